Source: an optimization exercise on an open RTL-to-GDS flow (aim: small area, a short achievable clock period and few clock cycles per item). Production flows keep margins and buffers that such runs may drop.
Where RTL was checked, it was by simulation tests only, not by an equivalence proof against the original.
Order is by start time. A run may have started before the one above it ended, and the first run may already hold edits.
The series may have gaps, and a smaller design here may also do less where the tests do not look.
Function not checked in runs 2 to 5, 7 and 10: the RTL went through the layout flow alone.
In runs 10 to 18 the design's own scripts or RTL, not TritonCTS, make the clock network.
The flow treats the clock pin as an ideal source. Dropping or thinning the clock tree relies on that and would not hold on a real chip.
Power and IR drop assume default switching activity.

===== flow/config.mk =====
export PLATFORM = sky130hd
export DESIGN_NAME = mul_top
export DESIGN_NICKNAME = mul_top
export VERILOG_FILES = /design/flow/design.v
export SDC_FILE = /design/flow/constraint.sdc
export NUM_CORES = 4
export LEC_CHECK = 0
export CAP_MARGIN = 20
export CORE_MARGIN = 2
export CORE_UTILIZATION = 40
export SLEW_MARGIN = 20

===== flow/constraint.sdc =====
create_clock -name core_clock -period 10.0 [get_ports {clk}]
set_input_delay 2.0000 -clock core_clock [delete_from_list [all_inputs] [get_ports {clk}]]
set_output_delay 2.0000 -clock core_clock [all_outputs]
set_load 0.01 [all_outputs]

===== flow/design.v =====
module mulN #(parameter N = 2)(input [N-1:0]a,b,output [2*N:0]res);
  wire [N-1:0][2*N:0]row;
  wire [N-1:0][2*N:0]shiftrow;
  wire [N-2:0][2*N:0] partialProd;
  genvar i,j;
  for(i=0;i<N;i=i+1) begin
    assign row[i][2*N:N] = {(N+1){1'b0}};
    for(j=0;j<N;j=j+1) begin
      assign row[i][j] = a[j]&b[i];
    end
    assign shiftrow[i] = row[i]<<i;
    if(i==N-1) begin
      assign res = shiftrow[i]+partialProd[i-1];
    end
    else if(i!=0) begin
      assign partialProd[i] = shiftrow[i] + partialProd[i-1];
    end
    else assign partialProd[i] = shiftrow[i];
  end
endmodule
module mul_top (
  input              clk,
  input              rst,
  input              in_valid,
  input      [15:0]  a,
  input      [15:0]  b,
  output reg         out_valid,
  output reg [32:0]  res
);
  localparam N = 16;
  reg          v_q;
  reg [N-1:0]  a_q, b_q;
  wire [2*N:0] prod;
  mulN #(.N(N)) u_mul (a_q, b_q, prod);
  always @(posedge clk) begin
    if (rst) begin
      v_q       <= 1'b0;
      out_valid <= 1'b0;
    end else begin
      v_q       <= in_valid;
      out_valid <= v_q;
    end
    a_q <= a;
    b_q <= b;
    res <= prod;
  end
endmodule

===== flow/run.sh =====
#!/bin/bash
# synth_recipe.tcl (not shown) runs the flow's synth.tcl, then flattens the netlist and writes it again
# the make line also repeats each setting of config.mk as NAME=value (left out here)
make -C /OpenROAD-flow-scripts/flow DESIGN_CONFIG=/design/flow/config.mk WORK_HOME=/design/flow/orfs CLKGATE_MAP_FILE= SYNTH_SCRIPT=/design/flow/synth_recipe.tcl finish

==> flow_summary.ini, run 1 <==
[outcome]
status = timing/DRC/antenna clean

[detailed_routing]
vias = 6974
totalWireLength_microns = 21380
drc = 0
drt_first_pass_iters = 4
viasPerCell = 4.918
wire_per_inst_microns = 15.08
drtIter0Drc = 202
ant_nets = 0

[yosys]
syn-cell-area_sq_mm = 0.009960
yosysUniqueCellTypes = 54
synth-edff-count = 0
synthFlopType = dfxtp_1
synth-seq-cells = 67
synth_cells = 1047
synth.avg_cell_area_sq_um = 9.512
yosys_warnings = 1
synth-async-reset-ratio_pct = 0
ys_seq_area_share_pct = 13.47

[worst_setup_path]
worstSetupEndpointType = register
start_kind = register
critPathMaxFanout = 16
critPathArrivalTime_ns = 7.91
critPathKind = register to register
crit_required_ns = 10.24

[grt]
antenna_found_initial = 0
grt_usage_pct = 17.56
grt-ovfl-total = 0
first_global_vias = 7576
grt_max_degree = 17
grt_pass1_wl_microns = 36850

[clocking]
insertion_delay_ns = 0.35
hold_buffers = 0
cts_setup_buffers = 0
cts_root_buf = clkbuf_16
numClockSinks = 67
cts_tree = yes
clk_pin_slew_ns = 0.07
cts_resized = 0
numCtsBuffers = 9
clk_path_buf_depth = 2
cts.htree.levels = 3

[timing]
period_needed_ns = 7.671
max_slew.worst_pin.slew_ns = 0.7156
finalSetupViolCount = 0
period_share_pct = 76.71
maxSlewViolCount = 0
clock-skew-final_ns = 0.009061
hold_viol = 0
tns_ns = 0
slew_headroom_pct = 52.23
fmax_mhz = 130.4
rsz0062_at_grt = false

[job]
maxCapViolations = 0

[floorplanning]
start_util_pct = 40.83
core_area_sq_mm = 0.02439
die_x_microns = 161.8
io_pins = 69
die-area_sq_mm = 0.02618
die_h_microns = 161.8
num_rows = 57

[layout]
area_delta_synth_final_pct = 12.45
fin_nets = 1419
diodes = 0
final_common_cell = fa_1
layout_common_cells = 187 x fa_1, 185 x inv_1, 142 x and2_1
drive_above_1_share_pct = 2.377

[min_path]
hold_class = register to register

[placement]
post-dp-hpwl_microns = 17450
io_buffers = 68
globalplace.congestion = 0.8529
[logic make-up after synthesis]
group	synth area share (%)
AOI/OAI and AO/OA	6.910
xor gates and xnor gates	3.078
adders and majority gates	51.16
buffers and inverters	8.455
DFF	13.47
and+or+nand+nor	16.93
[sequential cells by signal (all words and copies together), names as in the netlist]
name       flops
a_q           16
out_valid      1
b_q           16
v_q            1
res           33
[metal layers]
metal	share of wire (%)	track usage, %	vias up	routed length [microns]
met2	52	31.64	90	11100
met5	0	0	-	0
li1	-	-	3303	-
met3	2.7	2.375	18	587
met1	44	22.50	3563	9424
met4	1.2	3.781	0	267
[worst max-delay path: stages (launching register included)]
cell and delay, ns:
dfxtp_1 0.67, and2_1 0.21, ha_1 0.16, inv_1 0.06
fa_1 0.45, nor2b_1 0.13, o21ai_0 0.11, a21boi_1 0.26
o211ai_1 0.18, a21oi_1 0.20, nor3_1 0.08, xnor2_1 0.21
fa_1 0.45, inv_1 0.08, fa_1 0.44, fa_1 0.46
fa_1 0.48, inv_1 0.05, fa_1 0.49, fa_1 0.50
ha_1 0.40, a2111oi_0 0.44, o21ai_1 0.20, nand2_1 0.13
o21ai_1 0.12, a41oi_1 0.35, o21ai_1 0.13, xor2_1 0.15
[cell type report]
class / count / area, sq um
clock inverter: 7 / 76.32
inverter: 185 / 694.4
clock buffer: 9 / 225.2
sequential: 67 / 1341
fill: 2394 / 13190
timing repair buffer: 68 / 680.7
tap: 324 / 405.4
multi-input combinational: 758 / 7776
[cells in the mapped netlist, types with 4 or more instances]
library cell,instances,share of area [%]
fa_1,187,38
inv_1,185,7.0
and2_1,142,8.9
nand2_1,133,5.0
ha_1,108,14
dfxtp_1,67,13
a21oi_1,35,1.8
clkbuf_1,35,1.3
xnor2_1,25,2.2
nor2_1,13,0.49
a21o_1,12,0.90
xor2_1,10,0.88
o21ai_0,9,0.45
nor3_1,8,0.40
nor2b_1,7,0.44
o21ai_1,6,0.30
o21a_1,5,0.38
and3_1,4,0.25
nand2b_1,4,0.25
nand3_1,4,0.20
[per-stage QoR]
step                instances  utilization [%]  instance area, sq um  hold WS [ns]  setup WS (ns)
floorplan                1047                -                  9960        0.4138          3.142
global placement         1402            44.68                 10900        0.4220          2.593
detailed placement       1402            44.68                 10900        0.4443          2.368
CTS                      1418            45.92                 11200        0.4462          2.314
global route             1418            45.92                 11200        0.4641          1.832
finish                   1418            45.92                 11200        0.4397          2.329
[worst paths after layout]
| path | endpoint | slack, ns | cells after the start | start |
|---|---|---|---|---|
| setup reg to reg | res[28] | 2.33 | 27 | a_q[1] |
| hold / removal | out_valid | 0.44 | 1 | v_q |
| hold reg to reg | out_valid | 0.44 | 1 | v_q |
| setup / recovery | res[28] | 2.33 | 27 | a_q[1] |
Testbench counts, summed over its fixed seeds: cycles 16,008, items 16,000.
Power of run 1 is not shown: the default activity estimate is doubtful for this run.
==> run 2, diff against run 1 <==
==> flow/design.v (replaced) <==
module mulN #(parameter N = 2)(input [N-1:0]a,b,output [2*N:0]res);
  wire [N-1:0][2*N:0]row;
  wire [N-1:0][2*N:0]shiftrow;
  wire [N-2:0][2*N:0] partialProd;
  genvar i,j;
  for(i=0;i<N;i=i+1) begin
    assign row[i][2*N:N] = {(N+1){1'b0}};
    for(j=0;j<N;j=j+1) begin
      assign row[i][j] = a[j]&b[i];
    end
    assign shiftrow[i] = row[i]<<i;
    if(i==N-1) begin
      assign res = shiftrow[i]+partialProd[i-1];
    end
    else if(i!=0) begin
      assign partialProd[i] = shiftrow[i] + partialProd[i-1];
    end
    else assign partialProd[i] = shiftrow[i];
  end
endmodule
module mul_top (
  input              clk,
  input              rst,
  input              in_valid,
  input      [15:0]  a,
  input      [15:0]  b,
  output             out_valid,
  output     [32:0]  res
);
  reg [15:0] a_q, b_q;
  always @(posedge clk) begin a_q <= a; b_q <= b; end
  reg [2:0] v;
  always @(posedge clk) begin
    if (rst) v <= 0;
    else v <= {v[1:0], in_valid};
  end
  assign out_valid = v[2];
  wire pp_0_0 = a_q[0] & b_q[0];
  wire pp_0_1 = a_q[1] & b_q[0];
  wire pp_0_2 = a_q[2] & b_q[0];
  wire pp_0_3 = a_q[3] & b_q[0];
  wire pp_0_4 = a_q[4] & b_q[0];
  wire pp_0_5 = a_q[5] & b_q[0];
  wire pp_0_6 = a_q[6] & b_q[0];
  wire pp_0_7 = a_q[7] & b_q[0];
  wire pp_0_8 = a_q[8] & b_q[0];
  wire pp_0_9 = a_q[9] & b_q[0];
  wire pp_0_10 = a_q[10] & b_q[0];
  wire pp_0_11 = a_q[11] & b_q[0];
  wire pp_0_12 = a_q[12] & b_q[0];
  wire pp_0_13 = a_q[13] & b_q[0];
  wire pp_0_14 = a_q[14] & b_q[0];
  wire pp_0_15 = a_q[15] & b_q[0];
  wire pp_1_0 = a_q[0] & b_q[1];
  wire pp_1_1 = a_q[1] & b_q[1];
  wire pp_1_2 = a_q[2] & b_q[1];
  wire pp_1_3 = a_q[3] & b_q[1];
  wire pp_1_4 = a_q[4] & b_q[1];
  wire pp_1_5 = a_q[5] & b_q[1];
  wire pp_1_6 = a_q[6] & b_q[1];
  wire pp_1_7 = a_q[7] & b_q[1];
  wire pp_1_8 = a_q[8] & b_q[1];
  wire pp_1_9 = a_q[9] & b_q[1];
  wire pp_1_10 = a_q[10] & b_q[1];
  wire pp_1_11 = a_q[11] & b_q[1];
  wire pp_1_12 = a_q[12] & b_q[1];
  wire pp_1_13 = a_q[13] & b_q[1];
  wire pp_1_14 = a_q[14] & b_q[1];
  wire pp_1_15 = a_q[15] & b_q[1];
  wire pp_2_0 = a_q[0] & b_q[2];
  wire pp_2_1 = a_q[1] & b_q[2];
  wire pp_2_2 = a_q[2] & b_q[2];
  wire pp_2_3 = a_q[3] & b_q[2];
  wire pp_2_4 = a_q[4] & b_q[2];
  wire pp_2_5 = a_q[5] & b_q[2];
  wire pp_2_6 = a_q[6] & b_q[2];
  wire pp_2_7 = a_q[7] & b_q[2];
  wire pp_2_8 = a_q[8] & b_q[2];
  wire pp_2_9 = a_q[9] & b_q[2];
  wire pp_2_10 = a_q[10] & b_q[2];
  wire pp_2_11 = a_q[11] & b_q[2];
  wire pp_2_12 = a_q[12] & b_q[2];
  wire pp_2_13 = a_q[13] & b_q[2];
  wire pp_2_14 = a_q[14] & b_q[2];
  wire pp_2_15 = a_q[15] & b_q[2];
  wire pp_3_0 = a_q[0] & b_q[3];
  wire pp_3_1 = a_q[1] & b_q[3];
  wire pp_3_2 = a_q[2] & b_q[3];
  wire pp_3_3 = a_q[3] & b_q[3];
  wire pp_3_4 = a_q[4] & b_q[3];
  wire pp_3_5 = a_q[5] & b_q[3];
  wire pp_3_6 = a_q[6] & b_q[3];
  wire pp_3_7 = a_q[7] & b_q[3];
  wire pp_3_8 = a_q[8] & b_q[3];
  wire pp_3_9 = a_q[9] & b_q[3];
  wire pp_3_10 = a_q[10] & b_q[3];
  wire pp_3_11 = a_q[11] & b_q[3];
  wire pp_3_12 = a_q[12] & b_q[3];
  wire pp_3_13 = a_q[13] & b_q[3];
  wire pp_3_14 = a_q[14] & b_q[3];
  wire pp_3_15 = a_q[15] & b_q[3];
  wire pp_4_0 = a_q[0] & b_q[4];
  wire pp_4_1 = a_q[1] & b_q[4];
  wire pp_4_2 = a_q[2] & b_q[4];
  wire pp_4_3 = a_q[3] & b_q[4];
  wire pp_4_4 = a_q[4] & b_q[4];
  wire pp_4_5 = a_q[5] & b_q[4];
  wire pp_4_6 = a_q[6] & b_q[4];
  wire pp_4_7 = a_q[7] & b_q[4];
  wire pp_4_8 = a_q[8] & b_q[4];
  wire pp_4_9 = a_q[9] & b_q[4];
  wire pp_4_10 = a_q[10] & b_q[4];
  wire pp_4_11 = a_q[11] & b_q[4];
  wire pp_4_12 = a_q[12] & b_q[4];
  wire pp_4_13 = a_q[13] & b_q[4];
  wire pp_4_14 = a_q[14] & b_q[4];
  wire pp_4_15 = a_q[15] & b_q[4];
  wire pp_5_0 = a_q[0] & b_q[5];
  wire pp_5_1 = a_q[1] & b_q[5];
  wire pp_5_2 = a_q[2] & b_q[5];
  wire pp_5_3 = a_q[3] & b_q[5];
  wire pp_5_4 = a_q[4] & b_q[5];
  wire pp_5_5 = a_q[5] & b_q[5];
  wire pp_5_6 = a_q[6] & b_q[5];
  wire pp_5_7 = a_q[7] & b_q[5];
  wire pp_5_8 = a_q[8] & b_q[5];
  wire pp_5_9 = a_q[9] & b_q[5];
  wire pp_5_10 = a_q[10] & b_q[5];
  wire pp_5_11 = a_q[11] & b_q[5];
  wire pp_5_12 = a_q[12] & b_q[5];
  wire pp_5_13 = a_q[13] & b_q[5];
  wire pp_5_14 = a_q[14] & b_q[5];
  wire pp_5_15 = a_q[15] & b_q[5];
  wire pp_6_0 = a_q[0] & b_q[6];
  wire pp_6_1 = a_q[1] & b_q[6];
  wire pp_6_2 = a_q[2] & b_q[6];
  wire pp_6_3 = a_q[3] & b_q[6];
  wire pp_6_4 = a_q[4] & b_q[6];
  wire pp_6_5 = a_q[5] & b_q[6];
  wire pp_6_6 = a_q[6] & b_q[6];
  wire pp_6_7 = a_q[7] & b_q[6];
  wire pp_6_8 = a_q[8] & b_q[6];
  wire pp_6_9 = a_q[9] & b_q[6];
  wire pp_6_10 = a_q[10] & b_q[6];
  wire pp_6_11 = a_q[11] & b_q[6];
  wire pp_6_12 = a_q[12] & b_q[6];
  wire pp_6_13 = a_q[13] & b_q[6];
  wire pp_6_14 = a_q[14] & b_q[6];
  wire pp_6_15 = a_q[15] & b_q[6];
  wire pp_7_0 = a_q[0] & b_q[7];
  wire pp_7_1 = a_q[1] & b_q[7];
  wire pp_7_2 = a_q[2] & b_q[7];
  wire pp_7_3 = a_q[3] & b_q[7];
  wire pp_7_4 = a_q[4] & b_q[7];
  wire pp_7_5 = a_q[5] & b_q[7];
  wire pp_7_6 = a_q[6] & b_q[7];
  wire pp_7_7 = a_q[7] & b_q[7];
  wire pp_7_8 = a_q[8] & b_q[7];
  wire pp_7_9 = a_q[9] & b_q[7];
  wire pp_7_10 = a_q[10] & b_q[7];
  wire pp_7_11 = a_q[11] & b_q[7];
  wire pp_7_12 = a_q[12] & b_q[7];
  wire pp_7_13 = a_q[13] & b_q[7];
  wire pp_7_14 = a_q[14] & b_q[7];
  wire pp_7_15 = a_q[15] & b_q[7];
  wire pp_8_0 = a_q[0] & b_q[8];
  wire pp_8_1 = a_q[1] & b_q[8];
  wire pp_8_2 = a_q[2] & b_q[8];
  wire pp_8_3 = a_q[3] & b_q[8];
  wire pp_8_4 = a_q[4] & b_q[8];
  wire pp_8_5 = a_q[5] & b_q[8];
  wire pp_8_6 = a_q[6] & b_q[8];
  wire pp_8_7 = a_q[7] & b_q[8];
  wire pp_8_8 = a_q[8] & b_q[8];
  wire pp_8_9 = a_q[9] & b_q[8];
  wire pp_8_10 = a_q[10] & b_q[8];
  wire pp_8_11 = a_q[11] & b_q[8];
  wire pp_8_12 = a_q[12] & b_q[8];
  wire pp_8_13 = a_q[13] & b_q[8];
  wire pp_8_14 = a_q[14] & b_q[8];
  wire pp_8_15 = a_q[15] & b_q[8];
  wire pp_9_0 = a_q[0] & b_q[9];
  wire pp_9_1 = a_q[1] & b_q[9];
  wire pp_9_2 = a_q[2] & b_q[9];
  wire pp_9_3 = a_q[3] & b_q[9];
  wire pp_9_4 = a_q[4] & b_q[9];
  wire pp_9_5 = a_q[5] & b_q[9];
  wire pp_9_6 = a_q[6] & b_q[9];
  wire pp_9_7 = a_q[7] & b_q[9];
  wire pp_9_8 = a_q[8] & b_q[9];
  wire pp_9_9 = a_q[9] & b_q[9];
  wire pp_9_10 = a_q[10] & b_q[9];
  wire pp_9_11 = a_q[11] & b_q[9];
  wire pp_9_12 = a_q[12] & b_q[9];
  wire pp_9_13 = a_q[13] & b_q[9];
  wire pp_9_14 = a_q[14] & b_q[9];
  wire pp_9_15 = a_q[15] & b_q[9];
  wire pp_10_0 = a_q[0] & b_q[10];
  wire pp_10_1 = a_q[1] & b_q[10];
  wire pp_10_2 = a_q[2] & b_q[10];
  wire pp_10_3 = a_q[3] & b_q[10];
  wire pp_10_4 = a_q[4] & b_q[10];
  wire pp_10_5 = a_q[5] & b_q[10];
  wire pp_10_6 = a_q[6] & b_q[10];
  wire pp_10_7 = a_q[7] & b_q[10];
  wire pp_10_8 = a_q[8] & b_q[10];
  wire pp_10_9 = a_q[9] & b_q[10];
  wire pp_10_10 = a_q[10] & b_q[10];
  wire pp_10_11 = a_q[11] & b_q[10];
  wire pp_10_12 = a_q[12] & b_q[10];
  wire pp_10_13 = a_q[13] & b_q[10];
  wire pp_10_14 = a_q[14] & b_q[10];
  wire pp_10_15 = a_q[15] & b_q[10];
  wire pp_11_0 = a_q[0] & b_q[11];
  wire pp_11_1 = a_q[1] & b_q[11];
  wire pp_11_2 = a_q[2] & b_q[11];
  wire pp_11_3 = a_q[3] & b_q[11];
  wire pp_11_4 = a_q[4] & b_q[11];
  wire pp_11_5 = a_q[5] & b_q[11];
  wire pp_11_6 = a_q[6] & b_q[11];
  wire pp_11_7 = a_q[7] & b_q[11];
  wire pp_11_8 = a_q[8] & b_q[11];
  wire pp_11_9 = a_q[9] & b_q[11];
  wire pp_11_10 = a_q[10] & b_q[11];
  wire pp_11_11 = a_q[11] & b_q[11];
  wire pp_11_12 = a_q[12] & b_q[11];
  wire pp_11_13 = a_q[13] & b_q[11];
  wire pp_11_14 = a_q[14] & b_q[11];
  wire pp_11_15 = a_q[15] & b_q[11];
  wire pp_12_0 = a_q[0] & b_q[12];
  wire pp_12_1 = a_q[1] & b_q[12];
  wire pp_12_2 = a_q[2] & b_q[12];
  wire pp_12_3 = a_q[3] & b_q[12];
  wire pp_12_4 = a_q[4] & b_q[12];
  wire pp_12_5 = a_q[5] & b_q[12];
  wire pp_12_6 = a_q[6] & b_q[12];
  wire pp_12_7 = a_q[7] & b_q[12];
  wire pp_12_8 = a_q[8] & b_q[12];
  wire pp_12_9 = a_q[9] & b_q[12];
  wire pp_12_10 = a_q[10] & b_q[12];
  wire pp_12_11 = a_q[11] & b_q[12];
  wire pp_12_12 = a_q[12] & b_q[12];
  wire pp_12_13 = a_q[13] & b_q[12];
  wire pp_12_14 = a_q[14] & b_q[12];
  wire pp_12_15 = a_q[15] & b_q[12];
  wire pp_13_0 = a_q[0] & b_q[13];
  wire pp_13_1 = a_q[1] & b_q[13];
  wire pp_13_2 = a_q[2] & b_q[13];
  wire pp_13_3 = a_q[3] & b_q[13];
  wire pp_13_4 = a_q[4] & b_q[13];
  wire pp_13_5 = a_q[5] & b_q[13];
  wire pp_13_6 = a_q[6] & b_q[13];
  wire pp_13_7 = a_q[7] & b_q[13];
  wire pp_13_8 = a_q[8] & b_q[13];
  wire pp_13_9 = a_q[9] & b_q[13];
  wire pp_13_10 = a_q[10] & b_q[13];
  wire pp_13_11 = a_q[11] & b_q[13];
  wire pp_13_12 = a_q[12] & b_q[13];
  wire pp_13_13 = a_q[13] & b_q[13];
  wire pp_13_14 = a_q[14] & b_q[13];
  wire pp_13_15 = a_q[15] & b_q[13];
  wire pp_14_0 = a_q[0] & b_q[14];
  wire pp_14_1 = a_q[1] & b_q[14];
  wire pp_14_2 = a_q[2] & b_q[14];
  wire pp_14_3 = a_q[3] & b_q[14];
  wire pp_14_4 = a_q[4] & b_q[14];
  wire pp_14_5 = a_q[5] & b_q[14];
  wire pp_14_6 = a_q[6] & b_q[14];
  wire pp_14_7 = a_q[7] & b_q[14];
  wire pp_14_8 = a_q[8] & b_q[14];
  wire pp_14_9 = a_q[9] & b_q[14];
  wire pp_14_10 = a_q[10] & b_q[14];
  wire pp_14_11 = a_q[11] & b_q[14];
  wire pp_14_12 = a_q[12] & b_q[14];
  wire pp_14_13 = a_q[13] & b_q[14];
  wire pp_14_14 = a_q[14] & b_q[14];
  wire pp_14_15 = a_q[15] & b_q[14];
  wire pp_15_0 = a_q[0] & b_q[15];
  wire pp_15_1 = a_q[1] & b_q[15];
  wire pp_15_2 = a_q[2] & b_q[15];
  wire pp_15_3 = a_q[3] & b_q[15];
  wire pp_15_4 = a_q[4] & b_q[15];
  wire pp_15_5 = a_q[5] & b_q[15];
  wire pp_15_6 = a_q[6] & b_q[15];
  wire pp_15_7 = a_q[7] & b_q[15];
  wire pp_15_8 = a_q[8] & b_q[15];
  wire pp_15_9 = a_q[9] & b_q[15];
  wire pp_15_10 = a_q[10] & b_q[15];
  wire pp_15_11 = a_q[11] & b_q[15];
  wire pp_15_12 = a_q[12] & b_q[15];
  wire pp_15_13 = a_q[13] & b_q[15];
  wire pp_15_14 = a_q[14] & b_q[15];
  wire pp_15_15 = a_q[15] & b_q[15];
  wire s1 = pp_0_13 ^ pp_1_12;
  wire c2 = pp_0_13 & pp_1_12;
  wire s3 = pp_0_14 ^ pp_1_13 ^ pp_2_12;
  wire c4 = (pp_0_14 & pp_1_13) | (pp_0_14 & pp_2_12) | (pp_1_13 & pp_2_12);
  wire s5 = pp_3_11 ^ pp_4_10;
  wire c6 = pp_3_11 & pp_4_10;
  wire s7 = pp_0_15 ^ pp_1_14 ^ pp_2_13;
  wire c8 = (pp_0_15 & pp_1_14) | (pp_0_15 & pp_2_13) | (pp_1_14 & pp_2_13);
  wire s9 = pp_3_12 ^ pp_4_11 ^ pp_5_10;
  wire c10 = (pp_3_12 & pp_4_11) | (pp_3_12 & pp_5_10) | (pp_4_11 & pp_5_10);
  wire s11 = pp_6_9 ^ pp_7_8;
  wire c12 = pp_6_9 & pp_7_8;
  wire s13 = pp_1_15 ^ pp_2_14 ^ pp_3_13;
  wire c14 = (pp_1_15 & pp_2_14) | (pp_1_15 & pp_3_13) | (pp_2_14 & pp_3_13);
  wire s15 = pp_4_12 ^ pp_5_11 ^ pp_6_10;
  wire c16 = (pp_4_12 & pp_5_11) | (pp_4_12 & pp_6_10) | (pp_5_11 & pp_6_10);
  wire s17 = pp_7_9 ^ pp_8_8;
  wire c18 = pp_7_9 & pp_8_8;
  wire s19 = pp_2_15 ^ pp_3_14 ^ pp_4_13;
  wire c20 = (pp_2_15 & pp_3_14) | (pp_2_15 & pp_4_13) | (pp_3_14 & pp_4_13);
  wire s21 = pp_5_12 ^ pp_6_11 ^ pp_7_10;
  wire c22 = (pp_5_12 & pp_6_11) | (pp_5_12 & pp_7_10) | (pp_6_11 & pp_7_10);
  wire s23 = pp_3_15 ^ pp_4_14 ^ pp_5_13;
  wire c24 = (pp_3_15 & pp_4_14) | (pp_3_15 & pp_5_13) | (pp_4_14 & pp_5_13);
  wire s25 = pp_0_9 ^ pp_1_8;
  wire c26 = pp_0_9 & pp_1_8;
  wire s27 = pp_0_10 ^ pp_1_9 ^ pp_2_8;
  wire c28 = (pp_0_10 & pp_1_9) | (pp_0_10 & pp_2_8) | (pp_1_9 & pp_2_8);
  wire s29 = pp_3_7 ^ pp_4_6;
  wire c30 = pp_3_7 & pp_4_6;
  wire s31 = pp_0_11 ^ pp_1_10 ^ pp_2_9;
  wire c32 = (pp_0_11 & pp_1_10) | (pp_0_11 & pp_2_9) | (pp_1_10 & pp_2_9);
  wire s33 = pp_3_8 ^ pp_4_7 ^ pp_5_6;
  wire c34 = (pp_3_8 & pp_4_7) | (pp_3_8 & pp_5_6) | (pp_4_7 & pp_5_6);
  wire s35 = pp_6_5 ^ pp_7_4;
  wire c36 = pp_6_5 & pp_7_4;
  wire s37 = pp_0_12 ^ pp_1_11 ^ pp_2_10;
  wire c38 = (pp_0_12 & pp_1_11) | (pp_0_12 & pp_2_10) | (pp_1_11 & pp_2_10);
  wire s39 = pp_3_9 ^ pp_4_8 ^ pp_5_7;
  wire c40 = (pp_3_9 & pp_4_8) | (pp_3_9 & pp_5_7) | (pp_4_8 & pp_5_7);
  wire s41 = pp_6_6 ^ pp_7_5 ^ pp_8_4;
  wire c42 = (pp_6_6 & pp_7_5) | (pp_6_6 & pp_8_4) | (pp_7_5 & pp_8_4);
  wire s43 = pp_9_3 ^ pp_10_2;
  wire c44 = pp_9_3 & pp_10_2;
  wire s45 = s1 ^ pp_2_11 ^ pp_3_10;
  wire c46 = (s1 & pp_2_11) | (s1 & pp_3_10) | (pp_2_11 & pp_3_10);
  wire s47 = pp_4_9 ^ pp_5_8 ^ pp_6_7;
  wire c48 = (pp_4_9 & pp_5_8) | (pp_4_9 & pp_6_7) | (pp_5_8 & pp_6_7);
  wire s49 = pp_7_6 ^ pp_8_5 ^ pp_9_4;
  wire c50 = (pp_7_6 & pp_8_5) | (pp_7_6 & pp_9_4) | (pp_8_5 & pp_9_4);
  wire s51 = pp_10_3 ^ pp_11_2 ^ pp_12_1;
  wire c52 = (pp_10_3 & pp_11_2) | (pp_10_3 & pp_12_1) | (pp_11_2 & pp_12_1);
  wire s53 = s3 ^ s5 ^ pp_5_9;
  wire c54 = (s3 & s5) | (s3 & pp_5_9) | (s5 & pp_5_9);
  wire s55 = pp_6_8 ^ pp_7_7 ^ pp_8_6;
  wire c56 = (pp_6_8 & pp_7_7) | (pp_6_8 & pp_8_6) | (pp_7_7 & pp_8_6);
  wire s57 = pp_9_5 ^ pp_10_4 ^ pp_11_3;
  wire c58 = (pp_9_5 & pp_10_4) | (pp_9_5 & pp_11_3) | (pp_10_4 & pp_11_3);
  wire s59 = pp_12_2 ^ pp_13_1 ^ pp_14_0;
  wire c60 = (pp_12_2 & pp_13_1) | (pp_12_2 & pp_14_0) | (pp_13_1 & pp_14_0);
  wire s61 = s7 ^ s9 ^ s11;
  wire c62 = (s7 & s9) | (s7 & s11) | (s9 & s11);
  wire s63 = pp_8_7 ^ pp_9_6 ^ pp_10_5;
  wire c64 = (pp_8_7 & pp_9_6) | (pp_8_7 & pp_10_5) | (pp_9_6 & pp_10_5);
  wire s65 = pp_11_4 ^ pp_12_3 ^ pp_13_2;
  wire c66 = (pp_11_4 & pp_12_3) | (pp_11_4 & pp_13_2) | (pp_12_3 & pp_13_2);
  wire s67 = pp_14_1 ^ pp_15_0 ^ c4;
  wire c68 = (pp_14_1 & pp_15_0) | (pp_14_1 & c4) | (pp_15_0 & c4);
  wire s69 = s13 ^ s15 ^ s17;
  wire c70 = (s13 & s15) | (s13 & s17) | (s15 & s17);
  wire s71 = pp_9_7 ^ pp_10_6 ^ pp_11_5;
  wire c72 = (pp_9_7 & pp_10_6) | (pp_9_7 & pp_11_5) | (pp_10_6 & pp_11_5);
  wire s73 = pp_12_4 ^ pp_13_3 ^ pp_14_2;
  wire c74 = (pp_12_4 & pp_13_3) | (pp_12_4 & pp_14_2) | (pp_13_3 & pp_14_2);
  wire s75 = pp_15_1 ^ c8 ^ c10;
  wire c76 = (pp_15_1 & c8) | (pp_15_1 & c10) | (c8 & c10);
  wire s77 = s19 ^ s21 ^ pp_8_9;
  wire c78 = (s19 & s21) | (s19 & pp_8_9) | (s21 & pp_8_9);
  wire s79 = pp_9_8 ^ pp_10_7 ^ pp_11_6;
  wire c80 = (pp_9_8 & pp_10_7) | (pp_9_8 & pp_11_6) | (pp_10_7 & pp_11_6);
  wire s81 = pp_12_5 ^ pp_13_4 ^ pp_14_3;
  wire c82 = (pp_12_5 & pp_13_4) | (pp_12_5 & pp_14_3) | (pp_13_4 & pp_14_3);
  wire s83 = pp_15_2 ^ c14 ^ c16;
  wire c84 = (pp_15_2 & c14) | (pp_15_2 & c16) | (c14 & c16);
  wire s85 = s23 ^ pp_6_12 ^ pp_7_11;
  wire c86 = (s23 & pp_6_12) | (s23 & pp_7_11) | (pp_6_12 & pp_7_11);
  wire s87 = pp_8_10 ^ pp_9_9 ^ pp_10_8;
  wire c88 = (pp_8_10 & pp_9_9) | (pp_8_10 & pp_10_8) | (pp_9_9 & pp_10_8);
  wire s89 = pp_11_7 ^ pp_12_6 ^ pp_13_5;
  wire c90 = (pp_11_7 & pp_12_6) | (pp_11_7 & pp_13_5) | (pp_12_6 & pp_13_5);
  wire s91 = pp_14_4 ^ pp_15_3 ^ c20;
  wire c92 = (pp_14_4 & pp_15_3) | (pp_14_4 & c20) | (pp_15_3 & c20);
  wire s93 = pp_4_15 ^ pp_5_14 ^ pp_6_13;
  wire c94 = (pp_4_15 & pp_5_14) | (pp_4_15 & pp_6_13) | (pp_5_14 & pp_6_13);
  wire s95 = pp_7_12 ^ pp_8_11 ^ pp_9_10;
  wire c96 = (pp_7_12 & pp_8_11) | (pp_7_12 & pp_9_10) | (pp_8_11 & pp_9_10);
  wire s97 = pp_10_9 ^ pp_11_8 ^ pp_12_7;
  wire c98 = (pp_10_9 & pp_11_8) | (pp_10_9 & pp_12_7) | (pp_11_8 & pp_12_7);
  wire s99 = pp_13_6 ^ pp_14_5 ^ pp_15_4;
  wire c100 = (pp_13_6 & pp_14_5) | (pp_13_6 & pp_15_4) | (pp_14_5 & pp_15_4);
  wire s101 = pp_5_15 ^ pp_6_14 ^ pp_7_13;
  wire c102 = (pp_5_15 & pp_6_14) | (pp_5_15 & pp_7_13) | (pp_6_14 & pp_7_13);
  wire s103 = pp_8_12 ^ pp_9_11 ^ pp_10_10;
  wire c104 = (pp_8_12 & pp_9_11) | (pp_8_12 & pp_10_10) | (pp_9_11 & pp_10_10);
  wire s105 = pp_11_9 ^ pp_12_8 ^ pp_13_7;
  wire c106 = (pp_11_9 & pp_12_8) | (pp_11_9 & pp_13_7) | (pp_12_8 & pp_13_7);
  wire s107 = pp_6_15 ^ pp_7_14 ^ pp_8_13;
  wire c108 = (pp_6_15 & pp_7_14) | (pp_6_15 & pp_8_13) | (pp_7_14 & pp_8_13);
  wire s109 = pp_9_12 ^ pp_10_11 ^ pp_11_10;
  wire c110 = (pp_9_12 & pp_10_11) | (pp_9_12 & pp_11_10) | (pp_10_11 & pp_11_10);
  wire s111 = pp_7_15 ^ pp_8_14 ^ pp_9_13;
  wire c112 = (pp_7_15 & pp_8_14) | (pp_7_15 & pp_9_13) | (pp_8_14 & pp_9_13);
  wire s113 = pp_0_6 ^ pp_1_5;
  wire c114 = pp_0_6 & pp_1_5;
  wire s115 = pp_0_7 ^ pp_1_6 ^ pp_2_5;
  wire c116 = (pp_0_7 & pp_1_6) | (pp_0_7 & pp_2_5) | (pp_1_6 & pp_2_5);
  wire s117 = pp_3_4 ^ pp_4_3;
  wire c118 = pp_3_4 & pp_4_3;
  wire s119 = pp_0_8 ^ pp_1_7 ^ pp_2_6;
  wire c120 = (pp_0_8 & pp_1_7) | (pp_0_8 & pp_2_6) | (pp_1_7 & pp_2_6);
  wire s121 = pp_3_5 ^ pp_4_4 ^ pp_5_3;
  wire c122 = (pp_3_5 & pp_4_4) | (pp_3_5 & pp_5_3) | (pp_4_4 & pp_5_3);
  wire s123 = pp_6_2 ^ pp_7_1;
  wire c124 = pp_6_2 & pp_7_1;
  wire s125 = s25 ^ pp_2_7 ^ pp_3_6;
  wire c126 = (s25 & pp_2_7) | (s25 & pp_3_6) | (pp_2_7 & pp_3_6);
  wire s127 = pp_4_5 ^ pp_5_4 ^ pp_6_3;
  wire c128 = (pp_4_5 & pp_5_4) | (pp_4_5 & pp_6_3) | (pp_5_4 & pp_6_3);
  wire s129 = pp_7_2 ^ pp_8_1 ^ pp_9_0;
  wire c130 = (pp_7_2 & pp_8_1) | (pp_7_2 & pp_9_0) | (pp_8_1 & pp_9_0);
  wire s131 = s27 ^ s29 ^ pp_5_5;
  wire c132 = (s27 & s29) | (s27 & pp_5_5) | (s29 & pp_5_5);
  wire s133 = pp_6_4 ^ pp_7_3 ^ pp_8_2;
  wire c134 = (pp_6_4 & pp_7_3) | (pp_6_4 & pp_8_2) | (pp_7_3 & pp_8_2);
  wire s135 = pp_9_1 ^ pp_10_0 ^ c26;
  wire c136 = (pp_9_1 & pp_10_0) | (pp_9_1 & c26) | (pp_10_0 & c26);
  wire s137 = s31 ^ s33 ^ s35;
  wire c138 = (s31 & s33) | (s31 & s35) | (s33 & s35);
  wire s139 = pp_8_3 ^ pp_9_2 ^ pp_10_1;
  wire c140 = (pp_8_3 & pp_9_2) | (pp_8_3 & pp_10_1) | (pp_9_2 & pp_10_1);
  wire s141 = pp_11_0 ^ c28 ^ c30;
  wire c142 = (pp_11_0 & c28) | (pp_11_0 & c30) | (c28 & c30);
  wire s143 = s37 ^ s39 ^ s41;
  wire c144 = (s37 & s39) | (s37 & s41) | (s39 & s41);
  wire s145 = s43 ^ pp_11_1 ^ pp_12_0;
  wire c146 = (s43 & pp_11_1) | (s43 & pp_12_0) | (pp_11_1 & pp_12_0);
  wire s147 = c32 ^ c34 ^ c36;
  wire c148 = (c32 & c34) | (c32 & c36) | (c34 & c36);
  wire s149 = s45 ^ s47 ^ s49;
  wire c150 = (s45 & s47) | (s45 & s49) | (s47 & s49);
  wire s151 = s51 ^ pp_13_0 ^ c38;
  wire c152 = (s51 & pp_13_0) | (s51 & c38) | (pp_13_0 & c38);
  wire s153 = c40 ^ c42 ^ c44;
  wire c154 = (c40 & c42) | (c40 & c44) | (c42 & c44);
  wire s155 = s53 ^ s55 ^ s57;
  wire c156 = (s53 & s55) | (s53 & s57) | (s55 & s57);
  wire s157 = s59 ^ c2 ^ c46;
  wire c158 = (s59 & c2) | (s59 & c46) | (c2 & c46);
  wire s159 = c48 ^ c50 ^ c52;
  wire c160 = (c48 & c50) | (c48 & c52) | (c50 & c52);
  wire s161 = s61 ^ s63 ^ s65;
  wire c162 = (s61 & s63) | (s61 & s65) | (s63 & s65);
  wire s163 = s67 ^ c6 ^ c54;
  wire c164 = (s67 & c6) | (s67 & c54) | (c6 & c54);
  wire s165 = c56 ^ c58 ^ c60;
  wire c166 = (c56 & c58) | (c56 & c60) | (c58 & c60);
  wire s167 = s69 ^ s71 ^ s73;
  wire c168 = (s69 & s71) | (s69 & s73) | (s71 & s73);
  wire s169 = s75 ^ c12 ^ c62;
  wire c170 = (s75 & c12) | (s75 & c62) | (c12 & c62);
  wire s171 = c64 ^ c66 ^ c68;
  wire c172 = (c64 & c66) | (c64 & c68) | (c66 & c68);
  wire s173 = s77 ^ s79 ^ s81;
  wire c174 = (s77 & s79) | (s77 & s81) | (s79 & s81);
  wire s175 = s83 ^ c18 ^ c70;
  wire c176 = (s83 & c18) | (s83 & c70) | (c18 & c70);
  wire s177 = c72 ^ c74 ^ c76;
  wire c178 = (c72 & c74) | (c72 & c76) | (c74 & c76);
  wire s179 = s85 ^ s87 ^ s89;
  wire c180 = (s85 & s87) | (s85 & s89) | (s87 & s89);
  wire s181 = s91 ^ c22 ^ c78;
  wire c182 = (s91 & c22) | (s91 & c78) | (c22 & c78);
  wire s183 = c80 ^ c82 ^ c84;
  wire c184 = (c80 & c82) | (c80 & c84) | (c82 & c84);
  wire s185 = s93 ^ s95 ^ s97;
  wire c186 = (s93 & s95) | (s93 & s97) | (s95 & s97);
  wire s187 = s99 ^ c24 ^ c86;
  wire c188 = (s99 & c24) | (s99 & c86) | (c24 & c86);
  wire s189 = c88 ^ c90 ^ c92;
  wire c190 = (c88 & c90) | (c88 & c92) | (c90 & c92);
  wire s191 = s101 ^ s103 ^ s105;
  wire c192 = (s101 & s103) | (s101 & s105) | (s103 & s105);
  wire s193 = pp_14_6 ^ pp_15_5 ^ c94;
  wire c194 = (pp_14_6 & pp_15_5) | (pp_14_6 & c94) | (pp_15_5 & c94);
  wire s195 = c96 ^ c98 ^ c100;
  wire c196 = (c96 & c98) | (c96 & c100) | (c98 & c100);
  wire s197 = s107 ^ s109 ^ pp_12_9;
  wire c198 = (s107 & s109) | (s107 & pp_12_9) | (s109 & pp_12_9);
  wire s199 = pp_13_8 ^ pp_14_7 ^ pp_15_6;
  wire c200 = (pp_13_8 & pp_14_7) | (pp_13_8 & pp_15_6) | (pp_14_7 & pp_15_6);
  wire s201 = c102 ^ c104 ^ c106;
  wire c202 = (c102 & c104) | (c102 & c106) | (c104 & c106);
  wire s203 = s111 ^ pp_10_12 ^ pp_11_11;
  wire c204 = (s111 & pp_10_12) | (s111 & pp_11_11) | (pp_10_12 & pp_11_11);
  wire s205 = pp_12_10 ^ pp_13_9 ^ pp_14_8;
  wire c206 = (pp_12_10 & pp_13_9) | (pp_12_10 & pp_14_8) | (pp_13_9 & pp_14_8);
  wire s207 = pp_15_7 ^ c108 ^ c110;
  wire c208 = (pp_15_7 & c108) | (pp_15_7 & c110) | (c108 & c110);
  wire s209 = pp_8_15 ^ pp_9_14 ^ pp_10_13;
  wire c210 = (pp_8_15 & pp_9_14) | (pp_8_15 & pp_10_13) | (pp_9_14 & pp_10_13);
  wire s211 = pp_11_12 ^ pp_12_11 ^ pp_13_10;
  wire c212 = (pp_11_12 & pp_12_11) | (pp_11_12 & pp_13_10) | (pp_12_11 & pp_13_10);
  wire s213 = pp_14_9 ^ pp_15_8 ^ c112;
  wire c214 = (pp_14_9 & pp_15_8) | (pp_14_9 & c112) | (pp_15_8 & c112);
  wire s215 = pp_9_15 ^ pp_10_14 ^ pp_11_13;
  wire c216 = (pp_9_15 & pp_10_14) | (pp_9_15 & pp_11_13) | (pp_10_14 & pp_11_13);
  wire s217 = pp_12_12 ^ pp_13_11 ^ pp_14_10;
  wire c218 = (pp_12_12 & pp_13_11) | (pp_12_12 & pp_14_10) | (pp_13_11 & pp_14_10);
  wire s219 = pp_10_15 ^ pp_11_14 ^ pp_12_13;
  wire c220 = (pp_10_15 & pp_11_14) | (pp_10_15 & pp_12_13) | (pp_11_14 & pp_12_13);
  wire s221 = pp_0_4 ^ pp_1_3;
  wire c222 = pp_0_4 & pp_1_3;
  wire s223 = pp_0_5 ^ pp_1_4 ^ pp_2_3;
  wire c224 = (pp_0_5 & pp_1_4) | (pp_0_5 & pp_2_3) | (pp_1_4 & pp_2_3);
  wire s225 = pp_3_2 ^ pp_4_1;
  wire c226 = pp_3_2 & pp_4_1;
  wire s227 = s113 ^ pp_2_4 ^ pp_3_3;
  wire c228 = (s113 & pp_2_4) | (s113 & pp_3_3) | (pp_2_4 & pp_3_3);
  wire s229 = pp_4_2 ^ pp_5_1 ^ pp_6_0;
  wire c230 = (pp_4_2 & pp_5_1) | (pp_4_2 & pp_6_0) | (pp_5_1 & pp_6_0);
  wire s231 = s115 ^ s117 ^ pp_5_2;
  wire c232 = (s115 & s117) | (s115 & pp_5_2) | (s117 & pp_5_2);
  wire s233 = pp_6_1 ^ pp_7_0 ^ c114;
  wire c234 = (pp_6_1 & pp_7_0) | (pp_6_1 & c114) | (pp_7_0 & c114);
  wire s235 = s119 ^ s121 ^ s123;
  wire c236 = (s119 & s121) | (s119 & s123) | (s121 & s123);
  wire s237 = pp_8_0 ^ c116 ^ c118;
  wire c238 = (pp_8_0 & c116) | (pp_8_0 & c118) | (c116 & c118);
  wire s239 = s125 ^ s127 ^ s129;
  wire c240 = (s125 & s127) | (s125 & s129) | (s127 & s129);
  wire s241 = c120 ^ c122 ^ c124;
  wire c242 = (c120 & c122) | (c120 & c124) | (c122 & c124);
  wire s243 = s131 ^ s133 ^ s135;
  wire c244 = (s131 & s133) | (s131 & s135) | (s133 & s135);
  wire s245 = c126 ^ c128 ^ c130;
  wire c246 = (c126 & c128) | (c126 & c130) | (c128 & c130);
  wire s247 = s137 ^ s139 ^ s141;
  wire c248 = (s137 & s139) | (s137 & s141) | (s139 & s141);
  wire s249 = c132 ^ c134 ^ c136;
  wire c250 = (c132 & c134) | (c132 & c136) | (c134 & c136);
  wire s251 = s143 ^ s145 ^ s147;
  wire c252 = (s143 & s145) | (s143 & s147) | (s145 & s147);
  wire s253 = c138 ^ c140 ^ c142;
  wire c254 = (c138 & c140) | (c138 & c142) | (c140 & c142);
  wire s255 = s149 ^ s151 ^ s153;
  wire c256 = (s149 & s151) | (s149 & s153) | (s151 & s153);
  wire s257 = c144 ^ c146 ^ c148;
  wire c258 = (c144 & c146) | (c144 & c148) | (c146 & c148);
  wire s259 = s155 ^ s157 ^ s159;
  wire c260 = (s155 & s157) | (s155 & s159) | (s157 & s159);
  wire s261 = c150 ^ c152 ^ c154;
  wire c262 = (c150 & c152) | (c150 & c154) | (c152 & c154);
  wire s263 = s161 ^ s163 ^ s165;
  wire c264 = (s161 & s163) | (s161 & s165) | (s163 & s165);
  wire s265 = c156 ^ c158 ^ c160;
  wire c266 = (c156 & c158) | (c156 & c160) | (c158 & c160);
  wire s267 = s167 ^ s169 ^ s171;
  wire c268 = (s167 & s169) | (s167 & s171) | (s169 & s171);
  wire s269 = c162 ^ c164 ^ c166;
  wire c270 = (c162 & c164) | (c162 & c166) | (c164 & c166);
  wire s271 = s173 ^ s175 ^ s177;
  wire c272 = (s173 & s175) | (s173 & s177) | (s175 & s177);
  wire s273 = c168 ^ c170 ^ c172;
  wire c274 = (c168 & c170) | (c168 & c172) | (c170 & c172);
  wire s275 = s179 ^ s181 ^ s183;
  wire c276 = (s179 & s181) | (s179 & s183) | (s181 & s183);
  wire s277 = c174 ^ c176 ^ c178;
  wire c278 = (c174 & c176) | (c174 & c178) | (c176 & c178);
  wire s279 = s185 ^ s187 ^ s189;
  wire c280 = (s185 & s187) | (s185 & s189) | (s187 & s189);
  wire s281 = c180 ^ c182 ^ c184;
  wire c282 = (c180 & c182) | (c180 & c184) | (c182 & c184);
  wire s283 = s191 ^ s193 ^ s195;
  wire c284 = (s191 & s193) | (s191 & s195) | (s193 & s195);
  wire s285 = c186 ^ c188 ^ c190;
  wire c286 = (c186 & c188) | (c186 & c190) | (c188 & c190);
  wire s287 = s197 ^ s199 ^ s201;
  wire c288 = (s197 & s199) | (s197 & s201) | (s199 & s201);
  wire s289 = c192 ^ c194 ^ c196;
  wire c290 = (c192 & c194) | (c192 & c196) | (c194 & c196);
  wire s291 = s203 ^ s205 ^ s207;
  wire c292 = (s203 & s205) | (s203 & s207) | (s205 & s207);
  wire s293 = c198 ^ c200 ^ c202;
  wire c294 = (c198 & c200) | (c198 & c202) | (c200 & c202);
  wire s295 = s209 ^ s211 ^ s213;
  wire c296 = (s209 & s211) | (s209 & s213) | (s211 & s213);
  wire s297 = c204 ^ c206 ^ c208;
  wire c298 = (c204 & c206) | (c204 & c208) | (c206 & c208);
  wire s299 = s215 ^ s217 ^ pp_15_9;
  wire c300 = (s215 & s217) | (s215 & pp_15_9) | (s217 & pp_15_9);
  wire s301 = c210 ^ c212 ^ c214;
  wire c302 = (c210 & c212) | (c210 & c214) | (c212 & c214);
  wire s303 = s219 ^ pp_13_12 ^ pp_14_11;
  wire c304 = (s219 & pp_13_12) | (s219 & pp_14_11) | (pp_13_12 & pp_14_11);
  wire s305 = pp_15_10 ^ c216 ^ c218;
  wire c306 = (pp_15_10 & c216) | (pp_15_10 & c218) | (c216 & c218);
  wire s307 = pp_11_15 ^ pp_12_14 ^ pp_13_13;
  wire c308 = (pp_11_15 & pp_12_14) | (pp_11_15 & pp_13_13) | (pp_12_14 & pp_13_13);
  wire s309 = pp_14_12 ^ pp_15_11 ^ c220;
  wire c310 = (pp_14_12 & pp_15_11) | (pp_14_12 & c220) | (pp_15_11 & c220);
  wire s311 = pp_12_15 ^ pp_13_14 ^ pp_14_13;
  wire c312 = (pp_12_15 & pp_13_14) | (pp_12_15 & pp_14_13) | (pp_13_14 & pp_14_13);
  wire s313 = pp_0_3 ^ pp_1_2;
  wire c314 = pp_0_3 & pp_1_2;
  wire s315 = s221 ^ pp_2_2 ^ pp_3_1;
  wire c316 = (s221 & pp_2_2) | (s221 & pp_3_1) | (pp_2_2 & pp_3_1);
  wire s317 = s223 ^ s225 ^ pp_5_0;
  wire c318 = (s223 & s225) | (s223 & pp_5_0) | (s225 & pp_5_0);
  wire s319 = s227 ^ s229 ^ c224;
  wire c320 = (s227 & s229) | (s227 & c224) | (s229 & c224);
  wire s321 = s231 ^ s233 ^ c228;
  wire c322 = (s231 & s233) | (s231 & c228) | (s233 & c228);
  wire s323 = s235 ^ s237 ^ c232;
  wire c324 = (s235 & s237) | (s235 & c232) | (s237 & c232);
  wire s325 = s239 ^ s241 ^ c236;
  wire c326 = (s239 & s241) | (s239 & c236) | (s241 & c236);
  wire s327 = s243 ^ s245 ^ c240;
  wire c328 = (s243 & s245) | (s243 & c240) | (s245 & c240);
  wire s329 = s247 ^ s249 ^ c244;
  wire c330 = (s247 & s249) | (s247 & c244) | (s249 & c244);
  wire s331 = s251 ^ s253 ^ c248;
  wire c332 = (s251 & s253) | (s251 & c248) | (s253 & c248);
  wire s333 = s255 ^ s257 ^ c252;
  wire c334 = (s255 & s257) | (s255 & c252) | (s257 & c252);
  wire s335 = s259 ^ s261 ^ c256;
  wire c336 = (s259 & s261) | (s259 & c256) | (s261 & c256);
  wire s337 = s263 ^ s265 ^ c260;
  wire c338 = (s263 & s265) | (s263 & c260) | (s265 & c260);
  wire s339 = s267 ^ s269 ^ c264;
  wire c340 = (s267 & s269) | (s267 & c264) | (s269 & c264);
  wire s341 = s271 ^ s273 ^ c268;
  wire c342 = (s271 & s273) | (s271 & c268) | (s273 & c268);
  wire s343 = s275 ^ s277 ^ c272;
  wire c344 = (s275 & s277) | (s275 & c272) | (s277 & c272);
  wire s345 = s279 ^ s281 ^ c276;
  wire c346 = (s279 & s281) | (s279 & c276) | (s281 & c276);
  wire s347 = s283 ^ s285 ^ c280;
  wire c348 = (s283 & s285) | (s283 & c280) | (s285 & c280);
  wire s349 = s287 ^ s289 ^ c284;
  wire c350 = (s287 & s289) | (s287 & c284) | (s289 & c284);
  wire s351 = s291 ^ s293 ^ c288;
  wire c352 = (s291 & s293) | (s291 & c288) | (s293 & c288);
  wire s353 = s295 ^ s297 ^ c292;
  wire c354 = (s295 & s297) | (s295 & c292) | (s297 & c292);
  wire s355 = s299 ^ s301 ^ c296;
  wire c356 = (s299 & s301) | (s299 & c296) | (s301 & c296);
  wire s357 = s303 ^ s305 ^ c300;
  wire c358 = (s303 & s305) | (s303 & c300) | (s305 & c300);
  wire s359 = s307 ^ s309 ^ c304;
  wire c360 = (s307 & s309) | (s307 & c304) | (s309 & c304);
  wire s361 = s311 ^ pp_15_12 ^ c308;
  wire c362 = (s311 & pp_15_12) | (s311 & c308) | (pp_15_12 & c308);
  wire s363 = pp_13_15 ^ pp_14_14 ^ pp_15_13;
  wire c364 = (pp_13_15 & pp_14_14) | (pp_13_15 & pp_15_13) | (pp_14_14 & pp_15_13);
  wire s365 = pp_0_2 ^ pp_1_1;
  wire c366 = pp_0_2 & pp_1_1;
  wire s367 = s313 ^ pp_2_1 ^ pp_3_0;
  wire c368 = (s313 & pp_2_1) | (s313 & pp_3_0) | (pp_2_1 & pp_3_0);
  wire s369 = s315 ^ pp_4_0 ^ c314;
  wire c370 = (s315 & pp_4_0) | (s315 & c314) | (pp_4_0 & c314);
  wire s371 = s317 ^ c222 ^ c316;
  wire c372 = (s317 & c222) | (s317 & c316) | (c222 & c316);
  wire s373 = s319 ^ c226 ^ c318;
  wire c374 = (s319 & c226) | (s319 & c318) | (c226 & c318);
  wire s375 = s321 ^ c230 ^ c320;
  wire c376 = (s321 & c230) | (s321 & c320) | (c230 & c320);
  wire s377 = s323 ^ c234 ^ c322;
  wire c378 = (s323 & c234) | (s323 & c322) | (c234 & c322);
  wire s379 = s325 ^ c238 ^ c324;
  wire c380 = (s325 & c238) | (s325 & c324) | (c238 & c324);
  wire s381 = s327 ^ c242 ^ c326;
  wire c382 = (s327 & c242) | (s327 & c326) | (c242 & c326);
  wire s383 = s329 ^ c246 ^ c328;
  wire c384 = (s329 & c246) | (s329 & c328) | (c246 & c328);
  wire s385 = s331 ^ c250 ^ c330;
  wire c386 = (s331 & c250) | (s331 & c330) | (c250 & c330);
  wire s387 = s333 ^ c254 ^ c332;
  wire c388 = (s333 & c254) | (s333 & c332) | (c254 & c332);
  wire s389 = s335 ^ c258 ^ c334;
  wire c390 = (s335 & c258) | (s335 & c334) | (c258 & c334);
  wire s391 = s337 ^ c262 ^ c336;
  wire c392 = (s337 & c262) | (s337 & c336) | (c262 & c336);
  wire s393 = s339 ^ c266 ^ c338;
  wire c394 = (s339 & c266) | (s339 & c338) | (c266 & c338);
  wire s395 = s341 ^ c270 ^ c340;
  wire c396 = (s341 & c270) | (s341 & c340) | (c270 & c340);
  wire s397 = s343 ^ c274 ^ c342;
  wire c398 = (s343 & c274) | (s343 & c342) | (c274 & c342);
  wire s399 = s345 ^ c278 ^ c344;
  wire c400 = (s345 & c278) | (s345 & c344) | (c278 & c344);
  wire s401 = s347 ^ c282 ^ c346;
  wire c402 = (s347 & c282) | (s347 & c346) | (c282 & c346);
  wire s403 = s349 ^ c286 ^ c348;
  wire c404 = (s349 & c286) | (s349 & c348) | (c286 & c348);
  wire s405 = s351 ^ c290 ^ c350;
  wire c406 = (s351 & c290) | (s351 & c350) | (c290 & c350);
  wire s407 = s353 ^ c294 ^ c352;
  wire c408 = (s353 & c294) | (s353 & c352) | (c294 & c352);
  wire s409 = s355 ^ c298 ^ c354;
  wire c410 = (s355 & c298) | (s355 & c354) | (c298 & c354);
  wire s411 = s357 ^ c302 ^ c356;
  wire c412 = (s357 & c302) | (s357 & c356) | (c302 & c356);
  wire s413 = s359 ^ c306 ^ c358;
  wire c414 = (s359 & c306) | (s359 & c358) | (c306 & c358);
  wire s415 = s361 ^ c310 ^ c360;
  wire c416 = (s361 & c310) | (s361 & c360) | (c310 & c360);
  wire s417 = s363 ^ c312 ^ c362;
  wire c418 = (s363 & c312) | (s363 & c362) | (c312 & c362);
  wire s419 = pp_14_15 ^ pp_15_14 ^ c364;
  wire c420 = (pp_14_15 & pp_15_14) | (pp_14_15 & c364) | (pp_15_14 & c364);
  reg [60:0] rtree;
  always @(posedge clk) rtree <= {c420, pp_15_15, c418, s419, c416, s417, c414, s415, c412, s413, c410, s411, c408, s409, c406, s407, c404, s405, c402, s403, c400, s401, c398, s399, c396, s397, c394, s395, c392, s393, c390, s391, c388, s389, c386, s387, c384, s385, c382, s383, c380, s381, c378, s379, c376, s377, c374, s375, c372, s373, c370, s371, c368, s369, c366, s367, pp_2_0, s365, pp_1_0, pp_0_1, pp_0_0};
  wire [31:0] fa_a = {1'b0, rtree[59], rtree[57], rtree[55], rtree[53], rtree[51], rtree[49], rtree[47], rtree[45], rtree[43], rtree[41], rtree[39], rtree[37], rtree[35], rtree[33], rtree[31], rtree[29], rtree[27], rtree[25], rtree[23], rtree[21], rtree[19], rtree[17], rtree[15], rtree[13], rtree[11], rtree[9], rtree[7], rtree[5], rtree[3], rtree[1], rtree[0]};
  wire [31:0] fa_b = {1'b0, rtree[60], rtree[58], rtree[56], rtree[54], rtree[52], rtree[50], rtree[48], rtree[46], rtree[44], rtree[42], rtree[40], rtree[38], rtree[36], rtree[34], rtree[32], rtree[30], rtree[28], rtree[26], rtree[24], rtree[22], rtree[20], rtree[18], rtree[16], rtree[14], rtree[12], rtree[10], rtree[8], rtree[6], rtree[4], rtree[2], 1'b0};
  wire [31:0] prod = fa_a + fa_b;
  reg [31:0] res_q;
  always @(posedge clk) res_q <= prod;
  assign res = {1'b0, res_q};
endmodule
==> run 2 against run 1 <==
  * Still clean on timing, DRC and antenna
  * Sequential share of layout area increased by 9.3 points
  * Register-to-register slack improved by 3.5 ns
  * Global-route usage rose by 1.8 points
  * Synthesized cell count decreased by 0.76%
  * Area after synthesis rose by 4.8%
  * Clock-buffer cell count grew 9
  * First-iteration DRC count is 71% higher
  * Non-clock buffer count decreased by 1
  * Wire length rose by 13%
  * Core utilization increased by 0.60 points
  * Clock skew grew 0.0081 ns
==> flow_summary.ini, run 2 <==
[layout]
reg.largest.list = rtree x61, res_q x32
num-fill-cells = 2468
layout_common_cells = 196 x fa_1, 187 x inv_1, 159 x and2_1
top_register = rtree
drive_above_1_share_pct = 3.724
largest_reg_flops = 61
finalNonFillerCells = 1436
fin_nets = 1364
stdcell_area_sq_mm = 0.01202
area_delta_synth_final_pct = 15.17
diodes = 0
final_common_cell = fa_1

[clocking]
insertion_delay_ns = 0.44
cts_tree = yes
clk_pin_slew_ns = 0.07
hold_buffers = 0
numClockSinks = 128
clk_path_buf_depth = 2
cts.htree.levels = 4
cts_resized = 0
cts_root_buf = clkbuf_16
cts_setup_buffers = 0
numCtsBuffers = 17

[floorplanning]
die_x_microns = 165.5
core_area_sq_mm = 0.02584
io_pins = 69
die_h_microns = 165.5
start_util_pct = 40.39
die-area_sq_mm = 0.02740
num_rows = 59

[yosys]
synth-async-reset-ratio_pct = 0
synth-edff-count = 0
synthFlopType = dfxtp_1
synth.top_cell.area_share_pct = 37.60
synth_cells = 1039
syn-cell-area_sq_mm = 0.01044
yosys_warnings = 1
yosysMostFrequentCell = fa_1
synth_top_area_cell = fa_1
yosysUniqueCellTypes = 45
ys_seq_area_share_pct = 24.55
synth-seq-cells = 128
synth.avg_cell_area_sq_um = 10.04
synthTopCellsByArea = fa_1 38%, dfxtp_1 25%, and2_1 9.5%, inv_1 6.7%, ha_1 5.4%
synthTopCellsByCount = 196 x fa_1, 187 x inv_1, 159 x and2_1

[timing]
clock-skew-final_ns = 0.01720
slew_headroom_pct = 43.97
period_needed_ns = 4.153
maxSlewViolCount = 0
rsz0062_at_grt = false
fmax_mhz = 240.8
finalSetupViolCount = 0
tns_ns = 0
period_share_pct = 41.53
max_slew.worst_pin.slew_ns = 0.8393
hold_viol = 0

[min_path]
hold_class = register to register

[detailed_routing]
drt_first_pass_iters = 5
totalWireLength_microns = 24250
drc = 0
wire_per_inst_microns = 16.88
vias = 6875
drtIter0Drc = 346
ant_nets = 0
viasPerCell = 4.788

[worst_setup_path]
critPathMaxFanout = 16
critPathTopFamily = adder cells
critPathArrivalTime_ns = 4.45
slowest_delay_ns = 0.68
worstSetupEndpointType = register
cp_common_cell = fa_1
start_kind = register
crit_buf_inv = 1
cp_cell_sequence = nand2_1 -> fa_1 -> inv_1 -> fa_1 -> fa_1 -> fa_1 -> fa_1 -> fa_1
crit_slowest_cell = dfxtp_1
critPathKind = register to register
crit_required_ns = 10.30

[power]
p_leak_nw = 5.580
swShare_pct = 39.99
combPwrFrac_pct = 52.8
clkPwrFrac_pct = 22.0
ir_worst_vdd_v = 0.0001463
p_seq_share_pct = 25.3
p_int_mw = 1.866
power_density_mw_per_mm2 = 258.8
power.total_mw = 3.110
p_sw_mw = 1.244

[placement]
post-dp-hpwl_microns = 18230
placed_area_sq_mm = 0.01137
dp.cells = 1404
globalplace.congestion = 0.8118
io_buffers = 67

[grt]
antenna_found_initial = 0
grt-ovfl-total = 0
grt_usage_pct = 19.38
grt_max_degree = 17
first_global_vias = 7451
grt_pass1_wl_microns = 40000

[outcome]
status = timing/DRC/antenna clean

[job]
maxCapViolations = 0
run 2: cell types whose count changed after synthesis, sizes merged, moves of 4 or more:
cell and delta:
ha -63, dfxtp +61, and2 +18, nand2 -17, xnor2 -10, fa +9, nor2 +9, a21o -6
o21ai +4
run 2: layer usage:
metal | track usage (%) | routed length (microns)
met3 | 5.370 | 1755
met4 | 4.781 | 350
met1 | 26.26 | 11080
met2 | 30.89 | 11060
met5 | 0 | 0
run 2: area by class of cell:
class	count	area, sq um	area share (%)
multi-input cells	687	7020	58.41
flip-flops and latches	128	2562	21.32
inverters	187	701.9	5.840
repair buffers	67	670.6	5.580
clock buffers	18	439.2	3.654
well taps	335	419.2	3.487
clock inverters	14	205.2	1.707
run 2: power groups by stage:
stage	registers (mW)	clock network, mW	logic [mW]
after floorplan	0.786	0	1.12
after global placement	0.796	0	1.59
after detailed placement	0.797	0	1.65
after CTS	0.787	0.701	1.65
after global routing	0.800	0.720	1.87
final	0.785	0.683	1.64
run 2: kinds of logic (layout without fill, tap and decap cells):
family          after synthesis  after routing  synth area share, %
xor+xnor                     26             26                2.182
flops                       128            128                24.55
compound gates               88             88                5.611
other cells                   1              1              0.03593
buf+inv                     224            286                8.176
simple gates                331            331                16.45
fa+ha+maj                   241            241                42.99
run 2: stage by stage:
stage                     setup slack (ns)  util (%)  hold slack [ns]
final                                5.847     46.52           0.3334
after global routing                 5.597     46.52           0.3416
after CTS                            5.793     46.52           0.3383
after detailed placement             5.817     44.02           0.3322
after global placement               5.918     44.02           0.3206
after floorplan                      6.067         -           0.3096
run 2: final timing paths:
check | startpoint | to | slack (ns) | cells after the start
min reg2reg | rtree[0] | res_q[0] | 0.33 | 0
max reg2reg | a_q[12] | rtree[33] | 5.85 | 8
max | a_q[12] | rtree[33] | 5.85 | 8
min | rtree[0] | res_q[0] | 0.33 | 0
run 2: worst reg2reg max path, delay by kind of cell, from the launching register on:
| kind | cells | cell delay (ns) |
|---|---|---|
| adders and majority gates | 6 | 3.10 |
| DFF | 1 | 0.68 |
| buffers and inverters | 1 | 0.06 |
| and+or+nand+nor | 1 | 0.18 |
==> run 3, diff against run 2 <==
--- a/flow/design.v
+++ b/flow/design.v
@@ -655,66 +655,66 @@
   wire c362 = (s311 & pp_15_12) | (s311 & c308) | (pp_15_12 & c308);
   wire s363 = pp_13_15 ^ pp_14_14 ^ pp_15_13;
   wire c364 = (pp_13_15 & pp_14_14) | (pp_13_15 & pp_15_13) | (pp_14_14 & pp_15_13);
-  wire s365 = pp_0_2 ^ pp_1_1;
-  wire c366 = pp_0_2 & pp_1_1;
-  wire s367 = s313 ^ pp_2_1 ^ pp_3_0;
-  wire c368 = (s313 & pp_2_1) | (s313 & pp_3_0) | (pp_2_1 & pp_3_0);
-  wire s369 = s315 ^ pp_4_0 ^ c314;
-  wire c370 = (s315 & pp_4_0) | (s315 & c314) | (pp_4_0 & c314);
-  wire s371 = s317 ^ c222 ^ c316;
-  wire c372 = (s317 & c222) | (s317 & c316) | (c222 & c316);
-  wire s373 = s319 ^ c226 ^ c318;
-  wire c374 = (s319 & c226) | (s319 & c318) | (c226 & c318);
-  wire s375 = s321 ^ c230 ^ c320;
-  wire c376 = (s321 & c230) | (s321 & c320) | (c230 & c320);
-  wire s377 = s323 ^ c234 ^ c322;
-  wire c378 = (s323 & c234) | (s323 & c322) | (c234 & c322);
-  wire s379 = s325 ^ c238 ^ c324;
-  wire c380 = (s325 & c238) | (s325 & c324) | (c238 & c324);
-  wire s381 = s327 ^ c242 ^ c326;
-  wire c382 = (s327 & c242) | (s327 & c326) | (c242 & c326);
-  wire s383 = s329 ^ c246 ^ c328;
-  wire c384 = (s329 & c246) | (s329 & c328) | (c246 & c328);
-  wire s385 = s331 ^ c250 ^ c330;
-  wire c386 = (s331 & c250) | (s331 & c330) | (c250 & c330);
-  wire s387 = s333 ^ c254 ^ c332;
-  wire c388 = (s333 & c254) | (s333 & c332) | (c254 & c332);
-  wire s389 = s335 ^ c258 ^ c334;
-  wire c390 = (s335 & c258) | (s335 & c334) | (c258 & c334);
-  wire s391 = s337 ^ c262 ^ c336;
-  wire c392 = (s337 & c262) | (s337 & c336) | (c262 & c336);
-  wire s393 = s339 ^ c266 ^ c338;
-  wire c394 = (s339 & c266) | (s339 & c338) | (c266 & c338);
-  wire s395 = s341 ^ c270 ^ c340;
-  wire c396 = (s341 & c270) | (s341 & c340) | (c270 & c340);
-  wire s397 = s343 ^ c274 ^ c342;
-  wire c398 = (s343 & c274) | (s343 & c342) | (c274 & c342);
-  wire s399 = s345 ^ c278 ^ c344;
-  wire c400 = (s345 & c278) | (s345 & c344) | (c278 & c344);
-  wire s401 = s347 ^ c282 ^ c346;
-  wire c402 = (s347 & c282) | (s347 & c346) | (c282 & c346);
-  wire s403 = s349 ^ c286 ^ c348;
-  wire c404 = (s349 & c286) | (s349 & c348) | (c286 & c348);
-  wire s405 = s351 ^ c290 ^ c350;
-  wire c406 = (s351 & c290) | (s351 & c350) | (c290 & c350);
-  wire s407 = s353 ^ c294 ^ c352;
-  wire c408 = (s353 & c294) | (s353 & c352) | (c294 & c352);
-  wire s409 = s355 ^ c298 ^ c354;
-  wire c410 = (s355 & c298) | (s355 & c354) | (c298 & c354);
-  wire s411 = s357 ^ c302 ^ c356;
-  wire c412 = (s357 & c302) | (s357 & c356) | (c302 & c356);
-  wire s413 = s359 ^ c306 ^ c358;
-  wire c414 = (s359 & c306) | (s359 & c358) | (c306 & c358);
-  wire s415 = s361 ^ c310 ^ c360;
-  wire c416 = (s361 & c310) | (s361 & c360) | (c310 & c360);
-  wire s417 = s363 ^ c312 ^ c362;
-  wire c418 = (s363 & c312) | (s363 & c362) | (c312 & c362);
-  wire s419 = pp_14_15 ^ pp_15_14 ^ c364;
-  wire c420 = (pp_14_15 & pp_15_14) | (pp_14_15 & c364) | (pp_15_14 & c364);
-  reg [60:0] rtree;
-  always @(posedge clk) rtree <= {c420, pp_15_15, c418, s419, c416, s417, c414, s415, c412, s413, c410, s411, c408, s409, c406, s407, c404, s405, c402, s403, c400, s401, c398, s399, c396, s397, c394, s395, c392, s393, c390, s391, c388, s389, c386, s387, c384, s385, c382, s383, c380, s381, c378, s379, c376, s377, c374, s375, c372, s373, c370, s371, c368, s369, c366, s367, pp_2_0, s365, pp_1_0, pp_0_1, pp_0_0};
-  wire [31:0] fa_a = {1'b0, rtree[59], rtree[57], rtree[55], rtree[53], rtree[51], rtree[49], rtree[47], rtree[45], rtree[43], rtree[41], rtree[39], rtree[37], rtree[35], rtree[33], rtree[31], rtree[29], rtree[27], rtree[25], rtree[23], rtree[21], rtree[19], rtree[17], rtree[15], rtree[13], rtree[11], rtree[9], rtree[7], rtree[5], rtree[3], rtree[1], rtree[0]};
-  wire [31:0] fa_b = {1'b0, rtree[60], rtree[58], rtree[56], rtree[54], rtree[52], rtree[50], rtree[48], rtree[46], rtree[44], rtree[42], rtree[40], rtree[38], rtree[36], rtree[34], rtree[32], rtree[30], rtree[28], rtree[26], rtree[24], rtree[22], rtree[20], rtree[18], rtree[16], rtree[14], rtree[12], rtree[10], rtree[8], rtree[6], rtree[4], rtree[2], 1'b0};
+  reg [87:0] rst5;
+  always @(posedge clk) rst5 <= {pp_15_15, c364, pp_15_14, pp_14_15, c362, c312, s363, c360, c310, s361, c358, c306, s359, c356, c302, s357, c354, c298, s355, c352, c294, s353, c350, c290, s351, c348, c286, s349, c346, c282, s347, c344, c278, s345, c342, c274, s343, c340, c270, s341, c338, c266, s339, c336, c262, s337, c334, c258, s335, c332, c254, s333, c330, c250, s331, c328, c246, s329, c326, c242, s327, c324, c238, s325, c322, c234, s323, c320, c230, s321, c318, c226, s319, c316, c222, s317, c314, pp_4_0, s315, pp_3_0, pp_2_1, s313, pp_2_0, pp_1_1, pp_0_2, pp_1_0, pp_0_1, pp_0_0};
+  wire s365 = rst5[3] ^ rst5[4];
+  wire c366 = rst5[3] & rst5[4];
+  wire s367 = rst5[6] ^ rst5[7] ^ rst5[8];
+  wire c368 = (rst5[6] & rst5[7]) | (rst5[6] & rst5[8]) | (rst5[7] & rst5[8]);
+  wire s369 = rst5[9] ^ rst5[10] ^ rst5[11];
+  wire c370 = (rst5[9] & rst5[10]) | (rst5[9] & rst5[11]) | (rst5[10] & rst5[11]);
+  wire s371 = rst5[12] ^ rst5[13] ^ rst5[14];
+  wire c372 = (rst5[12] & rst5[13]) | (rst5[12] & rst5[14]) | (rst5[13] & rst5[14]);
+  wire s373 = rst5[15] ^ rst5[16] ^ rst5[17];
+  wire c374 = (rst5[15] & rst5[16]) | (rst5[15] & rst5[17]) | (rst5[16] & rst5[17]);
+  wire s375 = rst5[18] ^ rst5[19] ^ rst5[20];
+  wire c376 = (rst5[18] & rst5[19]) | (rst5[18] & rst5[20]) | (rst5[19] & rst5[20]);
+  wire s377 = rst5[21] ^ rst5[22] ^ rst5[23];
+  wire c378 = (rst5[21] & rst5[22]) | (rst5[21] & rst5[23]) | (rst5[22] & rst5[23]);
+  wire s379 = rst5[24] ^ rst5[25] ^ rst5[26];
+  wire c380 = (rst5[24] & rst5[25]) | (rst5[24] & rst5[26]) | (rst5[25] & rst5[26]);
+  wire s381 = rst5[27] ^ rst5[28] ^ rst5[29];
+  wire c382 = (rst5[27] & rst5[28]) | (rst5[27] & rst5[29]) | (rst5[28] & rst5[29]);
+  wire s383 = rst5[30] ^ rst5[31] ^ rst5[32];
+  wire c384 = (rst5[30] & rst5[31]) | (rst5[30] & rst5[32]) | (rst5[31] & rst5[32]);
+  wire s385 = rst5[33] ^ rst5[34] ^ rst5[35];
+  wire c386 = (rst5[33] & rst5[34]) | (rst5[33] & rst5[35]) | (rst5[34] & rst5[35]);
+  wire s387 = rst5[36] ^ rst5[37] ^ rst5[38];
+  wire c388 = (rst5[36] & rst5[37]) | (rst5[36] & rst5[38]) | (rst5[37] & rst5[38]);
+  wire s389 = rst5[39] ^ rst5[40] ^ rst5[41];
+  wire c390 = (rst5[39] & rst5[40]) | (rst5[39] & rst5[41]) | (rst5[40] & rst5[41]);
+  wire s391 = rst5[42] ^ rst5[43] ^ rst5[44];
+  wire c392 = (rst5[42] & rst5[43]) | (rst5[42] & rst5[44]) | (rst5[43] & rst5[44]);
+  wire s393 = rst5[45] ^ rst5[46] ^ rst5[47];
+  wire c394 = (rst5[45] & rst5[46]) | (rst5[45] & rst5[47]) | (rst5[46] & rst5[47]);
+  wire s395 = rst5[48] ^ rst5[49] ^ rst5[50];
+  wire c396 = (rst5[48] & rst5[49]) | (rst5[48] & rst5[50]) | (rst5[49] & rst5[50]);
+  wire s397 = rst5[51] ^ rst5[52] ^ rst5[53];
+  wire c398 = (rst5[51] & rst5[52]) | (rst5[51] & rst5[53]) | (rst5[52] & rst5[53]);
+  wire s399 = rst5[54] ^ rst5[55] ^ rst5[56];
+  wire c400 = (rst5[54] & rst5[55]) | (rst5[54] & rst5[56]) | (rst5[55] & rst5[56]);
+  wire s401 = rst5[57] ^ rst5[58] ^ rst5[59];
+  wire c402 = (rst5[57] & rst5[58]) | (rst5[57] & rst5[59]) | (rst5[58] & rst5[59]);
+  wire s403 = rst5[60] ^ rst5[61] ^ rst5[62];
+  wire c404 = (rst5[60] & rst5[61]) | (rst5[60] & rst5[62]) | (rst5[61] & rst5[62]);
+  wire s405 = rst5[63] ^ rst5[64] ^ rst5[65];
+  wire c406 = (rst5[63] & rst5[64]) | (rst5[63] & rst5[65]) | (rst5[64] & rst5[65]);
+  wire s407 = rst5[66] ^ rst5[67] ^ rst5[68];
+  wire c408 = (rst5[66] & rst5[67]) | (rst5[66] & rst5[68]) | (rst5[67] & rst5[68]);
+  wire s409 = rst5[69] ^ rst5[70] ^ rst5[71];
+  wire c410 = (rst5[69] & rst5[70]) | (rst5[69] & rst5[71]) | (rst5[70] & rst5[71]);
+  wire s411 = rst5[72] ^ rst5[73] ^ rst5[74];
+  wire c412 = (rst5[72] & rst5[73]) | (rst5[72] & rst5[74]) | (rst5[73] & rst5[74]);
+  wire s413 = rst5[75] ^ rst5[76] ^ rst5[77];
+  wire c414 = (rst5[75] & rst5[76]) | (rst5[75] & rst5[77]) | (rst5[76] & rst5[77]);
+  wire s415 = rst5[78] ^ rst5[79] ^ rst5[80];
+  wire c416 = (rst5[78] & rst5[79]) | (rst5[78] & rst5[80]) | (rst5[79] & rst5[80]);
+  wire s417 = rst5[81] ^ rst5[82] ^ rst5[83];
+  wire c418 = (rst5[81] & rst5[82]) | (rst5[81] & rst5[83]) | (rst5[82] & rst5[83]);
+  wire s419 = rst5[84] ^ rst5[85] ^ rst5[86];
+  wire c420 = (rst5[84] & rst5[85]) | (rst5[84] & rst5[86]) | (rst5[85] & rst5[86]);
+  wire [31:0] fa_a = {1'b0, rst5[87], s419, s417, s415, s413, s411, s409, s407, s405, s403, s401, s399, s397, s395, s393, s391, s389, s387, s385, s383, s381, s379, s377, s375, s373, s371, s369, s367, s365, rst5[1], rst5[0]};
+  wire [31:0] fa_b = {1'b0, c420, c418, c416, c414, c412, c410, c408, c406, c404, c402, c400, c398, c396, c394, c392, c390, c388, c386, c384, c382, c380, c378, c376, c374, c372, c370, c368, c366, rst5[5], rst5[2], 1'b0};
   wire [31:0] prod = fa_a + fa_b;
   reg [31:0] res_q;
   always @(posedge clk) res_q <= prod;
==> run 3 against run 2 <==
  * Flip-flop and latch count is 27 higher
  * Wire length is 4.1% higher
  * Sequential power is 17% higher
  * Non-clock buffer count stayed put
  * Cell count is 3.3% higher
  * Die area is 5.5% higher
  * First-iteration DRC count is 18% higher
  * Setup slack better by 0.45 ns
  * Register-to-register slack better by 0.45 ns
==> flow_summary.ini, run 3 <==
[grt]
grt_pass1_wl_microns = 41980
grt_max_degree = 17
grt-ovfl-total = 0
grt_usage_pct = 19.11
first_global_vias = 7708
antenna_found_initial = 0

[power]
power_density_mw_per_mm2 = 278.8
ir_worst_vdd_v = 0.0001495
power.total_mw = 3.501
p_leak_nw = 5.918

[job]
maxCapViolations = 0

[detailed_routing]
totalWireLength_microns = 25240
vias = 7170
drt_first_pass_iters = 5
drtIter0Drc = 410
viasPerCell = 4.832
drc = 0
wire_per_inst_microns = 17.01
ant_nets = 0

[timing]
maxSlewViolCount = 0
worst_slack_ns = 6.301
period_needed_ns = 3.699
rsz0062_at_grt = false
tns_ns = 0
clock-skew-final_ns = 0.01326
period_share_pct = 36.99
fmax_mhz = 270.3
hold_viol = 0
finalSetupViolCount = 0
whs_ns = 0.3258
slew_headroom_pct = 43.99
max_slew.worst_pin.slew_ns = 0.8391

[worst_setup_path]
r2r_slack_ns = 6.30
worstSetupEndpointType = register
critPathMaxFanout = 16
r2r-start = a_q[12]
critPathKind = register to register
reg2reg_to = rst5[39]
crit_required_ns = 10.29
start_kind = register
critPathArrivalTime_ns = 3.99
reg2regPathDepth = 9

[yosys]
yosys_warnings = 1
synthTopCellsByArea = fa_1 36%, dfxtp_1 28%, and2_1 7.3%, inv_1 7.2%, ha_1 5.1%
synth_top_area_cell = fa_1
ys_seq_area_share_pct = 28.15
synth-async-reset-ratio_pct = 0
synth_cells = 1083
yosysUniqueCellTypes = 54
synth.avg_cell_area_sq_um = 10.18
synth-seq-cells = 155
syn-cell-area_sq_mm = 0.01102
synth.top_cell.area_share_pct = 35.60
synthTopCellsByCount = 211 x inv_1, 196 x fa_1, 155 x dfxtp_1
synthFlopType = dfxtp_1
yosysMostFrequentCell = inv_1
synth-edff-count = 0

[layout]
stdcell_area_sq_mm = 0.01256
largest_reg_flops = 88
drive_above_1_share_pct = 3.762
final_common_cell = inv_1
num-fill-cells = 2579
fin_nets = 1406
layout_common_cells = 211 x inv_1, 196 x fa_1, 155 x dfxtp_1
area_delta_synth_final_pct = 13.95
diodes = 0
reg.largest.list = rst5 x88, res_q x32
top_register = rst5

[min_path]
hold_class = register to register
whs_path_depth = 0
min_to = res_q[0]
hold_start = rst5[0]

[placement]
io_buffers = 67
globalplace.congestion = 0.8607
pre_cts_slack_ns = 6.329
placed_area_sq_mm = 0.01195
post-dp-hpwl_microns = 19580

[clocking]
cts.htree.levels = 4
numClockSinks = 155
clk_path_buf_depth = 2
clk_pin_slew_ns = 0.06
cts_root_buf = clkbuf_16
cts_tree = yes
cts_resized = 0
insertion_delay_ns = 0.42
cts_setup_buffers = 0
numCtsBuffers = 17
hold_buffers = 0

[outcome]
status = timing/DRC/antenna clean

[floorplanning]
core_area_sq_mm = 0.02703
die_h_microns = 170.0
num_rows = 60
die_x_microns = 170.0
start_util_pct = 40.78
io_pins = 69
die-area_sq_mm = 0.02890
run 3: cell types whose count changed after synthesis, moves of 6 or more:
cell and delta:
nand2_1 +23, dfxtp_1 +27, inv_1 +24, o21ai_1 +6, and2_1 -31
run 3: logic make-up (layout without fill, tap and decap cells):
logic type,count (synthesis),in the layout,share of synthesized area [%]
AND/OR/NAND/NOR,315,315,14.34
flip-flops,155,155,28.15
XOR/XNOR,25,25,1.987
AO/OA/AOI/OAI,96,96,6.073
other,1,1,0.03402
adder cells (fa/ha/maj),241,241,40.71
buffers and inverters,250,310,8.707
run 3: worst max-delay path by stage:
stage	from	end	slack (ns)
after floorplan	a_q[12]	rst5[39]	6.56
after global placement	b_q[5]	rst5[48]	6.43
after detailed placement	a_q[12]	rst5[39]	6.33
after CTS	a_q[12]	rst5[39]	6.32
after global routing	a_q[12]	rst5[39]	6.13
final	a_q[12]	rst5[39]	6.30
run 3: per-layer routing:
metal	track usage [%]	vias up	routed length (microns)
met3	3.860	36	1438
met1	26.99	3595	11910
met5	0	-	0
met2	29.74	210	11340
li1	-	3329	-
met4	5.871	0	549
run 3: worst max-delay path, stage by stage, from the launching register on:
cell and delay [ns]:
dfxtp_1 0.69, nand2_1 0.17, fa_1 0.57, inv_1 0.05, fa_1 0.49, fa_1 0.50, inv_1 0.05, fa_1 0.52
inv_1 0.06, fa_1 0.47
run 3: final cells by class:
cell class	instances	area (sq um)	area share, %
inverters	211	792.0	6.306
flip-flops and latches	155	3103	24.71
clock buffers	22	444.2	3.537
well taps	341	426.7	3.397
clock inverters	10	163.9	1.305
multi-input cells	678	6959	55.41
repair buffers	67	670.6	5.340
run 3: per-stage QoR:
| stage | utilization, % | instances |
|---|---|---|
| after global routing | 46.47 | 1484 |
| after global placement | 44.22 | 1452 |
| after floorplan | - | 1083 |
| final | 46.47 | 1484 |
| after CTS | 46.47 | 1484 |
| after detailed placement | 44.22 | 1452 |
run 3: power breakdown:
part | leakage, nW | switching, mW | internal (mW)
logic | 4.33 | 1.07 | 0.832
registers | 1.30 | 0.103 | 0.818
clock network | 0.293 | 0.263 | 0.420
==> run 4, diff against run 3 <==
--- a/flow/design.v
+++ b/flow/design.v
@@ -603,118 +603,118 @@
   wire c310 = (pp_14_12 & pp_15_11) | (pp_14_12 & c220) | (pp_15_11 & c220);
   wire s311 = pp_12_15 ^ pp_13_14 ^ pp_14_13;
   wire c312 = (pp_12_15 & pp_13_14) | (pp_12_15 & pp_14_13) | (pp_13_14 & pp_14_13);
-  wire s313 = pp_0_3 ^ pp_1_2;
-  wire c314 = pp_0_3 & pp_1_2;
-  wire s315 = s221 ^ pp_2_2 ^ pp_3_1;
-  wire c316 = (s221 & pp_2_2) | (s221 & pp_3_1) | (pp_2_2 & pp_3_1);
-  wire s317 = s223 ^ s225 ^ pp_5_0;
-  wire c318 = (s223 & s225) | (s223 & pp_5_0) | (s225 & pp_5_0);
-  wire s319 = s227 ^ s229 ^ c224;
-  wire c320 = (s227 & s229) | (s227 & c224) | (s229 & c224);
-  wire s321 = s231 ^ s233 ^ c228;
-  wire c322 = (s231 & s233) | (s231 & c228) | (s233 & c228);
-  wire s323 = s235 ^ s237 ^ c232;
-  wire c324 = (s235 & s237) | (s235 & c232) | (s237 & c232);
-  wire s325 = s239 ^ s241 ^ c236;
-  wire c326 = (s239 & s241) | (s239 & c236) | (s241 & c236);
-  wire s327 = s243 ^ s245 ^ c240;
-  wire c328 = (s243 & s245) | (s243 & c240) | (s245 & c240);
-  wire s329 = s247 ^ s249 ^ c244;
-  wire c330 = (s247 & s249) | (s247 & c244) | (s249 & c244);
-  wire s331 = s251 ^ s253 ^ c248;
-  wire c332 = (s251 & s253) | (s251 & c248) | (s253 & c248);
-  wire s333 = s255 ^ s257 ^ c252;
-  wire c334 = (s255 & s257) | (s255 & c252) | (s257 & c252);
-  wire s335 = s259 ^ s261 ^ c256;
-  wire c336 = (s259 & s261) | (s259 & c256) | (s261 & c256);
-  wire s337 = s263 ^ s265 ^ c260;
-  wire c338 = (s263 & s265) | (s263 & c260) | (s265 & c260);
-  wire s339 = s267 ^ s269 ^ c264;
-  wire c340 = (s267 & s269) | (s267 & c264) | (s269 & c264);
-  wire s341 = s271 ^ s273 ^ c268;
-  wire c342 = (s271 & s273) | (s271 & c268) | (s273 & c268);
-  wire s343 = s275 ^ s277 ^ c272;
-  wire c344 = (s275 & s277) | (s275 & c272) | (s277 & c272);
-  wire s345 = s279 ^ s281 ^ c276;
-  wire c346 = (s279 & s281) | (s279 & c276) | (s281 & c276);
-  wire s347 = s283 ^ s285 ^ c280;
-  wire c348 = (s283 & s285) | (s283 & c280) | (s285 & c280);
-  wire s349 = s287 ^ s289 ^ c284;
-  wire c350 = (s287 & s289) | (s287 & c284) | (s289 & c284);
-  wire s351 = s291 ^ s293 ^ c288;
-  wire c352 = (s291 & s293) | (s291 & c288) | (s293 & c288);
-  wire s353 = s295 ^ s297 ^ c292;
-  wire c354 = (s295 & s297) | (s295 & c292) | (s297 & c292);
-  wire s355 = s299 ^ s301 ^ c296;
-  wire c356 = (s299 & s301) | (s299 & c296) | (s301 & c296);
-  wire s357 = s303 ^ s305 ^ c300;
-  wire c358 = (s303 & s305) | (s303 & c300) | (s305 & c300);
-  wire s359 = s307 ^ s309 ^ c304;
-  wire c360 = (s307 & s309) | (s307 & c304) | (s309 & c304);
-  wire s361 = s311 ^ pp_15_12 ^ c308;
-  wire c362 = (s311 & pp_15_12) | (s311 & c308) | (pp_15_12 & c308);
-  wire s363 = pp_13_15 ^ pp_14_14 ^ pp_15_13;
-  wire c364 = (pp_13_15 & pp_14_14) | (pp_13_15 & pp_15_13) | (pp_14_14 & pp_15_13);
-  reg [87:0] rst5;
-  always @(posedge clk) rst5 <= {pp_15_15, c364, pp_15_14, pp_14_15, c362, c312, s363, c360, c310, s361, c358, c306, s359, c356, c302, s357, c354, c298, s355, c352, c294, s353, c350, c290, s351, c348, c286, s349, c346, c282, s347, c344, c278, s345, c342, c274, s343, c340, c270, s341, c338, c266, s339, c336, c262, s337, c334, c258, s335, c332, c254, s333, c330, c250, s331, c328, c246, s329, c326, c242, s327, c324, c238, s325, c322, c234, s323, c320, c230, s321, c318, c226, s319, c316, c222, s317, c314, pp_4_0, s315, pp_3_0, pp_2_1, s313, pp_2_0, pp_1_1, pp_0_2, pp_1_0, pp_0_1, pp_0_0};
-  wire s365 = rst5[3] ^ rst5[4];
-  wire c366 = rst5[3] & rst5[4];
-  wire s367 = rst5[6] ^ rst5[7] ^ rst5[8];
-  wire c368 = (rst5[6] & rst5[7]) | (rst5[6] & rst5[8]) | (rst5[7] & rst5[8]);
-  wire s369 = rst5[9] ^ rst5[10] ^ rst5[11];
-  wire c370 = (rst5[9] & rst5[10]) | (rst5[9] & rst5[11]) | (rst5[10] & rst5[11]);
-  wire s371 = rst5[12] ^ rst5[13] ^ rst5[14];
-  wire c372 = (rst5[12] & rst5[13]) | (rst5[12] & rst5[14]) | (rst5[13] & rst5[14]);
-  wire s373 = rst5[15] ^ rst5[16] ^ rst5[17];
-  wire c374 = (rst5[15] & rst5[16]) | (rst5[15] & rst5[17]) | (rst5[16] & rst5[17]);
-  wire s375 = rst5[18] ^ rst5[19] ^ rst5[20];
-  wire c376 = (rst5[18] & rst5[19]) | (rst5[18] & rst5[20]) | (rst5[19] & rst5[20]);
-  wire s377 = rst5[21] ^ rst5[22] ^ rst5[23];
-  wire c378 = (rst5[21] & rst5[22]) | (rst5[21] & rst5[23]) | (rst5[22] & rst5[23]);
-  wire s379 = rst5[24] ^ rst5[25] ^ rst5[26];
-  wire c380 = (rst5[24] & rst5[25]) | (rst5[24] & rst5[26]) | (rst5[25] & rst5[26]);
-  wire s381 = rst5[27] ^ rst5[28] ^ rst5[29];
-  wire c382 = (rst5[27] & rst5[28]) | (rst5[27] & rst5[29]) | (rst5[28] & rst5[29]);
-  wire s383 = rst5[30] ^ rst5[31] ^ rst5[32];
-  wire c384 = (rst5[30] & rst5[31]) | (rst5[30] & rst5[32]) | (rst5[31] & rst5[32]);
-  wire s385 = rst5[33] ^ rst5[34] ^ rst5[35];
-  wire c386 = (rst5[33] & rst5[34]) | (rst5[33] & rst5[35]) | (rst5[34] & rst5[35]);
-  wire s387 = rst5[36] ^ rst5[37] ^ rst5[38];
-  wire c388 = (rst5[36] & rst5[37]) | (rst5[36] & rst5[38]) | (rst5[37] & rst5[38]);
-  wire s389 = rst5[39] ^ rst5[40] ^ rst5[41];
-  wire c390 = (rst5[39] & rst5[40]) | (rst5[39] & rst5[41]) | (rst5[40] & rst5[41]);
-  wire s391 = rst5[42] ^ rst5[43] ^ rst5[44];
-  wire c392 = (rst5[42] & rst5[43]) | (rst5[42] & rst5[44]) | (rst5[43] & rst5[44]);
-  wire s393 = rst5[45] ^ rst5[46] ^ rst5[47];
-  wire c394 = (rst5[45] & rst5[46]) | (rst5[45] & rst5[47]) | (rst5[46] & rst5[47]);
-  wire s395 = rst5[48] ^ rst5[49] ^ rst5[50];
-  wire c396 = (rst5[48] & rst5[49]) | (rst5[48] & rst5[50]) | (rst5[49] & rst5[50]);
-  wire s397 = rst5[51] ^ rst5[52] ^ rst5[53];
-  wire c398 = (rst5[51] & rst5[52]) | (rst5[51] & rst5[53]) | (rst5[52] & rst5[53]);
-  wire s399 = rst5[54] ^ rst5[55] ^ rst5[56];
-  wire c400 = (rst5[54] & rst5[55]) | (rst5[54] & rst5[56]) | (rst5[55] & rst5[56]);
-  wire s401 = rst5[57] ^ rst5[58] ^ rst5[59];
-  wire c402 = (rst5[57] & rst5[58]) | (rst5[57] & rst5[59]) | (rst5[58] & rst5[59]);
-  wire s403 = rst5[60] ^ rst5[61] ^ rst5[62];
-  wire c404 = (rst5[60] & rst5[61]) | (rst5[60] & rst5[62]) | (rst5[61] & rst5[62]);
-  wire s405 = rst5[63] ^ rst5[64] ^ rst5[65];
-  wire c406 = (rst5[63] & rst5[64]) | (rst5[63] & rst5[65]) | (rst5[64] & rst5[65]);
-  wire s407 = rst5[66] ^ rst5[67] ^ rst5[68];
-  wire c408 = (rst5[66] & rst5[67]) | (rst5[66] & rst5[68]) | (rst5[67] & rst5[68]);
-  wire s409 = rst5[69] ^ rst5[70] ^ rst5[71];
-  wire c410 = (rst5[69] & rst5[70]) | (rst5[69] & rst5[71]) | (rst5[70] & rst5[71]);
-  wire s411 = rst5[72] ^ rst5[73] ^ rst5[74];
-  wire c412 = (rst5[72] & rst5[73]) | (rst5[72] & rst5[74]) | (rst5[73] & rst5[74]);
-  wire s413 = rst5[75] ^ rst5[76] ^ rst5[77];
-  wire c414 = (rst5[75] & rst5[76]) | (rst5[75] & rst5[77]) | (rst5[76] & rst5[77]);
-  wire s415 = rst5[78] ^ rst5[79] ^ rst5[80];
-  wire c416 = (rst5[78] & rst5[79]) | (rst5[78] & rst5[80]) | (rst5[79] & rst5[80]);
-  wire s417 = rst5[81] ^ rst5[82] ^ rst5[83];
-  wire c418 = (rst5[81] & rst5[82]) | (rst5[81] & rst5[83]) | (rst5[82] & rst5[83]);
-  wire s419 = rst5[84] ^ rst5[85] ^ rst5[86];
-  wire c420 = (rst5[84] & rst5[85]) | (rst5[84] & rst5[86]) | (rst5[85] & rst5[86]);
-  wire [31:0] fa_a = {1'b0, rst5[87], s419, s417, s415, s413, s411, s409, s407, s405, s403, s401, s399, s397, s395, s393, s391, s389, s387, s385, s383, s381, s379, s377, s375, s373, s371, s369, s367, s365, rst5[1], rst5[0]};
-  wire [31:0] fa_b = {1'b0, c420, c418, c416, c414, c412, c410, c408, c406, c404, c402, c400, c398, c396, c394, c392, c390, c388, c386, c384, c382, c380, c378, c376, c374, c372, c370, c368, c366, rst5[5], rst5[2], 1'b0};
+  reg [112:0] rst4;
+  always @(posedge clk) rst4 <= {pp_15_15, pp_15_14, pp_14_15, c312, pp_15_13, pp_14_14, pp_13_15, c310, c308, pp_15_12, s311, c306, c304, s309, s307, c302, c300, s305, s303, c298, c296, s301, s299, c294, c292, s297, s295, c290, c288, s293, s291, c286, c284, s289, s287, c282, c280, s285, s283, c278, c276, s281, s279, c274, c272, s277, s275, c270, c268, s273, s271, c266, c264, s269, s267, c262, c260, s265, s263, c258, c256, s261, s259, c254, c252, s257, s255, c250, c248, s253, s251, c246, c244, s249, s247, c242, c240, s245, s243, c238, c236, s241, s239, c234, c232, s237, s235, c230, c228, s233, s231, c226, c224, s229, s227, c222, pp_5_0, s225, s223, pp_4_0, pp_3_1, pp_2_2, s221, pp_3_0, pp_2_1, pp_1_2, pp_0_3, pp_2_0, pp_1_1, pp_0_2, pp_1_0, pp_0_1, pp_0_0};
+  wire s313 = rst4[6] ^ rst4[7];
+  wire c314 = rst4[6] & rst4[7];
+  wire s315 = rst4[10] ^ rst4[11] ^ rst4[12];
+  wire c316 = (rst4[10] & rst4[11]) | (rst4[10] & rst4[12]) | (rst4[11] & rst4[12]);
+  wire s317 = rst4[14] ^ rst4[15] ^ rst4[16];
+  wire c318 = (rst4[14] & rst4[15]) | (rst4[14] & rst4[16]) | (rst4[15] & rst4[16]);
+  wire s319 = rst4[18] ^ rst4[19] ^ rst4[20];
+  wire c320 = (rst4[18] & rst4[19]) | (rst4[18] & rst4[20]) | (rst4[19] & rst4[20]);
+  wire s321 = rst4[22] ^ rst4[23] ^ rst4[24];
+  wire c322 = (rst4[22] & rst4[23]) | (rst4[22] & rst4[24]) | (rst4[23] & rst4[24]);
+  wire s323 = rst4[26] ^ rst4[27] ^ rst4[28];
+  wire c324 = (rst4[26] & rst4[27]) | (rst4[26] & rst4[28]) | (rst4[27] & rst4[28]);
+  wire s325 = rst4[30] ^ rst4[31] ^ rst4[32];
+  wire c326 = (rst4[30] & rst4[31]) | (rst4[30] & rst4[32]) | (rst4[31] & rst4[32]);
+  wire s327 = rst4[34] ^ rst4[35] ^ rst4[36];
+  wire c328 = (rst4[34] & rst4[35]) | (rst4[34] & rst4[36]) | (rst4[35] & rst4[36]);
+  wire s329 = rst4[38] ^ rst4[39] ^ rst4[40];
+  wire c330 = (rst4[38] & rst4[39]) | (rst4[38] & rst4[40]) | (rst4[39] & rst4[40]);
+  wire s331 = rst4[42] ^ rst4[43] ^ rst4[44];
+  wire c332 = (rst4[42] & rst4[43]) | (rst4[42] & rst4[44]) | (rst4[43] & rst4[44]);
+  wire s333 = rst4[46] ^ rst4[47] ^ rst4[48];
+  wire c334 = (rst4[46] & rst4[47]) | (rst4[46] & rst4[48]) | (rst4[47] & rst4[48]);
+  wire s335 = rst4[50] ^ rst4[51] ^ rst4[52];
+  wire c336 = (rst4[50] & rst4[51]) | (rst4[50] & rst4[52]) | (rst4[51] & rst4[52]);
+  wire s337 = rst4[54] ^ rst4[55] ^ rst4[56];
+  wire c338 = (rst4[54] & rst4[55]) | (rst4[54] & rst4[56]) | (rst4[55] & rst4[56]);
+  wire s339 = rst4[58] ^ rst4[59] ^ rst4[60];
+  wire c340 = (rst4[58] & rst4[59]) | (rst4[58] & rst4[60]) | (rst4[59] & rst4[60]);
+  wire s341 = rst4[62] ^ rst4[63] ^ rst4[64];
+  wire c342 = (rst4[62] & rst4[63]) | (rst4[62] & rst4[64]) | (rst4[63] & rst4[64]);
+  wire s343 = rst4[66] ^ rst4[67] ^ rst4[68];
+  wire c344 = (rst4[66] & rst4[67]) | (rst4[66] & rst4[68]) | (rst4[67] & rst4[68]);
+  wire s345 = rst4[70] ^ rst4[71] ^ rst4[72];
+  wire c346 = (rst4[70] & rst4[71]) | (rst4[70] & rst4[72]) | (rst4[71] & rst4[72]);
+  wire s347 = rst4[74] ^ rst4[75] ^ rst4[76];
+  wire c348 = (rst4[74] & rst4[75]) | (rst4[74] & rst4[76]) | (rst4[75] & rst4[76]);
+  wire s349 = rst4[78] ^ rst4[79] ^ rst4[80];
+  wire c350 = (rst4[78] & rst4[79]) | (rst4[78] & rst4[80]) | (rst4[79] & rst4[80]);
+  wire s351 = rst4[82] ^ rst4[83] ^ rst4[84];
+  wire c352 = (rst4[82] & rst4[83]) | (rst4[82] & rst4[84]) | (rst4[83] & rst4[84]);
+  wire s353 = rst4[86] ^ rst4[87] ^ rst4[88];
+  wire c354 = (rst4[86] & rst4[87]) | (rst4[86] & rst4[88]) | (rst4[87] & rst4[88]);
+  wire s355 = rst4[90] ^ rst4[91] ^ rst4[92];
+  wire c356 = (rst4[90] & rst4[91]) | (rst4[90] & rst4[92]) | (rst4[91] & rst4[92]);
+  wire s357 = rst4[94] ^ rst4[95] ^ rst4[96];
+  wire c358 = (rst4[94] & rst4[95]) | (rst4[94] & rst4[96]) | (rst4[95] & rst4[96]);
+  wire s359 = rst4[98] ^ rst4[99] ^ rst4[100];
+  wire c360 = (rst4[98] & rst4[99]) | (rst4[98] & rst4[100]) | (rst4[99] & rst4[100]);
+  wire s361 = rst4[102] ^ rst4[103] ^ rst4[104];
+  wire c362 = (rst4[102] & rst4[103]) | (rst4[102] & rst4[104]) | (rst4[103] & rst4[104]);
+  wire s363 = rst4[106] ^ rst4[107] ^ rst4[108];
+  wire c364 = (rst4[106] & rst4[107]) | (rst4[106] & rst4[108]) | (rst4[107] & rst4[108]);
+  wire s365 = rst4[3] ^ rst4[4];
+  wire c366 = rst4[3] & rst4[4];
+  wire s367 = s313 ^ rst4[8] ^ rst4[9];
+  wire c368 = (s313 & rst4[8]) | (s313 & rst4[9]) | (rst4[8] & rst4[9]);
+  wire s369 = s315 ^ rst4[13] ^ c314;
+  wire c370 = (s315 & rst4[13]) | (s315 & c314) | (rst4[13] & c314);
+  wire s371 = s317 ^ rst4[17] ^ c316;
+  wire c372 = (s317 & rst4[17]) | (s317 & c316) | (rst4[17] & c316);
+  wire s373 = s319 ^ rst4[21] ^ c318;
+  wire c374 = (s319 & rst4[21]) | (s319 & c318) | (rst4[21] & c318);
+  wire s375 = s321 ^ rst4[25] ^ c320;
+  wire c376 = (s321 & rst4[25]) | (s321 & c320) | (rst4[25] & c320);
+  wire s377 = s323 ^ rst4[29] ^ c322;
+  wire c378 = (s323 & rst4[29]) | (s323 & c322) | (rst4[29] & c322);
+  wire s379 = s325 ^ rst4[33] ^ c324;
+  wire c380 = (s325 & rst4[33]) | (s325 & c324) | (rst4[33] & c324);
+  wire s381 = s327 ^ rst4[37] ^ c326;
+  wire c382 = (s327 & rst4[37]) | (s327 & c326) | (rst4[37] & c326);
+  wire s383 = s329 ^ rst4[41] ^ c328;
+  wire c384 = (s329 & rst4[41]) | (s329 & c328) | (rst4[41] & c328);
+  wire s385 = s331 ^ rst4[45] ^ c330;
+  wire c386 = (s331 & rst4[45]) | (s331 & c330) | (rst4[45] & c330);
+  wire s387 = s333 ^ rst4[49] ^ c332;
+  wire c388 = (s333 & rst4[49]) | (s333 & c332) | (rst4[49] & c332);
+  wire s389 = s335 ^ rst4[53] ^ c334;
+  wire c390 = (s335 & rst4[53]) | (s335 & c334) | (rst4[53] & c334);
+  wire s391 = s337 ^ rst4[57] ^ c336;
+  wire c392 = (s337 & rst4[57]) | (s337 & c336) | (rst4[57] & c336);
+  wire s393 = s339 ^ rst4[61] ^ c338;
+  wire c394 = (s339 & rst4[61]) | (s339 & c338) | (rst4[61] & c338);
+  wire s395 = s341 ^ rst4[65] ^ c340;
+  wire c396 = (s341 & rst4[65]) | (s341 & c340) | (rst4[65] & c340);
+  wire s397 = s343 ^ rst4[69] ^ c342;
+  wire c398 = (s343 & rst4[69]) | (s343 & c342) | (rst4[69] & c342);
+  wire s399 = s345 ^ rst4[73] ^ c344;
+  wire c400 = (s345 & rst4[73]) | (s345 & c344) | (rst4[73] & c344);
+  wire s401 = s347 ^ rst4[77] ^ c346;
+  wire c402 = (s347 & rst4[77]) | (s347 & c346) | (rst4[77] & c346);
+  wire s403 = s349 ^ rst4[81] ^ c348;
+  wire c404 = (s349 & rst4[81]) | (s349 & c348) | (rst4[81] & c348);
+  wire s405 = s351 ^ rst4[85] ^ c350;
+  wire c406 = (s351 & rst4[85]) | (s351 & c350) | (rst4[85] & c350);
+  wire s407 = s353 ^ rst4[89] ^ c352;
+  wire c408 = (s353 & rst4[89]) | (s353 & c352) | (rst4[89] & c352);
+  wire s409 = s355 ^ rst4[93] ^ c354;
+  wire c410 = (s355 & rst4[93]) | (s355 & c354) | (rst4[93] & c354);
+  wire s411 = s357 ^ rst4[97] ^ c356;
+  wire c412 = (s357 & rst4[97]) | (s357 & c356) | (rst4[97] & c356);
+  wire s413 = s359 ^ rst4[101] ^ c358;
+  wire c414 = (s359 & rst4[101]) | (s359 & c358) | (rst4[101] & c358);
+  wire s415 = s361 ^ rst4[105] ^ c360;
+  wire c416 = (s361 & rst4[105]) | (s361 & c360) | (rst4[105] & c360);
+  wire s417 = s363 ^ rst4[109] ^ c362;
+  wire c418 = (s363 & rst4[109]) | (s363 & c362) | (rst4[109] & c362);
+  wire s419 = rst4[110] ^ rst4[111] ^ c364;
+  wire c420 = (rst4[110] & rst4[111]) | (rst4[110] & c364) | (rst4[111] & c364);
+  wire [31:0] fa_a = {1'b0, rst4[112], s419, s417, s415, s413, s411, s409, s407, s405, s403, s401, s399, s397, s395, s393, s391, s389, s387, s385, s383, s381, s379, s377, s375, s373, s371, s369, s367, s365, rst4[1], rst4[0]};
+  wire [31:0] fa_b = {1'b0, c420, c418, c416, c414, c412, c410, c408, c406, c404, c402, c400, c398, c396, c394, c392, c390, c388, c386, c384, c382, c380, c378, c376, c374, c372, c370, c368, c366, rst4[5], rst4[2], 1'b0};
   wire [31:0] prod = fa_a + fa_b;
   reg [31:0] res_q;
   always @(posedge clk) res_q <= prod;
==> run 4 against run 3 <==
  * Global-route usage shrank 0.061 points
  * Setup slack improved by 0.33 ns
  * Worst hold slack improved by 0.0073 ns
  * Clock skew grew 0.0013 ns
  * Non-clock buffer count rose by 2
  * Still clean
  * Die area is 4.9% higher
==> flow_summary.ini, run 4 <==
[yosys]
yosysMostFrequentCell = and2_1
synth-seq-cells = 180
synth.avg_cell_area_sq_um = 11.07
synthFlopType = dfxtp_1
synth-edff-count = 0
synth_cells = 1045
synth_top_area_cell = fa_1
synth-async-reset-ratio_pct = 0
synth.top_cell.area_share_pct = 33.91
syn-cell-area_sq_mm = 0.01157
ys_seq_area_share_pct = 31.15
yosys_warnings = 1
synthTopCellsByCount = 206 x and2_1, 196 x fa_1, 180 x dfxtp_1
yosysUniqueCellTypes = 61
synthTopCellsByArea = fa_1 34%, dfxtp_1 31%, and2_1 11%, ha_1 4.9%, inv_1 3.6%

[floorplanning]
num_rows = 62
die_x_microns = 174.1
io_pins = 69
die_h_microns = 174.1
start_util_pct = 40.42
die-area_sq_mm = 0.03030
core_area_sq_mm = 0.02863

[timing]
max_slew.worst_pin.slew_ns = 0.8458
tns_ns = 0
finalSetupViolCount = 0
fmax_mhz = 296.6
whs_ns = 0.3332
period_needed_ns = 3.372
period_share_pct = 33.72
maxSlewViolCount = 0
clock-skew-final_ns = 0.01458
slew_headroom_pct = 43.53
hold_viol = 0
rsz0062_at_grt = false

[worst_setup_path]
cp_cell_sequence = inv_1 -> fa_1 -> fa_1 -> inv_1 -> ha_1 -> o211ai_1 -> o211ai_2 -> a31oi_1 -> o32ai_2 -> a221o_1 -> a21o_1
worstSetupEndpointType = register
crit_required_ns = 10.34
r2r-start = rst4[10]
critPathKind = register to register
slowest_delay_ns = 0.49
critPathMaxFanout = 6
start_kind = register
critPathArrivalTime_ns = 3.72
crit_path_start = rst4[10]
crit_slowest_cell = fa_1

[clocking]
hold_buffers = 0
clk_path_buf_depth = 2
cts_tree = yes
cts_resized = 0
cts.htree.levels = 4
numCtsBuffers = 17
cts_setup_buffers = 0
cts_root_buf = clkbuf_16
clk_pin_slew_ns = 0.07
numClockSinks = 180
insertion_delay_ns = 0.45

[layout]
finalNonFillerCells = 1487
layout_common_cells = 206 x and2_1, 196 x fa_1, 180 x dfxtp_1
area_delta_synth_final_pct = 13.28
drive_above_1_share_pct = 4.533
largest_reg_flops = 113
diodes = 0
top_register = rst4
final_common_cell = and2_1
reg.largest.list = rst4 x113, res_q x32
fin_nets = 1366

[grt]
use_met3_pct = 3.828
grt_usage_pct = 19.05
grt-busiest-layer = met2
grt_max_degree = 20
use_met2_pct = 29.42
grt_pass1_wl_microns = 43970
first_global_vias = 8061
met1_usage_pct = 26.71
antenna_found_initial = 1
grt-ovfl-total = 0

[detailed_routing]
totalWireLength_microns = 26910
drt_first_pass_iters = 4
viasPerCell = 4.839
drc = 0
vias = 7196
wire_per_inst_microns = 18.10
ant_nets = 0
drtIter0Drc = 324

[placement]
dp.cells = 1455
globalplace.congestion = 0.8538
post-dp-hpwl_microns = 19260
io_buffers = 67

[min_path]
hold_class = register to register
hold_start = rst4[0]

[job]
maxCapViolations = 0

[outcome]
status = timing/DRC/antenna clean
run 4: cell count changes after synthesis, moves of 3 or more:
| cell | previous run | this run |
|---|---|---|
| nor2_1 | 17 | 21 |
| o21ai_0 | 11 | 17 |
| a21oi_1 | 29 | 34 |
| and2_1 | 128 | 206 |
| nand2b_1 | 1 | 5 |
| o21ai_1 | 7 | 2 |
| nand2_1 | 139 | 73 |
| inv_1 | 211 | 112 |
| dfxtp_1 | 155 | 180 |
| nor3_1 | 3 | 6 |
| a21o_1 | 10 | 4 |
run 4: worst paths after layout:
path	end	slack (ns)	cells past startpoint
setup / recovery	res_q[31]	6.63	11
hold / removal	res_q[0]	0.33	0
setup reg to reg	res_q[31]	6.63	11
hold reg to reg	res_q[0]	0.33	0
run 4: logic make-up (layout without fill, tap and decap cells):
kind of cell | count (synthesis) | after routing | share of synthesized area (%)
AND/OR/NAND/NOR | 346 | 346 | 16.60
adder cells (fa/ha/maj) | 241 | 241 | 38.78
flip-flops | 180 | 180 | 31.15
buffers and inverters | 155 | 213 | 5.537
AO/OA/AOI/OAI | 97 | 97 | 6.002
XOR/XNOR | 24 | 24 | 1.817
other | 1 | 1 | 0.03241
multiplexers | 1 | 1 | 0.08652
run 4: cell type report:
class	instances	area, sq um
inverters	112	420.4
fillers	2621	15520
flip-flops and latches	180	3603
clock buffers	18	429.2
well taps	384	480.5
clock inverters	14	161.4
multi-input cells	710	7326
repair buffers	69	685.7
run 4: metrics by stage:
step | util [%] | cell area (sq um) | setup slack [ns]
2_1_floorplan | - | 11570 | 7.026
3_3_place_gp | 43.72 | 12520 | 6.662
4_1_cts | 45.79 | 13110 | 6.641
6_report | 45.79 | 13110 | 6.628
5_1_grt | 45.79 | 13110 | 6.443
3_5_place_dp | 43.72 | 12520 | 6.659
run 4: layer usage:
metal | share of wire, % | wire (microns) | vias up
li1 | - | - | 3322
met4 | 2.2 | 597 | 0
met3 | 5.1 | 1376 | 42
met5 | 0 | 0 | -
met1 | 49 | 13080 | 3649
met2 | 44 | 11870 | 183
run 4: critical path, delay by kind of cell, from the launching register on:
kind                       cells  cell delay, ns
DFF                            1            0.31
AOI/OAI and AO/OA              6            1.54
buffers and inverters          2            0.09
adders and majority gates      3            1.32
Power of run 4 is not shown: the default activity estimate is doubtful for this run.
==> run 5, diff against run 4 <==
==> flow/design.v (replaced) <==
module mulN #(parameter N = 2)(input [N-1:0]a,b,output [2*N:0]res);
  wire [N-1:0][2*N:0]row;
  wire [N-1:0][2*N:0]shiftrow;
  wire [N-2:0][2*N:0] partialProd;
  genvar i,j;
  for(i=0;i<N;i=i+1) begin
    assign row[i][2*N:N] = {(N+1){1'b0}};
    for(j=0;j<N;j=j+1) begin
      assign row[i][j] = a[j]&b[i];
    end
    assign shiftrow[i] = row[i]<<i;
    if(i==N-1) begin
      assign res = shiftrow[i]+partialProd[i-1];
    end
    else if(i!=0) begin
      assign partialProd[i] = shiftrow[i] + partialProd[i-1];
    end
    else assign partialProd[i] = shiftrow[i];
  end
endmodule
module mul_top (
  input              clk,
  input              rst,
  input              in_valid,
  input      [15:0]  a,
  input      [15:0]  b,
  output             out_valid,
  output     [32:0]  res
);
  reg [15:0] a_q, b_q;
  always @(posedge clk) begin a_q <= a; b_q <= b; end
  reg [8:0] one_q, two_q, neg_q;
  always @(posedge clk) begin
    one_q[0] <= b[0] ^ 1'b0; two_q[0] <= (b[1] & ~b[0] & ~1'b0) | (~b[1] & b[0] & 1'b0); neg_q[0] <= b[1];
    one_q[1] <= b[2] ^ b[1]; two_q[1] <= (b[3] & ~b[2] & ~b[1]) | (~b[3] & b[2] & b[1]); neg_q[1] <= b[3];
    one_q[2] <= b[4] ^ b[3]; two_q[2] <= (b[5] & ~b[4] & ~b[3]) | (~b[5] & b[4] & b[3]); neg_q[2] <= b[5];
    one_q[3] <= b[6] ^ b[5]; two_q[3] <= (b[7] & ~b[6] & ~b[5]) | (~b[7] & b[6] & b[5]); neg_q[3] <= b[7];
    one_q[4] <= b[8] ^ b[7]; two_q[4] <= (b[9] & ~b[8] & ~b[7]) | (~b[9] & b[8] & b[7]); neg_q[4] <= b[9];
    one_q[5] <= b[10] ^ b[9]; two_q[5] <= (b[11] & ~b[10] & ~b[9]) | (~b[11] & b[10] & b[9]); neg_q[5] <= b[11];
    one_q[6] <= b[12] ^ b[11]; two_q[6] <= (b[13] & ~b[12] & ~b[11]) | (~b[13] & b[12] & b[11]); neg_q[6] <= b[13];
    one_q[7] <= b[14] ^ b[13]; two_q[7] <= (b[15] & ~b[14] & ~b[13]) | (~b[15] & b[14] & b[13]); neg_q[7] <= b[15];
    one_q[8] <= 1'b0 ^ b[15]; two_q[8] <= (1'b0 & ~1'b0 & ~b[15]) | (~1'b0 & 1'b0 & b[15]); neg_q[8] <= 1'b0;
  end
  reg [2:0] v;
  always @(posedge clk) begin
    if (rst) v <= 0;
    else v <= {v[1:0], in_valid};
  end
  assign out_valid = v[2];
  wire one_0 = one_q[0], two_0 = two_q[0], neg_0 = neg_q[0];
  wire one_1 = one_q[1], two_1 = two_q[1], neg_1 = neg_q[1];
  wire one_2 = one_q[2], two_2 = two_q[2], neg_2 = neg_q[2];
  wire one_3 = one_q[3], two_3 = two_q[3], neg_3 = neg_q[3];
  wire one_4 = one_q[4], two_4 = two_q[4], neg_4 = neg_q[4];
  wire one_5 = one_q[5], two_5 = two_q[5], neg_5 = neg_q[5];
  wire one_6 = one_q[6], two_6 = two_q[6], neg_6 = neg_q[6];
  wire one_7 = one_q[7], two_7 = two_q[7], neg_7 = neg_q[7];
  wire one_8 = one_q[8], two_8 = two_q[8], neg_8 = neg_q[8];
  wire pp_0_0 = ((one_0 & a_q[0]) | (two_0 & 1'b0)) ^ neg_0;
  wire pp_0_1 = ((one_0 & a_q[1]) | (two_0 & a_q[0])) ^ neg_0;
  wire pp_0_2 = ((one_0 & a_q[2]) | (two_0 & a_q[1])) ^ neg_0;
  wire pp_0_3 = ((one_0 & a_q[3]) | (two_0 & a_q[2])) ^ neg_0;
  wire pp_0_4 = ((one_0 & a_q[4]) | (two_0 & a_q[3])) ^ neg_0;
  wire pp_0_5 = ((one_0 & a_q[5]) | (two_0 & a_q[4])) ^ neg_0;
  wire pp_0_6 = ((one_0 & a_q[6]) | (two_0 & a_q[5])) ^ neg_0;
  wire pp_0_7 = ((one_0 & a_q[7]) | (two_0 & a_q[6])) ^ neg_0;
  wire pp_0_8 = ((one_0 & a_q[8]) | (two_0 & a_q[7])) ^ neg_0;
  wire pp_0_9 = ((one_0 & a_q[9]) | (two_0 & a_q[8])) ^ neg_0;
  wire pp_0_10 = ((one_0 & a_q[10]) | (two_0 & a_q[9])) ^ neg_0;
  wire pp_0_11 = ((one_0 & a_q[11]) | (two_0 & a_q[10])) ^ neg_0;
  wire pp_0_12 = ((one_0 & a_q[12]) | (two_0 & a_q[11])) ^ neg_0;
  wire pp_0_13 = ((one_0 & a_q[13]) | (two_0 & a_q[12])) ^ neg_0;
  wire pp_0_14 = ((one_0 & a_q[14]) | (two_0 & a_q[13])) ^ neg_0;
  wire pp_0_15 = ((one_0 & a_q[15]) | (two_0 & a_q[14])) ^ neg_0;
  wire pp_0_16 = ((one_0 & 1'b0) | (two_0 & a_q[15])) ^ neg_0;
  wire ns_0 = ~neg_0;
  wire pp_1_0 = ((one_1 & a_q[0]) | (two_1 & 1'b0)) ^ neg_1;
  wire pp_1_1 = ((one_1 & a_q[1]) | (two_1 & a_q[0])) ^ neg_1;
  wire pp_1_2 = ((one_1 & a_q[2]) | (two_1 & a_q[1])) ^ neg_1;
  wire pp_1_3 = ((one_1 & a_q[3]) | (two_1 & a_q[2])) ^ neg_1;
  wire pp_1_4 = ((one_1 & a_q[4]) | (two_1 & a_q[3])) ^ neg_1;
  wire pp_1_5 = ((one_1 & a_q[5]) | (two_1 & a_q[4])) ^ neg_1;
  wire pp_1_6 = ((one_1 & a_q[6]) | (two_1 & a_q[5])) ^ neg_1;
  wire pp_1_7 = ((one_1 & a_q[7]) | (two_1 & a_q[6])) ^ neg_1;
  wire pp_1_8 = ((one_1 & a_q[8]) | (two_1 & a_q[7])) ^ neg_1;
  wire pp_1_9 = ((one_1 & a_q[9]) | (two_1 & a_q[8])) ^ neg_1;
  wire pp_1_10 = ((one_1 & a_q[10]) | (two_1 & a_q[9])) ^ neg_1;
  wire pp_1_11 = ((one_1 & a_q[11]) | (two_1 & a_q[10])) ^ neg_1;
  wire pp_1_12 = ((one_1 & a_q[12]) | (two_1 & a_q[11])) ^ neg_1;
  wire pp_1_13 = ((one_1 & a_q[13]) | (two_1 & a_q[12])) ^ neg_1;
  wire pp_1_14 = ((one_1 & a_q[14]) | (two_1 & a_q[13])) ^ neg_1;
  wire pp_1_15 = ((one_1 & a_q[15]) | (two_1 & a_q[14])) ^ neg_1;
  wire pp_1_16 = ((one_1 & 1'b0) | (two_1 & a_q[15])) ^ neg_1;
  wire ns_1 = ~neg_1;
  wire pp_2_0 = ((one_2 & a_q[0]) | (two_2 & 1'b0)) ^ neg_2;
  wire pp_2_1 = ((one_2 & a_q[1]) | (two_2 & a_q[0])) ^ neg_2;
  wire pp_2_2 = ((one_2 & a_q[2]) | (two_2 & a_q[1])) ^ neg_2;
  wire pp_2_3 = ((one_2 & a_q[3]) | (two_2 & a_q[2])) ^ neg_2;
  wire pp_2_4 = ((one_2 & a_q[4]) | (two_2 & a_q[3])) ^ neg_2;
  wire pp_2_5 = ((one_2 & a_q[5]) | (two_2 & a_q[4])) ^ neg_2;
  wire pp_2_6 = ((one_2 & a_q[6]) | (two_2 & a_q[5])) ^ neg_2;
  wire pp_2_7 = ((one_2 & a_q[7]) | (two_2 & a_q[6])) ^ neg_2;
  wire pp_2_8 = ((one_2 & a_q[8]) | (two_2 & a_q[7])) ^ neg_2;
  wire pp_2_9 = ((one_2 & a_q[9]) | (two_2 & a_q[8])) ^ neg_2;
  wire pp_2_10 = ((one_2 & a_q[10]) | (two_2 & a_q[9])) ^ neg_2;
  wire pp_2_11 = ((one_2 & a_q[11]) | (two_2 & a_q[10])) ^ neg_2;
  wire pp_2_12 = ((one_2 & a_q[12]) | (two_2 & a_q[11])) ^ neg_2;
  wire pp_2_13 = ((one_2 & a_q[13]) | (two_2 & a_q[12])) ^ neg_2;
  wire pp_2_14 = ((one_2 & a_q[14]) | (two_2 & a_q[13])) ^ neg_2;
  wire pp_2_15 = ((one_2 & a_q[15]) | (two_2 & a_q[14])) ^ neg_2;
  wire pp_2_16 = ((one_2 & 1'b0) | (two_2 & a_q[15])) ^ neg_2;
  wire ns_2 = ~neg_2;
  wire pp_3_0 = ((one_3 & a_q[0]) | (two_3 & 1'b0)) ^ neg_3;
  wire pp_3_1 = ((one_3 & a_q[1]) | (two_3 & a_q[0])) ^ neg_3;
  wire pp_3_2 = ((one_3 & a_q[2]) | (two_3 & a_q[1])) ^ neg_3;
  wire pp_3_3 = ((one_3 & a_q[3]) | (two_3 & a_q[2])) ^ neg_3;
  wire pp_3_4 = ((one_3 & a_q[4]) | (two_3 & a_q[3])) ^ neg_3;
  wire pp_3_5 = ((one_3 & a_q[5]) | (two_3 & a_q[4])) ^ neg_3;
  wire pp_3_6 = ((one_3 & a_q[6]) | (two_3 & a_q[5])) ^ neg_3;
  wire pp_3_7 = ((one_3 & a_q[7]) | (two_3 & a_q[6])) ^ neg_3;
  wire pp_3_8 = ((one_3 & a_q[8]) | (two_3 & a_q[7])) ^ neg_3;
  wire pp_3_9 = ((one_3 & a_q[9]) | (two_3 & a_q[8])) ^ neg_3;
  wire pp_3_10 = ((one_3 & a_q[10]) | (two_3 & a_q[9])) ^ neg_3;
  wire pp_3_11 = ((one_3 & a_q[11]) | (two_3 & a_q[10])) ^ neg_3;
  wire pp_3_12 = ((one_3 & a_q[12]) | (two_3 & a_q[11])) ^ neg_3;
  wire pp_3_13 = ((one_3 & a_q[13]) | (two_3 & a_q[12])) ^ neg_3;
  wire pp_3_14 = ((one_3 & a_q[14]) | (two_3 & a_q[13])) ^ neg_3;
  wire pp_3_15 = ((one_3 & a_q[15]) | (two_3 & a_q[14])) ^ neg_3;
  wire pp_3_16 = ((one_3 & 1'b0) | (two_3 & a_q[15])) ^ neg_3;
  wire ns_3 = ~neg_3;
  wire pp_4_0 = ((one_4 & a_q[0]) | (two_4 & 1'b0)) ^ neg_4;
  wire pp_4_1 = ((one_4 & a_q[1]) | (two_4 & a_q[0])) ^ neg_4;
  wire pp_4_2 = ((one_4 & a_q[2]) | (two_4 & a_q[1])) ^ neg_4;
  wire pp_4_3 = ((one_4 & a_q[3]) | (two_4 & a_q[2])) ^ neg_4;
  wire pp_4_4 = ((one_4 & a_q[4]) | (two_4 & a_q[3])) ^ neg_4;
  wire pp_4_5 = ((one_4 & a_q[5]) | (two_4 & a_q[4])) ^ neg_4;
  wire pp_4_6 = ((one_4 & a_q[6]) | (two_4 & a_q[5])) ^ neg_4;
  wire pp_4_7 = ((one_4 & a_q[7]) | (two_4 & a_q[6])) ^ neg_4;
  wire pp_4_8 = ((one_4 & a_q[8]) | (two_4 & a_q[7])) ^ neg_4;
  wire pp_4_9 = ((one_4 & a_q[9]) | (two_4 & a_q[8])) ^ neg_4;
  wire pp_4_10 = ((one_4 & a_q[10]) | (two_4 & a_q[9])) ^ neg_4;
  wire pp_4_11 = ((one_4 & a_q[11]) | (two_4 & a_q[10])) ^ neg_4;
  wire pp_4_12 = ((one_4 & a_q[12]) | (two_4 & a_q[11])) ^ neg_4;
  wire pp_4_13 = ((one_4 & a_q[13]) | (two_4 & a_q[12])) ^ neg_4;
  wire pp_4_14 = ((one_4 & a_q[14]) | (two_4 & a_q[13])) ^ neg_4;
  wire pp_4_15 = ((one_4 & a_q[15]) | (two_4 & a_q[14])) ^ neg_4;
  wire pp_4_16 = ((one_4 & 1'b0) | (two_4 & a_q[15])) ^ neg_4;
  wire ns_4 = ~neg_4;
  wire pp_5_0 = ((one_5 & a_q[0]) | (two_5 & 1'b0)) ^ neg_5;
  wire pp_5_1 = ((one_5 & a_q[1]) | (two_5 & a_q[0])) ^ neg_5;
  wire pp_5_2 = ((one_5 & a_q[2]) | (two_5 & a_q[1])) ^ neg_5;
  wire pp_5_3 = ((one_5 & a_q[3]) | (two_5 & a_q[2])) ^ neg_5;
  wire pp_5_4 = ((one_5 & a_q[4]) | (two_5 & a_q[3])) ^ neg_5;
  wire pp_5_5 = ((one_5 & a_q[5]) | (two_5 & a_q[4])) ^ neg_5;
  wire pp_5_6 = ((one_5 & a_q[6]) | (two_5 & a_q[5])) ^ neg_5;
  wire pp_5_7 = ((one_5 & a_q[7]) | (two_5 & a_q[6])) ^ neg_5;
  wire pp_5_8 = ((one_5 & a_q[8]) | (two_5 & a_q[7])) ^ neg_5;
  wire pp_5_9 = ((one_5 & a_q[9]) | (two_5 & a_q[8])) ^ neg_5;
  wire pp_5_10 = ((one_5 & a_q[10]) | (two_5 & a_q[9])) ^ neg_5;
  wire pp_5_11 = ((one_5 & a_q[11]) | (two_5 & a_q[10])) ^ neg_5;
  wire pp_5_12 = ((one_5 & a_q[12]) | (two_5 & a_q[11])) ^ neg_5;
  wire pp_5_13 = ((one_5 & a_q[13]) | (two_5 & a_q[12])) ^ neg_5;
  wire pp_5_14 = ((one_5 & a_q[14]) | (two_5 & a_q[13])) ^ neg_5;
  wire pp_5_15 = ((one_5 & a_q[15]) | (two_5 & a_q[14])) ^ neg_5;
  wire pp_5_16 = ((one_5 & 1'b0) | (two_5 & a_q[15])) ^ neg_5;
  wire ns_5 = ~neg_5;
  wire pp_6_0 = ((one_6 & a_q[0]) | (two_6 & 1'b0)) ^ neg_6;
  wire pp_6_1 = ((one_6 & a_q[1]) | (two_6 & a_q[0])) ^ neg_6;
  wire pp_6_2 = ((one_6 & a_q[2]) | (two_6 & a_q[1])) ^ neg_6;
  wire pp_6_3 = ((one_6 & a_q[3]) | (two_6 & a_q[2])) ^ neg_6;
  wire pp_6_4 = ((one_6 & a_q[4]) | (two_6 & a_q[3])) ^ neg_6;
  wire pp_6_5 = ((one_6 & a_q[5]) | (two_6 & a_q[4])) ^ neg_6;
  wire pp_6_6 = ((one_6 & a_q[6]) | (two_6 & a_q[5])) ^ neg_6;
  wire pp_6_7 = ((one_6 & a_q[7]) | (two_6 & a_q[6])) ^ neg_6;
  wire pp_6_8 = ((one_6 & a_q[8]) | (two_6 & a_q[7])) ^ neg_6;
  wire pp_6_9 = ((one_6 & a_q[9]) | (two_6 & a_q[8])) ^ neg_6;
  wire pp_6_10 = ((one_6 & a_q[10]) | (two_6 & a_q[9])) ^ neg_6;
  wire pp_6_11 = ((one_6 & a_q[11]) | (two_6 & a_q[10])) ^ neg_6;
  wire pp_6_12 = ((one_6 & a_q[12]) | (two_6 & a_q[11])) ^ neg_6;
  wire pp_6_13 = ((one_6 & a_q[13]) | (two_6 & a_q[12])) ^ neg_6;
  wire pp_6_14 = ((one_6 & a_q[14]) | (two_6 & a_q[13])) ^ neg_6;
  wire pp_6_15 = ((one_6 & a_q[15]) | (two_6 & a_q[14])) ^ neg_6;
  wire pp_6_16 = ((one_6 & 1'b0) | (two_6 & a_q[15])) ^ neg_6;
  wire ns_6 = ~neg_6;
  wire pp_7_0 = ((one_7 & a_q[0]) | (two_7 & 1'b0)) ^ neg_7;
  wire pp_7_1 = ((one_7 & a_q[1]) | (two_7 & a_q[0])) ^ neg_7;
  wire pp_7_2 = ((one_7 & a_q[2]) | (two_7 & a_q[1])) ^ neg_7;
  wire pp_7_3 = ((one_7 & a_q[3]) | (two_7 & a_q[2])) ^ neg_7;
  wire pp_7_4 = ((one_7 & a_q[4]) | (two_7 & a_q[3])) ^ neg_7;
  wire pp_7_5 = ((one_7 & a_q[5]) | (two_7 & a_q[4])) ^ neg_7;
  wire pp_7_6 = ((one_7 & a_q[6]) | (two_7 & a_q[5])) ^ neg_7;
  wire pp_7_7 = ((one_7 & a_q[7]) | (two_7 & a_q[6])) ^ neg_7;
  wire pp_7_8 = ((one_7 & a_q[8]) | (two_7 & a_q[7])) ^ neg_7;
  wire pp_7_9 = ((one_7 & a_q[9]) | (two_7 & a_q[8])) ^ neg_7;
  wire pp_7_10 = ((one_7 & a_q[10]) | (two_7 & a_q[9])) ^ neg_7;
  wire pp_7_11 = ((one_7 & a_q[11]) | (two_7 & a_q[10])) ^ neg_7;
  wire pp_7_12 = ((one_7 & a_q[12]) | (two_7 & a_q[11])) ^ neg_7;
  wire pp_7_13 = ((one_7 & a_q[13]) | (two_7 & a_q[12])) ^ neg_7;
  wire pp_7_14 = ((one_7 & a_q[14]) | (two_7 & a_q[13])) ^ neg_7;
  wire pp_7_15 = ((one_7 & a_q[15]) | (two_7 & a_q[14])) ^ neg_7;
  wire pp_7_16 = ((one_7 & 1'b0) | (two_7 & a_q[15])) ^ neg_7;
  wire ns_7 = ~neg_7;
  wire pp_8_0 = one_8 & a_q[0];
  wire pp_8_1 = one_8 & a_q[1];
  wire pp_8_2 = one_8 & a_q[2];
  wire pp_8_3 = one_8 & a_q[3];
  wire pp_8_4 = one_8 & a_q[4];
  wire pp_8_5 = one_8 & a_q[5];
  wire pp_8_6 = one_8 & a_q[6];
  wire pp_8_7 = one_8 & a_q[7];
  wire pp_8_8 = one_8 & a_q[8];
  wire pp_8_9 = one_8 & a_q[9];
  wire pp_8_10 = one_8 & a_q[10];
  wire pp_8_11 = one_8 & a_q[11];
  wire pp_8_12 = one_8 & a_q[12];
  wire pp_8_13 = one_8 & a_q[13];
  wire pp_8_14 = one_8 & a_q[14];
  wire pp_8_15 = one_8 & a_q[15];
  wire s1, c2;
  mul_ha u_s1 (pp_0_10, pp_1_8, s1, c2);
  wire s3, c4;
  mul_ha u_s3 (pp_0_11, pp_1_9, s3, c4);
  wire s5, c6;
  mul_fa u_s5 (pp_0_12, pp_1_10, pp_2_8, s5, c6);
  wire s7, c8;
  mul_ha u_s7 (pp_3_6, pp_4_4, s7, c8);
  wire s9, c10;
  mul_fa u_s9 (pp_0_13, pp_1_11, pp_2_9, s9, c10);
  wire s11, c12;
  mul_ha u_s11 (pp_3_7, pp_4_5, s11, c12);
  wire s13, c14;
  mul_fa u_s13 (pp_0_14, pp_1_12, pp_2_10, s13, c14);
  wire s15, c16;
  mul_fa u_s15 (pp_3_8, pp_4_6, pp_5_4, s15, c16);
  wire s17, c18;
  mul_ha u_s17 (pp_6_2, pp_7_0, s17, c18);
  wire s19, c20;
  mul_fa u_s19 (pp_0_15, pp_1_13, pp_2_11, s19, c20);
  wire s21, c22;
  mul_fa u_s21 (pp_3_9, pp_4_7, pp_5_5, s21, c22);
  wire s23, c24;
  mul_ha u_s23 (pp_6_3, pp_7_1, s23, c24);
  wire s25, c26;
  mul_fa u_s25 (pp_0_16, pp_1_14, pp_2_12, s25, c26);
  wire s27, c28;
  mul_fa u_s27 (pp_3_10, pp_4_8, pp_5_6, s27, c28);
  wire s29, c30;
  mul_fa u_s29 (pp_6_4, pp_7_2, pp_8_0, s29, c30);
  wire s31, c32;
  mul_fa u_s31 (pp_1_15, pp_2_13, pp_3_11, s31, c32);
  wire s33, c34;
  mul_fa u_s33 (pp_4_9, pp_5_7, pp_6_5, s33, c34);
  wire s35, c36;
  mul_fa u_s35 (pp_7_3, pp_8_1, neg_0, s35, c36);
  wire s37, c38;
  mul_fa u_s37 (pp_1_16, pp_2_14, pp_3_12, s37, c38);
  wire s39, c40;
  mul_fa u_s39 (pp_4_10, pp_5_8, pp_6_6, s39, c40);
  wire s41, c42;
  mul_fa u_s41 (pp_7_4, pp_8_2, neg_0, s41, c42);
  wire s43, c44;
  mul_fa u_s43 (ns_1, pp_2_15, pp_3_13, s43, c44);
  wire s45, c46;
  mul_fa u_s45 (pp_4_11, pp_5_9, pp_6_7, s45, c46);
  wire s47, c48;
  mul_fa u_s47 (pp_7_5, pp_8_3, ns_0, s47, c48);
  wire s49, c50;
  mul_fa1 u_s49 (pp_2_16, pp_3_14, s49, c50);
  wire s51, c52;
  mul_fa u_s51 (pp_4_12, pp_5_10, pp_6_8, s51, c52);
  wire s53, c54;
  mul_ha u_s53 (pp_7_6, pp_8_4, s53, c54);
  wire s55, c56;
  mul_fa u_s55 (ns_2, pp_3_15, pp_4_13, s55, c56);
  wire s57, c58;
  mul_fa u_s57 (pp_5_11, pp_6_9, pp_7_7, s57, c58);
  wire s59, c60;
  mul_fa1 u_s59 (pp_3_16, pp_4_14, s59, c60);
  wire s61, c62;
  mul_ha u_s61 (pp_5_12, pp_6_10, s61, c62);
  wire s63, c64;
  mul_fa u_s63 (ns_3, pp_4_15, pp_5_13, s63, c64);
  wire s65, c66;
  mul_ha u_s65 (1'b1, pp_4_16, s65, c66);
  wire s67, c68;
  mul_ha u_s67 (pp_0_6, pp_1_4, s67, c68);
  wire s69, c70;
  mul_ha u_s69 (pp_0_7, pp_1_5, s69, c70);
  wire s71, c72;
  mul_fa u_s71 (pp_0_8, pp_1_6, pp_2_4, s71, c72);
  wire s73, c74;
  mul_ha u_s73 (pp_3_2, pp_4_0, s73, c74);
  wire s75, c76;
  mul_fa u_s75 (pp_0_9, pp_1_7, pp_2_5, s75, c76);
  wire s77, c78;
  mul_ha u_s77 (pp_3_3, pp_4_1, s77, c78);
  wire s79, c80;
  mul_fa u_s79 (s1, pp_2_6, pp_3_4, s79, c80);
  wire s81, c82;
  mul_fa u_s81 (pp_4_2, pp_5_0, neg_5, s81, c82);
  wire s83, c84;
  mul_fa u_s83 (s3, pp_2_7, pp_3_5, s83, c84);
  wire s85, c86;
  mul_fa u_s85 (pp_4_3, pp_5_1, c2, s85, c86);
  wire s87, c88;
  mul_fa u_s87 (s5, s7, pp_5_2, s87, c88);
  wire s89, c90;
  mul_fa u_s89 (pp_6_0, neg_6, c4, s89, c90);
  wire s91, c92;
  mul_fa u_s91 (s9, s11, pp_5_3, s91, c92);
  wire s93, c94;
  mul_fa u_s93 (pp_6_1, c6, c8, s93, c94);
  wire s95, c96;
  mul_fa u_s95 (s13, s15, s17, s95, c96);
  wire s97, c98;
  mul_fa u_s97 (neg_7, c10, c12, s97, c98);
  wire s99, c100;
  mul_fa u_s99 (s19, s21, s23, s99, c100);
  wire s101, c102;
  mul_fa u_s101 (c14, c16, c18, s101, c102);
  wire s103, c104;
  mul_fa u_s103 (s25, s27, s29, s103, c104);
  wire s105, c106;
  mul_fa u_s105 (c20, c22, c24, s105, c106);
  wire s107, c108;
  mul_fa u_s107 (s31, s33, s35, s107, c108);
  wire s109, c110;
  mul_fa u_s109 (c26, c28, c30, s109, c110);
  wire s111, c112;
  mul_fa u_s111 (s37, s39, s41, s111, c112);
  wire s113, c114;
  mul_fa u_s113 (c32, c34, c36, s113, c114);
  wire s115, c116;
  mul_fa u_s115 (s43, s45, s47, s115, c116);
  wire s117, c118;
  mul_fa u_s117 (c38, c40, c42, s117, c118);
  wire s119, c120;
  mul_fa u_s119 (s49, s51, s53, s119, c120);
  wire s121, c122;
  mul_fa u_s121 (c44, c46, c48, s121, c122);
  wire s123, c124;
  mul_fa u_s123 (s55, s57, pp_8_5, s123, c124);
  wire s125, c126;
  mul_fa u_s125 (c50, c52, c54, s125, c126);
  wire s127, c128;
  mul_fa u_s127 (s59, s61, pp_7_8, s127, c128);
  wire s129, c130;
  mul_fa u_s129 (pp_8_6, c56, c58, s129, c130);
  wire s131, c132;
  mul_fa u_s131 (s63, pp_6_11, pp_7_9, s131, c132);
  wire s133, c134;
  mul_fa u_s133 (pp_8_7, c60, c62, s133, c134);
  wire s135, c136;
  mul_fa u_s135 (s65, pp_5_14, pp_6_12, s135, c136);
  wire s137, c138;
  mul_fa u_s137 (pp_7_10, pp_8_8, c64, s137, c138);
  wire s139, c140;
  mul_fa u_s139 (ns_4, pp_5_15, pp_6_13, s139, c140);
  wire s141, c142;
  mul_fa u_s141 (pp_7_11, pp_8_9, c66, s141, c142);
  wire s143, c144;
  mul_fa1 u_s143 (pp_5_16, pp_6_14, s143, c144);
  wire s145, c146;
  mul_ha u_s145 (pp_7_12, pp_8_10, s145, c146);
  wire s147, c148;
  mul_fa u_s147 (ns_5, pp_6_15, pp_7_13, s147, c148);
  wire s149, c150;
  mul_ha u_s149 (1'b1, pp_6_16, s149, c150);
  wire s151, c152;
  mul_ha u_s151 (pp_0_4, pp_1_2, s151, c152);
  wire s153, c154;
  mul_ha u_s153 (pp_0_5, pp_1_3, s153, c154);
  wire s155, c156;
  mul_fa u_s155 (s67, pp_2_2, pp_3_0, s155, c156);
  wire s157, c158;
  mul_fa u_s157 (s69, pp_2_3, pp_3_1, s157, c158);
  wire s159, c160;
  mul_fa u_s159 (s71, s73, neg_4, s159, c160);
  wire s161, c162;
  mul_fa u_s161 (s75, s77, c72, s161, c162);
  wire s163, c164;
  mul_fa u_s163 (s79, s81, c76, s163, c164);
  wire s165, c166;
  mul_fa u_s165 (s83, s85, c80, s165, c166);
  wire s167, c168;
  mul_fa u_s167 (s87, s89, c84, s167, c168);
  wire s169, c170;
  mul_fa u_s169 (s91, s93, c88, s169, c170);
  wire s171, c172;
  mul_fa u_s171 (s95, s97, c92, s171, c172);
  wire s173, c174;
  mul_fa u_s173 (s99, s101, c96, s173, c174);
  wire s175, c176;
  mul_fa u_s175 (s103, s105, c100, s175, c176);
  wire s177, c178;
  mul_fa u_s177 (s107, s109, c104, s177, c178);
  wire s179, c180;
  mul_fa u_s179 (s111, s113, c108, s179, c180);
  wire s181, c182;
  mul_fa u_s181 (s115, s117, c112, s181, c182);
  wire s183, c184;
  mul_fa u_s183 (s119, s121, c116, s183, c184);
  wire s185, c186;
  mul_fa u_s185 (s123, s125, c120, s185, c186);
  wire s187, c188;
  mul_fa u_s187 (s127, s129, c124, s187, c188);
  wire s189, c190;
  mul_fa u_s189 (s131, s133, c128, s189, c190);
  wire s191, c192;
  mul_fa u_s191 (s135, s137, c132, s191, c192);
  wire s193, c194;
  mul_fa u_s193 (s139, s141, c136, s193, c194);
  wire s195, c196;
  mul_fa u_s195 (s143, s145, c140, s195, c196);
  wire s197, c198;
  mul_fa u_s197 (s147, pp_8_11, c144, s197, c198);
  wire s199, c200;
  mul_fa u_s199 (s149, pp_7_14, pp_8_12, s199, c200);
  wire s201, c202;
  mul_fa u_s201 (ns_6, pp_7_15, pp_8_13, s201, c202);
  wire s203, c204;
  mul_ha u_s203 (1'b1, pp_7_16, s203, c204);
  wire s205, c206;
  mul_ha u_s205 (pp_0_2, pp_1_0, s205, c206);
  wire s207, c208;
  mul_ha u_s207 (pp_0_3, pp_1_1, s207, c208);
  wire s209, c210;
  mul_fa u_s209 (s151, pp_2_0, neg_2, s209, c210);
  wire s211, c212;
  mul_fa u_s211 (s153, pp_2_1, c152, s211, c212);
  wire s213, c214;
  mul_fa u_s213 (s155, neg_3, c154, s213, c214);
  wire s215, c216;
  mul_fa u_s215 (s157, c68, c156, s215, c216);
  wire s217, c218;
  mul_fa u_s217 (s159, c70, c158, s217, c218);
  wire s219, c220;
  mul_fa u_s219 (s161, c74, c160, s219, c220);
  wire s221, c222;
  mul_fa u_s221 (s163, c78, c162, s221, c222);
  wire s223, c224;
  mul_fa u_s223 (s165, c82, c164, s223, c224);
  wire s225, c226;
  mul_fa u_s225 (s167, c86, c166, s225, c226);
  wire s227, c228;
  mul_fa u_s227 (s169, c90, c168, s227, c228);
  wire s229, c230;
  mul_fa u_s229 (s171, c94, c170, s229, c230);
  wire s231, c232;
  mul_fa u_s231 (s173, c98, c172, s231, c232);
  wire s233, c234;
  mul_fa u_s233 (s175, c102, c174, s233, c234);
  wire s235, c236;
  mul_fa u_s235 (s177, c106, c176, s235, c236);
  wire s237, c238;
  mul_fa u_s237 (s179, c110, c178, s237, c238);
  wire s239, c240;
  mul_fa u_s239 (s181, c114, c180, s239, c240);
  wire s241, c242;
  mul_fa u_s241 (s183, c118, c182, s241, c242);
  wire s243, c244;
  mul_fa u_s243 (s185, c122, c184, s243, c244);
  wire s245, c246;
  mul_fa u_s245 (s187, c126, c186, s245, c246);
  wire s247, c248;
  mul_fa u_s247 (s189, c130, c188, s247, c248);
  wire s249, c250;
  mul_fa u_s249 (s191, c134, c190, s249, c250);
  wire s251, c252;
  mul_fa u_s251 (s193, c138, c192, s251, c252);
  wire s253, c254;
  mul_fa u_s253 (s195, c142, c194, s253, c254);
  wire s255, c256;
  mul_fa u_s255 (s197, c146, c196, s255, c256);
  wire s257, c258;
  mul_fa u_s257 (s199, c148, c198, s257, c258);
  wire s259, c260;
  mul_fa u_s259 (s201, c150, c200, s259, c260);
  wire s261, c262;
  mul_fa u_s261 (s203, pp_8_14, c202, s261, c262);
  wire s263, c264;
  mul_fa u_s263 (ns_7, pp_8_15, c204, s263, c264);
  reg [63:0] rtree;
  always @(posedge clk) rtree <= {c264, c262, s263, c260, s261, c258, s259, c256, s257, c254, s255, c252, s253, c250, s251, c248, s249, c246, s247, c244, s245, c242, s243, c240, s241, c238, s239, c236, s237, c234, s235, c232, s233, c230, s231, c228, s229, c226, s227, c224, s225, c222, s223, c220, s221, c218, s219, c216, s217, c214, s215, c212, s213, c210, s211, c208, s209, c206, s207, neg_1, s205, pp_0_1, neg_0, pp_0_0};
  wire [31:0] fa_a = {rtree[61], rtree[59], rtree[57], rtree[55], rtree[53], rtree[51], rtree[49], rtree[47], rtree[45], rtree[43], rtree[41], rtree[39], rtree[37], rtree[35], rtree[33], rtree[31], rtree[29], rtree[27], rtree[25], rtree[23], rtree[21], rtree[19], rtree[17], rtree[15], rtree[13], rtree[11], rtree[9], rtree[7], rtree[5], rtree[3], rtree[2], rtree[0]};
  wire [31:0] fa_b = {rtree[62], rtree[60], rtree[58], rtree[56], rtree[54], rtree[52], rtree[50], rtree[48], rtree[46], rtree[44], rtree[42], rtree[40], rtree[38], rtree[36], rtree[34], rtree[32], rtree[30], rtree[28], rtree[26], rtree[24], rtree[22], rtree[20], rtree[18], rtree[16], rtree[14], rtree[12], rtree[10], rtree[8], rtree[6], rtree[4], 1'b0, rtree[1]};
  wire [31:0] prod = fa_a + fa_b;
  reg [31:0] res_q;
  always @(posedge clk) res_q <= prod;
  assign res = {1'b0, res_q};
endmodule
module mul_fa (input a, input b, input c, output s, output co);
  assign s = a ^ b ^ c;
  assign co = (a & b) | (a & c) | (b & c);
endmodule
module mul_fa1 (input a, input b, output s, output co);
  assign s = ~(a ^ b);
  assign co = a | b;
endmodule
module mul_ha (input a, input b, output s, output co);
  assign s = a ^ b;
  assign co = a & b;
endmodule
==> flow/flow/run.sh (new file) <==
# Standard ORFS layout (standard.sh) with plain buf_1 port buffers
# and a tighter setup-repair target; the SDC and clock period are unchanged.
export BUFFER_PORTS_ARGS="-buffer_cell sky130_fd_sc_hd__buf_1"
bash standard.sh SETUP_SLACK_MARGIN=7  finish > standard.log 2>&1
==> flow/standard.sh (new file) <==
#!/bin/bash
# synth_recipe.tcl (not shown) runs the flow's synth.tcl, then flattens the netlist and writes it again
# the make line also repeats each setting of config.mk as NAME=value (left out here)
make -C /OpenROAD-flow-scripts/flow DESIGN_CONFIG=/design/flow/config.mk WORK_HOME=/design/flow/orfs CLKGATE_MAP_FILE= SYNTH_SCRIPT=/design/flow/synth_recipe.tcl "${@:-finish}"
--- a/flow/config.mk
+++ b/flow/config.mk
@@ -9,3 +9,4 @@
 export CORE_MARGIN = 2
 export CORE_UTILIZATION = 40
 export SLEW_MARGIN = 20
+export SYNTH_HIERARCHICAL = 1
removed: flow/run.sh
==> run 5 against run 4 <==
  * Maximum frequency up 12%
  * Die area down 15%
  * Cell count down 12%
  * Critical path depth down 5
  * Final area down 14%
  * Global-route usage up 0.12 points
  * Clock-buffer cell count up 2
  * Register-to-register slack better by 0.37 ns
  * Clock skew up 0.0028 ns
  * Wire length down 8.0%
  * Critical path type unchanged
==> flow_summary.ini, run 5 <==
[clocking]
hold_buffers = 0
cts_tree = yes
cts.htree.levels = 4
insertion_delay_ns = 0.43
cts_root_buf = clkbuf_16
clk_pin_slew_ns = 0.07
numCtsBuffers = 17
numClockSinks = 138
clk_path_buf_depth = 2

[power]
power_density_mw_per_mm2 = 313.0
ir_worst_vdd_v = 0.0001085
power.total_mw = 3.540
p_leak_nw = 4.462

[worst_setup_path]
critPathMaxFanout = 15
start_kind = register
critPathArrivalTime_ns = 3.29
slowest_delay_ns = 0.56
cp_cell_sequence = a22oi_1 -> xnor2_1 -> fa_1 -> fa_1 -> fa_1 -> fa_1
cp_common_cell = fa_1
crit_path_start = a_q[9]
r2r-start = a_q[9]
crit_required_ns = 10.29
worstSetupEndpointType = register
crit_slowest_cell = fa_1
critPathKind = register to register

[placement]
io_buffers = 67
dp.cells = 1243
placed_area_sq_mm = 0.01018
globalplace.congestion = 0.8557
pre_cts_slack_ns = 6.474
post-dp-hpwl_microns = 16490

[timing]
fmax_mhz = 333.2
hold_viol = 0
whs_ns = 0.4471
rsz0062_at_grt = true
max_slew.worst_pin.slew_ns = 0.5106
tns_ns = 0
slew_headroom_pct = 65.67
clock-skew-final_ns = 0.01737
worst_slack_ns = 6.999
period_needed_ns = 3.001
period_share_pct = 30.01
maxSlewViolCount = 0
finalSetupViolCount = 0

[layout]
fin_nets = 1176
finalNonFillerCells = 1315
drive_above_1_share_pct = 13.22
stdcell_area_sq_mm = 0.01131
layout_common_cells = 145 x xnor2_1, 115 x a22oi_1, 108 x fa_1
reg.largest.list = rtree x63, res_q x32, a_q x16
final_common_cell = xnor2_1
diodes = 0
finalCoreUtilization_pct = 46.65
area_delta_synth_final_pct = 15.05
top_register = rtree
largest_reg_flops = 63

[floorplanning]
start_util_pct = 40.55
io_pins = 69
die_h_microns = 160.8
core_area_sq_mm = 0.02425
die-area_sq_mm = 0.02585
num_rows = 57
die_x_microns = 160.8

[yosys]
synth-edff-count = 0
yosys_warnings = 7
synthTopCellsByCount = 147 x xnor2_1, 138 x dfxtp_1, 121 x a22oi_1
syn-cell-area_sq_mm = 0.009832
yosysMostFrequentCell = xnor2_1
synth_cells = 937
synth.avg_cell_area_sq_um = 10.49
synthTopCellsByArea = dfxtp_1 28%, fa_1 22%, xnor2_1 13%, a22oi_1 9.2%, ha_1 6.9%
synthFlopType = dfxtp_1
synth-seq-cells = 138
synth_top_area_cell = dfxtp_1
synth-async-reset-ratio_pct = 0
ys_seq_area_share_pct = 28.10
synth.top_cell.area_share_pct = 28.10
yosysUniqueCellTypes = 57

[detailed_routing]
drt_first_pass_iters = 5
viasPerCell = 5.326
drtIter0Drc = 569
vias = 7004
ant_nets = 0
totalWireLength_microns = 24760
drc = 0
wire_per_inst_microns = 18.83

[grt]
antenna_found_initial = 0
grt-ovfl-total = 0
grt_usage_pct = 19.17
grt_max_degree = 36
grt_pass1_wl_microns = 38520
first_global_vias = 7054

[job]
maxCapViolations = 0

[outcome]
status = timing/DRC/antenna clean

[min_path]
hold_class = register to register
hold_start = v[1]
[run 5: changes by cell type in the layout (fill, tap and decap cells not counted), moves of 13 or more]
cell	delta
a21o_1	+13
a22oi_1	+115
and2_1	-188
buf_1	+67
buf_4	+32
clkdlybuf4s50_1	-67
dfxtp_1	-78
dfxtp_4	+35
fa_1	-88
inv_1	-81
nand2_1	-41
xnor2_1	+130
[run 5: critical path, delay by kind of cell, from the launching register on]
| family | cells | cell delay, ns |
|---|---|---|
| compound gates | 1 | 0.14 |
| flops | 1 | 0.49 |
| fa+ha+maj | 4 | 2.01 |
| xor+xnor | 1 | 0.22 |
[run 5: logic make-up (layout without fill, tap and decap cells)]
| group | after synthesis | after routing | share of synthesized area (%) |
|---|---|---|---|
| AO/OA/AOI/OAI | 225 | 225 | 16.44 |
| multiplexers | 1 | 1 | 0.1018 |
| adder cells (fa/ha/maj) | 163 | 163 | 29.07 |
| flip-flops | 138 | 138 | 28.10 |
| AND/OR/NAND/NOR | 117 | 117 | 6.439 |
| other | 2 | 4 | 0.07638 |
| XOR/XNOR | 168 | 168 | 14.97 |
| buffers and inverters | 123 | 175 | 4.810 |
[run 5: worst paths after layout]
| path | to | slack, ns | depth (start not counted) |
|---|---|---|---|
| worst max register to register | rtree[37] | 7.00 | 6 |
| worst min-delay path | v[2] | 0.45 | 1 |
| worst max-delay path | rtree[37] | 7.00 | 6 |
| worst min register to register | v[2] | 0.45 | 1 |
[run 5: repair_timing]
item / in CTS / in global routing
setup endpoints to repair: 34 / 22
setup buffers: 5 / 35
pin swaps: 0 / 12
hold endpoints to repair: 0 / 0
gates resized for setup: 69 / 21
[run 5: modules after synthesis, one instance, submodules excluded]
module | times used | cell area, sq um | cells
mul_fa1 | 3 | 27.53 | 5
mul_ha | 20 | 12.51 | 1
mul_top | 1 | 7317 | 793
mul_fa | 109 | 20.02 | 1
[run 5: area by class of cell]
type | instances | area [sq um]
Sequential cell | 138 | 2895
Clock inverter | 12 | 161.4
Multi-Input combinational cell | 678 | 6651
Timing Repair Buffer | 112 | 635.6
Tap cell | 324 | 405.4
Clock buffer | 20 | 446.7
Inverter | 31 | 116.4
Fill cell | 2313 | 12940
[run 5: per-layer routing]
metal / vias to the layer above / GRT usage (%) / share of wire [%]
met4: 0 / 7.630 / 2.1
met5: - / 0 / 0
met3: 35 / 4.158 / 7.4
met2: 310 / 29.57 / 45
li1: 3279 / - / -
met1: 3380 / 26.34 / 46
[run 5: power breakdown]
part	internal [mW]	total [mW]	switching, mW
clock	0.403	0.655	0.253
combinational	0.895	2.00	1.10
sequential	0.784	0.886	0.102
==> run 6, diff against run 5 <==
--- a/flow/design.v
+++ b/flow/design.v
@@ -420,70 +420,70 @@
   mul_fa u_s201 (ns_6, pp_7_15, pp_8_13, s201, c202);
   wire s203, c204;
   mul_ha u_s203 (1'b1, pp_7_16, s203, c204);
+  reg [91:0] rst3;
+  always @(posedge clk) rst3 <= {c204, pp_8_15, ns_7, c202, pp_8_14, s203, c200, c150, s201, c198, c148, s199, c196, c146, s197, c194, c142, s195, c192, c138, s193, c190, c134, s191, c188, c130, s189, c186, c126, s187, c184, c122, s185, c182, c118, s183, c180, c114, s181, c178, c110, s179, c176, c106, s177, c174, c102, s175, c172, c98, s173, c170, c94, s171, c168, c90, s169, c166, c86, s167, c164, c82, s165, c162, c78, s163, c160, c74, s161, c158, c70, s159, c156, c68, s157, c154, neg_3, s155, c152, pp_2_1, s153, neg_2, pp_2_0, s151, pp_1_1, pp_0_3, neg_1, pp_1_0, pp_0_2, pp_0_1, neg_0, pp_0_0};
   wire s205, c206;
-  mul_ha u_s205 (pp_0_2, pp_1_0, s205, c206);
+  mul_ha u_s205 (rst3[3], rst3[4], s205, c206);
   wire s207, c208;
-  mul_ha u_s207 (pp_0_3, pp_1_1, s207, c208);
+  mul_ha u_s207 (rst3[6], rst3[7], s207, c208);
   wire s209, c210;
-  mul_fa u_s209 (s151, pp_2_0, neg_2, s209, c210);
+  mul_fa u_s209 (rst3[8], rst3[9], rst3[10], s209, c210);
   wire s211, c212;
-  mul_fa u_s211 (s153, pp_2_1, c152, s211, c212);
+  mul_fa u_s211 (rst3[11], rst3[12], rst3[13], s211, c212);
   wire s213, c214;
-  mul_fa u_s213 (s155, neg_3, c154, s213, c214);
+  mul_fa u_s213 (rst3[14], rst3[15], rst3[16], s213, c214);
   wire s215, c216;
-  mul_fa u_s215 (s157, c68, c156, s215, c216);
+  mul_fa u_s215 (rst3[17], rst3[18], rst3[19], s215, c216);
   wire s217, c218;
-  mul_fa u_s217 (s159, c70, c158, s217, c218);
+  mul_fa u_s217 (rst3[20], rst3[21], rst3[22], s217, c218);
   wire s219, c220;
-  mul_fa u_s219 (s161, c74, c160, s219, c220);
+  mul_fa u_s219 (rst3[23], rst3[24], rst3[25], s219, c220);
   wire s221, c222;
-  mul_fa u_s221 (s163, c78, c162, s221, c222);
+  mul_fa u_s221 (rst3[26], rst3[27], rst3[28], s221, c222);
   wire s223, c224;
-  mul_fa u_s223 (s165, c82, c164, s223, c224);
+  mul_fa u_s223 (rst3[29], rst3[30], rst3[31], s223, c224);
   wire s225, c226;
-  mul_fa u_s225 (s167, c86, c166, s225, c226);
+  mul_fa u_s225 (rst3[32], rst3[33], rst3[34], s225, c226);
   wire s227, c228;
-  mul_fa u_s227 (s169, c90, c168, s227, c228);
+  mul_fa u_s227 (rst3[35], rst3[36], rst3[37], s227, c228);
   wire s229, c230;
-  mul_fa u_s229 (s171, c94, c170, s229, c230);
+  mul_fa u_s229 (rst3[38], rst3[39], rst3[40], s229, c230);
   wire s231, c232;
-  mul_fa u_s231 (s173, c98, c172, s231, c232);
+  mul_fa u_s231 (rst3[41], rst3[42], rst3[43], s231, c232);
   wire s233, c234;
-  mul_fa u_s233 (s175, c102, c174, s233, c234);
+  mul_fa u_s233 (rst3[44], rst3[45], rst3[46], s233, c234);
   wire s235, c236;
-  mul_fa u_s235 (s177, c106, c176, s235, c236);
+  mul_fa u_s235 (rst3[47], rst3[48], rst3[49], s235, c236);
   wire s237, c238;
-  mul_fa u_s237 (s179, c110, c178, s237, c238);
+  mul_fa u_s237 (rst3[50], rst3[51], rst3[52], s237, c238);
   wire s239, c240;
-  mul_fa u_s239 (s181, c114, c180, s239, c240);
+  mul_fa u_s239 (rst3[53], rst3[54], rst3[55], s239, c240);
   wire s241, c242;
-  mul_fa u_s241 (s183, c118, c182, s241, c242);
+  mul_fa u_s241 (rst3[56], rst3[57], rst3[58], s241, c242);
   wire s243, c244;
-  mul_fa u_s243 (s185, c122, c184, s243, c244);
+  mul_fa u_s243 (rst3[59], rst3[60], rst3[61], s243, c244);
   wire s245, c246;
-  mul_fa u_s245 (s187, c126, c186, s245, c246);
+  mul_fa u_s245 (rst3[62], rst3[63], rst3[64], s245, c246);
   wire s247, c248;
-  mul_fa u_s247 (s189, c130, c188, s247, c248);
+  mul_fa u_s247 (rst3[65], rst3[66], rst3[67], s247, c248);
   wire s249, c250;
-  mul_fa u_s249 (s191, c134, c190, s249, c250);
+  mul_fa u_s249 (rst3[68], rst3[69], rst3[70], s249, c250);
   wire s251, c252;
-  mul_fa u_s251 (s193, c138, c192, s251, c252);
+  mul_fa u_s251 (rst3[71], rst3[72], rst3[73], s251, c252);
   wire s253, c254;
-  mul_fa u_s253 (s195, c142, c194, s253, c254);
+  mul_fa u_s253 (rst3[74], rst3[75], rst3[76], s253, c254);
   wire s255, c256;
-  mul_fa u_s255 (s197, c146, c196, s255, c256);
+  mul_fa u_s255 (rst3[77], rst3[78], rst3[79], s255, c256);
   wire s257, c258;
-  mul_fa u_s257 (s199, c148, c198, s257, c258);
+  mul_fa u_s257 (rst3[80], rst3[81], rst3[82], s257, c258);
   wire s259, c260;
-  mul_fa u_s259 (s201, c150, c200, s259, c260);
+  mul_fa u_s259 (rst3[83], rst3[84], rst3[85], s259, c260);
   wire s261, c262;
-  mul_fa u_s261 (s203, pp_8_14, c202, s261, c262);
+  mul_fa u_s261 (rst3[86], rst3[87], rst3[88], s261, c262);
   wire s263, c264;
-  mul_fa u_s263 (ns_7, pp_8_15, c204, s263, c264);
-  reg [63:0] rtree;
-  always @(posedge clk) rtree <= {c264, c262, s263, c260, s261, c258, s259, c256, s257, c254, s255, c252, s253, c250, s251, c248, s249, c246, s247, c244, s245, c242, s243, c240, s241, c238, s239, c236, s237, c234, s235, c232, s233, c230, s231, c228, s229, c226, s227, c224, s225, c222, s223, c220, s221, c218, s219, c216, s217, c214, s215, c212, s213, c210, s211, c208, s209, c206, s207, neg_1, s205, pp_0_1, neg_0, pp_0_0};
-  wire [31:0] fa_a = {rtree[61], rtree[59], rtree[57], rtree[55], rtree[53], rtree[51], rtree[49], rtree[47], rtree[45], rtree[43], rtree[41], rtree[39], rtree[37], rtree[35], rtree[33], rtree[31], rtree[29], rtree[27], rtree[25], rtree[23], rtree[21], rtree[19], rtree[17], rtree[15], rtree[13], rtree[11], rtree[9], rtree[7], rtree[5], rtree[3], rtree[2], rtree[0]};
-  wire [31:0] fa_b = {rtree[62], rtree[60], rtree[58], rtree[56], rtree[54], rtree[52], rtree[50], rtree[48], rtree[46], rtree[44], rtree[42], rtree[40], rtree[38], rtree[36], rtree[34], rtree[32], rtree[30], rtree[28], rtree[26], rtree[24], rtree[22], rtree[20], rtree[18], rtree[16], rtree[14], rtree[12], rtree[10], rtree[8], rtree[6], rtree[4], 1'b0, rtree[1]};
+  mul_fa u_s263 (rst3[89], rst3[90], rst3[91], s263, c264);
+  wire [31:0] fa_a = {s263, s261, s259, s257, s255, s253, s251, s249, s247, s245, s243, s241, s239, s237, s235, s233, s231, s229, s227, s225, s223, s221, s219, s217, s215, s213, s211, s209, s207, s205, rst3[2], rst3[0]};
+  wire [31:0] fa_b = {c262, c260, c258, c256, c254, c252, c250, c248, c246, c244, c242, c240, c238, c236, c234, c232, c230, c228, c226, c224, c222, c220, c218, c216, c214, c212, c210, c208, c206, rst3[5], 1'b0, rst3[1]};
   wire [31:0] prod = fa_a + fa_b;
   reg [31:0] res_q;
   always @(posedge clk) res_q <= prod;
==> flow/flow/run.sh (replaced) <==
# Standard ORFS layout (standard.sh) with plain buf_1 port buffers
# and a tighter setup-repair target; the SDC and clock period are unchanged.
export BUFFER_PORTS_ARGS="-buffer_cell sky130_fd_sc_hd__buf_1"
bash standard.sh SETUP_SLACK_MARGIN=7.2  finish > standard.log 2>&1
==> run 6 against run 5 <==
  * Sequential share of layout area up 3.3 points
  * Die area grew 5.8%
  * Setup slack improved by 0.13 ns
  * Global-route usage increased by 0.15 points
  * Synthesized cell count rose by 3.1%
  * Non-clock buffer count is 33 lower
  * Flip-flop and latch count up 29
  * Area after synthesis is 5.9% higher
  * Highest routed layer unchanged
  * Worst hold slack lost 0.0014 ns
  * Maximum frequency up 4.7%
==> flow_summary.ini, run 6 <==
[detailed_routing]
viasPerCell = 5.359
drt_first_pass_iters = 7
drtIter0Drc = 542
met1_length_microns = 11640
ant_nets = 0
wl_met2_microns = 10870
wire_per_inst_microns = 19.18
totalWireLength_microns = 25350
top_layer_used = met4
vias = 7085
wl_met3_microns = 2090
drc = 0

[clocking]
clk_pin_slew_ns = 0.07
numClockSinks = 167
cts_tree = yes
insertion_delay_ns = 0.43
clk_path_buf_depth = 2
hold_buffers = 0
numCtsBuffers = 17
cts.htree.levels = 4
cts_root_buf = clkbuf_16

[grt]
grt_usage_pct = 19.32
first_global_vias = 7257
grt_pass1_wl_microns = 40280
grt-ovfl-total = 0
antenna_found_initial = 0
grt_max_degree = 36

[worst_setup_path]
cp_cell_sequence = buf_2
slowest_delay_ns = 0.31
critPathKind = register to primary output
r2r_slack_ns = 7.30
critPathMaxFanout = 1
critPathArrivalTime_ns = 0.87
crit_buf_inv = 1
crit_path_start = res_q[10]
start_kind = register
critPathTopFamily = flip-flops
crit_slowest_cell = dfxtp_1
worstSetupEndpointType = primary output
r2r-start = one_q[3]
crit_required_ns = 8.00

[timing]
maxSlewViolCount = 0
fmax_mhz = 348.8
period_share_pct = 28.67
finalSetupViolCount = 0
tns_ns = 0
max_slew.worst_pin.slew_ns = 0.7052
clock-skew-final_ns = 0.008023
rsz0062_at_grt = true
hold_viol = 0
slew_headroom_pct = 52.92
period_needed_ns = 2.867

[yosys]
syn-cell-area_sq_mm = 0.01041
synth-edff-count = 0
synth.top_cell.area_share_pct = 32.11
synthTopCellsByCount = 167 x dfxtp_1, 147 x xnor2_1, 121 x a22oi_1
yosysMostFrequentCell = dfxtp_1
yosysUniqueCellTypes = 57
synthTopCellsByArea = dfxtp_1 32%, fa_1 21%, xnor2_1 12%, a22oi_1 8.7%, ha_1 6.5%
synth_cells = 966
synth-seq-cells = 167
synthFlopType = dfxtp_1
yosys_warnings = 7
synth-async-reset-ratio_pct = 0
synth_top_area_cell = dfxtp_1
synth.avg_cell_area_sq_um = 10.78
ys_seq_area_share_pct = 32.11

[placement]
post-dp-hpwl_microns = 17270
placed_area_sq_mm = 0.01078
globalplace.congestion = 0.8673
io_buffers = 67

[floorplanning]
die_h_microns = 165.3
die_x_microns = 165.3
num_rows = 59
start_util_pct = 40.30
io_pins = 69
die-area_sq_mm = 0.02734
core_area_sq_mm = 0.02584

[layout]
stdcell_area_sq_mm = 0.01181
diodes = 0
final_common_cell = xnor2_1
area_delta_synth_final_pct = 13.46
seqCellArea_sq_mm = 0.003412
reg.largest.list = rst3 x92, res_q x32, a_q x16
num-fill-cells = 2409
drive_above_1_share_pct = 17.22
multi_input_area_sq_mm = 0.006834
largest_reg_flops = 92
top_register = rst3
fin_nets = 1172
layout_common_cells = 147 x xnor2_1, 121 x a22oi_1, 118 x dfxtp_1

[min_path]
hold_class = register to register
hold_start = v[0]

[job]
maxCapViolations = 0

[outcome]
status = timing/DRC/antenna clean
-- run 6: area by class of cell --
| cell class | instances | area share (%) |
|---|---|---|
| flip-flops and latches | 167 | 28.88 |
| clock inverters | 15 | 1.154 |
| multi-input cells | 678 | 57.85 |
| inverters | 31 | 0.9850 |
| well taps | 335 | 3.548 |
| repair buffers | 79 | 3.982 |
| clock buffers | 17 | 3.601 |
-- run 6: kinds of logic (layout without fill, tap and decap cells) --
kind of cell,count (synthesis),after routing,share of synthesized area [%]
buffers and inverters,123,142,4.542
xor gates and xnor gates,168,168,14.13
AOI/OAI and AO/OA,225,225,15.52
muxes,1,1,0.09613
and+or+nand+nor,117,117,6.080
other,2,4,0.07212
adders and majority gates,163,163,27.45
DFF,167,167,32.11
-- run 6: final timing paths --
kind | endpoint | cells after the start
max | res[10] | 1
max reg2reg | rst3[53] | 5
min | v[1] | 1
min reg2reg | v[1] | 1
-- run 6: modules after synthesis, one instance, submodules excluded --
module,copies in the design,area (sq um)
mul_fa1,3,27.53
mul_ha,20,12.51
mul_fa,109,20.02
mul_top,1,7898
-- run 6: per-stage QoR --
step                setup slack [ns]  std cells  utilization, %  hold WS, ns
floorplan                      7.230        968               -       0.3290
global placement               6.980       1284           41.72       0.4209
detailed placement             6.943       1284           41.72       0.4347
CTS                            7.089       1319           44.63       0.4485
global route                   7.088       1322           45.72       0.4699
finish                         7.133       1322           45.72       0.4456
-- run 6: routing by layer --
| layer | GRT usage, % | up-vias |
|---|---|---|
| li1 | - | 3295 |
| met1 | 27.72 | 3443 |
| met2 | 28.13 | 296 |
| met3 | 4.496 | 51 |
| met4 | 7.641 | 0 |
| met5 | 0 | - |
-- run 6: repair_timing --
action                     in CTS  in global routing
setup endpoints to repair      64                 55
buffers inserted                3                  3
pin swaps                       8                 14
gates resized for setup        77                 64
Testbench counts for the RTL of run 6, summed over its fixed seeds: cycles 16,016, items 16,000.
Power of run 6 is not shown: the default activity estimate is doubtful for this run.
==> run 7, diff against run 6 <==
--- a/flow/design.v
+++ b/flow/design.v
@@ -420,70 +420,89 @@
   mul_fa u_s201 (ns_6, pp_7_15, pp_8_13, s201, c202);
   wire s203, c204;
   mul_ha u_s203 (1'b1, pp_7_16, s203, c204);
-  reg [91:0] rst3;
-  always @(posedge clk) rst3 <= {c204, pp_8_15, ns_7, c202, pp_8_14, s203, c200, c150, s201, c198, c148, s199, c196, c146, s197, c194, c142, s195, c192, c138, s193, c190, c134, s191, c188, c130, s189, c186, c126, s187, c184, c122, s185, c182, c118, s183, c180, c114, s181, c178, c110, s179, c176, c106, s177, c174, c102, s175, c172, c98, s173, c170, c94, s171, c168, c90, s169, c166, c86, s167, c164, c82, s165, c162, c78, s163, c160, c74, s161, c158, c70, s159, c156, c68, s157, c154, neg_3, s155, c152, pp_2_1, s153, neg_2, pp_2_0, s151, pp_1_1, pp_0_3, neg_1, pp_1_0, pp_0_2, pp_0_1, neg_0, pp_0_0};
+  wire [13:0] lsum_st3 = {2'b0, {s165, s163, s161, s159, s157, s155, s153, s151, pp_0_3, pp_0_2, pp_0_1, pp_0_0}} + {2'b0, {c82, c78, c74, c70, c68, neg_3, pp_2_1, pp_2_0, pp_1_1, pp_1_0, 1'b0, neg_0}} + {2'b0, {c164, c162, c160, c158, c156, c154, c152, neg_2, 1'b0, neg_1, 1'b0, 1'b0}};
+  reg [73:0] rst3;
+  always @(posedge clk) rst3 <= {c204, pp_8_15, ns_7, c202, pp_8_14, s203, c200, c150, s201, c198, c148, s199, c196, c146, s197, c194, c142, s195, c192, c138, s193, c190, c134, s191, c188, c130, s189, c186, c126, s187, c184, c122, s185, c182, c118, s183, c180, c114, s181, c178, c110, s179, c176, c106, s177, c174, c102, s175, c172, c98, s173, c170, c94, s171, lsum_st3[13], c168, c90, s169, lsum_st3[12], c166, c86, s167, lsum_st3[11], lsum_st3[10], lsum_st3[9], lsum_st3[8], lsum_st3[7], lsum_st3[6], lsum_st3[5], lsum_st3[4], lsum_st3[3], lsum_st3[2], lsum_st3[1], lsum_st3[0]};
   wire s205, c206;
-  mul_ha u_s205 (rst3[3], rst3[4], s205, c206);
+  mul_fa u_s205 (rst3[12], rst3[13], rst3[14], s205, c206);
   wire s207, c208;
-  mul_ha u_s207 (rst3[6], rst3[7], s207, c208);
+  mul_fa u_s207 (rst3[16], rst3[17], rst3[18], s207, c208);
   wire s209, c210;
-  mul_fa u_s209 (rst3[8], rst3[9], rst3[10], s209, c210);
+  mul_fa u_s209 (rst3[20], rst3[21], rst3[22], s209, c210);
   wire s211, c212;
-  mul_fa u_s211 (rst3[11], rst3[12], rst3[13], s211, c212);
+  mul_fa u_s211 (rst3[23], rst3[24], rst3[25], s211, c212);
   wire s213, c214;
-  mul_fa u_s213 (rst3[14], rst3[15], rst3[16], s213, c214);
+  mul_fa u_s213 (rst3[26], rst3[27], rst3[28], s213, c214);
   wire s215, c216;
-  mul_fa u_s215 (rst3[17], rst3[18], rst3[19], s215, c216);
+  mul_fa u_s215 (rst3[29], rst3[30], rst3[31], s215, c216);
   wire s217, c218;
-  mul_fa u_s217 (rst3[20], rst3[21], rst3[22], s217, c218);
+  mul_fa u_s217 (rst3[32], rst3[33], rst3[34], s217, c218);
   wire s219, c220;
-  mul_fa u_s219 (rst3[23], rst3[24], rst3[25], s219, c220);
+  mul_fa u_s219 (rst3[35], rst3[36], rst3[37], s219, c220);
   wire s221, c222;
-  mul_fa u_s221 (rst3[26], rst3[27], rst3[28], s221, c222);
+  mul_fa u_s221 (rst3[38], rst3[39], rst3[40], s221, c222);
   wire s223, c224;
-  mul_fa u_s223 (rst3[29], rst3[30], rst3[31], s223, c224);
+  mul_fa u_s223 (rst3[41], rst3[42], rst3[43], s223, c224);
   wire s225, c226;
-  mul_fa u_s225 (rst3[32], rst3[33], rst3[34], s225, c226);
+  mul_fa u_s225 (rst3[44], rst3[45], rst3[46], s225, c226);
   wire s227, c228;
-  mul_fa u_s227 (rst3[35], rst3[36], rst3[37], s227, c228);
+  mul_fa u_s227 (rst3[47], rst3[48], rst3[49], s227, c228);
   wire s229, c230;
-  mul_fa u_s229 (rst3[38], rst3[39], rst3[40], s229, c230);
+  mul_fa u_s229 (rst3[50], rst3[51], rst3[52], s229, c230);
   wire s231, c232;
-  mul_fa u_s231 (rst3[41], rst3[42], rst3[43], s231, c232);
+  mul_fa u_s231 (rst3[53], rst3[54], rst3[55], s231, c232);
   wire s233, c234;
-  mul_fa u_s233 (rst3[44], rst3[45], rst3[46], s233, c234);
+  mul_fa u_s233 (rst3[56], rst3[57], rst3[58], s233, c234);
   wire s235, c236;
-  mul_fa u_s235 (rst3[47], rst3[48], rst3[49], s235, c236);
+  mul_fa u_s235 (rst3[59], rst3[60], rst3[61], s235, c236);
   wire s237, c238;
-  mul_fa u_s237 (rst3[50], rst3[51], rst3[52], s237, c238);
+  mul_fa u_s237 (rst3[62], rst3[63], rst3[64], s237, c238);
   wire s239, c240;
-  mul_fa u_s239 (rst3[53], rst3[54], rst3[55], s239, c240);
+  mul_fa u_s239 (rst3[65], rst3[66], rst3[67], s239, c240);
   wire s241, c242;
-  mul_fa u_s241 (rst3[56], rst3[57], rst3[58], s241, c242);
+  mul_fa u_s241 (rst3[68], rst3[69], rst3[70], s241, c242);
   wire s243, c244;
-  mul_fa u_s243 (rst3[59], rst3[60], rst3[61], s243, c244);
+  mul_fa u_s243 (rst3[71], rst3[72], rst3[73], s243, c244);
   wire s245, c246;
-  mul_fa u_s245 (rst3[62], rst3[63], rst3[64], s245, c246);
+  mul_ha u_s245 (s207, rst3[19], s245, c246);
   wire s247, c248;
-  mul_fa u_s247 (rst3[65], rst3[66], rst3[67], s247, c248);
+  mul_ha u_s247 (s209, c208, s247, c248);
   wire s249, c250;
-  mul_fa u_s249 (rst3[68], rst3[69], rst3[70], s249, c250);
+  mul_ha u_s249 (s211, c210, s249, c250);
   wire s251, c252;
-  mul_fa u_s251 (rst3[71], rst3[72], rst3[73], s251, c252);
+  mul_ha u_s251 (s213, c212, s251, c252);
   wire s253, c254;
-  mul_fa u_s253 (rst3[74], rst3[75], rst3[76], s253, c254);
+  mul_ha u_s253 (s215, c214, s253, c254);
   wire s255, c256;
-  mul_fa u_s255 (rst3[77], rst3[78], rst3[79], s255, c256);
+  mul_ha u_s255 (s217, c216, s255, c256);
   wire s257, c258;
-  mul_fa u_s257 (rst3[80], rst3[81], rst3[82], s257, c258);
+  mul_ha u_s257 (s219, c218, s257, c258);
   wire s259, c260;
-  mul_fa u_s259 (rst3[83], rst3[84], rst3[85], s259, c260);
+  mul_ha u_s259 (s221, c220, s259, c260);
   wire s261, c262;
-  mul_fa u_s261 (rst3[86], rst3[87], rst3[88], s261, c262);
+  mul_ha u_s261 (s223, c222, s261, c262);
   wire s263, c264;
-  mul_fa u_s263 (rst3[89], rst3[90], rst3[91], s263, c264);
-  wire [31:0] fa_a = {s263, s261, s259, s257, s255, s253, s251, s249, s247, s245, s243, s241, s239, s237, s235, s233, s231, s229, s227, s225, s223, s221, s219, s217, s215, s213, s211, s209, s207, s205, rst3[2], rst3[0]};
-  wire [31:0] fa_b = {c262, c260, c258, c256, c254, c252, c250, c248, c246, c244, c242, c240, c238, c236, c234, c232, c230, c228, c226, c224, c222, c220, c218, c216, c214, c212, c210, c208, c206, rst3[5], 1'b0, rst3[1]};
+  mul_ha u_s263 (s225, c224, s263, c264);
+  wire s265, c266;
+  mul_ha u_s265 (s227, c226, s265, c266);
+  wire s267, c268;
+  mul_ha u_s267 (s229, c228, s267, c268);
+  wire s269, c270;
+  mul_ha u_s269 (s231, c230, s269, c270);
+  wire s271, c272;
+  mul_ha u_s271 (s233, c232, s271, c272);
+  wire s273, c274;
+  mul_ha u_s273 (s235, c234, s273, c274);
+  wire s275, c276;
+  mul_ha u_s275 (s237, c236, s275, c276);
+  wire s277, c278;
+  mul_ha u_s277 (s239, c238, s277, c278);
+  wire s279, c280;
+  mul_ha u_s279 (s241, c240, s279, c280);
+  wire s281, c282;
+  mul_ha u_s281 (s243, c242, s281, c282);
+  wire [31:0] fa_a = {s281, s279, s277, s275, s273, s271, s269, s267, s265, s263, s261, s259, s257, s255, s253, s251, s249, s247, s245, s205, rst3[11], rst3[10], rst3[9], rst3[8], rst3[7], rst3[6], rst3[5], rst3[4], rst3[3], rst3[2], rst3[1], rst3[0]};
+  wire [31:0] fa_b = {c280, c278, c276, c274, c272, c270, c268, c266, c264, c262, c260, c258, c256, c254, c252, c250, c248, c246, c206, rst3[15], 1'b0, 1'b0, 1'b0, 1'b0, 1'b0, 1'b0, 1'b0, 1'b0, 1'b0, 1'b0, 1'b0, 1'b0};
   wire [31:0] prod = fa_a + fa_b;
   reg [31:0] res_q;
   always @(posedge clk) res_q <= prod;
==> run 7 against run 6 <==
  * Register-to-register slack lost 0.88 ns
  * Wire length shrank 6.8%
  * Final area grew 3.0%
  * Via count shrank 2.2%
  * Still clean on timing, DRC and antenna
  * Setup slack lost 0.71 ns
==> flow_summary.ini, run 7 <==
[worst_setup_path]
crit_required_ns = 10.37
cp_common_cell = fa_1
r2r-start = a_q[7]
start_kind = register
critPathArrivalTime_ns = 3.95
r2r_slack_ns = 6.42
critPathMaxFanout = 6
reg2reg_to = rst3[11]
cp_cell_sequence = buf_8 -> a22oi_2 -> xnor2_2 -> fa_1 -> fa_2 -> fa_1 -> ha_4 -> a21o_4 -> a2111oi_4 -> o31ai_2 -> a21oi_1 -> xnor2_1
crit_slowest_cell = fa_2
reg2regPathDepth = 12
critPathKind = register to register
worstSetupEndpointType = register
crit_path_start = a_q[7]
slowest_delay_ns = 0.59

[clocking]
numCtsBuffers = 17
clk_path_buf_depth = 2
cts.htree.levels = 4
cts_root_buf = clkbuf_16
numClockSinks = 149
clk_pin_slew_ns = 0.07
cts_tree = yes
insertion_delay_ns = 0.43

[detailed_routing]
totalWireLength_microns = 23630
vias = 6932
wire_per_inst_microns = 17.92
drt_first_pass_iters = 6
viasPerCell = 5.255
ant_nets = 0
drc = 0
drtIter0Drc = 410

[yosys]
synthTopCellsByCount = 149 x dfxtp_1, 149 x xnor2_1, 121 x a22oi_1
synth.top_cell.area_share_pct = 29.85
synth_cells = 922
synthFlopType = dfxtp_1
syn-cell-area_sq_mm = 0.009993
yosys_warnings = 7
synth-async-reset-ratio_pct = 0
synth.avg_cell_area_sq_um = 10.84
yosysUniqueCellTypes = 50
synth-seq-cells = 149
synthTopCellsByArea = dfxtp_1 30%, fa_1 22%, xnor2_1 13%, a22oi_1 9.1%, ha_1 9.0%
synth-edff-count = 0
synth_top_area_cell = dfxtp_1
ys_seq_area_share_pct = 29.85

[timing]
period_share_pct = 35.81
hold_viol = 0
clock-skew-final_ns = 0.01632
period_needed_ns = 3.581
fmax_mhz = 279.2
tns_ns = 0
maxSlewViolCount = 0
finalSetupViolCount = 0
rsz0062_at_grt = true

[grt]
grt_max_degree = 36
first_global_vias = 7228
antenna_found_initial = 0
grt-ovfl-total = 0
grt_pass1_wl_microns = 38090
grt_usage_pct = 18.56

[layout]
fin_nets = 1198
final_common_cell = xnor2_1
num-fill-cells = 2187
largest_reg_flops = 74
top_register = rst3
layout_common_cells = 147 x xnor2_1, 109 x dfxtp_1, 107 x fa_1
area_delta_synth_final_pct = 21.80
diodes = 0
reg.largest.list = rst3 x74, res_q x32, a_q x16
stdcell_area_sq_mm = 0.01217
finalCoreUtilization_pct = 49.90
drive_above_1_share_pct = 23.12

[min_path]
hold_class = register to register
whs_path_depth = 0
min_to = res_q[4]
hold_start = rst3[4]

[job]
maxCapViolations = 0

[floorplanning]
die-area_sq_mm = 0.02626
die_x_microns = 162.1
num_rows = 57
die_h_microns = 162.1
core_area_sq_mm = 0.02439
start_util_pct = 40.97
io_pins = 69

[outcome]
status = timing/DRC/antenna clean

[placement]
globalplace.congestion = 0.8553
io_buffers = 67
placed_area_sq_mm = 0.01061
post-dp-hpwl_microns = 15880
[run 7: changes by cell type after synthesis, moves of 5 or more]
cell | previous run | this run
a211oi_1 | 6 | 1
dfxtp_1 | 167 | 149
nand4_1 | 9 | 3
ha_1 | 54 | 72
clkbuf_1 | 81 | 73
nor2_1 | 15 | 9
[run 7: Yosys stat by module (local to each module, per instance)]
| module | flip-flops and latches | area [sq um] | cells inside |
|---|---|---|---|
| mul_fa | 0 | 20.02 | 1 |
| mul_top | 149 | 7426 | 769 |
| mul_fa1 | 0 | 27.53 | 5 |
| mul_ha | 0 | 12.51 | 1 |
[run 7: how the worst max path moves through the flow]
stage,to,slack (ns)
final,rst3[11],6.42
after global routing,rst3[15],6.28
after CTS,rst3[15],6.42
after detailed placement,rst3[11],6.02
after global placement,rst3[15],6.06
after floorplan,rst3[15],6.45
[run 7: area by class of cell]
type	count	area [sq um]	area share, %
inverters	34	127.6	1.049
flip-flops and latches	149	3065	25.18
multi-input cells	657	7107	58.39
well taps	324	405.4	3.331
clock inverters	11	116.4	0.9560
repair buffers	123	899.6	7.391
clock buffers	21	450.4	3.701
[run 7: critical path, delay by kind of cell (launching register included)]
kind	cells	cell delay [ns]
fa+ha+maj	4	1.79
compound gates	5	0.98
flops	1	0.32
xor+xnor	2	0.27
buf+inv	1	0.13
[run 7: what timing repair did]
| item | CTS | global route |
|---|---|---|
| gates cloned | 0 | 1 |
| pin swaps | 12 | 21 |
| setup buffers | 28 | 9 |
| gates resized for setup | 109 | 69 |
| setup endpoints to repair | 70 | 56 |
| hold buffers | 0 | 0 |
[run 7: routing by layer]
| metal | wire length [microns] | track usage (%) |
|---|---|---|
| met3 | 1488 | 4.750 |
| met4 | 473 | 5.511 |
| met1 | 11100 | 25.82 |
| met5 | 0 | 0 |
| met2 | 10570 | 28.59 |
[run 7: cell families after synthesis]
family | count (synthesis) | synth area share (%)
compound gates | 205 | 14.51
fa+ha+maj | 181 | 30.85
xor+xnor | 167 | 14.77
flops | 149 | 29.85
buf+inv | 118 | 4.520
simple gates | 99 | 5.309
other cells | 2 | 0.07515
mux | 1 | 0.1127
[run 7: per-stage QoR]
step                hold WS, ns  instances  worst slack [ns]
detailed placement       0.3135       1249             6.016
global route             0.3249       1319             6.279
finish                   0.3203       1319             6.419
global placement         0.3134       1249             6.061
floorplan                0.3096        924             6.448
CTS                      0.3255       1309             6.416
Power of run 7 is not shown: the default activity estimate is doubtful for this run.
==> run 8, diff against run 7 <==
==> flow/design.v: back to that of run 6 <==
==> flow/flow/run.sh (replaced) <==
# Standard ORFS layout (standard.sh) with plain buf_1 port buffers
# and a tighter setup-repair target; the SDC and clock period are unchanged.
export BUFFER_PORTS_ARGS="-buffer_cell sky130_fd_sc_hd__buf_1"
export POST_CTS_TCL=$PWD/flow/post_cts.tcl
bash standard.sh SETUP_SLACK_MARGIN=7.4 CTS_CLUSTER_SIZE=45 CTS_CLUSTER_DIAMETER=200 finish > standard.log 2>&1
==> flow/flow/post_cts.tcl (new file) <==
set block [ord::get_db_block]
set port_net [$block findNet clk]
set roots {}
foreach it [$port_net getITerms] { lappend roots [$it getInst] }
puts "post_cts: clock port drives [llength $roots] cell pins"
if {[llength $roots] == 1} {
  set root [lindex $roots 0]
  set master [[$root getMaster] getName]
  set out_net [[$root findITerm X] getNet]
  set loads {}
  foreach it [$out_net getITerms] { if {[$it getInst] != $root} { lappend loads $it } }
  set ok [expr {[llength $loads] <= 4 && [string match *clkbuf* $master]}]
  foreach it $loads { if {![string match *clkbuf* [[[$it getInst] getMaster] getName]]} { set ok 0 } }
  puts "post_cts: root [$root getName] ($master) drives [llength $loads] loads; remove: $ok"
  if {$ok} {
    foreach it $loads { $it disconnect; $it connect $port_net }
    [$root findITerm A] disconnect
    [$root findITerm X] disconnect
    odb::dbInst_destroy $root
    odb::dbNet_destroy $out_net
    estimate_parasitics -placement
    report_clock_skew
    repair_timing_helper
    detailed_placement
    check_placement -verbose
  }
}
==> run 8 against run 7 <==
  * Still clean on timing, DRC and antenna
  * Critical endpoint is now res[7]
  * Final area increased by 0.87%
  * Die area increased by 4.1%
  * Via count is 2.8% higher
  * Largest cell class unchanged
==> flow_summary.ini, run 8 <==
[floorplanning]
io_pins = 69
core_area_sq_mm = 0.02584
start_util_pct = 40.30
die_h_microns = 165.3
num_rows = 59
die_x_microns = 165.3
die-area_sq_mm = 0.02734

[grt]
grt-ovfl-total = 0
use_met2_pct = 28.45
grt_max_degree = 36
grt-busiest-layer = met2
first_global_vias = 7225
met1_usage_pct = 27.19
antenna_found_initial = 0
grt_pass1_wl_microns = 40080
grt_usage_pct = 19.19
use_met3_pct = 4.870

[timing]
period_share_pct = 28.63
period_needed_ns = 2.863
clock-skew-final_ns = 0.01495
maxSlewViolCount = 0
hold_viol = 0
finalSetupViolCount = 0
rsz0062_at_grt = true
tns_ns = 0
fmax_mhz = 349.3

[detailed_routing]
drtIter0Drc = 462
ant_nets = 0
totalWireLength_microns = 25560
wire_per_inst_microns = 18.99
viasPerCell = 5.293
drc = 0
vias = 7125
drt_first_pass_iters = 6

[yosys]
yosysMostFrequentCell = dfxtp_1
synthTopCellsByCount = 167 x dfxtp_1, 147 x xnor2_1, 121 x a22oi_1
synthFlopType = dfxtp_1
yosys_warnings = 7
synth-edff-count = 0
synth.top_cell.area_share_pct = 32.11
yosysUniqueCellTypes = 57
synth_top_area_cell = dfxtp_1
syn-cell-area_sq_mm = 0.01041
ys_seq_area_share_pct = 32.11
synth-async-reset-ratio_pct = 0
synth_cells = 966
synth.avg_cell_area_sq_um = 10.78
synth-seq-cells = 167
synthTopCellsByArea = dfxtp_1 32%, fa_1 21%, xnor2_1 12%, a22oi_1 8.7%, ha_1 6.5%

[placement]
post-dp-hpwl_microns = 17120
globalplace.congestion = 0.8601
io_buffers = 67

[layout]
reg.largest.list = rst3 x92, res_q x32, a_q x16
top_register = rst3
fin_nets = 1197
largest_reg_flops = 92
area_delta_synth_final_pct = 17.92
layout_common_cells = 146 x xnor2_1, 117 x a22oi_1, 114 x dfxtp_1
drive_above_1_share_pct = 22.06
diodes = 0
final_common_cell = xnor2_1

[worst_setup_path]
critPathKind = register to primary output
cp_cell_sequence = buf_2
crit_slowest_cell = dfxtp_1
crit_buf_inv = 1
crit_required_ns = 8.00
critPathMaxFanout = 1
critPathTopFamily = flip-flops
worstSetupEndpointType = primary output
slowest_delay_ns = 0.31
critPathArrivalTime_ns = 0.86
start_kind = register

[clocking]
cts_tree = yes
clk_pin_slew_ns = 0.07
numClockSinks = 167
insertion_delay_ns = 0.43

[outcome]
status = timing/DRC/antenna clean

[job]
maxCapViolations = 0

[min_path]
hold_class = register to register
## run 8: final cells by class
| cell class | instances | area, sq um |
|---|---|---|
| timing repair buffer | 104 | 695.7 |
| inverter | 31 | 116.4 |
| fill | 2368 | 13560 |
| multi-input combinational | 678 | 7007 |
| clock inverter | 10 | 87.58 |
| sequential | 167 | 3492 |
| tap | 335 | 419.2 |
| clock buffer | 21 | 460.4 |
## run 8: kinds of logic after synthesis
family | count (synthesis) | synth area share, %
other | 2 | 0.07212
AO/OA/AOI/OAI | 225 | 15.52
AND/OR/NAND/NOR | 117 | 6.080
multiplexers | 1 | 0.09613
XOR/XNOR | 168 | 14.13
buffers and inverters | 123 | 4.542
adder cells (fa/ha/maj) | 163 | 27.45
flip-flops | 167 | 32.11
## run 8: layer usage
metal | part of all wire [%] | vias up
met3 | 7.6 | 47
met1 | 46 | 3458
met2 | 44 | 271
met4 | 2.4 | 0
met5 | 0 | -
li1 | - | 3349
## run 8: worst paths after layout
check	startpoint	endpoint	slack (ns)	depth (start not counted)
min	v[1]	v[2]	0.45	1
max	res_q[7]	res[7]	7.14	1
min reg2reg	v[1]	v[2]	0.45	1
max reg2reg	rst3[8]	res_q[31]	7.26	9
## run 8: Yosys stat by module (local to each module, per instance)
module	cell area, sq um	flops+latches	cells inside	copies in the design
mul_fa	20.02	0	1	109
mul_fa1	27.53	0	5	3
mul_ha	12.51	0	1	20
mul_top	7898	167	822	1
## run 8: per-stage QoR
stage / cells / util, % / area [sq um] / hold slack [ns] / worst slack [ns]
floorplan: 968 / - / 10480 / 0.3300 / 7.391
global placement: 1283 / 41.69 / 10770 / 0.4213 / 6.917
detailed placement: 1283 / 41.69 / 10770 / 0.4446 / 6.936
global route: 1346 / 47.52 / 12280 / 0.4730 / 7.089
finish: 1346 / 47.52 / 12280 / 0.4475 / 7.137
Testbench counts for the RTL of run 8, summed over its fixed seeds: cycles 16,016, items 16,000.
Power of run 8 is not shown: the default activity estimate is doubtful for this run.
==> run 9, diff against run 8 <==
==> flow/flow/run.sh (replaced) <==
# Standard ORFS layout (standard.sh) with plain buf_1 port buffers
# and a tighter setup-repair target; the SDC and clock period are unchanged.
export BUFFER_PORTS_ARGS="-buffer_cell sky130_fd_sc_hd__buf_1"
export POST_CTS_TCL=$PWD/flow/post_cts.tcl
bash standard.sh SETUP_SLACK_MARGIN=7.4  finish > standard.log 2>&1
==> flow/flow/post_cts.tcl (replaced) <==
set nclus 4
set block [ord::get_db_block]
set db [ord::get_db]
set port_net [$block findNet clk]

proc is_clkbuf {inst} { return [string match sky130_fd_sc_hd__clkbuf* [[$inst getMaster] getName]] }

# collect the register clock pins below the clock port, and the clock buffers
set sinks {}
set bufs {}
set todo [list $port_net]
while {[llength $todo]} {
  set net [lindex $todo 0]; set todo [lrange $todo 1 end]
  foreach it [$net getITerms] {
    set inst [$it getInst]
    if {[$it isOutputSignal]} { continue }
    if {[is_clkbuf $inst]} {
      lappend bufs $inst
      lappend todo [[$inst findITerm X] getNet]
    } else {
      lappend sinks $it
    }
  }
}
puts "post_cts: [llength $sinks] sinks, [llength $bufs] clock buffers"

# remove the existing buffers and their nets
foreach b $bufs {
  set on [[$b findITerm X] getNet]
  foreach it [$b getITerms] { if {[$it getNet] ne "NULL"} { $it disconnect } }
  odb::dbInst_destroy $b
  if {$on ne "NULL"} {
    foreach it [$on getITerms] { $it disconnect }
    odb::dbNet_destroy $on
  }
}

# sink locations
set pts {}
foreach it $sinks {
  set bb [[$it getInst] getBBox]
  lappend pts [list [expr {([$bb xMin] + [$bb xMax]) / 2.0}] [expr {([$bb yMin] + [$bb yMax]) / 2.0}]]
}
# k-means, seeded from the extremes of the bounding box quadrants
set xs [lmap p $pts {lindex $p 0}]; set ys [lmap p $pts {lindex $p 1}]
set x0 [tcl::mathfunc::min {*}$xs]; set x1 [tcl::mathfunc::max {*}$xs]
set y0 [tcl::mathfunc::min {*}$ys]; set y1 [tcl::mathfunc::max {*}$ys]
set cx [list [expr {$x0 + ($x1-$x0)*0.25}] [expr {$x0 + ($x1-$x0)*0.75}] [expr {$x0 + ($x1-$x0)*0.25}] [expr {$x0 + ($x1-$x0)*0.75}]]
set cy [list [expr {$y0 + ($y1-$y0)*0.25}] [expr {$y0 + ($y1-$y0)*0.25}] [expr {$y0 + ($y1-$y0)*0.75}] [expr {$y0 + ($y1-$y0)*0.75}]]
set n [llength $pts]
set cap [expr {int(ceil($n / double($nclus))) + 2}]
for {set iter 0} {$iter < 30} {incr iter} {
  # balanced assignment: nearest centre with room
  set order {}
  set i 0
  foreach p $pts {
    set best 1e30
    for {set k 0} {$k < $nclus} {incr k} {
      set d [expr {abs([lindex $p 0]-[lindex $cx $k]) + abs([lindex $p 1]-[lindex $cy $k])}]
      if {$d < $best} { set best $d }
    }
    lappend order [list $i $best]
    incr i
  }
  set asg [lrepeat $n 0]
  set cnt [lrepeat $nclus 0]
  foreach e [lsort -real -decreasing -index 1 $order] {
    set i [lindex $e 0]; set p [lindex $pts $i]
    set best 1e30; set bk 0
    for {set k 0} {$k < $nclus} {incr k} {
      if {[lindex $cnt $k] >= $cap} { continue }
      set d [expr {abs([lindex $p 0]-[lindex $cx $k]) + abs([lindex $p 1]-[lindex $cy $k])}]
      if {$d < $best} { set best $d; set bk $k }
    }
    lset asg $i $bk
    lset cnt $bk [expr {[lindex $cnt $bk] + 1}]
  }
  set sx [lrepeat $nclus 0.0]; set sy [lrepeat $nclus 0.0]
  for {set i 0} {$i < $n} {incr i} {
    set k [lindex $asg $i]; set p [lindex $pts $i]
    lset sx $k [expr {[lindex $sx $k] + [lindex $p 0]}]
    lset sy $k [expr {[lindex $sy $k] + [lindex $p 1]}]
  }
  for {set k 0} {$k < $nclus} {incr k} {
    if {[lindex $cnt $k] > 0} {
      lset cx $k [expr {[lindex $sx $k] / [lindex $cnt $k]}]
      lset cy $k [expr {[lindex $sy $k] / [lindex $cnt $k]}]
    }
  }
}
puts "post_cts: cluster sizes $cnt"

set master [$db findMaster sky130_fd_sc_hd__clkbuf_16]
for {set k 0} {$k < $nclus} {incr k} {
  if {[lindex $cnt $k] == 0} { continue }
  set inst [odb::dbInst_create $block $master clkbuf_bench_$k]
  set net [odb::dbNet_create $block clknet_bench_$k]
  $net setSigType CLOCK
  [$inst findITerm A] connect $port_net
  [$inst findITerm X] connect $net
  $inst setLocation [expr {int([lindex $cx $k])}] [expr {int([lindex $cy $k])}]
  $inst setPlacementStatus PLACED
  set_dont_touch $inst
  for {set i 0} {$i < $n} {incr i} {
    if {[lindex $asg $i] == $k} { [lindex $sinks $i] connect $net }
  }
}
foreach it [$port_net getITerms] { }
detailed_placement
foreach inst [$block getInsts] { if {[string match clkbuf_bench_* [$inst getName]]} { unset_dont_touch $inst } }
estimate_parasitics -placement
report_clock_skew
report_clock_latency
repair_timing_helper
detailed_placement
check_placement -verbose
==> run 9 against run 8 <==
  * The run now fails in clock tree synthesis (4_1_cts)
  * Area after synthesis stayed put
  * Synthesized cell count stayed put
==> flow_summary.ini, run 9 <==
[floorplanning]
die_x_microns = 165.3
start_util_pct = 40.30
die_h_microns = 165.3
num_rows = 59
io_pins = 69

[yosys]
synth-seq-cells = 167
synthTopCellsByArea = dfxtp_1 32%, fa_1 21%, xnor2_1 12%, a22oi_1 8.7%, ha_1 6.5%
yosysUniqueCellTypes = 57
synth.avg_cell_area_sq_um = 10.78
ys_seq_area_share_pct = 32.11
yosys_warnings = 7
synth-edff-count = 0
synth_top_area_cell = dfxtp_1
synthFlopType = dfxtp_1
synth-async-reset-ratio_pct = 0
syn-cell-area_sq_mm = 0.01041
synth_cells = 966
synth.top_cell.area_share_pct = 32.11
yosysMostFrequentCell = dfxtp_1
synthTopCellsByCount = 167 x dfxtp_1, 147 x xnor2_1, 121 x a22oi_1

[placement]
dp.cells = 1283
post-dp-hpwl_microns = 17120
io_buffers = 67
globalplace.congestion = 0.8601
pre_cts_slack_ns = 6.936

[outcome]
status = stopped before the end
error = Error: cts.tcl, 90 invalid command name "NULL"
failed_stage = clock tree synthesis (4_1_cts)

[clocking]
numClockSinks = 167
-- run 9: modules after synthesis, one instance, submodules excluded --
module,cell area (sq um),times used,flip-flops and latches
mul_fa,20.02,109,0
mul_fa1,27.53,3,0
mul_ha,12.51,20,0
mul_top,7898,1,167
-- run 9: kinds of logic after synthesis --
kind of cell / after synthesis / synth area share [%]
muxes: 1 / 0.09613
other: 2 / 0.07212
adders and majority gates: 163 / 27.45
buffers and inverters: 123 / 4.542
DFF: 167 / 32.11
and+or+nand+nor: 117 / 6.080
AOI/OAI and AO/OA: 225 / 15.52
xor gates and xnor gates: 168 / 14.13
-- run 9: through the flow --
stage	util [%]	hold slack, ns	area (sq um)
detailed placement	41.69	0.4446	10770
global placement	41.69	0.4213	10770
floorplan	-	0.3300	10480
-- run 9: how the worst max path moves through the flow --
stage / from / endpoint / slack [ns]
after floorplan: a_q[1] / rst3[44] / 7.39
after global placement: neg_q[5] / rst3[44] / 6.92
after detailed placement: neg_q[5] / rst3[44] / 6.94
==> run 10, diff against run 9 <==
--- a/flow/design.v
+++ b/flow/design.v
@@ -420,70 +420,105 @@
   mul_fa u_s201 (ns_6, pp_7_15, pp_8_13, s201, c202);
   wire s203, c204;
   mul_ha u_s203 (1'b1, pp_7_16, s203, c204);
-  reg [91:0] rst3;
-  always @(posedge clk) rst3 <= {c204, pp_8_15, ns_7, c202, pp_8_14, s203, c200, c150, s201, c198, c148, s199, c196, c146, s197, c194, c142, s195, c192, c138, s193, c190, c134, s191, c188, c130, s189, c186, c126, s187, c184, c122, s185, c182, c118, s183, c180, c114, s181, c178, c110, s179, c176, c106, s177, c174, c102, s175, c172, c98, s173, c170, c94, s171, c168, c90, s169, c166, c86, s167, c164, c82, s165, c162, c78, s163, c160, c74, s161, c158, c70, s159, c156, c68, s157, c154, neg_3, s155, c152, pp_2_1, s153, neg_2, pp_2_0, s151, pp_1_1, pp_0_3, neg_1, pp_1_0, pp_0_2, pp_0_1, neg_0, pp_0_0};
+  wire [9:0] lsum_st3 = {2'b0, {s157, s155, s153, s151, pp_0_3, pp_0_2, pp_0_1, pp_0_0}} + {2'b0, {c68, neg_3, pp_2_1, pp_2_0, pp_1_1, pp_1_0, 1'b0, neg_0}} + {2'b0, {c156, c154, c152, neg_2, 1'b0, neg_1, 1'b0, 1'b0}};
+  reg [81:0] rst3;
+  always @(posedge clk) rst3 <= {c204, pp_8_15, ns_7, c202, pp_8_14, s203, c200, c150, s201, c198, c148, s199, c196, c146, s197, c194, c142, s195, c192, c138, s193, c190, c134, s191, c188, c130, s189, c186, c126, s187, c184, c122, s185, c182, c118, s183, c180, c114, s181, c178, c110, s179, c176, c106, s177, c174, c102, s175, c172, c98, s173, c170, c94, s171, c168, c90, s169, c166, c86, s167, c164, c82, s165, c162, c78, s163, lsum_st3[9], c160, c74, s161, lsum_st3[8], c158, c70, s159, lsum_st3[7], lsum_st3[6], lsum_st3[5], lsum_st3[4], lsum_st3[3], lsum_st3[2], lsum_st3[1], lsum_st3[0]};
   wire s205, c206;
-  mul_ha u_s205 (rst3[3], rst3[4], s205, c206);
+  mul_fa u_s205 (rst3[8], rst3[9], rst3[10], s205, c206);
   wire s207, c208;
-  mul_ha u_s207 (rst3[6], rst3[7], s207, c208);
+  mul_fa u_s207 (rst3[12], rst3[13], rst3[14], s207, c208);
   wire s209, c210;
-  mul_fa u_s209 (rst3[8], rst3[9], rst3[10], s209, c210);
+  mul_fa u_s209 (rst3[16], rst3[17], rst3[18], s209, c210);
   wire s211, c212;
-  mul_fa u_s211 (rst3[11], rst3[12], rst3[13], s211, c212);
+  mul_fa u_s211 (rst3[19], rst3[20], rst3[21], s211, c212);
   wire s213, c214;
-  mul_fa u_s213 (rst3[14], rst3[15], rst3[16], s213, c214);
+  mul_fa u_s213 (rst3[22], rst3[23], rst3[24], s213, c214);
   wire s215, c216;
-  mul_fa u_s215 (rst3[17], rst3[18], rst3[19], s215, c216);
+  mul_fa u_s215 (rst3[25], rst3[26], rst3[27], s215, c216);
   wire s217, c218;
-  mul_fa u_s217 (rst3[20], rst3[21], rst3[22], s217, c218);
+  mul_fa u_s217 (rst3[28], rst3[29], rst3[30], s217, c218);
   wire s219, c220;
-  mul_fa u_s219 (rst3[23], rst3[24], rst3[25], s219, c220);
+  mul_fa u_s219 (rst3[31], rst3[32], rst3[33], s219, c220);
   wire s221, c222;
-  mul_fa u_s221 (rst3[26], rst3[27], rst3[28], s221, c222);
+  mul_fa u_s221 (rst3[34], rst3[35], rst3[36], s221, c222);
   wire s223, c224;
-  mul_fa u_s223 (rst3[29], rst3[30], rst3[31], s223, c224);
+  mul_fa u_s223 (rst3[37], rst3[38], rst3[39], s223, c224);
   wire s225, c226;
-  mul_fa u_s225 (rst3[32], rst3[33], rst3[34], s225, c226);
+  mul_fa u_s225 (rst3[40], rst3[41], rst3[42], s225, c226);
   wire s227, c228;
-  mul_fa u_s227 (rst3[35], rst3[36], rst3[37], s227, c228);
+  mul_fa u_s227 (rst3[43], rst3[44], rst3[45], s227, c228);
   wire s229, c230;
-  mul_fa u_s229 (rst3[38], rst3[39], rst3[40], s229, c230);
+  mul_fa u_s229 (rst3[46], rst3[47], rst3[48], s229, c230);
   wire s231, c232;
-  mul_fa u_s231 (rst3[41], rst3[42], rst3[43], s231, c232);
+  mul_fa u_s231 (rst3[49], rst3[50], rst3[51], s231, c232);
   wire s233, c234;
-  mul_fa u_s233 (rst3[44], rst3[45], rst3[46], s233, c234);
+  mul_fa u_s233 (rst3[52], rst3[53], rst3[54], s233, c234);
   wire s235, c236;
-  mul_fa u_s235 (rst3[47], rst3[48], rst3[49], s235, c236);
+  mul_fa u_s235 (rst3[55], rst3[56], rst3[57], s235, c236);
   wire s237, c238;
-  mul_fa u_s237 (rst3[50], rst3[51], rst3[52], s237, c238);
+  mul_fa u_s237 (rst3[58], rst3[59], rst3[60], s237, c238);
   wire s239, c240;
-  mul_fa u_s239 (rst3[53], rst3[54], rst3[55], s239, c240);
+  mul_fa u_s239 (rst3[61], rst3[62], rst3[63], s239, c240);
   wire s241, c242;
-  mul_fa u_s241 (rst3[56], rst3[57], rst3[58], s241, c242);
+  mul_fa u_s241 (rst3[64], rst3[65], rst3[66], s241, c242);
   wire s243, c244;
-  mul_fa u_s243 (rst3[59], rst3[60], rst3[61], s243, c244);
+  mul_fa u_s243 (rst3[67], rst3[68], rst3[69], s243, c244);
   wire s245, c246;
-  mul_fa u_s245 (rst3[62], rst3[63], rst3[64], s245, c246);
+  mul_fa u_s245 (rst3[70], rst3[71], rst3[72], s245, c246);
   wire s247, c248;
-  mul_fa u_s247 (rst3[65], rst3[66], rst3[67], s247, c248);
+  mul_fa u_s247 (rst3[73], rst3[74], rst3[75], s247, c248);
   wire s249, c250;
-  mul_fa u_s249 (rst3[68], rst3[69], rst3[70], s249, c250);
+  mul_fa u_s249 (rst3[76], rst3[77], rst3[78], s249, c250);
   wire s251, c252;
-  mul_fa u_s251 (rst3[71], rst3[72], rst3[73], s251, c252);
+  mul_fa u_s251 (rst3[79], rst3[80], rst3[81], s251, c252);
   wire s253, c254;
-  mul_fa u_s253 (rst3[74], rst3[75], rst3[76], s253, c254);
+  mul_ha u_s253 (s207, rst3[15], s253, c254);
   wire s255, c256;
-  mul_fa u_s255 (rst3[77], rst3[78], rst3[79], s255, c256);
+  mul_ha u_s255 (s209, c208, s255, c256);
   wire s257, c258;
-  mul_fa u_s257 (rst3[80], rst3[81], rst3[82], s257, c258);
+  mul_ha u_s257 (s211, c210, s257, c258);
   wire s259, c260;
-  mul_fa u_s259 (rst3[83], rst3[84], rst3[85], s259, c260);
+  mul_ha u_s259 (s213, c212, s259, c260);
   wire s261, c262;
-  mul_fa u_s261 (rst3[86], rst3[87], rst3[88], s261, c262);
+  mul_ha u_s261 (s215, c214, s261, c262);
   wire s263, c264;
-  mul_fa u_s263 (rst3[89], rst3[90], rst3[91], s263, c264);
-  wire [31:0] fa_a = {s263, s261, s259, s257, s255, s253, s251, s249, s247, s245, s243, s241, s239, s237, s235, s233, s231, s229, s227, s225, s223, s221, s219, s217, s215, s213, s211, s209, s207, s205, rst3[2], rst3[0]};
-  wire [31:0] fa_b = {c262, c260, c258, c256, c254, c252, c250, c248, c246, c244, c242, c240, c238, c236, c234, c232, c230, c228, c226, c224, c222, c220, c218, c216, c214, c212, c210, c208, c206, rst3[5], 1'b0, rst3[1]};
+  mul_ha u_s263 (s217, c216, s263, c264);
+  wire s265, c266;
+  mul_ha u_s265 (s219, c218, s265, c266);
+  wire s267, c268;
+  mul_ha u_s267 (s221, c220, s267, c268);
+  wire s269, c270;
+  mul_ha u_s269 (s223, c222, s269, c270);
+  wire s271, c272;
+  mul_ha u_s271 (s225, c224, s271, c272);
+  wire s273, c274;
+  mul_ha u_s273 (s227, c226, s273, c274);
+  wire s275, c276;
+  mul_ha u_s275 (s229, c228, s275, c276);
+  wire s277, c278;
+  mul_ha u_s277 (s231, c230, s277, c278);
+  wire s279, c280;
+  mul_ha u_s279 (s233, c232, s279, c280);
+  wire s281, c282;
+  mul_ha u_s281 (s235, c234, s281, c282);
+  wire s283, c284;
+  mul_ha u_s283 (s237, c236, s283, c284);
+  wire s285, c286;
+  mul_ha u_s285 (s239, c238, s285, c286);
+  wire s287, c288;
+  mul_ha u_s287 (s241, c240, s287, c288);
+  wire s289, c290;
+  mul_ha u_s289 (s243, c242, s289, c290);
+  wire s291, c292;
+  mul_ha u_s291 (s245, c244, s291, c292);
+  wire s293, c294;
+  mul_ha u_s293 (s247, c246, s293, c294);
+  wire s295, c296;
+  mul_ha u_s295 (s249, c248, s295, c296);
+  wire s297, c298;
+  mul_ha u_s297 (s251, c250, s297, c298);
+  wire [31:0] fa_a = {s297, s295, s293, s291, s289, s287, s285, s283, s281, s279, s277, s275, s273, s271, s269, s267, s265, s263, s261, s259, s257, s255, s253, s205, rst3[7], rst3[6], rst3[5], rst3[4], rst3[3], rst3[2], rst3[1], rst3[0]};
+  wire [31:0] fa_b = {c296, c294, c292, c290, c288, c286, c284, c282, c280, c278, c276, c274, c272, c270, c268, c266, c264, c262, c260, c258, c256, c254, c206, rst3[11], 1'b0, 1'b0, 1'b0, 1'b0, 1'b0, 1'b0, 1'b0, 1'b0};
   wire [31:0] prod = fa_a + fa_b;
   reg [31:0] res_q;
   always @(posedge clk) res_q <= prod;
==> flow/flow/run.sh (replaced) <==
# Standard ORFS layout (standard.sh) with plain buf_1 port buffers
# and a tighter setup-repair target; the SDC and clock period are unchanged.
export BUFFER_PORTS_ARGS="-buffer_cell sky130_fd_sc_hd__buf_1"
export POST_CTS_TCL=$PWD/flow/post_cts.tcl
bash standard.sh SETUP_SLACK_MARGIN=7.2  finish > standard.log 2>&1
==> flow/flow/post_cts.tcl (replaced) <==
set ngrp 4
set nsub 2
if {[info exists ::env(FLOW_NGRP)]} { set ngrp $::env(FLOW_NGRP) }
if {[info exists ::env(FLOW_NSUB)]} { set nsub $::env(FLOW_NSUB) }
set midcell sky130_fd_sc_hd__clkbuf_8
if {[info exists ::env(FLOW_MIDCELL)]} { set midcell $::env(FLOW_MIDCELL) }
set block [ord::get_db_block]
set db [ord::get_db]
set port_net [$block findNet clk]

# collect the register clock pins below the clock port, the clock buffers and
# the dummy loads that CTS added
set sinks {}
set bufs {}
set todo [list $port_net]
while {[llength $todo]} {
  set net [lindex $todo 0]; set todo [lrange $todo 1 end]
  foreach it [$net getITerms] {
    set inst [$it getInst]
    if {[$it isOutputSignal]} { continue }
    set m [[$inst getMaster] getName]
    set on "NULL"
    foreach o [$inst getITerms] { if {[$o isOutputSignal]} { set on [$o getNet] } }
    if {[string match *__df* $m]} {
      lappend sinks $it
    } elseif {$on eq "NULL" || [string match sky130_fd_sc_hd__clkbuf* $m]} {
      lappend bufs $inst
      if {$on ne "NULL"} { lappend todo $on }
    } else {
      error "post_cts: unexpected cell $m on the clock tree"
    }
  }
}
puts "post_cts: [llength $sinks] sinks, [llength $bufs] clock tree cells removed"
foreach b $bufs {
  set nets {}
  foreach it [$b getITerms] {
    if {[$it isOutputSignal] && [$it getNet] ne "NULL"} { lappend nets [$it getNet] }
  }
  foreach it [$b getITerms] { if {[$it getNet] ne "NULL"} { $it disconnect } }
  odb::dbInst_destroy $b
  foreach on $nets {
    foreach it [$on getITerms] { $it disconnect }
    odb::dbNet_destroy $on
  }
}

set pts {}
foreach it $sinks {
  set bb [[$it getInst] getBBox]
  lappend pts [list [expr {([$bb xMin] + [$bb xMax]) / 2.0}] [expr {([$bb yMin] + [$bb yMax]) / 2.0}]]
}

# balanced k-means on a subset of points; returns {assignments centres}
proc kmeans {pts idx k} {
  set n [llength $idx]
  set xs {}; set ys {}
  foreach i $idx { lappend xs [lindex $pts $i 0]; lappend ys [lindex $pts $i 1] }
  set x0 [tcl::mathfunc::min {*}$xs]; set x1 [tcl::mathfunc::max {*}$xs]
  set y0 [tcl::mathfunc::min {*}$ys]; set y1 [tcl::mathfunc::max {*}$ys]
  set cx {}; set cy {}
  if {($x1 - $x0) >= ($y1 - $y0)} { set gx [expr {int(ceil(sqrt($k)))}]; set gy [expr {int(ceil($k / double($gx)))}] } else { set gy [expr {int(ceil(sqrt($k)))}]; set gx [expr {int(ceil($k / double($gy)))}] }
  for {set c 0} {$c < $k} {incr c} {
    set i [expr {$c % $gx}]; set j [expr {$c / $gx}]
    lappend cx [expr {$x0 + ($x1-$x0)*($i+0.5)/$gx}]
    lappend cy [expr {$y0 + ($y1-$y0)*($j+0.5)/$gy}]
  }
  set cap [expr {int(ceil($n / double($k))) + 1}]
  for {set iter 0} {$iter < 40} {incr iter} {
    set order {}
    foreach i $idx {
      set best 1e30
      for {set c 0} {$c < $k} {incr c} {
        set d [expr {abs([lindex $pts $i 0]-[lindex $cx $c]) + abs([lindex $pts $i 1]-[lindex $cy $c])}]
        if {$d < $best} { set best $d }
      }
      lappend order [list $i $best]
    }
    set asg [dict create]
    set cnt [lrepeat $k 0]
    foreach e [lsort -real -decreasing -index 1 $order] {
      set i [lindex $e 0]
      set best 1e30; set bk 0
      for {set c 0} {$c < $k} {incr c} {
        if {[lindex $cnt $c] >= $cap} { continue }
        set d [expr {abs([lindex $pts $i 0]-[lindex $cx $c]) + abs([lindex $pts $i 1]-[lindex $cy $c])}]
        if {$d < $best} { set best $d; set bk $c }
      }
      dict set asg $i $bk
      lset cnt $bk [expr {[lindex $cnt $bk] + 1}]
    }
    set sx [lrepeat $k 0.0]; set sy [lrepeat $k 0.0]
    foreach i $idx {
      set c [dict get $asg $i]
      lset sx $c [expr {[lindex $sx $c] + [lindex $pts $i 0]}]
      lset sy $c [expr {[lindex $sy $c] + [lindex $pts $i 1]}]
    }
    for {set c 0} {$c < $k} {incr c} {
      if {[lindex $cnt $c] > 0} {
        lset cx $c [expr {[lindex $sx $c] / [lindex $cnt $c]}]
        lset cy $c [expr {[lindex $sy $c] / [lindex $cnt $c]}]
      }
    }
  }
  return [list $asg $cx $cy $cnt]
}

proc add_buf {block master name in_net x y} {
  set inst [odb::dbInst_create $block $master $name]
  set net [odb::dbNet_create $block clknet_$name]
  $net setSigType CLOCK
  [$inst findITerm A] connect $in_net
  [$inst findITerm X] connect $net
  $inst setLocation [expr {int($x)}] [expr {int($y)}]
  $inst setPlacementStatus PLACED
  return $net
}

set leafm [$db findMaster sky130_fd_sc_hd__clkbuf_16]
set midm [$db findMaster $midcell]
set all {}
for {set i 0} {$i < [llength $pts]} {incr i} { lappend all $i }
lassign [kmeans $pts $all $ngrp] gasg gcx gcy gcnt
puts "post_cts: group sizes $gcnt"
for {set g 0} {$g < $ngrp} {incr g} {
  set gidx {}
  foreach i $all { if {[dict get $gasg $i] == $g} { lappend gidx $i } }
  if {![llength $gidx]} { continue }
  if {$nsub <= 1} {
    set lnet [add_buf $block $leafm my_g${g} $port_net [lindex $gcx $g] [lindex $gcy $g]]
    foreach i $gidx { [lindex $sinks $i] connect $lnet }
    continue
  }
  lassign [kmeans $pts $gidx $nsub] sasg scx scy scnt
  puts "post_cts: group $g sub-group sizes $scnt"
  # the group buffer sits at the centre of its leaf buffers
  set mx 0.0; set my 0.0; set nk 0
  for {set s 0} {$s < $nsub} {incr s} { if {[lindex $scnt $s] > 0} { set mx [expr {$mx + [lindex $scx $s]}]; set my [expr {$my + [lindex $scy $s]}]; incr nk } }
  set mnet [add_buf $block $midm my_g${g} $port_net [expr {$mx / $nk}] [expr {$my / $nk}]]
  for {set s 0} {$s < $nsub} {incr s} {
    if {[lindex $scnt $s] == 0} { continue }
    set lnet [add_buf $block $leafm my_g${g}_s${s} $mnet [lindex $scx $s] [lindex $scy $s]]
    foreach i $gidx { if {[dict get $sasg $i] == $s} { [lindex $sinks $i] connect $lnet } }
  }
}
detailed_placement
estimate_parasitics -placement
report_clock_skew
report_clock_latency
repair_timing_helper
detailed_placement
check_placement -verbose
==> run 10 against run 9 <==
  * Now clean on timing, DRC and antenna
  * Area after synthesis shrank 0.38%
  * Synthesized cell count shrank 0.83%
==> flow_summary.ini, run 10 <==
[yosys]
synthTopCellsByCount = 157 x dfxtp_1, 152 x xnor2_1, 119 x a22oi_1
yosysUniqueCellTypes = 55
synth_cells = 958
synth-seq-cells = 157
synth.top_cell.area_share_pct = 30.30
synthTopCellsByArea = dfxtp_1 30%, fa_1 21%, xnor2_1 13%, ha_1 9.2%, a22oi_1 8.6%
syn-cell-area_sq_mm = 0.01037
synth-async-reset-ratio_pct = 0
yosysMostFrequentCell = dfxtp_1
synthFlopType = dfxtp_1
synth_top_area_cell = dfxtp_1
synth-edff-count = 0
synth.avg_cell_area_sq_um = 10.83
ys_seq_area_share_pct = 30.30
yosys_warnings = 7

[timing]
rsz0062_at_grt = true
hold_viol = 0
tns_ns = 0
whs_ns = 0.3307
clock-skew-final_ns = 0.01502
maxSlewViolCount = 0
period_needed_ns = 2.864
finalSetupViolCount = 0
period_share_pct = 28.64
fmax_mhz = 349.1

[grt]
grt-ovfl-total = 0
first_global_vias = 7309
grt_usage_pct = 17.69
grt_pass1_wl_microns = 37980
grt_max_degree = 36
antenna_found_initial = 0

[layout]
area_delta_synth_final_pct = 13.50
drive_above_1_share_pct = 18.48
top_register = rst3
num-fill-cells = 2303
final_common_cell = xnor2_1
fin_nets = 1212
layout_common_cells = 152 x xnor2_1, 118 x dfxtp_1, 111 x a22oi_1
largest_reg_flops = 82
reg.largest.list = rst3 x82, res_q x32, a_q x16
diodes = 0

[worst_setup_path]
crit_slowest_cell = fa_1
critPathTopFamily = adder cells
reg2regPathDepth = 11
worstSetupEndpointType = register
crit_required_ns = 10.18
slowest_delay_ns = 0.50
crit_buf_inv = 1
critPathMaxFanout = 17
cp_cell_sequence = buf_6 -> a22oi_2 -> xnor2_1 -> ha_1 -> fa_1 -> fa_1 -> ha_4 -> nor2_1 -> nor2_1 -> o41ai_2 -> xnor2_1
start_kind = register
critPathKind = register to register
worst-path-stages = 11
critPathArrivalTime_ns = 3.04

[clocking]
numClockSinks = 157
clk_pin_slew_ns = 0.08
insertion_delay_ns = 0.29

[floorplanning]
num_rows = 58
core_area_sq_mm = 0.02533
start_util_pct = 40.95
io_pins = 69
die_x_microns = 165.0
die_h_microns = 165.0
die-area_sq_mm = 0.02723

[min_path]
whs_path_depth = 0
hold_class = register to register

[detailed_routing]
wire_per_inst_microns = 17.69
totalWireLength_microns = 23350
vias = 6941
ant_nets = 0
viasPerCell = 5.258
drt_first_pass_iters = 5
drtIter0Drc = 410
drc = 0

[job]
maxCapViolations = 0

[placement]
post-dp-hpwl_microns = 16220
io_buffers = 67
globalplace.congestion = 0.8771

[outcome]
status = timing/DRC/antenna clean
-- run 10: changes by cell type after synthesis, sizes merged, moves of 4 or more --
cell / before / now
a21o: 17 / 6
nand4: 9 / 4
dfxtp: 167 / 157
o211ai: 2 / 6
xor2: 21 / 12
clkbuf: 81 / 75
ha: 54 / 76
a211oi: 7 / 3
nor2b: 5 / 10
xnor2: 147 / 153
-- run 10: layer usage --
metal / global-route usage (%) / part of all wire, % / vias to the layer above
met4: 6.403 / 2.3 / 0
met5: 0 / 0 / -
met3: 3.390 / 5.6 / 36
li1: - / - / 3302
met1: 24.34 / 47 / 3392
met2: 27.77 / 45 / 211
-- run 10: layout make-up --
type | instances | area [sq um] | area share [%]
multi-input combinational | 683 | 7096 | 60.27
sequential | 157 | 3217 | 27.33
timing repair buffer | 107 | 675.6 | 5.739
tap | 330 | 412.9 | 3.507
buffer | 12 | 255.2 | 2.168
inverter | 31 | 116.4 | 0.9884
-- run 10: cells by family after synthesis --
logic type	Yosys count	share of synthesized area [%]
AO/OA/AOI/OAI	202	13.87
XOR/XNOR	165	14.00
adder cells (fa/ha/maj)	185	30.21
buffers and inverters	120	4.535
flip-flops	157	30.30
multiplexers	6	0.6152
other	2	0.07240
AND/OR/NAND/NOR	121	6.393
-- run 10: per-stage QoR --
stage               setup WS [ns]  util (%)  instance area, sq um  std cells
detailed placement          6.734     42.76                 10830       1277
global route                7.013     46.48                 11770       1320
floorplan                   7.159         -                 10570        960
global placement            6.793     42.76                 10830       1277
finish                      7.136     46.48                 11770       1320
-- run 10: worst reg2reg max path, cell delays in order, from the launching register on --
cell     delay, ns
dfxtp_1       0.31
buf_6         0.16
a22oi_2       0.22
xnor2_1       0.15
ha_1          0.27
fa_1          0.50
fa_1          0.45
ha_4          0.30
nor2_1        0.04
nor2_1        0.12
o41ai_2       0.09
xnor2_1       0.12
-- run 10: worst paths after layout --
kind                              start  slack [ns]  endpoint
worst max-delay path             a_q[6]        7.14  rst3[11]
worst min-delay path            rst3[7]        0.33  res_q[7]
worst max register to register   a_q[6]        7.14  rst3[11]
worst min register to register  rst3[7]        0.33  res_q[7]
-- run 10: per-module statistics from Yosys (local to each module, per instance) --
module   cells  area, sq um
mul_fa       1        20.02
mul_fa1      5        27.53
mul_ha       1        12.51
mul_top    797         7675
Power of run 10 is not shown: the default activity estimate is doubtful for this run.
==> run 11, diff against run 10 <==
==> flow/design.v: back to that of run 6 <==
==> run 11 against run 10 <==
  * Critical path depth down 10
  * Critical endpoint is now res[0]
  * Core utilization down 2.1 points
  * Area after synthesis up 0.39%
  * Via count up 2.4%
  * Maximum frequency up 4.8%
  * Wire length up 7.7%
  * Still clean on timing, DRC and antenna
  * Setup slack better by 0.13 ns
  * Worst hold slack better by 0.11 ns
==> flow_summary.ini, run 11 <==
[timing]
slew_headroom_pct = 52.35
fmax_mhz = 365.7
clock-skew-final_ns = 0.02407
tns_ns = 0
finalSetupViolCount = 0
rsz0062_at_grt = true
max_slew.worst_pin.slew_ns = 0.7138
period_needed_ns = 2.734
maxSlewViolCount = 0
period_share_pct = 27.34
hold_viol = 0

[detailed_routing]
viasPerCell = 5.444
totalWireLength_microns = 25150
drc = 0
drtIter0Drc = 470
ant_nets = 0
vias = 7105
drt_first_pass_iters = 5
wire_per_inst_microns = 19.27

[worst_setup_path]
reg2regPathDepth = 9
reg2reg_to = res_q[31]
worstSetupEndpointType = primary output
critPathKind = register to primary output
slowest_delay_ns = 0.30
crit_buf_inv = 1
critPathMaxFanout = 1
crit_required_ns = 8.00
start_kind = register
crit_slowest_cell = dfxtp_1
r2r-start = rst3[32]
r2r_slack_ns = 7.28
cp_cell_sequence = buf_2
critPathArrivalTime_ns = 0.73
critPathTopFamily = flip-flops

[layout]
reg.largest.list = rst3 x92, res_q x32, a_q x16
largest_reg_flops = 92
num-fill-cells = 2430
fin_nets = 1170
area_delta_synth_final_pct = 10.01
top_register = rst3
layout_common_cells = 147 x xnor2_1, 129 x dfxtp_1, 121 x a22oi_1
final_common_cell = xnor2_1
diodes = 0
drive_above_1_share_pct = 14.33

[yosys]
synth-edff-count = 0
synthTopCellsByCount = 167 x dfxtp_1, 147 x xnor2_1, 121 x a22oi_1
syn-cell-area_sq_mm = 0.01041
synth.top_cell.area_share_pct = 32.11
synth_top_area_cell = dfxtp_1
ys_seq_area_share_pct = 32.11
synth_cells = 966
synthTopCellsByArea = dfxtp_1 32%, fa_1 21%, xnor2_1 12%, a22oi_1 8.7%, ha_1 6.5%
synth.avg_cell_area_sq_um = 10.78
yosys_warnings = 7
synthFlopType = dfxtp_1
yosysUniqueCellTypes = 57
yosysMostFrequentCell = dfxtp_1
synth-seq-cells = 167
synth-async-reset-ratio_pct = 0

[floorplanning]
die_h_microns = 165.3
die-area_sq_mm = 0.02734
core_area_sq_mm = 0.02584
die_x_microns = 165.3
start_util_pct = 40.30
num_rows = 59
io_pins = 69

[grt]
grt-ovfl-total = 0
first_global_vias = 7243
grt_max_degree = 36
grt_usage_pct = 18.81
antenna_found_initial = 0
grt_pass1_wl_microns = 39930

[placement]
io_buffers = 67
post-dp-hpwl_microns = 17270
globalplace.congestion = 0.8673

[job]
maxCapViolations = 0

[min_path]
hold_class = register to register
whs_path_depth = 1
min_to = res_q[0]
hold_start = rst3[1]

[clocking]
insertion_delay_ns = 0.31
clk_pin_slew_ns = 0.09
numClockSinks = 167

[outcome]
status = timing/DRC/antenna clean
[run 11: cell types whose count changed after synthesis, sizes merged, moves of 6 or more]
cell / before / now
clkbuf: 75 / 81
xor2: 12 / 21
a21o: 6 / 17
dfxtp: 157 / 167
ha: 76 / 54
xnor2: 153 / 147
[run 11: metrics by stage]
stage               cell area [sq um]  hold WS [ns]  util (%)  worst slack, ns  cells
finish                          11450        0.4409     44.33            7.266   1305
global route                    11450        0.4696     44.33            7.167   1305
floorplan                       10430        0.3290         -            7.230    968
global placement                10780        0.4209     41.72            6.980   1284
detailed placement              10780        0.4347     41.72            6.943   1284
[run 11: cell families after synthesis]
family / count (synthesis) / share of synthesized area, %
compound gates: 225 / 15.52
xor+xnor: 168 / 14.13
fa+ha+maj: 163 / 27.45
buf+inv: 123 / 4.542
flops: 167 / 32.11
mux: 1 / 0.09613
other cells: 2 / 0.07212
simple gates: 117 / 6.080
[run 11: final cells by class]
class | count | area, sq um | area share [%]
multi-input cells | 678 | 6854 | 59.84
flip-flops and latches | 167 | 3398 | 29.67
well taps | 335 | 419.2 | 3.659
repair buffers | 82 | 411.6 | 3.594
plain buffers | 12 | 255.2 | 2.228
inverters | 31 | 116.4 | 1.016
[run 11: worst max path at each step]
stage,start,endpoint,slack [ns],cells after the start
3_5_place_dp,neg_q[4],rst3[47],6.94,4
2_1_floorplan,neg_q[6],rst3[44],7.23,6
5_1_grt,rst3[26],res_q[29],7.17,11
6_report,res_q[0],res[0],7.27,1
3_3_place_gp,neg_q[4],rst3[47],6.98,4
[run 11: modules after synthesis (local to each module, per instance)]
module	times used	cells inside	flip-flops and latches	area, sq um
mul_fa	109	1	0	20.02
mul_fa1	3	5	0	27.53
mul_top	1	822	167	7898
mul_ha	20	1	0	12.51
[run 11: layer usage]
layer | part of all wire (%) | GRT usage, % | up-vias
met5 | 0 | 0 | -
met1 | 47 | 27.62 | 3444
met4 | 3.2 | 6.270 | 0
met3 | 7.3 | 3.347 | 66
li1 | - | - | 3280
met2 | 43 | 27.97 | 315
Testbench counts for the RTL of run 11, summed over its fixed seeds: cycles 16,016, items 16,000.
Power of run 11 is not shown: the default activity estimate is doubtful for this run.
==> run 12, diff against run 11 <==
--- a/flow/config.mk
+++ b/flow/config.mk
@@ -7,6 +7,6 @@
 export LEC_CHECK = 0
 export CAP_MARGIN = 20
 export CORE_MARGIN = 2
-export CORE_UTILIZATION = 40
+export CORE_UTILIZATION = 55
 export SLEW_MARGIN = 20
 export SYNTH_HIERARCHICAL = 1
==> run 12 against run 11 <==
  * Global-route usage up 7.8 points
  * Cell count down 8.0%
  * Highest routed layer unchanged
  * Flip-flop and latch count unchanged
  * Largest cell class unchanged
  * Wire length up 3.5%
  * Worst hold slack better by 0.0096 ns
  * Synthesized cell count unchanged
  * Critical path type is now register to register
  * Sequential share of layout area up 0.44 points
==> flow_summary.ini, run 12 <==
[outcome]
status = timing/DRC/antenna clean

[floorplanning]
io_pins = 69
num_rows = 50
die_x_microns = 141.6
die-area_sq_mm = 0.02005
die_h_microns = 141.6
core_area_sq_mm = 0.01864
start_util_pct = 55.85

[worst_setup_path]
worst-path-stages = 9
cp_cell_sequence = fa_1 -> ha_4 -> a211o_1 -> a211oi_2 -> nand4bb_4 -> nor3b_4 -> o31ai_2 -> a211oi_2 -> xnor2_1
critPathTopFamily = compound AO/OA/AOI/OAI gates
critPathMaxFanout = 7
reg2reg_to = res_q[28]
critPathArrivalTime_ns = 3.02
start_kind = register
crit_required_ns = 10.21
cp_common_cell = a211oi_2
critPathKind = register to register
reg2regPathDepth = 9
slowest_delay_ns = 0.58
crit_slowest_cell = fa_1
endpoint = res_q[28]
crit_buf_inv = 0
r2r-start = rst3[17]
worstSetupEndpointType = register
crit_path_start = rst3[17]
r2r_slack_ns = 7.20

[placement]
io_buffers = 67
globalplace.congestion = 0.9611
post-dp-hpwl_microns = 17540

[yosys]
synth-async-reset-ratio_pct = 0
synthFlopType = dfxtp_1
synth.avg_cell_area_sq_um = 10.78
ys_seq_area_share_pct = 32.11
synthTopCellsByCount = 167 x dfxtp_1, 147 x xnor2_1, 121 x a22oi_1
synth.top_cell.area_share_pct = 32.11
synth_cells = 966
syn-cell-area_sq_mm = 0.01041
yosys_warnings = 7
synth_top_area_cell = dfxtp_1
synthTopCellsByArea = dfxtp_1 32%, fa_1 21%, xnor2_1 12%, a22oi_1 8.7%, ha_1 6.5%
synth-edff-count = 0
yosysUniqueCellTypes = 57
synth-seq-cells = 167
yosysMostFrequentCell = dfxtp_1

[layout]
fin_nets = 1166
largest_reg_flops = 92
seqCellArea_sq_mm = 0.003396
multi_input_area_sq_mm = 0.006839
diodes = 0
top_register = rst3
num-fill-cells = 1548
layout_common_cells = 147 x xnor2_1, 129 x dfxtp_1, 121 x a22oi_1
drive_above_1_share_pct = 14.18
reg.largest.list = rst3 x92, res_q x32, a_q x16
final_common_cell = xnor2_1
area_delta_synth_final_pct = 8.339

[timing]
clock-skew-final_ns = 0.01976
finalSetupViolCount = 0
period_needed_ns = 2.803
rsz0062_at_grt = true
period_share_pct = 28.03
slew_headroom_pct = 52.22
hold_viol = 0
fmax_mhz = 356.8
maxSlewViolCount = 0
max_slew.worst_pin.slew_ns = 0.7157
tns_ns = 0

[job]
maxCapViolations = 0

[grt]
grt_usage_pct = 26.57
first_global_vias = 7398
grt_max_degree = 36
antenna_found_initial = 0
grt-ovfl-total = 0
grt_pass1_wl_microns = 40740

[min_path]
hold_start = rst3[1]
hold_class = register to register

[detailed_routing]
drc = 0
ant_nets = 0
drtIter0Drc = 490
drt_first_pass_iters = 5
viasPerCell = 5.975
vias = 7170
wire_per_inst_microns = 21.69
totalWireLength_microns = 26030

[clocking]
insertion_delay_ns = 0.30
numClockSinks = 167
clk_pin_slew_ns = 0.09
==> run 12: cell types whose count changed in the layout (fill, tap and decap cells not counted), sizes merged <==
cell and change:
buf -4
==> run 12: layer usage <==
layer | track usage, % | vias up | part of all wire, %
met5 | 0 | - | 0
met3 | 7.762 | 59 | 8.8
met1 | 37.55 | 3501 | 46
met2 | 39.83 | 342 | 43
li1 | - | 3268 | -
met4 | 7.947 | 0 | 2.4
==> run 12: worst min-delay path by stage <==
stage / cells after the start / slack (ns) / endpoint
after floorplan: 0 / 0.33 / rst3[10]
after global placement: 1 / 0.42 / res_q[0]
after detailed placement: 1 / 0.43 / res_q[0]
after global routing: 1 / 0.47 / res_q[0]
final: 1 / 0.45 / res_q[0]
==> run 12: cell type report <==
cell class | instances | share of cell area [%]
Multi-Input combinational cell | 678 | 60.63
Inverter | 31 | 1.032
Tap cell | 234 | 2.595
Timing Repair Buffer | 78 | 3.383
Sequential cell | 167 | 30.10
Buffer | 12 | 2.263
==> run 12: cells by family (layout without fill, tap and decap cells) <==
group           count (synthesis)  count (layout)  share of synthesized area, %
buf+inv                       123             121                         4.542
simple gates                  117             117                         6.080
flops                         167             167                         32.11
xor+xnor                      168             168                         14.13
compound gates                225             225                         15.52
mux                             1               1                       0.09613
fa+ha+maj                     163             163                         27.45
other cells                     2               4                       0.07212
==> run 12: worst reg2reg max path: cells and delay by family, from the launching register on <==
family / cells / cell delay (ns)
compound gates: 4 / 0.97
xor+xnor: 1 / 0.16
fa+ha+maj: 2 / 0.81
flops: 1 / 0.32
simple gates: 2 / 0.45
==> run 12: through the flow <==
stage / cells / util, % / area [sq um] / worst slack [ns] / hold slack (ns)
after global placement: 1181 / 57.06 / 10640 / 6.968 / 0.4212
after detailed placement: 1181 / 57.07 / 10640 / 6.928 / 0.4308
after floorplan: 968 / - / 10430 / 7.230 / 0.3290
after global routing: 1200 / 60.51 / 11280 / 7.147 / 0.4679
final: 1200 / 60.51 / 11280 / 7.197 / 0.4505
==> run 12: modules after synthesis (local to each module, per instance) <==
module,times used,cell area [sq um],flops+latches
mul_top,1,7898,167
mul_fa1,3,27.53,0
mul_fa,109,20.02,0
mul_ha,20,12.51,0
Power of run 12 is not shown: the default activity estimate is doubtful for this run.
==> run 13, diff against run 12 <==
--- a/flow/design.v
+++ b/flow/design.v
@@ -420,70 +420,70 @@
   mul_fa u_s201 (ns_6, pp_7_15, pp_8_13, s201, c202);
   wire s203, c204;
   mul_ha u_s203 (1'b1, pp_7_16, s203, c204);
-  reg [91:0] rst3;
-  always @(posedge clk) rst3 <= {c204, pp_8_15, ns_7, c202, pp_8_14, s203, c200, c150, s201, c198, c148, s199, c196, c146, s197, c194, c142, s195, c192, c138, s193, c190, c134, s191, c188, c130, s189, c186, c126, s187, c184, c122, s185, c182, c118, s183, c180, c114, s181, c178, c110, s179, c176, c106, s177, c174, c102, s175, c172, c98, s173, c170, c94, s171, c168, c90, s169, c166, c86, s167, c164, c82, s165, c162, c78, s163, c160, c74, s161, c158, c70, s159, c156, c68, s157, c154, neg_3, s155, c152, pp_2_1, s153, neg_2, pp_2_0, s151, pp_1_1, pp_0_3, neg_1, pp_1_0, pp_0_2, pp_0_1, neg_0, pp_0_0};
   wire s205, c206;
-  mul_ha u_s205 (rst3[3], rst3[4], s205, c206);
+  mul_fa u_s205 (ns_7, pp_8_15, c204, s205, c206);
   wire s207, c208;
-  mul_ha u_s207 (rst3[6], rst3[7], s207, c208);
+  mul_fa u_s207 (s203, pp_8_14, c202, s207, c208);
   wire s209, c210;
-  mul_fa u_s209 (rst3[8], rst3[9], rst3[10], s209, c210);
+  mul_fa u_s209 (s201, c150, c200, s209, c210);
   wire s211, c212;
-  mul_fa u_s211 (rst3[11], rst3[12], rst3[13], s211, c212);
+  mul_fa u_s211 (s199, c148, c198, s211, c212);
   wire s213, c214;
-  mul_fa u_s213 (rst3[14], rst3[15], rst3[16], s213, c214);
+  mul_fa u_s213 (s197, c146, c196, s213, c214);
   wire s215, c216;
-  mul_fa u_s215 (rst3[17], rst3[18], rst3[19], s215, c216);
+  mul_fa u_s215 (pp_0_2, pp_1_0, neg_1, s215, c216);
+  reg [84:0] rst3;
+  always @(posedge clk) rst3 <= {c208, s205, c210, s207, c212, s209, c214, s211, s213, c194, c142, s195, c192, c138, s193, c190, c134, s191, c188, c130, s189, c186, c126, s187, c184, c122, s185, c182, c118, s183, c180, c114, s181, c178, c110, s179, c176, c106, s177, c174, c102, s175, c172, c98, s173, c170, c94, s171, c168, c90, s169, c166, c86, s167, c164, c82, s165, c162, c78, s163, c160, c74, s161, c158, c70, s159, c156, c68, s157, c154, neg_3, s155, c152, pp_2_1, s153, neg_2, pp_2_0, s151, c216, pp_1_1, pp_0_3, s215, pp_0_1, neg_0, pp_0_0};
   wire s217, c218;
-  mul_fa u_s217 (rst3[20], rst3[21], rst3[22], s217, c218);
+  mul_ha u_s217 (rst3[4], rst3[5], s217, c218);
   wire s219, c220;
-  mul_fa u_s219 (rst3[23], rst3[24], rst3[25], s219, c220);
+  mul_fa u_s219 (rst3[7], rst3[8], rst3[9], s219, c220);
   wire s221, c222;
-  mul_fa u_s221 (rst3[26], rst3[27], rst3[28], s221, c222);
+  mul_fa u_s221 (rst3[10], rst3[11], rst3[12], s221, c222);
   wire s223, c224;
-  mul_fa u_s223 (rst3[29], rst3[30], rst3[31], s223, c224);
+  mul_fa u_s223 (rst3[13], rst3[14], rst3[15], s223, c224);
   wire s225, c226;
-  mul_fa u_s225 (rst3[32], rst3[33], rst3[34], s225, c226);
+  mul_fa u_s225 (rst3[16], rst3[17], rst3[18], s225, c226);
   wire s227, c228;
-  mul_fa u_s227 (rst3[35], rst3[36], rst3[37], s227, c228);
+  mul_fa u_s227 (rst3[19], rst3[20], rst3[21], s227, c228);
   wire s229, c230;
-  mul_fa u_s229 (rst3[38], rst3[39], rst3[40], s229, c230);
+  mul_fa u_s229 (rst3[22], rst3[23], rst3[24], s229, c230);
   wire s231, c232;
-  mul_fa u_s231 (rst3[41], rst3[42], rst3[43], s231, c232);
+  mul_fa u_s231 (rst3[25], rst3[26], rst3[27], s231, c232);
   wire s233, c234;
-  mul_fa u_s233 (rst3[44], rst3[45], rst3[46], s233, c234);
+  mul_fa u_s233 (rst3[28], rst3[29], rst3[30], s233, c234);
   wire s235, c236;
-  mul_fa u_s235 (rst3[47], rst3[48], rst3[49], s235, c236);
+  mul_fa u_s235 (rst3[31], rst3[32], rst3[33], s235, c236);
   wire s237, c238;
-  mul_fa u_s237 (rst3[50], rst3[51], rst3[52], s237, c238);
+  mul_fa u_s237 (rst3[34], rst3[35], rst3[36], s237, c238);
   wire s239, c240;
-  mul_fa u_s239 (rst3[53], rst3[54], rst3[55], s239, c240);
+  mul_fa u_s239 (rst3[37], rst3[38], rst3[39], s239, c240);
   wire s241, c242;
-  mul_fa u_s241 (rst3[56], rst3[57], rst3[58], s241, c242);
+  mul_fa u_s241 (rst3[40], rst3[41], rst3[42], s241, c242);
   wire s243, c244;
-  mul_fa u_s243 (rst3[59], rst3[60], rst3[61], s243, c244);
+  mul_fa u_s243 (rst3[43], rst3[44], rst3[45], s243, c244);
   wire s245, c246;
-  mul_fa u_s245 (rst3[62], rst3[63], rst3[64], s245, c246);
+  mul_fa u_s245 (rst3[46], rst3[47], rst3[48], s245, c246);
   wire s247, c248;
-  mul_fa u_s247 (rst3[65], rst3[66], rst3[67], s247, c248);
+  mul_fa u_s247 (rst3[49], rst3[50], rst3[51], s247, c248);
   wire s249, c250;
-  mul_fa u_s249 (rst3[68], rst3[69], rst3[70], s249, c250);
+  mul_fa u_s249 (rst3[52], rst3[53], rst3[54], s249, c250);
   wire s251, c252;
-  mul_fa u_s251 (rst3[71], rst3[72], rst3[73], s251, c252);
+  mul_fa u_s251 (rst3[55], rst3[56], rst3[57], s251, c252);
   wire s253, c254;
-  mul_fa u_s253 (rst3[74], rst3[75], rst3[76], s253, c254);
+  mul_fa u_s253 (rst3[58], rst3[59], rst3[60], s253, c254);
   wire s255, c256;
-  mul_fa u_s255 (rst3[77], rst3[78], rst3[79], s255, c256);
+  mul_fa u_s255 (rst3[61], rst3[62], rst3[63], s255, c256);
   wire s257, c258;
-  mul_fa u_s257 (rst3[80], rst3[81], rst3[82], s257, c258);
+  mul_fa u_s257 (rst3[64], rst3[65], rst3[66], s257, c258);
   wire s259, c260;
-  mul_fa u_s259 (rst3[83], rst3[84], rst3[85], s259, c260);
+  mul_fa u_s259 (rst3[67], rst3[68], rst3[69], s259, c260);
   wire s261, c262;
-  mul_fa u_s261 (rst3[86], rst3[87], rst3[88], s261, c262);
+  mul_fa u_s261 (rst3[70], rst3[71], rst3[72], s261, c262);
   wire s263, c264;
-  mul_fa u_s263 (rst3[89], rst3[90], rst3[91], s263, c264);
-  wire [31:0] fa_a = {s263, s261, s259, s257, s255, s253, s251, s249, s247, s245, s243, s241, s239, s237, s235, s233, s231, s229, s227, s225, s223, s221, s219, s217, s215, s213, s211, s209, s207, s205, rst3[2], rst3[0]};
-  wire [31:0] fa_b = {c262, c260, c258, c256, c254, c252, c250, c248, c246, c244, c242, c240, c238, c236, c234, c232, c230, c228, c226, c224, c222, c220, c218, c216, c214, c212, c210, c208, c206, rst3[5], 1'b0, rst3[1]};
+  mul_fa u_s263 (rst3[73], rst3[74], rst3[75], s263, c264);
+  wire [31:0] fa_a = {rst3[83], rst3[81], rst3[79], rst3[77], rst3[76], s263, s261, s259, s257, s255, s253, s251, s249, s247, s245, s243, s241, s239, s237, s235, s233, s231, s229, s227, s225, s223, s221, s219, s217, rst3[3], rst3[2], rst3[0]};
+  wire [31:0] fa_b = {rst3[84], rst3[82], rst3[80], rst3[78], c264, c262, c260, c258, c256, c254, c252, c250, c248, c246, c244, c242, c240, c238, c236, c234, c232, c230, c228, c226, c224, c222, c220, c218, rst3[6], 1'b0, 1'b0, rst3[1]};
   wire [31:0] prod = fa_a + fa_b;
   reg [31:0] res_q;
   always @(posedge clk) res_q <= prod;
==> flow/flow/run.sh (replaced) <==
# Standard ORFS layout (standard.sh) with plain buf_1 port buffers
# and a tighter setup-repair target; the SDC and clock period are unchanged.
export BUFFER_PORTS_ARGS="-buffer_cell sky130_fd_sc_hd__buf_1"
export POST_CTS_TCL=$PWD/flow/post_cts.tcl
bash standard.sh SETUP_SLACK_MARGIN=7.3  finish > standard.log 2>&1
--- a/flow/config.mk
+++ b/flow/config.mk
@@ -7,6 +7,6 @@
 export LEC_CHECK = 0
 export CAP_MARGIN = 20
 export CORE_MARGIN = 2
-export CORE_UTILIZATION = 55
+export CORE_UTILIZATION = 40
 export SLEW_MARGIN = 20
 export SYNTH_HIERARCHICAL = 1
==> run 13 against run 12 <==
  * Still clean
  * Worst hold slack worse by 0.0060 ns
  * Flip-flop and latch count shrank 7
  * Global-route usage down 7.0 points
  * Setup slack improved by 0.070 ns
  * Highest routed layer unchanged
==> flow_summary.ini, run 13 <==
[outcome]
status = timing/DRC/antenna clean

[clocking]
insertion_delay_ns = 0.31
numClockSinks = 160
clk_pin_slew_ns = 0.09

[worst_setup_path]
r2r_slack_ns = 7.28
slowest_delay_ns = 0.33
critPathTopFamily = flip-flops
crit_buf_inv = 1
critPathArrivalTime_ns = 0.73
worstSetupEndpointType = primary output
cp_cell_sequence = buf_6
endpoint = res[10]
critPathKind = register to primary output
crit_path_start = res_q[10]
r2r-start = rst3[10]
start_kind = register
reg2regPathDepth = 9
crit_required_ns = 8.00
reg2reg_to = res_q[24]
crit_slowest_cell = dfxtp_2
critPathMaxFanout = 1
worst-path-stages = 1

[timing]
period_share_pct = 27.32
tns_ns = 0
max_slew.worst_pin.slew_ns = 0.7285
hold_viol = 0
fmax_mhz = 366.0
maxSlewViolCount = 0
period_needed_ns = 2.732
clock-skew-final_ns = 0.02613
worst_slack_ns = 7.268
finalSetupViolCount = 0
rsz0062_at_grt = true
slew_headroom_pct = 51.36
whs_ns = 0.4445

[yosys]
synth_top_area_cell = dfxtp_1
synthTopCellsByArea = dfxtp_1 31%, fa_1 21%, xnor2_1 13%, a22oi_1 8.8%, ha_1 6.3%
syn-cell-area_sq_mm = 0.01032
synthFlopType = dfxtp_1
synth-edff-count = 0
synth-async-reset-ratio_pct = 0
synth-seq-cells = 160
yosysUniqueCellTypes = 53
synthTopCellsByCount = 160 x dfxtp_1, 153 x xnor2_1, 121 x a22oi_1
ys_seq_area_share_pct = 31.05
synth.top_cell.area_share_pct = 31.05
yosysMostFrequentCell = dfxtp_1
yosys_warnings = 7
synth.avg_cell_area_sq_um = 10.55
synth_cells = 978

[placement]
post-dp-hpwl_microns = 17330
globalplace.congestion = 0.8762
pre_cts_slack_ns = 6.970
io_buffers = 67
placed_area_sq_mm = 0.01067

[layout]
stdcell_area_sq_mm = 0.01145
seqCellArea_sq_mm = 0.003308
top_register = rst3
reg.largest.list = rst3 x85, res_q x32, a_q x16
layout_common_cells = 153 x xnor2_1, 121 x a22oi_1, 118 x dfxtp_1
final_common_cell = xnor2_1
diodes = 0
multi_input_area_sq_mm = 0.006908
largest_reg_flops = 85
num-fill-cells = 2359
area_delta_synth_final_pct = 10.95
drive_above_1_share_pct = 15.00
fin_nets = 1179

[floorplanning]
io_pins = 69
start_util_pct = 40.85
die_x_microns = 164.6
die-area_sq_mm = 0.02709
core_area_sq_mm = 0.02525
die_h_microns = 164.6
num_rows = 58

[grt]
grt-ovfl-total = 0
grt_usage_pct = 19.55
antenna_found_initial = 1
grt_pass1_wl_microns = 40900
first_global_vias = 7356
grt_max_degree = 36

[detailed_routing]
drtIter0Drc = 618
viasPerCell = 5.495
ant_nets = 0
drt_first_pass_iters = 6
wire_per_inst_microns = 19.88
drc = 0
vias = 7199
totalWireLength_microns = 26050

[job]
maxCapViolations = 0

[min_path]
hold_class = register to register
## run 13: worst min path at each step
stage,startpoint,to,depth (start not counted)
floorplan,neg_q[3],rst3[14],0
finish,v[0],v[1],1
global placement,v[0],v[1],1
global route,v[0],v[1],1
detailed placement,v[1],v[2],1
## run 13: cells by family (layout without fill, tap and decap cells)
kind of cell             count (synthesis)  after routing  share of synthesized area (%)
XOR/XNOR                               170            170                          14.43
other                                    2              4                        0.07280
flip-flops                             160            160                          31.05
buffers and inverters                  122            122                          4.524
AO/OA/AOI/OAI                          220            220                          15.14
adder cells (fa/ha/maj)                162            162                          27.65
AND/OR/NAND/NOR                        142            142                          7.132
## run 13: area by class of cell
class                           count  area share [%]
Timing Repair Buffer               83           4.023
Buffer                             12           2.230
Sequential cell                   160           28.90
Tap cell                          330           3.607
Multi-Input combinational cell    698           60.35
Inverter                           27          0.8854
## run 13: through the flow
stage | cells | util [%]
floorplan | 980 | -
global route | 1310 | 45.32
global placement | 1288 | 42.24
detailed placement | 1288 | 42.24
finish | 1310 | 45.32
## run 13: metal layers
layer,up-vias,share of wire (%),global-route usage (%)
met4,0,3.1,7.787
met2,373,43,29.63
li1,3309,-,-
met5,-,0,0
met3,64,8.6,4.169
met1,3453,45,27.27
## run 13: Yosys stat by module (local to each module, per instance)
module	copies in the design	flip-flops and latches	cell area [sq um]	cells
mul_ha	19	0	12.51	1
mul_top	1	160	7794	834
mul_fa1	3	0	27.53	5
mul_fa	110	0	20.02	1
Testbench counts for the RTL of run 13, summed over its fixed seeds: cycles 16,016, items 16,000.
Power of run 13 is not shown: the default activity estimate is doubtful for this run.
==> run 14, diff against run 13 <==
==> flow/flow/run.sh (replaced) <==
# Standard ORFS layout (standard.sh) with plain buf_1 port buffers
# and a tighter setup-repair target; the SDC and clock period are unchanged.
export BUFFER_PORTS_ARGS="-buffer_cell sky130_fd_sc_hd__buf_1"
export POST_CTS_TCL=$PWD/flow/post_cts.tcl
bash standard.sh SETUP_SLACK_MARGIN=7.2  finish > standard.log 2>&1
==> run 14 against run 13 <==
  * Area after synthesis unchanged
  * Critical path type unchanged
  * Via count decreased by 2.5%
  * Worst hold slack got worse by 0.0017 ns
  * Setup slack got worse by 0.011 ns
  * Critical path depth unchanged
  * Die area unchanged
  * Still clean
  * Wire length decreased by 3.2%
  * Cell count decreased by 0.38%
  * First-iteration DRC count decreased by 10%
  * Core utilization decreased by 1.3 points
==> flow_summary.ini, run 14 <==
[clocking]
clk_pin_slew_ns = 0.10
insertion_delay_ns = 0.31
numClockSinks = 160

[yosys]
yosysMostFrequentCell = dfxtp_1
synth.avg_cell_area_sq_um = 10.55
ys_seq_area_share_pct = 31.05
yosysUniqueCellTypes = 53
synth_top_area_cell = dfxtp_1
synth_cells = 978
synthFlopType = dfxtp_1
synth.top_cell.area_share_pct = 31.05
synth-edff-count = 0
syn-cell-area_sq_mm = 0.01032
synth-async-reset-ratio_pct = 0
yosys_warnings = 7
synth-seq-cells = 160
synthTopCellsByCount = 160 x dfxtp_1, 153 x xnor2_1, 121 x a22oi_1
synthTopCellsByArea = dfxtp_1 31%, fa_1 21%, xnor2_1 13%, a22oi_1 8.8%, ha_1 6.3%

[job]
maxCapViolations = 0

[layout]
reg.largest.list = rst3 x85, res_q x32, a_q x16
layout_common_cells = 153 x xnor2_1, 127 x dfxtp_1, 121 x a22oi_1
drive_above_1_share_pct = 11.79
top_register = rst3
final_common_cell = xnor2_1
diodes = 0
fin_nets = 1174
area_delta_synth_final_pct = 7.847
largest_reg_flops = 85

[floorplanning]
die-area_sq_mm = 0.02709
start_util_pct = 40.85
num_rows = 58
die_h_microns = 164.6
io_pins = 69
core_area_sq_mm = 0.02525
die_x_microns = 164.6

[placement]
post-dp-hpwl_microns = 17550
globalplace.congestion = 0.9031
io_buffers = 67

[worst_setup_path]
cp_cell_sequence = buf_2
r2r-start = rst3[43]
critPathKind = register to primary output
critPathTopFamily = flip-flops
crit_slowest_cell = dfxtp_1
crit_buf_inv = 1
crit_required_ns = 8.00
start_kind = register
critPathArrivalTime_ns = 0.74
worstSetupEndpointType = primary output
r2r_slack_ns = 7.27
slowest_delay_ns = 0.31
crit_path_start = res_q[1]
critPathMaxFanout = 1

[min_path]
hold_start = v[0]
hold_class = register to register

[timing]
hold_viol = 0
finalSetupViolCount = 0
fmax_mhz = 364.5
rsz0062_at_grt = true
maxSlewViolCount = 0
period_share_pct = 27.43
period_needed_ns = 2.743
slew_headroom_pct = 55.01
clock-skew-final_ns = 0.03337
max_slew.worst_pin.slew_ns = 0.6740
tns_ns = 0

[outcome]
status = timing/DRC/antenna clean

[detailed_routing]
drc = 0
vias = 7019
viasPerCell = 5.379
totalWireLength_microns = 25210
wire_per_inst_microns = 19.32
drt_first_pass_iters = 6
ant_nets = 0
drtIter0Drc = 554

[grt]
grt_max_degree = 36
grt-ovfl-total = 0
grt_pass1_wl_microns = 39960
first_global_vias = 7180
grt_usage_pct = 19.21
antenna_found_initial = 1
run 14: cell counts after synthesis:
No cell type changed its count.
run 14: area by class of cell:
| class | instances | area (sq um) |
|---|---|---|
| Buffer | 12 | 255.2 |
| Fill cell | 2420 | 14130 |
| Inverter | 27 | 101.3 |
| Multi-Input combinational cell | 698 | 6736 |
| Sequential cell | 160 | 3244 |
| Tap cell | 330 | 412.9 |
| Timing Repair Buffer | 78 | 375.4 |
run 14: path summary, 6_finish.rpt:
path	end	depth (start not counted)
worst min-delay path	v[1]	1
worst min register to register	v[1]	1
worst max register to register	res_q[31]	8
worst max-delay path	res[1]	1
run 14: cells by family after synthesis:
group | after synthesis | share of synthesized area, %
other cells | 2 | 0.07280
xor+xnor | 170 | 14.43
simple gates | 142 | 7.132
buf+inv | 122 | 4.524
flops | 160 | 31.05
compound gates | 220 | 15.14
fa+ha+maj | 162 | 27.65
run 14: modules after synthesis, one instance, submodules excluded:
module	cells inside	cell area (sq um)
mul_fa	1	20.02
mul_top	834	7794
mul_ha	1	12.51
mul_fa1	5	27.53
run 14: routing by layer:
metal  up-vias  global-route usage, %  routed length [microns]
li1       3300                      -                        -
met5         -                      0                       13
met2       267                  29.06                    11000
met4         2                  5.731                      441
met3        35                  4.771                     1992
met1      3415                  27.19                    11760
run 14: per-stage QoR:
stage	cells	hold WS [ns]	area, sq um	setup WS (ns)	utilization, %
after floorplan	980	0.3290	10330	7.240	-
after global placement	1288	0.4175	10670	6.983	42.24
after detailed placement	1288	0.4278	10670	6.970	42.24
after global routing	1305	0.4683	11130	7.149	44.05
final	1305	0.4428	11130	7.257	44.05
Power of run 14 is not shown: the default activity estimate is doubtful for this run.
==> run 15, diff against run 14 <==
==> flow/flow/run.sh (replaced) <==
# Standard ORFS layout (standard.sh) with plain buf_1 port buffers
# and a tighter setup-repair target; the SDC and clock period are unchanged.
export BUFFER_PORTS_ARGS="-buffer_cell sky130_fd_sc_hd__buf_1"
export POST_CTS_TCL=$PWD/flow/post_cts.tcl
bash standard.sh SETUP_SLACK_MARGIN=7.25  finish > standard.log 2>&1
==> run 15 against run 14 <==
  * Final area increased by 0.71%
  * Global-route usage decreased by 0.070 points
  * Sequential share of layout area about the same
  * Area after synthesis unchanged
  * Die area unchanged
  * Core utilization increased by 0.31 points
  * Clock skew decreased by 0.018 ns
  * Critical path type unchanged
==> flow_summary.ini, run 15 <==
[timing]
period_share_pct = 27.32
period_needed_ns = 2.732
finalSetupViolCount = 0
maxSlewViolCount = 0
whs_ns = 0.4381
hold_viol = 0
fmax_mhz = 366.0
clock-skew-final_ns = 0.01510
rsz0062_at_grt = true
worst_slack_ns = 7.268
max_slew.worst_pin.slew_ns = 0.7007
slew_headroom_pct = 53.22
tns_ns = 0

[placement]
post-dp-hpwl_microns = 17520
pre_cts_slack_ns = 6.972
globalplace.congestion = 0.8919
io_buffers = 67

[clocking]
clk_pin_slew_ns = 0.08
numClockSinks = 160
insertion_delay_ns = 0.29

[floorplanning]
die_x_microns = 164.6
start_util_pct = 40.85
die_h_microns = 164.6
num_rows = 58
core_area_sq_mm = 0.02525
die-area_sq_mm = 0.02709
io_pins = 69

[worst_setup_path]
reg2regPathDepth = 8
critPathTopFamily = flip-flops
worst-path-stages = 1
crit_required_ns = 8.00
crit_buf_inv = 1
r2r-start = rst3[12]
slowest_delay_ns = 0.31
critPathMaxFanout = 1
r2r_slack_ns = 7.30
worstSetupEndpointType = primary output
endpoint = res[25]
critPathArrivalTime_ns = 0.73
critPathKind = register to primary output
reg2reg_to = res_q[24]
crit_path_start = res_q[25]
start_kind = register
crit_slowest_cell = dfxtp_1
cp_cell_sequence = buf_2

[detailed_routing]
ant_nets = 0
viasPerCell = 5.402
drtIter0Drc = 518
drc = 0
vias = 7033
drt_first_pass_iters = 5
totalWireLength_microns = 25060
wire_per_inst_microns = 19.25

[grt]
antenna_found_initial = 0
grt_max_degree = 36
grt-ovfl-total = 0
first_global_vias = 7182
grt_usage_pct = 19.14
grt_pass1_wl_microns = 40410

[yosys]
syn-cell-area_sq_mm = 0.01032
ys_seq_area_share_pct = 31.05
synth_cells = 978
yosysUniqueCellTypes = 53
synthFlopType = dfxtp_1
synthTopCellsByCount = 160 x dfxtp_1, 153 x xnor2_1, 121 x a22oi_1
yosys_warnings = 7
yosysMostFrequentCell = dfxtp_1
synth.avg_cell_area_sq_um = 10.55
synth.top_cell.area_share_pct = 31.05
synth-seq-cells = 160
synth-async-reset-ratio_pct = 0
synth-edff-count = 0
synth_top_area_cell = dfxtp_1
synthTopCellsByArea = dfxtp_1 31%, fa_1 21%, xnor2_1 13%, a22oi_1 8.8%, ha_1 6.3%

[layout]
largest_reg_flops = 85
diodes = 0
fin_nets = 1171
layout_common_cells = 153 x xnor2_1, 121 x a22oi_1, 119 x dfxtp_1
reg.largest.list = rst3 x85, res_q x32, a_q x16
final_common_cell = xnor2_1
finalCoreUtilization_pct = 44.37
area_delta_synth_final_pct = 8.611
multi_input_area_sq_mm = 0.006759
num-fill-cells = 2374
seqCellArea_sq_mm = 0.003267
drive_above_1_share_pct = 12.45
top_register = rst3

[job]
maxCapViolations = 0

[min_path]
hold_class = register to register

[outcome]
status = timing/DRC/antenna clean
## run 15: cell counts after synthesis
Identical to the previous run, type by type.
## run 15: cell type report
class	count	share of cell area, %
well taps	330	3.685
flip-flops and latches	160	29.16
repair buffers	75	3.652
inverters	27	0.9045
multi-input cells	698	60.32
plain buffers	12	2.278
## run 15: per-module statistics from Yosys, one instance, submodules excluded
module / cell area [sq um] / copies in the design / cells inside / flops+latches
mul_ha: 12.51 / 19 / 1 / 0
mul_fa: 20.02 / 110 / 1 / 0
mul_fa1: 27.53 / 3 / 5 / 0
mul_top: 7794 / 1 / 834 / 160
## run 15: logic make-up after synthesis
| group | after synthesis | synth area share (%) |
|---|---|---|
| AOI/OAI and AO/OA | 220 | 15.14 |
| xor gates and xnor gates | 170 | 14.43 |
| DFF | 160 | 31.05 |
| adders and majority gates | 162 | 27.65 |
| other | 2 | 0.07280 |
| and+or+nand+nor | 142 | 7.132 |
| buffers and inverters | 122 | 4.524 |
## run 15: how the worst min path moves through the flow
stage                     slack (ns)  cells after the start  startpoint       end
final                           0.44                      1        v[1]      v[2]
after global routing            0.47                      1        v[1]      v[2]
after detailed placement        0.43                      1        v[1]      v[2]
after global placement          0.42                      1        v[0]      v[1]
after floorplan                 0.33                      0    neg_q[3]  rst3[14]
## run 15: through the flow
| step | instance area [sq um] | cells |
|---|---|---|
| final | 11200 | 1302 |
| after floorplan | 10330 | 980 |
| after detailed placement | 10660 | 1287 |
| after global routing | 11200 | 1302 |
| after global placement | 10660 | 1287 |
## run 15: metal layers
layer | track usage (%) | up-vias | routed length (microns)
met2 | 29.57 | 259 | 11150
met4 | 5.375 | 0 | 448
met5 | 0 | - | 0
met3 | 4.621 | 33 | 1837
met1 | 26.79 | 3440 | 11630
li1 | - | 3301 | -
Power of run 15 is not shown: the default activity estimate is doubtful for this run.
==> run 16, diff against run 15 <==
==> flow/flow/run.sh (replaced) <==
# Standard ORFS layout (standard.sh) with plain buf_1 port buffers
# and a tighter setup-repair target; the SDC and clock period are unchanged.
export BUFFER_PORTS_ARGS="-buffer_cell sky130_fd_sc_hd__buf_1"
export FLOW_NSUB=3 FLOW_MIDCELL=sky130_fd_sc_hd__clkbuf_16
export POST_CTS_TCL=$PWD/flow/post_cts.tcl
bash standard.sh SETUP_SLACK_MARGIN=7.25  finish > standard.log 2>&1
==> run 16 against run 15 <==
  * Still clean on timing, DRC and antenna
  * Via count decreased by 0.18%
  * Worst hold slack got worse by 0.0043 ns
  * Cell count increased by 0.15%
==> flow_summary.ini, run 16 <==
[worst_setup_path]
critPathMaxFanout = 6
critPathArrivalTime_ns = 2.90
critPathKind = register to register
critPathTopFamily = compound AO/OA/AOI/OAI gates
crit_required_ns = 10.16
start_kind = register
crit_slowest_cell = fa_1
crit_buf_inv = 0
cp_cell_sequence = fa_1 -> ha_2 -> or3_4 -> o221a_4 -> a41oi_4 -> a211oi_1 -> a311o_1 -> xor2_1
worstSetupEndpointType = register
slowest_delay_ns = 0.48

[timing]
hold_viol = 0
tns_ns = 0
slew_headroom_pct = 52.44
fmax_mhz = 365.7
max_slew.worst_pin.slew_ns = 0.7125
period_needed_ns = 2.734
period_share_pct = 27.34
finalSetupViolCount = 0
clock-skew-final_ns = 0.01194
maxSlewViolCount = 0
rsz0062_at_grt = true

[yosys]
synthTopCellsByArea = dfxtp_1 31%, fa_1 21%, xnor2_1 13%, a22oi_1 8.8%, ha_1 6.3%
synth.top_cell.area_share_pct = 31.05
synth-seq-cells = 160
ys_seq_area_share_pct = 31.05
syn-cell-area_sq_mm = 0.01032
yosysUniqueCellTypes = 53
synth.avg_cell_area_sq_um = 10.55
synth-async-reset-ratio_pct = 0
yosysMostFrequentCell = dfxtp_1
synthTopCellsByCount = 160 x dfxtp_1, 153 x xnor2_1, 121 x a22oi_1
synth_top_area_cell = dfxtp_1
synthFlopType = dfxtp_1
yosys_warnings = 7
synth-edff-count = 0
synth_cells = 978

[placement]
io_buffers = 67
dp.cells = 1287
post-dp-hpwl_microns = 17520
globalplace.congestion = 0.8919

[layout]
fin_nets = 1173
reg.largest.list = rst3 x85, res_q x32, a_q x16
seqCellArea_sq_mm = 0.003258
num-fill-cells = 2372
finalCoreUtilization_pct = 44.60
finalNonFillerCells = 1304
largest_reg_flops = 85
layout_common_cells = 153 x xnor2_1, 124 x dfxtp_1, 121 x a22oi_1
area_delta_synth_final_pct = 9.181
top_register = rst3
multi_input_area_sq_mm = 0.006746
diodes = 0
final_common_cell = xnor2_1
drive_above_1_share_pct = 12.01

[detailed_routing]
drtIter0Drc = 437
drc = 0
totalWireLength_microns = 25220
drt_first_pass_iters = 5
vias = 7020
viasPerCell = 5.383
ant_nets = 0
wire_per_inst_microns = 19.34

[clocking]
numClockSinks = 160
insertion_delay_ns = 0.28
clk_pin_slew_ns = 0.07

[floorplanning]
core_area_sq_mm = 0.02525
num_rows = 58
die_x_microns = 164.6
die_h_microns = 164.6
start_util_pct = 40.85
io_pins = 69
die-area_sq_mm = 0.02709

[job]
maxCapViolations = 0

[grt]
antenna_found_initial = 0
grt_usage_pct = 19.23
first_global_vias = 7211
grt_pass1_wl_microns = 40570
grt-ovfl-total = 0
grt_max_degree = 36

[outcome]
status = timing/DRC/antenna clean

[min_path]
hold_class = register to register
-- run 16: cell types whose count changed in the layout (fill, tap and decap cells not counted), sizes merged --
cell | previous run | this run
clkbuf | 12 | 16
buf | 75 | 73
-- run 16: per-module statistics from Yosys (local to each module, per instance) --
module	flops+latches	copies in the design	area, sq um
mul_ha	0	19	12.51
mul_fa	0	110	20.02
mul_fa1	0	3	27.53
mul_top	160	1	7794
-- run 16: final cells by class --
cell class | count | share of cell area, %
sequential | 160 | 28.93
multi-input combinational | 698 | 59.90
buffer | 16 | 3.555
timing repair buffer | 73 | 3.055
tap | 330 | 3.666
inverter | 27 | 0.8998
-- run 16: through the flow --
stage                     setup slack (ns)  instance area [sq um]  hold WS, ns
after global placement               7.012                  10660       0.4175
after floorplan                      7.251                  10330       0.3290
final                                7.266                  11260       0.4338
after global routing                 7.182                  11260       0.4646
after detailed placement             6.972                  10660       0.4283
-- run 16: worst reg2reg max path, stage by stage (launching register included) --
cell and delay [ns]:
dfxtp_1 0.32, fa_1 0.48, ha_2 0.21, or3_4 0.40, o221a_4 0.25, a41oi_4 0.33
a211oi_1 0.13, a311o_1 0.36, xor2_1 0.15
-- run 16: kinds of logic (layout without fill, tap and decap cells) --
group | after synthesis | count (layout) | synth area share [%]
AOI/OAI and AO/OA | 220 | 220 | 15.14
xor gates and xnor gates | 170 | 170 | 14.43
adders and majority gates | 162 | 162 | 27.65
buffers and inverters | 122 | 116 | 4.524
DFF | 160 | 160 | 31.05
other | 2 | 4 | 0.07280
and+or+nand+nor | 142 | 142 | 7.132
-- run 16: path summary, 6_finish.rpt --
kind | endpoint | start | slack [ns] | depth (start not counted)
max | res_q[24] | rst3[10] | 7.27 | 8
min | v[2] | v[1] | 0.43 | 1
max reg2reg | res_q[24] | rst3[10] | 7.27 | 8
min reg2reg | v[2] | v[1] | 0.43 | 1
-- run 16: per-layer routing --
metal / vias up / GRT usage [%] / part of all wire (%)
li1: 3303 / - / -
met1: 3404 / 26.68 / 45
met2: 277 / 29.55 / 44
met3: 36 / 4.997 / 8.8
met4: 0 / 5.731 / 2.0
met5: - / 0 / 0
Power of run 16 is not shown: the default activity estimate is doubtful for this run.
==> run 17, diff against run 16 <==
--- a/flow/design.v
+++ b/flow/design.v
@@ -217,273 +217,275 @@
   wire pp_8_14 = one_8 & a_q[14];
   wire pp_8_15 = one_8 & a_q[15];
   wire s1, c2;
-  mul_ha u_s1 (pp_0_10, pp_1_8, s1, c2);
+  mul_fa u_s1 (pp_0_2, pp_1_0, neg_1, s1, c2);
   wire s3, c4;
-  mul_ha u_s3 (pp_0_11, pp_1_9, s3, c4);
+  mul_fa u_s3 (pp_0_5, pp_1_3, pp_2_1, s3, c4);
   wire s5, c6;
-  mul_fa u_s5 (pp_0_12, pp_1_10, pp_2_8, s5, c6);
+  mul_fa u_s5 (pp_0_6, pp_1_4, pp_2_2, s5, c6);
   wire s7, c8;
-  mul_ha u_s7 (pp_3_6, pp_4_4, s7, c8);
+  mul_fa u_s7 (pp_0_7, pp_1_5, pp_2_3, s7, c8);
   wire s9, c10;
-  mul_fa u_s9 (pp_0_13, pp_1_11, pp_2_9, s9, c10);
+  mul_fa u_s9 (pp_0_8, pp_1_6, pp_2_4, s9, c10);
   wire s11, c12;
-  mul_ha u_s11 (pp_3_7, pp_4_5, s11, c12);
+  mul_fa u_s11 (pp_3_2, pp_4_0, neg_4, s11, c12);
   wire s13, c14;
-  mul_fa u_s13 (pp_0_14, pp_1_12, pp_2_10, s13, c14);
+  mul_fa u_s13 (pp_0_9, pp_1_7, pp_2_5, s13, c14);
   wire s15, c16;
-  mul_fa u_s15 (pp_3_8, pp_4_6, pp_5_4, s15, c16);
+  mul_ha u_s15 (pp_3_3, pp_4_1, s15, c16);
   wire s17, c18;
-  mul_ha u_s17 (pp_6_2, pp_7_0, s17, c18);
+  mul_fa u_s17 (pp_0_10, pp_1_8, pp_2_6, s17, c18);
   wire s19, c20;
-  mul_fa u_s19 (pp_0_15, pp_1_13, pp_2_11, s19, c20);
+  mul_fa u_s19 (pp_0_11, pp_1_9, pp_2_7, s19, c20);
   wire s21, c22;
-  mul_fa u_s21 (pp_3_9, pp_4_7, pp_5_5, s21, c22);
+  mul_fa u_s21 (pp_0_12, pp_1_10, pp_2_8, s21, c22);
   wire s23, c24;
-  mul_ha u_s23 (pp_6_3, pp_7_1, s23, c24);
+  mul_fa u_s23 (pp_3_6, pp_4_4, pp_5_2, s23, c24);
   wire s25, c26;
-  mul_fa u_s25 (pp_0_16, pp_1_14, pp_2_12, s25, c26);
+  mul_fa u_s25 (pp_0_13, pp_1_11, pp_2_9, s25, c26);
   wire s27, c28;
-  mul_fa u_s27 (pp_3_10, pp_4_8, pp_5_6, s27, c28);
+  mul_ha u_s27 (pp_3_7, pp_4_5, s27, c28);
   wire s29, c30;
-  mul_fa u_s29 (pp_6_4, pp_7_2, pp_8_0, s29, c30);
+  mul_fa u_s29 (pp_0_14, pp_1_12, pp_2_10, s29, c30);
   wire s31, c32;
-  mul_fa u_s31 (pp_1_15, pp_2_13, pp_3_11, s31, c32);
+  mul_fa u_s31 (pp_3_8, pp_4_6, pp_5_4, s31, c32);
   wire s33, c34;
-  mul_fa u_s33 (pp_4_9, pp_5_7, pp_6_5, s33, c34);
+  mul_ha u_s33 (pp_6_2, pp_7_0, s33, c34);
   wire s35, c36;
-  mul_fa u_s35 (pp_7_3, pp_8_1, neg_0, s35, c36);
+  mul_fa u_s35 (pp_0_15, pp_1_13, pp_2_11, s35, c36);
   wire s37, c38;
-  mul_fa u_s37 (pp_1_16, pp_2_14, pp_3_12, s37, c38);
+  mul_fa u_s37 (pp_3_9, pp_4_7, pp_5_5, s37, c38);
   wire s39, c40;
-  mul_fa u_s39 (pp_4_10, pp_5_8, pp_6_6, s39, c40);
+  mul_ha u_s39 (pp_6_3, pp_7_1, s39, c40);
   wire s41, c42;
-  mul_fa u_s41 (pp_7_4, pp_8_2, neg_0, s41, c42);
+  mul_fa u_s41 (pp_0_16, pp_1_14, pp_2_12, s41, c42);
   wire s43, c44;
-  mul_fa u_s43 (ns_1, pp_2_15, pp_3_13, s43, c44);
+  mul_fa u_s43 (pp_3_10, pp_4_8, pp_5_6, s43, c44);
   wire s45, c46;
-  mul_fa u_s45 (pp_4_11, pp_5_9, pp_6_7, s45, c46);
+  mul_fa u_s45 (pp_6_4, pp_7_2, pp_8_0, s45, c46);
   wire s47, c48;
-  mul_fa u_s47 (pp_7_5, pp_8_3, ns_0, s47, c48);
+  mul_fa u_s47 (pp_1_15, pp_2_13, pp_3_11, s47, c48);
   wire s49, c50;
-  mul_fa1 u_s49 (pp_2_16, pp_3_14, s49, c50);
+  mul_fa u_s49 (pp_4_9, pp_5_7, pp_6_5, s49, c50);
   wire s51, c52;
-  mul_fa u_s51 (pp_4_12, pp_5_10, pp_6_8, s51, c52);
+  mul_fa u_s51 (pp_7_3, pp_8_1, neg_0, s51, c52);
   wire s53, c54;
-  mul_ha u_s53 (pp_7_6, pp_8_4, s53, c54);
+  mul_fa u_s53 (pp_1_16, pp_2_14, pp_3_12, s53, c54);
   wire s55, c56;
-  mul_fa u_s55 (ns_2, pp_3_15, pp_4_13, s55, c56);
+  mul_fa u_s55 (pp_4_10, pp_5_8, pp_6_6, s55, c56);
   wire s57, c58;
-  mul_fa u_s57 (pp_5_11, pp_6_9, pp_7_7, s57, c58);
+  mul_fa u_s57 (pp_7_4, pp_8_2, neg_0, s57, c58);
   wire s59, c60;
-  mul_fa1 u_s59 (pp_3_16, pp_4_14, s59, c60);
+  mul_fa u_s59 (ns_1, pp_2_15, pp_3_13, s59, c60);
   wire s61, c62;
-  mul_ha u_s61 (pp_5_12, pp_6_10, s61, c62);
+  mul_fa u_s61 (pp_4_11, pp_5_9, pp_6_7, s61, c62);
   wire s63, c64;
-  mul_fa u_s63 (ns_3, pp_4_15, pp_5_13, s63, c64);
+  mul_fa u_s63 (pp_7_5, pp_8_3, ns_0, s63, c64);
   wire s65, c66;
-  mul_ha u_s65 (1'b1, pp_4_16, s65, c66);
+  mul_fa1 u_s65 (pp_2_16, pp_3_14, s65, c66);
   wire s67, c68;
-  mul_ha u_s67 (pp_0_6, pp_1_4, s67, c68);
+  mul_fa u_s67 (pp_4_12, pp_5_10, pp_6_8, s67, c68);
   wire s69, c70;
-  mul_ha u_s69 (pp_0_7, pp_1_5, s69, c70);
+  mul_ha u_s69 (pp_7_6, pp_8_4, s69, c70);
   wire s71, c72;
-  mul_fa u_s71 (pp_0_8, pp_1_6, pp_2_4, s71, c72);
+  mul_fa u_s71 (ns_2, pp_3_15, pp_4_13, s71, c72);
   wire s73, c74;
-  mul_ha u_s73 (pp_3_2, pp_4_0, s73, c74);
+  mul_fa u_s73 (pp_5_11, pp_6_9, pp_7_7, s73, c74);
   wire s75, c76;
-  mul_fa u_s75 (pp_0_9, pp_1_7, pp_2_5, s75, c76);
+  mul_fa1 u_s75 (pp_3_16, pp_4_14, s75, c76);
   wire s77, c78;
-  mul_ha u_s77 (pp_3_3, pp_4_1, s77, c78);
+  mul_ha u_s77 (pp_5_12, pp_6_10, s77, c78);
   wire s79, c80;
-  mul_fa u_s79 (s1, pp_2_6, pp_3_4, s79, c80);
+  mul_fa u_s79 (ns_3, pp_4_15, pp_5_13, s79, c80);
   wire s81, c82;
-  mul_fa u_s81 (pp_4_2, pp_5_0, neg_5, s81, c82);
+  mul_fa1 u_s81 (pp_4_16, pp_5_14, s81, c82);
   wire s83, c84;
-  mul_fa u_s83 (s3, pp_2_7, pp_3_5, s83, c84);
+  mul_ha u_s83 (pp_6_12, pp_7_10, s83, c84);
   wire s85, c86;
-  mul_fa u_s85 (pp_4_3, pp_5_1, c2, s85, c86);
+  mul_fa u_s85 (ns_4, pp_5_15, pp_6_13, s85, c86);
   wire s87, c88;
-  mul_fa u_s87 (s5, s7, pp_5_2, s87, c88);
+  mul_fa1 u_s87 (pp_5_16, pp_6_14, s87, c88);
   wire s89, c90;
-  mul_fa u_s89 (pp_6_0, neg_6, c4, s89, c90);
+  mul_ha u_s89 (pp_7_12, pp_8_10, s89, c90);
   wire s91, c92;
-  mul_fa u_s91 (s9, s11, pp_5_3, s91, c92);
+  mul_fa u_s91 (ns_5, pp_6_15, pp_7_13, s91, c92);
   wire s93, c94;
-  mul_fa u_s93 (pp_6_1, c6, c8, s93, c94);
+  mul_fa1 u_s93 (pp_6_16, pp_7_14, s93, c94);
   wire s95, c96;
-  mul_fa u_s95 (s13, s15, s17, s95, c96);
+  mul_fa u_s95 (ns_6, pp_7_15, pp_8_13, s95, c96);
   wire s97, c98;
-  mul_fa u_s97 (neg_7, c10, c12, s97, c98);
+  mul_fa1 u_s97 (pp_7_16, pp_8_14, s97, c98);
   wire s99, c100;
-  mul_fa u_s99 (s19, s21, s23, s99, c100);
+  mul_ha u_s99 (ns_7, pp_8_15, s99, c100);
   wire s101, c102;
-  mul_fa u_s101 (c14, c16, c18, s101, c102);
+  mul_fa u_s101 (pp_0_3, pp_1_1, c2, s101, c102);
   wire s103, c104;
-  mul_fa u_s103 (s25, s27, s29, s103, c104);
+  mul_fa u_s103 (pp_0_4, pp_1_2, pp_2_0, s103, c104);
   wire s105, c106;
-  mul_fa u_s105 (c20, c22, c24, s105, c106);
+  mul_fa u_s105 (s5, pp_3_0, neg_3, s105, c106);
   wire s107, c108;
-  mul_fa u_s107 (s31, s33, s35, s107, c108);
+  mul_fa u_s107 (s7, pp_3_1, c6, s107, c108);
   wire s109, c110;
-  mul_fa u_s109 (c26, c28, c30, s109, c110);
+  mul_fa u_s109 (s9, s11, c8, s109, c110);
   wire s111, c112;
-  mul_fa u_s111 (s37, s39, s41, s111, c112);
+  mul_fa u_s111 (s13, s15, c10, s111, c112);
   wire s113, c114;
-  mul_fa u_s113 (c32, c34, c36, s113, c114);
+  mul_fa u_s113 (s17, pp_3_4, pp_4_2, s113, c114);
   wire s115, c116;
-  mul_fa u_s115 (s43, s45, s47, s115, c116);
+  mul_fa u_s115 (s19, pp_3_5, pp_4_3, s115, c116);
   wire s117, c118;
-  mul_fa u_s117 (c38, c40, c42, s117, c118);
+  mul_ha u_s117 (pp_5_1, c18, s117, c118);
   wire s119, c120;
-  mul_fa u_s119 (s49, s51, s53, s119, c120);
+  mul_fa u_s119 (s21, s23, pp_6_0, s119, c120);
   wire s121, c122;
-  mul_fa u_s121 (c44, c46, c48, s121, c122);
+  mul_ha u_s121 (neg_6, c20, s121, c122);
   wire s123, c124;
-  mul_fa u_s123 (s55, s57, pp_8_5, s123, c124);
+  mul_fa u_s123 (s25, s27, pp_5_3, s123, c124);
   wire s125, c126;
-  mul_fa u_s125 (c50, c52, c54, s125, c126);
+  mul_fa u_s125 (pp_6_1, c22, c24, s125, c126);
   wire s127, c128;
-  mul_fa u_s127 (s59, s61, pp_7_8, s127, c128);
+  mul_fa u_s127 (s29, s31, s33, s127, c128);
   wire s129, c130;
-  mul_fa u_s129 (pp_8_6, c56, c58, s129, c130);
+  mul_fa u_s129 (s35, s37, s39, s129, c130);
   wire s131, c132;
-  mul_fa u_s131 (s63, pp_6_11, pp_7_9, s131, c132);
+  mul_fa u_s131 (c30, c32, c34, s131, c132);
   wire s133, c134;
-  mul_fa u_s133 (pp_8_7, c60, c62, s133, c134);
+  mul_fa u_s133 (s41, s43, s45, s133, c134);
   wire s135, c136;
-  mul_fa u_s135 (s65, pp_5_14, pp_6_12, s135, c136);
+  mul_fa u_s135 (c36, c38, c40, s135, c136);
   wire s137, c138;
-  mul_fa u_s137 (pp_7_10, pp_8_8, c64, s137, c138);
+  mul_fa u_s137 (s47, s49, s51, s137, c138);
   wire s139, c140;
-  mul_fa u_s139 (ns_4, pp_5_15, pp_6_13, s139, c140);
+  mul_fa u_s139 (c42, c44, c46, s139, c140);
   wire s141, c142;
-  mul_fa u_s141 (pp_7_11, pp_8_9, c66, s141, c142);
+  mul_fa u_s141 (s53, s55, s57, s141, c142);
   wire s143, c144;
-  mul_fa1 u_s143 (pp_5_16, pp_6_14, s143, c144);
+  mul_fa u_s143 (c48, c50, c52, s143, c144);
   wire s145, c146;
-  mul_ha u_s145 (pp_7_12, pp_8_10, s145, c146);
+  mul_fa u_s145 (s59, s61, s63, s145, c146);
   wire s147, c148;
-  mul_fa u_s147 (ns_5, pp_6_15, pp_7_13, s147, c148);
+  mul_fa u_s147 (c54, c56, c58, s147, c148);
   wire s149, c150;
-  mul_ha u_s149 (1'b1, pp_6_16, s149, c150);
+  mul_fa u_s149 (s65, s67, s69, s149, c150);
   wire s151, c152;
-  mul_ha u_s151 (pp_0_4, pp_1_2, s151, c152);
+  mul_fa u_s151 (c60, c62, c64, s151, c152);
   wire s153, c154;
-  mul_ha u_s153 (pp_0_5, pp_1_3, s153, c154);
+  mul_fa u_s153 (s71, s73, pp_8_5, s153, c154);
   wire s155, c156;
-  mul_fa u_s155 (s67, pp_2_2, pp_3_0, s155, c156);
+  mul_fa u_s155 (c66, c68, c70, s155, c156);
   wire s157, c158;
-  mul_fa u_s157 (s69, pp_2_3, pp_3_1, s157, c158);
+  mul_fa u_s157 (s75, s77, pp_7_8, s157, c158);
   wire s159, c160;
-  mul_fa u_s159 (s71, s73, neg_4, s159, c160);
+  mul_fa u_s159 (s79, pp_6_11, pp_7_9, s159, c160);
   wire s161, c162;
-  mul_fa u_s161 (s75, s77, c72, s161, c162);
+  mul_fa u_s161 (pp_8_7, c76, c78, s161, c162);
   wire s163, c164;
-  mul_fa u_s163 (s79, s81, c76, s163, c164);
+  mul_fa u_s163 (s81, s83, pp_8_8, s163, c164);
   wire s165, c166;
-  mul_fa u_s165 (s83, s85, c80, s165, c166);
+  mul_fa u_s165 (s93, pp_8_12, c92, s165, c166);
   wire s167, c168;
-  mul_fa u_s167 (s87, s89, c84, s167, c168);
+  mul_ha u_s167 (s99, c98, s167, c168);
   wire s169, c170;
-  mul_fa u_s169 (s91, s93, c88, s169, c170);
+  mul_fa u_s169 (s113, pp_5_0, neg_5, s169, c170);
   wire s171, c172;
-  mul_fa u_s171 (s95, s97, c92, s171, c172);
+  mul_ha u_s171 (c14, c16, s171, c172);
   wire s173, c174;
-  mul_fa u_s173 (s99, s101, c96, s173, c174);
+  mul_fa u_s173 (s115, s117, c114, s173, c174);
   wire s175, c176;
-  mul_fa u_s175 (s103, s105, c100, s175, c176);
+  mul_fa u_s175 (s119, s121, c116, s175, c176);
   wire s177, c178;
-  mul_fa u_s177 (s107, s109, c104, s177, c178);
+  mul_fa u_s177 (s123, s125, c120, s177, c178);
   wire s179, c180;
-  mul_fa u_s179 (s111, s113, c108, s179, c180);
+  mul_fa u_s179 (s127, neg_7, c26, s179, c180);
   wire s181, c182;
-  mul_fa u_s181 (s115, s117, c112, s181, c182);
+  mul_fa u_s181 (c28, c124, c126, s181, c182);
   wire s183, c184;
-  mul_fa u_s183 (s119, s121, c116, s183, c184);
+  mul_fa u_s183 (s129, s131, c128, s183, c184);
   wire s185, c186;
-  mul_fa u_s185 (s123, s125, c120, s185, c186);
+  mul_fa u_s185 (s133, s135, c130, s185, c186);
   wire s187, c188;
-  mul_fa u_s187 (s127, s129, c124, s187, c188);
+  mul_fa u_s187 (s137, s139, c134, s187, c188);
   wire s189, c190;
-  mul_fa u_s189 (s131, s133, c128, s189, c190);
+  mul_fa u_s189 (s141, s143, c138, s189, c190);
   wire s191, c192;
-  mul_fa u_s191 (s135, s137, c132, s191, c192);
+  mul_fa u_s191 (s145, s147, c142, s191, c192);
   wire s193, c194;
-  mul_fa u_s193 (s139, s141, c136, s193, c194);
+  mul_fa u_s193 (s149, s151, c146, s193, c194);
   wire s195, c196;
-  mul_fa u_s195 (s143, s145, c140, s195, c196);
+  mul_fa u_s195 (s153, s155, c150, s195, c196);
   wire s197, c198;
-  mul_fa u_s197 (s147, pp_8_11, c144, s197, c198);
+  mul_fa u_s197 (s157, pp_8_6, c72, s197, c198);
   wire s199, c200;
-  mul_fa u_s199 (s149, pp_7_14, pp_8_12, s199, c200);
+  mul_fa u_s199 (c74, c154, c156, s199, c200);
   wire s201, c202;
-  mul_fa u_s201 (ns_6, pp_7_15, pp_8_13, s201, c202);
+  mul_fa u_s201 (s159, s161, c158, s201, c202);
   wire s203, c204;
-  mul_ha u_s203 (1'b1, pp_7_16, s203, c204);
+  mul_fa u_s203 (s163, c80, c160, s203, c204);
   wire s205, c206;
-  mul_fa u_s205 (ns_7, pp_8_15, c204, s205, c206);
+  mul_fa u_s205 (s85, pp_7_11, pp_8_9, s205, c206);
   wire s207, c208;
-  mul_fa u_s207 (s203, pp_8_14, c202, s207, c208);
+  mul_fa u_s207 (c82, c84, c164, s207, c208);
   wire s209, c210;
-  mul_fa u_s209 (s201, c150, c200, s209, c210);
+  mul_fa u_s209 (s87, s89, c86, s209, c210);
   wire s211, c212;
-  mul_fa u_s211 (s199, c148, c198, s211, c212);
+  mul_fa u_s211 (s91, pp_8_11, c88, s211, c212);
   wire s213, c214;
-  mul_fa u_s213 (s197, c146, c196, s213, c214);
+  mul_fa u_s213 (s95, c94, c166, s213, c214);
   wire s215, c216;
-  mul_fa u_s215 (pp_0_2, pp_1_0, neg_1, s215, c216);
-  reg [84:0] rst3;
-  always @(posedge clk) rst3 <= {c208, s205, c210, s207, c212, s209, c214, s211, s213, c194, c142, s195, c192, c138, s193, c190, c134, s191, c188, c130, s189, c186, c126, s187, c184, c122, s185, c182, c118, s183, c180, c114, s181, c178, c110, s179, c176, c106, s177, c174, c102, s175, c172, c98, s173, c170, c94, s171, c168, c90, s169, c166, c86, s167, c164, c82, s165, c162, c78, s163, c160, c74, s161, c158, c70, s159, c156, c68, s157, c154, neg_3, s155, c152, pp_2_1, s153, neg_2, pp_2_0, s151, c216, pp_1_1, pp_0_3, s215, pp_0_1, neg_0, pp_0_0};
+  mul_fa u_s215 (s211, c90, c210, s215, c216);
   wire s217, c218;
-  mul_ha u_s217 (rst3[4], rst3[5], s217, c218);
+  mul_fa u_s217 (s103, neg_2, c102, s217, c218);
+  reg [77:0] rst3;
+  always @(posedge clk) rst3 <= {s167, c214, c96, s97, s213, c216, c212, s165, s215, c208, c206, s209, c204, s207, s205, c202, c162, s203, c200, c198, s201, c196, s199, s197, c194, c152, s195, c192, c148, s193, c190, c144, s191, c188, c140, s189, c186, c136, s187, c184, c132, s185, c182, c180, s183, c178, s181, s179, c176, c122, s177, c174, c118, s175, c172, c170, s173, c112, s171, s169, c110, c12, s111, c108, s109, c106, s107, c4, s105, c218, c104, s3, s217, s101, s1, pp_0_1, neg_0, pp_0_0};
   wire s219, c220;
-  mul_fa u_s219 (rst3[7], rst3[8], rst3[9], s219, c220);
+  mul_ha u_s219 (rst3[6], rst3[7], s219, c220);
   wire s221, c222;
-  mul_fa u_s221 (rst3[10], rst3[11], rst3[12], s221, c222);
+  mul_ha u_s221 (rst3[9], rst3[10], s221, c222);
   wire s223, c224;
-  mul_fa u_s223 (rst3[13], rst3[14], rst3[15], s223, c224);
+  mul_ha u_s223 (rst3[11], rst3[12], s223, c224);
   wire s225, c226;
-  mul_fa u_s225 (rst3[16], rst3[17], rst3[18], s225, c226);
+  mul_ha u_s225 (rst3[13], rst3[14], s225, c226);
   wire s227, c228;
-  mul_fa u_s227 (rst3[19], rst3[20], rst3[21], s227, c228);
+  mul_fa u_s227 (rst3[15], rst3[16], rst3[17], s227, c228);
   wire s229, c230;
-  mul_fa u_s229 (rst3[22], rst3[23], rst3[24], s229, c230);
+  mul_fa u_s229 (rst3[18], rst3[19], rst3[20], s229, c230);
   wire s231, c232;
-  mul_fa u_s231 (rst3[25], rst3[26], rst3[27], s231, c232);
+  mul_fa u_s231 (rst3[21], rst3[22], rst3[23], s231, c232);
   wire s233, c234;
-  mul_fa u_s233 (rst3[28], rst3[29], rst3[30], s233, c234);
+  mul_fa u_s233 (rst3[24], rst3[25], rst3[26], s233, c234);
   wire s235, c236;
-  mul_fa u_s235 (rst3[31], rst3[32], rst3[33], s235, c236);
+  mul_fa u_s235 (rst3[27], rst3[28], rst3[29], s235, c236);
   wire s237, c238;
-  mul_fa u_s237 (rst3[34], rst3[35], rst3[36], s237, c238);
+  mul_fa u_s237 (rst3[30], rst3[31], rst3[32], s237, c238);
   wire s239, c240;
-  mul_fa u_s239 (rst3[37], rst3[38], rst3[39], s239, c240);
+  mul_fa u_s239 (rst3[33], rst3[34], rst3[35], s239, c240);
   wire s241, c242;
-  mul_fa u_s241 (rst3[40], rst3[41], rst3[42], s241, c242);
+  mul_fa u_s241 (rst3[36], rst3[37], rst3[38], s241, c242);
   wire s243, c244;
-  mul_fa u_s243 (rst3[43], rst3[44], rst3[45], s243, c244);
+  mul_fa u_s243 (rst3[39], rst3[40], rst3[41], s243, c244);
   wire s245, c246;
-  mul_fa u_s245 (rst3[46], rst3[47], rst3[48], s245, c246);
+  mul_fa u_s245 (rst3[42], rst3[43], rst3[44], s245, c246);
   wire s247, c248;
-  mul_fa u_s247 (rst3[49], rst3[50], rst3[51], s247, c248);
+  mul_fa u_s247 (rst3[45], rst3[46], rst3[47], s247, c248);
   wire s249, c250;
-  mul_fa u_s249 (rst3[52], rst3[53], rst3[54], s249, c250);
+  mul_fa u_s249 (rst3[48], rst3[49], rst3[50], s249, c250);
   wire s251, c252;
-  mul_fa u_s251 (rst3[55], rst3[56], rst3[57], s251, c252);
+  mul_fa u_s251 (rst3[51], rst3[52], rst3[53], s251, c252);
   wire s253, c254;
-  mul_fa u_s253 (rst3[58], rst3[59], rst3[60], s253, c254);
+  mul_fa u_s253 (rst3[54], rst3[55], rst3[56], s253, c254);
   wire s255, c256;
-  mul_fa u_s255 (rst3[61], rst3[62], rst3[63], s255, c256);
+  mul_fa u_s255 (rst3[57], rst3[58], rst3[59], s255, c256);
   wire s257, c258;
-  mul_fa u_s257 (rst3[64], rst3[65], rst3[66], s257, c258);
+  mul_fa u_s257 (rst3[60], rst3[61], rst3[62], s257, c258);
   wire s259, c260;
-  mul_fa u_s259 (rst3[67], rst3[68], rst3[69], s259, c260);
+  mul_fa u_s259 (rst3[63], rst3[64], rst3[65], s259, c260);
   wire s261, c262;
-  mul_fa u_s261 (rst3[70], rst3[71], rst3[72], s261, c262);
+  mul_fa u_s261 (rst3[66], rst3[67], rst3[68], s261, c262);
   wire s263, c264;
-  mul_fa u_s263 (rst3[73], rst3[74], rst3[75], s263, c264);
-  wire [31:0] fa_a = {rst3[83], rst3[81], rst3[79], rst3[77], rst3[76], s263, s261, s259, s257, s255, s253, s251, s249, s247, s245, s243, s241, s239, s237, s235, s233, s231, s229, s227, s225, s223, s221, s219, s217, rst3[3], rst3[2], rst3[0]};
-  wire [31:0] fa_b = {rst3[84], rst3[82], rst3[80], rst3[78], c264, c262, c260, c258, c256, c254, c252, c250, c248, c246, c244, c242, c240, c238, c236, c234, c232, c230, c228, c226, c224, c222, c220, c218, rst3[6], 1'b0, 1'b0, rst3[1]};
+  mul_ha u_s263 (rst3[70], rst3[71], s263, c264);
+  wire s265, c266;
+  mul_ha u_s265 (rst3[74], rst3[75], s265, c266);
+  wire [31:0] fa_a = {rst3[77], s265, rst3[73], s263, rst3[69], s261, s259, s257, s255, s253, s251, s249, s247, s245, s243, s241, s239, s237, s235, s233, s231, s229, s227, s225, s223, s221, s219, rst3[5], rst3[4], rst3[3], rst3[2], rst3[0]};
+  wire [31:0] fa_b = {c266, rst3[76], c264, rst3[72], c262, c260, c258, c256, c254, c252, c250, c248, c246, c244, c242, c240, c238, c236, c234, c232, c230, c228, c226, c224, c222, c220, rst3[8], 1'b0, 1'b0, 1'b0, 1'b0, rst3[1]};
   wire [31:0] prod = fa_a + fa_b;
   reg [31:0] res_q;
   always @(posedge clk) res_q <= prod;
==> flow/flow/run.sh (replaced) <==
# Standard ORFS layout (standard.sh) with plain buf_1 port buffers
# and a tighter setup-repair target; the SDC and clock period are unchanged.
export BUFFER_PORTS_ARGS="-buffer_cell sky130_fd_sc_hd__buf_1"
export POST_CTS_TCL=$PWD/flow/post_cts.tcl
bash standard.sh SETUP_SLACK_MARGIN=7.25  finish > standard.log 2>&1
==> run 17 against run 16 <==
  * Global-route usage decreased by 1.0 points
  * Final area decreased by 4.6%
  * Area after synthesis decreased by 4.6%
  * Synthesized cell count decreased by 6.9%
  * Critical path type is now register to primary output
  * Still clean
  * Sequential share of layout area increased by 0.21 points
  * Wire length decreased by 7.7%
  * Cell count decreased by 5.0%
==> flow_summary.ini, run 17 <==
[timing]
tns_ns = 0
period_needed_ns = 2.728
maxSlewViolCount = 0
period_share_pct = 27.28
clock-skew-final_ns = 0.01410
finalSetupViolCount = 0
rsz0062_at_grt = true
whs_ns = 0.4448
hold_viol = 0
slew_headroom_pct = 50.04
fmax_mhz = 366.6
max_slew.worst_pin.slew_ns = 0.7484

[min_path]
hold_start = v[0]
hold_class = register to register

[detailed_routing]
vias = 6635
viasPerCell = 5.355
totalWireLength_microns = 23270
drt_first_pass_iters = 5
wire_per_inst_microns = 18.78
drtIter0Drc = 432
ant_nets = 0
drc = 0

[yosys]
synth.top_cell.area_share_pct = 31.12
synth_cells = 911
synth-async-reset-ratio_pct = 0
synth_top_area_cell = dfxtp_1
synth.avg_cell_area_sq_um = 10.80
synthFlopType = dfxtp_1
yosysUniqueCellTypes = 45
yosys_warnings = 7
synthTopCellsByArea = dfxtp_1 31%, fa_1 22%, xnor2_1 14%, a22oi_1 9.2%, ha_1 6.7%
ys_seq_area_share_pct = 31.12
synth-seq-cells = 153
yosysMostFrequentCell = xnor2_1
syn-cell-area_sq_mm = 0.009842
synth-edff-count = 0
synthTopCellsByCount = 156 x xnor2_1, 153 x dfxtp_1, 120 x a22oi_1

[floorplanning]
io_pins = 69
num_rows = 57
die_h_microns = 160.9
die_x_microns = 160.9
core_area_sq_mm = 0.02425
start_util_pct = 40.59
die-area_sq_mm = 0.02588

[worst_setup_path]
cp_cell_sequence = buf_2
r2r-start = rst3[27]
start_kind = register
critPathMaxFanout = 1
crit_path_start = res_q[0]
crit_required_ns = 8.00
r2r_slack_ns = 7.31
critPathTopFamily = flip-flops
crit_slowest_cell = dfxtp_1
slowest_delay_ns = 0.32
crit_buf_inv = 1
worstSetupEndpointType = primary output
critPathArrivalTime_ns = 0.73
critPathKind = register to primary output

[clocking]
clk_pin_slew_ns = 0.08
numClockSinks = 153
insertion_delay_ns = 0.29

[power]
power.total_mw = 3.876
ir_worst_vdd_v = 0.0001463
p_leak_nw = 4.123
power_density_mw_per_mm2 = 360.7

[layout]
diodes = 0
final_common_cell = xnor2_1
seqCellArea_sq_mm = 0.003131
stdcell_area_sq_mm = 0.01074
area_delta_synth_final_pct = 9.166
top_register = rst3
drive_above_1_share_pct = 12.13
fin_nets = 1113
multi_input_area_sq_mm = 0.006405
layout_common_cells = 156 x xnor2_1, 120 x a22oi_1, 115 x dfxtp_1
finalCoreUtilization_pct = 44.31
largest_reg_flops = 78
num-fill-cells = 2306
reg.largest.list = rst3 x78, res_q x32, a_q x16

[grt]
grt_max_degree = 36
first_global_vias = 6932
grt_pass1_wl_microns = 37210
antenna_found_initial = 0
grt-ovfl-total = 0
grt_usage_pct = 18.20

[placement]
globalplace.congestion = 0.8550
placed_area_sq_mm = 0.01022
post-dp-hpwl_microns = 15600
io_buffers = 67

[outcome]
status = timing/DRC/antenna clean

[job]
maxCapViolations = 0
## run 17: changes by cell type in the layout (fill, tap and decap cells not counted), sizes merged, moves of 4 or more
cell / previous run / this run
inv: 27 / 38
nand2: 43 / 32
a21oi: 30 / 26
nor3: 7 / 0
a21o: 9 / 5
dfxtp: 160 / 153
clkbuf: 16 / 12
nor2: 20 / 7
buf: 73 / 77
## run 17: worst paths after layout
path	end	cells after the start
setup / recovery	res[0]	1
hold / removal	v[1]	1
setup reg to reg	res_q[29]	9
hold reg to reg	v[1]	1
## run 17: cell families (layout without fill, tap and decap cells)
kind of cell,count (synthesis),count (layout),synth area share (%)
buffers and inverters,123,127,4.729
AND/OR/NAND/NOR,95,95,5.136
AO/OA/AOI/OAI,204,204,14.79
XOR/XNOR,174,174,15.48
other,1,1,0.03810
adder cells (fa/ha/maj),161,161,28.71
flip-flops,153,153,31.12
## run 17: through the flow
stage               instances  worst slack [ns]
global route             1239             7.209
floorplan                 911             7.257
global placement         1223             6.966
finish                   1239             7.272
detailed placement       1223             6.970
## run 17: final cells by class
class,count,area share [%]
Buffer,12,2.376
Timing Repair Buffer,77,3.773
Multi-Input combinational cell,635,59.61
Sequential cell,153,29.14
Tap cell,324,3.773
Inverter,38,1.328
## run 17: report_power, final
part / internal [mW] / switching (mW)
logic: 1.15 / 1.33
registers: 0.873 / 0.154
clock network: 0.180 / 0.185
## run 17: metal layers
layer  up-vias  wire [microns]  global-route usage, %
met1      3222           10730                  25.47
met2       289           10180                  28.13
met4         0             650                  6.696
met3        59            1715                  3.487
li1       3065               -                      -
met5         -               0                      0
## run 17: Yosys stat by module, one instance, submodules excluded
module,flops+latches,area [sq um],times used,cells
mul_fa,0,20.02,108,1
mul_fa1,0,27.53,6,5
mul_top,153,7277,1,754
mul_ha,0,12.51,19,1
Testbench counts for the RTL of run 17, summed over its fixed seeds: cycles 16,016, items 16,000.
==> run 18, diff against run 17 <==
--- a/flow/design.v
+++ b/flow/design.v
@@ -27,9 +27,10 @@
   output             out_valid,
   output     [32:0]  res
 );
-  reg [15:0] a_q, b_q;
-  always @(posedge clk) begin a_q <= a; b_q <= b; end
-  reg [8:0] one_q, two_q, neg_q;
+  reg [15:0] a_q;
+  always @(posedge clk) a_q <= a;
+  reg [8:0] one_q;
+  reg [7:0] two_q, neg_q;
   always @(posedge clk) begin
     one_q[0] <= b[0] ^ 1'b0; two_q[0] <= (b[1] & ~b[0] & ~1'b0) | (~b[1] & b[0] & 1'b0); neg_q[0] <= b[1];
     one_q[1] <= b[2] ^ b[1]; two_q[1] <= (b[3] & ~b[2] & ~b[1]) | (~b[3] & b[2] & b[1]); neg_q[1] <= b[3];
@@ -39,7 +40,7 @@
     one_q[5] <= b[10] ^ b[9]; two_q[5] <= (b[11] & ~b[10] & ~b[9]) | (~b[11] & b[10] & b[9]); neg_q[5] <= b[11];
     one_q[6] <= b[12] ^ b[11]; two_q[6] <= (b[13] & ~b[12] & ~b[11]) | (~b[13] & b[12] & b[11]); neg_q[6] <= b[13];
     one_q[7] <= b[14] ^ b[13]; two_q[7] <= (b[15] & ~b[14] & ~b[13]) | (~b[15] & b[14] & b[13]); neg_q[7] <= b[15];
-    one_q[8] <= 1'b0 ^ b[15]; two_q[8] <= (1'b0 & ~1'b0 & ~b[15]) | (~1'b0 & 1'b0 & b[15]); neg_q[8] <= 1'b0;
+    one_q[8] <= 1'b0 ^ b[15];
   end
   reg [2:0] v;
   always @(posedge clk) begin
@@ -55,7 +56,7 @@
   wire one_5 = one_q[5], two_5 = two_q[5], neg_5 = neg_q[5];
   wire one_6 = one_q[6], two_6 = two_q[6], neg_6 = neg_q[6];
   wire one_7 = one_q[7], two_7 = two_q[7], neg_7 = neg_q[7];
-  wire one_8 = one_q[8], two_8 = two_q[8], neg_8 = neg_q[8];
+  wire one_8 = one_q[8], two_8 = 1'b0, neg_8 = 1'b0;
   wire pp_0_0 = ((one_0 & a_q[0]) | (two_0 & 1'b0)) ^ neg_0;
   wire pp_0_1 = ((one_0 & a_q[1]) | (two_0 & a_q[0])) ^ neg_0;
   wire pp_0_2 = ((one_0 & a_q[2]) | (two_0 & a_q[1])) ^ neg_0;
==> run 18 against run 17 <==
  * Still clean
  * Worst hold slack lost 0.0048 ns
  * Global-route usage grew 0.12 points
  * First-iteration DRC count rose by 38%
  * Critical path depth did not move
  * Via count down 0.54%
  * Core utilization up 0.20 points
  * Clock power rose by 4%
  * Clock skew rose by 0.023 ns
  * Wire length decreased by 0.70%
  * Register-to-register slack about the same
  * Flip-flop and latch count is the same
  * Critical path type unchanged
==> flow_summary.ini, run 18 <==
[outcome]
status = timing/DRC/antenna clean

[worst_setup_path]
crit_buf_inv = 1
slowest_delay_ns = 0.32
worstSetupEndpointType = primary output
critPathKind = register to primary output
crit_slowest_cell = dfxtp_1
start_kind = register
critPathArrivalTime_ns = 0.73
r2r_slack_ns = 7.31
critPathMaxFanout = 1
crit_required_ns = 8.00
critPathTopFamily = flip-flops
cp_cell_sequence = buf_2

[yosys]
synth_compound_area_share_pct = 14.73
synthTopCellsByCount = 156 x xnor2_1, 153 x dfxtp_1, 120 x a22oi_1
synthFlopType = dfxtp_1
synth-seq-cells = 153
ys_seq_area_share_pct = 30.93
yosys.area_share.simple_pct = 5.471
synth-async-reset-ratio_pct = 0
yosysUniqueCellTypes = 46
synthMuxAreaShare_pct = 0
synth.avg_cell_area_sq_um = 10.75
synthAdderAreaFrac_pct = 28.53
yosysMostFrequentCell = xnor2_1
synth-xor-area-share_pct = 15.39
yosys_warnings = 7
synthTopCellsByArea = dfxtp_1 31%, fa_1 22%, xnor2_1 14%, a22oi_1 9.1%, ha_1 6.7%
synth_top_area_cell = dfxtp_1
synth_cells = 921
synth_top_family_by_area = adder cells
syn-cell-area_sq_mm = 0.009902
synth.top_cell.area_share_pct = 30.93
synth-edff-count = 0

[detailed_routing]
drtIter0Drc = 594
ant_nets = 0
drc = 0
wire_per_inst_microns = 18.50
totalWireLength_microns = 23110
viasPerCell = 5.283
drt_first_pass_iters = 5
vias = 6599

[timing]
hold_viol = 0
period_needed_ns = 2.728
tns_ns = 0
clock-skew-final_ns = 0.03735
max_slew.worst_pin.slew_ns = 0.6799
finalSetupViolCount = 0
rsz0062_at_grt = true
slew_headroom_pct = 54.61
maxSlewViolCount = 0
fmax_mhz = 366.5
period_share_pct = 27.28

[grt]
grt_pass1_wl_microns = 37760
antenna_found_initial = 0
grt_max_degree = 36
grt-ovfl-total = 0
grt_usage_pct = 18.32
first_global_vias = 6949

[layout]
layout_common_cells = 156 x xnor2_1, 120 x a22oi_1, 113 x dfxtp_1
final_common_cell = xnor2_1
fin_nets = 1123
area_delta_synth_final_pct = 9.312
reg.largest.list = rst3 x78, res_q x32, a_q x16
finalCoreUtilization_pct = 44.51
largest_reg_flops = 78
drive_above_1_share_pct = 12.65
top_register = rst3
diodes = 0
stdcell_area_sq_mm = 0.01082

[floorplanning]
core_area_sq_mm = 0.02432
io_pins = 69
start_util_pct = 40.72
die-area_sq_mm = 0.02603
die_h_microns = 161.3
die_x_microns = 161.3
num_rows = 57

[power]
ir_worst_vdd_v = 0.0001525
p_leak_nw = 4.171
power.total_mw = 3.935
power_density_mw_per_mm2 = 363.6

[placement]
post-dp-hpwl_microns = 15630
io_buffers = 67
placed_area_sq_mm = 0.01027
globalplace.congestion = 0.8608

[clocking]
clk_pin_slew_ns = 0.08
insertion_delay_ns = 0.32
numClockSinks = 153

[min_path]
hold_class = register to register

[job]
maxCapViolations = 0
==> run 18: per-module statistics from Yosys (local to each module, per instance) <==
module,copies in the design,cells,cell area [sq um]
mul_ha,19,1,12.51
mul_fa1,6,5,27.53
mul_top,1,764,7337
mul_fa,108,1,20.02
==> run 18: final timing paths <==
path	startpoint	endpoint	depth (start not counted)
worst max-delay path	res_q[29]	res[29]	1
worst min-delay path	v[0]	v[1]	1
worst min register to register	v[0]	v[1]	1
worst max register to register	a_q[5]	rst3[33]	5
==> run 18: power breakdown <==
group	leakage (nW)	switching (mW)	total [mW]	internal, mW
combinational	2.75	1.36	2.53	1.18
sequential	1.29	0.149	1.02	0.874
clock	0.127	0.197	0.377	0.180
total	4.17	1.70	3.94	2.23
==> run 18: kinds of logic after synthesis <==
| group | after synthesis |
|---|---|
| compound gates | 200 |
| xor+xnor | 174 |
| fa+ha+maj | 161 |
| buf+inv | 127 |
| flops | 153 |
| other cells | 1 |
| simple gates | 105 |
==> run 18: cell type report <==
type / count / area, sq um
multi-input combinational: 641 / 6405
tap: 324 / 405.4
fill: 2293 / 13500
timing repair buffer: 81 / 485.5
sequential: 153 / 3131
inverter: 38 / 142.6
buffer: 12 / 255.2
==> run 18: metrics by stage <==
stage                     setup WS, ns  hold slack, ns  cells
final                            7.272          0.4401   1249
after global routing             7.219          0.4661   1249
after global placement           6.994          0.4207   1230
after floorplan                  7.257          0.3866    921
after detailed placement         6.992          0.4247   1230
==> run 18: per-layer routing <==
metal  GRT usage, %  wire length [microns]
met5              0                      0
met3          3.749                   1822
met1          26.60                  11020
met4          6.169                    512
met2          27.27                   9752
Testbench counts for the RTL of run 18, summed over its fixed seeds: cycles 16,016, items 16,000.

separate check: timing with driven ports:
In the flow no input, the clock included, has a driving cell. The finished layouts below were timed again as built, in two steps. Step 1 assumes that a clkbuf_16 drives the clock port and a buf_2 every other input. Step 2 moves the port delays by t, midway between the first and last clock arrival at a register: inputs arrive t later, outputs are due t later. That takes back most of the time a late clock gives input paths. a / b / c = ideal / step 1 / step 2; a / b = the first two.
run | t (ns) | setup WS [ns] | pins driven straight from the clock port
run 1 | 0.388 | 2.329 / 2.329 / 2.329 | 1
run 2 | 0.471 | 5.847 / 5.847 / 5.847 | 1
run 3 | 0.459 | 6.301 / 6.301 / 6.301 | 1
run 4 | 0.495 | 6.628 / 6.628 / 6.628 | 1
run 5 | 0.462 | 6.999 / 6.999 / 6.999 | 1
run 6 | 0.480 | 7.133 / 7.084 / 7.299 | 1
run 7 | 0.467 | 6.419 / 6.419 / 6.419 | 1
run 8 | 0.464 | 7.137 / 7.092 / 7.260 | 1
run 10 | 0.369 | 7.136 / 7.136 / 7.136 | 4
run 11 | 0.371 | 7.266 / 7.189 / 7.285 | 4
run 12 | 0.373 | 7.197 / 7.183 / 7.197 | 4
run 13 | 0.380 | 7.268 / 7.185 / 7.276 | 4
run 14 | 0.379 | 7.257 / 7.173 / 7.267 | 4
run 15 | 0.371 | 7.268 / 7.186 / 7.302 | 4
run 16 | 0.377 | 7.266 / 7.187 / 7.266 | 4
run 17 | 0.369 | 7.272 / 7.190 / 7.314 | 4
run 18 | 0.377 | 7.272 / 7.193 / 7.312 | 4
After both steps every run listed still meets setup and hold.
